This is an optimization exercise on Yosys and OpenROAD, whose aim is small area and a short achievable clock period, not a production implementation.
At most, simulation tests tie the RTL to the original design; equivalence was not proved.
Runs are listed by start time; runs that overlapped did not see each other's results, and the first one shown may already differ from the original design.
Not every run is shown, and edits may drop behaviour that the tests do not exercise.
The RTL of runs 2 to 14, 16 to 18, 22 to 25, 28, 32, 35 to 41, 45 and 46 was laid out without a check of its function.
No activity file was given, so power comes from the tool's default toggle rates.

==> flow/run.sh <==
#!/bin/bash
# synth_recipe.tcl (not shown) runs the flow's synth.tcl, then flattens the netlist and writes it again
# the make line also repeats each setting of config.mk as NAME=value (left out here)
make -C /OpenROAD-flow-scripts/flow DESIGN_CONFIG=/design/flow/config.mk WORK_HOME=/design/flow/orfs CLKGATE_MAP_FILE= SYNTH_SCRIPT=/design/flow/synth_recipe.tcl finish
==> flow/config.mk <==
export PLATFORM = sky130hd
export DESIGN_NAME = float_copro
export DESIGN_NICKNAME = float_copro
export VERILOG_FILES = /design/flow/design.v
export SDC_FILE = /design/flow/constraint.sdc
export NUM_CORES = 4
export LEC_CHECK = 0
export CAP_MARGIN = 20
export CORE_MARGIN = 2
export CORE_UTILIZATION = 40
export SLEW_MARGIN = 20
==> flow/constraint.sdc <==
create_clock -name core_clock -period 14.0 [get_ports {clk}]
set_input_delay 2.8000 -clock core_clock [delete_from_list [all_inputs] [get_ports {clk}]]
set_output_delay 2.8000 -clock core_clock [all_outputs]
set_load 0.01 [all_outputs]
==> flow/design.v <==
module float_copro_dp(opcode, op0, op1, result);
   input  logic[10:0]        opcode;
   input  logic[31:0]        op0;
   input  logic[31:0]        op1;
   output logic[31:0]        result;
   always_comb
     begin
        result <= '0;
        case (opcode)
          11'd0:
            result <= op0 + op1;
          11'd1:
            result <= op0 - op1;
          11'd2:
            result <= op0 * op1;
        endcase
     end
endmodule
module float_copro # (parameter cycle_add = 2, cycle_mul = 1, cycle_div = 10)  
   (
    input logic clk,
    input logic copro_valid,
    input logic copro_accept,
    input logic [10:0] copro_opcode,
    input logic [31:0] copro_op0,
    input logic [31:0] copro_op1,
    output logic copro_complete, 
    output logic[31:0] copro_result
    );
   logic [31:0]               op0;
   logic [31:0] 	      op1;
   logic [31:0] 	      resultat;
   enum 		      logic	      {INIT,BUSY} state, n_state;
   logic [4:0] 		      counter;
   logic [10:0] 	      opcode;
   float_copro_dp datapath(opcode,op0,op1,resultat);
   assign opcode = copro_opcode;
   assign op0 = copro_op0;
   assign op1 = copro_op1;
   assign copro_result=resultat;
   always_comb  
     begin
	n_state <= state ;
	case (state)
	  INIT : if(copro_valid == 1)
	    n_state <= BUSY;
	  BUSY : if (copro_accept == 1)
	    n_state <= INIT;
	endcase
     end  
   always_comb
     begin
	copro_complete <= 0;
	if (state == BUSY)
	  case(copro_opcode)
	    11'd0 :
	      if (counter >= cycle_add)
		copro_complete <= 1;
	    11'd1 :
	      if (counter >= cycle_add)
		copro_complete <= 1;
	    11'd2 :
	      if (counter >= cycle_mul)
		copro_complete <= 1;
	    11'd3 :
	      if (counter >= cycle_div)
		copro_complete <= 1;
	  endcase	
     end
   always_ff@(posedge clk)
     begin
	if (~copro_valid)
	  state <= INIT;
	else
	  begin
	     state <= n_state;
	     if (state == BUSY)
	       counter <= counter + 1;
	     else
	       counter <= 0;
	  end
     end
endmodule
==> results.toml, run 1 <==
[worst_hold_path]
whs_endpoint = "state$_SDFF_PN0_"
min_from = "state$_SDFF_PN0_"
hold_path.class = "reg2reg"
hold_depth = 1

[cts]
cts_tree = "done"
numCtsBuffers = 3
cts.clk_slew.worst_paths_ns = 0.04
post_cts_buffers = 0
clockRootBuffer = "clkbuf_16"
htreeDepth = 1
clockBufferDepth = 2
clock_latency_ns = 0.23
clock_sinks = 6

[die]
start_util_pct = 40.7
ios = 111
core-area_mm2 = 0.0456
num_rows = 78
die_y_um = 219
chipWidth_um = 219
dieArea_mm2 = 0.0481

[yosys]
synth_area_mm2 = 0.0186
synthCells = 2137
synth_seq_cells = 6
synthTopCellsByCount = "fa_1 (409), inv_1 (399), and2_1 (314)"
ys.flop_type = "edfxtp_1"
yosys-top-cells-area = "fa_1 (44%), ha_1 (11%), and2_1 (11%)"
yosysMostFrequentCell = "fa_1"
syn_area_per_cell_um2 = 8.68
yosysSeqAreaShare_pct = 0.917
async_flop_share_pct = 0
ys_warn_count = 2
yosysTopAreaCell = "fa_1"
synth-edff-count = 5
synth_cell_types = 70
netlist.area_leader.share_pct = 44.1

[sta]
fin_crit_sh_pct = 98.1
post-route-min-period_ns = 13.73
hold_viol = 0
fin_skew_ns = 0.00105
slew_headroom_pct = 33.2
drv_slew = 0
max_freq_mhz = 72.8
tns_ns = 0
tightest_slew_ns = 1.00
finalSetupViolCount = 0

[global_routing]
grt_use_total_pct = 26.2
grt-ovfl-total = 0
grt_pass1_wl_mm = 94.8
antenna_found_initial = 8
grt_pass1_vias = 16284
grt_start_max_net_pins = 29

[route]
vias = 14831
routed_wl_mm = 60.5
drtAntennaViolNets = 0
drc = 0
wl_per_cell_um = 21.4
dr.first_iter.drc_count = 896
dr.pass1.iters = 5
viasPerCell = 5.26

[placed_design]
numPortBuffers = 110
placedCellCount = 2813
gp_congestion = 0.926
hpwlAfterDp_mm = 51.4

[worst_setup_path]
critPathTopFamily = "adder cells"
crit_chain = "clkdlybuf4s50_1 -> buf_4 -> and2_1 -> fa_1 -> inv_1 -> fa_1 -> fa_1 -> fa_1 -> inv_1 -> fa_1 -> fa_1 -> fa_1 -> fa_1 -> ha_1 -> nand3_1 -> nor4_1 -> o211ai_1 -> a21oi_1 -> nor3b_2 -> o31ai_1 -> nor2_1 -> or4_1 -> o31ai_1 -> clkdlybuf4s50_1"
crit_fanout = 16
cp-start-kind = "input pin"
critPathRequiredTime_ns = 11.20
crit_arrival_ns = 10.93
r2r_setup_slack_ns = 12.70
end_kind = "output pin"
path_buf_inv = 5
regToRegStartpoint = "counter[0]$_SDFFCE_PN0P_"
rr_endpoint = "counter[4]$_SDFFCE_PN0P_"
crit_path_frequent_cell = "fa_1"
r2r_cells = 4
critical_path_class = "in2out"
max_stage_delay_ns = 0.61
crit_slowest_cell = "clkdlybuf4s50_1"

[final_layout]
fillers = 4426
drive_above_1_share_pct = 4.60
area_delta_synth_final_pct = 11.7
fin_nets = 2864
fin_cells = 2822

[job]
cap_violations = 0

[status]
status = "finished clean"
-- cell type report --
class	instances	area (µm²)	area share, %
timing repair buffer	188	1770	8.52
clock buffer	4	78.8	0.380
sequential	6	170	0.821
multi-input combinational	1620	16500	79.4
antenna	5	12.5	0.0604
tap	600	751	3.62
inverter	399	1500	7.22
-- how the worst max path moves through the flow --
stage / slack, ns / cells past startpoint / start / to
6_report: 0.27 / 24 / copro_op0[16] / copro_result[29]
3_5_place_dp: 0.30 / 24 / copro_op1[7] / copro_result[29]
5_1_grt: -0.005 / 24 / copro_op0[14] / copro_result[29]
3_3_place_gp: 0.34 / 26 / copro_op1[3] / copro_result[30]
4_1_cts: 0.26 / 24 / copro_op1[7] / copro_result[29]
2_1_floorplan: 1.82 / 25 / copro_op0[12] / copro_result[31]
-- registers in the layout, indices dropped and copies added (netlist names) --
name     count
counter      5
state        1
-- stage by stage --
stage               hold WS (ns)  util, %  setup WS, ns  cell area, µm²
finish                     0.573     45.5         0.269           20700
detailed placement         0.575     45.2         0.298           20600
global placement           0.562     45.2         0.344           20600
floorplan                  0.480        -          1.82           18600
global route               0.655     45.5      -0.00508           20700
CTS                        0.586     45.4         0.260           20700
-- layout by cell type (no fill, tap or decap), drive strengths merged, types with 50 or more instances in the layout --
cell type,instances
xor2,50
and2,315
buf,78
ha,159
a21oi,56
fa,409
inv,399
nand2,251
xnor2,93
clkdlybuf4s50,106
-- layer usage --
layer,vias to the layer above,global-route usage (%),wire length (µm)
met3,75,2.83,4060
li1,6634,-,-
met5,-,0,35
met4,6,5.29,1440
met2,502,43.0,27500
met1,7614,37.5,27500
-- cell families (layout without fill, tap and decap cells) --
family | Yosys count | in the layout | synth area share (%)
AND/OR/NAND/NOR | 704 | 704 | 19.9
other | 0 | 5 | 0
buffers and inverters | 511 | 591 | 10.4
XOR/XNOR | 143 | 143 | 6.75
AO/OA/AOI/OAI | 203 | 203 | 7.02
adder cells (fa/ha/maj) | 568 | 568 | 54.9
multiplexers | 2 | 2 | 0.108
flip-flops | 6 | 6 | 0.917
-- what timing repair did --
item                                    CTS  global route
gates resized for setup                   0             7
hold buffers                              0             0
endpoints found under the setup margin    0             5
Power of run 1 is left out: the tool's default activity adds up to more than one toggle a clock period on the data nets, which glitch-free logic cannot reach.
--- run 2: outline of the changes from run 1 ---
flow/design.v: 83 -> 1565 lines; modules unchanged: 0
  float_copro_dp: edited, 18 -> 1522 lines, shown in part
  float_copro: edited, 65 -> 43 lines, not shown
==> module float_copro_dp, changes in run 2, first 35 of 1540 lines <==
@@ -1,18 +1,1522 @@
-module float_copro_dp(opcode, op0, op1, result);
-   input  logic[10:0]        opcode;
-   input  logic[31:0]        op0;
-   input  logic[31:0]        op1;
-   output logic[31:0]        result;
-   always_comb
-     begin
-        result <= '0;
-        case (opcode)
-          11'd0:
-            result <= op0 + op1;
-          11'd1:
-            result <= op0 - op1;
-          11'd2:
-            result <= op0 * op1;
-        endcase
-     end
+module float_copro_dp (
+   input  logic [31:0] a,
+   input  logic [31:0] b,
+   input  logic [1:0]  opc,
+   output logic [15:0] lo,
+   output logic        lo_cy,
+   output logic [15:0] hi_s,
+   output logic [15:0] hi_c
+   );
+   wire mul = opc == 2'd2;
+   wire add = opc == 2'd0;
+   wire sub = opc == 2'd1;
+   wire [15:0] one, two, neg;
+   wire [31:0] c = a & {32{add | sub}};
+   genvar k;
+   generate
+      for (k = 0; k < 16; k = k + 1) begin : enc
==> results.toml, run 2 <==
[yosys]
yosys-top-cells-area = "fa_1 (32%), dfxtp_1 (15%), a22oi_1 (13%)"
ys_warn_count = 1
synthCells = 1463
synth_area_mm2 = 0.0142
yosysSeqAreaShare_pct = 14.5
netlist.area_leader.share_pct = 31.8
async_flop_share_pct = 0
synthTopCellsByCount = "a22oi_1 (248), fa_1 (225), inv_1 (173)"
syn_area_per_cell_um2 = 9.70
synth-edff-count = 0
ys.flop_type = "dfxtp_1"
synth_seq_cells = 103
yosysTopAreaCell = "fa_1"
synth_cell_types = 52
yosysMostFrequentCell = "a22oi_1"

[power_and_ir_drop]
p_leak_nw = 6.00
peakVddDrop_v = 0.000123
switchingPower_mw = 1.22
finalPower_mw = 2.71
seqPwrFrac_pct = 16.7
p_int_mw = 1.49
p_per_area_mw_per_mm2 = 171
pwr-share-comb_pct = 74.1
p_sw_share_pct = 45.0
clockPowerShare_pct = 9.3

[worst_setup_path]
r2r_cells = 59
crit_slowest_cell = "dfxtp_1"
crit_fanout = 33
regToRegStartpoint = "opc_r[1]$_DFF_P_"
max_stage_delay_ns = 0.58
critPathRequiredTime_ns = 14.26
crit_path_frequent_cell = "fa_1"
cp-start-kind = "register"
end_kind = "register"
critical_path_class = "reg2reg"
crit_arrival_ns = 12.80
worstSetupStartpoint = "opc_r[1]$_DFF_P_"

[sta]
drv_slew = 0
slew_headroom_pct = 25.0
rsz0062_at_grt = "no"
tightest_slew_ns = 1.13
post-route-min-period_ns = 12.54
fin_skew_ns = 0.00837
tns_ns = 0
finalSetupViolCount = 0
fin_crit_sh_pct = 89.6
hold_viol = 0
hold_ws_ns = 0.569
max_freq_mhz = 79.7

[final_layout]
drive_above_1_share_pct = 5.96
fin_cells = 1949
final_area_mm2 = 0.0159
mostFrequentLayoutCells = "a22oi_1 (248), fa_1 (225), inv_1 (173)"
area_delta_synth_final_pct = 12.1
fin_nets = 1813
n_antenna_cell = 0
layout_commonest_cell = "a22oi_1"
top_regs = "a_r: 32 flops, b_r: 32 flops"

[route]
routed_wl_mm = 43.5
drc = 0
dr.first_iter.drc_count = 1123
drtAntennaViolNets = 0
wl_per_cell_um = 22.3
dr.pass1.iters = 7
vias = 11006
viasPerCell = 5.65

[die]
core-area_mm2 = 0.0347
ios = 111
die_y_um = 192
chipWidth_um = 192
num_rows = 68
dieArea_mm2 = 0.0370
start_util_pct = 40.9

[cts]
numCtsBuffers = 9
clock_sinks = 103
cts_resized = 0
clockRootBuffer = "clkbuf_16"
htreeDepth = 3
cts_tree = "done"
ctsHoldBuffers = 0
cts.clk_slew.worst_paths_ns = 0.07
post_cts_buffers = 0
clockBufferDepth = 2
clock_latency_ns = 0.38

[placed_design]
numPortBuffers = 101
placedCellCount = 1933
hpwlAfterDp_mm = 31.9
gp_congestion = 0.935
placed_cell_area_mm2 = 0.0156

[global_routing]
grt_use_total_pct = 24.5
grt_pass1_vias = 11621
grt-ovfl-total = 0
antenna_found_initial = 0
grt_pass1_wl_mm = 67.4
grt_start_max_net_pins = 35

[status]
status = "finished clean"

[worst_hold_path]
hold_depth = 2
min_from = "cnt[2]$_SDFFE_PP0P_"
hold_path.class = "reg2reg"

[job]
cap_violations = 0
[run 2: changes by cell type in the layout (fill, tap and decap cells not counted), moves of 107 or more]
cell	previous run	this run
fa_1	409	225
xor2_1	50	157
inv_1	399	173
nand2_1	251	41
a22oi_1	0	248
and2_1	314	17
ha_1	159	21
[run 2: kinds of logic (layout without fill, tap and decap cells)]
group | Yosys count | count (layout) | share of synthesized area (%)
xor gates and xnor gates | 325 | 325 | 20.4
AOI/OAI and AO/OA | 312 | 312 | 16.1
buffers and inverters | 309 | 340 | 8.41
adders and majority gates | 246 | 246 | 33.6
and+or+nand+nor | 166 | 166 | 6.75
DFF | 103 | 103 | 14.5
muxes | 2 | 2 | 0.168
[run 2: layer usage]
| metal | part of all wire [%] | global-route usage, % |
|---|---|---|
| met2 | 45 | 38.1 |
| met3 | 7.8 | 4.20 |
| met5 | 0 | 0 |
| met4 | 5.5 | 14.3 |
| met1 | 41 | 32.1 |
[run 2: power groups by stage]
stage / clock network, mW / registers, mW / logic, mW
6_report: 0.252 / 0.452 / 2.01
5_1_grt: 0.272 / 0.458 / 2.34
4_1_cts: 0.262 / 0.451 / 2.08
3_5_place_dp: 0 / 0.458 / 2.07
3_3_place_gp: 0 / 0.457 / 2.04
2_1_floorplan: 0 / 0.443 / 1.48
[run 2: layout make-up]
type	instances	area (µm²)
clock buffer	11	243
clock inverter	5	38.8
fill	3353	18800
inverter	176	661
multi-input combinational	1051	11000
sequential	103	2060
tap	455	569
timing repair buffer	148	1360
[run 2: final timing paths]
check                                            to  slack [ns]
worst min-delay path            cnt[2]$_SDFFE_PP0P_        0.57
worst max-delay path               hs_r[15]$_DFF_P_        1.46
worst max register to register     hs_r[15]$_DFF_P_        1.46
worst min register to register  cnt[2]$_SDFFE_PP0P_        0.57
[run 2: per-stage QoR]
stage,util [%],setup slack [ns]
floorplan,-,2.23
global placement,45.0,1.52
detailed placement,45.0,1.43
CTS,45.8,1.39
global route,45.8,0.703
finish,45.8,1.46
[run 2: critical path: cells and delay by family, from the launching register on]
kind | cells | cell delay [ns]
AOI/OAI and AO/OA | 1 | 0.08
xor gates and xnor gates | 8 | 1.51
buffers and inverters | 18 | 1.56
DFF | 1 | 0.58
and+or+nand+nor | 3 | 0.50
adders and majority gates | 29 | 8.16
--- run 3: outline of the changes from run 2 ---
flow/design.v: 1565 -> 1560 lines; modules unchanged: 0
  float_copro_dp: edited, 1522 -> 1521 lines, shown in part
  float_copro: edited, 43 -> 39 lines, not shown
==> module float_copro_dp, changes in run 3, first 29 of 1213 lines <==
@@ -1,17 +1,16 @@
 module float_copro_dp (
    input  logic [31:0] a,
    input  logic [31:0] b,
-   input  logic [1:0]  opc,
+   input  logic        mul,     
+   input  logic        addsub,      
+   input  logic        sub,     
    output logic [15:0] lo,
    output logic        lo_cy,
    output logic [15:0] hi_s,
    output logic [15:0] hi_c
    );
-   wire mul = opc == 2'd2;
-   wire add = opc == 2'd0;
-   wire sub = opc == 2'd1;
    wire [15:0] one, two, neg;
-   wire [31:0] c = a & {32{add | sub}};
+   wire [31:0] c = a & {32{addsub}};
    genvar k;
    generate
       for (k = 0; k < 16; k = k + 1) begin : enc
@@ -22,7 +21,7 @@
          wire e2 = (x2 & ~x1 & ~x0) | (~x2 & x1 & x0);
          wire en = x2 & ~(x1 & x0);
          if (k == 0) begin : r0
-            assign one[k] = mul ? e1 : (add | sub);
+            assign one[k] = mul ? e1 : addsub;
             assign two[k] = mul & e2;
==> results.toml, run 3 <==
[die]
start_util_pct = 40.5
core-area_mm2 = 0.0376
ios = 111
dieArea_mm2 = 0.0396
die_y_um = 199
num_rows = 71
chipWidth_um = 199

[final_layout]
multi_input_area_mm2 = 0.0114
mostFrequentLayoutCells = "xnor2_1 (277), a22oi_1 (240), inv_1 (224)"
area_delta_synth_final_pct = 13.3
drive_above_1_share_pct = 6.05
fin_nets = 2010
seq_area_mm2 = 0.00240
top_regs = "a_r: 32 flops, b_r: 32 flops"
layout_commonest_cell = "xnor2_1"
fillers = 3539
n_antenna_cell = 0
fin_cells = 2180

[power_and_ir_drop]
p_per_area_mw_per_mm2 = 156
peakVddDrop_v = 0.0000646
p_leak_nw = 7.14

[cts]
numCtsBuffers = 17
htreeDepth = 4
cts.clk_slew.worst_paths_ns = 0.06
clockBufferDepth = 2
clock_latency_ns = 0.44
clock_sinks = 120
cts_tree = "done"
post_cts_buffers = 0
cts_resized = 0
clockRootBuffer = "clkbuf_16"
ctsHoldBuffers = 0

[sta]
slew_headroom_pct = 26.4
fin_skew_ns = 0.0125
tightest_slew_ns = 1.10
rsz0062_at_grt = "no"
post-route-min-period_ns = 6.57
tns_ns = 0
finalSetupViolCount = 0
drv_slew = 0
fin_crit_sh_pct = 46.9
hold_viol = 0
max_freq_mhz = 152

[global_routing]
grt_pass1_vias = 12479
grt-ovfl-total = 0
met2_usage_pct = 37.8
grt_pass1_wl_mm = 71.4
grt_busiest_layer = "met2"
antenna_found_initial = 0
grt_start_max_net_pins = 65
use_met1_pct = 32.2
grt_use_total_pct = 23.8
use_met3_pct = 4.05

[yosys]
syn_area_per_cell_um2 = 9.35
async_flop_share_pct = 0
yosysMostFrequentCell = "xnor2_1"
synthTopCellsByCount = "xnor2_1 (277), a22oi_1 (240), inv_1 (224)"
synth_seq_cells = 120
yosysSeqAreaShare_pct = 15.8
netlist.area_leader.share_pct = 26.2
synth_area_mm2 = 0.0152
yosysTopAreaCell = "fa_1"
synthCells = 1628
synth_cell_types = 62
synth-edff-count = 0
ys_warn_count = 1
ys.flop_type = "dfxtp_1"
yosys-top-cells-area = "fa_1 (26%), xnor2_1 (16%), dfxtp_1 (16%)"

[worst_hold_path]
hold_path.class = "reg2reg"
min_from = "cnt[3]$_SDFFE_PP0P_"

[worst_setup_path]
critPathRequiredTime_ns = 11.20
critical_path_class = "reg2out"
crit_fanout = 3
regToRegStartpoint = "mul_r$_DFF_P_"
end_kind = "output pin"
worstSetupStartpoint = "cy_r$_DFF_P_"
cp-start-kind = "register"
crit_arrival_ns = 3.77

[route]
viasPerCell = 5.53
wl_per_cell_um = 20.7
drtAntennaViolNets = 0
dr.first_iter.drc_count = 1276
drc = 0
vias = 12064
dr.pass1.iters = 6
routed_wl_mm = 45.2

[placed_design]
hpwlAfterDp_mm = 32.1
numPortBuffers = 101
placedCellCount = 2148
gp_congestion = 0.911

[job]
cap_violations = 0

[status]
status = "finished clean"
run 3: cell types whose count changed after synthesis, moves of 26 or more:
| cell | change |
|---|---|
| xnor2_1 | +113 |
| xor2_1 | -110 |
| ha_1 | +56 |
| inv_1 | +51 |
| nand2_1 | +48 |
| fa_1 | -26 |
run 3: power breakdown:
| part | internal [mW] | leakage, nW | switching [mW] |
|---|---|---|---|
| Sequential | 0.447 | 1.01 | 0.0411 |
| Combinational | 0.823 | 5.84 | 0.910 |
| Clock | 0.285 | 0.295 | 0.189 |
run 3: critical path, stage by stage (launching register included):
cell	delay, ns
dfxtp_1	0.30
inv_1	0.07
fa_1	0.20
inv_1	0.06
fa_1	0.39
a21o_1	0.20
a21oi_1	0.20
nand2b_1	0.13
a21boi_0	0.18
o211a_1	0.31
or2_2	0.32
o31ai_1	0.26
xnor2_1	0.15
clkdlybuf4s50_1	0.56
run 3: final timing paths:
kind | to | slack [ns] | cells past startpoint
min | cnt[3]$_SDFFE_PP0P_ | 0.57 | 1
max | copro_result[28] | 7.43 | 13
min reg2reg | cnt[3]$_SDFFE_PP0P_ | 0.57 | 1
max reg2reg | hc_r[15]$_DFF_P_ | 8.03 | 22
run 3: kinds of logic (layout without fill, tap and decap cells):
| group | Yosys count | count (layout) | share of synthesized area, % |
|---|---|---|---|
| buffers and inverters | 363 | 404 | 9.29 |
| XOR/XNOR | 326 | 326 | 18.9 |
| multiplexers | 2 | 2 | 0.156 |
| adder cells (fa/ha/maj) | 277 | 277 | 32.6 |
| AO/OA/AOI/OAI | 354 | 354 | 17.2 |
| flip-flops | 120 | 120 | 15.8 |
| AND/OR/NAND/NOR | 186 | 186 | 6.15 |
run 3: through the flow:
step	util (%)	hold slack, ns	setup WS, ns	power [mW]	cell area [µm²]
2_1_floorplan	-	0.503	8.68	1.66	15200
3_3_place_gp	44.3	0.531	7.87	2.22	16600
3_5_place_dp	44.3	0.564	7.83	2.26	16600
4_1_cts	45.9	0.569	7.36	2.74	17300
5_1_grt	45.9	0.596	7.21	2.98	17300
6_report	45.9	0.572	7.43	2.70	17300
run 3: per-layer routing:
metal / vias up / share of wire (%)
li1: 5366 / -
met1: 5909 / 42
met2: 667 / 45
met3: 122 / 8.9
met4: 0 / 3.5
met5: - / 0
run 3: area by class of cell:
class,instances,share of cell area (%)
Clock buffer,18,2.49
Multi-Input combinational cell,1145,66.2
Tap cell,511,3.71
Sequential cell,120,13.9
Inverter,233,5.07
Timing Repair Buffer,139,7.51
Clock inverter,14,1.08
==> run 4: changes to the inputs <==
--- a/flow/config.mk
+++ b/flow/config.mk
@@ -5,6 +5,7 @@
 export SDC_FILE = /design/flow/constraint.sdc
 export NUM_CORES = 4
 export LEC_CHECK = 0
+export ABC_CLOCK_PERIOD_IN_PS = 3500
 export CAP_MARGIN = 20
 export CORE_MARGIN = 2
 export CORE_UTILIZATION = 40
==> results.toml, run 4 <==
[power_and_ir_drop]
pwr-share-comb_pct = 64.3
seqPwrFrac_pct = 18.1
p_int_mw = 1.56
p_per_area_mw_per_mm2 = 156
switchingPower_mw = 1.14
p_sw_share_pct = 42.3
peakVddDrop_v = 0.0000646
clockPowerShare_pct = 17.6
p_leak_nw = 7.14

[worst_setup_path]
regToRegStartpoint = "mul_r$_DFF_P_"
critPathRequiredTime_ns = 11.20
max_stage_delay_ns = 0.56
crit_cells = 13
rr_endpoint = "hc_r[15]$_DFF_P_"
crit_slowest_cell = "clkdlybuf4s50_1"
cp-start-kind = "register"
end_kind = "output pin"
critPathTopFamily = "compound AO/OA/AOI/OAI gates"
critical_path_class = "reg2out"
path_buf_inv = 3
r2r_cells = 22
crit_arrival_ns = 3.77
crit_fanout = 3
crit_chain = "inv_1 -> fa_1 -> inv_1 -> fa_1 -> a21o_1 -> a21oi_1 -> nand2b_1 -> a21boi_0 -> o211a_1 -> or2_2 -> o31ai_1 -> xnor2_1 -> clkdlybuf4s50_1"
r2r_setup_slack_ns = 8.03

[yosys]
synth_seq_cells = 120
synth_area_mm2 = 0.0152
syn_area_per_cell_um2 = 9.35
netlist.area_leader.share_pct = 26.2
yosysTopAreaCell = "fa_1"
async_flop_share_pct = 0
synth_cell_types = 62
synth-edff-count = 0
synthCells = 1628
yosysSeqAreaShare_pct = 15.8
yosys-top-cells-area = "fa_1 (26%), xnor2_1 (16%), dfxtp_1 (16%)"
ys.flop_type = "dfxtp_1"
ys_warn_count = 1
yosysMostFrequentCell = "xnor2_1"
synthTopCellsByCount = "xnor2_1 (277), a22oi_1 (240), inv_1 (224)"

[placed_design]
placedCellCount = 2148
gp_congestion = 0.911
hpwlAfterDp_mm = 32.1
numPortBuffers = 101

[cts]
clockBufferDepth = 2
post_cts_buffers = 0
clockRootBuffer = "clkbuf_16"
htreeDepth = 4
clock_sinks = 120
cts.clk_slew.worst_paths_ns = 0.06
ctsHoldBuffers = 0
cts_tree = "done"
clock_latency_ns = 0.44
numCtsBuffers = 17
cts_resized = 0

[die]
start_util_pct = 40.5
chipWidth_um = 199
dieArea_mm2 = 0.0396
ios = 111
num_rows = 71
die_y_um = 199
core-area_mm2 = 0.0376

[sta]
fin_skew_ns = 0.0125
fin_crit_sh_pct = 46.9
post-route-min-period_ns = 6.57
hold_viol = 0
finalSetupViolCount = 0
slew_headroom_pct = 26.4
tns_ns = 0
rsz0062_at_grt = "no"
max_freq_mhz = 152
tightest_slew_ns = 1.10
drv_slew = 0

[final_layout]
fin_cells = 2180
top_regs = "a_r: 32 flops, b_r: 32 flops"
fin_nets = 2010
layout_commonest_cell = "xnor2_1"
area_delta_synth_final_pct = 13.3
drive_above_1_share_pct = 6.05
mostFrequentLayoutCells = "xnor2_1 (277), a22oi_1 (240), inv_1 (224)"
n_antenna_cell = 0

[route]
wl_per_cell_um = 20.7
viasPerCell = 5.53
dr.first_iter.drc_count = 1276
drc = 0
dr.pass1.iters = 6
drtAntennaViolNets = 0
vias = 12064
routed_wl_mm = 45.2

[global_routing]
grt_use_total_pct = 23.8
antenna_found_initial = 0
grt-ovfl-total = 0
grt_pass1_vias = 12479
grt_pass1_wl_mm = 71.4
grt_start_max_net_pins = 65

[worst_hold_path]
min_from = "cnt[3]$_SDFFE_PP0P_"
hold_path.class = "reg2reg"
whs_endpoint = "cnt[3]$_SDFFE_PP0P_"
hold_depth = 1

[job]
cap_violations = 0

[status]
status = "finished clean"
run 4: kinds of logic after synthesis:
family                   Yosys count  share of synthesized area (%)
multiplexers                       2                          0.156
buffers and inverters            363                           9.29
adder cells (fa/ha/maj)          277                           32.6
AND/OR/NAND/NOR                  186                           6.15
flip-flops                       120                           15.8
AO/OA/AOI/OAI                    354                           17.2
XOR/XNOR                         326                           18.9
run 4: per-layer routing:
| layer | vias to the layer above | wire (µm) | GRT usage, % |
|---|---|---|---|
| li1 | 5366 | - | - |
| met1 | 5909 | 19100 | 32.2 |
| met2 | 667 | 20400 | 37.8 |
| met3 | 122 | 4010 | 4.05 |
| met4 | 0 | 1600 | 9.51 |
| met5 | - | 0 | 0 |
run 4: metrics by stage:
stage / instance area (µm²) / total power, mW / utilization, % / setup slack (ns) / hold WS, ns
2_1_floorplan: 15200 / 1.66 / - / 8.68 / 0.503
6_report: 17300 / 2.70 / 45.9 / 7.43 / 0.572
3_5_place_dp: 16600 / 2.26 / 44.3 / 7.83 / 0.564
5_1_grt: 17300 / 2.98 / 45.9 / 7.21 / 0.596
3_3_place_gp: 16600 / 2.22 / 44.3 / 7.87 / 0.531
4_1_cts: 17300 / 2.74 / 45.9 / 7.36 / 0.569
run 4: worst max path at each step:
stage | endpoint | slack [ns] | from
after floorplan | copro_result[28] | 8.68 | cy_r$_DFF_P_
after global placement | copro_result[28] | 7.87 | cy_r$_DFF_P_
after detailed placement | copro_result[28] | 7.83 | cy_r$_DFF_P_
after CTS | copro_result[28] | 7.36 | cy_r$_DFF_P_
after global routing | copro_result[28] | 7.21 | cy_r$_DFF_P_
final | copro_result[28] | 7.43 | cy_r$_DFF_P_
run 4: worst register-to-register path: stages, from the launching register on:
cell and delay [ns]:
dfxtp_2 0.31, buf_4 0.50, mux2i_2 0.28, buf_4 0.29, clkinv_1 0.39, buf_4 0.36
xnor2_1 0.36, fa_1 0.49, inv_1 0.08, fa_1 0.44, fa_1 0.37, inv_1 0.08
fa_1 0.16, inv_1 0.04, fa_1 0.40, xor2_1 0.17, xnor2_1 0.18, xnor2_1 0.10
xnor2_1 0.22, xnor2_1 0.16, xnor2_1 0.15, xnor2_1 0.15, xnor2_1 0.17
run 4: cell type report:
| type | instances | area [µm²] |
|---|---|---|
| sequential | 120 | 2400 |
| inverter | 233 | 875 |
| timing repair buffer | 139 | 1300 |
| fill | 3539 | 20300 |
| clock buffer | 18 | 429 |
| tap | 511 | 639 |
| multi-input combinational | 1145 | 11400 |
| clock inverter | 14 | 186 |
run 4: power groups by stage:
stage	combinational, mW	clock [mW]	sequential (mW)
after floorplan	1.17	0	0.492
after global placement	1.72	0	0.495
after detailed placement	1.77	0	0.496
after CTS	1.77	0.483	0.489
after global routing	1.99	0.498	0.497
final	1.73	0.474	0.488
==> run 5: changes to the inputs <==
==> flow/flow/run.sh (new file) <==
#!/bin/bash
set -euo pipefail
MARGIN=${MARGIN:-9.5}
for step in synth floorplan place cts route finish; do
  bash standard.sh SETUP_SLACK_MARGIN=$MARGIN $step > log_$step.txt 2>&1
done
==> flow/standard.sh (new file) <==
#!/bin/bash
# synth_recipe.tcl (not shown) runs the flow's synth.tcl, then flattens the netlist and writes it again
# the make line also repeats each setting of config.mk as NAME=value (left out here)
make -C /OpenROAD-flow-scripts/flow DESIGN_CONFIG=/design/flow/config.mk WORK_HOME=/design/flow/orfs CLKGATE_MAP_FILE= SYNTH_SCRIPT=/design/flow/synth_recipe.tcl "${@:-finish}"
--- a/flow/config.mk
+++ b/flow/config.mk
@@ -5,7 +5,6 @@
 export SDC_FILE = /design/flow/constraint.sdc
 export NUM_CORES = 4
 export LEC_CHECK = 0
-export ABC_CLOCK_PERIOD_IN_PS = 3500
 export CAP_MARGIN = 20
 export CORE_MARGIN = 2
 export CORE_UTILIZATION = 40
removed: flow/run.sh
==> results.toml, run 5 <==
[status]
status = "finished clean"

[final_layout]
layout_commonest_cell = "xnor2_1"
n_antenna_cell = 0
utilization_pct = 51.6
area_delta_synth_final_pct = 27.5
fin_nets = 2107
mostFrequentLayoutCells = "xnor2_1 (265), a22oi_1 (220), inv_1 (187)"
final_area_mm2 = 0.0194
drive_above_1_share_pct = 24.8
top_regs = "a_r: 32 flops, b_r: 32 flops"

[power_and_ir_drop]
p_leak_nw = 7.96
finalPower_mw = 2.99
peakVddDrop_v = 0.0000835
p_per_area_mw_per_mm2 = 154

[cts]
clock_sinks = 120
cts.clk_slew.worst_paths_ns = 0.07
clockBufferDepth = 2
ctsHoldBuffers = 0
numCtsBuffers = 17
cts_tree = "done"
clockRootBuffer = "clkbuf_16"
clock_latency_ns = 0.44
htreeDepth = 4

[worst_setup_path]
crit_slowest_cell = "fa_2"
critPathRequiredTime_ns = 11.20
end_kind = "output pin"
max_stage_delay_ns = 0.33
crit_arrival_ns = 2.90
cp-start-kind = "register"
crit_fanout = 2
crit_chain = "inv_2 -> fa_2 -> inv_2 -> fa_2 -> a21o_1 -> a21oi_2 -> nand2b_4 -> a21boi_4 -> o211a_1 -> or2_4 -> o31ai_4 -> xnor2_2 -> buf_2"
critical_path_class = "reg2out"

[sta]
tightest_slew_ns = 1.08
tns_ns = 0
post-route-min-period_ns = 5.70
fin_crit_sh_pct = 40.7
slew_headroom_pct = 27.7
hold_viol = 0
max_freq_mhz = 175
finalSetupViolCount = 0
rsz0062_at_grt = "yes"
drv_slew = 0
worst_slack_ns = 8.30
fin_skew_ns = 0.0126

[route]
viasPerCell = 5.60
drc = 0
dr.pass1.iters = 6
dr.first_iter.drc_count = 1295
wl_per_cell_um = 21.9
drtAntennaViolNets = 0
routed_wl_mm = 49.8
vias = 12748

[global_routing]
grt_start_max_net_pins = 33
grt_use_total_pct = 25.1
grt-ovfl-total = 0
grt_pass1_vias = 12989
antenna_found_initial = 0
grt_pass1_wl_mm = 74.5

[yosys]
synth_area_mm2 = 0.0152
async_flop_share_pct = 0
synthTopCellsByCount = "xnor2_1 (277), a22oi_1 (240), inv_1 (224)"
synth_seq_cells = 120
yosysTopAreaCell = "fa_1"
ys.flop_type = "dfxtp_1"
syn_area_per_cell_um2 = 9.35
yosys-top-cells-area = "fa_1 (26%), xnor2_1 (16%), dfxtp_1 (16%)"
synth_cell_types = 62
synth-edff-count = 0
yosysMostFrequentCell = "xnor2_1"
netlist.area_leader.share_pct = 26.2
synthCells = 1628
yosysSeqAreaShare_pct = 15.8
ys_warn_count = 1

[die]
dieArea_mm2 = 0.0396
chipWidth_um = 199
core-area_mm2 = 0.0376
die_y_um = 199
ios = 111
start_util_pct = 40.5
num_rows = 71

[job]
cap_violations = 0

[placed_design]
numPortBuffers = 101
hpwlAfterDp_mm = 32.0
gp_congestion = 0.912
placed_cell_area_mm2 = 0.0168
place_ws_ns = 7.97

[worst_hold_path]
hold_path.class = "reg2reg"
run 5: cell counts after synthesis:
Identical to the previous run, type by type.
run 5: power by group:
part | switching [mW] | internal (mW) | total [mW]
logic | 1.04 | 0.978 | 2.02
clock network | 0.195 | 0.285 | 0.479
registers | 0.0467 | 0.447 | 0.494
run 5: repair_timing:
| action | 4_1_cts | 5_1_grt |
|---|---|---|
| pin swaps | 91 | 117 |
| gates cloned | 11 | 0 |
| resized for setup | 244 | 129 |
| endpoints found under the setup margin | 54 | 54 |
| buffers inserted | 66 | 24 |
run 5: metrics by stage:
| stage | instances | hold slack (ns) |
|---|---|---|
| 6_report | 2277 | 0.549 |
| 4_1_cts | 2253 | 0.556 |
| 3_5_place_dp | 2144 | 0.557 |
| 3_3_place_gp | 2144 | 0.530 |
| 2_1_floorplan | 1628 | 0.503 |
| 5_1_grt | 2277 | 0.562 |
run 5: logic make-up after synthesis:
| family | count (synthesis) | synth area share, % |
|---|---|---|
| simple gates | 186 | 6.15 |
| fa+ha+maj | 277 | 32.6 |
| mux | 2 | 0.156 |
| buf+inv | 363 | 9.29 |
| xor+xnor | 326 | 18.9 |
| compound gates | 354 | 17.2 |
| flops | 120 | 15.8 |
run 5: path summary, 6_finish.rpt:
| kind | startpoint | end | slack [ns] | cells past startpoint |
|---|---|---|---|---|
| worst max register to register | a_r[3]$_DFF_P_ | hc_r[15]$_DFF_P_ | 9.02 | 22 |
| worst min-delay path | cnt[1]$_SDFFE_PP0P_ | cnt[1]$_SDFFE_PP0P_ | 0.55 | 2 |
| worst min register to register | cnt[1]$_SDFFE_PP0P_ | cnt[1]$_SDFFE_PP0P_ | 0.55 | 2 |
| worst max-delay path | hc_r[0]$_DFF_P_ | copro_result[28] | 8.30 | 13 |
run 5: per-layer routing:
metal  part of all wire [%]  wire, µm  vias up  global-route usage (%)
li1                       -         -     5575                       -
met1                     41     20500     6323                    33.8
met2                     45     22300      697                    39.1
met3                    8.9      4410      153                    3.76
met4                    5.2      2570        0                    13.2
met5                      0         0        -                       0
run 5: cell type report:
class	instances	area (µm²)
fill	3341	18200
multi-input combinational	1146	12400
timing repair buffer	235	2440
sequential	120	2430
inverter	233	905
tap	511	639
clock buffer	17	425
clock inverter	15	191
run 5: critical path: cells and delay by family, from the launching register on:
kind,cells,cell delay (ns)
adder cells (fa/ha/maj),2,0.55
AO/OA/AOI/OAI,5,0.82
buffers and inverters,3,0.24
flip-flops,1,0.32
XOR/XNOR,1,0.13
AND/OR/NAND/NOR,2,0.40
--- run 6: outline of the changes from run 5 ---
new, not shown: flow/flow/fixinv.py
--- a/flow/design.v
+++ b/flow/design.v
@@ -1556,5 +1556,6 @@
          cnt <= cnt + 4'd1;
    end
    assign copro_complete = mul_r ? cnt >= 4'd2 : as_r ? cnt >= 4'd3 : cnt >= 4'd11;
-   assign copro_result = {hs_r + hc_r + {{15{1'b0}}, cy_r}, lo_r};
+   wire [16:0] hi = {hs_r, 1'b1} + {hc_r, cy_r};
+   assign copro_result = {hi[16:1], lo_r};
 endmodule
==> flow/flow/run.sh (replaced) <==
#!/bin/bash
set -euo pipefail
MARGIN=${MARGIN:-9.5}
R=orfs/results/$FLOW_PLATFORM/float_copro/base
bash standard.sh synth > log_synth.txt 2>&1
python3 flow/fixinv.py $R/1_2_yosys.v $R/1_2_yosys_fixinv.v > log_fixinv.txt 2>&1
cp $R/1_2_yosys.v $R/1_2_yosys_orig.v
cp $R/1_2_yosys_fixinv.v $R/1_2_yosys.v
rm -f $R/1_synth.odb $R/1_synth.sdc
bash standard.sh synth > log_synth_odb.txt 2>&1
for step in floorplan place cts route finish; do
  bash standard.sh SETUP_SLACK_MARGIN=$MARGIN $step > log_$step.txt 2>&1
done
==> results.toml, run 6 <==
[power_and_ir_drop]
finalPower_mw = 2.90
p_per_area_mw_per_mm2 = 158
p_leak_nw = 7.25
peakVddDrop_v = 0.0000740

[final_layout]
fin_cells = 2041
mostFrequentLayoutCells = "a22oi_1 (231), xnor2_1 (167), fa_1 (166)"
fillers = 3149
area_delta_synth_final_pct = 26.4
n_antenna_cell = 0
layout_commonest_cell = "a22oi_1"
top_regs = "a_r: 32 flops, b_r: 32 flops"
drive_above_1_share_pct = 23.2
fin_nets = 1921

[worst_hold_path]
hold_path.class = "reg2reg"

[sta]
rsz0062_at_grt = "yes"
max_freq_mhz = 181
post-route-min-period_ns = 5.53
tns_ns = 0
tightest_slew_ns = 0.905
hold_viol = 0
drv_slew = 0
hold_ws_ns = 0.556
worst_slack_ns = 8.47
fin_skew_ns = 0.00642
slew_headroom_pct = 39.6
finalSetupViolCount = 0
fin_crit_sh_pct = 39.5

[job]
cap_violations = 0

[route]
vias = 12018
routed_wl_mm = 49.1
dr.first_iter.drc_count = 1212
viasPerCell = 5.89
drc = 0
drtAntennaViolNets = 0
dr.pass1.iters = 6
wl_per_cell_um = 24.1

[yosys]
ys_warn_count = 1
syn_area_per_cell_um2 = 10.1
synth_area_mm2 = 0.0145
synthCells = 1432

[global_routing]
grt_pass1_vias = 12269
grt_pass1_wl_mm = 73.7
grt-ovfl-total = 0
antenna_found_initial = 0
grt_use_total_pct = 25.6
grt_start_max_net_pins = 33

[worst_setup_path]
end_kind = "output pin"
critical_path_class = "reg2out"
crit_arrival_ns = 2.73
critPathRequiredTime_ns = 11.20
cp-start-kind = "register"
crit_fanout = 4

[placed_design]
numPortBuffers = 101
gp_congestion = 0.893
hpwlAfterDp_mm = 31.3
place_ws_ns = 7.84
placedCellCount = 1898

[die]
core-area_mm2 = 0.0357
chipWidth_um = 194
dieArea_mm2 = 0.0378
start_util_pct = 40.7
num_rows = 69
die_y_um = 194
ios = 111

[cts]
numCtsBuffers = 17
cts_tree = "done"
cts.clk_slew.worst_paths_ns = 0.06
clockBufferDepth = 2
htreeDepth = 4
ctsHoldBuffers = 0
clockRootBuffer = "clkbuf_16"
clock_latency_ns = 0.43
clock_sinks = 120

[status]
status = "finished clean"
-- run 6: changes by cell type in the layout (fill, tap and decap cells not counted), moves of 9 or more --
cell and delta:
buf_6 -16, nand2_1 -15, inv_1 -147, inv_2 -37, xor2_1 +97, xnor2_1 -98, buf_4 +24, a22oi_2 -9
ha_1 +9, fa_1 +22, a22oi_1 +11, fa_2 -23
-- run 6: critical path, cell delays in order, from the launching register on --
cell and delay (ns):
dfxtp_4 0.36, buf_6 0.11, fa_2 0.35, inv_2 0.07, nor2b_2 0.04, o21ai_2 0.15, a21oi_2 0.09, o21ai_2 0.16
a21oi_4 0.10, and3b_2 0.24, buf_6 0.12, o2111a_1 0.23, a211oi_2 0.13, buf_2 0.16
-- run 6: metal layers --
| layer | vias to the layer above | track usage (%) | part of all wire, % |
|---|---|---|---|
| li1 | 5218 | - | - |
| met1 | 5940 | 34.4 | 41 |
| met2 | 713 | 40.0 | 45 |
| met3 | 147 | 5.01 | 9.7 |
| met4 | 0 | 11.3 | 4.5 |
| met5 | - | 0 | 0 |
-- run 6: metrics by stage --
step                      cell area, µm²  util (%)
after floorplan                    14800         -
after global placement             16000      44.8
after detailed placement           16000      44.8
after CTS                          17700      49.7
after global routing               18300      51.5
final                              18300      51.5
-- run 6: power breakdown --
part	internal [mW]	switching (mW)
clock	0.283	0.183
combinational	0.961	0.976
sequential	0.448	0.0467
-- run 6: path summary, 6_finish.rpt --
check / cells past startpoint / start / end / slack, ns
max: 13 / hs_r[0]$_DFF_P_ / copro_result[31] / 8.47
min reg2reg: 2 / cnt[1]$_SDFFE_PP0P_ / cnt[1]$_SDFFE_PP0P_ / 0.56
min: 2 / cnt[1]$_SDFFE_PP0P_ / cnt[1]$_SDFFE_PP0P_ / 0.56
max reg2reg: 17 / a_r[21]$_DFF_P_ / hc_r[15]$_DFF_P_ / 9.14
-- run 6: repair_timing --
item                                    in CTS  in global routing
setup buffers                               76                 24
endpoints found under the setup margin      58                 45
pin swaps                                   56                 74
resized for setup                          188                108
cloned                                      10                  1
-- run 6: area by class of cell --
cell class	instances	area [µm²]	share of cell area, %
Sequential cell	120	2450	13.4
Clock inverter	12	166	0.907
Clock buffer	20	437	2.38
Timing Repair Buffer	244	2410	13.1
Tap cell	461	577	3.14
Inverter	52	225	1.23
Multi-Input combinational cell	1132	12100	65.8
--- run 7: outline of the changes from run 6 ---
flow/design.v: 1561 -> 1591 lines; modules unchanged: 1
  float_copro_dp: edited, 1521 -> 1551 lines, shown in part
==> module float_copro_dp, changes in run 7, first 27 of 1171 lines <==
@@ -335,28 +335,32 @@
    wire fc8;
    wire hs6;
    wire hc6;
-   wire fs9;
-   wire fs10;
-   wire fs11;
    wire hs7;
+   wire hc7;
    wire hs8;
    wire hc8;
+   wire fs9;
+   wire fc9;
    wire hs9;
    wire hc9;
-   wire fs12;
-   wire fc12;
+   wire fs10;
+   wire fc10;
    wire hs10;
    wire hc10;
-   wire fs13;
-   wire fc13;
+   wire fs11;
+   wire fc11;
+   wire fs12;
+   wire fc12;
==> flow/flow/run.sh (replaced) <==
#!/bin/bash
set -euo pipefail
MARGIN=${MARGIN:-9.0}
R=orfs/results/$FLOW_PLATFORM/float_copro/base
bash standard.sh synth > log_synth.txt 2>&1
python3 flow/fixinv.py $R/1_2_yosys.v $R/1_2_yosys_fixinv.v > log_fixinv.txt 2>&1
cp $R/1_2_yosys.v $R/1_2_yosys_orig.v
cp $R/1_2_yosys_fixinv.v $R/1_2_yosys.v
rm -f $R/1_synth.odb $R/1_synth.sdc
bash standard.sh synth > log_synth_odb.txt 2>&1
for step in floorplan place cts route finish; do
  bash standard.sh SETUP_SLACK_MARGIN=$MARGIN \
    "BUFFER_PORTS_ARGS=-buffer_cell sky130_fd_sc_hd__buf_1" $step > log_$step.txt 2>&1
done
==> results.toml, run 7 <==
[final_layout]
mostFrequentLayoutCells = "a22oi_1 (241), fa_1 (194), xnor2_1 (172)"
fin_nets = 1938
utilization_pct = 48.1
n_antenna_cell = 0
fin_cells = 2058
drive_above_1_share_pct = 16.8
area_delta_synth_final_pct = 17.9
layout_commonest_cell = "a22oi_1"
top_regs = "a_r: 32 flops, b_r: 32 flops"

[die]
ios = 111
chipWidth_um = 195
dieArea_mm2 = 0.0380
die_y_um = 195
core-area_mm2 = 0.0357
start_util_pct = 40.8
num_rows = 69

[sta]
finalSetupViolCount = 0
worst_slack_ns = 8.62
post-route-min-period_ns = 5.38
rsz0062_at_grt = "yes"
max_freq_mhz = 186
fin_crit_sh_pct = 38.4
tns_ns = 0
drv_slew = 0
tightest_slew_ns = 1.15
fin_skew_ns = 0.00842
slew_headroom_pct = 23.2
hold_viol = 0

[worst_hold_path]
hold_path.class = "reg2reg"
min_from = "cnt[3]$_SDFFE_PP0P_"
whs_endpoint = "cnt[3]$_SDFFE_PP0P_"
hold_depth = 1

[worst_setup_path]
crit_slowest_cell = "fa_1"
critPathRequiredTime_ns = 14.30
crit_chain = "buf_12 -> nand2_1 -> o21ai_4 -> buf_12 -> buf_4 -> a22oi_1 -> xor2_1 -> fa_1 -> fa_1 -> fa_1 -> fa_2 -> fa_1 -> fa_2 -> xnor2_2 -> xnor2_1 -> xnor2_1 -> xnor2_1 -> xnor2_1 -> xnor3_1"
max_stage_delay_ns = 0.53
crit_arrival_ns = 5.68
critPathTopFamily = "adder cells"
r2r_setup_slack_ns = 8.62
r2r_cells = 19
end_kind = "register"
path_buf_inv = 3
critical_path_class = "reg2reg"
crit_fanout = 16
cp-start-kind = "register"
regToRegStartpoint = "mul_r$_DFF_P_"
rr_endpoint = "hs_r[15]$_DFF_P_"

[route]
highest_layer = "met4"
wl_met2_mm = 22.1
drc = 0
vias = 12122
m1WireLength_mm = 19.8
viasPerCell = 5.89
dr.first_iter.drc_count = 1404
routed_wl_mm = 48.3
dr.pass1.iters = 6
routed-wl-met3_mm = 4.49
drtAntennaViolNets = 0
wl_per_cell_um = 23.5

[global_routing]
grt_start_max_net_pins = 64
grt_use_total_pct = 25.1
grt-ovfl-total = 0
grt_pass1_wl_mm = 72.9
grt_pass1_vias = 12261
antenna_found_initial = 0

[cts]
clock_latency_ns = 0.45
cts.clk_slew.worst_paths_ns = 0.07
clockRootBuffer = "clkbuf_16"
htreeDepth = 4
cts_tree = "done"
clock_sinks = 119
numCtsBuffers = 17
clockBufferDepth = 2

[yosys]
syn_area_per_cell_um2 = 9.91
synth_area_mm2 = 0.0146
ys_warn_count = 1
synthCells = 1472

[placed_design]
placedCellCount = 1932
gp_congestion = 0.871
place_ws_ns = 7.60
hpwlAfterDp_mm = 31.9
numPortBuffers = 101

[job]
cap_violations = 0

[power_and_ir_drop]
p_per_area_mw_per_mm2 = 164
p_leak_nw = 6.85
peakVddDrop_v = 0.0000981

[status]
status = "finished clean"
run 7: changes by cell type in the layout (fill, tap and decap cells not counted), moves of 10 or more:
cell | before | now
buf_1 | 0 | 89
clkdlybuf4s50_1 | 84 | 0
fa_1 | 166 | 194
fa_2 | 32 | 4
nand2_1 | 66 | 91
buf_6 | 17 | 4
nor2_1 | 16 | 29
xnor2_2 | 18 | 5
a22oi_1 | 231 | 241
a22oi_2 | 15 | 5
run 7: routing by layer:
layer | GRT usage [%] | up-vias
li1 | - | 5287
met1 | 33.8 | 6015
met2 | 39.7 | 694
met3 | 4.93 | 126
met4 | 9.58 | 0
met5 | 0 | -
run 7: worst register-to-register path: cells and delay by family, from the launching register on:
kind / cells / cell delay [ns]
xor gates and xnor gates: 7 / 1.34
AOI/OAI and AO/OA: 2 / 0.29
and+or+nand+nor: 1 / 0.10
adders and majority gates: 6 / 2.70
buffers and inverters: 3 / 0.43
DFF: 1 / 0.39
run 7: final cells by class:
cell class | instances | area [µm²]
fillers | 3364 | 18500
multi-input cells | 1176 | 11900
well taps | 461 | 577
clock buffers | 17 | 425
clock inverters | 15 | 154
flip-flops and latches | 119 | 2420
inverters | 50 | 218
repair buffers | 220 | 1480
run 7: worst max-delay path by stage:
stage	start	endpoint	slack [ns]	cells past startpoint
6_report	mul_r$_DFF_P_	hs_r[15]$_DFF_P_	8.62	19
5_1_grt	a_r[19]$_DFF_P_	hs_r[15]$_DFF_P_	8.48	17
4_1_cts	hc_r[0]$_DFF_P_	copro_result[30]	8.53	11
3_5_place_dp	mul_r$_DFF_P_	hs_r[15]$_DFF_P_	7.60	15
3_3_place_gp	mul_r$_DFF_P_	hs_r[15]$_DFF_P_	7.59	15
2_1_floorplan	mul_r$_DFF_P_	hs_r[15]$_DFF_P_	9.01	18
run 7: report_power, final:
group	switching [mW]	leakage (nW)	internal [mW]	total, mW
clock	0.207	0.280	0.238	0.445
combinational	1.01	5.56	0.874	1.88
sequential	0.0530	1.00	0.443	0.496
run 7: per-stage QoR:
| step | total power [mW] | cell area, µm² | hold WS, ns |
|---|---|---|---|
| floorplan | 1.72 | 14700 | 0.503 |
| finish | 2.82 | 17200 | 0.558 |
| global route | 3.08 | 17200 | 0.599 |
| detailed placement | 2.19 | 15300 | 0.536 |
| global placement | 2.15 | 15300 | 0.529 |
| CTS | 2.76 | 16600 | 0.550 |
run 7: what timing repair did:
action / 4_1_cts / 5_1_grt
hold buffers: 0 / 0
gates cloned: 3 / 4
endpoints found under the setup margin: 40 / 17
pin swaps: 28 / 35
resized for setup: 80 / 66
setup buffers: 49 / 38
==> run 8: changes to the inputs <==
--- a/flow/flow/run.sh
+++ b/flow/flow/run.sh
@@ -1,6 +1,6 @@
 #!/bin/bash
 set -euo pipefail
-MARGIN=${MARGIN:-9.0}
+MARGIN=${MARGIN:-9.5}
 R=orfs/results/$FLOW_PLATFORM/float_copro/base
 bash standard.sh synth > log_synth.txt 2>&1
 python3 flow/fixinv.py $R/1_2_yosys.v $R/1_2_yosys_fixinv.v > log_fixinv.txt 2>&1
==> results.toml, run 8 <==
[sta]
tns_ns = 0
post-route-min-period_ns = 5.38
fin_crit_sh_pct = 38.5
hold_viol = 0
tightest_slew_ns = 1.12
slew_headroom_pct = 25.0
fin_skew_ns = 0.0122
drv_slew = 0
finalSetupViolCount = 0
worst_slack_ns = 8.62
max_freq_mhz = 186
rsz0062_at_grt = "yes"

[power_and_ir_drop]
peakVddDrop_v = 0.000112
pwr-share-comb_pct = 67.7
p_per_area_mw_per_mm2 = 172
clockPowerShare_pct = 15.9
seqPwrFrac_pct = 16.4
p_int_mw = 1.73
switchingPower_mw = 1.30
p_leak_nw = 6.98
p_sw_share_pct = 43.0

[die]
ios = 111
start_util_pct = 40.8
core-area_mm2 = 0.0357
num_rows = 69
die_y_um = 195
dieArea_mm2 = 0.0380
chipWidth_um = 195

[final_layout]
top_regs = "a_r: 32 flops, b_r: 32 flops"
drive_above_1_share_pct = 19.9
fin_nets = 1946
n_antenna_cell = 0
layout_commonest_cell = "a22oi_1"
area_delta_synth_final_pct = 20.7
mostFrequentLayoutCells = "a22oi_1 (240), fa_1 (185), xnor2_1 (167)"

[cts]
numCtsBuffers = 17
ctsHoldBuffers = 0
htreeDepth = 4
clock_latency_ns = 0.44
cts_tree = "done"
cts.clk_slew.worst_paths_ns = 0.07
clock_sinks = 119
clockBufferDepth = 2
clockRootBuffer = "clkbuf_16"

[worst_setup_path]
crit_chain = "ha_4 -> a21o_1 -> a21oi_2 -> nor2b_1 -> o21ai_2 -> a211o_1 -> a31oi_4 -> buf_6 -> nor4bb_2 -> a211o_1 -> buf_2"
path_buf_inv = 2
end_kind = "output pin"
critPathRequiredTime_ns = 11.20
critical_path_class = "reg2out"
crit_path_frequent_cell = "a211o_1"
cp-start-kind = "register"
crit_slowest_cell = "dfxtp_4"
max_stage_delay_ns = 0.36
crit_arrival_ns = 2.58
crit_fanout = 4
critPathTopFamily = "compound AO/OA/AOI/OAI gates"

[global_routing]
grt_start_max_net_pins = 33
grt-ovfl-total = 0
grt_pass1_wl_mm = 74.1
antenna_found_initial = 0
grt_use_total_pct = 25.5
grt_pass1_vias = 12474

[route]
dr.first_iter.drc_count = 1265
routed_wl_mm = 48.3
wl_per_cell_um = 23.4
vias = 12159
dr.pass1.iters = 7
viasPerCell = 5.89
drc = 0
drtAntennaViolNets = 0

[job]
cap_violations = 0

[placed_design]
numPortBuffers = 101
gp_congestion = 0.877
place_ws_ns = 7.58
hpwlAfterDp_mm = 31.9

[status]
status = "finished clean"

[yosys]
synthCells = 1472
ys_warn_count = 1
synth_area_mm2 = 0.0146
syn_area_per_cell_um2 = 9.91

[worst_hold_path]
hold_path.class = "reg2reg"
## run 8: layer usage
layer	part of all wire [%]	track usage [%]
met4	4.8	12.9
met5	0	0
met3	9.1	5.08
met1	41	33.7
met2	45	39.6
## run 8: per-stage QoR
stage / power [mW] / std cells / hold slack, ns / util (%) / cell area [µm²]
finish: 3.03 / 2066 / 0.545 / 49.2 / 17600
global route: 3.29 / 2066 / 0.590 / 49.2 / 17600
CTS: 2.90 / 2037 / 0.547 / 47.6 / 17000
detailed placement: 2.23 / 1934 / 0.547 / 43.0 / 15400
global placement: 2.20 / 1934 / 0.527 / 43.0 / 15400
floorplan: 1.76 / 1472 / 0.503 / - / 14800
## run 8: power by group through the flow
stage	Combinational, mW	Sequential, mW	Clock, mW
2_1_floorplan	1.27	0.490	0
3_3_place_gp	1.70	0.498	0
3_5_place_dp	1.73	0.499	0
4_1_cts	1.91	0.496	0.489
5_1_grt	2.28	0.507	0.504
6_report	2.05	0.498	0.481
## run 8: final cells by class
cell class / instances / area (µm²)
flip-flops and latches: 119 / 2430
clock inverters: 15 / 203
repair buffers: 228 / 1640
clock buffers: 17 / 425
fillers: 3320 / 18100
well taps: 461 / 577
multi-input cells: 1176 / 12100
inverters: 50 / 218
## run 8: worst min-delay path, cell delays in order, from the launching register on
cell and delay, ns:
dfxtp_4 0.37, xnor2_1 0.07, nor2_1 0.07
## run 8: path summary, 6_finish.rpt
path	from	to	slack (ns)	depth (start not counted)
setup / recovery	hs_r[0]$_DFF_P_	copro_result[30]	8.62	11
hold / removal	cnt[0]$_SDFFE_PP0P_	cnt[0]$_SDFFE_PP0P_	0.55	2
setup reg to reg	mul_r$_DFF_P_	hs_r[15]$_DFF_P_	8.65	16
hold reg to reg	cnt[0]$_SDFFE_PP0P_	cnt[0]$_SDFFE_PP0P_	0.55	2
## run 8: what timing repair did
action	in CTS	in global routing
cloned	5	2
pin swaps	33	38
endpoints found under the setup margin	56	38
resized for setup	114	92
buffers inserted	66	27
==> run 9: changes to the inputs <==
--- a/flow/design.v
+++ b/flow/design.v
@@ -4,10 +4,10 @@
    input  logic        mul,     
    input  logic        addsub,      
    input  logic        sub,     
-   output logic [15:0] lo,
+   output logic [19:0] lo,
    output logic        lo_cy,
-   output logic [15:0] hi_s,
-   output logic [15:0] hi_c
+   output logic [11:0] hi_s,
+   output logic [11:0] hi_c
    );
    wire [15:0] one, two, neg;
    wire [31:0] c = a & {32{addsub}};
@@ -1545,9 +1545,9 @@
    assign tx29 = tx28 ^ fc196;
    wire [31:0] rs = {tx29, fc195, fc194, fc193, fc192, fc191, fc190, fc189, fc188, fc187, fc186, fc185, fc184, fc183, fc182, fc181, fc180, fc179, fc178, fc177, fc176, fc175, fc174, fc173, fc172, fc171, fc170, hc29, hs29, hc28, hc27, pp0_0};
    wire [31:0] rc = {1'b0, fs196, fs195, fs194, fs193, fs192, fs191, fs190, fs189, fs188, fs187, fs186, fs185, fs184, fs183, fs182, fs181, fs180, fs179, fs178, fs177, fs176, fs175, fs174, fs173, fs172, fs171, fs170, fc169, fs169, hs28, hs27};
-   assign {lo_cy, lo} = {1'b0, rs[15:0]} + {1'b0, rc[15:0]};
-   assign hi_s = rs[31:16];
-   assign hi_c = rc[31:16];
+   assign {lo_cy, lo} = {1'b0, rs[19:0]} + {1'b0, rc[19:0]};
+   assign hi_s = rs[31:20];
+   assign hi_c = rc[31:20];
 endmodule
 module float_copro
    (
@@ -1563,9 +1563,9 @@
    logic [31:0] a_r, b_r;
    logic        mul_r, as_r, sub_r;    
    logic [3:0]  cnt;           
-   logic [15:0] lo_d, lo_r;
+   logic [19:0] lo_d, lo_r;
    logic        cy_d, cy_r;
-   logic [15:0] hs_d, hc_d, hs_r, hc_r;
+   logic [11:0] hs_d, hc_d, hs_r, hc_r;
    float_copro_dp datapath (
       .a(a_r), .b(b_r), .mul(mul_r), .addsub(as_r), .sub(sub_r),
       .lo(lo_d), .lo_cy(cy_d), .hi_s(hs_d), .hi_c(hc_d)
@@ -1586,6 +1586,6 @@
          cnt <= cnt + 4'd1;
    end
    assign copro_complete = mul_r ? cnt >= 4'd2 : as_r ? cnt >= 4'd3 : cnt >= 4'd11;
-   wire [16:0] hi = {hs_r, 1'b1} + {hc_r, cy_r};
-   assign copro_result = {hi[16:1], lo_r};
+   wire [12:0] hi = {hs_r, 1'b1} + {hc_r, cy_r};
+   assign copro_result = {hi[12:1], lo_r};
 endmodule
--- a/flow/flow/run.sh
+++ b/flow/flow/run.sh
@@ -1,6 +1,6 @@
 #!/bin/bash
 set -euo pipefail
-MARGIN=${MARGIN:-9.5}
+MARGIN=${MARGIN:-9.0}
 R=orfs/results/$FLOW_PLATFORM/float_copro/base
 bash standard.sh synth > log_synth.txt 2>&1
 python3 flow/fixinv.py $R/1_2_yosys.v $R/1_2_yosys_fixinv.v > log_fixinv.txt 2>&1
==> results.toml, run 9 <==
[sta]
fin_crit_sh_pct = 39.3
tightest_slew_ns = 0.867
finalSetupViolCount = 0
drv_slew = 0
fin_skew_ns = 0.0192
rsz0062_at_grt = "yes"
hold_viol = 0
max_freq_mhz = 182
slew_headroom_pct = 42.1
post-route-min-period_ns = 5.51
tns_ns = 0

[power_and_ir_drop]
p_per_area_mw_per_mm2 = 177
peakVddDrop_v = 0.000110
p_leak_nw = 6.53

[yosys]
syn_area_per_cell_um2 = 9.92
ys_warn_count = 1
synth_area_mm2 = 0.0145
synthCells = 1458

[cts]
clockBufferDepth = 2
ctsHoldBuffers = 0
clockRootBuffer = "clkbuf_16"
numCtsBuffers = 17
clock_latency_ns = 0.45
htreeDepth = 4
clock_sinks = 115
cts.clk_slew.worst_paths_ns = 0.06
cts_tree = "done"

[route]
drc = 0
dr.pass1.iters = 7
drtAntennaViolNets = 0
wl_per_cell_um = 23.2
viasPerCell = 5.88
vias = 11762
routed_wl_mm = 46.5
dr.first_iter.drc_count = 1231

[worst_setup_path]
end_kind = "register"
critPathRequiredTime_ns = 14.33
critical_path_class = "reg2reg"
crit_arrival_ns = 5.83
crit_fanout = 29
cp-start-kind = "register"

[die]
ios = 111
core-area_mm2 = 0.0356
chipWidth_um = 194
num_rows = 69
dieArea_mm2 = 0.0377
die_y_um = 194
start_util_pct = 40.7

[status]
status = "finished clean"

[final_layout]
fin_nets = 1882
seq_area_mm2 = 0.00233
top_regs = "a_r: 32 flops, b_r: 32 flops, lo_r: 20 flops"
area_delta_synth_final_pct = 15.8
drive_above_1_share_pct = 14.3
mostFrequentLayoutCells = "a22oi_1 (240), xnor2_1 (189), fa_1 (188)"
multi_input_area_mm2 = 0.0119
fillers = 3374
n_antenna_cell = 0
fin_cells = 2002
layout_commonest_cell = "a22oi_1"

[global_routing]
grt_use_total_pct = 24.6
grt_start_max_net_pins = 38
grt_pass1_vias = 11832
grt_pass1_wl_mm = 72.0
antenna_found_initial = 0
grt-ovfl-total = 0

[placed_design]
hpwlAfterDp_mm = 31.8
numPortBuffers = 101
gp_congestion = 0.918
placedCellCount = 1929

[worst_hold_path]
hold_path.class = "reg2reg"

[job]
cap_violations = 0
run 9: final timing paths:
kind | start | end | slack, ns | depth (start not counted)
worst max-delay path | a_r[1]$_DFF_P_ | hs_r[11]$_DFF_P_ | 8.49 | 19
worst max register to register | a_r[1]$_DFF_P_ | hs_r[11]$_DFF_P_ | 8.49 | 19
worst min-delay path | cnt[3]$_SDFFE_PP0P_ | cnt[2]$_SDFFE_PP0P_ | 0.58 | 2
worst min register to register | cnt[3]$_SDFFE_PP0P_ | cnt[2]$_SDFFE_PP0P_ | 0.58 | 2
run 9: layer usage:
metal  global-route usage (%)  routed length (µm)
met5                        0                   0
met4                     9.60                1890
met3                     4.51                4240
met1                     33.6               19200
met2                     38.8               21200
run 9: layout make-up:
class                      count  share of cell area (%)
clock buffer                  17                    2.54
clock inverter                15                    1.09
inverter                      55                    1.37
multi-input combinational   1165                    70.9
sequential                   115                    13.9
tap                          461                    3.44
timing repair buffer         174                    6.73
run 9: per-stage QoR:
| step | instance area, µm² | power (mW) | setup WS, ns | hold slack (ns) | utilization, % |
|---|---|---|---|---|---|
| detailed placement | 15200 | 2.27 | 7.40 | 0.569 | 42.7 |
| global route | 16800 | 3.21 | 8.38 | 0.627 | 47.1 |
| CTS | 16400 | 2.87 | 8.44 | 0.581 | 46.1 |
| finish | 16800 | 2.96 | 8.49 | 0.583 | 47.1 |
| floorplan | 14500 | 1.78 | 8.75 | 0.524 | - |
| global placement | 15200 | 2.22 | 7.41 | 0.549 | 42.7 |
run 9: critical path: stages, from the launching register on:
cell and delay, ns:
dfxtp_4 0.37, ha_1 0.28, and2_1 0.18, buf_8 0.17, a22oi_1 0.24, xnor2_1 0.20
nand2_1 0.14, ha_4 0.24, fa_1 0.60, fa_2 0.46, fa_2 0.36, fa_2 0.38
fa_2 0.38, xnor2_2 0.14, xnor2_1 0.21, xnor2_1 0.14, xnor2_1 0.28, xnor2_1 0.19
xnor2_1 0.13, xnor2_2 0.29
run 9: report_power, final:
| part | total, mW | switching [mW] | internal [mW] |
|---|---|---|---|
| Sequential | 0.476 | 0.0447 | 0.431 |
| Clock | 0.466 | 0.196 | 0.270 |
| Combinational | 2.02 | 1.06 | 0.959 |
| Total | 2.96 | 1.30 | 1.66 |
run 9: repair_timing:
item | CTS | global route
gates cloned | 4 | 1
resized for setup | 90 | 66
buffers inserted | 27 | 9
endpoints found under the hold margin | 0 | 0
pin swaps | 23 | 31
setup endpoints to repair | 33 | 16
==> run 10: changes to the inputs <==
--- a/flow/design.v
+++ b/flow/design.v
@@ -4,10 +4,10 @@
    input  logic        mul,     
    input  logic        addsub,      
    input  logic        sub,     
-   output logic [19:0] lo,
+   output logic [23:0] lo,
    output logic        lo_cy,
-   output logic [11:0] hi_s,
-   output logic [11:0] hi_c
+   output logic [7:0] hi_s,
+   output logic [7:0] hi_c
    );
    wire [15:0] one, two, neg;
    wire [31:0] c = a & {32{addsub}};
@@ -1545,9 +1545,9 @@
    assign tx29 = tx28 ^ fc196;
    wire [31:0] rs = {tx29, fc195, fc194, fc193, fc192, fc191, fc190, fc189, fc188, fc187, fc186, fc185, fc184, fc183, fc182, fc181, fc180, fc179, fc178, fc177, fc176, fc175, fc174, fc173, fc172, fc171, fc170, hc29, hs29, hc28, hc27, pp0_0};
    wire [31:0] rc = {1'b0, fs196, fs195, fs194, fs193, fs192, fs191, fs190, fs189, fs188, fs187, fs186, fs185, fs184, fs183, fs182, fs181, fs180, fs179, fs178, fs177, fs176, fs175, fs174, fs173, fs172, fs171, fs170, fc169, fs169, hs28, hs27};
-   assign {lo_cy, lo} = {1'b0, rs[19:0]} + {1'b0, rc[19:0]};
-   assign hi_s = rs[31:20];
-   assign hi_c = rc[31:20];
+   assign {lo_cy, lo} = {1'b0, rs[23:0]} + {1'b0, rc[23:0]};
+   assign hi_s = rs[31:24];
+   assign hi_c = rc[31:24];
 endmodule
 module float_copro
    (
@@ -1563,9 +1563,9 @@
    logic [31:0] a_r, b_r;
    logic        mul_r, as_r, sub_r;    
    logic [3:0]  cnt;           
-   logic [19:0] lo_d, lo_r;
+   logic [23:0] lo_d, lo_r;
    logic        cy_d, cy_r;
-   logic [11:0] hs_d, hc_d, hs_r, hc_r;
+   logic [7:0] hs_d, hc_d, hs_r, hc_r;
    float_copro_dp datapath (
       .a(a_r), .b(b_r), .mul(mul_r), .addsub(as_r), .sub(sub_r),
       .lo(lo_d), .lo_cy(cy_d), .hi_s(hs_d), .hi_c(hc_d)
@@ -1586,6 +1586,6 @@
          cnt <= cnt + 4'd1;
    end
    assign copro_complete = mul_r ? cnt >= 4'd2 : as_r ? cnt >= 4'd3 : cnt >= 4'd11;
-   wire [12:0] hi = {hs_r, 1'b1} + {hc_r, cy_r};
-   assign copro_result = {hi[12:1], lo_r};
+   wire [8:0] hi = {hs_r, 1'b1} + {hc_r, cy_r};
+   assign copro_result = {hi[8:1], lo_r};
 endmodule
==> results.toml, run 10 <==
[route]
m1WireLength_mm = 19.8
routed_wl_mm = 46.2
routed-wl-met3_mm = 3.80
dr.pass1.iters = 6
dr.first_iter.drc_count = 1298
vias = 11795
wl_per_cell_um = 23.2
viasPerCell = 5.93
highest_layer = "met4"
wl_met2_mm = 20.9
drtAntennaViolNets = 0
drc = 0

[worst_setup_path]
end_kind = "register"
max_stage_delay_ns = 0.61
critical_path_class = "reg2reg"
critPathRequiredTime_ns = 14.25
rr_endpoint = "hs_r[7]$_DFF_P_"
regToRegStartpoint = "a_r[19]$_DFF_P_"
path_buf_inv = 0
r2r_setup_slack_ns = 8.28
cp-start-kind = "register"
worstSetupStartpoint = "a_r[19]$_DFF_P_"
crit_chain = "ha_1 -> and2_4 -> a22oi_2 -> xor2_1 -> fa_1 -> fa_1 -> fa_1 -> fa_2 -> fa_1 -> fa_2 -> xnor2_2 -> xnor2_1 -> xnor2_1 -> xnor2_1 -> xnor2_1 -> xnor2_2 -> xnor3_1 -> xnor3_1"
crit_slowest_cell = "fa_1"
crit_fanout = 11
critPathTopFamily = "adder cells"
r2r_cells = 18
crit_arrival_ns = 5.97

[power_and_ir_drop]
peakVddDrop_v = 0.000108
p_leak_nw = 6.40
p_per_area_mw_per_mm2 = 190
finalPower_mw = 3.13

[cts]
clock_latency_ns = 0.40
htreeDepth = 3
clockRootBuffer = "clkbuf_16"
clockBufferDepth = 2
cts.clk_slew.worst_paths_ns = 0.09
cts_tree = "done"
numCtsBuffers = 9
clock_sinks = 111
ctsHoldBuffers = 0

[yosys]
ys_warn_count = 1
syn_area_per_cell_um2 = 9.89
synth_area_mm2 = 0.0144
synthCells = 1458

[die]
ios = 111
start_util_pct = 40.6
chipWidth_um = 194
num_rows = 69
die_y_um = 194
core-area_mm2 = 0.0356
dieArea_mm2 = 0.0376

[final_layout]
drive_above_1_share_pct = 14.9
top_regs = "a_r: 32 flops, b_r: 32 flops, lo_r: 24 flops"
mostFrequentLayoutCells = "a22oi_1 (238), fa_1 (178), xor2_1 (161)"
layout_commonest_cell = "a22oi_1"
fin_nets = 1876
area_delta_synth_final_pct = 14.2
n_antenna_cell = 0

[sta]
max_freq_mhz = 175
rsz0062_at_grt = "yes"
post-route-min-period_ns = 5.72
tightest_slew_ns = 1.16
hold_viol = 0
fin_skew_ns = 0.0298
finalSetupViolCount = 0
fin_crit_sh_pct = 40.9
drv_slew = 0
tns_ns = 0
slew_headroom_pct = 22.7

[worst_hold_path]
whs_endpoint = "cnt[1]$_SDFFE_PP0P_"
hold_path.class = "reg2reg"
min_from = "cnt[1]$_SDFFE_PP0P_"
hold_depth = 2

[global_routing]
grt_use_total_pct = 24.3
grt_start_max_net_pins = 35
grt_pass1_wl_mm = 70.5
grt_pass1_vias = 11585
grt-ovfl-total = 0
antenna_found_initial = 0

[status]
status = "finished clean"

[placed_design]
numPortBuffers = 101
gp_congestion = 0.908
hpwlAfterDp_mm = 31.7

[job]
cap_violations = 0
run 10: area by class of cell:
cell class                 count  area [µm²]
tap                          461         577
clock buffer                   9         225
sequential                   111        2250
multi-input combinational   1164       12000
timing repair buffer         187        1150
fill                        3383       19100
clock inverter                 7        96.3
inverter                      49         201
run 10: worst max-delay path by stage:
stage | cells after the start | slack, ns | to
6_report | 18 | 8.28 | hs_r[7]$_DFF_P_
5_1_grt | 20 | 8.13 | hs_r[7]$_DFF_P_
4_1_cts | 18 | 8.21 | hs_r[7]$_DFF_P_
3_5_place_dp | 17 | 7.47 | hs_r[7]$_DFF_P_
3_3_place_gp | 17 | 7.48 | hs_r[7]$_DFF_P_
2_1_floorplan | 22 | 8.54 | hs_r[7]$_DFF_P_
run 10: repair_timing:
action,4_1_cts,5_1_grt
gates cloned,6,2
endpoints found under the setup margin,23,16
pin swaps,23,41
setup buffers,21,31
gates resized for setup,50,71
run 10: metal layers:
layer  GRT usage (%)  vias to the layer above
met3            3.36                      105
met4            8.81                        0
li1                -                     5145
met2            38.2                      641
met1            34.3                     5904
met5               0                        -
run 10: worst reg2reg max path: stages (launching register included):
cell	delay, ns
dfxtp_2	0.38
ha_1	0.33
and2_4	0.27
a22oi_2	0.08
xor2_1	0.19
fa_1	0.61
fa_1	0.46
fa_1	0.54
fa_2	0.36
fa_1	0.46
fa_2	0.40
xnor2_2	0.16
xnor2_1	0.18
xnor2_1	0.17
xnor2_1	0.12
xnor2_1	0.25
xnor2_2	0.14
xnor3_1	0.25
xnor3_1	0.25
run 10: stage by stage:
stage / instance area (µm²) / utilization [%] / hold slack [ns] / std cells / worst slack, ns
after global routing: 16500 / 46.3 / 0.604 / 1988 / 8.13
after detailed placement: 15200 / 42.8 / 0.559 / 1912 / 7.47
after global placement: 15200 / 42.8 / 0.547 / 1912 / 7.48
final: 16500 / 46.3 / 0.567 / 1988 / 8.28
after CTS: 16000 / 44.9 / 0.572 / 1955 / 8.21
after floorplan: 14700 / - / 0.524 / 1458 / 8.54
run 10: where the power goes:
part | internal (mW) | total [mW] | switching (mW) | leakage, nW
clock | 0.133 | 0.294 | 0.161 | 0.156
sequential | 0.419 | 0.465 | 0.0469 | 0.937
combinational | 1.14 | 2.37 | 1.23 | 5.30
--- run 11: outline of the changes from run 10 ---
flow/design.v: 1591 -> 1591 lines; modules unchanged: 0
  float_copro_dp: edited, 1551 -> 1551 lines, not shown
  float_copro: edited, 40 -> 40 lines, not shown
new, not shown: flow/flow/xorbal.py
==> flow/flow/run.sh (replaced) <==
#!/bin/bash
# Standard ORFS layout (standard.sh) with these changes:
#  - after the standard synthesis, flow/fixinv.py removes the inverters that
#    Yosys's full-adder extraction leaves between adder cells (it flips the
#    polarity of adder cells, which are self-dual), and the netlist is loaded
#    from the result;
#  - ports are buffered with buf_1 cells (the standard flow picks a larger
#    delay cell); the resizer still sizes them up where timing needs it;
set -euo pipefail
MARGIN=${MARGIN:-9.0}
R=orfs/results/$FLOW_PLATFORM/float_copro/base
bash standard.sh synth > log_synth.txt 2>&1
cp $R/1_2_yosys.v $R/1_2_yosys_orig.v
python3 flow/fixinv.py $R/1_2_yosys_orig.v $R/1_2_yosys_fixinv.v > log_fixinv.txt 2>&1
python3 flow/xorbal.py $R/1_2_yosys_fixinv.v $R/1_2_yosys.v > log_xorbal.txt 2>&1
rm -f $R/1_synth.odb $R/1_synth.sdc
bash standard.sh synth > log_synth_odb.txt 2>&1
for step in floorplan place cts route finish; do
  bash standard.sh SETUP_SLACK_MARGIN=$MARGIN \
    "BUFFER_PORTS_ARGS=-buffer_cell sky130_fd_sc_hd__buf_1" $step > log_$step.txt 2>&1
done
==> results.toml, run 11 <==
[global_routing]
grt_pass1_wl_mm = 71.4
grt_use_total_pct = 24.4
grt-ovfl-total = 0
grt_start_max_net_pins = 37
antenna_found_initial = 0
grt_pass1_vias = 12218

[cts]
cts_tree = "done"
clockRootBuffer = "clkbuf_16"
htreeDepth = 4
numCtsBuffers = 17
clock_latency_ns = 0.45
clockBufferDepth = 2
clock_sinks = 115
cts.clk_slew.worst_paths_ns = 0.07

[final_layout]
fillers = 3355
n_antenna_cell = 0
mostFrequentLayoutCells = "a22oi_1 (241), fa_1 (194), xor2_1 (167)"
drive_above_1_share_pct = 16.2
seq_area_mm2 = 0.00235
area_delta_synth_final_pct = 17.6
layout_commonest_cell = "a22oi_1"
fin_nets = 1919
top_regs = "a_r: 32 flops, b_r: 32 flops, lo_r: 20 flops"
utilization_pct = 47.8
multi_input_area_mm2 = 0.0118

[sta]
rsz0062_at_grt = "yes"
slew_headroom_pct = 41.6
fin_crit_sh_pct = 39.1
max_freq_mhz = 183
tns_ns = 0
post-route-min-period_ns = 5.48
fin_skew_ns = 0.0177
tightest_slew_ns = 0.875
hold_viol = 0
worst_slack_ns = 8.52
finalSetupViolCount = 0
drv_slew = 0
hold_ws_ns = 0.573

[status]
status = "finished clean"

[route]
drtAntennaViolNets = 0
wl_per_cell_um = 23.0
dr.pass1.iters = 5
dr.first_iter.drc_count = 1356
routed_wl_mm = 46.8
vias = 11989
viasPerCell = 5.88
drc = 0

[die]
ios = 111
chipWidth_um = 194
start_util_pct = 40.6
dieArea_mm2 = 0.0377
die_y_um = 194
num_rows = 69
core-area_mm2 = 0.0356

[placed_design]
hpwlAfterDp_mm = 31.3
place_ws_ns = 7.61
numPortBuffers = 101
gp_congestion = 0.868

[worst_setup_path]
r2r_setup_slack_ns = 8.82
max_stage_delay_ns = 0.36
crit_arrival_ns = 2.68
critical_path_class = "reg2out"
crit_chain = "ha_4 -> a21o_1 -> a21oi_2 -> o21ai_2 -> a21oi_2 -> buf_4 -> buf_4 -> buf_4 -> buf_4 -> buf_4 -> buf_4 -> buf_4 -> buf_4 -> xnor2_2 -> buf_2"
crit_path_frequent_cell = "buf_4"
crit_slowest_cell = "dfxtp_4"
critPathTopFamily = "buffers and inverters"
path_buf_inv = 9
end_kind = "output pin"
critPathRequiredTime_ns = 11.20
crit_fanout = 2
cp-start-kind = "register"

[power_and_ir_drop]
p_int_mw = 1.60
clockPowerShare_pct = 15.8
p_leak_nw = 6.77
p_per_area_mw_per_mm2 = 168
seqPwrFrac_pct = 16.7
pwr-share-comb_pct = 67.6
peakVddDrop_v = 0.0000942
p_sw_share_pct = 44.0
switchingPower_mw = 1.26

[job]
cap_violations = 0

[yosys]
ys_warn_count = 1
synthCells = 1453
synth_area_mm2 = 0.0145
syn_area_per_cell_um2 = 9.95

[worst_hold_path]
hold_path.class = "reg2reg"
[run 11: changes by cell type in the layout (fill, tap and decap cells not counted), sizes merged, moves of 5 or more]
cell / change
buf: +32
nand2: +14
nand3b: -12
nor2b: +12
clkbuf: +7
xor2: +7
nor2: -6
clkinvlp: +5
nand4b: +5
o21a: -5
[run 11: worst register-to-register path, stage by stage, from the launching register on]
cell and delay (ns):
dfxtp_4 0.38, buf_12 0.15, mux2i_4 0.26, buf_6 0.15, xor2_2 0.13, xor2_1 0.19, xor2_1 0.25, xor2_1 0.20
xor2_1 0.19, xor2_1 0.20, xor2_1 0.19, xor2_1 0.19, xor2_1 0.21, xor2_1 0.24, xor2_1 0.29, xor2_1 0.20
xor2_1 0.19, xor2_1 0.19, xor2_1 0.27, xor2_1 0.21, xor2_1 0.19, xor2_1 0.22, xor2_1 0.19, xor2_1 0.21
[run 11: area by class of cell]
| class | count | area share, % |
|---|---|---|
| clock buffers | 17 | 2.50 |
| well taps | 461 | 3.39 |
| clock inverters | 15 | 0.935 |
| multi-input cells | 1164 | 69.6 |
| flip-flops and latches | 115 | 13.8 |
| inverters | 50 | 1.26 |
| repair buffers | 217 | 8.53 |
[run 11: final timing paths]
check | start | cells after the start | endpoint
hold reg to reg | cnt[1]$_SDFFE_PP0P_ | 2 | cnt[1]$_SDFFE_PP0P_
setup / recovery | hs_r[0]$_DFF_P_ | 15 | copro_result[24]
setup reg to reg | mul_r$_DFF_P_ | 23 | hs_r[11]$_DFF_P_
hold / removal | cnt[1]$_SDFFE_PP0P_ | 2 | cnt[1]$_SDFFE_PP0P_
[run 11: power groups by stage]
stage               Sequential (mW)  Clock [mW]  Combinational (mW)
floorplan                     0.477           0                1.23
global placement              0.480           0                1.64
detailed placement            0.479           0                1.69
CTS                           0.475       0.458                1.82
global route                  0.485       0.474                2.16
finish                        0.476       0.451                1.93
[run 11: per-stage QoR]
stage          area [µm²]  power, mW  std cells
6_report            17000       2.86       2039
5_1_grt             17000       3.12       2039
4_1_cts             16500       2.75       2016
3_5_place_dp        15200       2.16       1923
3_3_place_gp        15200       2.12       1923
2_1_floorplan       14500       1.71       1453
[run 11: what timing repair did]
action | CTS | global route
pin swaps | 35 | 48
resized for setup | 84 | 69
setup buffers | 59 | 20
hold buffers | 0 | 0
endpoints found under the setup margin | 42 | 20
gates cloned | 2 | 3
[run 11: per-layer routing]
metal  GRT usage, %  vias to the layer above  wire, µm
met4           9.57                        0      1480
met5              0                        -         0
met2           37.4                      765     21000
met3           5.01                      116      4640
met1           33.8                     5893     19700
li1               -                     5215         -
==> run 12: changes to the inputs <==
--- a/flow/config.mk
+++ b/flow/config.mk
@@ -7,5 +7,5 @@
 export LEC_CHECK = 0
 export CAP_MARGIN = 20
 export CORE_MARGIN = 2
-export CORE_UTILIZATION = 40
+export CORE_UTILIZATION = 65
 export SLEW_MARGIN = 20
==> results.toml, run 12 <==
[status]
status = "finished clean"

[final_layout]
drive_above_1_share_pct = 14.7
seq_area_mm2 = 0.00234
layout_commonest_cell = "a22oi_1"
fin_nets = 1899
area_delta_synth_final_pct = 15.0
multi_input_area_mm2 = 0.0119
fillers = 1549
mostFrequentLayoutCells = "a22oi_1 (240), fa_1 (193), xor2_1 (167)"
utilization_pct = 76.1
top_regs = "a_r: 32 flops, b_r: 32 flops, lo_r: 20 flops"
n_antenna_cell = 0

[cts]
cts.clk_slew.worst_paths_ns = 0.07
cts_tree = "done"
clock_sinks = 115
htreeDepth = 4
clock_latency_ns = 0.43
clockRootBuffer = "clkbuf_16"
ctsHoldBuffers = 0
clockBufferDepth = 2
numCtsBuffers = 17

[sta]
rsz0062_at_grt = "yes"
slew_headroom_pct = 46.7
hold_ws_ns = 0.570
drv_slew = 0
fin_skew_ns = 0.0163
fin_crit_sh_pct = 38.6
hold_viol = 0
tns_ns = 0
post-route-min-period_ns = 5.41
max_freq_mhz = 185
finalSetupViolCount = 0
tightest_slew_ns = 0.798

[power_and_ir_drop]
seqPwrFrac_pct = 17.3
p_per_area_mw_per_mm2 = 164
p_leak_nw = 6.66
clockPowerShare_pct = 15.5
switchingPower_mw = 1.19
finalPower_mw = 2.73
p_sw_share_pct = 43.7
peakVddDrop_v = 0.000116
p_int_mw = 1.54
pwr-share-comb_pct = 67.3

[route]
routed_wl_mm = 44.7
dr.pass1.iters = 9
vias = 12092
drtAntennaViolNets = 0
dr.first_iter.drc_count = 1689
drc = 0
viasPerCell = 6.58
wl_per_cell_um = 24.3

[yosys]
synth_area_mm2 = 0.0145
ys_warn_count = 1
synthCells = 1453
syn_area_per_cell_um2 = 9.95

[worst_setup_path]
cp-start-kind = "register"
crit_slowest_cell = "fa_2"
path_buf_inv = 2
critical_path_class = "reg2out"
critPathRequiredTime_ns = 11.20
crit_arrival_ns = 2.61
end_kind = "output pin"
crit_path_frequent_cell = "o21ai_2"
crit_chain = "fa_2 -> inv_2 -> nor2b_2 -> o21ai_2 -> a21boi_2 -> o21ai_1 -> nand2b_1 -> a21oi_2 -> o21ai_2 -> o41a_1 -> xor2_1 -> buf_2"
max_stage_delay_ns = 0.39
crit_fanout = 2
critPathTopFamily = "compound AO/OA/AOI/OAI gates"

[die]
start_util_pct = 66.2
ios = 111
dieArea_mm2 = 0.0234
core-area_mm2 = 0.0218
die_y_um = 153
chipWidth_um = 153
num_rows = 54

[placed_design]
hpwlAfterDp_mm = 29.0
gp_congestion = 0.953
numPortBuffers = 101

[global_routing]
antenna_found_initial = 0
grt_start_max_net_pins = 37
grt-ovfl-total = 0
grt_pass1_vias = 12380
grt_use_total_pct = 38.0
grt_pass1_wl_mm = 69.0

[worst_hold_path]
hold_path.class = "reg2reg"

[job]
cap_violations = 0
[run 12: metal layers]
layer | GRT usage [%] | vias to the layer above | wire length, µm
li1 | - | 5184 | -
met5 | 0 | - | 0
met2 | 56.5 | 925 | 19400
met3 | 9.44 | 220 | 5700
met4 | 18.3 | 0 | 2420
met1 | 52.3 | 5763 | 17100
[run 12: per-stage QoR]
| stage | instance area (µm²) | worst slack, ns | cells |
|---|---|---|---|
| floorplan | 14500 | 9.01 | 1453 |
| global placement | 14900 | 7.74 | 1741 |
| detailed placement | 14900 | 7.68 | 1741 |
| CTS | 16100 | 8.51 | 1814 |
| global route | 16600 | 8.40 | 1838 |
| finish | 16600 | 8.59 | 1838 |
[run 12: timing repair]
action,CTS,global route
pin swaps,43,44
setup endpoints to repair,41,15
gates cloned,4,4
resized for setup,86,63
buffers inserted,37,20
[run 12: power groups by stage]
stage | logic (mW) | registers (mW) | clock network (mW)
detailed placement | 1.64 | 0.474 | 0
floorplan | 1.23 | 0.477 | 0
CTS | 1.71 | 0.471 | 0.424
global route | 2.07 | 0.479 | 0.440
global placement | 1.59 | 0.472 | 0
finish | 1.84 | 0.472 | 0.423
[run 12: worst paths after layout]
check	startpoint	endpoint	slack (ns)	depth (start not counted)
max	cy_r$_DFF_P_	copro_result[31]	8.59	12
max reg2reg	mul_r$_DFF_P_	hs_r[11]$_DFF_P_	8.71	22
min	cnt[3]$_SDFFE_PP0P_	cnt[2]$_SDFFE_PP0P_	0.57	2
min reg2reg	cnt[3]$_SDFFE_PP0P_	cnt[2]$_SDFFE_PP0P_	0.57	2
[run 12: worst min-delay path, cell delays in order, from the launching register on]
cell,delay (ns)
dfxtp_1,0.36
nor2_1,0.12
nor3_1,0.05
[run 12: area by class of cell]
class,count,share of cell area [%]
sequential,115,14.1
multi-input combinational,1166,71.4
clock buffer,19,2.61
inverter,50,1.26
timing repair buffer,195,7.89
tap,280,2.11
clock inverter,13,0.678
==> run 13: changes to the inputs <==
--- a/flow/flow/run.sh
+++ b/flow/flow/run.sh
@@ -7,7 +7,7 @@
 #  - ports are buffered with buf_1 cells (the standard flow picks a larger
 #    delay cell); the resizer still sizes them up where timing needs it;
 set -euo pipefail
-MARGIN=${MARGIN:-9.0}
+MARGIN=${MARGIN:-8.3}
 R=orfs/results/$FLOW_PLATFORM/float_copro/base
 bash standard.sh synth > log_synth.txt 2>&1
 cp $R/1_2_yosys.v $R/1_2_yosys_orig.v
--- a/flow/flow/xorbal.py
+++ b/flow/flow/xorbal.py
@@ -94,6 +94,7 @@
 sys.setrecursionlimit(10000)
 for n in list(drv):
     arrival(n)
+QUANT = 0.8
 roots = [c for c in order if is_x(c) and not inner(c)]
 newid = [0]
 new_wires = []
@@ -127,7 +128,9 @@
     leaves = [n for n in cnt for _ in range(cnt[n] % 2)]
     if len(leaves) < 2:
         continue
-    items = sorted((arrival(n), n) for n in leaves)
+    # arrival estimates are coarse: quantize them so that leaves of about the
+    # same arrival are joined in balanced trees rather than chains
+    items = sorted((round(arrival(n) / QUANT) * QUANT, n) for n in leaves)
     rout = cells[r][1][XOR[base(r)][1]]
     for c in members:
         del cells[c]
--- a/flow/config.mk
+++ b/flow/config.mk
@@ -7,5 +7,5 @@
 export LEC_CHECK = 0
 export CAP_MARGIN = 20
 export CORE_MARGIN = 2
-export CORE_UTILIZATION = 65
+export CORE_UTILIZATION = 40
 export SLEW_MARGIN = 20
==> results.toml, run 13 <==
[global_routing]
grt_use_total_pct = 23.8
antenna_found_initial = 0
grt_start_max_net_pins = 73
grt_pass1_wl_mm = 69.7
grt_pass1_vias = 11979
grt-ovfl-total = 0

[power_and_ir_drop]
switchingPower_mw = 1.17
pwr-share-comb_pct = 65.0
peakVddDrop_v = 0.000103
seqPwrFrac_pct = 18.0
clockPowerShare_pct = 17.0
p_int_mw = 1.44
p_leak_nw = 6.25
p_sw_share_pct = 44.7
p_per_area_mw_per_mm2 = 165

[worst_hold_path]
min_from = "cnt[1]$_SDFFE_PP0P_"
hold_path.class = "reg2reg"

[placed_design]
numPortBuffers = 101
gp_congestion = 0.911
hpwlAfterDp_mm = 31.5
placedCellCount = 1920
place_ws_ns = 7.56

[cts]
clockBufferDepth = 2
clock_sinks = 115
numCtsBuffers = 17
clockRootBuffer = "clkbuf_16"
cts.clk_slew.worst_paths_ns = 0.06
cts_tree = "done"
clock_latency_ns = 0.44
htreeDepth = 4

[die]
ios = 111
num_rows = 69
chipWidth_um = 194
die_y_um = 194
dieArea_mm2 = 0.0377
core-area_mm2 = 0.0356
start_util_pct = 40.6

[worst_setup_path]
end_kind = "register"
worstSetupStartpoint = "mul_r$_DFF_P_"
crit_fanout = 72
cp-start-kind = "register"
crit_arrival_ns = 5.84
critical_path_class = "reg2reg"
regToRegStartpoint = "mul_r$_DFF_P_"
critPathRequiredTime_ns = 14.29

[final_layout]
mostFrequentLayoutCells = "a22oi_1 (244), fa_1 (198), xor2_1 (169)"
n_antenna_cell = 0
drive_above_1_share_pct = 7.01
fin_cells = 1958
fin_nets = 1838
area_delta_synth_final_pct = 9.70
layout_commonest_cell = "a22oi_1"
top_regs = "a_r: 32 flops, b_r: 32 flops, lo_r: 20 flops"

[route]
vias = 11509
dr.first_iter.drc_count = 1427
drc = 0
drtAntennaViolNets = 0
wl_per_cell_um = 22.7
routed_wl_mm = 44.5
dr.pass1.iters = 6
viasPerCell = 5.88

[status]
status = "finished clean"

[job]
cap_violations = 0

[sta]
hold_viol = 0
rsz0062_at_grt = "no"
drv_slew = 0
fin_skew_ns = 0.0190
slew_headroom_pct = 25.1
finalSetupViolCount = 0
tns_ns = 0
max_freq_mhz = 180
fin_crit_sh_pct = 39.6
worst_slack_ns = 8.45
post-route-min-period_ns = 5.55
tightest_slew_ns = 1.12

[yosys]
syn_area_per_cell_um2 = 9.95
synthCells = 1453
ys_warn_count = 1
synth_area_mm2 = 0.0145
## run 13: through the flow
stage	utilization (%)	hold slack, ns	cell area (µm²)	total power, mW
2_1_floorplan	-	0.524	14500	1.70
3_3_place_gp	42.5	0.555	15100	2.11
3_5_place_dp	42.5	0.566	15100	2.16
4_1_cts	44.4	0.574	15800	2.62
5_1_grt	44.6	0.608	15900	2.87
6_report	44.6	0.570	15900	2.61
## run 13: area by class of cell
cell class	instances	area, µm²
clock buffers	18	429
clock inverters	14	153
fillers	3452	19700
inverters	50	206
multi-input cells	1163	11500
flip-flops and latches	115	2310
well taps	461	577
repair buffers	137	656
## run 13: what timing repair did
action	4_1_cts	5_1_grt
resized for setup	16	20
hold buffers	0	0
buffers inserted	5	1
pin swaps	1	8
setup endpoints to repair	13	8
## run 13: power by group through the flow
| stage | clock network, mW | registers, mW | logic (mW) |
|---|---|---|---|
| 2_1_floorplan | 0 | 0.477 | 1.22 |
| 3_3_place_gp | 0 | 0.477 | 1.64 |
| 3_5_place_dp | 0 | 0.478 | 1.68 |
| 4_1_cts | 0.453 | 0.471 | 1.70 |
| 5_1_grt | 0.472 | 0.478 | 1.92 |
| 6_report | 0.443 | 0.470 | 1.70 |
## run 13: final timing paths
kind / to / slack, ns / depth (start not counted)
worst min register to register: cnt[1]$_SDFFE_PP0P_ / 0.57 / 2
worst max-delay path: cy_r$_DFF_P_ / 8.45 / 15
worst min-delay path: cnt[1]$_SDFFE_PP0P_ / 0.57 / 2
worst max register to register: cy_r$_DFF_P_ / 8.45 / 15
## run 13: routing by layer
layer	global-route usage (%)	part of all wire, %
met4	11.0	4.3
met2	36.2	44
met3	3.60	9.3
met5	0	0
met1	33.4	43
## run 13: worst max-delay path, stage by stage, from the launching register on
cell,delay (ns)
dfxtp_2,0.32
buf_6,0.42
and2_1,0.91
a22oi_1,0.23
xor2_1,0.19
ha_1,0.34
fa_1,0.49
fa_1,0.52
fa_1,0.42
ha_1,0.37
a21oi_1,0.22
o21ai_0,0.14
a21oi_1,0.17
nor2b_1,0.06
a311oi_1,0.44
a21oi_1,0.12
==> run 14: changes to the inputs <==
--- a/flow/flow/run.sh
+++ b/flow/flow/run.sh
@@ -7,7 +7,7 @@
 #  - ports are buffered with buf_1 cells (the standard flow picks a larger
 #    delay cell); the resizer still sizes them up where timing needs it;
 set -euo pipefail
-MARGIN=${MARGIN:-8.3}
+MARGIN=${MARGIN:-7.8}
 R=orfs/results/$FLOW_PLATFORM/float_copro/base
 bash standard.sh synth > log_synth.txt 2>&1
 cp $R/1_2_yosys.v $R/1_2_yosys_orig.v
--- a/flow/config.mk
+++ b/flow/config.mk
@@ -7,5 +7,5 @@
 export LEC_CHECK = 0
 export CAP_MARGIN = 20
 export CORE_MARGIN = 2
-export CORE_UTILIZATION = 40
+export CORE_UTILIZATION = 65
 export SLEW_MARGIN = 20
==> results.toml, run 14 <==
[cts]
cts.clk_slew.worst_paths_ns = 0.06
clockRootBuffer = "clkbuf_16"
clock_latency_ns = 0.43
numCtsBuffers = 17
cts_tree = "done"
htreeDepth = 4
clockBufferDepth = 2
ctsHoldBuffers = 0
clock_sinks = 115

[sta]
slew_headroom_pct = 22.6
tightest_slew_ns = 1.16
fin_crit_sh_pct = 42.2
tns_ns = 0
rsz0062_at_grt = "no"
max_freq_mhz = 169
fin_skew_ns = 0.0140
drv_slew = 0
post-route-min-period_ns = 5.90
hold_viol = 0
finalSetupViolCount = 0

[global_routing]
grt_use_total_pct = 36.2
grt_pass1_vias = 11890
grt_pass1_wl_mm = 65.6
antenna_found_initial = 0
grt-ovfl-total = 0
grt_start_max_net_pins = 73

[route]
m1WireLength_mm = 16.6
vias = 11608
wl_met2_mm = 18.3
drc = 0
drtAntennaViolNets = 0
highest_layer = "met4"
dr.first_iter.drc_count = 1445
wl_per_cell_um = 23.5
dr.pass1.iters = 6
viasPerCell = 6.54
routed-wl-met3_mm = 5.08
routed_wl_mm = 41.7

[final_layout]
seq_area_mm2 = 0.00230
drive_above_1_share_pct = 5.48
final_area_mm2 = 0.0156
fillers = 1717
n_antenna_cell = 0
fin_nets = 1836
top_regs = "a_r: 32 flops, b_r: 32 flops, lo_r: 20 flops"
multi_input_area_mm2 = 0.0115
area_delta_synth_final_pct = 7.81
fin_cells = 1775
mostFrequentLayoutCells = "a22oi_1 (244), fa_1 (198), xor2_1 (169)"
layout_commonest_cell = "a22oi_1"

[placed_design]
placed_cell_area_mm2 = 0.0149
hpwlAfterDp_mm = 29.0
gp_congestion = 0.947
placedCellCount = 1738
numPortBuffers = 101

[die]
ios = 111
num_rows = 54
chipWidth_um = 153
dieArea_mm2 = 0.0234
core-area_mm2 = 0.0218
die_y_um = 153
start_util_pct = 66.2

[job]
cap_violations = 0

[yosys]
synth_area_mm2 = 0.0145
synthCells = 1453
syn_area_per_cell_um2 = 9.95
ys_warn_count = 1

[worst_setup_path]
critPathTopFamily = "XOR/XNOR gates"
cp-start-kind = "register"
crit_slowest_cell = "and2_1"
path_buf_inv = 1
crit_chain = "buf_4 -> and2_1 -> a22oi_1 -> xor2_1 -> xor2_1 -> xor2_1 -> xor2_1 -> xor2_1 -> xor2_1 -> xor2_1 -> xor2_1 -> xor2_1 -> xor2_1 -> xor2_1 -> xor2_1 -> xor2_1 -> xor2_1 -> xor2_1 -> xor2_1 -> xor2_1"
crit_arrival_ns = 6.23
crit_path_frequent_cell = "xor2_1"
end_kind = "register"
critical_path_class = "reg2reg"
max_stage_delay_ns = 0.83
critPathRequiredTime_ns = 14.32
crit_fanout = 72

[power_and_ir_drop]
p_leak_nw = 6.23
peakVddDrop_v = 0.0000976
p_per_area_mw_per_mm2 = 166

[status]
status = "finished clean"

[worst_hold_path]
hold_path.class = "reg2reg"
run 14: power by group:
| part | switching [mW] | internal, mW |
|---|---|---|
| registers | 0.0412 | 0.430 |
| logic | 0.908 | 0.732 |
| clock network | 0.183 | 0.292 |
run 14: layout make-up:
class | count | area share (%)
multi-input cells | 1163 | 73.6
flip-flops and latches | 115 | 14.8
repair buffers | 135 | 4.07
clock buffers | 19 | 2.91
well taps | 280 | 2.25
inverters | 50 | 1.28
clock inverters | 13 | 1.10
run 14: tightest hold or removal path: cells and delay by family, from the launching register on:
| family | cells | cell delay [ns] |
|---|---|---|
| flops | 1 | 0.36 |
| simple gates | 2 | 0.18 |
run 14: worst paths after layout:
check	startpoint	to	slack [ns]	cells past startpoint
worst max-delay path	mul_r$_DFF_P_	hs_r[11]$_DFF_P_	8.10	20
worst min register to register	cnt[3]$_SDFFE_PP0P_	cnt[2]$_SDFFE_PP0P_	0.59	2
worst min-delay path	cnt[3]$_SDFFE_PP0P_	cnt[2]$_SDFFE_PP0P_	0.59	2
worst max register to register	mul_r$_DFF_P_	hs_r[11]$_DFF_P_	8.10	20
run 14: per-layer routing:
metal / vias to the layer above / GRT usage (%)
met5: - / 0.207
met4: 0 / 15.5
met3: 154 / 8.76
met2: 824 / 55.4
met1: 5585 / 49.3
li1: 5045 / -
run 14: metrics by stage:
step,setup slack [ns],utilization [%],hold slack [ns],power (mW)
after floorplan,8.82,-,0.524,1.70
after global placement,7.67,68.3,0.549,2.05
after detailed placement,7.62,68.3,0.577,2.12
after CTS,8.04,71.3,0.587,2.60
after global routing,7.83,71.4,0.635,2.83
final,8.10,71.4,0.587,2.59
run 14: repair_timing:
action / in CTS / in global routing
resized for setup: 1 / 4
setup buffers: 5 / 0
setup endpoints to repair: 4 / 4
gates cloned: 0 / 0
--- run 15: outline of the changes from run 14 ---
flow/design.v: 1591 -> 1614 lines; modules unchanged: 0
  float_copro_dp: edited, 1551 -> 1529 lines, shown in part
  float_copro_enc: new, 30 lines, not shown
  float_copro: edited, 40 -> 55 lines, not shown
==> module float_copro_dp, changes in run 15, first 20 of 55 lines <==
@@ -1,36 +1,14 @@
 module float_copro_dp (
-   input  logic [31:0] a,
+   input  logic [15:0] one,
+   input  logic [15:0] two,
+   input  logic [15:0] neg,
    input  logic [31:0] b,
-   input  logic        mul,     
-   input  logic        addsub,      
-   input  logic        sub,     
-   output logic [19:0] lo,
+   input  logic [31:0] c,
+   output logic [21:0] lo,
    output logic        lo_cy,
-   output logic [11:0] hi_s,
-   output logic [11:0] hi_c
+   output logic [9:0] hi_s,
+   output logic [9:0] hi_c
    );
-   wire [15:0] one, two, neg;
--- a/flow/flow/run.sh
+++ b/flow/flow/run.sh
@@ -7,7 +7,7 @@
 #  - ports are buffered with buf_1 cells (the standard flow picks a larger
 #    delay cell); the resizer still sizes them up where timing needs it;
 set -euo pipefail
-MARGIN=${MARGIN:-7.8}
+MARGIN=${MARGIN:-9.2}
 R=orfs/results/$FLOW_PLATFORM/float_copro/base
 bash standard.sh synth > log_synth.txt 2>&1
 cp $R/1_2_yosys.v $R/1_2_yosys_orig.v
==> results.toml, run 15 <==
[sta]
drv_slew = 0
tightest_slew_ns = 1.03
hold_viol = 0
max_freq_mhz = 197
slew_headroom_pct = 31.3
post-route-min-period_ns = 5.07
fin_crit_sh_pct = 36.2
finalSetupViolCount = 0
fin_skew_ns = 0.0216
rsz0062_at_grt = "yes"
tns_ns = 0

[final_layout]
drive_above_1_share_pct = 9.32
n_antenna_cell = 0
layout_commonest_cell = "a22oi_1"
fin_nets = 1918
area_delta_synth_final_pct = 9.26
mostFrequentLayoutCells = "a22oi_1 (254), xnor2_1 (242), fa_1 (197)"
top_regs = "b_r: 32 flops, c_r: 32 flops, lo_r: 22 flops"
final_area_mm2 = 0.0170

[status]
status = "finished clean"

[route]
viasPerCell = 6.37
dr.first_iter.drc_count = 1284
wl_per_cell_um = 22.8
dr.pass1.iters = 6
drc = 0
vias = 12082
routed_wl_mm = 43.3
drtAntennaViolNets = 0

[worst_setup_path]
cp-start-kind = "register"
path_buf_inv = 8
end_kind = "output pin"
critical_path_class = "reg2out"
crit_path_frequent_cell = "buf_6"
crit_chain = "fa_2 -> inv_2 -> nor2b_4 -> o21ai_2 -> buf_4 -> buf_6 -> buf_6 -> buf_6 -> buf_6 -> buf_6 -> nand2_2 -> nor2_2 -> nor2_1 -> buf_2"
critPathTopFamily = "buffers and inverters"
critPathRequiredTime_ns = 11.20
crit_fanout = 2
max_stage_delay_ns = 0.36
crit_arrival_ns = 2.27
crit_slowest_cell = "dfxtp_4"

[global_routing]
grt_use_total_pct = 35.5
grt_pass1_vias = 12284
grt-ovfl-total = 0
antenna_found_initial = 0
grt_pass1_wl_mm = 67.6
grt_start_max_net_pins = 51

[die]
ios = 111
core-area_mm2 = 0.0235
die_y_um = 159
start_util_pct = 66.1
num_rows = 56
chipWidth_um = 159
dieArea_mm2 = 0.0251

[cts]
clock_sinks = 160
clockRootBuffer = "clkbuf_16"
cts_tree = "done"
cts.clk_slew.worst_paths_ns = 0.08
numCtsBuffers = 17
clock_latency_ns = 0.44
htreeDepth = 4
ctsHoldBuffers = 0
clockBufferDepth = 2

[power_and_ir_drop]
p_leak_nw = 6.73
p_per_area_mw_per_mm2 = 186
peakVddDrop_v = 0.000206

[yosys]
synthCells = 1532
syn_area_per_cell_um2 = 10.1
ys_warn_count = 1
synth_area_mm2 = 0.0155

[placed_design]
hpwlAfterDp_mm = 29.0
numPortBuffers = 101
gp_congestion = 0.890
placed_cell_area_mm2 = 0.0160

[worst_hold_path]
hold_path.class = "reg2reg"

[job]
cap_violations = 0
==> run 15: path summary, 6_finish.rpt <==
| kind | from | end | slack (ns) | cells after the start |
|---|---|---|---|---|
| worst max-delay path | hs_r[0]$_DFF_P_ | copro_result[25] | 8.93 | 14 |
| worst max register to register | two_r[1]$_DFF_P_ | cy_r$_DFF_P_ | 9.31 | 15 |
| worst min register to register | cnt[1]$_SDFFE_PP0P_ | cnt[1]$_SDFFE_PP0P_ | 0.55 | 2 |
| worst min-delay path | cnt[1]$_SDFFE_PP0P_ | cnt[1]$_SDFFE_PP0P_ | 0.55 | 2 |
==> run 15: final cells by class <==
cell class                      count  area (µm²)
Clock buffer                       17         425
Sequential cell                   160        3230
Multi-Input combinational cell   1201       11700
Inverter                           26        97.6
Tap cell                          319         399
Fill cell                        1803        6520
Timing Repair Buffer              158         873
Clock inverter                     15         183
==> run 15: metal layers <==
metal / GRT usage [%] / routed length, µm
met2: 53.7 / 19100
met4: 12.9 / 1650
met3: 7.78 / 4200
met1: 50.5 / 18300
met5: 0 / 0
==> run 15: report_power, final <==
part	internal, mW	total, mW	leakage [nW]	switching (mW)
combinational	0.931	2.05	5.11	1.12
clock	0.243	0.491	0.290	0.248
sequential	0.564	0.609	1.34	0.0442
==> run 15: worst reg2reg max path: cells and delay by family, from the launching register on <==
kind            cells  cell delay [ns]
fa+ha+maj           6             2.58
compound gates      4             0.58
flops               1             0.34
buf+inv             1             0.25
simple gates        3             0.67
xor+xnor            1             0.15
==> run 15: repair_timing <==
action                                  in CTS  in global routing
endpoints found under the setup margin      12                 14
resized for setup                           33                 36
setup buffers                               13                  5
pin swaps                                    8                  9
==> run 15: stage by stage <==
step	total power, mW	hold WS (ns)	setup slack, ns	instances	util [%]
finish	3.15	0.546	8.93	1896	72.2
floorplan	2.06	0.507	9.29	1532	-
CTS	3.10	0.565	8.90	1891	71.6
global route	3.42	0.578	8.83	1896	72.2
detailed placement	2.54	0.544	8.74	1846	68.3
global placement	2.48	0.553	8.78	1846	68.3
==> run 16: changes to the inputs <==
--- a/flow/design.v
+++ b/flow/design.v
@@ -4,10 +4,10 @@
    input  logic [15:0] neg,
    input  logic [31:0] b,
    input  logic [31:0] c,
-   output logic [21:0] lo,
+   output logic [23:0] lo,
    output logic        lo_cy,
-   output logic [9:0] hi_s,
-   output logic [9:0] hi_c
+   output logic [7:0] hi_s,
+   output logic [7:0] hi_c
    );
    wire pp0_0;
    wire pp0_1;
@@ -1523,9 +1523,9 @@
    assign tx29 = tx28 ^ fc196;
    wire [31:0] rs = {tx29, fc195, fc194, fc193, fc192, fc191, fc190, fc189, fc188, fc187, fc186, fc185, fc184, fc183, fc182, fc181, fc180, fc179, fc178, fc177, fc176, fc175, fc174, fc173, fc172, fc171, fc170, hc29, hs29, hc28, hc27, pp0_0};
    wire [31:0] rc = {1'b0, fs196, fs195, fs194, fs193, fs192, fs191, fs190, fs189, fs188, fs187, fs186, fs185, fs184, fs183, fs182, fs181, fs180, fs179, fs178, fs177, fs176, fs175, fs174, fs173, fs172, fs171, fs170, fc169, fs169, hs28, hs27};
-   assign {lo_cy, lo} = {1'b0, rs[21:0]} + {1'b0, rc[21:0]};
-   assign hi_s = rs[31:22];
-   assign hi_c = rc[31:22];
+   float_copro_add #(.N(24), .CI(0)) lo_add (.a(rs[23:0]), .b(rc[23:0]), .ci(1'b0), .y({lo_cy, lo}));
+   assign hi_s = rs[31:24];
+   assign hi_c = rc[31:24];
 endmodule
 module float_copro_enc (
    input  logic [31:0] a,
@@ -1557,6 +1557,21 @@
       end
    endgenerate
 endmodule
+module float_copro_add #(parameter N = 8, parameter CI = 0) (
+   input  logic [N-1:0] a,
+   input  logic [N-1:0] b,
+   input  logic         ci,
+   output logic [N:0]   y
+   );
+   generate
+      if (CI == 0) begin : c0
+         assign y = {1'b0, a} + {1'b0, b};
+      end else begin : c1
+         wire [N+1:0] t = {1'b0, a, 1'b1} + {1'b0, b, (CI == 1) ? 1'b1 : ci};
+         assign y = t[N+1:1];
+      end
+   endgenerate
+endmodule
 module float_copro
    (
     input  logic        clk,
@@ -1584,9 +1599,9 @@
    assign one = one_r;
    assign two = two_r;
    assign neg = neg_r;
-   logic [21:0] lo_d, lo_r;
+   logic [23:0] lo_d, lo_r;
    logic        cy_d, cy_r;
-   logic [9:0] hs_d, hc_d, hs_r, hc_r;
+   logic [7:0] hs_d, hc_d, hs_r, hc_r;
    float_copro_dp datapath (
       .one(one), .two(two), .neg(neg), .b(b_r), .c(c_r),
       .lo(lo_d), .lo_cy(cy_d), .hi_s(hs_d), .hi_c(hc_d)
@@ -1609,6 +1624,7 @@
          cnt <= cnt + 4'd1;
    end
    assign copro_complete = mul_r ? cnt >= 4'd2 : as_r ? cnt >= 4'd3 : cnt >= 4'd11;
-   wire [10:0] hi = {hs_r, 1'b1} + {hc_r, cy_r};
-   assign copro_result = {hi[10:1], lo_r};
+   wire [8:0] hi;
+   float_copro_add #(.N(8), .CI(2)) hi_add (.a(hs_r), .b(hc_r), .ci(cy_r), .y(hi));
+   assign copro_result = {hi[7:0], lo_r};
 endmodule
--- a/flow/flow/run.sh
+++ b/flow/flow/run.sh
@@ -7,7 +7,7 @@
 #  - ports are buffered with buf_1 cells (the standard flow picks a larger
 #    delay cell); the resizer still sizes them up where timing needs it;
 set -euo pipefail
-MARGIN=${MARGIN:-9.2}
+MARGIN=${MARGIN:-9.0}
 R=orfs/results/$FLOW_PLATFORM/float_copro/base
 bash standard.sh synth > log_synth.txt 2>&1
 cp $R/1_2_yosys.v $R/1_2_yosys_orig.v
==> results.toml, run 16 <==
[final_layout]
top_regs = "b_r: 32 flops, c_r: 32 flops, lo_r: 24 flops"
drive_above_1_share_pct = 7.38
mostFrequentLayoutCells = "a22oi_1 (256), xnor2_1 (254), fa_1 (197)"
fin_nets = 1872
fillers = 1856
area_delta_synth_final_pct = 8.45
n_antenna_cell = 0
layout_commonest_cell = "a22oi_1"

[sta]
finalSetupViolCount = 0
drv_slew = 0
max_freq_mhz = 192
hold_ws_ns = 0.584
rsz0062_at_grt = "yes"
fin_skew_ns = 0.0170
tightest_slew_ns = 1.16
fin_crit_sh_pct = 37.2
tns_ns = 0
slew_headroom_pct = 22.8
post-route-min-period_ns = 5.21
hold_viol = 0

[worst_setup_path]
r2r_cells = 13
critical_path_class = "reg2out"
crit_fanout = 2
critPathRequiredTime_ns = 11.20
r2r_setup_slack_ns = 8.94
end_kind = "output pin"
endpoint = "copro_result[31]"
regToRegStartpoint = "neg_r[3]$_DFF_P_"
crit_arrival_ns = 2.41
cp-start-kind = "register"
rr_endpoint = "lo_r[23]$_DFF_P_"
worstSetupStartpoint = "cy_r$_DFF_P_"

[die]
start_util_pct = 65.5
chipWidth_um = 157
die_y_um = 157
num_rows = 56
ios = 111
dieArea_mm2 = 0.0247
core-area_mm2 = 0.0233

[global_routing]
grt_pass1_wl_mm = 66.4
grt_use_total_pct = 35.7
grt-ovfl-total = 0
grt_pass1_vias = 11810
grt_start_max_net_pins = 51
antenna_found_initial = 0

[route]
dr.first_iter.drc_count = 1459
dr.pass1.iters = 10
drtAntennaViolNets = 0
wl_per_cell_um = 23.0
routed_wl_mm = 42.6
drc = 0
viasPerCell = 6.28
vias = 11626

[power_and_ir_drop]
p_per_area_mw_per_mm2 = 183
p_leak_nw = 6.62
peakVddDrop_v = 0.000144

[cts]
clock_latency_ns = 0.45
cts.clk_slew.worst_paths_ns = 0.08
cts_tree = "done"
clock_sinks = 158
htreeDepth = 4
ctsHoldBuffers = 0
numCtsBuffers = 17
clockRootBuffer = "clkbuf_16"
clockBufferDepth = 2

[placed_design]
gp_congestion = 0.925
hpwlAfterDp_mm = 28.7
numPortBuffers = 101

[job]
cap_violations = 0

[yosys]
synthCells = 1496
synth_area_mm2 = 0.0152
syn_area_per_cell_um2 = 10.2
ys_warn_count = 1

[worst_hold_path]
min_from = "cnt[3]$_SDFFE_PP0P_"
hold_path.class = "reg2reg"

[status]
status = "finished clean"
==> run 16: layout make-up <==
type                       instances  area, µm²  share of cell area (%)
multi-input combinational       1172      11500                    69.5
sequential                       158       3200                    19.3
timing repair buffer             145        773                    4.68
clock buffer                      19        453                    2.74
tap                              319        399                    2.41
clock inverter                    13        134                   0.810
inverter                          24       90.1                   0.545
==> run 16: through the flow <==
stage | worst slack (ns) | cell area (µm²) | util [%] | total power [mW] | cells
finish | 8.79 | 16500 | 71.1 | 3.02 | 1850
detailed placement | 8.48 | 15800 | 67.8 | 2.52 | 1812
global placement | 8.47 | 15800 | 67.8 | 2.47 | 1812
CTS | 8.83 | 16400 | 70.6 | 3.02 | 1846
global route | 8.69 | 16500 | 71.1 | 3.31 | 1850
floorplan | 9.01 | 15300 | - | 2.06 | 1496
==> run 16: timing repair <==
action,in CTS,in global routing
pin swaps,12,5
resized for setup,21,22
endpoints found under the setup margin,8,8
buffers inserted,2,4
cloned,0,0
==> run 16: worst min path at each step <==
| stage | end | slack [ns] | cells after the start |
|---|---|---|---|
| floorplan | cnt[2]$_SDFFE_PP0P_ | 0.52 | 2 |
| global placement | cnt[2]$_SDFFE_PP0P_ | 0.55 | 2 |
| detailed placement | cnt[2]$_SDFFE_PP0P_ | 0.57 | 2 |
| CTS | cnt[2]$_SDFFE_PP0P_ | 0.58 | 2 |
| global route | cnt[1]$_SDFFE_PP0P_ | 0.61 | 2 |
| finish | cnt[2]$_SDFFE_PP0P_ | 0.58 | 2 |
==> run 16: worst max-delay path, stage by stage, from the launching register on <==
cell	delay (ns)
dfxtp_2	0.34
fa_2	0.38
inv_2	0.07
nor2b_1	0.04
o21ai_1	0.18
a21boi_1	0.12
o21ai_1	0.15
nand2b_1	0.10
a21o_1	0.19
a21oi_2	0.13
xnor2_1	0.13
buf_2	0.15
==> run 16: per-layer routing <==
layer,GRT usage [%],part of all wire [%]
met1,51.6,42
met2,53.4,44
met3,8.54,12
met4,10.4,3.0
met5,1.66,0.12
==> run 16: power by group <==
part	total (mW)	switching [mW]	internal (mW)
sequential	0.606	0.0475	0.558
combinational	1.94	1.04	0.893
clock	0.479	0.231	0.248
total	3.02	1.32	1.70
==> run 17: changes to the inputs <==
--- a/flow/flow/run.sh
+++ b/flow/flow/run.sh
@@ -6,6 +6,8 @@
 #    from the result;
 #  - ports are buffered with buf_1 cells (the standard flow picks a larger
 #    delay cell); the resizer still sizes them up where timing needs it;
+#  - the buffers ABC put in are removed at floorplan (REMOVE_ABC_BUFFERS),
+#    so that the resizer buffers the design from scratch;
 set -euo pipefail
 MARGIN=${MARGIN:-9.0}
 R=orfs/results/$FLOW_PLATFORM/float_copro/base
@@ -16,6 +18,6 @@
 rm -f $R/1_synth.odb $R/1_synth.sdc
 bash standard.sh synth > log_synth_odb.txt 2>&1
 for step in floorplan place cts route finish; do
-  bash standard.sh SETUP_SLACK_MARGIN=$MARGIN \
+  bash standard.sh SETUP_SLACK_MARGIN=$MARGIN REMOVE_ABC_BUFFERS=1 \
     "BUFFER_PORTS_ARGS=-buffer_cell sky130_fd_sc_hd__buf_1" $step > log_$step.txt 2>&1
 done
==> results.toml, run 17 <==
[status]
status = "finished clean"

[route]
wl_per_cell_um = 23.3
dr.first_iter.drc_count = 1287
routed_wl_mm = 43.6
viasPerCell = 6.38
drtAntennaViolNets = 0
drc = 0
vias = 11926
dr.pass1.iters = 8

[job]
cap_violations = 0

[final_layout]
fin_nets = 1890
area_delta_synth_final_pct = 10.3
mostFrequentLayoutCells = "a22oi_1 (256), xnor2_1 (254), fa_1 (196)"
top_regs = "b_r: 32 flops, c_r: 32 flops, lo_r: 24 flops"
drive_above_1_share_pct = 9.04
layout_commonest_cell = "a22oi_1"

[sta]
drv_slew = 0
fin_skew_ns = 0.0168
hold_viol = 0
max_freq_mhz = 191
rsz0062_at_grt = "yes"
slew_headroom_pct = 35.3
tightest_slew_ns = 0.969
post-route-min-period_ns = 5.23
fin_crit_sh_pct = 37.3
tns_ns = 0
worst_slack_ns = 8.77
finalSetupViolCount = 0

[cts]
clockRootBuffer = "clkbuf_16"
numCtsBuffers = 17
cts_tree = "done"
clock_sinks = 158
clock_latency_ns = 0.45
ctsHoldBuffers = 0
clockBufferDepth = 2
htreeDepth = 4
cts.clk_slew.worst_paths_ns = 0.08

[placed_design]
numPortBuffers = 101
hpwlAfterDp_mm = 28.1
place_ws_ns = 8.66
gp_congestion = 0.849

[die]
num_rows = 56
start_util_pct = 65.5
die_y_um = 157
dieArea_mm2 = 0.0247
core-area_mm2 = 0.0233
ios = 111
chipWidth_um = 157

[global_routing]
grt-ovfl-total = 0
grt_use_total_pct = 35.9
antenna_found_initial = 1
grt_start_max_net_pins = 51
grt_pass1_vias = 12050
grt_pass1_wl_mm = 66.8

[worst_setup_path]
rr_endpoint = "lo_r[23]$_DFF_P_"
crit_fanout = 2
critical_path_class = "reg2out"
cp-start-kind = "register"
critPathRequiredTime_ns = 11.20
crit_arrival_ns = 2.43
end_kind = "output pin"
r2r_setup_slack_ns = 9.08
regToRegStartpoint = "one_r[1]$_DFF_P_"
r2r_cells = 17

[worst_hold_path]
hold_depth = 2
min_from = "cnt[3]$_SDFFE_PP0P_"
hold_path.class = "reg2reg"
whs_endpoint = "cnt[2]$_SDFFE_PP0P_"

[power_and_ir_drop]
p_leak_nw = 6.74
peakVddDrop_v = 0.000214
finalPower_mw = 3.19
p_per_area_mw_per_mm2 = 190

[yosys]
synthCells = 1496
ys_warn_count = 1
syn_area_per_cell_um2 = 10.2
synth_area_mm2 = 0.0152
-- run 17: critical path: stages (launching register included) --
cell and delay, ns:
dfxtp_2 0.34, fa_2 0.38, inv_2 0.07, nor2b_2 0.04
o21ai_2 0.15, a21boi_2 0.09, o21ai_1 0.15, nand2b_1 0.12
a21o_1 0.21, a21oi_2 0.17, xnor2_1 0.12, buf_2 0.14
-- run 17: how the worst max path moves through the flow --
| stage | from | to | slack (ns) | cells past startpoint |
|---|---|---|---|---|
| after detailed placement | b_r[13]$_DFF_P_ | lo_r[23]$_DFF_P_ | 8.66 | 15 |
| after floorplan | neg_r[0]$_DFF_P_ | lo_r[23]$_DFF_P_ | 8.68 | 14 |
| after global routing | hs_r[0]$_DFF_P_ | copro_result[31] | 8.64 | 11 |
| after global placement | b_r[13]$_DFF_P_ | lo_r[23]$_DFF_P_ | 8.77 | 15 |
| final | hs_r[0]$_DFF_P_ | copro_result[31] | 8.77 | 11 |
| after CTS | cy_r$_DFF_P_ | copro_result[31] | 8.76 | 11 |
-- run 17: where the power goes --
group	internal [mW]	total, mW	switching [mW]	leakage, nW
Clock	0.238	0.468	0.230	0.277
Combinational	0.994	2.12	1.13	5.14
Sequential	0.558	0.601	0.0435	1.32
-- run 17: stage by stage --
stage,utilization [%],hold WS [ns],instance area [µm²],cells
3_5_place_dp,67.9,0.574,15800,1815
3_3_place_gp,67.9,0.555,15800,1815
2_1_floorplan,-,0.524,14700,1354
5_1_grt,72.3,0.611,16800,1869
6_report,72.3,0.574,16800,1869
4_1_cts,71.0,0.592,16500,1856
-- run 17: final cells by class --
cell class	count	area, µm²
Fill cell	1812	6440
Inverter	24	90.1
Clock buffer	18	429
Clock inverter	14	148
Antenna cell	1	2.50
Sequential cell	158	3190
Timing Repair Buffer	163	1020
Tap cell	319	399
Multi-Input combinational cell	1172	11500
-- run 17: repair_timing --
| item | 4_1_cts | 5_1_grt |
|---|---|---|
| buffers inserted | 9 | 9 |
| gates cloned | 0 | 3 |
| pin swaps | 10 | 22 |
| resized for setup | 28 | 45 |
| endpoints found under the setup margin | 6 | 8 |
-- run 17: layer usage --
layer	part of all wire [%]	GRT usage (%)
met5	0	0
met4	3.2	11.6
met3	11	8.48
met2	46	57.5
met1	39	48.5
--- run 18: outline of the changes from run 17 ---
flow/design.v: 1630 -> 1646 lines; modules unchanged: 2
  float_copro_dp: edited, 1529 -> 1529 lines, not shown
  float_copro: edited, 56 -> 72 lines, not shown
--- a/flow/flow/run.sh
+++ b/flow/flow/run.sh
@@ -6,10 +6,8 @@
 #    from the result;
 #  - ports are buffered with buf_1 cells (the standard flow picks a larger
 #    delay cell); the resizer still sizes them up where timing needs it;
-#  - the buffers ABC put in are removed at floorplan (REMOVE_ABC_BUFFERS),
-#    so that the resizer buffers the design from scratch;
 set -euo pipefail
-MARGIN=${MARGIN:-9.0}
+MARGIN=${MARGIN:-9.2}
 R=orfs/results/$FLOW_PLATFORM/float_copro/base
 bash standard.sh synth > log_synth.txt 2>&1
 cp $R/1_2_yosys.v $R/1_2_yosys_orig.v
@@ -18,6 +16,6 @@
 rm -f $R/1_synth.odb $R/1_synth.sdc
 bash standard.sh synth > log_synth_odb.txt 2>&1
 for step in floorplan place cts route finish; do
-  bash standard.sh SETUP_SLACK_MARGIN=$MARGIN REMOVE_ABC_BUFFERS=1 \
+  bash standard.sh SETUP_SLACK_MARGIN=$MARGIN \
     "BUFFER_PORTS_ARGS=-buffer_cell sky130_fd_sc_hd__buf_1" $step > log_$step.txt 2>&1
 done
==> results.toml, run 18 <==
[sta]
tns_ns = 0
hold_viol = 0
drv_slew = 0
fin_crit_sh_pct = 35.3
finalSetupViolCount = 0
tightest_slew_ns = 1.12
worst_slack_ns = 9.06
max_freq_mhz = 202
rsz0062_at_grt = "yes"
hold_ws_ns = 0.571
slew_headroom_pct = 25.0
fin_skew_ns = 0.0126
post-route-min-period_ns = 4.94

[placed_design]
numPortBuffers = 101
hpwlAfterDp_mm = 28.4
gp_congestion = 0.903
place_ws_ns = 9.08
placedCellCount = 1759
placed_cell_area_mm2 = 0.0156

[job]
cap_violations = 0

[cts]
numCtsBuffers = 17
clockBufferDepth = 2
clock_sinks = 162
cts.clk_slew.worst_paths_ns = 0.08
htreeDepth = 4
ctsHoldBuffers = 0
cts_tree = "done"
clockRootBuffer = "clkbuf_16"
clock_latency_ns = 0.45

[power_and_ir_drop]
seqPwrFrac_pct = 22.0
pwr-share-comb_pct = 60.5
clockPowerShare_pct = 17.5
p_per_area_mw_per_mm2 = 177
p_sw_share_pct = 42.9
switchingPower_mw = 1.24
peakVddDrop_v = 0.000154
p_leak_nw = 6.38
finalPower_mw = 2.88
p_int_mw = 1.64

[worst_setup_path]
crit_chain = "a21oi_2 -> o21a_1 -> o21a_1 -> or3_4 -> a31oi_4 -> a21oi_2 -> xnor2_1 -> buf_2"
end_kind = "output pin"
r2r_setup_slack_ns = 9.46
critical_path_class = "reg2out"
cp-start-kind = "register"
crit_slowest_cell = "or3_4"
critPathRequiredTime_ns = 11.20
crit_arrival_ns = 2.14
crit_fanout = 2
max_stage_delay_ns = 0.35

[die]
die_y_um = 157
dieArea_mm2 = 0.0246
core-area_mm2 = 0.0228
num_rows = 55
start_util_pct = 66.7
chipWidth_um = 157
ios = 111

[status]
status = "finished clean"

[route]
dr.pass1.iters = 6
wl_per_cell_um = 23.1
routed_wl_mm = 41.5
drtAntennaViolNets = 0
drc = 0
dr.first_iter.drc_count = 1271
viasPerCell = 6.40
vias = 11494

[yosys]
synth_area_mm2 = 0.0152
ys_warn_count = 3
synthCells = 1457
syn_area_per_cell_um2 = 10.4

[global_routing]
grt_start_max_net_pins = 51
grt_use_total_pct = 35.2
grt_pass1_vias = 11733
grt_pass1_wl_mm = 65.0
grt-ovfl-total = 0
antenna_found_initial = 0

[final_layout]
mostFrequentLayoutCells = "xnor2_1 (260), a22oi_1 (226), fa_1 (196)"
area_delta_synth_final_pct = 7.35
n_antenna_cell = 0
utilization_pct = 71.6
top_regs = "b_r: 32 flops, c_r: 32 flops, lo_r: 20 flops"
final_area_mm2 = 0.0163
layout_commonest_cell = "xnor2_1"
fin_nets = 1823
drive_above_1_share_pct = 7.08
fin_cells = 1796

[worst_hold_path]
hold_path.class = "reg2reg"
## run 18: repair_timing
action / 4_1_cts / 5_1_grt
pin swaps: 5 / 3
buffers inserted: 4 / 1
endpoints found under the setup margin: 7 / 8
resized for setup: 12 / 10
## run 18: layer usage
layer	share of wire, %	GRT usage, %	vias up
li1	-	-	5050
met1	42	49.3	5666
met2	45	54.5	682
met3	9.4	7.06	96
met4	3.2	12.4	0
met5	0	0	-
## run 18: worst paths after layout
path                       start                  end  cells past startpoint
max reg2reg     two_r[5]$_DFF_P_     lo_r[19]$_DFF_P_                     12
min          cnt[3]$_SDFFE_PP0P_  cnt[2]$_SDFFE_PP0P_                      2
max                 cy_r$_DFF_P_     copro_result[31]                      8
min reg2reg  cnt[3]$_SDFFE_PP0P_  cnt[2]$_SDFFE_PP0P_                      2
## run 18: critical path: cells and delay by family, from the launching register on
family	cells	cell delay (ns)
compound gates	5	0.73
simple gates	1	0.35
flops	1	0.34
buf+inv	1	0.14
xor+xnor	1	0.13
## run 18: final cells by class
type	count	area (µm²)
Inverter	11	45.0
Sequential cell	162	3250
Fill cell	1752	6470
Clock inverter	15	204
Tap cell	313	392
Timing Repair Buffer	135	643
Multi-Input combinational cell	1143	11300
Clock buffer	17	425
## run 18: power by group through the flow
stage / logic, mW / clock network, mW / registers, mW
2_1_floorplan: 1.28 / 0 / 0.626
3_3_place_gp: 1.66 / 0 / 0.637
3_5_place_dp: 1.72 / 0 / 0.640
4_1_cts: 1.74 / 0.509 / 0.631
5_1_grt: 1.97 / 0.530 / 0.642
6_report: 1.74 / 0.504 / 0.633
==> run 19: changes to the inputs <==
--- a/flow/design.v
+++ b/flow/design.v
@@ -4,10 +4,10 @@
    input  logic [15:0] neg,
    input  logic [31:0] b,
    input  logic [31:0] c,
-   output logic [19:0] lo,
+   output logic [20:0] lo,
    output logic        lo_cy,
-   output logic [11:0] hi_s,
-   output logic [11:0] hi_c
+   output logic [10:0] hi_s,
+   output logic [10:0] hi_c
    );
    wire pp0_0;
    wire pp0_1;
@@ -1523,9 +1523,9 @@
    assign tx29 = tx28 ^ fc196;
    wire [31:0] rs = {tx29, fc195, fc194, fc193, fc192, fc191, fc190, fc189, fc188, fc187, fc186, fc185, fc184, fc183, fc182, fc181, fc180, fc179, fc178, fc177, fc176, fc175, fc174, fc173, fc172, fc171, fc170, hc29, hs29, hc28, hc27, pp0_0};
    wire [31:0] rc = {1'b0, fs196, fs195, fs194, fs193, fs192, fs191, fs190, fs189, fs188, fs187, fs186, fs185, fs184, fs183, fs182, fs181, fs180, fs179, fs178, fs177, fs176, fs175, fs174, fs173, fs172, fs171, fs170, fc169, fs169, hs28, hs27};
-   float_copro_add #(.N(20), .CI(0)) lo_add (.a(rs[19:0]), .b(rc[19:0]), .ci(1'b0), .y({lo_cy, lo}));
-   assign hi_s = rs[31:20] ^ rc[31:20];
-   assign hi_c = rs[31:20] & rc[31:20];
+   float_copro_add #(.N(21), .CI(0)) lo_add (.a(rs[20:0]), .b(rc[20:0]), .ci(1'b0), .y({lo_cy, lo}));
+   assign hi_s = rs[31:21] ^ rc[31:21];
+   assign hi_c = rs[31:21] & rc[31:21];
 endmodule
 module float_copro_enc (
    input  logic [31:0] a,
@@ -1599,9 +1599,9 @@
    assign one = one_r;
    assign two = two_r;
    assign neg = neg_r;
-   logic [19:0] lo_d, lo_r;
+   logic [20:0] lo_d, lo_r;
    logic        cy_d, cy_r;
-   logic [11:0] hs_d, hc_d, hs_r, hc_r;
+   logic [10:0] hs_d, hc_d, hs_r, hc_r;
    float_copro_dp datapath (
       .one(one), .two(two), .neg(neg), .b(b_r), .c(c_r),
       .lo(lo_d), .lo_cy(cy_d), .hi_s(hs_d), .hi_c(hc_d)
@@ -1624,13 +1624,13 @@
          cnt <= cnt + 4'd1;
    end
    assign copro_complete = mul_r ? cnt >= 4'd2 : as_r ? cnt >= 4'd3 : cnt >= 4'd11;
-   logic [11:0] gg [0:4];
-   logic [11:0] pp [0:4];
+   logic [10:0] gg [0:4];
+   logic [10:0] pp [0:4];
    always_comb begin
       gg[0] = hc_r;
       pp[0] = hs_r;
       for (int l = 0; l < 4; l++)
-         for (int i = 0; i < 12; i++)
+         for (int i = 0; i < 11; i++)
             if (i >= (1 << l)) begin
                gg[l+1][i] = gg[l][i] | (pp[l][i] & gg[l][i - (1 << l)]);
                pp[l+1][i] = pp[l][i] & pp[l][i - (1 << l)];
@@ -1639,8 +1639,8 @@
                pp[l+1][i] = pp[l][i];
             end
    end
-   wire [11:0] gl = gg[4];
-   wire [11:0] pl = pp[4];
-   wire [11:0] carry = {gl[10:0] | (pl[10:0] & {11{cy_r}}), cy_r};
+   wire [10:0] gl = gg[4];
+   wire [10:0] pl = pp[4];
+   wire [10:0] carry = {gl[9:0] | (pl[9:0] & {10{cy_r}}), cy_r};
    assign copro_result = {hs_r ^ carry, lo_r};
 endmodule
--- a/flow/flow/run.sh
+++ b/flow/flow/run.sh
@@ -7,7 +7,7 @@
 #  - ports are buffered with buf_1 cells (the standard flow picks a larger
 #    delay cell); the resizer still sizes them up where timing needs it;
 set -euo pipefail
-MARGIN=${MARGIN:-9.2}
+MARGIN=${MARGIN:-9.0}
 R=orfs/results/$FLOW_PLATFORM/float_copro/base
 bash standard.sh synth > log_synth.txt 2>&1
 cp $R/1_2_yosys.v $R/1_2_yosys_orig.v
==> results.toml, run 19 <==
[sta]
fin_crit_sh_pct = 35.8
tightest_slew_ns = 1.18
drv_slew = 0
fin_skew_ns = 0.0138
worst_slack_ns = 8.99
post-route-min-period_ns = 5.01
max_freq_mhz = 199
slew_headroom_pct = 21.2
tns_ns = 0
finalSetupViolCount = 0
hold_viol = 0
rsz0062_at_grt = "yes"

[route]
vias = 11496
drtAntennaViolNets = 0
dr.pass1.iters = 8
drc = 0
dr.first_iter.drc_count = 1203
wl_per_cell_um = 23.5
viasPerCell = 6.49
routed_wl_mm = 41.6

[placed_design]
gp_congestion = 0.912
numPortBuffers = 101
hpwlAfterDp_mm = 28.4
placedCellCount = 1738
place_ws_ns = 8.86

[worst_setup_path]
crit_arrival_ns = 2.21
crit_fanout = 3
critical_path_class = "reg2out"
cp-start-kind = "register"
critPathRequiredTime_ns = 11.20
end_kind = "output pin"

[final_layout]
fin_cells = 1772
multi_input_area_mm2 = 0.0113
seq_area_mm2 = 0.00324
n_antenna_cell = 0
fillers = 1744
fin_nets = 1828
layout_commonest_cell = "xnor2_1"
mostFrequentLayoutCells = "xnor2_1 (257), a22oi_1 (227), fa_1 (196)"
utilization_pct = 71.3
area_delta_synth_final_pct = 7.14
drive_above_1_share_pct = 6.32
top_regs = "b_r: 32 flops, c_r: 32 flops, lo_r: 21 flops"

[cts]
clockRootBuffer = "clkbuf_16"
cts.clk_slew.worst_paths_ns = 0.07
clock_sinks = 161
htreeDepth = 4
cts_tree = "done"
numCtsBuffers = 17
clockBufferDepth = 2
ctsHoldBuffers = 0
clock_latency_ns = 0.43

[global_routing]
grt-ovfl-total = 0
grt_start_max_net_pins = 51
grt_pass1_wl_mm = 65.8
grt_use_total_pct = 35.4
antenna_found_initial = 0
grt_pass1_vias = 11947

[power_and_ir_drop]
peakVddDrop_v = 0.000163
p_per_area_mw_per_mm2 = 173
p_leak_nw = 6.35

[status]
status = "finished clean"

[yosys]
synthCells = 1458
synth_area_mm2 = 0.0151
ys_warn_count = 3
syn_area_per_cell_um2 = 10.4

[job]
cap_violations = 0

[die]
num_rows = 55
start_util_pct = 66.5
die_y_um = 156
dieArea_mm2 = 0.0245
core-area_mm2 = 0.0227
chipWidth_um = 156
ios = 111

[worst_hold_path]
hold_path.class = "reg2reg"
run 19: cell count changes in the layout (fill, tap and decap cells not counted), moves of 4 or more:
cell	before	now
nand2_1	43	36
xor2_1	67	74
o21a_1	9	3
buf_4	34	38
nor2_1	69	63
buf_1	94	98
clkinv_8	5	1
inv_1	10	19
nor2b_1	32	37
buf_2	6	2
run 19: critical path: stages, from the launching register on:
cell,delay [ns]
dfxtp_2,0.33
a21o_1,0.18
a21oi_2,0.17
and4b_1,0.24
buf_4,0.14
nor3_2,0.20
o21bai_2,0.10
a21oi_2,0.14
xnor2_1,0.12
buf_2,0.15
run 19: final timing paths:
check | startpoint | endpoint | slack, ns | cells past startpoint
setup / recovery | cy_r$_DFF_P_ | copro_result[29] | 8.99 | 9
hold / removal | cnt[3]$_SDFFE_PP0P_ | cnt[2]$_SDFFE_PP0P_ | 0.57 | 2
setup reg to reg | b_r[9]$_DFF_P_ | cy_r$_DFF_P_ | 9.21 | 13
hold reg to reg | cnt[3]$_SDFFE_PP0P_ | cnt[2]$_SDFFE_PP0P_ | 0.57 | 2
run 19: layout make-up:
class / count / area share (%)
Clock buffer: 17 / 2.63
Multi-Input combinational cell: 1137 / 69.8
Sequential cell: 161 / 20.0
Clock inverter: 14 / 0.835
Timing Repair Buffer: 139 / 4.13
Tap cell: 285 / 2.20
Inverter: 19 / 0.441
run 19: timing repair:
| item | 4_1_cts | 5_1_grt |
|---|---|---|
| pin swaps | 4 | 2 |
| gates resized for setup | 8 | 7 |
| setup endpoints to repair | 9 | 5 |
| setup buffers | 1 | 2 |
run 19: metrics by stage:
stage	power, mW	instance area, µm²	hold slack, ns
2_1_floorplan	1.89	15100	0.524
4_1_cts	2.82	16200	0.571
6_report	2.81	16200	0.568
5_1_grt	3.06	16200	0.626
3_5_place_dp	2.34	15600	0.561
3_3_place_gp	2.29	15600	0.551
run 19: routing by layer:
| layer | GRT usage [%] | routed length (µm) | vias up |
|---|---|---|---|
| li1 | - | - | 5053 |
| met3 | 10.9 | 4660 | 82 |
| met5 | 0 | 0 | - |
| met2 | 54.6 | 18900 | 697 |
| met4 | 12.2 | 1090 | 0 |
| met1 | 47.8 | 17000 | 5664 |
run 19: where the power goes:
part	total (mW)	internal, mW	switching, mW
clock network	0.460	0.236	0.224
logic	1.72	0.793	0.926
registers	0.626	0.569	0.0570
==> run 20: changes to the inputs <==
--- a/flow/flow/run.sh
+++ b/flow/flow/run.sh
@@ -7,7 +7,7 @@
 #  - ports are buffered with buf_1 cells (the standard flow picks a larger
 #    delay cell); the resizer still sizes them up where timing needs it;
 set -euo pipefail
-MARGIN=${MARGIN:-9.0}
+MARGIN=${MARGIN:-9.4}
 R=orfs/results/$FLOW_PLATFORM/float_copro/base
 bash standard.sh synth > log_synth.txt 2>&1
 cp $R/1_2_yosys.v $R/1_2_yosys_orig.v
==> results.toml, run 20 <==
[worst_hold_path]
hold_path.class = "reg2reg"
min_from = "cnt[3]$_SDFFE_PP0P_"
hold_depth = 2
whs_endpoint = "cnt[2]$_SDFFE_PP0P_"

[final_layout]
n_antenna_cell = 0
drive_above_1_share_pct = 8.79
top_regs = "b_r: 32 flops, c_r: 32 flops, lo_r: 21 flops"
fillers = 1722
layout_commonest_cell = "xnor2_1"
multi_input_area_mm2 = 0.0114
seq_area_mm2 = 0.00326
area_delta_synth_final_pct = 8.76
mostFrequentLayoutCells = "xnor2_1 (255), a22oi_1 (227), fa_1 (196)"
fin_nets = 1832

[sta]
tns_ns = 0
fin_crit_sh_pct = 35.3
worst_slack_ns = 9.06
max_freq_mhz = 202
post-route-min-period_ns = 4.94
finalSetupViolCount = 0
tightest_slew_ns = 1.03
slew_headroom_pct = 31.2
fin_skew_ns = 0.0202
rsz0062_at_grt = "yes"
hold_viol = 0
drv_slew = 0

[die]
chipWidth_um = 156
num_rows = 55
dieArea_mm2 = 0.0245
die_y_um = 156
core-area_mm2 = 0.0227
start_util_pct = 66.5
ios = 111

[global_routing]
grt_use_total_pct = 35.4
grt-ovfl-total = 0
grt_pass1_vias = 11559
grt_pass1_wl_mm = 65.4
antenna_found_initial = 0
grt_start_max_net_pins = 51

[worst_setup_path]
rr_endpoint = "hs_r[8]$_DFF_P_"
regToRegStartpoint = "neg_r[10]$_DFF_P_"
crit_slowest_cell = "dfxtp_2"
crit_chain = "a21o_1 -> a21oi_2 -> and4b_2 -> nor3_2 -> o41a_1 -> o21bai_1 -> xor2_1 -> buf_2"
r2r_cells = 8
max_stage_delay_ns = 0.35
critPathRequiredTime_ns = 11.20
crit_arrival_ns = 2.14
path_buf_inv = 1
r2r_setup_slack_ns = 9.50
critical_path_class = "reg2out"
critPathTopFamily = "compound AO/OA/AOI/OAI gates"
crit_fanout = 2
end_kind = "output pin"
cp-start-kind = "register"

[yosys]
ys_warn_count = 3
synthCells = 1458
synth_area_mm2 = 0.0151
syn_area_per_cell_um2 = 10.4

[cts]
cts.clk_slew.worst_paths_ns = 0.08
ctsHoldBuffers = 0
clockRootBuffer = "clkbuf_16"
htreeDepth = 4
clock_sinks = 161
cts_tree = "done"
clock_latency_ns = 0.44
numCtsBuffers = 17
clockBufferDepth = 2

[power_and_ir_drop]
peakVddDrop_v = 0.000147
p_per_area_mw_per_mm2 = 175
p_leak_nw = 6.44

[route]
routed_wl_mm = 42.0
viasPerCell = 6.56
drc = 0
dr.first_iter.drc_count = 1273
wl_per_cell_um = 23.7
dr.pass1.iters = 6
drtAntennaViolNets = 0
vias = 11652

[placed_design]
numPortBuffers = 101
place_ws_ns = 8.82
hpwlAfterDp_mm = 28.3
gp_congestion = 0.898

[status]
status = "finished clean"

[job]
cap_violations = 0
## run 20: worst max-delay path by stage
stage / from / to / depth (start not counted) / slack, ns
floorplan: neg_r[0]$_DFF_P_ / lo_r[16]$_DFF_P_ / 16 / 9.47
global placement: copro_opcode[1] / neg_r[7]$_DFF_P_ / 3 / 8.78
detailed placement: b_r[10]$_DFF_P_ / cy_r$_DFF_P_ / 13 / 8.82
CTS: cy_r$_DFF_P_ / copro_result[31] / 8 / 9.01
global route: cy_r$_DFF_P_ / copro_result[31] / 8 / 8.94
finish: cy_r$_DFF_P_ / copro_result[31] / 8 / 9.06
## run 20: per-stage QoR
stage	util [%]	power [mW]	instances	hold WS [ns]	cell area (µm²)
final	72.4	2.88	1776	0.575	16400
after CTS	71.4	2.86	1772	0.579	16200
after detailed placement	68.5	2.36	1736	0.572	15600
after global placement	68.5	2.28	1736	0.550	15600
after floorplan	-	1.89	1458	0.524	15100
after global routing	72.4	3.14	1776	0.628	16400
## run 20: worst register-to-register path: stages, from the launching register on
cell and delay, ns:
dfxtp_1 0.95, xnor2_1 0.21, fa_1 0.51, fa_1 0.58, fa_1 0.46, fa_1 0.40
fa_1 0.51, fa_1 0.46, ha_1 0.29
## run 20: metal layers
metal / track usage (%) / routed length (µm) / up-vias
li1: - / - / 5055
met2: 54.8 / 18500 / 755
met5: 0 / 0 / -
met3: 7.20 / 4660 / 119
met1: 49.7 / 17400 / 5723
met4: 12.8 / 1400 / 0
## run 20: final cells by class
class | count | area share, %
timing repair buffer | 143 | 4.86
clock buffer | 17 | 2.59
multi-input combinational | 1137 | 69.2
tap | 285 | 2.17
inverter | 19 | 0.457
sequential | 161 | 19.8
clock inverter | 14 | 0.883
## run 20: power by group
| group | internal, mW | switching [mW] | total [mW] |
|---|---|---|---|
| clock network | 0.237 | 0.230 | 0.467 |
| logic | 0.831 | 0.955 | 1.79 |
| registers | 0.568 | 0.0572 | 0.626 |
## run 20: repair_timing
item | in CTS | in global routing
pin swaps | 7 | 8
endpoints found under the setup margin | 20 | 18
setup buffers | 5 | 3
resized for setup | 26 | 45
cloned | 0 | 1
==> run 21: changes to the inputs <==
--- a/flow/flow/run.sh
+++ b/flow/flow/run.sh
@@ -7,7 +7,7 @@
 #  - ports are buffered with buf_1 cells (the standard flow picks a larger
 #    delay cell); the resizer still sizes them up where timing needs it;
 set -euo pipefail
-MARGIN=${MARGIN:-9.4}
+MARGIN=${MARGIN:-9.0}
 R=orfs/results/$FLOW_PLATFORM/float_copro/base
 bash standard.sh synth > log_synth.txt 2>&1
 cp $R/1_2_yosys.v $R/1_2_yosys_orig.v
--- a/flow/config.mk
+++ b/flow/config.mk
@@ -7,5 +7,6 @@
 export LEC_CHECK = 0
 export CAP_MARGIN = 20
 export CORE_MARGIN = 2
-export CORE_UTILIZATION = 65
+export CORE_UTILIZATION = 70
+export PLACE_DENSITY = 0.8
 export SLEW_MARGIN = 20
==> results.toml, run 21 <==
[route]
wl_per_cell_um = 23.6
dr.first_iter.drc_count = 1544
vias = 11805
viasPerCell = 6.71
routed_wl_mm = 41.5
drtAntennaViolNets = 0
dr.pass1.iters = 6
drc = 0

[final_layout]
drive_above_1_share_pct = 6.27
n_antenna_cell = 0
top_regs = "b_r: 32 flops, c_r: 32 flops, lo_r: 21 flops"
area_delta_synth_final_pct = 6.97
layout_commonest_cell = "xnor2_1"
fillers = 1454
mostFrequentLayoutCells = "xnor2_1 (257), a22oi_1 (227), fa_1 (196)"
fin_nets = 1824

[sta]
fin_skew_ns = 0.0192
hold_viol = 0
post-route-min-period_ns = 4.97
rsz0062_at_grt = "yes"
drv_slew = 0
fin_crit_sh_pct = 35.5
slew_headroom_pct = 32.4
tns_ns = 0
finalSetupViolCount = 0
max_freq_mhz = 201
tightest_slew_ns = 1.01

[yosys]
syn_area_per_cell_um2 = 10.4
synthCells = 1458
ys_warn_count = 3
synth_area_mm2 = 0.0151

[power_and_ir_drop]
switchingPower_mw = 1.20
p_per_area_mw_per_mm2 = 173
p_sw_share_pct = 42.8
finalPower_mw = 2.79
p_leak_nw = 6.32
seqPwrFrac_pct = 22.4
p_int_mw = 1.60
peakVddDrop_v = 0.000100
clockPowerShare_pct = 16.9
pwr-share-comb_pct = 60.7

[job]
cap_violations = 0

[worst_setup_path]
end_kind = "output pin"
critical_path_class = "reg2out"
crit_chain = "a21o_1 -> a21oi_2 -> and4b_2 -> nor3_1 -> o41a_1 -> o21bai_1 -> xor2_1 -> buf_2"
crit_arrival_ns = 2.17
max_stage_delay_ns = 0.35
worstSetupStartpoint = "cy_r$_DFF_P_"
crit_slowest_cell = "dfxtp_2"
endpoint = "copro_result[31]"
critPathTopFamily = "compound AO/OA/AOI/OAI gates"
r2r_setup_slack_ns = 9.22
crit_cells = 8
regToRegStartpoint = "neg_r[6]$_DFF_P_"
r2r_cells = 13
crit_fanout = 2
cp-start-kind = "register"
critPathRequiredTime_ns = 11.20
rr_endpoint = "cy_r$_DFF_P_"
path_buf_inv = 1

[die]
num_rows = 53
chipWidth_um = 151
die_y_um = 151
dieArea_mm2 = 0.0228
core-area_mm2 = 0.0211
start_util_pct = 71.7
ios = 111

[cts]
clockBufferDepth = 2
cts_tree = "done"
cts.clk_slew.worst_paths_ns = 0.08
htreeDepth = 4
clock_latency_ns = 0.45
clockRootBuffer = "clkbuf_16"
numCtsBuffers = 17
clock_sinks = 161

[worst_hold_path]
hold_path.class = "reg2reg"

[global_routing]
antenna_found_initial = 0
grt_start_max_net_pins = 51
grt_use_total_pct = 38.1
grt-ovfl-total = 0
grt_pass1_vias = 11969
grt_pass1_wl_mm = 65.3

[placed_design]
gp_congestion = 0.908
hpwlAfterDp_mm = 27.8
numPortBuffers = 101

[status]
status = "finished clean"
-- run 21: worst min-delay path: stages, from the launching register on --
cell	delay [ns]
dfxtp_1	0.37
nor2_1	0.12
nor3_1	0.05
-- run 21: how the worst min path moves through the flow --
stage                                    from                  end  cells after the start
final                     cnt[3]$_SDFFE_PP0P_  cnt[2]$_SDFFE_PP0P_                      2
after global routing      cnt[3]$_SDFFE_PP0P_  cnt[2]$_SDFFE_PP0P_                      2
after CTS                 cnt[3]$_SDFFE_PP0P_  cnt[2]$_SDFFE_PP0P_                      2
after detailed placement  cnt[3]$_SDFFE_PP0P_  cnt[2]$_SDFFE_PP0P_                      2
after global placement    cnt[3]$_SDFFE_PP0P_  cnt[2]$_SDFFE_PP0P_                      2
after floorplan           cnt[3]$_SDFFE_PP0P_  cnt[2]$_SDFFE_PP0P_                      2
-- run 21: layout make-up --
type                    instances  area [µm²]  area share (%)
clock inverters                13         139           0.859
repair buffers                135         638            3.95
flip-flops and latches        161        3240            20.0
well taps                     275         344            2.13
multi-input cells            1137       11300            69.9
inverters                      19        71.3           0.441
clock buffers                  19         443            2.74
-- run 21: power by group through the flow --
stage	combinational [mW]	clock, mW	sequential (mW)
2_1_floorplan	1.27	0	0.623
3_3_place_gp	1.62	0	0.630
3_5_place_dp	1.68	0	0.632
4_1_cts	1.70	0.475	0.622
5_1_grt	1.93	0.492	0.634
6_report	1.69	0.473	0.625
-- run 21: repair_timing --
item                                    in CTS  in global routing
setup buffers                                1                  1
endpoints found under the setup margin       6                  8
pin swaps                                    5                  1
resized for setup                            8                  8
hold buffers                                 0                  0
hold endpoints to repair                     0                  0
-- run 21: metal layers --
layer,up-vias,share of wire (%),track usage [%]
met2,899,44,57.8
met3,183,13,9.49
met4,0,5.3,18.0
met5,-,0,0
met1,5679,38,51.5
li1,5044,-,-
-- run 21: stage by stage --
stage	cells	hold WS, ns	utilization (%)	setup WS (ns)	cell area [µm²]
floorplan	1458	0.524	-	9.25	15100
CTS	1758	0.576	76.6	8.98	16100
global route	1759	0.601	76.7	8.89	16200
global placement	1725	0.552	73.7	8.97	15500
finish	1759	0.584	76.7	9.03	16200
detailed placement	1725	0.557	73.7	8.88	15500
## Run 22: large edit since run 21, in outline
flow/design.v: 1646 -> 1630 lines; modules unchanged: 2
  float_copro_dp: edited, 1529 -> 1529 lines, not shown
  float_copro: edited, 72 -> 56 lines, shown in part
==> module float_copro, changes in run 22, first 22 of 39 lines <==
@@ -25,9 +25,9 @@
    assign one = one_r;
    assign two = two_r;
    assign neg = neg_r;
-   logic [20:0] lo_d, lo_r;
+   logic [17:0] lo_d, lo_r;
    logic        cy_d, cy_r;
-   logic [10:0] hs_d, hc_d, hs_r, hc_r;
+   logic [13:0] hs_d, hc_d, hs_r, hc_r;
    float_copro_dp datapath (
       .one(one), .two(two), .neg(neg), .b(b_r), .c(c_r),
       .lo(lo_d), .lo_cy(cy_d), .hi_s(hs_d), .hi_c(hc_d)
@@ -50,23 +50,7 @@
          cnt <= cnt + 4'd1;
    end
    assign copro_complete = mul_r ? cnt >= 4'd2 : as_r ? cnt >= 4'd3 : cnt >= 4'd11;
-   logic [10:0] gg [0:4];
-   logic [10:0] pp [0:4];
-   always_comb begin
-      gg[0] = hc_r;
-      pp[0] = hs_r;
-      for (int l = 0; l < 4; l++)
changed, not shown: flow/flow/run.sh
new, not shown: flow/flow/ksadd.py
--- a/flow/config.mk
+++ b/flow/config.mk
@@ -7,6 +7,5 @@
 export LEC_CHECK = 0
 export CAP_MARGIN = 20
 export CORE_MARGIN = 2
-export CORE_UTILIZATION = 70
-export PLACE_DENSITY = 0.8
+export CORE_UTILIZATION = 65
 export SLEW_MARGIN = 20
==> results.toml, run 22 <==
[status]
status = "finished clean"

[die]
num_rows = 56
die_y_um = 158
ios = 111
core-area_mm2 = 0.0233
start_util_pct = 65.8
chipWidth_um = 158
dieArea_mm2 = 0.0249

[sta]
hold_viol = 0
max_freq_mhz = 205
post-route-min-period_ns = 4.87
rsz0062_at_grt = "yes"
drv_slew = 0
fin_skew_ns = 0.0199
tightest_slew_ns = 1.22
fin_crit_sh_pct = 34.8
tns_ns = 0
slew_headroom_pct = 18.4
finalSetupViolCount = 0

[worst_setup_path]
crit_arrival_ns = 2.07
max_stage_delay_ns = 0.36
critPathTopFamily = "compound AO/OA/AOI/OAI gates"
critical_path_class = "reg2out"
crit_path_frequent_cell = "a21oi_1"
worstSetupStartpoint = "hs_r[1]$_DFF_P_"
crit_slowest_cell = "dfxtp_1"
cp-start-kind = "register"
crit_fanout = 4
regToRegStartpoint = "neg_r[6]$_DFF_P_"
end_kind = "output pin"
crit_chain = "xnor2_2 -> o21ai_1 -> a21oi_1 -> inv_1 -> a21oi_1 -> xor2_1 -> buf_1"
path_buf_inv = 2
critPathRequiredTime_ns = 11.20

[global_routing]
grt_pass1_wl_mm = 66.0
antenna_found_initial = 0
grt_pass1_vias = 11767
grt-ovfl-total = 0
grt_start_max_net_pins = 51
grt_use_total_pct = 35.1

[route]
dr.pass1.iters = 6
routed_wl_mm = 42.0
dr.first_iter.drc_count = 1218
viasPerCell = 6.31
wl_per_cell_um = 22.6
vias = 11726
drtAntennaViolNets = 0
drc = 0

[worst_hold_path]
hold_path.class = "reg2reg"
min_from = "cnt[3]$_SDFFE_PP0P_"

[power_and_ir_drop]
finalPower_mw = 2.85
p_per_area_mw_per_mm2 = 173
peakVddDrop_v = 0.000127
p_leak_nw = 6.40

[final_layout]
layout_commonest_cell = "xnor2_1"
mostFrequentLayoutCells = "xnor2_1 (260), a22oi_1 (227), fa_1 (196)"
drive_above_1_share_pct = 5.91
area_delta_synth_final_pct = 7.36
top_regs = "b_r: 32 flops, c_r: 32 flops, lo_r: 18 flops"
fin_nets = 1865
n_antenna_cell = 0
utilization_pct = 70.7
fillers = 1856

[cts]
clockRootBuffer = "clkbuf_16"
htreeDepth = 4
cts_tree = "done"
cts.clk_slew.worst_paths_ns = 0.09
ctsHoldBuffers = 0
clockBufferDepth = 2
clock_latency_ns = 0.44
numCtsBuffers = 17
clock_sinks = 164

[yosys]
synthCells = 1513
synth_area_mm2 = 0.0154
syn_area_per_cell_um2 = 10.2
ys_warn_count = 1

[placed_design]
numPortBuffers = 101
hpwlAfterDp_mm = 29.3
gp_congestion = 0.936

[job]
cap_violations = 0
==> run 22: timing repair <==
action,4_1_cts,5_1_grt
buffers inserted,0,1
resized for setup,2,9
pin swaps,0,1
setup endpoints to repair,2,7
==> run 22: worst paths after layout <==
check	endpoint	slack, ns	cells after the start
min	cnt[3]$_SDFFE_PP0P_	0.57	1
max reg2reg	lo_r[16]$_DFF_P_	9.19	13
max	copro_result[28]	9.13	7
min reg2reg	cnt[3]$_SDFFE_PP0P_	0.57	1
==> run 22: layout make-up <==
cell class,count,area [µm²],share of cell area [%]
Clock inverter,15,166,1.01
Clock buffer,17,425,2.58
Multi-Input combinational cell,1189,11500,69.8
Timing Repair Buffer,134,628,3.81
Sequential cell,164,3280,19.9
Tap cell,319,399,2.42
Inverter,20,75.1,0.455
==> run 22: metrics by stage <==
step | area, µm² | instances | hold slack [ns] | setup WS [ns]
2_1_floorplan | 15400 | 1513 | 0.507 | 9.65
3_3_place_gp | 15800 | 1825 | 0.548 | 8.93
3_5_place_dp | 15800 | 1825 | 0.557 | 9.22
4_1_cts | 16400 | 1857 | 0.573 | 9.01
5_1_grt | 16500 | 1858 | 0.599 | 8.98
6_report | 16500 | 1858 | 0.570 | 9.13
==> run 22: report_power, final <==
| part | internal (mW) | switching [mW] | total (mW) |
|---|---|---|---|
| registers | 0.576 | 0.0735 | 0.649 |
| clock network | 0.240 | 0.241 | 0.480 |
| logic | 0.765 | 0.954 | 1.72 |
==> run 22: routing by layer <==
| metal | up-vias | track usage [%] | share of wire (%) |
|---|---|---|---|
| met3 | 76 | 5.50 | 9.7 |
| met5 | - | 0 | 0 |
| met4 | 0 | 12.3 | 2.8 |
| met1 | 5763 | 50.3 | 42 |
| met2 | 665 | 54.2 | 45 |
| li1 | 5222 | - | - |
==> run 23: changes to the inputs <==
--- a/flow/flow/run.sh
+++ b/flow/flow/run.sh
@@ -10,7 +10,7 @@
 #  - ports are buffered with buf_1 cells (the standard flow picks a larger
 #    delay cell); the resizer still sizes them up where timing needs it;
 set -euo pipefail
-MARGIN=${MARGIN:-9.0}
+MARGIN=${MARGIN:-9.5}
 SPLIT=18      # S of gen/gen.py: result bits below it come from lo_r
 R=orfs/results/$FLOW_PLATFORM/float_copro/base
 bash standard.sh synth > log_synth.txt 2>&1
==> results.toml, run 23 <==
[die]
chipWidth_um = 158
num_rows = 56
ios = 111
start_util_pct = 65.8
core-area_mm2 = 0.0233
die_y_um = 158
dieArea_mm2 = 0.0249

[final_layout]
final_area_mm2 = 0.0171
layout_commonest_cell = "xnor2_1"
fin_nets = 1892
area_delta_synth_final_pct = 11.3
fin_cells = 1885
mostFrequentLayoutCells = "xnor2_1 (255), a22oi_1 (227), fa_1 (196)"
drive_above_1_share_pct = 13.5
top_regs = "b_r: 32 flops, c_r: 32 flops, lo_r: 18 flops"
fillers = 1744
n_antenna_cell = 0

[cts]
cts.clk_slew.worst_paths_ns = 0.08
clock_sinks = 164
cts_tree = "done"
htreeDepth = 4
clockRootBuffer = "clkbuf_16"
numCtsBuffers = 17
clockBufferDepth = 2
clock_latency_ns = 0.44
ctsHoldBuffers = 0

[worst_setup_path]
critical_path_class = "reg2out"
crit_fanout = 3
critPathRequiredTime_ns = 11.20
crit_arrival_ns = 1.91
r2r_setup_slack_ns = 9.65
end_kind = "output pin"
cp-start-kind = "register"

[placed_design]
placedCellCount = 1827
numPortBuffers = 101
gp_congestion = 0.925
placed_cell_area_mm2 = 0.0158
place_ws_ns = 9.25
hpwlAfterDp_mm = 29.2

[global_routing]
antenna_found_initial = 0
grt_start_max_net_pins = 51
grt_pass1_vias = 12083
grt_pass1_wl_mm = 66.7
grt-ovfl-total = 0
grt_use_total_pct = 35.5

[route]
dr.pass1.iters = 6
viasPerCell = 6.38
drc = 0
drtAntennaViolNets = 0
wl_per_cell_um = 22.9
vias = 12031
dr.first_iter.drc_count = 1350
routed_wl_mm = 43.2

[yosys]
syn_area_per_cell_um2 = 10.2
ys_warn_count = 1
synth_area_mm2 = 0.0154
synthCells = 1513

[worst_hold_path]
hold_path.class = "reg2reg"

[sta]
drv_slew = 0
fin_skew_ns = 0.0235
finalSetupViolCount = 0
slew_headroom_pct = 31.5
max_freq_mhz = 212
tns_ns = 0
post-route-min-period_ns = 4.71
hold_viol = 0
hold_ws_ns = 0.580
worst_slack_ns = 9.29
fin_crit_sh_pct = 33.6
rsz0062_at_grt = "yes"
tightest_slew_ns = 1.03

[power_and_ir_drop]
peakVddDrop_v = 0.000183
p_leak_nw = 6.65
p_per_area_mw_per_mm2 = 183

[job]
cap_violations = 0

[status]
status = "finished clean"
[run 23: what timing repair did]
action	4_1_cts	5_1_grt
resized for setup	67	65
cloned	0	0
endpoints found under the setup margin	17	18
buffers inserted	25	1
pin swaps	29	31
[run 23: cell type report]
| class | count | area, µm² | share of cell area (%) |
|---|---|---|---|
| clock buffer | 17 | 425 | 2.49 |
| clock inverter | 15 | 165 | 0.966 |
| inverter | 20 | 78.8 | 0.461 |
| multi-input combinational | 1189 | 11800 | 69.1 |
| sequential | 164 | 3340 | 19.5 |
| tap | 319 | 399 | 2.33 |
| timing repair buffer | 161 | 881 | 5.15 |
[run 23: per-stage QoR]
step | util [%] | power, mW
5_1_grt | 73.3 | 3.37
2_1_floorplan | - | 1.90
6_report | 73.3 | 3.13
4_1_cts | 72.2 | 2.99
3_3_place_gp | 67.8 | 2.30
3_5_place_dp | 67.9 | 2.34
[run 23: final timing paths]
path                                          start             endpoint  depth (start not counted)
worst max-delay path                hc_r[3]$_DFF_P_     copro_result[27]                          8
worst min-delay path            cnt[3]$_SDFFE_PP0P_  cnt[2]$_SDFFE_PP0P_                          2
worst max register to register       b_r[9]$_DFF_P_     lo_r[16]$_DFF_P_                         14
worst min register to register  cnt[3]$_SDFFE_PP0P_  cnt[2]$_SDFFE_PP0P_                          2
[run 23: worst max-delay path, cell delays in order, from the launching register on]
cell and delay (ns):
dfxtp_2 0.36, xnor2_4 0.23, buf_6 0.15, nor2_4 0.04
a21oi_2 0.17, o21ai_1 0.08, a21oi_1 0.14, xor2_1 0.16
buf_2 0.15
[run 23: where the power goes]
part           switching [mW]  internal, mW  leakage, nW
logic                    1.06         0.921         5.00
clock network           0.241         0.239        0.282
registers              0.0889         0.582         1.38
total                    1.39          1.74         6.65
[run 23: layer usage]
layer	routed length, µm	global-route usage, %
met2	19600	55.3
met1	17800	48.6
met3	4150	7.42
met4	1580	14.1
met5	0	0
--- run 24: outline of the changes from run 23 ---
flow/design.v: 1630 -> 1628 lines; modules unchanged: 2
  float_copro_dp: edited, 1529 -> 1529 lines, not shown
  float_copro: edited, 56 -> 54 lines, not shown
changed, not shown: flow/flow/ksadd.py
--- a/flow/flow/run.sh
+++ b/flow/flow/run.sh
@@ -5,19 +5,19 @@
 #    polarity of adder cells, which are self-dual), and the netlist is loaded
 #    from the result;
 #  - then flow/ksadd.py replaces the gates that add the upper result bits in
-#    stage 2 (from the hs_r/hc_r carry-save registers and cy_r) by a
+#    stage 2 (from the hs_r/hc_r propagate/generate registers and cy_r) by a
 #    Kogge-Stone adder;
 #  - ports are buffered with buf_1 cells (the standard flow picks a larger
 #    delay cell); the resizer still sizes them up where timing needs it;
 set -euo pipefail
 MARGIN=${MARGIN:-9.5}
-SPLIT=18      # S of gen/gen.py: result bits below it come from lo_r
+SPLIT=19      # S of gen/gen.py: result bits below it come from lo_r
 R=orfs/results/$FLOW_PLATFORM/float_copro/base
 bash standard.sh synth > log_synth.txt 2>&1
 cp $R/1_2_yosys.v $R/1_2_yosys_orig.v
 python3 flow/fixinv.py $R/1_2_yosys_orig.v $R/1_2_yosys_fixinv.v > log_fixinv.txt 2>&1
 python3 flow/xorbal.py $R/1_2_yosys_fixinv.v $R/1_2_yosys_xorbal.v > log_xorbal.txt 2>&1
-python3 flow/ksadd.py $R/1_2_yosys_xorbal.v $R/1_2_yosys.v $SPLIT sc > log_ksadd.txt 2>&1
+python3 flow/ksadd.py $R/1_2_yosys_xorbal.v $R/1_2_yosys.v $SPLIT > log_ksadd.txt 2>&1
 rm -f $R/1_synth.odb $R/1_synth.sdc
 bash standard.sh synth > log_synth_odb.txt 2>&1
 for step in floorplan place cts route finish; do
==> results.toml, run 24 <==
[status]
status = "finished clean"

[cts]
cts_tree = "done"
clock_latency_ns = 0.45
clock_sinks = 163
clockRootBuffer = "clkbuf_16"
numCtsBuffers = 17
cts.clk_slew.worst_paths_ns = 0.08
ctsHoldBuffers = 0
clockBufferDepth = 2
htreeDepth = 4

[placed_design]
gp_congestion = 0.913
numPortBuffers = 101
hpwlAfterDp_mm = 29.1

[power_and_ir_drop]
p_leak_nw = 6.54
finalPower_mw = 2.92
p_per_area_mw_per_mm2 = 174
peakVddDrop_v = 0.000146

[yosys]
synthCells = 1498
ys_warn_count = 1
syn_area_per_cell_um2 = 10.2
synth_area_mm2 = 0.0153

[sta]
fin_crit_sh_pct = 32.5
rsz0062_at_grt = "yes"
max_freq_mhz = 220
post-route-min-period_ns = 4.55
fin_skew_ns = 0.0288
tns_ns = 0
tightest_slew_ns = 0.986
finalSetupViolCount = 0
slew_headroom_pct = 34.3
hold_viol = 0
drv_slew = 0

[global_routing]
grt_start_max_net_pins = 51
antenna_found_initial = 0
grt_pass1_wl_mm = 68.2
grt_use_total_pct = 36.2
grt-ovfl-total = 0
grt_pass1_vias = 12042

[job]
cap_violations = 0

[die]
die_y_um = 158
chipWidth_um = 158
ios = 111
core-area_mm2 = 0.0233
num_rows = 56
start_util_pct = 65.8
dieArea_mm2 = 0.0249

[worst_hold_path]
min_from = "cnt[3]$_SDFFE_PP0P_"
whs_endpoint = "cnt[2]$_SDFFE_PP0P_"
hold_path.class = "reg2reg"
hold_depth = 2

[final_layout]
top_regs = "b_r: 32 flops, c_r: 32 flops, lo_r: 19 flops"
area_delta_synth_final_pct = 9.28
drive_above_1_share_pct = 10.7
fin_nets = 1876
mostFrequentLayoutCells = "xnor2_1 (251), a22oi_1 (225), fa_1 (196)"
n_antenna_cell = 0
layout_commonest_cell = "xnor2_1"

[worst_setup_path]
regToRegStartpoint = "one_r[1]$_DFF_P_"
critPathRequiredTime_ns = 11.20
r2r_cells = 12
crit_arrival_ns = 1.75
crit_fanout = 4
rr_endpoint = "lo_r[18]$_DFF_P_"
end_kind = "output pin"
r2r_setup_slack_ns = 9.57
cp-start-kind = "register"
critical_path_class = "reg2out"

[route]
drtAntennaViolNets = 0
vias = 11877
routed_wl_mm = 43.4
dr.first_iter.drc_count = 1494
viasPerCell = 6.40
dr.pass1.iters = 6
wl_per_cell_um = 23.4
drc = 0
==> run 24: how the worst max path moves through the flow <==
| stage | start | endpoint | slack (ns) |
|---|---|---|---|
| floorplan | two_r[0]$_DFF_P_ | lo_r[18]$_DFF_P_ | 9.54 |
| global placement | neg_r[6]$_DFF_P_ | lo_r[18]$_DFF_P_ | 9.13 |
| detailed placement | neg_r[6]$_DFF_P_ | lo_r[18]$_DFF_P_ | 9.11 |
| CTS | cnt[1]$_SDFFE_PP0P_ | copro_complete | 9.42 |
| global route | cnt[0]$_SDFFE_PP0P_ | copro_complete | 9.37 |
| finish | cnt[0]$_SDFFE_PP0P_ | copro_complete | 9.45 |
==> run 24: per-layer routing <==
layer | up-vias | GRT usage, % | part of all wire, %
met2 | 759 | 55.8 | 45
met4 | 0 | 13.3 | 3.4
met5 | - | 0 | 0
li1 | 5200 | - | -
met1 | 5796 | 51.4 | 42
met3 | 122 | 6.19 | 10
==> run 24: repair_timing <==
action / CTS / global route
endpoints found under the setup margin: 18 / 15
endpoints found under the hold margin: 0 / 0
pin swaps: 4 / 9
setup buffers: 6 / 2
resized for setup: 33 / 64
==> run 24: critical path, cell delays in order, from the launching register on <==
cell     delay, ns
dfxtp_4       0.36
ha_4          0.16
or2_4         0.22
maj3_2        0.29
nor2_1        0.09
a21oi_1       0.05
buf_2         0.14
==> run 24: through the flow <==
stage	utilization [%]	hold WS, ns	instances	cell area [µm²]	setup WS, ns
after floorplan	-	0.507	1498	15400	9.54
after global placement	67.8	0.544	1816	15800	9.13
after detailed placement	67.8	0.547	1816	15800	9.11
after CTS	71.1	0.569	1854	16600	9.42
after global routing	71.9	0.612	1856	16800	9.37
final	71.9	0.580	1856	16800	9.45
==> run 24: power breakdown <==
group / leakage [nW] / internal (mW) / switching (mW)
sequential: 1.36 / 0.583 / 0.0743
clock: 0.300 / 0.262 / 0.249
combinational: 4.87 / 0.794 / 0.961
total: 6.54 / 1.64 / 1.28
==> run 24: cell type report <==
class | count | area, µm²
Tap cell | 319 | 399
Sequential cell | 163 | 3320
Fill cell | 1795 | 6560
Multi-Input combinational cell | 1170 | 11600
Clock buffer | 17 | 425
Timing Repair Buffer | 148 | 764
Inverter | 24 | 93.8
Clock inverter | 15 | 203
--- run 25: outline of the changes from run 24 ---
changed, not shown: flow/flow/run.sh
changed, not shown: flow/flow/ksadd.py
--- a/flow/design.v
+++ b/flow/design.v
@@ -1624,5 +1624,13 @@
          cnt <= cnt + 4'd1;
    end
    assign copro_complete = mul_r ? cnt >= 4'd2 : as_r ? cnt >= 4'd3 : cnt >= 4'd11;
-   assign copro_result = {hs_r + {hc_r[11:0], cy_r}, lo_r};
+   wire [13:0] carry;
+   assign carry[0] = cy_r;
+   genvar i;
+   generate
+      for (i = 0; i < 13; i = i + 1) begin : hi_carry
+         assign carry[i+1] = hc_r[i] | (hs_r[i] & carry[i]);
+      end
+   endgenerate
+   assign copro_result = {hs_r ^ carry[12:0], lo_r};
 endmodule
==> results.toml, run 25 <==
[final_layout]
mostFrequentLayoutCells = "xnor2_1 (269), a22oi_1 (226), fa_1 (194)"
drive_above_1_share_pct = 10.8
n_antenna_cell = 0
fillers = 1832
utilization_pct = 72.3
fin_cells = 1857
area_delta_synth_final_pct = 9.72
fin_nets = 1877
layout_commonest_cell = "xnor2_1"
top_regs = "b_r: 32 flops, c_r: 32 flops, lo_r: 19 flops"
final_area_mm2 = 0.0169

[die]
core-area_mm2 = 0.0234
start_util_pct = 65.9
num_rows = 56
die_y_um = 158
dieArea_mm2 = 0.0250
chipWidth_um = 158
ios = 111

[sta]
fin_skew_ns = 0.0238
slew_headroom_pct = 32.4
post-route-min-period_ns = 4.53
tightest_slew_ns = 1.01
worst_slack_ns = 9.47
rsz0062_at_grt = "yes"
finalSetupViolCount = 0
max_freq_mhz = 221
fin_crit_sh_pct = 32.4
drv_slew = 0
tns_ns = 0
hold_viol = 0

[power_and_ir_drop]
peakVddDrop_v = 0.000136
seqPwrFrac_pct = 22.0
p_leak_nw = 6.55
p_per_area_mw_per_mm2 = 176
p_sw_share_pct = 43.9
p_int_mw = 1.67
switchingPower_mw = 1.31
pwr-share-comb_pct = 61.5
clockPowerShare_pct = 16.6

[route]
routed_wl_mm = 42.5
dr.pass1.iters = 7
wl_per_cell_um = 22.9
dr.first_iter.drc_count = 1229
vias = 11919
viasPerCell = 6.42
drtAntennaViolNets = 0
drc = 0

[global_routing]
grt_pass1_vias = 11700
grt_start_max_net_pins = 51
grt_use_total_pct = 35.1
grt_pass1_wl_mm = 65.7
grt-ovfl-total = 0
antenna_found_initial = 0

[status]
status = "finished clean"

[worst_setup_path]
critPathRequiredTime_ns = 11.20
r2r_cells = 9
regToRegStartpoint = "one_r[10]$_DFF_P_"
worstSetupStartpoint = "cnt[1]$_SDFFE_PP0P_"
crit_chain = "ha_4 -> or2_4 -> maj3_2 -> nor2_1 -> a21oi_1 -> buf_2"
cp-start-kind = "register"
r2r_setup_slack_ns = 9.52
critical_path_class = "reg2out"
crit_arrival_ns = 1.73
crit_fanout = 2
max_stage_delay_ns = 0.36
end_kind = "output pin"
crit_slowest_cell = "dfxtp_4"
rr_endpoint = "hs_r[11]$_DFF_P_"

[placed_design]
gp_congestion = 0.874
hpwlAfterDp_mm = 29.1
numPortBuffers = 101
placed_cell_area_mm2 = 0.0159
place_ws_ns = 9.30
placedCellCount = 1821

[worst_hold_path]
min_from = "cnt[3]$_SDFFE_PP0P_"
whs_endpoint = "cnt[3]$_SDFFE_PP0P_"
hold_path.class = "reg2reg"
hold_depth = 1

[yosys]
synthCells = 1507
synth_area_mm2 = 0.0154
syn_area_per_cell_um2 = 10.2
ys_warn_count = 1

[cts]
clockRootBuffer = "clkbuf_16"
cts.clk_slew.worst_paths_ns = 0.08
clockBufferDepth = 2
cts_tree = "done"
htreeDepth = 4
clock_latency_ns = 0.45
clock_sinks = 163
numCtsBuffers = 17

[job]
cap_violations = 0
-- run 25: stage by stage --
stage                     power [mW]  hold slack [ns]
after detailed placement        2.41            0.545
after global placement          2.37            0.543
after CTS                       2.93            0.565
after floorplan                 1.95            0.507
after global routing            3.26            0.613
final                           2.98            0.574
-- run 25: routing by layer --
layer  wire length, µm  track usage [%]  vias to the layer above
li1                  -                -                     5242
met1             17800             48.5                     5834
met2             19100             54.4                      739
met3              4150             7.97                      102
met4              1390             12.7                        2
met5                36                0                        -
-- run 25: worst max path at each step --
| stage | slack [ns] | end | depth (start not counted) |
|---|---|---|---|
| after global placement | 8.87 | neg_r[14]$_DFF_P_ | 3 |
| final | 9.47 | copro_complete | 6 |
| after CTS | 9.44 | copro_complete | 6 |
| after global routing | 9.41 | copro_complete | 6 |
| after detailed placement | 9.30 | neg_r[9]$_DFF_P_ | 3 |
| after floorplan | 9.62 | lo_r[18]$_DFF_P_ | 15 |
-- run 25: timing repair --
action | 4_1_cts | 5_1_grt
hold buffers | 0 | 0
resized for setup | 33 | 82
pin swaps | 4 | 15
setup endpoints to repair | 12 | 12
endpoints found under the hold margin | 0 | 0
cloned | 0 | 0
setup buffers | 3 | 1
-- run 25: critical path: cells and delay by family (launching register included) --
kind	cells	cell delay [ns]
AO/OA/AOI/OAI	1	0.04
flip-flops	1	0.36
AND/OR/NAND/NOR	2	0.30
adder cells (fa/ha/maj)	2	0.43
buffers and inverters	1	0.14
-- run 25: power by group through the flow --
stage	Sequential, mW	Combinational (mW)	Clock [mW]
after floorplan	0.634	1.32	0
after CTS	0.638	1.79	0.501
final	0.655	1.83	0.494
after global placement	0.644	1.72	0
after detailed placement	0.645	1.76	0
after global routing	0.665	2.07	0.522
-- run 25: layout make-up --
type	count	area [µm²]	share of cell area, %
timing repair buffer	143	764	4.52
tap	319	399	2.36
clock inverter	15	198	1.17
multi-input combinational	1186	11800	69.5
sequential	163	3330	19.6
inverter	14	52.6	0.310
clock buffer	17	425	2.51
==> run 26: changes to the inputs <==
--- a/flow/design.v
+++ b/flow/design.v
@@ -4,10 +4,10 @@
    input  logic [15:0] neg,
    input  logic [31:0] b,
    input  logic [31:0] c,
-   output logic [18:0] lo,
+   output logic [20:0] lo,
    output logic        lo_cy,
-   output logic [12:0] hi_s,
-   output logic [12:0] hi_c
+   output logic [10:0] hi_s,
+   output logic [10:0] hi_c
    );
    wire pp0_0;
    wire pp0_1;
@@ -1523,9 +1523,9 @@
    assign tx29 = tx28 ^ fc196;
    wire [31:0] rs = {tx29, fc195, fc194, fc193, fc192, fc191, fc190, fc189, fc188, fc187, fc186, fc185, fc184, fc183, fc182, fc181, fc180, fc179, fc178, fc177, fc176, fc175, fc174, fc173, fc172, fc171, fc170, hc29, hs29, hc28, hc27, pp0_0};
    wire [31:0] rc = {1'b0, fs196, fs195, fs194, fs193, fs192, fs191, fs190, fs189, fs188, fs187, fs186, fs185, fs184, fs183, fs182, fs181, fs180, fs179, fs178, fs177, fs176, fs175, fs174, fs173, fs172, fs171, fs170, fc169, fs169, hs28, hs27};
-   float_copro_add #(.N(19), .CI(0)) lo_add (.a(rs[18:0]), .b(rc[18:0]), .ci(1'b0), .y({lo_cy, lo}));
-   assign hi_s = rs[31:19] ^ rc[31:19];
-   assign hi_c = rs[31:19] & rc[31:19];
+   float_copro_add #(.N(21), .CI(0)) lo_add (.a(rs[20:0]), .b(rc[20:0]), .ci(1'b0), .y({lo_cy, lo}));
+   assign hi_s = rs[31:21] ^ rc[31:21];
+   assign hi_c = rs[31:21] & rc[31:21];
 endmodule
 module float_copro_enc (
    input  logic [31:0] a,
@@ -1599,9 +1599,9 @@
    assign one = one_r;
    assign two = two_r;
    assign neg = neg_r;
-   logic [18:0] lo_d, lo_r;
+   logic [20:0] lo_d, lo_r;
    logic        cy_d, cy_r;
-   logic [12:0] hs_d, hc_d, hs_r, hc_r;
+   logic [10:0] hs_d, hc_d, hs_r, hc_r;
    float_copro_dp datapath (
       .one(one), .two(two), .neg(neg), .b(b_r), .c(c_r),
       .lo(lo_d), .lo_cy(cy_d), .hi_s(hs_d), .hi_c(hc_d)
@@ -1624,13 +1624,13 @@
          cnt <= cnt + 4'd1;
    end
    assign copro_complete = mul_r ? cnt >= 4'd2 : as_r ? cnt >= 4'd3 : cnt >= 4'd11;
-   wire [13:0] carry;
+   wire [11:0] carry;
    assign carry[0] = cy_r;
    genvar i;
    generate
-      for (i = 0; i < 13; i = i + 1) begin : hi_carry
+      for (i = 0; i < 11; i = i + 1) begin : hi_carry
          assign carry[i+1] = hc_r[i] | (hs_r[i] & carry[i]);
       end
    endgenerate
-   assign copro_result = {hs_r ^ carry[12:0], lo_r};
+   assign copro_result = {hs_r ^ carry[10:0], lo_r};
 endmodule
--- a/flow/flow/run.sh
+++ b/flow/flow/run.sh
@@ -12,7 +12,7 @@
 #    delay cell); the resizer still sizes them up where timing needs it;
 set -euo pipefail
 MARGIN=${MARGIN:-9.5}
-SPLIT=19      # S of gen/gen.py: result bits below it come from lo_r
+SPLIT=21      # S of gen/gen.py: result bits below it come from lo_r
 R=orfs/results/$FLOW_PLATFORM/float_copro/base
 bash standard.sh synth > log_synth.txt 2>&1
 cp $R/1_2_yosys.v $R/1_2_yosys_orig.v
==> results.toml, run 26 <==
[die]
die_y_um = 157
core-area_mm2 = 0.0233
ios = 111
dieArea_mm2 = 0.0248
chipWidth_um = 157
num_rows = 56
start_util_pct = 65.8

[sta]
rsz0062_at_grt = "yes"
hold_viol = 0
max_freq_mhz = 222
drv_slew = 0
post-route-min-period_ns = 4.51
fin_crit_sh_pct = 32.2
hold_ws_ns = 0.556
finalSetupViolCount = 0
slew_headroom_pct = 31.4
fin_skew_ns = 0.0157
tightest_slew_ns = 1.03
tns_ns = 0

[power_and_ir_drop]
p_per_area_mw_per_mm2 = 180
peakVddDrop_v = 0.000156
p_leak_nw = 6.61

[cts]
clockBufferDepth = 2
clock_latency_ns = 0.44
ctsHoldBuffers = 0
numCtsBuffers = 17
cts_tree = "done"
clock_sinks = 161
cts.clk_slew.worst_paths_ns = 0.08
htreeDepth = 4
clockRootBuffer = "clkbuf_16"

[global_routing]
antenna_found_initial = 0
grt-ovfl-total = 0
grt_start_max_net_pins = 51
grt_pass1_wl_mm = 66.6
grt_pass1_vias = 11691
grt_use_total_pct = 35.3

[route]
dr.pass1.iters = 9
routed_wl_mm = 42.8
dr.first_iter.drc_count = 1514
wl_per_cell_um = 23.1
vias = 11914
drc = 0
drtAntennaViolNets = 0
viasPerCell = 6.44

[worst_setup_path]
max_stage_delay_ns = 0.76
crit_path_frequent_cell = "fa_1"
critPathTopFamily = "adder cells"
cp-start-kind = "register"
path_buf_inv = 0
crit_slowest_cell = "dfxtp_1"
critical_path_class = "reg2reg"
critPathRequiredTime_ns = 14.31
crit_chain = "a22oi_1 -> xnor2_1 -> fa_1 -> fa_1 -> fa_1 -> fa_1 -> fa_1 -> ha_1 -> nand3_1 -> o41ai_1"
end_kind = "register"
crit_fanout = 13
crit_arrival_ns = 4.82

[yosys]
syn_area_per_cell_um2 = 10.2
ys_warn_count = 1
synth_area_mm2 = 0.0153
synthCells = 1495

[final_layout]
area_delta_synth_final_pct = 10.1
layout_commonest_cell = "xnor2_1"
drive_above_1_share_pct = 10.1
fin_nets = 1870
fillers = 1786
top_regs = "b_r: 32 flops, c_r: 32 flops, lo_r: 21 flops"
mostFrequentLayoutCells = "xnor2_1 (256), a22oi_1 (227), fa_1 (195)"
n_antenna_cell = 0

[status]
status = "finished clean"

[job]
cap_violations = 0

[placed_design]
numPortBuffers = 101
gp_congestion = 0.907
hpwlAfterDp_mm = 28.9

[worst_hold_path]
hold_path.class = "reg2reg"
-- run 26: stage by stage --
stage,worst slack (ns),total power [mW],utilization (%),instances,instance area (µm²)
6_report,9.49,3.03,72.4,1850,16800
5_1_grt,9.43,3.31,72.4,1850,16800
4_1_cts,9.47,2.99,71.0,1848,16500
3_5_place_dp,9.06,2.47,68.0,1813,15800
3_3_place_gp,9.07,2.42,68.0,1813,15800
2_1_floorplan,9.50,1.98,-,1495,15300
-- run 26: worst paths after layout --
path / cells after the start / to / slack [ns] / startpoint
max: 10 / cy_r$_DFF_P_ / 9.49 / b_r[19]$_DFF_P_
min: 2 / cnt[2]$_SDFFE_PP0P_ / 0.56 / cnt[3]$_SDFFE_PP0P_
max reg2reg: 10 / cy_r$_DFF_P_ / 9.49 / b_r[19]$_DFF_P_
min reg2reg: 2 / cnt[2]$_SDFFE_PP0P_ / 0.56 / cnt[3]$_SDFFE_PP0P_
-- run 26: area by class of cell --
class / instances / area [µm²] / share of cell area (%)
clock buffer: 17 / 425 / 2.53
clock inverter: 15 / 190 / 1.13
inverter: 18 / 71.3 / 0.423
multi-input combinational: 1174 / 11600 / 68.9
sequential: 161 / 3270 / 19.4
tap: 319 / 399 / 2.37
timing repair buffer: 146 / 881 / 5.23
-- run 26: timing repair --
action	4_1_cts	5_1_grt
gates resized for setup	19	82
cloned	0	2
setup endpoints to repair	19	15
setup buffers	3	0
pin swaps	1	9
-- run 26: metal layers --
| metal | vias to the layer above | global-route usage, % | wire (µm) |
|---|---|---|---|
| met1 | 5822 | 51.0 | 17900 |
| met3 | 127 | 6.36 | 4640 |
| met4 | 0 | 11.1 | 1290 |
| met2 | 766 | 54.0 | 19000 |
| met5 | - | 0 | 0 |
| li1 | 5199 | - | - |
-- run 26: tightest hold or removal path, cell delays in order, from the launching register on --
cell	delay, ns
dfxtp_1	0.36
nor2_1	0.12
nor3_1	0.05
-- run 26: report_power, final --
group | switching (mW) | leakage (nW) | internal (mW)
clock network | 0.237 | 0.297 | 0.257
registers | 0.0647 | 1.35 | 0.573
logic | 1.04 | 4.97 | 0.863
==> run 27: changes to the inputs <==
--- a/flow/flow/run.sh
+++ b/flow/flow/run.sh
@@ -8,6 +8,8 @@
 #    stage 2 (from the hs_r/hc_r propagate/generate registers and cy_r) by a
 #    Kogge-Stone adder (kept only if Yosys proves the two netlists
 #    equivalent);
+#  - then flow/faexp.py rebuilds the full adders of the last tree levels
+#    (depth 3 and more) from xor2 and maj3 cells, which are faster;
 #  - ports are buffered with buf_1 cells (the standard flow picks a larger
 #    delay cell); the resizer still sizes them up where timing needs it;
 set -euo pipefail
@@ -35,11 +37,12 @@
 equiv_status -assert
 EOT
 if $FLOW_HOME/../tools/install/yosys/bin/yosys -q -s eq_ksadd.ys > log_eq_ksadd.txt 2>&1; then
-  cp $R/1_2_yosys_ksadd.v $R/1_2_yosys.v
+  cp $R/1_2_yosys_ksadd.v $R/1_2_yosys_s2.v
 else
   echo "ksadd netlist not proved equivalent; using the one before" >> log_eq_ksadd.txt
-  cp $R/1_2_yosys_xorbal.v $R/1_2_yosys.v
+  cp $R/1_2_yosys_xorbal.v $R/1_2_yosys_s2.v
 fi
+python3 flow/faexp.py $R/1_2_yosys_s2.v $R/1_2_yosys.v 3 > log_faexp.txt 2>&1
 rm -f $R/1_synth.odb $R/1_synth.sdc
 bash standard.sh synth > log_synth_odb.txt 2>&1
 for step in floorplan place cts route finish; do
==> flow/flow/faexp.py (new file) <==
#!/usr/bin/env python3
"""Replace the full-adder cells of the last adder-tree levels by faster gates.

A sky130 full-adder cell is compact but slow from its inputs to SUM.  The
last levels of the product's adder tree lie on the longest paths of the
multiplier stage, so this script rebuilds each full adder whose depth (in
full adders from the registers) is at least MINDEPTH from two xor2 cells for
the sum and a maj3 cell for the carry.
Usage: faexp.py IN.v OUT.v MINDEPTH"""
import re, sys

inp, outp, mind = sys.argv[1], sys.argv[2], int(sys.argv[3])
LIB = "sky130_fd_sc_hd__"
OUTPINS = {"X", "Y", "Q", "Q_N", "COUT", "SUM", "HI", "LO"}
src = open(inp).read()
m = re.search(r"^\s*" + LIB, src, re.M)
head, body = src[:m.start()], src[m.start():]
end = body.rindex("endmodule")
tail, body = body[end:], body[:end]
inst_re = re.compile(r"\s*(" + LIB + r"\w+)\s+(\S+)\s*\((.*?)\);\s*", re.S)
pin_re = re.compile(r"\.(\w+)\(\s*(.*?)\s*\)\s*(?:,|$)", re.S)
cells, order = {}, []
pos = 0
while pos < len(body):
    mm = inst_re.match(body, pos)
    if not mm:
        if body[pos:].strip():
            sys.exit("unparsed netlist text: " + body[pos:pos + 200])
        break
    typ, name, pins = mm.groups()
    cells[name] = [typ, {p: n.strip() for p, n in pin_re.findall(pins.strip())}]
    order.append(name)
    pos = mm.end()
drv = {}
for c, (t, pm) in cells.items():
    for p, n in pm.items():
        if p in OUTPINS:
            drv[n] = c
def base(c):
    return cells[c][0][len(LIB):]
sys.setrecursionlimit(10000)
memo = {}
def depth(n):
    """full adders on the longest path from a register to net n"""
    if n in memo:
        return memo[n]
    memo[n] = 0
    c = drv.get(n)
    if c is None or base(c).startswith("df"):
        return 0
    d = max([depth(x) for p, x in cells[c][1].items() if p not in OUTPINS] + [0])
    if base(c).startswith("fa_"):
        d += 1
    memo[n] = d
    return d
fadepth = {c: depth(cells[c][1]["SUM"]) for c in order if base(c).startswith("fa_")}
nid = [0]
wires = []
count = 0
for c in list(order):
    if c not in cells or not base(c).startswith("fa_"):
        continue
    pm = cells[c][1]
    if fadepth[c] < mind:
        continue
    a, b, ci = pm["A"], pm["B"], pm["CIN"]
    nid[0] += 1
    t = f"_faexp_n{nid[0]}_"
    wires.append(t)
    del cells[c]
    cells[c + "_x1"] = [LIB + "xor2_1", {"A": a, "B": b, "X": t}]
    cells[c + "_x2"] = [LIB + "xor2_1", {"A": t, "B": ci, "X": pm["SUM"]}]
    cells[c + "_mj"] = [LIB + "maj3_1", {"A": a, "B": b, "C": ci, "X": pm["COUT"]}]
    order += [c + "_x1", c + "_x2", c + "_mj"]
    count += 1
def esc(n):
    return n + " " if n.startswith("\\") else n
def cname(n):
    return n if not n.startswith("\\") else n + " "
out = [head]
for w in wires:
    out.append(f"  wire {w};\n")
for c in order:
    if c in cells:
        t, pm = cells[c]
        out.append(f"  {t} {cname(c)} (\n" + ",\n".join(f"    .{p}({esc(n)})" for p, n in pm.items()) + "\n  );\n")
out.append(tail)
open(outp, "w").write("".join(out))
print(f"faexp: {count} full adders of depth >= {mind} rebuilt from gates", file=sys.stderr)
==> results.toml, run 27 <==
[route]
routed_wl_mm = 43.1
drc = 0
dr.pass1.iters = 7
drtAntennaViolNets = 0
viasPerCell = 6.31
wl_per_cell_um = 21.8
dr.first_iter.drc_count = 1130
vias = 12484

[placed_design]
placed_cell_area_mm2 = 0.0163
gp_congestion = 0.911
hpwlAfterDp_mm = 29.6
place_ws_ns = 9.08
placedCellCount = 1943
numPortBuffers = 101

[yosys]
ys_warn_count = 1
syn_area_per_cell_um2 = 9.71
synth_area_mm2 = 0.0158
synthCells = 1625

[status]
status = "finished clean"

[die]
start_util_pct = 65.5
dieArea_mm2 = 0.0255
die_y_um = 160
chipWidth_um = 160
ios = 111
core-area_mm2 = 0.0241
num_rows = 57

[final_layout]
fin_cells = 1977
top_regs = "b_r: 32 flops, c_r: 32 flops, lo_r: 21 flops"
mostFrequentLayoutCells = "xnor2_1 (258), a22oi_1 (227), xor2_1 (204)"
layout_commonest_cell = "xnor2_1"
drive_above_1_share_pct = 8.17
final_area_mm2 = 0.0170
n_antenna_cell = 0
area_delta_synth_final_pct = 7.93
fin_nets = 1928
utilization_pct = 70.7

[sta]
worst_slack_ns = 9.59
finalSetupViolCount = 0
fin_crit_sh_pct = 31.5
drv_slew = 0
max_freq_mhz = 227
rsz0062_at_grt = "yes"
slew_headroom_pct = 31.8
hold_viol = 0
fin_skew_ns = 0.0203
hold_ws_ns = 0.542
post-route-min-period_ns = 4.41
tns_ns = 0
tightest_slew_ns = 1.02

[global_routing]
grt_use_total_pct = 34.2
grt-ovfl-total = 0
grt_start_max_net_pins = 51
grt_pass1_wl_mm = 68.8
grt_pass1_vias = 12426
antenna_found_initial = 0

[worst_setup_path]
crit_arrival_ns = 1.61
critPathRequiredTime_ns = 11.20
max_stage_delay_ns = 0.41
critical_path_class = "reg2out"
crit_slowest_cell = "dfxtp_4"
crit_fanout = 5
cp-start-kind = "register"
crit_path_frequent_cell = "inv_1"
end_kind = "output pin"
crit_chain = "inv_1 -> o21ai_2 -> inv_1 -> o21ai_1 -> xor2_1 -> buf_1"

[cts]
cts.clk_slew.worst_paths_ns = 0.08
cts_tree = "done"
clockBufferDepth = 2
numCtsBuffers = 17
clock_latency_ns = 0.44
clockRootBuffer = "clkbuf_16"
htreeDepth = 4
ctsHoldBuffers = 0
clock_sinks = 161

[power_and_ir_drop]
p_leak_nw = 6.83
finalPower_mw = 3.15
peakVddDrop_v = 0.000183
p_per_area_mw_per_mm2 = 185

[worst_hold_path]
hold_path.class = "reg2reg"

[job]
cap_violations = 0
[run 27: layout make-up]
cell class	instances	area [µm²]
repair buffers	139	688
multi-input cells	1304	12000
fillers	1942	7070
well taps	324	405
clock inverters	13	148
flip-flops and latches	161	3260
inverters	18	71.3
clock buffers	18	439
[run 27: timing repair]
item | in CTS | in global routing
buffers inserted | 0 | 3
pin swaps | 0 | 3
gates cloned | 0 | 0
gates resized for setup | 9 | 47
endpoints found under the setup margin | 12 | 14
[run 27: worst paths after layout]
| kind | startpoint | slack (ns) | cells past startpoint | end |
|---|---|---|---|---|
| max | cy_r$_DFF_P_ | 9.59 | 6 | copro_result[31] |
| min | cnt[1]$_SDFFE_PP0P_ | 0.54 | 2 | cnt[1]$_SDFFE_PP0P_ |
| max reg2reg | b_r[10]$_DFF_P_ | 9.64 | 16 | lo_r[20]$_DFF_P_ |
| min reg2reg | cnt[1]$_SDFFE_PP0P_ | 0.54 | 2 | cnt[1]$_SDFFE_PP0P_ |
[run 27: layer usage]
layer	up-vias	share of wire, %	global-route usage, %
met5	-	0	0
li1	5637	-	-
met1	6074	42	47.7
met4	0	2.6	10.4
met3	88	9.4	6.70
met2	685	46	54.1
[run 27: worst max-delay path, delay by kind of cell (launching register included)]
family	cells	cell delay [ns]
AOI/OAI and AO/OA	2	0.32
DFF	1	0.41
xor gates and xnor gates	1	0.15
buffers and inverters	3	0.29
[run 27: power breakdown]
part           internal, mW  switching (mW)  total (mW)
logic                 0.898            1.12        2.02
registers             0.572          0.0664       0.639
clock network         0.258           0.235       0.493
total                  1.73            1.42        3.15
==> run 28: changes to the inputs <==
--- a/flow/design.v
+++ b/flow/design.v
@@ -4,10 +4,10 @@
    input  logic [15:0] neg,
    input  logic [31:0] b,
    input  logic [31:0] c,
-   output logic [20:0] lo,
+   output logic [18:0] lo,
    output logic        lo_cy,
-   output logic [10:0] hi_s,
-   output logic [10:0] hi_c
+   output logic [12:0] hi_s,
+   output logic [12:0] hi_c
    );
    wire pp0_0;
    wire pp0_1;
@@ -1523,9 +1523,9 @@
    assign tx29 = tx28 ^ fc196;
    wire [31:0] rs = {tx29, fc195, fc194, fc193, fc192, fc191, fc190, fc189, fc188, fc187, fc186, fc185, fc184, fc183, fc182, fc181, fc180, fc179, fc178, fc177, fc176, fc175, fc174, fc173, fc172, fc171, fc170, hc29, hs29, hc28, hc27, pp0_0};
    wire [31:0] rc = {1'b0, fs196, fs195, fs194, fs193, fs192, fs191, fs190, fs189, fs188, fs187, fs186, fs185, fs184, fs183, fs182, fs181, fs180, fs179, fs178, fs177, fs176, fs175, fs174, fs173, fs172, fs171, fs170, fc169, fs169, hs28, hs27};
-   float_copro_add #(.N(21), .CI(0)) lo_add (.a(rs[20:0]), .b(rc[20:0]), .ci(1'b0), .y({lo_cy, lo}));
-   assign hi_s = rs[31:21] ^ rc[31:21];
-   assign hi_c = rs[31:21] & rc[31:21];
+   float_copro_add #(.N(19), .CI(0)) lo_add (.a(rs[18:0]), .b(rc[18:0]), .ci(1'b0), .y({lo_cy, lo}));
+   assign hi_s = rs[31:19] ^ rc[31:19];
+   assign hi_c = rs[31:19] & rc[31:19];
 endmodule
 module float_copro_enc (
    input  logic [31:0] a,
@@ -1599,9 +1599,9 @@
    assign one = one_r;
    assign two = two_r;
    assign neg = neg_r;
-   logic [20:0] lo_d, lo_r;
+   logic [18:0] lo_d, lo_r;
    logic        cy_d, cy_r;
-   logic [10:0] hs_d, hc_d, hs_r, hc_r;
+   logic [12:0] hs_d, hc_d, hs_r, hc_r;
    float_copro_dp datapath (
       .one(one), .two(two), .neg(neg), .b(b_r), .c(c_r),
       .lo(lo_d), .lo_cy(cy_d), .hi_s(hs_d), .hi_c(hc_d)
@@ -1624,13 +1624,13 @@
          cnt <= cnt + 4'd1;
    end
    assign copro_complete = mul_r ? cnt >= 4'd2 : as_r ? cnt >= 4'd3 : cnt >= 4'd11;
-   wire [11:0] carry;
+   wire [13:0] carry;
    assign carry[0] = cy_r;
    genvar i;
    generate
-      for (i = 0; i < 11; i = i + 1) begin : hi_carry
+      for (i = 0; i < 13; i = i + 1) begin : hi_carry
          assign carry[i+1] = hc_r[i] | (hs_r[i] & carry[i]);
       end
    endgenerate
-   assign copro_result = {hs_r ^ carry[10:0], lo_r};
+   assign copro_result = {hs_r ^ carry[12:0], lo_r};
 endmodule
--- a/flow/flow/run.sh
+++ b/flow/flow/run.sh
@@ -14,7 +14,7 @@
 #    delay cell); the resizer still sizes them up where timing needs it;
 set -euo pipefail
 MARGIN=${MARGIN:-9.5}
-SPLIT=21      # S of gen/gen.py: result bits below it come from lo_r
+SPLIT=19      # S of gen/gen.py: result bits below it come from lo_r
 R=orfs/results/$FLOW_PLATFORM/float_copro/base
 bash standard.sh synth > log_synth.txt 2>&1
 cp $R/1_2_yosys.v $R/1_2_yosys_orig.v
==> results.toml, run 28 <==
[status]
status = "finished clean"

[final_layout]
n_antenna_cell = 0
top_regs = "b_r: 32 flops, c_r: 32 flops, lo_r: 19 flops"
area_delta_synth_final_pct = 8.19
mostFrequentLayoutCells = "xnor2_1 (271), a22oi_1 (226), xor2_1 (191)"
layout_commonest_cell = "xnor2_1"
drive_above_1_share_pct = 8.76
fillers = 1928
fin_nets = 1940
final_area_mm2 = 0.0172
utilization_pct = 71.2

[sta]
post-route-min-period_ns = 4.54
hold_viol = 0
worst_slack_ns = 9.46
slew_headroom_pct = 39.9
finalSetupViolCount = 0
tns_ns = 0
fin_crit_sh_pct = 32.4
fin_skew_ns = 0.0234
drv_slew = 0
tightest_slew_ns = 0.902
max_freq_mhz = 220
rsz0062_at_grt = "yes"

[cts]
cts_tree = "done"
numCtsBuffers = 17
clockRootBuffer = "clkbuf_16"
clockBufferDepth = 2
clock_sinks = 163
ctsHoldBuffers = 0
cts.clk_slew.worst_paths_ns = 0.09
htreeDepth = 4
clock_latency_ns = 0.45

[global_routing]
grt_use_total_pct = 34.0
grt_start_max_net_pins = 51
antenna_found_initial = 0
grt_pass1_wl_mm = 68.8
grt-ovfl-total = 0
grt_pass1_vias = 12570

[die]
ios = 111
start_util_pct = 65.8
die_y_um = 160
num_rows = 57
dieArea_mm2 = 0.0258
chipWidth_um = 160
core-area_mm2 = 0.0242

[power_and_ir_drop]
p_leak_nw = 6.83
p_per_area_mw_per_mm2 = 183
peakVddDrop_v = 0.000150

[route]
routed_wl_mm = 43.5
drtAntennaViolNets = 0
dr.pass1.iters = 6
dr.first_iter.drc_count = 1422
drc = 0
wl_per_cell_um = 21.9
vias = 12679
viasPerCell = 6.37

[placed_design]
gp_congestion = 0.887
place_ws_ns = 9.18
hpwlAfterDp_mm = 29.7
placed_cell_area_mm2 = 0.0164
numPortBuffers = 101

[worst_setup_path]
critical_path_class = "reg2out"
critPathRequiredTime_ns = 11.20
critPathTopFamily = "adder cells"
path_buf_inv = 1
cp-start-kind = "register"
max_stage_delay_ns = 0.36
crit_slowest_cell = "dfxtp_4"
end_kind = "output pin"
crit_fanout = 2
crit_chain = "ha_4 -> or2_4 -> maj3_2 -> nor2_1 -> a21oi_1 -> buf_2"
crit_arrival_ns = 1.74

[yosys]
synth_area_mm2 = 0.0159
syn_area_per_cell_um2 = 9.72
ys_warn_count = 1
synthCells = 1637

[job]
cap_violations = 0

[worst_hold_path]
hold_path.class = "reg2reg"
-- run 28: repair_timing --
item | 4_1_cts | 5_1_grt
hold endpoints to repair | 0 | 0
setup endpoints to repair | 10 | 16
pin swaps | 3 | 9
gates resized for setup | 26 | 49
setup buffers | 3 | 4
-- run 28: worst paths after layout --
path / from / end / slack (ns) / cells past startpoint
min: cnt[3]$_SDFFE_PP0P_ / cnt[2]$_SDFFE_PP0P_ / 0.58 / 2
min reg2reg: cnt[3]$_SDFFE_PP0P_ / cnt[2]$_SDFFE_PP0P_ / 0.58 / 2
max: cnt[0]$_SDFFE_PP0P_ / copro_complete / 9.46 / 6
max reg2reg: one_r[0]$_DFF_P_ / lo_r[16]$_DFF_P_ / 9.69 / 14
-- run 28: metal layers --
metal	GRT usage, %	vias up	wire, µm
met4	12.8	0	1340
li1	-	5700	-
met5	0	-	0
met3	5.48	101	3960
met1	47.5	6173	18500
met2	53.5	705	19700
-- run 28: tightest hold or removal path, delay by kind of cell, from the launching register on --
| family | cells | cell delay (ns) |
|---|---|---|
| AND/OR/NAND/NOR | 2 | 0.17 |
| flip-flops | 1 | 0.38 |
-- run 28: layout make-up --
type / count / area (µm²) / area share (%)
repair buffers: 141 / 688 / 4.00
inverters: 14 / 52.6 / 0.305
multi-input cells: 1316 / 12100 / 70.5
well taps: 324 / 405 / 2.35
flip-flops and latches: 163 / 3320 / 19.3
clock inverters: 15 / 200 / 1.16
clock buffers: 17 / 425 / 2.47
-- run 28: report_power, final --
group          internal [mW]  total, mW  switching, mW
clock                  0.261      0.508          0.246
sequential             0.580      0.655         0.0751
combinational          0.886       1.99           1.10
total                   1.73       3.15           1.42
-- run 28: metrics by stage --
step | power, mW | std cells | hold WS, ns
after detailed placement | 2.59 | 1951 | 0.549
final | 3.15 | 1990 | 0.583
after floorplan | 2.17 | 1637 | 0.507
after global routing | 3.41 | 1990 | 0.626
after global placement | 2.54 | 1951 | 0.546
after CTS | 3.12 | 1986 | 0.569
==> run 29: changes to the inputs <==
--- a/flow/design.v
+++ b/flow/design.v
@@ -4,10 +4,10 @@
    input  logic [15:0] neg,
    input  logic [31:0] b,
    input  logic [31:0] c,
-   output logic [18:0] lo,
+   output logic [20:0] lo,
    output logic        lo_cy,
-   output logic [12:0] hi_s,
-   output logic [12:0] hi_c
+   output logic [10:0] hi_s,
+   output logic [10:0] hi_c
    );
    wire pp0_0;
    wire pp0_1;
@@ -1523,9 +1523,9 @@
    assign tx29 = tx28 ^ fc196;
    wire [31:0] rs = {tx29, fc195, fc194, fc193, fc192, fc191, fc190, fc189, fc188, fc187, fc186, fc185, fc184, fc183, fc182, fc181, fc180, fc179, fc178, fc177, fc176, fc175, fc174, fc173, fc172, fc171, fc170, hc29, hs29, hc28, hc27, pp0_0};
    wire [31:0] rc = {1'b0, fs196, fs195, fs194, fs193, fs192, fs191, fs190, fs189, fs188, fs187, fs186, fs185, fs184, fs183, fs182, fs181, fs180, fs179, fs178, fs177, fs176, fs175, fs174, fs173, fs172, fs171, fs170, fc169, fs169, hs28, hs27};
-   float_copro_add #(.N(19), .CI(0)) lo_add (.a(rs[18:0]), .b(rc[18:0]), .ci(1'b0), .y({lo_cy, lo}));
-   assign hi_s = rs[31:19] ^ rc[31:19];
-   assign hi_c = rs[31:19] & rc[31:19];
+   float_copro_add #(.N(21), .CI(0)) lo_add (.a(rs[20:0]), .b(rc[20:0]), .ci(1'b0), .y({lo_cy, lo}));
+   assign hi_s = rs[31:21] ^ rc[31:21];
+   assign hi_c = rs[31:21] & rc[31:21];
 endmodule
 module float_copro_enc (
    input  logic [31:0] a,
@@ -1599,9 +1599,9 @@
    assign one = one_r;
    assign two = two_r;
    assign neg = neg_r;
-   logic [18:0] lo_d, lo_r;
+   logic [20:0] lo_d, lo_r;
    logic        cy_d, cy_r;
-   logic [12:0] hs_d, hc_d, hs_r, hc_r;
+   logic [10:0] hs_d, hc_d, hs_r, hc_r;
    float_copro_dp datapath (
       .one(one), .two(two), .neg(neg), .b(b_r), .c(c_r),
       .lo(lo_d), .lo_cy(cy_d), .hi_s(hs_d), .hi_c(hc_d)
@@ -1624,13 +1624,13 @@
          cnt <= cnt + 4'd1;
    end
    assign copro_complete = mul_r ? cnt >= 4'd2 : as_r ? cnt >= 4'd3 : cnt >= 4'd11;
-   wire [13:0] carry;
+   wire [11:0] carry;
    assign carry[0] = cy_r;
    genvar i;
    generate
-      for (i = 0; i < 13; i = i + 1) begin : hi_carry
+      for (i = 0; i < 11; i = i + 1) begin : hi_carry
          assign carry[i+1] = hc_r[i] | (hs_r[i] & carry[i]);
       end
    endgenerate
-   assign copro_result = {hs_r ^ carry[12:0], lo_r};
+   assign copro_result = {hs_r ^ carry[10:0], lo_r};
 endmodule
--- a/flow/flow/run.sh
+++ b/flow/flow/run.sh
@@ -13,8 +13,8 @@
 #  - ports are buffered with buf_1 cells (the standard flow picks a larger
 #    delay cell); the resizer still sizes them up where timing needs it;
 set -euo pipefail
-MARGIN=${MARGIN:-9.5}
-SPLIT=19      # S of gen/gen.py: result bits below it come from lo_r
+MARGIN=${MARGIN:-9.7}
+SPLIT=21      # S of gen/gen.py: result bits below it come from lo_r
 R=orfs/results/$FLOW_PLATFORM/float_copro/base
 bash standard.sh synth > log_synth.txt 2>&1
 cp $R/1_2_yosys.v $R/1_2_yosys_orig.v
==> results.toml, run 29 <==
[die]
chipWidth_um = 160
start_util_pct = 65.5
ios = 111
die_y_um = 160
core-area_mm2 = 0.0241
num_rows = 57
dieArea_mm2 = 0.0255

[cts]
cts_tree = "done"
clockRootBuffer = "clkbuf_16"
clockBufferDepth = 2
numCtsBuffers = 17
cts.clk_slew.worst_paths_ns = 0.07
clock_latency_ns = 0.44
ctsHoldBuffers = 0
clock_sinks = 161
htreeDepth = 4

[sta]
fin_crit_sh_pct = 31.5
fin_skew_ns = 0.0171
hold_viol = 0
post-route-min-period_ns = 4.41
slew_headroom_pct = 43.4
drv_slew = 0
tns_ns = 0
tightest_slew_ns = 0.848
finalSetupViolCount = 0
max_freq_mhz = 227
rsz0062_at_grt = "yes"

[route]
drc = 0
dr.pass1.iters = 9
drtAntennaViolNets = 0
vias = 12516
viasPerCell = 6.31
wl_per_cell_um = 22.0
routed_wl_mm = 43.6
dr.first_iter.drc_count = 1144

[final_layout]
top_regs = "b_r: 32 flops, c_r: 32 flops, lo_r: 21 flops"
area_delta_synth_final_pct = 9.78
fin_nets = 1934
multi_input_area_mm2 = 0.0122
n_antenna_cell = 0
layout_commonest_cell = "xnor2_1"
fin_cells = 1984
mostFrequentLayoutCells = "xnor2_1 (257), a22oi_1 (227), xor2_1 (204)"
fillers = 1930
drive_above_1_share_pct = 10.8
utilization_pct = 71.9
seq_area_mm2 = 0.00330

[placed_design]
hpwlAfterDp_mm = 29.8
gp_congestion = 0.912
numPortBuffers = 101
placedCellCount = 1944

[worst_setup_path]
rr_endpoint = "lo_r[20]$_DFF_P_"
cp-start-kind = "register"
path_buf_inv = 1
max_stage_delay_ns = 0.37
r2r_cells = 16
crit_path_frequent_cell = "o21ai_2"
worstSetupStartpoint = "hs_r[2]$_DFF_P_"
critPathRequiredTime_ns = 11.20
critical_path_class = "reg2out"
r2r_setup_slack_ns = 9.78
end_kind = "output pin"
crit_cells = 6
endpoint = "copro_result[30]"
crit_fanout = 4
critPathTopFamily = "compound AO/OA/AOI/OAI gates"
crit_slowest_cell = "dfxtp_4"
regToRegStartpoint = "b_r[10]$_DFF_P_"
crit_arrival_ns = 1.61
crit_chain = "a21oi_4 -> o21ai_2 -> a21oi_2 -> o21ai_2 -> xor2_1 -> buf_2"

[global_routing]
use_met1_pct = 46.5
grt_start_max_net_pins = 51
antenna_found_initial = 0
grt_busiest_layer = "met2"
use_met3_pct = 7.22
grt_pass1_wl_mm = 68.8
grt-ovfl-total = 0
met2_usage_pct = 55.3
grt_use_total_pct = 34.2
grt_pass1_vias = 12408

[yosys]
synthCells = 1625
syn_area_per_cell_um2 = 9.71
synth_area_mm2 = 0.0158
ys_warn_count = 1

[power_and_ir_drop]
p_per_area_mw_per_mm2 = 186
p_leak_nw = 6.92
finalPower_mw = 3.22
peakVddDrop_v = 0.000171

[worst_hold_path]
hold_path.class = "reg2reg"

[job]
cap_violations = 0

[status]
status = "finished clean"
run 29: stage by stage:
| stage | setup slack [ns] | hold slack, ns | cell area, µm² |
|---|---|---|---|
| after floorplan | 9.77 | 0.524 | 15800 |
| after CTS | 9.62 | 0.550 | 17100 |
| after global placement | 8.85 | 0.553 | 16300 |
| after global routing | 9.52 | 0.605 | 17300 |
| final | 9.59 | 0.563 | 17300 |
| after detailed placement | 9.02 | 0.550 | 16300 |
run 29: what timing repair did:
| item | in CTS | in global routing |
|---|---|---|
| gates cloned | 0 | 0 |
| gates resized for setup | 67 | 60 |
| pin swaps | 10 | 12 |
| setup endpoints to repair | 23 | 16 |
| buffers inserted | 5 | 3 |
run 29: final cells by class:
cell class	instances	area share (%)
flip-flops and latches	161	19.0
clock inverters	14	0.946
inverters	18	0.412
clock buffers	18	2.53
repair buffers	145	4.48
well taps	324	2.34
multi-input cells	1304	70.3
run 29: worst min-delay path by stage:
stage                             start             endpoint  slack, ns  cells after the start
CTS                 cnt[1]$_SDFFE_PP0P_  cnt[1]$_SDFFE_PP0P_       0.55                      2
floorplan           cnt[3]$_SDFFE_PP0P_  cnt[2]$_SDFFE_PP0P_       0.52                      2
global placement    cnt[1]$_SDFFE_PP0P_  cnt[1]$_SDFFE_PP0P_       0.55                      2
detailed placement  cnt[3]$_SDFFE_PP0P_  cnt[2]$_SDFFE_PP0P_       0.55                      2
finish              cnt[0]$_SDFFE_PP0P_  cnt[0]$_SDFFE_PP0P_       0.56                      2
global route        cnt[1]$_SDFFE_PP0P_  cnt[1]$_SDFFE_PP0P_       0.60                      2
run 29: worst reg2reg max path, delay by kind of cell (launching register included):
family	cells	cell delay [ns]
fa+ha+maj	4	1.60
xor+xnor	4	0.64
flops	1	0.30
compound gates	7	1.39
buf+inv	1	0.23
run 29: layer usage:
metal / vias up / share of wire [%]
met1: 6130 / 42
met5: - / 0
met4: 0 / 2.6
met3: 71 / 9.5
met2: 661 / 46
li1: 5654 / -
run 29: where the power goes:
| part | total, mW | internal [mW] | switching (mW) |
|---|---|---|---|
| Clock | 0.488 | 0.246 | 0.242 |
| Sequential | 0.650 | 0.578 | 0.0727 |
| Combinational | 2.09 | 0.934 | 1.15 |
| Total | 3.22 | 1.76 | 1.47 |
==> run 30: changes to the inputs <==
--- a/flow/flow/run.sh
+++ b/flow/flow/run.sh
@@ -8,8 +8,6 @@
 #    stage 2 (from the hs_r/hc_r propagate/generate registers and cy_r) by a
 #    Kogge-Stone adder (kept only if Yosys proves the two netlists
 #    equivalent);
-#  - then flow/faexp.py rebuilds the full adders of the last tree levels
-#    (depth 3 and more) from xor2 and maj3 cells, which are faster;
 #  - ports are buffered with buf_1 cells (the standard flow picks a larger
 #    delay cell); the resizer still sizes them up where timing needs it;
 set -euo pipefail
@@ -37,12 +35,11 @@
 equiv_status -assert
 EOT
 if $FLOW_HOME/../tools/install/yosys/bin/yosys -q -s eq_ksadd.ys > log_eq_ksadd.txt 2>&1; then
-  cp $R/1_2_yosys_ksadd.v $R/1_2_yosys_s2.v
+  cp $R/1_2_yosys_ksadd.v $R/1_2_yosys.v
 else
   echo "ksadd netlist not proved equivalent; using the one before" >> log_eq_ksadd.txt
-  cp $R/1_2_yosys_xorbal.v $R/1_2_yosys_s2.v
+  cp $R/1_2_yosys_xorbal.v $R/1_2_yosys.v
 fi
-python3 flow/faexp.py $R/1_2_yosys_s2.v $R/1_2_yosys.v 3 > log_faexp.txt 2>&1
 rm -f $R/1_synth.odb $R/1_synth.sdc
 bash standard.sh synth > log_synth_odb.txt 2>&1
 for step in floorplan place cts route finish; do
removed: flow/flow/faexp.py
==> results.toml, run 30 <==
[die]
num_rows = 56
ios = 111
dieArea_mm2 = 0.0248
die_y_um = 157
core-area_mm2 = 0.0233
chipWidth_um = 157
start_util_pct = 65.8

[final_layout]
fillers = 1700
n_antenna_cell = 0
area_delta_synth_final_pct = 13.3
mostFrequentLayoutCells = "xnor2_1 (253), a22oi_1 (223), fa_1 (194)"
layout_commonest_cell = "xnor2_1"
final_area_mm2 = 0.0173
multi_input_area_mm2 = 0.0120
utilization_pct = 74.5
fin_nets = 1878
drive_above_1_share_pct = 15.2
seq_area_mm2 = 0.00332
top_regs = "b_r: 32 flops, c_r: 32 flops, lo_r: 21 flops"

[cts]
numCtsBuffers = 17
clock_sinks = 161
clock_latency_ns = 0.44
ctsHoldBuffers = 0
clockBufferDepth = 2
htreeDepth = 4
cts_tree = "done"
clockRootBuffer = "clkbuf_16"
cts.clk_slew.worst_paths_ns = 0.08

[worst_setup_path]
crit_slowest_cell = "dfxtp_2"
critical_path_class = "reg2out"
path_buf_inv = 1
max_stage_delay_ns = 0.38
end_kind = "output pin"
crit_arrival_ns = 1.64
critPathTopFamily = "flip-flops"
crit_fanout = 4
cp-start-kind = "register"
critPathRequiredTime_ns = 11.20
crit_path_frequent_cell = "o21ai_2"
crit_chain = "nand2_1 -> o21ai_2 -> a21oi_2 -> o21ai_2 -> xor2_1 -> buf_2"

[placed_design]
hpwlAfterDp_mm = 29.0
gp_congestion = 0.892
place_ws_ns = 9.08
numPortBuffers = 101
placed_cell_area_mm2 = 0.0158

[sta]
finalSetupViolCount = 0
drv_slew = 0
max_freq_mhz = 225
worst_slack_ns = 9.56
fin_skew_ns = 0.0186
tightest_slew_ns = 0.726
tns_ns = 0
hold_viol = 0
slew_headroom_pct = 51.4
post-route-min-period_ns = 4.44
rsz0062_at_grt = "yes"
fin_crit_sh_pct = 31.7

[yosys]
synth_area_mm2 = 0.0153
ys_warn_count = 1
syn_area_per_cell_um2 = 10.2
synthCells = 1495

[global_routing]
grt_use_total_pct = 35.9
grt_pass1_vias = 12039
grt_pass1_wl_mm = 67.5
antenna_found_initial = 0
grt_start_max_net_pins = 51
grt-ovfl-total = 0

[route]
wl_per_cell_um = 24.0
dr.pass1.iters = 6
drtAntennaViolNets = 0
dr.first_iter.drc_count = 1436
viasPerCell = 6.48
routed_wl_mm = 44.6
vias = 12047
drc = 0

[status]
status = "finished clean"

[power_and_ir_drop]
peakVddDrop_v = 0.000174
p_leak_nw = 6.77
finalPower_mw = 3.22
p_per_area_mw_per_mm2 = 186

[job]
cap_violations = 0

[worst_hold_path]
hold_path.class = "reg2reg"
## run 30: final timing paths
path / slack (ns) / endpoint / cells after the start / startpoint
worst max-delay path: 9.56 / copro_result[30] / 6 / hs_r[3]$_DFF_P_
worst min-delay path: 0.58 / cnt[1]$_SDFFE_PP0P_ / 2 / cnt[1]$_SDFFE_PP0P_
worst min register to register: 0.58 / cnt[1]$_SDFFE_PP0P_ / 2 / cnt[1]$_SDFFE_PP0P_
worst max register to register: 9.69 / cy_r$_DFF_P_ / 13 / one_r[1]$_DFF_P_
## run 30: routing by layer
layer / routed length [µm] / track usage (%) / vias to the layer above
met4: 1470 / 12.0 / 0
met5: 0 / 0 / -
met3: 4630 / 6.39 / 131
li1: - / - / 5214
met2: 20300 / 56.4 / 801
met1: 18300 / 50.6 / 5901
## run 30: per-stage QoR
step                hold WS [ns]  std cells
finish                     0.581       1858
detailed placement         0.576       1809
CTS                        0.562       1848
global placement           0.554       1809
floorplan                  0.524       1495
global route               0.611       1858
## run 30: area by class of cell
type / instances / area share, %
tap: 319 / 2.30
clock buffer: 19 / 2.61
clock inverter: 13 / 0.780
timing repair buffer: 154 / 5.78
multi-input combinational: 1174 / 69.0
sequential: 161 / 19.2
inverter: 18 / 0.411
## run 30: repair_timing
item | 4_1_cts | 5_1_grt
endpoints found under the setup margin | 45 | 23
pin swaps | 14 | 40
resized for setup | 91 | 115
cloned | 0 | 3
endpoints found under the hold margin | 0 | 0
setup buffers | 7 | 7
## run 30: worst reg2reg max path, cell delays in order (launching register included)
cell	delay (ns)
dfxtp_1	0.33
buf_12	0.19
a221oi_2	0.30
xnor2_1	0.20
fa_1	0.48
fa_1	0.52
fa_1	0.41
fa_1	0.52
fa_1	0.46
ha_4	0.28
a21oi_1	0.13
o21ai_0	0.10
a21oi_1	0.19
o41ai_2	0.10
## run 30: report_power, final
part	switching (mW)	leakage, nW	internal, mW
sequential	0.0785	1.35	0.576
combinational	1.10	5.13	0.979
clock	0.234	0.287	0.247
total	1.41	6.77	1.80
==> run 31: changes to the inputs <==
--- a/flow/flow/run.sh
+++ b/flow/flow/run.sh
@@ -8,10 +8,12 @@
 #    stage 2 (from the hs_r/hc_r propagate/generate registers and cy_r) by a
 #    Kogge-Stone adder (kept only if Yosys proves the two netlists
 #    equivalent);
+#  - then flow/faexp.py rebuilds the full adders of the last tree levels
+#    (depth 3 and more) from xor2 and maj3 cells, which are faster;
 #  - ports are buffered with buf_1 cells (the standard flow picks a larger
 #    delay cell); the resizer still sizes them up where timing needs it;
 set -euo pipefail
-MARGIN=${MARGIN:-9.7}
+MARGIN=${MARGIN:-9.5}
 SPLIT=21      # S of gen/gen.py: result bits below it come from lo_r
 R=orfs/results/$FLOW_PLATFORM/float_copro/base
 bash standard.sh synth > log_synth.txt 2>&1
@@ -35,11 +37,12 @@
 equiv_status -assert
 EOT
 if $FLOW_HOME/../tools/install/yosys/bin/yosys -q -s eq_ksadd.ys > log_eq_ksadd.txt 2>&1; then
-  cp $R/1_2_yosys_ksadd.v $R/1_2_yosys.v
+  cp $R/1_2_yosys_ksadd.v $R/1_2_yosys_s2.v
 else
   echo "ksadd netlist not proved equivalent; using the one before" >> log_eq_ksadd.txt
-  cp $R/1_2_yosys_xorbal.v $R/1_2_yosys.v
+  cp $R/1_2_yosys_xorbal.v $R/1_2_yosys_s2.v
 fi
+python3 flow/faexp.py $R/1_2_yosys_s2.v $R/1_2_yosys.v 3 > log_faexp.txt 2>&1
 rm -f $R/1_synth.odb $R/1_synth.sdc
 bash standard.sh synth > log_synth_odb.txt 2>&1
 for step in floorplan place cts route finish; do
==> flow/flow/faexp.py: back to that of run 27 <==
--- a/flow/config.mk
+++ b/flow/config.mk
@@ -8,4 +8,6 @@
 export CAP_MARGIN = 20
 export CORE_MARGIN = 2
 export CORE_UTILIZATION = 65
+export CTS_CLUSTER_DIAMETER = 200
+export CTS_CLUSTER_SIZE = 40
 export SLEW_MARGIN = 20
==> results.toml, run 31 <==
[status]
status = "finished clean"

[sta]
hold_ws_ns = 0.548
max_freq_mhz = 226
hold_viol = 0
slew_headroom_pct = 32.3
worst_slack_ns = 9.57
drv_slew = 0
finalSetupViolCount = 0
tns_ns = 0
rsz0062_at_grt = "yes"
fin_crit_sh_pct = 31.6
post-route-min-period_ns = 4.43
fin_skew_ns = 0.0259
tightest_slew_ns = 1.02

[die]
dieArea_mm2 = 0.0255
core-area_mm2 = 0.0241
ios = 111
die_y_um = 160
chipWidth_um = 160
num_rows = 57
start_util_pct = 65.5

[cts]
cts.clk_slew.worst_paths_ns = 0.10
clock_latency_ns = 0.45
cts_tree = "done"
ctsHoldBuffers = 0
clock_sinks = 161
htreeDepth = 4
numCtsBuffers = 17
clockBufferDepth = 2
clockRootBuffer = "clkbuf_16"

[placed_design]
hpwlAfterDp_mm = 30.2
placed_cell_area_mm2 = 0.0163
gp_congestion = 0.910
numPortBuffers = 101
place_ws_ns = 9.07

[power_and_ir_drop]
seqPwrFrac_pct = 20.1
p_int_mw = 1.72
p_per_area_mw_per_mm2 = 186
p_sw_share_pct = 45.6
pwr-share-comb_pct = 64.2
switchingPower_mw = 1.44
peakVddDrop_v = 0.000180
clockPowerShare_pct = 15.6
p_leak_nw = 6.84
finalPower_mw = 3.17

[global_routing]
antenna_found_initial = 0
grt_use_total_pct = 34.6
grt_pass1_vias = 12462
grt_start_max_net_pins = 51
grt-ovfl-total = 0
grt_pass1_wl_mm = 69.4

[final_layout]
layout_commonest_cell = "xnor2_1"
mostFrequentLayoutCells = "xnor2_1 (258), a22oi_1 (227), xor2_1 (204)"
final_area_mm2 = 0.0171
fin_nets = 1929
area_delta_synth_final_pct = 8.07
n_antenna_cell = 0
drive_above_1_share_pct = 8.16
top_regs = "b_r: 32 flops, c_r: 32 flops, lo_r: 21 flops"
fillers = 1999

[worst_hold_path]
hold_depth = 2
hold_path.class = "reg2reg"

[route]
drc = 0
drtAntennaViolNets = 0
dr.first_iter.drc_count = 1393
dr.pass1.iters = 6
wl_per_cell_um = 22.0
vias = 12489
routed_wl_mm = 43.6
viasPerCell = 6.31

[yosys]
ys_warn_count = 1
synthCells = 1625
syn_area_per_cell_um2 = 9.71
synth_area_mm2 = 0.0158

[worst_setup_path]
crit_arrival_ns = 1.63
crit_fanout = 4
critPathRequiredTime_ns = 11.20
critical_path_class = "reg2out"
cp-start-kind = "register"
end_kind = "output pin"
r2r_cells = 16

[job]
cap_violations = 0
==> run 31: layout make-up <==
type | count | area (µm²) | area share (%)
clock buffer | 18 | 439 | 2.57
timing repair buffer | 140 | 688 | 4.03
clock inverter | 14 | 164 | 0.961
tap | 324 | 405 | 2.38
inverter | 18 | 71.3 | 0.418
multi-input combinational | 1304 | 12000 | 70.5
sequential | 161 | 3260 | 19.1
==> run 31: path summary, 6_finish.rpt <==
check                                          from                   to  slack [ns]
worst max-delay path                   cy_r$_DFF_P_     copro_result[31]        9.57
worst min-delay path            cnt[1]$_SDFFE_PP0P_  cnt[1]$_SDFFE_PP0P_        0.55
worst max register to register      b_r[10]$_DFF_P_     lo_r[20]$_DFF_P_        9.64
worst min register to register  cnt[1]$_SDFFE_PP0P_  cnt[1]$_SDFFE_PP0P_        0.55
==> run 31: through the flow <==
step	utilization (%)	cells
floorplan	-	1625
global placement	67.5	1944
detailed placement	67.5	1944
CTS	70.2	1976
global route	70.8	1979
finish	70.8	1979
==> run 31: per-layer routing <==
layer	share of wire (%)	GRT usage [%]
met2	45	53.6
met4	3.6	13.3
met3	9.7	7.14
met5	0	0
met1	41	47.9
==> run 31: power by group through the flow <==
stage          Clock (mW)  Combinational, mW  Sequential, mW
2_1_floorplan           0               1.56           0.628
3_3_place_gp            0               1.94           0.636
3_5_place_dp            0               2.01           0.637
4_1_cts             0.501               2.02           0.630
5_1_grt             0.517               2.28           0.646
6_report            0.496               2.03           0.638
==> run 31: critical path: stages (launching register included) <==
cell      delay (ns)
dfxtp_4         0.41
inv_1           0.06
o21ai_2         0.20
inv_1           0.06
o21ai_1         0.15
xor2_1          0.15
clkbuf_2        0.14
==> run 31: timing repair <==
action,in CTS,in global routing
pin swaps,1,2
buffers inserted,0,3
endpoints found under the setup margin,12,14
gates resized for setup,12,44
==> run 32: changes to the inputs <==
--- a/flow/design.v
+++ b/flow/design.v
@@ -4,10 +4,10 @@
    input  logic [15:0] neg,
    input  logic [31:0] b,
    input  logic [31:0] c,
-   output logic [20:0] lo,
+   output logic [23:0] lo,
    output logic        lo_cy,
-   output logic [10:0] hi_s,
-   output logic [10:0] hi_c
+   output logic [7:0] hi_s,
+   output logic [7:0] hi_c
    );
    wire pp0_0;
    wire pp0_1;
@@ -1523,9 +1523,9 @@
    assign tx29 = tx28 ^ fc196;
    wire [31:0] rs = {tx29, fc195, fc194, fc193, fc192, fc191, fc190, fc189, fc188, fc187, fc186, fc185, fc184, fc183, fc182, fc181, fc180, fc179, fc178, fc177, fc176, fc175, fc174, fc173, fc172, fc171, fc170, hc29, hs29, hc28, hc27, pp0_0};
    wire [31:0] rc = {1'b0, fs196, fs195, fs194, fs193, fs192, fs191, fs190, fs189, fs188, fs187, fs186, fs185, fs184, fs183, fs182, fs181, fs180, fs179, fs178, fs177, fs176, fs175, fs174, fs173, fs172, fs171, fs170, fc169, fs169, hs28, hs27};
-   float_copro_add #(.N(21), .CI(0)) lo_add (.a(rs[20:0]), .b(rc[20:0]), .ci(1'b0), .y({lo_cy, lo}));
-   assign hi_s = rs[31:21] ^ rc[31:21];
-   assign hi_c = rs[31:21] & rc[31:21];
+   float_copro_add #(.N(24), .CI(0)) lo_add (.a(rs[23:0]), .b(rc[23:0]), .ci(1'b0), .y({lo_cy, lo}));
+   assign hi_s = rs[31:24] ^ rc[31:24];
+   assign hi_c = rs[31:24] & rc[31:24];
 endmodule
 module float_copro_enc (
    input  logic [31:0] a,
@@ -1599,9 +1599,9 @@
    assign one = one_r;
    assign two = two_r;
    assign neg = neg_r;
-   logic [20:0] lo_d, lo_r;
+   logic [23:0] lo_d, lo_r;
    logic        cy_d, cy_r;
-   logic [10:0] hs_d, hc_d, hs_r, hc_r;
+   logic [7:0] hs_d, hc_d, hs_r, hc_r;
    float_copro_dp datapath (
       .one(one), .two(two), .neg(neg), .b(b_r), .c(c_r),
       .lo(lo_d), .lo_cy(cy_d), .hi_s(hs_d), .hi_c(hc_d)
@@ -1624,13 +1624,13 @@
          cnt <= cnt + 4'd1;
    end
    assign copro_complete = mul_r ? cnt >= 4'd2 : as_r ? cnt >= 4'd3 : cnt >= 4'd11;
-   wire [11:0] carry;
+   wire [8:0] carry;
    assign carry[0] = cy_r;
    genvar i;
    generate
-      for (i = 0; i < 11; i = i + 1) begin : hi_carry
+      for (i = 0; i < 8; i = i + 1) begin : hi_carry
          assign carry[i+1] = hc_r[i] | (hs_r[i] & carry[i]);
       end
    endgenerate
-   assign copro_result = {hs_r ^ carry[10:0], lo_r};
+   assign copro_result = {hs_r ^ carry[7:0], lo_r};
 endmodule
--- a/flow/flow/run.sh
+++ b/flow/flow/run.sh
@@ -14,7 +14,7 @@
 #    delay cell); the resizer still sizes them up where timing needs it;
 set -euo pipefail
 MARGIN=${MARGIN:-9.5}
-SPLIT=21      # S of gen/gen.py: result bits below it come from lo_r
+SPLIT=24      # S of gen/gen.py: result bits below it come from lo_r
 R=orfs/results/$FLOW_PLATFORM/float_copro/base
 bash standard.sh synth > log_synth.txt 2>&1
 cp $R/1_2_yosys.v $R/1_2_yosys_orig.v
--- a/flow/config.mk
+++ b/flow/config.mk
@@ -8,6 +8,4 @@
 export CAP_MARGIN = 20
 export CORE_MARGIN = 2
 export CORE_UTILIZATION = 65
-export CTS_CLUSTER_DIAMETER = 200
-export CTS_CLUSTER_SIZE = 40
 export SLEW_MARGIN = 20
==> results.toml, run 32 <==
[status]
status = "finished clean"

[job]
cap_violations = 0

[final_layout]
mostFrequentLayoutCells = "xnor2_1 (257), a22oi_1 (226), xor2_1 (201)"
top_regs = "b_r: 32 flops, c_r: 32 flops, lo_r: 24 flops"
n_antenna_cell = 0
fin_cells = 1973
final_area_mm2 = 0.0173
fillers = 1803
layout_commonest_cell = "xnor2_1"
multi_input_area_mm2 = 0.0121
drive_above_1_share_pct = 9.31
area_delta_synth_final_pct = 10.8
fin_nets = 1928
seq_area_mm2 = 0.00321

[sta]
slew_headroom_pct = 36.5
tightest_slew_ns = 0.950
fin_skew_ns = 0.0206
post-route-min-period_ns = 4.43
fin_crit_sh_pct = 31.6
finalSetupViolCount = 0
drv_slew = 0
rsz0062_at_grt = "yes"
hold_viol = 0
max_freq_mhz = 226
tns_ns = 0

[die]
chipWidth_um = 159
num_rows = 56
dieArea_mm2 = 0.0253
ios = 111
die_y_um = 159
core-area_mm2 = 0.0235
start_util_pct = 66.4

[cts]
cts_tree = "done"
htreeDepth = 4
numCtsBuffers = 17
clockRootBuffer = "clkbuf_16"
clockBufferDepth = 2
cts.clk_slew.worst_paths_ns = 0.08
ctsHoldBuffers = 0
clock_latency_ns = 0.45
clock_sinks = 158

[worst_setup_path]
max_stage_delay_ns = 0.95
critical_path_class = "reg2reg"
cp-start-kind = "register"
crit_fanout = 12
r2r_cells = 10
crit_arrival_ns = 4.76
crit_slowest_cell = "dfxtp_1"
critPathRequiredTime_ns = 14.34
r2r_setup_slack_ns = 9.57
crit_chain = "xnor2_1 -> fa_1 -> fa_1 -> maj3_1 -> maj3_1 -> xor2_1 -> xor2_1 -> ha_2 -> and4bb_4 -> a2111oi_4"
end_kind = "register"

[route]
wl_per_cell_um = 22.2
drc = 0
viasPerCell = 6.38
dr.pass1.iters = 7
routed_wl_mm = 43.7
dr.first_iter.drc_count = 1252
drtAntennaViolNets = 0
vias = 12593

[global_routing]
antenna_found_initial = 0
grt_use_total_pct = 33.9
grt_start_max_net_pins = 51
grt_pass1_vias = 12237
grt_pass1_wl_mm = 67.5
grt-ovfl-total = 0

[placed_design]
placed_cell_area_mm2 = 0.0162
gp_congestion = 0.904
numPortBuffers = 101
placedCellCount = 1928
hpwlAfterDp_mm = 29.6

[power_and_ir_drop]
p_per_area_mw_per_mm2 = 197
peakVddDrop_v = 0.000230
p_leak_nw = 6.88

[yosys]
syn_area_per_cell_um2 = 9.72
synthCells = 1609
synth_area_mm2 = 0.0156
ys_warn_count = 1

[worst_hold_path]
hold_depth = 2
hold_path.class = "reg2reg"
-- run 32: report_power, final --
group,leakage (nW),internal (mW),switching [mW],total [mW]
Sequential,1.32,0.559,0.0573,0.616
Combinational,5.27,1.07,1.24,2.31
Clock,0.291,0.255,0.229,0.484
Total,6.88,1.88,1.53,3.41
-- run 32: cell type report --
cell class / instances / area share (%)
timing repair buffer: 153 / 5.32
inverter: 19 / 0.433
clock buffer: 18 / 2.48
clock inverter: 14 / 0.975
multi-input combinational: 1292 / 69.9
tap: 319 / 2.30
sequential: 158 / 18.6
-- run 32: metal layers --
| metal | share of wire (%) | global-route usage [%] | vias to the layer above | wire length [µm] |
|---|---|---|---|---|
| met5 | 0 | 0 | - | 0 |
| met3 | 11 | 8.70 | 133 | 4740 |
| met4 | 3.8 | 11.2 | 0 | 1650 |
| met1 | 41 | 46.2 | 6071 | 17900 |
| li1 | - | - | 5641 | - |
| met2 | 44 | 52.8 | 748 | 19400 |
-- run 32: stage by stage --
stage	total power, mW	util (%)	setup slack, ns	hold WS (ns)
6_report	3.41	73.6	9.57	0.541
5_1_grt	3.69	73.6	9.44	0.579
4_1_cts	3.27	71.8	9.46	0.576
3_5_place_dp	2.77	68.7	8.86	0.565
3_3_place_gp	2.69	68.7	8.90	0.552
2_1_floorplan	2.31	-	9.51	0.524
-- run 32: worst max-delay path, delay by kind of cell, from the launching register on --
family	cells	cell delay, ns
adder cells (fa/ha/maj)	5	2.32
flip-flops	1	0.95
AND/OR/NAND/NOR	1	0.22
AO/OA/AOI/OAI	1	0.27
XOR/XNOR	3	0.56
-- run 32: worst paths after layout --
| check | startpoint | to |
|---|---|---|
| worst max-delay path | neg_r[10]$_DFF_P_ | lo_r[23]$_DFF_P_ |
| worst min-delay path | cnt[1]$_SDFFE_PP0P_ | cnt[1]$_SDFFE_PP0P_ |
| worst max register to register | neg_r[10]$_DFF_P_ | lo_r[23]$_DFF_P_ |
| worst min register to register | cnt[1]$_SDFFE_PP0P_ | cnt[1]$_SDFFE_PP0P_ |
-- run 32: what timing repair did --
action / in CTS / in global routing
endpoints found under the setup margin: 12 / 7
cloned: 0 / 2
setup buffers: 2 / 9
gates resized for setup: 32 / 72
pin swaps: 2 / 23
hold endpoints to repair: 0 / 0
==> run 33: changes to the inputs <==
--- a/flow/design.v
+++ b/flow/design.v
@@ -4,10 +4,10 @@
    input  logic [15:0] neg,
    input  logic [31:0] b,
    input  logic [31:0] c,
-   output logic [23:0] lo,
+   output logic [20:0] lo,
    output logic        lo_cy,
-   output logic [7:0] hi_s,
-   output logic [7:0] hi_c
+   output logic [10:0] hi_s,
+   output logic [10:0] hi_c
    );
    wire pp0_0;
    wire pp0_1;
@@ -1523,9 +1523,9 @@
    assign tx29 = tx28 ^ fc196;
    wire [31:0] rs = {tx29, fc195, fc194, fc193, fc192, fc191, fc190, fc189, fc188, fc187, fc186, fc185, fc184, fc183, fc182, fc181, fc180, fc179, fc178, fc177, fc176, fc175, fc174, fc173, fc172, fc171, fc170, hc29, hs29, hc28, hc27, pp0_0};
    wire [31:0] rc = {1'b0, fs196, fs195, fs194, fs193, fs192, fs191, fs190, fs189, fs188, fs187, fs186, fs185, fs184, fs183, fs182, fs181, fs180, fs179, fs178, fs177, fs176, fs175, fs174, fs173, fs172, fs171, fs170, fc169, fs169, hs28, hs27};
-   float_copro_add #(.N(24), .CI(0)) lo_add (.a(rs[23:0]), .b(rc[23:0]), .ci(1'b0), .y({lo_cy, lo}));
-   assign hi_s = rs[31:24] ^ rc[31:24];
-   assign hi_c = rs[31:24] & rc[31:24];
+   float_copro_add #(.N(21), .CI(0)) lo_add (.a(rs[20:0]), .b(rc[20:0]), .ci(1'b0), .y({lo_cy, lo}));
+   assign hi_s = rs[31:21] ^ rc[31:21];
+   assign hi_c = rs[31:21] & rc[31:21];
 endmodule
 module float_copro_enc (
    input  logic [31:0] a,
@@ -1599,9 +1599,9 @@
    assign one = one_r;
    assign two = two_r;
    assign neg = neg_r;
-   logic [23:0] lo_d, lo_r;
+   logic [20:0] lo_d, lo_r;
    logic        cy_d, cy_r;
-   logic [7:0] hs_d, hc_d, hs_r, hc_r;
+   logic [10:0] hs_d, hc_d, hs_r, hc_r;
    float_copro_dp datapath (
       .one(one), .two(two), .neg(neg), .b(b_r), .c(c_r),
       .lo(lo_d), .lo_cy(cy_d), .hi_s(hs_d), .hi_c(hc_d)
@@ -1624,13 +1624,13 @@
          cnt <= cnt + 4'd1;
    end
    assign copro_complete = mul_r ? cnt >= 4'd2 : as_r ? cnt >= 4'd3 : cnt >= 4'd11;
-   wire [8:0] carry;
+   wire [11:0] carry;
    assign carry[0] = cy_r;
    genvar i;
    generate
-      for (i = 0; i < 8; i = i + 1) begin : hi_carry
+      for (i = 0; i < 11; i = i + 1) begin : hi_carry
          assign carry[i+1] = hc_r[i] | (hs_r[i] & carry[i]);
       end
    endgenerate
-   assign copro_result = {hs_r ^ carry[7:0], lo_r};
+   assign copro_result = {hs_r ^ carry[10:0], lo_r};
 endmodule
--- a/flow/flow/run.sh
+++ b/flow/flow/run.sh
@@ -14,7 +14,7 @@
 #    delay cell); the resizer still sizes them up where timing needs it;
 set -euo pipefail
 MARGIN=${MARGIN:-9.5}
-SPLIT=24      # S of gen/gen.py: result bits below it come from lo_r
+SPLIT=21      # S of gen/gen.py: result bits below it come from lo_r
 R=orfs/results/$FLOW_PLATFORM/float_copro/base
 bash standard.sh synth > log_synth.txt 2>&1
 cp $R/1_2_yosys.v $R/1_2_yosys_orig.v
--- a/flow/config.mk
+++ b/flow/config.mk
@@ -9,3 +9,4 @@
 export CORE_MARGIN = 2
 export CORE_UTILIZATION = 65
 export SLEW_MARGIN = 20
+export TNS_END_PERCENT = 20
==> results.toml, run 33 <==
[status]
status = "finished clean"

[die]
chipWidth_um = 160
dieArea_mm2 = 0.0255
start_util_pct = 65.5
ios = 111
num_rows = 57
die_y_um = 160
core-area_mm2 = 0.0241

[cts]
clockRootBuffer = "clkbuf_16"
clock_sinks = 161
numCtsBuffers = 17
cts_tree = "done"
clock_latency_ns = 0.44
cts.clk_slew.worst_paths_ns = 0.08
htreeDepth = 4
ctsHoldBuffers = 0
clockBufferDepth = 2

[worst_setup_path]
critical_path_class = "reg2out"
crit_arrival_ns = 1.67
crit_fanout = 5
rr_endpoint = "lo_r[20]$_DFF_P_"
r2r_setup_slack_ns = 9.59
regToRegStartpoint = "one_r[0]$_DFF_P_"
cp-start-kind = "register"
r2r_cells = 16
end_kind = "output pin"
critPathRequiredTime_ns = 11.20

[sta]
tns_ns = 0
finalSetupViolCount = 0
max_freq_mhz = 224
drv_slew = 0
tightest_slew_ns = 1.00
fin_crit_sh_pct = 31.9
rsz0062_at_grt = "yes"
post-route-min-period_ns = 4.47
slew_headroom_pct = 33.2
hold_ws_ns = 0.542
hold_viol = 0
fin_skew_ns = 0.0157

[final_layout]
n_antenna_cell = 0
area_delta_synth_final_pct = 7.91
layout_commonest_cell = "xnor2_1"
fin_nets = 1928
mostFrequentLayoutCells = "xnor2_1 (258), a22oi_1 (227), xor2_1 (204)"
final_area_mm2 = 0.0170
drive_above_1_share_pct = 7.62
top_regs = "b_r: 32 flops, c_r: 32 flops, lo_r: 21 flops"

[route]
dr.first_iter.drc_count = 1412
drtAntennaViolNets = 0
routed_wl_mm = 43.4
wl_per_cell_um = 21.9
vias = 12602
drc = 0
dr.pass1.iters = 6
viasPerCell = 6.37

[global_routing]
grt_pass1_wl_mm = 69.0
grt_start_max_net_pins = 51
grt-ovfl-total = 0
antenna_found_initial = 0
grt_use_total_pct = 34.2
grt_pass1_vias = 12466

[placed_design]
gp_congestion = 0.910
numPortBuffers = 101
hpwlAfterDp_mm = 30.0
placed_cell_area_mm2 = 0.0163

[worst_hold_path]
hold_path.class = "reg2reg"
hold_depth = 2
whs_endpoint = "cnt[1]$_SDFFE_PP0P_"
min_from = "cnt[1]$_SDFFE_PP0P_"

[power_and_ir_drop]
peakVddDrop_v = 0.000178
p_per_area_mw_per_mm2 = 186
p_leak_nw = 6.82

[yosys]
synthCells = 1625
synth_area_mm2 = 0.0158
ys_warn_count = 1
syn_area_per_cell_um2 = 9.71

[job]
cap_violations = 0
[run 33: through the flow]
stage | total power [mW] | std cells | setup WS [ns] | utilization [%]
floorplan | 2.19 | 1625 | 9.62 | -
global placement | 2.58 | 1944 | 8.85 | 67.5
detailed placement | 2.66 | 1944 | 9.06 | 67.5
CTS | 3.15 | 1976 | 9.46 | 70.1
global route | 3.43 | 1978 | 9.46 | 70.7
finish | 3.17 | 1978 | 9.53 | 70.7
[run 33: layout make-up]
type,instances,area (µm²)
fill,1984,7070
timing repair buffer,139,686
clock buffer,18,439
inverter,18,71.3
tap,324,405
clock inverter,14,164
multi-input combinational,1304,12000
sequential,161,3250
[run 33: layer usage]
metal,global-route usage [%],vias up,wire length [µm]
li1,-,5640,-
met1,46.8,6098,18000
met2,54.7,742,19600
met3,6.62,122,4330
met4,11.3,0,1440
met5,1.14,-,0
[run 33: repair_timing]
action / 4_1_cts / 5_1_grt
resized for setup: 8 / 40
gates cloned: 0 / 0
setup endpoints to repair: 12 / 16
buffers inserted: 0 / 2
pin swaps: 0 / 2
[run 33: critical path: stages (launching register included)]
cell     delay, ns
dfxtp_2       0.43
inv_1         0.08
o21ai_2       0.21
inv_1         0.06
o21ai_1       0.14
xor2_1        0.15
buf_1         0.16
[run 33: how the worst max path moves through the flow]
stage	to	startpoint	slack (ns)	depth (start not counted)
final	copro_result[31]	cy_r$_DFF_P_	9.53	6
after global routing	copro_result[28]	cy_r$_DFF_P_	9.46	5
after CTS	lo_r[20]$_DFF_P_	b_r[9]$_DFF_P_	9.46	14
after floorplan	lo_r[20]$_DFF_P_	neg_r[0]$_DFF_P_	9.62	16
after detailed placement	lo_r[20]$_DFF_P_	b_r[9]$_DFF_P_	9.06	14
after global placement	neg_r[7]$_DFF_P_	copro_opcode[1]	8.85	3
[run 33: power breakdown]
part           switching [mW]  leakage (nW)  internal, mW
clock network           0.246         0.292         0.246
logic                    1.14          5.19         0.902
registers              0.0654          1.34         0.572
total                    1.45          6.82          1.72
==> run 34: changes to the inputs <==
--- a/flow/flow/run.sh
+++ b/flow/flow/run.sh
@@ -13,7 +13,7 @@
 #  - ports are buffered with buf_1 cells (the standard flow picks a larger
 #    delay cell); the resizer still sizes them up where timing needs it;
 set -euo pipefail
-MARGIN=${MARGIN:-9.5}
+MARGIN=${MARGIN:-9.6}
 SPLIT=21      # S of gen/gen.py: result bits below it come from lo_r
 R=orfs/results/$FLOW_PLATFORM/float_copro/base
 bash standard.sh synth > log_synth.txt 2>&1
--- a/flow/config.mk
+++ b/flow/config.mk
@@ -9,4 +9,3 @@
 export CORE_MARGIN = 2
 export CORE_UTILIZATION = 65
 export SLEW_MARGIN = 20
-export TNS_END_PERCENT = 20
==> results.toml, run 34 <==
[status]
status = "finished clean"

[worst_setup_path]
critPathRequiredTime_ns = 11.20
end_kind = "output pin"
crit_fanout = 4
max_stage_delay_ns = 0.39
critical_path_class = "reg2out"
crit_arrival_ns = 1.65
cp-start-kind = "register"
crit_slowest_cell = "dfxtp_4"
path_buf_inv = 1
critPathTopFamily = "compound AO/OA/AOI/OAI gates"
crit_path_frequent_cell = "o21ai_2"
crit_chain = "a21oi_4 -> o21ai_2 -> a21oi_2 -> o21ai_2 -> xor2_1 -> buf_2"

[yosys]
syn_area_per_cell_um2 = 9.71
ys_warn_count = 1
synthCells = 1625
synth_area_mm2 = 0.0158

[die]
ios = 111
die_y_um = 160
core-area_mm2 = 0.0241
num_rows = 57
dieArea_mm2 = 0.0255
chipWidth_um = 160
start_util_pct = 65.5

[route]
dr.pass1.iters = 8
routed_wl_mm = 43.8
drc = 0
viasPerCell = 6.32
wl_per_cell_um = 22.1
vias = 12528
dr.first_iter.drc_count = 1189
drtAntennaViolNets = 0

[global_routing]
grt-ovfl-total = 0
grt_pass1_wl_mm = 69.8
antenna_found_initial = 0
grt_pass1_vias = 12728
grt_use_total_pct = 34.6
grt_start_max_net_pins = 51

[power_and_ir_drop]
pwr-share-comb_pct = 64.1
switchingPower_mw = 1.47
seqPwrFrac_pct = 20.1
peakVddDrop_v = 0.000174
p_sw_share_pct = 45.2
finalPower_mw = 3.25
p_per_area_mw_per_mm2 = 188
p_int_mw = 1.78
p_leak_nw = 6.92
clockPowerShare_pct = 15.8

[sta]
tightest_slew_ns = 0.915
drv_slew = 0
hold_viol = 0
rsz0062_at_grt = "yes"
finalSetupViolCount = 0
tns_ns = 0
post-route-min-period_ns = 4.45
slew_headroom_pct = 39.0
max_freq_mhz = 225
worst_slack_ns = 9.55
fin_skew_ns = 0.0147
fin_crit_sh_pct = 31.8

[placed_design]
gp_congestion = 0.910
place_ws_ns = 9.05
hpwlAfterDp_mm = 30.1
numPortBuffers = 101

[final_layout]
fillers = 1919
area_delta_synth_final_pct = 9.67
mostFrequentLayoutCells = "xnor2_1 (258), a22oi_1 (227), xor2_1 (204)"
drive_above_1_share_pct = 10.7
seq_area_mm2 = 0.00329
n_antenna_cell = 0
top_regs = "b_r: 32 flops, c_r: 32 flops, lo_r: 21 flops"
multi_input_area_mm2 = 0.0122
layout_commonest_cell = "xnor2_1"
fin_nets = 1932

[worst_hold_path]
hold_path.class = "reg2reg"

[cts]
cts.clk_slew.worst_paths_ns = 0.08
clockBufferDepth = 2
numCtsBuffers = 17
htreeDepth = 4
clockRootBuffer = "clkbuf_16"
clock_latency_ns = 0.44
cts_tree = "done"
ctsHoldBuffers = 0
clock_sinks = 161

[job]
cap_violations = 0
==> run 34: cell count changes in the layout (fill, tap and decap cells not counted), moves of 4 or more <==
cell,previous run,this run
nor2_1,63,59
a21oi_2,4,11
buf_2,0,6
buf_1,99,92
a21oi_1,48,38
inv_6,1,5
nand2_1,50,45
buf_6,5,12
dfxtp_1,140,129
dfxtp_4,2,12
==> run 34: worst paths after layout <==
kind                            start             endpoint  slack [ns]  cells past startpoint
setup / recovery      hs_r[1]$_DFF_P_     copro_result[29]        9.55                      6
hold reg to reg   cnt[1]$_SDFFE_PP0P_  cnt[1]$_SDFFE_PP0P_        0.56                      2
setup reg to reg      b_r[10]$_DFF_P_     lo_r[19]$_DFF_P_        9.67                     15
hold / removal    cnt[1]$_SDFFE_PP0P_  cnt[1]$_SDFFE_PP0P_        0.56                      2
==> run 34: layer usage <==
metal	vias to the layer above	GRT usage, %	routed length [µm]
met4	0	11.5	1230
met2	654	54.1	19800
li1	5647	-	-
met3	99	7.87	4100
met5	-	0	0
met1	6128	47.7	18700
==> run 34: worst min-delay path: cells and delay by family (launching register included) <==
family	cells	cell delay [ns]
AO/OA/AOI/OAI	1	0.05
flip-flops	1	0.37
AND/OR/NAND/NOR	1	0.11
==> run 34: metrics by stage <==
stage               instances  instance area, µm²  hold slack, ns  util (%)
floorplan                1625               15800           0.524         -
global placement         1944               16300           0.553      67.5
detailed placement       1944               16300           0.555      67.5
CTS                      1980               17000           0.550      70.6
global route             1982               17300           0.588      71.8
finish                   1982               17300           0.565      71.8
==> run 34: area by class of cell <==
class                           instances  share of cell area (%)
Clock inverter                         14                    1.10
Inverter                               18                   0.412
Clock buffer                           18                    2.48
Tap cell                              324                    2.34
Timing Repair Buffer                  143                    4.34
Sequential cell                       161                    19.0
Multi-Input combinational cell       1304                    70.3
==> run 34: power by group through the flow <==
stage,sequential [mW],clock [mW],combinational [mW]
global route,0.663,0.535,2.33
global placement,0.636,0,1.94
floorplan,0.628,0,1.56
finish,0.655,0.512,2.08
detailed placement,0.637,0,2.01
CTS,0.634,0.518,2.04
==> run 34: timing repair <==
action	in CTS	in global routing
pin swaps	4	21
gates resized for setup	37	87
setup endpoints to repair	17	30
setup buffers	4	2
## Run 35: large edit since run 34, in outline
flow/design.v: 1636 -> 1636 lines; modules unchanged: 2
  float_copro_dp: edited, 1529 -> 1529 lines, not shown
  float_copro: edited, 62 -> 62 lines, not shown
removed: flow/flow/faexp.py
--- a/flow/flow/run.sh
+++ b/flow/flow/run.sh
@@ -8,12 +8,10 @@
 #    stage 2 (from the hs_r/hc_r propagate/generate registers and cy_r) by a
 #    Kogge-Stone adder (kept only if Yosys proves the two netlists
 #    equivalent);
-#  - then flow/faexp.py rebuilds the full adders of the last tree levels
-#    (depth 3 and more) from xor2 and maj3 cells, which are faster;
 #  - ports are buffered with buf_1 cells (the standard flow picks a larger
 #    delay cell); the resizer still sizes them up where timing needs it;
 set -euo pipefail
-MARGIN=${MARGIN:-9.6}
+MARGIN=${MARGIN:-9.5}
 SPLIT=21      # S of gen/gen.py: result bits below it come from lo_r
 R=orfs/results/$FLOW_PLATFORM/float_copro/base
 bash standard.sh synth > log_synth.txt 2>&1
@@ -37,12 +35,11 @@
 equiv_status -assert
 EOT
 if $FLOW_HOME/../tools/install/yosys/bin/yosys -q -s eq_ksadd.ys > log_eq_ksadd.txt 2>&1; then
-  cp $R/1_2_yosys_ksadd.v $R/1_2_yosys_s2.v
+  cp $R/1_2_yosys_ksadd.v $R/1_2_yosys.v
 else
   echo "ksadd netlist not proved equivalent; using the one before" >> log_eq_ksadd.txt
-  cp $R/1_2_yosys_xorbal.v $R/1_2_yosys_s2.v
+  cp $R/1_2_yosys_xorbal.v $R/1_2_yosys.v
 fi
-python3 flow/faexp.py $R/1_2_yosys_s2.v $R/1_2_yosys.v 3 > log_faexp.txt 2>&1
 rm -f $R/1_synth.odb $R/1_synth.sdc
 bash standard.sh synth > log_synth_odb.txt 2>&1
 for step in floorplan place cts route finish; do
==> results.toml, run 35 <==
[cts]
numCtsBuffers = 17
htreeDepth = 4
clock_latency_ns = 0.44
cts.clk_slew.worst_paths_ns = 0.08
cts_tree = "done"
clockRootBuffer = "clkbuf_16"
clockBufferDepth = 2
clock_sinks = 161

[die]
die_y_um = 156
start_util_pct = 66.2
num_rows = 55
dieArea_mm2 = 0.0243
ios = 111
core-area_mm2 = 0.0226
chipWidth_um = 156

[global_routing]
grt_busiest_layer = "met2"
grt_start_max_net_pins = 36
grt_use_total_pct = 35.1
grt_pass1_wl_mm = 65.2
use_met1_pct = 49.1
grt-ovfl-total = 0
met2_usage_pct = 53.5
use_met3_pct = 7.06
antenna_found_initial = 0
grt_pass1_vias = 11935

[placed_design]
hpwlAfterDp_mm = 28.0
numPortBuffers = 101
place_ws_ns = 8.80
gp_congestion = 0.908

[sta]
finalSetupViolCount = 0
drv_slew = 0
tightest_slew_ns = 0.913
fin_crit_sh_pct = 31.7
tns_ns = 0
max_freq_mhz = 225
fin_skew_ns = 0.0170
hold_viol = 0
post-route-min-period_ns = 4.44
rsz0062_at_grt = "yes"
slew_headroom_pct = 39.0
worst_slack_ns = 9.56

[worst_setup_path]
crit_fanout = 11
critical_path_class = "reg2reg"
max_stage_delay_ns = 0.74
crit_chain = "o22ai_1 -> xor2_1 -> fa_1 -> fa_1 -> fa_1 -> fa_1 -> fa_1 -> fa_1 -> ha_1"
end_kind = "register"
r2r_cells = 9
crit_arrival_ns = 4.76
critPathRequiredTime_ns = 14.32
r2r_setup_slack_ns = 9.56
path_buf_inv = 0
crit_path_frequent_cell = "fa_1"
regToRegStartpoint = "ntwo_r[10]$_DFF_P_"
worstSetupStartpoint = "ntwo_r[10]$_DFF_P_"
crit_slowest_cell = "dfxtp_1"
rr_endpoint = "hs_r[8]$_DFF_P_"
critPathTopFamily = "adder cells"
cp-start-kind = "register"

[final_layout]
fin_nets = 1933
drive_above_1_share_pct = 10.4
top_regs = "c_r: 32 flops, nb_r: 32 flops, lo_r: 21 flops"
mostFrequentLayoutCells = "xor2_1 (274), o22ai_1 (256), fa_1 (193)"
layout_commonest_cell = "xor2_1"
n_antenna_cell = 0
area_delta_synth_final_pct = 11.4

[route]
dr.pass1.iters = 6
viasPerCell = 6.44
vias = 12108
routed_wl_mm = 42.5
drtAntennaViolNets = 0
wl_per_cell_um = 22.6
drc = 0
dr.first_iter.drc_count = 1531

[power_and_ir_drop]
p_per_area_mw_per_mm2 = 175
p_leak_nw = 8.11
peakVddDrop_v = 0.000119

[job]
cap_violations = 0

[worst_hold_path]
hold_path.class = "reg2reg"
hold_depth = 2
whs_endpoint = "cnt[1]$_SDFFE_PP0P_"
min_from = "cnt[1]$_SDFFE_PP0P_"

[yosys]
synthCells = 1541
syn_area_per_cell_um2 = 9.73
ys_warn_count = 1
synth_area_mm2 = 0.0150

[status]
status = "finished clean"
[run 35: cell type report]
class,count,area [µm²]
Clock inverter,14,164
Fill cell,1652,5930
Sequential cell,161,3300
Timing Repair Buffer,159,1030
Tap cell,285,357
Timing Repair inverter,1,7.51
Inverter,49,191
Clock buffer,18,439
Multi-Input combinational cell,1192,11200
[run 35: repair_timing]
item                       4_1_cts  5_1_grt
gates cloned                     2        4
setup endpoints to repair       46       14
pin swaps                        2       18
hold buffers                     0        0
gates resized for setup         41       76
buffers inserted                 1       16
[run 35: stage by stage]
step	util (%)	power (mW)	instances	instance area, µm²	hold slack (ns)
finish	73.8	2.93	1879	16700	0.541
floorplan	-	1.91	1541	15000	0.524
CTS	71.8	2.89	1859	16300	0.575
global placement	68.4	2.31	1824	15500	0.556
global route	73.8	3.19	1879	16700	0.567
detailed placement	68.4	2.37	1824	15500	0.560
[run 35: how the worst max path moves through the flow]
stage,end,slack (ns),cells past startpoint
after floorplan,cy_r$_DFF_P_,9.50,14
after global placement,cy_r$_DFF_P_,8.82,14
after detailed placement,cy_r$_DFF_P_,8.80,14
after CTS,cy_r$_DFF_P_,9.46,15
after global routing,cy_r$_DFF_P_,9.44,16
final,hs_r[8]$_DFF_P_,9.56,9
[run 35: worst min-delay path, delay by kind of cell, from the launching register on]
kind             cells  cell delay (ns)
AO/OA/AOI/OAI        1             0.05
flip-flops           1             0.35
AND/OR/NAND/NOR      1             0.10
[run 35: metal layers]
metal	part of all wire (%)	wire, µm	vias up
li1	-	-	5310
met1	41	17400	5820
met2	44	18800	835
met3	11	4740	143
met4	3.7	1570	0
met5	0	0	-
[run 35: power breakdown]
group	switching [mW]	internal [mW]
sequential	0.0669	0.572
clock	0.241	0.246
combinational	0.975	0.831
==> run 36: changes to the inputs <==
--- a/flow/flow/run.sh
+++ b/flow/flow/run.sh
@@ -8,6 +8,8 @@
 #    stage 2 (from the hs_r/hc_r propagate/generate registers and cy_r) by a
 #    Kogge-Stone adder (kept only if Yosys proves the two netlists
 #    equivalent);
+#  - then flow/faexp.py rebuilds the full adders of the last tree levels
+#    (depth 3 and more) from xor2 and maj3 cells, which are faster;
 #  - ports are buffered with buf_1 cells (the standard flow picks a larger
 #    delay cell); the resizer still sizes them up where timing needs it;
 set -euo pipefail
@@ -35,11 +37,12 @@
 equiv_status -assert
 EOT
 if $FLOW_HOME/../tools/install/yosys/bin/yosys -q -s eq_ksadd.ys > log_eq_ksadd.txt 2>&1; then
-  cp $R/1_2_yosys_ksadd.v $R/1_2_yosys.v
+  cp $R/1_2_yosys_ksadd.v $R/1_2_yosys_s2.v
 else
   echo "ksadd netlist not proved equivalent; using the one before" >> log_eq_ksadd.txt
-  cp $R/1_2_yosys_xorbal.v $R/1_2_yosys.v
+  cp $R/1_2_yosys_xorbal.v $R/1_2_yosys_s2.v
 fi
+python3 flow/faexp.py $R/1_2_yosys_s2.v $R/1_2_yosys.v 3 > log_faexp.txt 2>&1
 rm -f $R/1_synth.odb $R/1_synth.sdc
 bash standard.sh synth > log_synth_odb.txt 2>&1
 for step in floorplan place cts route finish; do
==> flow/flow/faexp.py: back to that of run 27 <==
==> results.toml, run 36 <==
[status]
status = "finished clean"

[worst_hold_path]
min_from = "cnt[1]$_SDFFE_PP0P_"
hold_path.class = "reg2reg"
whs_endpoint = "cnt[1]$_SDFFE_PP0P_"
hold_depth = 2

[worst_setup_path]
cp-start-kind = "register"
crit_arrival_ns = 1.65
regToRegStartpoint = "nb_r[6]$_DFF_P_"
end_kind = "output pin"
crit_fanout = 5
r2r_setup_slack_ns = 9.62
rr_endpoint = "cy_r$_DFF_P_"
critPathRequiredTime_ns = 11.20
critical_path_class = "reg2out"
r2r_cells = 14

[sta]
hold_viol = 0
tns_ns = 0
post-route-min-period_ns = 4.45
finalSetupViolCount = 0
drv_slew = 0
rsz0062_at_grt = "yes"
tightest_slew_ns = 0.835
fin_skew_ns = 0.0184
fin_crit_sh_pct = 31.8
max_freq_mhz = 225
slew_headroom_pct = 44.3
worst_slack_ns = 9.55

[power_and_ir_drop]
finalPower_mw = 3.08
seqPwrFrac_pct = 20.6
p_per_area_mw_per_mm2 = 183
p_sw_share_pct = 44.3
peakVddDrop_v = 0.000148
p_int_mw = 1.71
clockPowerShare_pct = 16.7
switchingPower_mw = 1.36
p_leak_nw = 8.26
pwr-share-comb_pct = 62.7

[global_routing]
grt_start_max_net_pins = 36
grt_use_total_pct = 34.4
grt-ovfl-total = 0
antenna_found_initial = 0
grt_pass1_wl_mm = 65.7
grt_pass1_vias = 12040

[die]
ios = 111
num_rows = 56
chipWidth_um = 158
start_util_pct = 66.2
dieArea_mm2 = 0.0251
die_y_um = 158
core-area_mm2 = 0.0234

[route]
drc = 0
viasPerCell = 6.18
drtAntennaViolNets = 0
routed_wl_mm = 41.9
dr.first_iter.drc_count = 1299
wl_per_cell_um = 20.8
vias = 12495
dr.pass1.iters = 6

[final_layout]
n_antenna_cell = 0
mostFrequentLayoutCells = "xor2_1 (404), o22ai_1 (257), dfxtp_1 (140)"
utilization_pct = 71.9
fin_nets = 1976
fin_cells = 2021
layout_commonest_cell = "xor2_1"
area_delta_synth_final_pct = 8.60
drive_above_1_share_pct = 6.87
top_regs = "c_r: 32 flops, nb_r: 32 flops, lo_r: 21 flops"

[cts]
htreeDepth = 4
cts_tree = "done"
clockBufferDepth = 2
clock_latency_ns = 0.44
clock_sinks = 161
clockRootBuffer = "clkbuf_16"
cts.clk_slew.worst_paths_ns = 0.08
numCtsBuffers = 17
post_cts_buffers = 0

[yosys]
ys_warn_count = 1
synth_area_mm2 = 0.0155
synthCells = 1671
syn_area_per_cell_um2 = 9.27

[placed_design]
gp_congestion = 0.929
placedCellCount = 1988
place_ws_ns = 8.83
numPortBuffers = 101
hpwlAfterDp_mm = 28.9

[job]
cap_violations = 0
## run 36: power groups by stage
stage	logic, mW	registers, mW	clock network, mW
floorplan	1.49	0.628	0
global placement	1.84	0.633	0
detailed placement	1.91	0.634	0
CTS	1.92	0.625	0.519
global route	2.16	0.643	0.538
finish	1.93	0.635	0.513
## run 36: worst max path at each step
stage | to | slack, ns | start | cells after the start
global placement | ntwo_r[0]$_DFF_P_ | 8.87 | copro_opcode[1] | 5
detailed placement | ntwo_r[4]$_DFF_P_ | 8.83 | copro_opcode[1] | 5
floorplan | cy_r$_DFF_P_ | 9.53 | neg_r[3]$_DFF_P_ | 14
finish | copro_result[31] | 9.55 | cy_r$_DFF_P_ | 6
CTS | neg_r[0]$_DFF_P_ | 9.40 | copro_opcode[1] | 6
global route | copro_result[29] | 9.44 | hs_r[7]$_DFF_P_ | 6
## run 36: timing repair
| action | 4_1_cts | 5_1_grt |
|---|---|---|
| setup endpoints to repair | 40 | 45 |
| pin swaps | 0 | 2 |
| gates resized for setup | 13 | 50 |
| gates cloned | 0 | 1 |
| hold buffers | 0 | 0 |
## run 36: worst max-delay path, cell delays in order (launching register included)
cell and delay, ns:
dfxtp_2 0.42, inv_1 0.07, o21ai_2 0.22, inv_1 0.06, o21ai_1 0.14, xor2_1 0.15, clkbuf_2 0.14
## run 36: per-stage QoR
step | cell area (µm²) | hold WS [ns]
4_1_cts | 16700 | 0.584
2_1_floorplan | 15500 | 0.524
3_5_place_dp | 16000 | 0.571
3_3_place_gp | 16000 | 0.554
6_report | 16800 | 0.546
5_1_grt | 16800 | 0.565
## run 36: cell type report
cell class	instances	area, µm²
well taps	319	399
clock buffers	18	439
inverters	49	188
multi-input cells	1322	11600
clock inverters	14	188
fillers	1874	6580
flip-flops and latches	161	3250
repair buffers	137	732
repair inverters	1	7.51
## run 36: per-layer routing
layer	GRT usage [%]	vias up	part of all wire [%]
li1	-	5721	-
met1	46.8	5981	42
met2	54.4	695	45
met3	8.27	98	10
met4	10.6	0	2.7
met5	0	-	0
==> run 37: changes to the inputs <==
--- a/flow/flow/run.sh
+++ b/flow/flow/run.sh
@@ -13,7 +13,7 @@
 #  - ports are buffered with buf_1 cells (the standard flow picks a larger
 #    delay cell); the resizer still sizes them up where timing needs it;
 set -euo pipefail
-MARGIN=${MARGIN:-9.5}
+MARGIN=${MARGIN:-9.7}
 SPLIT=21      # S of gen/gen.py: result bits below it come from lo_r
 R=orfs/results/$FLOW_PLATFORM/float_copro/base
 bash standard.sh synth > log_synth.txt 2>&1
==> results.toml, run 37 <==
[sta]
worst_slack_ns = 9.53
fin_crit_sh_pct = 31.9
slew_headroom_pct = 41.2
tightest_slew_ns = 0.881
post-route-min-period_ns = 4.47
rsz0062_at_grt = "yes"
drv_slew = 0
fin_skew_ns = 0.0149
tns_ns = 0
max_freq_mhz = 224
hold_viol = 0
finalSetupViolCount = 0

[global_routing]
grt_use_total_pct = 35.3
grt_pass1_wl_mm = 67.6
antenna_found_initial = 1
grt_pass1_vias = 12483
grt-ovfl-total = 0
grt_start_max_net_pins = 36

[route]
viasPerCell = 6.30
drtAntennaViolNets = 0
routed_wl_mm = 44.2
drc = 0
dr.first_iter.drc_count = 1402
m1WireLength_mm = 17.9
highest_layer = "met5"
wl_per_cell_um = 21.7
routed-wl-met3_mm = 4.96
dr.pass1.iters = 8
vias = 12851
wl_met2_mm = 19.7

[worst_setup_path]
regToRegStartpoint = "none_r[1]$_DFF_P_"
critPathRequiredTime_ns = 11.20
crit_fanout = 4
crit_arrival_ns = 1.67
r2r_setup_slack_ns = 9.78
r2r_cells = 16
critical_path_class = "reg2out"
rr_endpoint = "lo_r[19]$_DFF_P_"
end_kind = "output pin"
cp-start-kind = "register"

[final_layout]
fillers = 1765
mostFrequentLayoutCells = "xor2_1 (401), o22ai_1 (255), dfxtp_1 (128)"
drive_above_1_share_pct = 11.6
fin_nets = 1995
area_delta_synth_final_pct = 12.8
n_antenna_cell = 0
layout_commonest_cell = "xor2_1"
top_regs = "c_r: 32 flops, nb_r: 32 flops, lo_r: 21 flops"
fin_cells = 2040

[yosys]
synth_area_mm2 = 0.0155
synthCells = 1671
syn_area_per_cell_um2 = 9.27
ys_warn_count = 1

[cts]
clockBufferDepth = 2
cts_tree = "done"
clock_latency_ns = 0.44
clock_sinks = 161
htreeDepth = 4
numCtsBuffers = 17
ctsHoldBuffers = 0
clockRootBuffer = "clkbuf_16"
cts.clk_slew.worst_paths_ns = 0.08

[worst_hold_path]
hold_depth = 2
hold_path.class = "reg2reg"
whs_endpoint = "cnt[2]$_SDFFE_PP0P_"
min_from = "cnt[3]$_SDFFE_PP0P_"

[job]
cap_violations = 0

[placed_design]
numPortBuffers = 101
gp_congestion = 0.915
hpwlAfterDp_mm = 29.4
place_ws_ns = 8.90
placedCellCount = 1987

[die]
die_y_um = 158
dieArea_mm2 = 0.0251
start_util_pct = 66.2
ios = 111
chipWidth_um = 158
num_rows = 56
core-area_mm2 = 0.0234

[power_and_ir_drop]
peakVddDrop_v = 0.000163
finalPower_mw = 3.21
p_per_area_mw_per_mm2 = 184
p_leak_nw = 8.51

[status]
status = "finished clean"
-- run 37: cell count changes in the layout (fill, tap and decap cells not counted), sizes merged --
| cell | before | now |
|---|---|---|
| bufinv | 2 | 1 |
| inv | 55 | 54 |
| clkinvlp | 3 | 4 |
| buf | 132 | 151 |
| clkbuf | 23 | 21 |
| clkinv | 4 | 6 |
| bufbuf | 0 | 1 |
-- run 37: repair_timing --
action / 4_1_cts / 5_1_grt
gates resized for setup: 93 / 84
pin swaps: 16 / 27
setup buffers: 9 / 6
endpoints found under the setup margin: 52 / 16
gates cloned: 2 / 4
-- run 37: how the worst max path moves through the flow --
| stage | slack, ns | endpoint | start | depth (start not counted) |
|---|---|---|---|---|
| 5_1_grt | 9.49 | copro_result[29] | hs_r[1]$_DFF_P_ | 6 |
| 4_1_cts | 9.61 | copro_result[31] | hs_r[3]$_DFF_P_ | 6 |
| 6_report | 9.53 | copro_result[29] | hs_r[1]$_DFF_P_ | 6 |
| 3_5_place_dp | 8.90 | ntwo_r[0]$_DFF_P_ | copro_opcode[1] | 5 |
| 3_3_place_gp | 8.91 | ntwo_r[0]$_DFF_P_ | copro_opcode[1] | 5 |
| 2_1_floorplan | 9.70 | cy_r$_DFF_P_ | neg_r[4]$_DFF_P_ | 14 |
-- run 37: cell type report --
class | count | area (µm²) | area share [%]
Timing Repair inverter | 1 | 7.51 | 0.0430
Tap cell | 319 | 399 | 2.29
Inverter | 49 | 188 | 1.07
Clock buffer | 17 | 425 | 2.44
Multi-Input combinational cell | 1322 | 11900 | 68.1
Sequential cell | 161 | 3310 | 18.9
Timing Repair Buffer | 156 | 1060 | 6.07
Clock inverter | 15 | 193 | 1.10
-- run 37: per-stage QoR --
| step | area (µm²) | utilization (%) | hold slack, ns |
|---|---|---|---|
| after floorplan | 15500 | - | 0.524 |
| after global placement | 16000 | 68.4 | 0.555 |
| after detailed placement | 16000 | 68.4 | 0.560 |
| after CTS | 17000 | 72.7 | 0.561 |
| after global routing | 17500 | 74.6 | 0.615 |
| final | 17500 | 74.6 | 0.585 |
-- run 37: metal layers --
layer  up-vias  track usage [%]
li1       5764                -
met1      6127             48.0
met2       828             54.6
met3       130             8.55
met4         2             13.5
met5         -                0
-- run 37: where the power goes --
group	switching [mW]	internal (mW)	leakage, nW	total (mW)
clock network	0.245	0.259	0.295	0.503
logic	1.12	0.934	6.87	2.05
registers	0.0800	0.576	1.35	0.656
-- run 37: worst max-delay path, stage by stage, from the launching register on --
cell	delay [ns]
dfxtp_4	0.38
a21oi_4	0.18
o21ai_2	0.11
a21oi_2	0.19
o21ai_2	0.09
xor2_1	0.14
buf_2	0.14
==> run 38: changes to the inputs <==
--- a/flow/flow/run.sh
+++ b/flow/flow/run.sh
@@ -8,8 +8,6 @@
 #    stage 2 (from the hs_r/hc_r propagate/generate registers and cy_r) by a
 #    Kogge-Stone adder (kept only if Yosys proves the two netlists
 #    equivalent);
-#  - then flow/faexp.py rebuilds the full adders of the last tree levels
-#    (depth 3 and more) from xor2 and maj3 cells, which are faster;
 #  - ports are buffered with buf_1 cells (the standard flow picks a larger
 #    delay cell); the resizer still sizes them up where timing needs it;
 set -euo pipefail
@@ -37,12 +35,11 @@
 equiv_status -assert
 EOT
 if $FLOW_HOME/../tools/install/yosys/bin/yosys -q -s eq_ksadd.ys > log_eq_ksadd.txt 2>&1; then
-  cp $R/1_2_yosys_ksadd.v $R/1_2_yosys_s2.v
+  cp $R/1_2_yosys_ksadd.v $R/1_2_yosys.v
 else
   echo "ksadd netlist not proved equivalent; using the one before" >> log_eq_ksadd.txt
-  cp $R/1_2_yosys_xorbal.v $R/1_2_yosys_s2.v
+  cp $R/1_2_yosys_xorbal.v $R/1_2_yosys.v
 fi
-python3 flow/faexp.py $R/1_2_yosys_s2.v $R/1_2_yosys.v 3 > log_faexp.txt 2>&1
 rm -f $R/1_synth.odb $R/1_synth.sdc
 bash standard.sh synth > log_synth_odb.txt 2>&1
 for step in floorplan place cts route finish; do
removed: flow/flow/faexp.py
==> results.toml, run 38 <==
[status]
status = "finished clean"

[worst_setup_path]
crit_arrival_ns = 1.64
max_stage_delay_ns = 0.37
path_buf_inv = 2
r2r_setup_slack_ns = 9.66
regToRegStartpoint = "ntwo_r[0]$_DFF_P_"
crit_chain = "a21oi_4 -> o21ai_2 -> buf_4 -> a21oi_4 -> xnor2_1 -> buf_2"
critPathRequiredTime_ns = 11.20
rr_endpoint = "hs_r[8]$_DFF_P_"
cp-start-kind = "register"
crit_slowest_cell = "dfxtp_4"
crit_path_frequent_cell = "a21oi_4"
crit_fanout = 2
end_kind = "output pin"
r2r_cells = 11
critical_path_class = "reg2out"
critPathTopFamily = "compound AO/OA/AOI/OAI gates"

[sta]
fin_skew_ns = 0.0164
tightest_slew_ns = 0.608
rsz0062_at_grt = "yes"
tns_ns = 0
max_freq_mhz = 225
fin_crit_sh_pct = 31.7
post-route-min-period_ns = 4.44
slew_headroom_pct = 59.4
finalSetupViolCount = 0
drv_slew = 0
hold_viol = 0

[cts]
clockRootBuffer = "clkbuf_16"
clock_latency_ns = 0.44
clock_sinks = 161
clockBufferDepth = 2
ctsHoldBuffers = 0
cts.clk_slew.worst_paths_ns = 0.09
htreeDepth = 4
cts_tree = "done"
numCtsBuffers = 17

[route]
vias = 12381
dr.first_iter.drc_count = 1550
wl_per_cell_um = 23.5
routed_wl_mm = 44.7
drtAntennaViolNets = 0
drc = 0
dr.pass1.iters = 7
viasPerCell = 6.52

[power_and_ir_drop]
p_per_area_mw_per_mm2 = 184
peakVddDrop_v = 0.000159
p_leak_nw = 8.35

[global_routing]
grt-ovfl-total = 0
grt_use_total_pct = 36.3
grt_start_max_net_pins = 36
antenna_found_initial = 0
grt_pass1_wl_mm = 67.4
grt_pass1_vias = 12401

[yosys]
synth_area_mm2 = 0.0150
ys_warn_count = 1
synthCells = 1541
syn_area_per_cell_um2 = 9.73

[placed_design]
placed_cell_area_mm2 = 0.0155
hpwlAfterDp_mm = 28.2
gp_congestion = 0.918
numPortBuffers = 101

[worst_hold_path]
min_from = "cnt[3]$_SDFFE_PP0P_"
hold_depth = 2
hold_path.class = "reg2reg"
whs_endpoint = "cnt[2]$_SDFFE_PP0P_"

[die]
ios = 111
dieArea_mm2 = 0.0243
die_y_um = 156
core-area_mm2 = 0.0226
chipWidth_um = 156
num_rows = 55
start_util_pct = 66.2

[final_layout]
multi_input_area_mm2 = 0.0116
layout_commonest_cell = "xor2_1"
n_antenna_cell = 0
final_area_mm2 = 0.0174
area_delta_synth_final_pct = 16.3
fin_nets = 1953
seq_area_mm2 = 0.00336
top_regs = "c_r: 32 flops, nb_r: 32 flops, lo_r: 21 flops"
drive_above_1_share_pct = 16.7
mostFrequentLayoutCells = "xor2_1 (271), o22ai_1 (248), fa_1 (186)"
fillers = 1556

[job]
cap_violations = 0
## run 38: worst min-delay path, cell delays in order (launching register included)
cell	delay [ns]
dfxtp_2	0.36
nor2_1	0.11
nor3_1	0.05
## run 38: layout make-up
type / count / share of cell area [%]
timing repair inverter: 1 / 0.0430
multi-input combinational: 1192 / 66.5
clock buffer: 17 / 2.44
sequential: 161 / 19.3
clock inverter: 15 / 1.09
tap: 285 / 2.04
timing repair buffer: 179 / 7.52
inverter: 49 / 1.10
## run 38: metal layers
layer	up-vias	routed length, µm	track usage (%)
met5	-	0	0
met4	0	2050	15.4
met3	188	5120	9.03
met2	883	19600	55.2
met1	5948	17900	49.7
li1	5362	-	-
## run 38: per-stage QoR
stage / util, % / cells / worst slack, ns / power (mW) / hold WS [ns]
after floorplan: - / 1541 / 9.71 / 1.94 / 0.524
after global placement: 68.4 / 1820 / 8.88 / 2.33 / 0.555
after detailed placement: 68.4 / 1820 / 8.85 / 2.39 / 0.554
after CTS: 74.2 / 1883 / 9.57 / 3.01 / 0.566
after global routing: 77.0 / 1899 / 9.50 / 3.46 / 0.605
final: 77.0 / 1899 / 9.56 / 3.20 / 0.552
## run 38: how the worst max path moves through the flow
stage / from / endpoint / slack (ns) / cells past startpoint
after floorplan: ntwo_r[0]$_DFF_P_ / cy_r$_DFF_P_ / 9.71 / 15
after global placement: copro_opcode[1] / ntwo_r[0]$_DFF_P_ / 8.88 / 5
after detailed placement: copro_opcode[1] / none_r[8]$_DFF_P_ / 8.85 / 5
after CTS: hc_r[2]$_DFF_P_ / copro_result[31] / 9.57 / 6
after global routing: hc_r[3]$_DFF_P_ / copro_result[26] / 9.50 / 6
final: hc_r[1]$_DFF_P_ / copro_result[26] / 9.56 / 6
## run 38: power by group
group / internal (mW) / switching (mW) / leakage, nW / total (mW)
clock network: 0.257 / 0.235 / 0.296 / 0.493
registers: 0.576 / 0.0818 / 1.35 / 0.658
logic: 0.984 / 1.07 / 6.70 / 2.05
## run 38: repair_timing
action                                  CTS  global route
gates cloned                              6             1
setup buffers                            25            15
resized for setup                       129           115
pin swaps                                33            67
endpoints found under the setup margin   64            26
==> run 39: changes to the inputs <==
--- a/flow/design.v
+++ b/flow/design.v
@@ -4,10 +4,10 @@
    input  logic [15:0] neg,
    input  logic [31:0] nb,      
    input  logic [31:0] c,
-   output logic [20:0] lo,
+   output logic [24:0] lo,
    output logic        lo_cy,
-   output logic [10:0] hi_s,
-   output logic [10:0] hi_c
+   output logic [6:0] hi_s,
+   output logic [6:0] hi_c
    );
    wire pp0_0;
    wire pp0_1;
@@ -1523,9 +1523,9 @@
    assign tx29 = tx28 ^ fc196;
    wire [31:0] rs = {tx29, fc195, fc194, fc193, fc192, fc191, fc190, fc189, fc188, fc187, fc186, fc185, fc184, fc183, fc182, fc181, fc180, fc179, fc178, fc177, fc176, fc175, fc174, fc173, fc172, fc171, fc170, hc29, hs29, hc28, hc27, pp0_0};
    wire [31:0] rc = {1'b0, fs196, fs195, fs194, fs193, fs192, fs191, fs190, fs189, fs188, fs187, fs186, fs185, fs184, fs183, fs182, fs181, fs180, fs179, fs178, fs177, fs176, fs175, fs174, fs173, fs172, fs171, fs170, fc169, fs169, hs28, hs27};
-   float_copro_add #(.N(21), .CI(0)) lo_add (.a(rs[20:0]), .b(rc[20:0]), .ci(1'b0), .y({lo_cy, lo}));
-   assign hi_s = rs[31:21] ^ rc[31:21];
-   assign hi_c = rs[31:21] & rc[31:21];
+   float_copro_add #(.N(25), .CI(0)) lo_add (.a(rs[24:0]), .b(rc[24:0]), .ci(1'b0), .y({lo_cy, lo}));
+   assign hi_s = rs[31:25] ^ rc[31:25];
+   assign hi_c = rs[31:25] & rc[31:25];
 endmodule
 module float_copro_enc (
    input  logic [31:0] a,
@@ -1599,9 +1599,9 @@
    assign one = ~none_r;
    assign two = ~ntwo_r;
    assign neg = neg_r;
-   logic [20:0] lo_d, lo_r;
+   logic [24:0] lo_d, lo_r;
    logic        cy_d, cy_r;
-   logic [10:0] hs_d, hc_d, hs_r, hc_r;
+   logic [6:0] hs_d, hc_d, hs_r, hc_r;
    float_copro_dp datapath (
       .none(~one), .ntwo(~two), .neg(neg), .nb(nb_r), .c(c_r),
       .lo(lo_d), .lo_cy(cy_d), .hi_s(hs_d), .hi_c(hc_d)
@@ -1624,13 +1624,13 @@
          cnt <= cnt + 4'd1;
    end
    assign copro_complete = mul_r ? cnt >= 4'd2 : as_r ? cnt >= 4'd3 : cnt >= 4'd11;
-   wire [11:0] carry;
+   wire [7:0] carry;
    assign carry[0] = cy_r;
    genvar i;
    generate
-      for (i = 0; i < 11; i = i + 1) begin : hi_carry
+      for (i = 0; i < 7; i = i + 1) begin : hi_carry
          assign carry[i+1] = hc_r[i] | (hs_r[i] & carry[i]);
       end
    endgenerate
-   assign copro_result = {hs_r ^ carry[10:0], lo_r};
+   assign copro_result = {hs_r ^ carry[6:0], lo_r};
 endmodule
--- a/flow/flow/run.sh
+++ b/flow/flow/run.sh
@@ -8,11 +8,13 @@
 #    stage 2 (from the hs_r/hc_r propagate/generate registers and cy_r) by a
 #    Kogge-Stone adder (kept only if Yosys proves the two netlists
 #    equivalent);
+#  - then flow/faexp.py rebuilds the full adders of the last tree levels
+#    (depth 3 and more) from xor2 and maj3 cells, which are faster;
 #  - ports are buffered with buf_1 cells (the standard flow picks a larger
 #    delay cell); the resizer still sizes them up where timing needs it;
 set -euo pipefail
-MARGIN=${MARGIN:-9.7}
-SPLIT=21      # S of gen/gen.py: result bits below it come from lo_r
+MARGIN=${MARGIN:-9.5}
+SPLIT=25      # S of gen/gen.py: result bits below it come from lo_r
 R=orfs/results/$FLOW_PLATFORM/float_copro/base
 bash standard.sh synth > log_synth.txt 2>&1
 cp $R/1_2_yosys.v $R/1_2_yosys_orig.v
@@ -35,11 +37,12 @@
 equiv_status -assert
 EOT
 if $FLOW_HOME/../tools/install/yosys/bin/yosys -q -s eq_ksadd.ys > log_eq_ksadd.txt 2>&1; then
-  cp $R/1_2_yosys_ksadd.v $R/1_2_yosys.v
+  cp $R/1_2_yosys_ksadd.v $R/1_2_yosys_s2.v
 else
   echo "ksadd netlist not proved equivalent; using the one before" >> log_eq_ksadd.txt
-  cp $R/1_2_yosys_xorbal.v $R/1_2_yosys.v
+  cp $R/1_2_yosys_xorbal.v $R/1_2_yosys_s2.v
 fi
+python3 flow/faexp.py $R/1_2_yosys_s2.v $R/1_2_yosys.v 3 > log_faexp.txt 2>&1
 rm -f $R/1_synth.odb $R/1_synth.sdc
 bash standard.sh synth > log_synth_odb.txt 2>&1
 for step in floorplan place cts route finish; do
==> flow/flow/faexp.py: back to that of run 27 <==
==> results.toml, run 39 <==
[sta]
rsz0062_at_grt = "yes"
post-route-min-period_ns = 4.55
fin_crit_sh_pct = 32.5
hold_viol = 0
slew_headroom_pct = 44.5
fin_skew_ns = 0.0131
finalSetupViolCount = 0
worst_slack_ns = 9.45
max_freq_mhz = 220
hold_ws_ns = 0.573
drv_slew = 0
tns_ns = 0
tightest_slew_ns = 0.824

[worst_setup_path]
max_stage_delay_ns = 0.36
rr_endpoint = "lo_r[24]$_DFF_P_"
critPathTopFamily = "adder cells"
crit_fanout = 4
endpoint = "copro_complete"
r2r_setup_slack_ns = 9.52
end_kind = "output pin"
crit_cells = 6
r2r_cells = 16
worstSetupStartpoint = "cnt[1]$_SDFFE_PP0P_"
regToRegStartpoint = "neg_r[1]$_DFF_P_"
crit_chain = "ha_4 -> or2_4 -> maj3_2 -> nor2_1 -> a21oi_1 -> buf_2"
critPathRequiredTime_ns = 11.20
path_buf_inv = 1
cp-start-kind = "register"
crit_slowest_cell = "dfxtp_4"
crit_arrival_ns = 1.75
critical_path_class = "reg2out"

[placed_design]
gp_congestion = 0.939
placedCellCount = 2005
place_ws_ns = 8.83
placed_cell_area_mm2 = 0.0161
hpwlAfterDp_mm = 29.4
numPortBuffers = 101

[cts]
cts.clk_slew.worst_paths_ns = 0.07
clockRootBuffer = "clkbuf_16"
clock_sinks = 157
clockBufferDepth = 2
ctsHoldBuffers = 0
clock_latency_ns = 0.44
cts_tree = "done"
htreeDepth = 4
numCtsBuffers = 17

[job]
cap_violations = 0

[final_layout]
utilization_pct = 73.7
n_antenna_cell = 0
fin_nets = 2009
fin_cells = 2054
mostFrequentLayoutCells = "xor2_1 (392), o22ai_1 (253), dfxtp_1 (131)"
area_delta_synth_final_pct = 11.3
final_area_mm2 = 0.0174
drive_above_1_share_pct = 8.88
fillers = 1850
top_regs = "c_r: 32 flops, nb_r: 32 flops, lo_r: 25 flops"
layout_commonest_cell = "xor2_1"

[power_and_ir_drop]
p_leak_nw = 8.42
peakVddDrop_v = 0.000293
p_per_area_mw_per_mm2 = 212
finalPower_mw = 3.68

[global_routing]
antenna_found_initial = 0
grt_pass1_vias = 12916
grt_pass1_wl_mm = 69.8
grt_use_total_pct = 35.0
grt_start_max_net_pins = 36
grt-ovfl-total = 0

[yosys]
synth_area_mm2 = 0.0156
syn_area_per_cell_um2 = 9.23
synthCells = 1690
ys_warn_count = 1

[die]
die_y_um = 159
ios = 111
num_rows = 56
core-area_mm2 = 0.0235
start_util_pct = 66.2
dieArea_mm2 = 0.0252
chipWidth_um = 159

[worst_hold_path]
hold_depth = 2
hold_path.class = "reg2reg"

[route]
wl_per_cell_um = 21.8
drc = 0
drtAntennaViolNets = 0
routed_wl_mm = 44.9
dr.pass1.iters = 9
dr.first_iter.drc_count = 1466
viasPerCell = 6.37
vias = 13079

[status]
status = "finished clean"
run 39: cell types whose count changed in the layout (fill, tap and decap cells not counted), sizes merged, moves of 4 or more:
cell | previous run | this run
a211oi | 1 | 5
dfxtp | 161 | 157
xor2 | 275 | 392
inv | 53 | 59
clkinv | 7 | 2
fa | 196 | 131
o21ai | 36 | 31
nor3 | 3 | 8
a21o | 8 | 12
xnor2 | 57 | 67
buf | 173 | 147
clkbuf | 18 | 23
maj3 | 0 | 66
run 39: how the worst min path moves through the flow:
stage / startpoint / to / slack (ns)
6_report: cnt[3]$_SDFFE_PP0P_ / cnt[2]$_SDFFE_PP0P_ / 0.57
5_1_grt: cnt[3]$_SDFFE_PP0P_ / cnt[3]$_SDFFE_PP0P_ / 0.61
4_1_cts: cnt[3]$_SDFFE_PP0P_ / cnt[2]$_SDFFE_PP0P_ / 0.57
3_5_place_dp: cnt[3]$_SDFFE_PP0P_ / cnt[2]$_SDFFE_PP0P_ / 0.56
3_3_place_gp: cnt[3]$_SDFFE_PP0P_ / cnt[3]$_SDFFE_PP0P_ / 0.53
2_1_floorplan: cnt[3]$_SDFFE_PP0P_ / cnt[3]$_SDFFE_PP0P_ / 0.51
run 39: area by class of cell:
type	count	area, µm²	share of cell area [%]
repair buffers	155	1100	6.33
flip-flops and latches	157	3210	18.5
clock buffers	19	443	2.55
clock inverters	13	144	0.829
well taps	319	399	2.30
repair inverters	1	7.51	0.0432
inverters	51	195	1.12
multi-input cells	1339	11900	68.4
run 39: per-layer routing:
layer | part of all wire [%] | up-vias | global-route usage [%]
met5 | 0 | - | 0
met4 | 4.2 | 0 | 15.0
met3 | 12 | 166 | 8.12
met2 | 43 | 851 | 52.4
met1 | 41 | 6228 | 48.6
li1 | - | 5834 | -
run 39: worst reg2reg max path, stage by stage, from the launching register on:
cell and delay (ns):
dfxtp_1 0.34, clkbuf_8 0.38, xnor2_1 0.18, fa_1 0.55
fa_2 0.48, maj3_2 0.37, maj3_1 0.40, xor2_1 0.18
xor2_1 0.22, ha_2 0.33, o21ai_0 0.08, nand2b_1 0.08
a21oi_1 0.14, a31oi_1 0.09, and4_1 0.24, mux2i_1 0.14
o2111ai_1 0.14
run 39: repair_timing:
action | CTS | global route
setup endpoints to repair | 45 | 13
gates cloned | 5 | 2
pin swaps | 10 | 21
resized for setup | 68 | 54
buffers inserted | 5 | 5
run 39: power by group:
group	internal, mW	leakage [nW]	total [mW]	switching (mW)
registers	0.556	1.31	0.608	0.0524
clock network	0.258	0.287	0.482	0.224
logic	1.16	6.83	2.59	1.43
total	1.98	8.42	3.68	1.70
==> run 40: changes to the inputs <==
--- a/flow/flow/run.sh
+++ b/flow/flow/run.sh
@@ -13,7 +13,7 @@
 #  - ports are buffered with buf_1 cells (the standard flow picks a larger
 #    delay cell); the resizer still sizes them up where timing needs it;
 set -euo pipefail
-MARGIN=${MARGIN:-9.5}
+MARGIN=${MARGIN:-9.7}
 SPLIT=25      # S of gen/gen.py: result bits below it come from lo_r
 R=orfs/results/$FLOW_PLATFORM/float_copro/base
 bash standard.sh synth > log_synth.txt 2>&1
==> results.toml, run 40 <==
[status]
status = "finished clean"

[sta]
hold_viol = 0
tightest_slew_ns = 0.788
post-route-min-period_ns = 4.54
rsz0062_at_grt = "yes"
tns_ns = 0
drv_slew = 0
finalSetupViolCount = 0
fin_crit_sh_pct = 32.4
slew_headroom_pct = 46.9
fin_skew_ns = 0.0177
max_freq_mhz = 220

[global_routing]
grt_start_max_net_pins = 36
grt_pass1_wl_mm = 71.9
grt_busiest_layer = "met2"
grt_pass1_vias = 13078
use_met3_pct = 7.03
grt-ovfl-total = 0
antenna_found_initial = 0
grt_use_total_pct = 36.0
met2_usage_pct = 55.9
use_met1_pct = 49.8

[route]
vias = 13332
drtAntennaViolNets = 0
dr.pass1.iters = 6
drc = 0
dr.first_iter.drc_count = 1514
wl_per_cell_um = 22.4
viasPerCell = 6.42
routed_wl_mm = 46.6

[worst_setup_path]
crit_fanout = 2
path_buf_inv = 1
max_stage_delay_ns = 0.36
critPathRequiredTime_ns = 11.20
crit_slowest_cell = "dfxtp_4"
regToRegStartpoint = "ntwo_r[1]$_DFF_P_"
endpoint = "copro_complete"
crit_chain = "ha_4 -> or2_4 -> maj3_2 -> nor2_1 -> a21oi_1 -> buf_2"
end_kind = "output pin"
crit_cells = 6
critPathTopFamily = "adder cells"
worstSetupStartpoint = "cnt[1]$_SDFFE_PP0P_"
crit_arrival_ns = 1.74
cp-start-kind = "register"
rr_endpoint = "lo_r[24]$_DFF_P_"
critical_path_class = "reg2out"
r2r_setup_slack_ns = 9.61
r2r_cells = 18

[placed_design]
numPortBuffers = 101
placed_cell_area_mm2 = 0.0161
hpwlAfterDp_mm = 29.8
gp_congestion = 0.940

[final_layout]
drive_above_1_share_pct = 14.3
n_antenna_cell = 0
top_regs = "c_r: 32 flops, nb_r: 32 flops, lo_r: 25 flops"
fin_nets = 2033
area_delta_synth_final_pct = 14.9
final_area_mm2 = 0.0179
layout_commonest_cell = "xor2_1"
mostFrequentLayoutCells = "xor2_1 (388), o22ai_1 (251), fa_1 (121)"
fillers = 1754

[die]
ios = 111
start_util_pct = 66.2
core-area_mm2 = 0.0235
dieArea_mm2 = 0.0252
chipWidth_um = 159
num_rows = 56
die_y_um = 159

[yosys]
ys_warn_count = 1
synth_area_mm2 = 0.0156
synthCells = 1690
syn_area_per_cell_um2 = 9.23

[cts]
clockBufferDepth = 2
numCtsBuffers = 17
clockRootBuffer = "clkbuf_16"
ctsHoldBuffers = 0
cts.clk_slew.worst_paths_ns = 0.08
htreeDepth = 4
clock_latency_ns = 0.45
clock_sinks = 157
cts_tree = "done"

[power_and_ir_drop]
peakVddDrop_v = 0.000384
p_int_mw = 2.16
p_leak_nw = 8.58
pwr-share-comb_pct = 73.1
switchingPower_mw = 1.88
seqPwrFrac_pct = 15.3
p_sw_share_pct = 46.5
p_per_area_mw_per_mm2 = 225
clockPowerShare_pct = 11.6

[job]
cap_violations = 0

[worst_hold_path]
hold_path.class = "reg2reg"
## run 40: area by class of cell
| class | instances | area, µm² | area share, % |
|---|---|---|---|
| repair buffers | 179 | 1330 | 7.42 |
| inverters | 51 | 195 | 1.09 |
| repair inverters | 1 | 7.51 | 0.0419 |
| clock buffers | 19 | 443 | 2.47 |
| well taps | 319 | 399 | 2.23 |
| flip-flops and latches | 157 | 3240 | 18.1 |
| multi-input cells | 1339 | 12200 | 68.0 |
| clock inverters | 13 | 123 | 0.684 |
## run 40: repair_timing
action                                  4_1_cts  5_1_grt
cloned                                        6        2
endpoints found under the setup margin       51       16
buffers inserted                             17       18
pin swaps                                    31       57
resized for setup                           108      115
## run 40: metrics by stage
stage	instances	hold WS [ns]	worst slack, ns	utilization [%]	power [mW]
CTS	2058	0.578	9.44	73.5	3.72
global route	2078	0.619	9.43	76.1	4.34
global placement	2003	0.534	8.84	68.4	2.98
floorplan	1690	0.507	9.70	-	2.56
detailed placement	2003	0.551	8.81	68.4	3.08
finish	2078	0.572	9.46	76.1	4.04
## run 40: power groups by stage
stage	clock, mW	sequential [mW]	combinational [mW]
floorplan	0	0.613	1.95
global placement	0	0.615	2.37
detailed placement	0	0.617	2.46
CTS	0.468	0.608	2.64
global route	0.489	0.622	3.23
finish	0.470	0.616	2.95
## run 40: how the worst min path moves through the flow
stage,startpoint,endpoint,slack [ns],cells after the start
2_1_floorplan,cnt[3]$_SDFFE_PP0P_,cnt[3]$_SDFFE_PP0P_,0.51,1
3_3_place_gp,cnt[3]$_SDFFE_PP0P_,cnt[3]$_SDFFE_PP0P_,0.53,1
3_5_place_dp,cnt[3]$_SDFFE_PP0P_,cnt[3]$_SDFFE_PP0P_,0.55,1
4_1_cts,cnt[3]$_SDFFE_PP0P_,cnt[3]$_SDFFE_PP0P_,0.58,1
5_1_grt,cnt[3]$_SDFFE_PP0P_,cnt[3]$_SDFFE_PP0P_,0.62,1
6_report,cnt[3]$_SDFFE_PP0P_,cnt[3]$_SDFFE_PP0P_,0.57,1
## run 40: metal layers
layer / vias up / wire length (µm)
met5: - / 0
met1: 6393 / 19100
met4: 0 / 1760
li1: 5886 / -
met2: 883 / 20800
met3: 170 / 5000
==> run 41: changes to the inputs <==
--- a/flow/design.v
+++ b/flow/design.v
@@ -4,10 +4,10 @@
    input  logic [15:0] neg,
    input  logic [31:0] nb,      
    input  logic [31:0] c,
-   output logic [24:0] lo,
+   output logic [20:0] lo,
    output logic        lo_cy,
-   output logic [6:0] hi_s,
-   output logic [6:0] hi_c
+   output logic [10:0] hi_s,
+   output logic [10:0] hi_c
    );
    wire pp0_0;
    wire pp0_1;
@@ -1523,9 +1523,9 @@
    assign tx29 = tx28 ^ fc196;
    wire [31:0] rs = {tx29, fc195, fc194, fc193, fc192, fc191, fc190, fc189, fc188, fc187, fc186, fc185, fc184, fc183, fc182, fc181, fc180, fc179, fc178, fc177, fc176, fc175, fc174, fc173, fc172, fc171, fc170, hc29, hs29, hc28, hc27, pp0_0};
    wire [31:0] rc = {1'b0, fs196, fs195, fs194, fs193, fs192, fs191, fs190, fs189, fs188, fs187, fs186, fs185, fs184, fs183, fs182, fs181, fs180, fs179, fs178, fs177, fs176, fs175, fs174, fs173, fs172, fs171, fs170, fc169, fs169, hs28, hs27};
-   float_copro_add #(.N(25), .CI(0)) lo_add (.a(rs[24:0]), .b(rc[24:0]), .ci(1'b0), .y({lo_cy, lo}));
-   assign hi_s = rs[31:25] ^ rc[31:25];
-   assign hi_c = rs[31:25] & rc[31:25];
+   float_copro_add #(.N(21), .CI(0)) lo_add (.a(rs[20:0]), .b(rc[20:0]), .ci(1'b0), .y({lo_cy, lo}));
+   assign hi_s = rs[31:21] ^ rc[31:21];
+   assign hi_c = rs[31:21] & rc[31:21];
 endmodule
 module float_copro_enc (
    input  logic [31:0] a,
@@ -1586,7 +1586,8 @@
    wire mul_d    = copro_opcode[1:0] == 2'd2;
    wire addsub_d = !copro_opcode[1];
    wire sub_d    = copro_opcode[1:0] == 2'd1;
-   logic        mul_r, as_r;    
+   wire done_d;
+   logic        done_r;         
    logic [3:0]  cnt;            
    logic [31:0] nb_r, c_r;     
    logic [15:0] one, two, neg;
@@ -1599,17 +1600,16 @@
    assign one = ~none_r;
    assign two = ~ntwo_r;
    assign neg = neg_r;
-   logic [24:0] lo_d, lo_r;
+   logic [20:0] lo_d, lo_r;
    logic        cy_d, cy_r;
-   logic [6:0] hs_d, hc_d, hs_r, hc_r;
+   logic [10:0] hs_d, hc_d, hs_r, hc_r;
    float_copro_dp datapath (
       .none(~one), .ntwo(~two), .neg(neg), .nb(nb_r), .c(c_r),
       .lo(lo_d), .lo_cy(cy_d), .hi_s(hs_d), .hi_c(hc_d)
    );
    always_ff @(posedge clk) begin
       nb_r  <= ~copro_op1;
-      mul_r <= mul_d;
-      as_r  <= addsub_d;
+      done_r <= done_d;
       none_r <= ~one_d;
       ntwo_r <= ~two_d;
       neg_r <= neg_d;
@@ -1623,14 +1623,17 @@
       else if (cnt != 4'd15)
          cnt <= cnt + 4'd1;
    end
-   assign copro_complete = mul_r ? cnt >= 4'd2 : as_r ? cnt >= 4'd3 : cnt >= 4'd11;
-   wire [7:0] carry;
+   wire [3:0] cnt_nx = (cnt == 4'd15) ? cnt : cnt + 4'd1;
+   assign done_d = copro_valid && !copro_accept &&
+                   (mul_d ? cnt_nx >= 4'd2 : addsub_d ? cnt_nx >= 4'd3 : cnt_nx >= 4'd11);
+   assign copro_complete = done_r;
+   wire [11:0] carry;
    assign carry[0] = cy_r;
    genvar i;
    generate
-      for (i = 0; i < 7; i = i + 1) begin : hi_carry
+      for (i = 0; i < 11; i = i + 1) begin : hi_carry
          assign carry[i+1] = hc_r[i] | (hs_r[i] & carry[i]);
       end
    endgenerate
-   assign copro_result = {hs_r ^ carry[6:0], lo_r};
+   assign copro_result = {hs_r ^ carry[10:0], lo_r};
 endmodule
--- a/flow/flow/run.sh
+++ b/flow/flow/run.sh
@@ -13,8 +13,8 @@
 #  - ports are buffered with buf_1 cells (the standard flow picks a larger
 #    delay cell); the resizer still sizes them up where timing needs it;
 set -euo pipefail
-MARGIN=${MARGIN:-9.7}
-SPLIT=25      # S of gen/gen.py: result bits below it come from lo_r
+MARGIN=${MARGIN:-9.5}
+SPLIT=21      # S of gen/gen.py: result bits below it come from lo_r
 R=orfs/results/$FLOW_PLATFORM/float_copro/base
 bash standard.sh synth > log_synth.txt 2>&1
 cp $R/1_2_yosys.v $R/1_2_yosys_orig.v
==> results.toml, run 41 <==
[yosys]
synth_area_mm2 = 0.0156
ys_warn_count = 1
syn_area_per_cell_um2 = 9.26
synthCells = 1681

[power_and_ir_drop]
p_per_area_mw_per_mm2 = 184
p_leak_nw = 8.18
finalPower_mw = 3.15
peakVddDrop_v = 0.000161

[worst_setup_path]
crit_fanout = 4
r2r_setup_slack_ns = 9.64
end_kind = "output pin"
rr_endpoint = "lo_r[20]$_DFF_P_"
r2r_cells = 12
critical_path_class = "reg2out"
regToRegStartpoint = "ntwo_r[4]$_DFF_P_"
critPathRequiredTime_ns = 11.20
crit_arrival_ns = 1.72
cp-start-kind = "register"

[sta]
tightest_slew_ns = 0.731
worst_slack_ns = 9.48
hold_ws_ns = 0.549
fin_skew_ns = 0.0180
finalSetupViolCount = 0
post-route-min-period_ns = 4.52
slew_headroom_pct = 51.2
fin_crit_sh_pct = 32.3
max_freq_mhz = 221
tns_ns = 0
rsz0062_at_grt = "yes"
hold_viol = 0
drv_slew = 0

[final_layout]
fin_nets = 1995
mostFrequentLayoutCells = "xor2_1 (395), o22ai_1 (254), dfxtp_1 (129)"
area_delta_synth_final_pct = 9.61
n_antenna_cell = 0
drive_above_1_share_pct = 8.54
utilization_pct = 72.7
final_area_mm2 = 0.0171
layout_commonest_cell = "xor2_1"
fin_cells = 2040
top_regs = "c_r: 32 flops, nb_r: 32 flops, lo_r: 21 flops"

[cts]
clockRootBuffer = "clkbuf_16"
ctsHoldBuffers = 0
cts.clk_slew.worst_paths_ns = 0.09
clock_latency_ns = 0.45
clock_sinks = 160
clockBufferDepth = 2
cts_tree = "done"
htreeDepth = 4
numCtsBuffers = 17

[worst_hold_path]
hold_path.class = "reg2reg"
hold_depth = 2
min_from = "cnt[1]$_SDFFE_PN0N_"
whs_endpoint = "cnt[1]$_SDFFE_PN0N_"

[die]
dieArea_mm2 = 0.0252
ios = 111
chipWidth_um = 159
start_util_pct = 66.3
core-area_mm2 = 0.0235
num_rows = 56
die_y_um = 159

[status]
status = "finished clean"

[route]
wl_per_cell_um = 20.9
dr.pass1.iters = 6
vias = 12663
viasPerCell = 6.21
routed_wl_mm = 42.7
drc = 0
drtAntennaViolNets = 0
dr.first_iter.drc_count = 1418

[placed_design]
placedCellCount = 1999
gp_congestion = 0.911
place_ws_ns = 9.08
hpwlAfterDp_mm = 29.5
placed_cell_area_mm2 = 0.0161
numPortBuffers = 101

[global_routing]
grt_start_max_net_pins = 39
grt-ovfl-total = 0
grt_pass1_wl_mm = 67.1
grt_use_total_pct = 33.5
grt_pass1_vias = 12292
antenna_found_initial = 0

[job]
cap_violations = 0
## run 41: cell type report
| type | instances | area, µm² |
|---|---|---|
| Multi-Input combinational cell | 1332 | 11700 |
| Fill cell | 1872 | 6410 |
| Sequential cell | 160 | 3270 |
| Timing Repair Buffer | 150 | 903 |
| Clock buffer | 19 | 453 |
| Tap cell | 319 | 399 |
| Inverter | 47 | 180 |
| Clock inverter | 13 | 138 |
## run 41: worst max path at each step
stage / start / to / cells after the start
after floorplan: none_r[0]$_DFF_P_ / cy_r$_DFF_P_ / 16
after global placement: neg_r[6]$_DFF_P_ / lo_r[20]$_DFF_P_ / 12
after detailed placement: neg_r[6]$_DFF_P_ / lo_r[20]$_DFF_P_ / 12
after CTS: cy_r$_DFF_P_ / copro_result[28] / 5
after global routing: hs_r[7]$_DFF_P_ / copro_result[29] / 6
final: hs_r[7]$_DFF_P_ / copro_result[29] / 6
## run 41: what timing repair did
item                                    in CTS  in global routing
pin swaps                                    0                 15
cloned                                       0                  2
resized for setup                           16                 79
setup buffers                                0                  7
endpoints found under the setup margin      10                 10
## run 41: per-layer routing
layer | track usage (%) | wire [µm] | up-vias
li1 | - | - | 5804
met1 | 47.2 | 17900 | 6027
met2 | 52.7 | 19300 | 732
met3 | 5.56 | 4330 | 100
met4 | 11.1 | 1230 | 0
met5 | 0 | 0 | -
## run 41: worst max-delay path: stages, from the launching register on
cell and delay [ns]:
dfxtp_2 0.35, a21oi_1 0.23, o21ai_1 0.15, a21oi_1 0.15, o21ai_1 0.10, xor2_1 0.13
clkbuf_2 0.14
## run 41: report_power, final
part / switching [mW] / internal (mW) / total [mW]
Combinational: 1.12 / 0.905 / 2.02
Clock: 0.243 / 0.248 / 0.491
Sequential: 0.0630 / 0.570 / 0.633
--- run 42: outline of the changes from run 41 ---
flow/design.v: 1639 -> 1646 lines; modules unchanged: 2
  float_copro_dp: edited, 1529 -> 1533 lines, not shown
  float_copro: edited, 65 -> 68 lines, not shown
changed, not shown: flow/flow/ksadd.py
--- a/flow/flow/run.sh
+++ b/flow/flow/run.sh
@@ -5,7 +5,7 @@
 #    polarity of adder cells, which are self-dual), and the netlist is loaded
 #    from the result;
 #  - then flow/ksadd.py replaces the gates that add the upper result bits in
-#    stage 2 (from the hs_r/hc_r propagate/generate registers and cy_r) by a
+#    stage 2 (from the hs_r/hc_r/hp_r propagate/generate registers and cy_r) by a
 #    Kogge-Stone adder (kept only if Yosys proves the two netlists
 #    equivalent);
 #  - then flow/faexp.py rebuilds the full adders of the last tree levels
@@ -20,7 +20,7 @@
 cp $R/1_2_yosys.v $R/1_2_yosys_orig.v
 python3 flow/fixinv.py $R/1_2_yosys_orig.v $R/1_2_yosys_fixinv.v > log_fixinv.txt 2>&1
 python3 flow/xorbal.py $R/1_2_yosys_fixinv.v $R/1_2_yosys_xorbal.v > log_xorbal.txt 2>&1
-python3 flow/ksadd.py $R/1_2_yosys_xorbal.v $R/1_2_yosys_ksadd.v $SPLIT > log_ksadd.txt 2>&1
+python3 flow/ksadd.py $R/1_2_yosys_xorbal.v $R/1_2_yosys_ksadd.v $SPLIT pg2 > log_ksadd.txt 2>&1
 # keep the Kogge-Stone netlist only if Yosys proves it equivalent to the one before
 LIB=$FLOW_HOME/platforms/$FLOW_PLATFORM/lib/sky130_fd_sc_hd__tt_025C_1v80.lib
 cat > eq_ksadd.ys <<EOT
==> results.toml, run 42 <==
[status]
status = "finished clean"

[die]
chipWidth_um = 161
ios = 111
start_util_pct = 65.9
num_rows = 57
die_y_um = 161
dieArea_mm2 = 0.0259
core-area_mm2 = 0.0242

[placed_design]
numPortBuffers = 101
hpwlAfterDp_mm = 30.1
gp_congestion = 0.899

[yosys]
synthCells = 1712
syn_area_per_cell_um2 = 9.33
synth_area_mm2 = 0.0160
ys_warn_count = 1

[sta]
post-route-min-period_ns = 4.42
max_freq_mhz = 226
tightest_slew_ns = 1.18
fin_skew_ns = 0.0238
fin_crit_sh_pct = 31.6
rsz0062_at_grt = "yes"
hold_ws_ns = 0.549
tns_ns = 0
slew_headroom_pct = 21.0
drv_slew = 0
finalSetupViolCount = 0
hold_viol = 0

[worst_setup_path]
crit_arrival_ns = 4.81
critPathRequiredTime_ns = 14.39
regToRegStartpoint = "none_r[1]$_DFF_P_"
crit_cells = 17
cp-start-kind = "register"
critPathTopFamily = "adder cells"
critical_path_class = "reg2reg"
r2r_cells = 17
end_kind = "register"
path_buf_inv = 1
r2r_setup_slack_ns = 9.58
max_stage_delay_ns = 0.49
crit_fanout = 30
crit_slowest_cell = "fa_1"
crit_chain = "buf_8 -> o22ai_1 -> nor2_1 -> xnor2_1 -> fa_1 -> fa_1 -> maj3_1 -> xor2_1 -> xor2_1 -> ha_1 -> a211oi_2 -> nand2_1 -> o21a_2 -> a41oi_2 -> a21oi_2 -> or4_1 -> nand3_1"
rr_endpoint = "lo_r[19]$_DFF_P_"

[worst_hold_path]
hold_path.class = "reg2reg"
hold_depth = 2
whs_endpoint = "cnt[1]$_SDFFE_PN0N_"
min_from = "cnt[1]$_SDFFE_PN0N_"

[final_layout]
layout_commonest_cell = "xor2_1"
drive_above_1_share_pct = 5.99
n_antenna_cell = 0
mostFrequentLayoutCells = "xor2_1 (396), o22ai_1 (256), dfxtp_1 (152)"
top_regs = "c_r: 32 flops, nb_r: 32 flops, lo_r: 21 flops"
area_delta_synth_final_pct = 7.68
fin_nets = 2011

[global_routing]
grt_start_max_net_pins = 39
grt_pass1_wl_mm = 69.2
grt_pass1_vias = 12731
antenna_found_initial = 0
grt-ovfl-total = 0
grt_use_total_pct = 34.1

[route]
routed_wl_mm = 43.7
highest_layer = "met4"
vias = 12999
routed-wl-met3_mm = 4.30
m1WireLength_mm = 18.5
viasPerCell = 6.31
drtAntennaViolNets = 0
wl_per_cell_um = 21.2
dr.first_iter.drc_count = 1486
drc = 0
dr.pass1.iters = 6
wl_met2_mm = 19.5

[cts]
clockRootBuffer = "clkbuf_16"
cts_tree = "done"
ctsHoldBuffers = 0
htreeDepth = 4
cts.clk_slew.worst_paths_ns = 0.08
clock_sinks = 169
clock_latency_ns = 0.45
clockBufferDepth = 2
numCtsBuffers = 17

[job]
cap_violations = 0

[power_and_ir_drop]
peakVddDrop_v = 0.000254
p_per_area_mw_per_mm2 = 208
p_leak_nw = 8.34
==> run 42: stage by stage <==
step	utilization, %	std cells	power (mW)	worst slack, ns	area [µm²]
finish	70.9	2061	3.58	9.58	17200
global route	70.9	2061	3.88	9.42	17200
CTS	70.5	2059	3.58	9.42	17100
detailed placement	67.7	2024	3.07	9.10	16400
global placement	67.7	2024	3.00	9.19	16400
floorplan	-	1712	2.56	9.61	16000
==> run 42: worst max path at each step <==
stage,slack (ns),start,endpoint
floorplan,9.61,none_r[0]$_DFF_P_,lo_r[19]$_DFF_P_
global placement,9.19,nb_r[8]$_DFF_P_,lo_r[20]$_DFF_P_
detailed placement,9.10,nb_r[10]$_DFF_P_,lo_r[19]$_DFF_P_
CTS,9.42,cy_r$_DFF_P_,copro_result[31]
global route,9.42,none_r[1]$_DFF_P_,lo_r[19]$_DFF_P_
finish,9.58,none_r[1]$_DFF_P_,lo_r[19]$_DFF_P_
==> run 42: layer usage <==
layer / vias up / GRT usage, %
met3: 115 / 7.15
met1: 6296 / 47.4
met2: 721 / 52.7
met5: - / 0
met4: 0 / 12.9
li1: 5867 / -
==> run 42: layout make-up <==
class                   count  area (µm²)
clock buffers              18         439
clock inverters            14         179
fillers                  1941        7040
inverters                  49         188
multi-input cells        1350       11900
flip-flops and latches    169        3420
well taps                 324         405
repair buffers            137         712
==> run 42: what timing repair did <==
item	4_1_cts	5_1_grt
pin swaps	0	2
setup endpoints to repair	14	19
gates resized for setup	9	30
setup buffers	3	2
==> run 42: worst register-to-register path: cells and delay by family, from the launching register on <==
| kind | cells | cell delay (ns) |
|---|---|---|
| and+or+nand+nor | 4 | 0.80 |
| DFF | 1 | 0.36 |
| buffers and inverters | 1 | 0.24 |
| xor gates and xnor gates | 3 | 0.51 |
| AOI/OAI and AO/OA | 5 | 0.86 |
| adders and majority gates | 4 | 1.61 |
==> run 42: power breakdown <==
part | switching [mW] | leakage [nW] | internal, mW | total (mW)
registers | 0.0657 | 1.41 | 0.620 | 0.686
logic | 1.32 | 6.64 | 1.07 | 2.39
clock network | 0.242 | 0.295 | 0.262 | 0.504
total | 1.62 | 8.34 | 1.96 | 3.58
==> run 43: changes to the inputs <==
--- a/flow/flow/run.sh
+++ b/flow/flow/run.sh
@@ -13,7 +13,7 @@
 #  - ports are buffered with buf_1 cells (the standard flow picks a larger
 #    delay cell); the resizer still sizes them up where timing needs it;
 set -euo pipefail
-MARGIN=${MARGIN:-9.5}
+MARGIN=${MARGIN:-9.7}
 SPLIT=21      # S of gen/gen.py: result bits below it come from lo_r
 R=orfs/results/$FLOW_PLATFORM/float_copro/base
 bash standard.sh synth > log_synth.txt 2>&1
==> results.toml, run 43 <==
[sta]
post-route-min-period_ns = 4.28
hold_viol = 0
hold_ws_ns = 0.548
worst_slack_ns = 9.72
finalSetupViolCount = 0
rsz0062_at_grt = "yes"
fin_skew_ns = 0.0182
tns_ns = 0
slew_headroom_pct = 43.5
fin_crit_sh_pct = 30.6
max_freq_mhz = 234
tightest_slew_ns = 0.847
drv_slew = 0

[route]
dr.first_iter.drc_count = 1280
dr.pass1.iters = 5
routed_wl_mm = 44.5
drtAntennaViolNets = 0
wl_per_cell_um = 21.5
viasPerCell = 6.29
vias = 13043
drc = 0

[final_layout]
seq_area_mm2 = 0.00345
fillers = 1874
mostFrequentLayoutCells = "xor2_1 (395), o22ai_1 (255), dfxtp_1 (142)"
multi_input_area_mm2 = 0.0120
n_antenna_cell = 0
fin_nets = 2022
layout_commonest_cell = "xor2_1"
top_regs = "c_r: 32 flops, nb_r: 32 flops, lo_r: 21 flops"
drive_above_1_share_pct = 8.87
area_delta_synth_final_pct = 9.59

[cts]
numCtsBuffers = 17
clock_sinks = 169
cts.clk_slew.worst_paths_ns = 0.07
clockRootBuffer = "clkbuf_16"
clock_latency_ns = 0.44
cts_tree = "done"
ctsHoldBuffers = 0
clockBufferDepth = 2
htreeDepth = 4

[worst_setup_path]
critical_path_class = "reg2out"
crit_arrival_ns = 1.48
worstSetupStartpoint = "cy_r$_DFF_P_"
rr_endpoint = "lo_r[20]$_DFF_P_"
endpoint = "copro_result[30]"
critPathRequiredTime_ns = 11.20
r2r_cells = 12
r2r_setup_slack_ns = 9.81
regToRegStartpoint = "nb_r[17]$_DFF_P_"
cp-start-kind = "register"
end_kind = "output pin"
crit_fanout = 7

[yosys]
ys_warn_count = 1
syn_area_per_cell_um2 = 9.33
synth_area_mm2 = 0.0160
synthCells = 1712

[die]
die_y_um = 161
dieArea_mm2 = 0.0259
num_rows = 57
core-area_mm2 = 0.0242
ios = 111
chipWidth_um = 161
start_util_pct = 65.9

[power_and_ir_drop]
p_leak_nw = 8.46
finalPower_mw = 3.70
p_per_area_mw_per_mm2 = 211
peakVddDrop_v = 0.000234

[global_routing]
grt-ovfl-total = 0
antenna_found_initial = 0
grt_pass1_wl_mm = 69.4
grt_start_max_net_pins = 39
grt_pass1_vias = 12871
grt_use_total_pct = 34.2

[placed_design]
place_ws_ns = 9.13
hpwlAfterDp_mm = 30.1
numPortBuffers = 101
gp_congestion = 0.901

[status]
status = "finished clean"

[job]
cap_violations = 0

[worst_hold_path]
hold_path.class = "reg2reg"
[run 43: layout make-up]
| type | instances | area share [%] |
|---|---|---|
| Tap cell | 324 | 2.32 |
| Clock buffer | 18 | 2.45 |
| Inverter | 49 | 1.07 |
| Timing Repair Buffer | 148 | 5.17 |
| Clock inverter | 14 | 0.872 |
| Multi-Input combinational cell | 1350 | 68.4 |
| Sequential cell | 169 | 19.7 |
[run 43: through the flow]
step / std cells / util (%) / area, µm²
5_1_grt: 2072 / 72.2 / 17500
6_report: 2072 / 72.2 / 17500
3_5_place_dp: 2024 / 67.7 / 16400
3_3_place_gp: 2024 / 67.7 / 16400
2_1_floorplan: 1712 / - / 16000
4_1_cts: 2063 / 70.9 / 17200
[run 43: critical path, stage by stage, from the launching register on]
cell,delay [ns]
dfxtp_4,0.39
a21oi_4,0.18
inv_1,0.07
a21oi_2,0.15
xnor2_1,0.13
buf_2,0.14
[run 43: worst min path at each step]
stage | slack (ns) | start | depth (start not counted) | to
6_report | 0.55 | cnt[1]$_SDFFE_PN0N_ | 2 | cnt[1]$_SDFFE_PN0N_
3_5_place_dp | 0.54 | cnt[1]$_SDFFE_PN0N_ | 2 | cnt[1]$_SDFFE_PN0N_
4_1_cts | 0.55 | cnt[1]$_SDFFE_PN0N_ | 2 | cnt[1]$_SDFFE_PN0N_
2_1_floorplan | 0.51 | cnt[1]$_SDFFE_PN0N_ | 2 | cnt[1]$_SDFFE_PN0N_
3_3_place_gp | 0.53 | cnt[1]$_SDFFE_PN0N_ | 2 | cnt[1]$_SDFFE_PN0N_
5_1_grt | 0.62 | cnt[1]$_SDFFE_PN0N_ | 2 | cnt[1]$_SDFFE_PN0N_
[run 43: repair_timing]
action | CTS | global route
gates resized for setup | 45 | 68
cloned | 1 | 1
setup endpoints to repair | 30 | 18
pin swaps | 2 | 20
buffers inserted | 6 | 8
[run 43: per-layer routing]
layer | vias to the layer above | track usage, % | part of all wire [%] | wire, µm
li1 | 5892 | - | - | -
met1 | 6295 | 46.7 | 41 | 18400
met2 | 732 | 54.1 | 45 | 20100
met3 | 124 | 6.74 | 10 | 4440
met4 | 0 | 12.9 | 3.3 | 1490
met5 | - | 0 | 0 | 0
[run 43: power by group]
| group | switching (mW) | internal (mW) |
|---|---|---|
| Clock | 0.230 | 0.254 |
| Sequential | 0.0695 | 0.621 |
| Combinational | 1.37 | 1.16 |
| Total | 1.67 | 2.03 |
==> run 44: changes to the inputs <==
--- a/flow/flow/run.sh
+++ b/flow/flow/run.sh
@@ -13,7 +13,7 @@
 #  - ports are buffered with buf_1 cells (the standard flow picks a larger
 #    delay cell); the resizer still sizes them up where timing needs it;
 set -euo pipefail
-MARGIN=${MARGIN:-9.7}
+MARGIN=${MARGIN:-9.9}
 SPLIT=21      # S of gen/gen.py: result bits below it come from lo_r
 R=orfs/results/$FLOW_PLATFORM/float_copro/base
 bash standard.sh synth > log_synth.txt 2>&1
==> results.toml, run 44 <==
[worst_setup_path]
crit_path_frequent_cell = "a21oi_4"
crit_arrival_ns = 1.48
crit_slowest_cell = "dfxtp_4"
max_stage_delay_ns = 0.39
end_kind = "output pin"
critical_path_class = "reg2out"
critPathTopFamily = "flip-flops"
critPathRequiredTime_ns = 11.20
path_buf_inv = 2
crit_chain = "a21oi_4 -> inv_2 -> a21oi_4 -> xnor2_1 -> buf_2"
cp-start-kind = "register"
crit_fanout = 7

[yosys]
synth_area_mm2 = 0.0160
syn_area_per_cell_um2 = 9.33
ys_warn_count = 1
synthCells = 1712

[final_layout]
seq_area_mm2 = 0.00351
mostFrequentLayoutCells = "xor2_1 (392), o22ai_1 (247), dfxtp_1 (123)"
fillers = 1769
fin_nets = 2047
fin_cells = 2097
n_antenna_cell = 0
area_delta_synth_final_pct = 14.0
drive_above_1_share_pct = 14.7
layout_commonest_cell = "xor2_1"
multi_input_area_mm2 = 0.0123
top_regs = "c_r: 32 flops, nb_r: 32 flops, lo_r: 21 flops"

[placed_design]
hpwlAfterDp_mm = 29.9
gp_congestion = 0.891
placedCellCount = 2022
numPortBuffers = 101

[sta]
hold_viol = 0
slew_headroom_pct = 54.8
rsz0062_at_grt = "yes"
finalSetupViolCount = 0
hold_ws_ns = 0.540
post-route-min-period_ns = 4.28
tightest_slew_ns = 0.676
fin_skew_ns = 0.0149
fin_crit_sh_pct = 30.5
tns_ns = 0
drv_slew = 0
max_freq_mhz = 234

[power_and_ir_drop]
peakVddDrop_v = 0.000237
p_sw_share_pct = 44.8
seqPwrFrac_pct = 18.2
switchingPower_mw = 1.72
p_leak_nw = 8.74
clockPowerShare_pct = 12.7
p_int_mw = 2.12
pwr-share-comb_pct = 69.1
p_per_area_mw_per_mm2 = 211

[cts]
clockRootBuffer = "clkbuf_16"
ctsHoldBuffers = 0
cts_tree = "done"
clock_sinks = 169
cts.clk_slew.worst_paths_ns = 0.08
htreeDepth = 4
clock_latency_ns = 0.45
numCtsBuffers = 17
clockBufferDepth = 2

[die]
core-area_mm2 = 0.0242
chipWidth_um = 161
num_rows = 57
die_y_um = 161
start_util_pct = 65.9
ios = 111
dieArea_mm2 = 0.0259

[status]
status = "finished clean"

[global_routing]
grt_pass1_vias = 12578
grt-ovfl-total = 0
grt_pass1_wl_mm = 69.1
grt_use_total_pct = 34.1
grt_start_max_net_pins = 39
antenna_found_initial = 0

[route]
drc = 0
routed_wl_mm = 46.1
viasPerCell = 6.33
drtAntennaViolNets = 0
wl_per_cell_um = 22.0
dr.pass1.iters = 6
routed-wl-met3_mm = 4.95
wl_met2_mm = 20.6
dr.first_iter.drc_count = 1436
highest_layer = "met4"
vias = 13275
m1WireLength_mm = 18.9

[job]
cap_violations = 0

[worst_hold_path]
hold_path.class = "reg2reg"
run 44: through the flow:
step / util, % / area (µm²) / setup WS [ns] / total power, mW
4_1_cts: 71.8 / 17400 / 9.73 / 3.62
5_1_grt: 75.1 / 18200 / 9.64 / 4.16
3_3_place_gp: 67.7 / 16400 / 9.24 / 2.99
2_1_floorplan: - / 16000 / 9.90 / 2.56
3_5_place_dp: 67.7 / 16400 / 9.18 / 3.06
6_report: 75.1 / 18200 / 9.72 / 3.84
run 44: power groups by stage:
stage,clock [mW],sequential [mW],combinational (mW)
2_1_floorplan,0,0.678,1.88
3_3_place_gp,0,0.694,2.30
3_5_place_dp,0,0.695,2.36
4_1_cts,0.488,0.692,2.44
5_1_grt,0.510,0.706,2.94
6_report,0.486,0.698,2.65
run 44: path summary, 6_finish.rpt:
check,start,end,slack [ns],cells after the start
worst min register to register,cnt[1]$_SDFFE_PN0N_,cnt[1]$_SDFFE_PN0N_,0.54,2
worst max register to register,ntwo_r[0]$_DFF_P_,lo_r[19]$_DFF_P_,9.81,15
worst max-delay path,cy_r$_DFF_P_,copro_result[30],9.72,5
worst min-delay path,cnt[1]$_SDFFE_PN0N_,cnt[1]$_SDFFE_PN0N_,0.54,2
run 44: area by class of cell:
type,instances,area share [%]
multi-input combinational,1350,67.4
sequential,169,19.3
timing repair buffer,173,6.80
clock buffer,18,2.41
tap,324,2.23
inverter,49,1.03
clock inverter,14,0.845
run 44: worst register-to-register path: cells and delay by family, from the launching register on:
family / cells / cell delay (ns)
adders and majority gates: 5 / 1.84
AOI/OAI and AO/OA: 5 / 0.90
and+or+nand+nor: 3 / 0.66
DFF: 1 / 0.37
xor gates and xnor gates: 1 / 0.20
buffers and inverters: 1 / 0.16
run 44: layer usage:
metal	track usage, %	vias to the layer above
met1	46.8	6395
met4	13.5	0
met3	8.37	123
li1	-	5954
met5	0	-
met2	52.0	803
run 44: repair_timing:
| action | 4_1_cts | 5_1_grt |
|---|---|---|
| cloned | 1 | 4 |
| hold endpoints to repair | 0 | 0 |
| gates resized for setup | 105 | 125 |
| pin swaps | 18 | 62 |
| buffers inserted | 8 | 30 |
| endpoints found under the setup margin | 50 | 39 |
==> run 45: changes to the inputs <==
--- a/flow/design.v
+++ b/flow/design.v
@@ -4,11 +4,11 @@
    input  logic [15:0] neg,
    input  logic [31:0] nb,      
    input  logic [31:0] c,
-   output logic [20:0] lo,
+   output logic [18:0] lo,
    output logic        lo_cy,
-   output logic [10:0] hi_s,
-   output logic [10:0] hi_c,
-   output logic [10:0] hi_p2
+   output logic [12:0] hi_s,
+   output logic [12:0] hi_c,
+   output logic [12:0] hi_p2
    );
    wire pp0_0;
    wire pp0_1;
@@ -1524,12 +1524,12 @@
    assign tx29 = tx28 ^ fc196;
    wire [31:0] rs = {tx29, fc195, fc194, fc193, fc192, fc191, fc190, fc189, fc188, fc187, fc186, fc185, fc184, fc183, fc182, fc181, fc180, fc179, fc178, fc177, fc176, fc175, fc174, fc173, fc172, fc171, fc170, hc29, hs29, hc28, hc27, pp0_0};
    wire [31:0] rc = {1'b0, fs196, fs195, fs194, fs193, fs192, fs191, fs190, fs189, fs188, fs187, fs186, fs185, fs184, fs183, fs182, fs181, fs180, fs179, fs178, fs177, fs176, fs175, fs174, fs173, fs172, fs171, fs170, fc169, fs169, hs28, hs27};
-   float_copro_add #(.N(21), .CI(0)) lo_add (.a(rs[20:0]), .b(rc[20:0]), .ci(1'b0), .y({lo_cy, lo}));
-   wire [10:0] up = rs[31:21] ^ rc[31:21];
-   wire [10:0] ug = rs[31:21] & rc[31:21];
+   float_copro_add #(.N(19), .CI(0)) lo_add (.a(rs[18:0]), .b(rc[18:0]), .ci(1'b0), .y({lo_cy, lo}));
+   wire [12:0] up = rs[31:19] ^ rc[31:19];
+   wire [12:0] ug = rs[31:19] & rc[31:19];
    assign hi_s = up;
-   assign hi_c = {ug[10:1] | (up[10:1] & ug[9:0]), ug[0]};
-   assign hi_p2 = {up[10:1] & up[9:0], 1'b0};
+   assign hi_c = {ug[12:1] | (up[12:1] & ug[11:0]), ug[0]};
+   assign hi_p2 = {up[12:1] & up[11:0], 1'b0};
 endmodule
 module float_copro_enc (
    input  logic [31:0] a,
@@ -1604,10 +1604,10 @@
    assign one = ~none_r;
    assign two = ~ntwo_r;
    assign neg = neg_r;
-   logic [20:0] lo_d, lo_r;
+   logic [18:0] lo_d, lo_r;
    logic        cy_d, cy_r;
-   logic [10:0] hs_d, hc_d, hs_r, hc_r;
-   logic [10:0] hp_d, hp_r;
+   logic [12:0] hs_d, hc_d, hs_r, hc_r;
+   logic [12:0] hp_d, hp_r;
    float_copro_dp datapath (
       .none(~one), .ntwo(~two), .neg(neg), .nb(nb_r), .c(c_r),
       .lo(lo_d), .lo_cy(cy_d), .hi_s(hs_d), .hi_c(hc_d), .hi_p2(hp_d)
@@ -1633,12 +1633,12 @@
    assign done_d = copro_valid && !copro_accept &&
                    (mul_d ? cnt_nx >= 4'd2 : addsub_d ? cnt_nx >= 4'd3 : cnt_nx >= 4'd11);
    assign copro_complete = done_r;
-   wire [10:0] carry;
+   wire [12:0] carry;
    assign carry[0] = cy_r;
    assign carry[1] = hc_r[0] | (hs_r[0] & cy_r);
    genvar i;
    generate
-      for (i = 2; i < 11; i = i + 1) begin : hi_carry
+      for (i = 2; i < 13; i = i + 1) begin : hi_carry
          assign carry[i] = hc_r[i-1] | (hp_r[i-1] & carry[i-2]);
       end
    endgenerate
--- a/flow/flow/run.sh
+++ b/flow/flow/run.sh
@@ -13,8 +13,8 @@
 #  - ports are buffered with buf_1 cells (the standard flow picks a larger
 #    delay cell); the resizer still sizes them up where timing needs it;
 set -euo pipefail
-MARGIN=${MARGIN:-9.9}
-SPLIT=21      # S of gen/gen.py: result bits below it come from lo_r
+MARGIN=${MARGIN:-9.7}
+SPLIT=19      # S of gen/gen.py: result bits below it come from lo_r
 R=orfs/results/$FLOW_PLATFORM/float_copro/base
 bash standard.sh synth > log_synth.txt 2>&1
 cp $R/1_2_yosys.v $R/1_2_yosys_orig.v
==> results.toml, run 45 <==
[die]
die_y_um = 160
core-area_mm2 = 0.0241
chipWidth_um = 160
dieArea_mm2 = 0.0256
ios = 111
start_util_pct = 65.7
num_rows = 57

[placed_design]
numPortBuffers = 101
gp_congestion = 0.915
placed_cell_area_mm2 = 0.0163
hpwlAfterDp_mm = 29.7
place_ws_ns = 9.36
placedCellCount = 2004

[sta]
max_freq_mhz = 232
rsz0062_at_grt = "yes"
hold_viol = 0
slew_headroom_pct = 55.3
tightest_slew_ns = 0.669
finalSetupViolCount = 0
fin_crit_sh_pct = 30.8
post-route-min-period_ns = 4.32
fin_skew_ns = 0.0144
tns_ns = 0
drv_slew = 0
worst_slack_ns = 9.68
hold_ws_ns = 0.556

[final_layout]
area_delta_synth_final_pct = 8.77
fillers = 1919
mostFrequentLayoutCells = "xor2_1 (398), o22ai_1 (255), fa_1 (131)"
layout_commonest_cell = "xor2_1"
fin_cells = 2040
n_antenna_cell = 0
fin_nets = 1990
final_area_mm2 = 0.0172
top_regs = "c_r: 32 flops, nb_r: 32 flops, lo_r: 19 flops"
drive_above_1_share_pct = 8.33

[cts]
numCtsBuffers = 17
clock_sinks = 173
cts.clk_slew.worst_paths_ns = 0.09
ctsHoldBuffers = 0
clockRootBuffer = "clkbuf_16"
cts_tree = "done"
htreeDepth = 4
clockBufferDepth = 2
clock_latency_ns = 0.45

[global_routing]
grt_pass1_wl_mm = 68.6
grt-ovfl-total = 0
antenna_found_initial = 0
grt_pass1_vias = 12739
grt_use_total_pct = 33.8
grt_start_max_net_pins = 39

[power_and_ir_drop]
switchingPower_mw = 1.52
p_sw_share_pct = 44.1
p_leak_nw = 8.32
pwr-share-comb_pct = 63.8
p_per_area_mw_per_mm2 = 200
seqPwrFrac_pct = 21.2
p_int_mw = 1.92
clockPowerShare_pct = 15.1
peakVddDrop_v = 0.000154

[worst_setup_path]
crit_fanout = 2
crit_arrival_ns = 1.52
end_kind = "output pin"
cp-start-kind = "register"
critical_path_class = "reg2out"
critPathRequiredTime_ns = 11.20

[status]
status = "finished clean"

[yosys]
synth_area_mm2 = 0.0158
syn_area_per_cell_um2 = 9.35
ys_warn_count = 1
synthCells = 1695

[route]
drtAntennaViolNets = 0
dr.pass1.iters = 6
routed_wl_mm = 43.0
drc = 0
vias = 12736
dr.first_iter.drc_count = 1533
viasPerCell = 6.24
wl_per_cell_um = 21.1

[worst_hold_path]
hold_path.class = "reg2reg"

[job]
cap_violations = 0
==> run 45: critical path, cell delays in order (launching register included) <==
cell and delay [ns]:
dfxtp_1 0.44, a21oi_2 0.10, o21ai_1 0.19, a21oi_2 0.06, xnor2_1 0.14, buf_2 0.15
==> run 45: stage by stage <==
| stage | total power [mW] | util, % |
|---|---|---|
| detailed placement | 2.88 | 67.5 |
| global route | 3.72 | 71.5 |
| floorplan | 2.39 | - |
| finish | 3.44 | 71.5 |
| CTS | 3.43 | 70.7 |
| global placement | 2.83 | 67.5 |
==> run 45: power by group through the flow <==
stage / registers, mW / logic, mW / clock network, mW
after floorplan: 0.698 / 1.69 / 0
after global placement: 0.723 / 2.10 / 0
after detailed placement: 0.725 / 2.15 / 0
after CTS: 0.723 / 2.18 / 0.523
after global routing: 0.735 / 2.44 / 0.542
final: 0.727 / 2.19 / 0.519
==> run 45: final timing paths <==
check	startpoint	to	slack [ns]	depth (start not counted)
worst max register to register	nb_r[21]$_DFF_P_	hs_r[12]$_DFF_P_	9.91	16
worst min-delay path	cnt[1]$_SDFFE_PN0N_	cnt[1]$_SDFFE_PN0N_	0.56	2
worst min register to register	cnt[1]$_SDFFE_PN0N_	cnt[1]$_SDFFE_PN0N_	0.56	2
worst max-delay path	hc_r[3]$_DFF_P_	copro_result[29]	9.68	5
==> run 45: final cells by class <==
class                   count  area, µm²  share of cell area, %
clock buffers              17        425                   2.47
clock inverters            15        218                   1.26
inverters                  47        176                   1.02
multi-input cells        1334      11800                   68.3
flip-flops and latches    173       3550                   20.6
well taps                 324        405                   2.35
repair buffers            130        688                   3.99
==> run 45: repair_timing <==
item / in CTS / in global routing
pin swaps: 8 / 9
endpoints found under the setup margin: 46 / 32
gates resized for setup: 43 / 67
setup buffers: 1 / 3
==> run 45: layer usage <==
metal  GRT usage [%]  vias to the layer above  part of all wire, %
met2            53.3                      761                   45
met1            46.1                     6054                   41
met4            11.7                        0                  3.9
met3            7.69                      139                   10
li1                -                     5782                    -
met5               0                        -                    0
==> run 46: changes to the inputs <==
--- a/flow/flow/run.sh
+++ b/flow/flow/run.sh
@@ -13,7 +13,7 @@
 #  - ports are buffered with buf_1 cells (the standard flow picks a larger
 #    delay cell); the resizer still sizes them up where timing needs it;
 set -euo pipefail
-MARGIN=${MARGIN:-9.7}
+MARGIN=${MARGIN:-9.8}
 SPLIT=19      # S of gen/gen.py: result bits below it come from lo_r
 R=orfs/results/$FLOW_PLATFORM/float_copro/base
 bash standard.sh synth > log_synth.txt 2>&1
==> results.toml, run 46 <==
[route]
routed_wl_mm = 43.8
vias = 12868
drc = 0
dr.pass1.iters = 6
dr.first_iter.drc_count = 1364
viasPerCell = 6.29
drtAntennaViolNets = 0
wl_per_cell_um = 21.4

[sta]
fin_skew_ns = 0.0194
max_freq_mhz = 231
drv_slew = 0
fin_crit_sh_pct = 31.0
rsz0062_at_grt = "yes"
post-route-min-period_ns = 4.34
finalSetupViolCount = 0
tns_ns = 0
hold_viol = 0
slew_headroom_pct = 52.3
tightest_slew_ns = 0.715

[yosys]
synthCells = 1695
ys_warn_count = 1
synth_area_mm2 = 0.0158
syn_area_per_cell_um2 = 9.35

[worst_setup_path]
crit_fanout = 3
critical_path_class = "reg2out"
cp-start-kind = "register"
end_kind = "output pin"
critPathRequiredTime_ns = 11.20
crit_arrival_ns = 1.54

[cts]
cts_tree = "done"
cts.clk_slew.worst_paths_ns = 0.08
numCtsBuffers = 17
clockRootBuffer = "clkbuf_16"
clock_sinks = 173
clock_latency_ns = 0.45
ctsHoldBuffers = 0
htreeDepth = 4
clockBufferDepth = 2

[final_layout]
utilization_pct = 71.9
drive_above_1_share_pct = 9.06
top_regs = "c_r: 32 flops, nb_r: 32 flops, lo_r: 19 flops"
fin_nets = 1996
n_antenna_cell = 0
mostFrequentLayoutCells = "xor2_1 (398), o22ai_1 (256), dfxtp_1 (132)"
layout_commonest_cell = "xor2_1"
area_delta_synth_final_pct = 9.37
fin_cells = 2046

[worst_hold_path]
hold_path.class = "reg2reg"

[global_routing]
grt_busiest_layer = "met2"
grt_pass1_wl_mm = 68.2
antenna_found_initial = 0
grt-ovfl-total = 0
grt_use_total_pct = 33.6
use_met3_pct = 6.52
grt_start_max_net_pins = 39
use_met1_pct = 46.3
met2_usage_pct = 52.8
grt_pass1_vias = 12578

[status]
status = "finished clean"

[die]
chipWidth_um = 160
die_y_um = 160
core-area_mm2 = 0.0241
num_rows = 57
start_util_pct = 65.7
ios = 111
dieArea_mm2 = 0.0256

[power_and_ir_drop]
p_per_area_mw_per_mm2 = 199
peakVddDrop_v = 0.000211
p_leak_nw = 8.38

[placed_design]
hpwlAfterDp_mm = 29.7
gp_congestion = 0.903
placedCellCount = 2007
numPortBuffers = 101

[job]
cap_violations = 0
==> run 46: final cells by class <==
| type | count | area [µm²] |
|---|---|---|
| sequential | 173 | 3540 |
| fill | 1941 | 6780 |
| timing repair buffer | 136 | 801 |
| clock inverter | 15 | 169 |
| clock buffer | 17 | 425 |
| multi-input combinational | 1334 | 11800 |
| inverter | 47 | 179 |
| tap | 324 | 405 |
==> run 46: final timing paths <==
path                  startpoint             endpoint  slack [ns]  depth (start not counted)
max              hp_r[3]$_DFF_P_     copro_result[31]        9.66                          5
max reg2reg    ntwo_r[8]$_DFF_P_     hs_r[12]$_DFF_P_        9.82                         16
min          cnt[1]$_SDFFE_PN0N_  cnt[1]$_SDFFE_PN0N_        0.54                          2
min reg2reg  cnt[1]$_SDFFE_PN0N_  cnt[1]$_SDFFE_PN0N_        0.54                          2
==> run 46: power by group <==
part	internal, mW	switching [mW]
clock	0.241	0.250
combinational	1.03	1.20
sequential	0.644	0.0859
total	1.92	1.54
==> run 46: routing by layer <==
metal / routed length [µm] / vias to the layer above
li1: - / 5786
met3: 3920 / 153
met4: 1630 / 0
met2: 20000 / 751
met1: 18300 / 6178
met5: 0 / -
==> run 46: through the flow <==
step | area, µm² | hold WS [ns] | setup slack (ns) | power [mW]
3_3_place_gp | 16300 | 0.522 | 9.42 | 2.82
4_1_cts | 17100 | 0.533 | 9.69 | 3.43
3_5_place_dp | 16300 | 0.522 | 9.41 | 2.88
2_1_floorplan | 15800 | 0.507 | 9.83 | 2.39
5_1_grt | 17300 | 0.610 | 9.60 | 3.74
6_report | 17300 | 0.542 | 9.66 | 3.46
==> run 46: critical path, stage by stage, from the launching register on <==
cell and delay [ns]:
dfxtp_2 0.35, a21oi_4 0.19, o21ai_4 0.09, a21oi_2 0.20
xnor2_1 0.13, buf_2 0.14
==> run 46: repair_timing <==
item / CTS / global route
pin swaps: 13 / 7
gates resized for setup: 58 / 69
gates cloned: 0 / 2
buffers inserted: 4 / 1
endpoints found under the setup margin: 45 / 39

==> port drivers added, routing unchanged <==
In the flow no input, the clock included, has a driving cell. The finished layouts below were timed again as built, in two steps.
Step 1, drivers: a clkbuf_16 drives clk and a buf_2 each remaining input, both assumed.
Step 2 times the ports against the registers' clock, not the clock port: input delays grow and output delays shrink by t, the midpoint of the rising clock arrivals with the driver on.
Slacks: ideal / step 1 / step 2; pairs: ideal / step 1.
run | shift t [ns] | setup WS [ns] | worst setup path after step 2
run 1 | 0.256 | 0.269 / 0.234 / 0.234 | input to output
run 2 | 0.425 | 1.461 / 1.461 / 1.461 | register to register
run 3 | 0.489 | 7.430 / 7.376 / 7.865 | register to output
run 4 | 0.489 | 7.430 / 7.376 / 7.865 | register to output
run 5 | 0.485 | 8.297 / 8.244 / 8.729 | register to output
run 6 | 0.480 | 8.470 / 8.418 / 8.899 | register to output
run 7 | 0.492 | 8.621 / 8.596 / 8.621 | register to register
run 8 | 0.481 | 8.616 / 8.565 / 8.653 | register to register
run 9 | 0.493 | 8.494 / 8.474 / 8.494 | register to register
run 10 | 0.434 | 8.276 / 8.276 / 8.276 | register to register
run 11 | 0.493 | 8.522 / 8.468 / 8.824 | register to register
run 12 | 0.473 | 8.590 / 8.540 / 8.708 | register to register
run 13 | 0.481 | 8.455 / 8.438 / 8.455 | register to register
run 14 | 0.472 | 8.098 / 8.086 / 8.098 | register to register
run 15 | 0.484 | 8.932 / 8.881 / 9.199 | input to register
run 16 | 0.488 | 8.788 / 8.738 / 8.942 | register to register
run 17 | 0.496 | 8.773 / 8.720 / 9.082 | register to register
run 18 | 0.489 | 9.061 / 9.011 / 9.282 | input to register
run 19 | 0.475 | 8.986 / 8.936 / 9.161 | input to register
run 20 | 0.482 | 9.055 / 9.005 / 9.159 | input to register
run 21 | 0.492 | 9.033 / 8.982 / 9.213 | input to register
run 22 | 0.485 | 9.131 / 9.079 / 9.195 | register to register
run 23 | 0.481 | 9.294 / 9.245 / 9.222 | input to register
run 24 | 0.483 | 9.448 / 9.396 / 9.572 | register to register
run 25 | 0.488 | 9.469 / 9.416 / 9.290 | input to register
run 26 | 0.487 | 9.487 / 9.487 / 9.487 | register to register
run 27 | 0.485 | 9.589 / 9.536 / 9.188 | input to register
run 28 | 0.488 | 9.459 / 9.406 / 9.261 | input to register
run 29 | 0.482 | 9.591 / 9.538 / 9.603 | input to register
run 30 | 0.483 | 9.562 / 9.512 / 9.526 | input to register
run 31 | 0.487 | 9.570 / 9.519 / 9.252 | input to register
run 32 | 0.488 | 9.574 / 9.535 / 9.574 | register to register
run 33 | 0.479 | 9.532 / 9.481 / 9.209 | input to register
run 34 | 0.483 | 9.552 / 9.501 / 9.279 | input to register
run 35 | 0.484 | 9.558 / 9.542 / 9.555 | input to register
run 36 | 0.479 | 9.553 / 9.505 / 9.191 | input to register
run 37 | 0.482 | 9.529 / 9.479 / 9.535 | input to register
run 38 | 0.481 | 9.563 / 9.512 / 9.504 | input to register
run 39 | 0.489 | 9.450 / 9.398 / 9.459 | input to register
run 40 | 0.491 | 9.462 / 9.412 / 9.428 | input to register
run 41 | 0.492 | 9.483 / 9.432 / 9.642 | register to register
run 42 | 0.486 | 9.579 / 9.572 / 9.579 | register to register
run 43 | 0.482 | 9.720 / 9.668 / 9.664 | input to register
run 44 | 0.489 | 9.723 / 9.672 / 9.714 | input to register
run 45 | 0.487 | 9.685 / 9.636 / 9.717 | input to register
run 46 | 0.489 | 9.663 / 9.612 / 9.754 | input to register
After both steps every run listed still meets setup and hold. For run 27, which loses most, drivers alone change the setup slack by -0.053 ns; drivers and shift together by -0.401 ns.
